Source: an optimization exercise on an open RTL-to-GDS flow (aim: small area and a short achievable clock period). Production flows keep margins and buffers that such runs may drop. RTL that was checked went through simulation tests only; none was proved equivalent to the original. Order is by start time. A run may have started before the one above it ended, and the first run may already hold edits. The series may have gaps, and a smaller design here may also do less where the tests do not look. Function not checked in runs 23, 24 and 32 to 34: the RTL went through the layout flow alone.

## flow/run.sh

```bash
#!/bin/bash
# synth_recipe.tcl (not shown) runs the flow's synth.tcl, then flattens the netlist and writes it again
# the make line also repeats each setting of config.mk as NAME=value (left out here)
make -C /OpenROAD-flow-scripts/flow DESIGN_CONFIG=/design/flow/config.mk WORK_HOME=/design/flow/orfs CLKGATE_MAP_FILE= SYNTH_SCRIPT=/design/flow/synth_recipe.tcl finish
```

## flow/config.mk

```make
export PLATFORM = sky130hd
export DESIGN_NAME = ntt4point
export DESIGN_NICKNAME = ntt4point
export VERILOG_FILES = /design/flow/design.v
export SDC_FILE = /design/flow/constraint.sdc
export NUM_CORES = 4
export LEC_CHECK = 0
export CAP_MARGIN = 20
export CORE_MARGIN = 2
export CORE_UTILIZATION = 40
export SLEW_MARGIN = 20
```

## flow/constraint.sdc

```tcl
create_clock -name core_clock -period 60.0 [get_ports {clk}]
set_input_delay 12.0000 -clock core_clock [delete_from_list [all_inputs] [get_ports {clk}]]
set_output_delay 12.0000 -clock core_clock [all_outputs]
set_load 0.01 [all_outputs]
```

## flow/design.v

```verilog
module ntt4point(
    input clk, rst,
    input [15:0] in0, in1, in2, in3,
    output reg [15:0] out0, out1, out2, out3
);
    wire [15:0] q_val = 16'd7681;
    wire [15:0] phi1 = 16'd1925;
    wire [15:0] phi2 = 16'd3383;
    wire [15:0] phi3 = 16'd6468;
    wire [15:0] temp0, temp1, temp2, temp3;
    wire [15:0] y0, y1, y2, y3;
    ctbf u0(.in_up(in0), .in_down(in2), .twf(phi2), .q(q_val), .out_up(temp0), .out_down(temp2));
    ctbf u1(.in_up(in1), .in_down(in3), .twf(phi2), .q(q_val), .out_up(temp1), .out_down(temp3));
    ctbf u2(.in_up(temp0), .in_down(temp1), .twf(phi1), .q(q_val), .out_up(y0), .out_down(y1));
    ctbf u3(.in_up(temp2), .in_down(temp3), .twf(phi3), .q(q_val), .out_up(y2), .out_down(y3));
    always @(posedge clk) begin
      if (rst) begin
        out0 <= 0;
        out1 <= 0;
        out2 <= 0;
        out3 <= 0;
      end else begin
        out0 <= y0;   
        out1 <= y2;  
        out2 <= y1;  
        out3 <= y3; 
      end
    end  
endmodule
module ctbf(
  input [15:0] in_up, in_down, twf, q,
  output [15:0] out_up, out_down
);
  wire [15:0] temp;
  modmul mm(.a(in_down), .b(twf), .q(q), .y(temp));
  modadd ma(.a(in_up), .b(temp), .q(q), .y(out_up));
  modsub ms(.a(in_up), .b(temp), .q(q), .y(out_down)); 
endmodule
module modadd(
    input [15:0] a, b, q,
    output [15:0] y
);
    wire [16:0] sum;
    assign sum = a + b;
    assign y = (sum >= q) ? sum - q : sum;
endmodule
module modsub(
    input [15:0] a, b, q,
    output [15:0] y
);
    wire [15:0] aminusb;
    assign aminusb = a - b;
    assign y = (a >= b) ? aminusb : aminusb + q;
endmodule
module modmul(
    input [15:0] a, b, q,
    output [15:0] y
);
    wire [31:0] result;
    assign result = a * b;
    assign y = result % q;
endmodule
```

==> results of run 1 <==
[path summary, 6_finish.rpt]
path | slack (ns) | start | depth (start not counted) | end
max | 1.61 | in3[8] | 215 | out1[5]$_SDFF_PP0_
min | 12.26 | rst | 3 | out3[3]$_SDFF_PP0_
[metrics by stage]
stage,std cells,setup slack [ns]
2_1_floorplan,7936,0.0167
3_3_place_gp,11297,-1.76
3_5_place_dp,11297,-2.19
4_1_cts,11344,0.00470
5_1_grt,11517,-0.752
6_report,11519,1.61
[state kept, by name, indices dropped and copies added, names as in the netlist]
signal	count
out0	16
out1	16
out2	16
out3	16
[final cells by class]
class	count	area share, %
tap	1876	3.04
multi-input combinational	7000	72.5
inverter	648	3.15
antenna	2	0.00647
clock buffer	11	0.327
clock inverter	5	0.0712
sequential	64	1.66
timing repair buffer	1913	19.2
[layer usage]
layer / vias to the layer above / wire, microns / global-route usage, %
met5: - / 0 / 0
met4: 0 / 3230 / 3.97
met3: 229 / 7200 / 0.822
met2: 1662 / 94500 / 44.1
met1: 31335 / 92500 / 35.1
li1: 32535 / - / -
[synth_stat cells, types with 128 or more instances]
cell type  number  share of area [%]
fa_1          231                8.2
nor3_1        234                2.1
clkbuf_1      128               0.85
ha_1          513                 11
xor2_1        228                3.5
xnor2_1       597                9.2
nand3_1       280                2.5
o21ai_0       298                2.6
inv_1         641                4.3
a21oi_1       513                4.5
nand2_1       623                4.1
nor2_1        754                5.0
[worst max-delay path, delay by kind of cell]
| family | cells | cell delay [ns] |
|---|---|---|
| compound gates | 87 | 17.86 |
| simple gates | 60 | 14.68 |
| buf+inv | 41 | 6.06 |
| fa+ha+maj | 15 | 5.40 |
| xor+xnor | 10 | 2.03 |
| mux | 2 | 0.58 |
[kinds of logic after synthesis]
group	Yosys count	synth area share (%)
AOI/OAI and AO/OA	2291	28.8
xor gates and xnor gates	843	13.4
adders and majority gates	760	19.8
buffers and inverters	875	6.29
DFF	64	2.27
muxes	148	2.79
and+or+nand+nor	2955	26.7
[what timing repair did]
action,in CTS,in global routing
cloned,1,4
gates resized for setup,96,697
hold buffers,0,0
setup buffers,30,169
pin swaps,33,257
setup endpoints to repair,32,64
==> summary.txt, run 1 <==
Run status -> finished clean
Gpl congestion -> 0.971
Routed WL per cell -> 17.1 microns
Post-Layout Inst Area -> 77300 sq um
Syn Area/Cell -> 7.13 sq um
Floorplan core area -> 140000 sq um
Max-slew headroom -> 27.5%
Clk root buf -> clkbuf_16
Clock Sinks -> 64
Total global routing overflow -> 0
H-tree depth -> 3
Worst Tran Pin Value -> 1.08 ns
Max Cap Viol -> 0
Die area -> 144000 sq um
Fin crit period -> 58.39 ns
Iteration-0 DRC Markers -> 4514
Crit path required time -> 60.25 ns
Hold slack -> 12.26 ns
Max Clock Freq -> 17.1 MHz
EDFF count, synth -> 0
Number of port buffers -> 129
Post-DP HPWL -> 165 mm
Yosys Warn Count -> 1
Final period util -> 97.3%
Synth Flop Type -> dfxtp_1
Final setup fails -> 0
Crit Path Class -> in2reg
Area grow syn2layout -> 36.7%
Post-Route WL -> 197 mm
Total track usage -> 25.3%
Post-route setup TNS -> 0 ns
Mapped Cells -> 7936
Async SR Flop Fraction -> 0%
DRT Pass-1 Iters -> 6
Slew Limit Fails -> 0
First-pass GRT wire length -> 316 mm
Fin. Hold Viols -> 0
Max incr delay on CP -> 0.57 ns
Critical-path top delay cell -> or4b_4
Largest net degree at the start of global routing -> 65
Nets -> 10.4k
Commonest cells after routing, fill and taps aside -> buf_4 (1753), nor2_1 (728), inv_1 (631)
IO Pins -> 130
Vias -> 65.8k
Number of global-route vias before repair -> 62.5k
Sequential area share after synthesis -> 2.27%
Reg clk slew, reported paths -> 0.06 ns
Fraction of layout cells with a size suffix above 1 -> 28.6%
DP Area -> 71400 sq um
Hold Crit Class -> in2reg
Chip Height -> 380 microns
Initial antenna violation count -> 0
Clock Tree Buf Depth -> 2
Fill count -> 13.4k
Unique cell type count in the Yosys netlist -> 156
Die X -> 380 microns
Area of the multi-input gates -> 56100 sq um
Via density -> 5.71
Finished Core Util -> 55.3%
Num CTS Buffers -> 9
Initial Utilization -> 40.4%
Startpoint Class -> input pin
Most common cell after layout, fill and taps aside -> buf_4
Cell area after synthesis -> 56600 sq um
Antenna Nets Post-Route -> 0
Row cnt -> 137
CTS tree -> yes
Register area -> 1280 sq um
Post-route DRC -> 0
Critical path fanouts, max -> 8
Endpoint class of the critical path -> flip-flop
#FFs+latches synth -> 64
Setup repair after global routing missed its margin -> true
Most frequent CP cell -> buf_4
CP arrival -> 58.64 ns
Power of run 1 is left out: the tool's default activity adds up to more than one toggle a clock period on the data nets, which glitch-free logic cannot reach.
==> run 2: changes to the inputs <==
==> flow/design.v (replaced) <==
module ntt4point(
    input clk, rst,
    input [15:0] in0, in1, in2, in3,
    output [15:0] out0, out1, out2, out3
);
  wire n1 = ~in2[0];
  wire n2 = ~in2[0];
  wire n3 = ~in2[0];
  wire n4 = ~in2[0];
  wire n5 = ~in2[1];
  wire n6 = ~in2[1];
  wire n7 = ~in2[1];
  wire n8 = ~in2[2];
  wire n9 = ~in2[2];
  wire n10 = ~in2[2];
  wire n11 = ~in2[3];
  wire n12 = ~in2[3];
  wire n13 = ~in2[3];
  wire n14 = ~in2[4];
  wire n15 = ~in2[4];
  wire n16 = ~in2[5];
  wire n17 = ~in2[5];
  wire n18 = ~in2[6];
  wire n19 = ~in2[6];
  wire n20 = ~in2[7];
  wire n21 = ~in2[8];
  wire n22 = ~in2[8];
  wire n23 = ~in2[9];
  wire n24 = ~in2[9];
  wire n25 = ~in2[10];
  wire n26 = ~in2[11];
  wire n27 = ~in2[12];
  wire n28 = in2[1] ^ in2[4] ^ n21;
  wire n29 = (in2[1] & in2[4]) | (in2[1] & n21) | (in2[4] & n21);
  wire n30 = n1 ^ in2[2] ^ in2[5];
  wire n31 = (n1 & in2[2]) | (n1 & in2[5]) | (in2[2] & in2[5]);
  wire n32 = n5 ^ in2[3] ^ in2[6];
  wire n33 = (n5 & in2[3]) | (n5 & in2[6]) | (in2[3] & in2[6]);
  wire n34 = n2 ^ n8 ^ in2[4];
  wire n35 = (n2 & n8) | (n2 & in2[4]) | (n8 & in2[4]);
  wire n36 = n6 ^ n11 ^ in2[5];
  wire n37 = (n6 & n11) | (n6 & in2[5]) | (n11 & in2[5]);
  wire n38 = n9 ^ n14 ^ in2[6];
  wire n39 = (n9 & n14) | (n9 & in2[6]) | (n14 & in2[6]);
  wire n40 = in2[0] ^ n12 ^ n16;
  wire n41 = (in2[0] & n12) | (in2[0] & n16) | (n12 & n16);
  wire n42 = in2[1] ^ n15 ^ n18;
  wire n43 = (in2[1] & n15) | (in2[1] & n18) | (n15 & n18);
  wire n44 = n3 ^ in2[2] ^ n17;
  wire n45 = (n3 & in2[2]) | (n3 & n17) | (in2[2] & n17);
  wire n46 = n20 ^ n24 ^ in2[12];
  wire n47 = (n20 & n24) | (n20 & in2[12]) | (n24 & in2[12]);
  wire n48 = in2[3] ^ in2[4] ^ n19;
  wire n49 = (in2[3] & in2[4]) | (in2[3] & n19) | (in2[4] & n19);
  wire n50 = n7 ^ in2[5] ^ in2[7];
  wire n51 = (n7 & in2[5]) | (n7 & in2[7]) | (in2[5] & in2[7]);
  wire n52 = n10 ^ in2[6] ^ in2[7];
  wire n53 = (n10 & in2[6]) | (n10 & in2[7]) | (in2[6] & in2[7]);
  wire n54 = n4 ^ n13 ^ in2[9];
  wire n55 = (n4 & n13) | (n4 & in2[9]) | (n13 & in2[9]);
  wire n56 = ~n55;
  wire n57 = n28 ^ n23 ^ in2[10];
  wire n58 = (n28 & n23) | (n28 & in2[10]) | (n23 & in2[10]);
  wire n59 = n29 ^ n30 ^ in2[11];
  wire n60 = (n29 & n30) | (n29 & in2[11]) | (n30 & in2[11]);
  wire n61 = n31 ^ n32 ^ n25;
  wire n62 = (n31 & n32) | (n31 & n25) | (n32 & n25);
  wire n63 = n33 ^ n34 ^ in2[7];
  wire n64 = (n33 & n34) | (n33 & in2[7]) | (n34 & in2[7]);
  wire n65 = n35 ^ n36 ^ in2[8];
  wire n66 = (n35 & n36) | (n35 & in2[8]) | (n36 & in2[8]);
  wire n67 = n37 ^ n38 ^ in2[9];
  wire n68 = (n37 & n38) | (n37 & in2[9]) | (n38 & in2[9]);
  wire n69 = n39 ^ n40 ^ in2[7];
  wire n70 = (n39 & n40) | (n39 & in2[7]) | (n40 & in2[7]);
  wire n71 = n41 ^ n42 ^ in2[8];
  wire n72 = (n41 & n42) | (n41 & in2[8]) | (n42 & in2[8]);
  wire n73 = n43 ^ n44 ^ n46;
  wire n74 = (n43 & n44) | (n43 & n46) | (n44 & n46);
  wire n75 = n45 ^ n47 ^ n48;
  wire n76 = (n45 & n47) | (n45 & n48) | (n47 & n48);
  wire n77 = n51 ^ n52 ^ n22;
  wire n78 = (n51 & n52) | (n51 & n22) | (n52 & n22);
  wire n79 = n60 ^ n61 ^ in2[12];
  wire n80 = (n60 & n61) | (n60 & in2[12]) | (n61 & in2[12]);
  wire n81 = n62 ^ n63 ^ n26;
  wire n82 = (n62 & n63) | (n62 & n26) | (n63 & n26);
  wire n83 = n64 ^ n65 ^ n27;
  wire n84 = (n64 & n65) | (n64 & n27) | (n65 & n27);
  wire n85 = n68 ^ n69 ^ in2[10];
  wire n86 = (n68 & n69) | (n68 & in2[10]) | (n69 & in2[10]);
  wire n87 = n70 ^ n71 ^ in2[11];
  wire n88 = (n70 & n71) | (n70 & in2[11]) | (n71 & in2[11]);
  wire n89 = n74 ^ n75 ^ n55;
  wire n90 = (n74 & n75) | (n74 & n55) | (n75 & n55);
  wire n91 = n76 ^ n49 ^ n50;
  wire n92 = (n76 & n49) | (n76 & n50) | (n49 & n50);
  wire n93 = n78 ^ n53 ^ n54;
  wire n94 = (n78 & n53) | (n78 & n54) | (n53 & n54);
  wire n95 = ~n94;
  wire n96 = n57 ^ n56 ^ n95;
  wire n97 = (n57 & n56) | (n57 & n95) | (n56 & n95);
  wire n98 = n84 ^ n66 ^ n67;
  wire n99 = (n84 & n66) | (n84 & n67) | (n66 & n67);
  wire n100 = n88 ^ n72 ^ n73;
  wire n101 = (n88 & n72) | (n88 & n73) | (n72 & n73);
  wire n102 = n97 ^ n58 ^ n59;
  wire n103 = (n97 & n58) | (n97 & n59) | (n58 & n59);
  wire n104 = n101 ^ n89 ^ n94;
  wire n105 = (n101 & n89) | (n101 & n94) | (n89 & n94);
  wire n106 = n105 ^ n90 ^ n91;
  wire n107 = (n105 & n90) | (n105 & n91) | (n90 & n91);
  wire n108 = n107 ^ n92 ^ n77;
  wire n109 = (n107 & n92) | (n107 & n77) | (n92 & n77);
  wire n110 = ~in1[0];
  wire n111 = ~in1[1];
  wire n112 = ~in1[9];
  wire n113 = ~in1[10];
  wire n114 = ~in1[11];
  wire n115 = ~in1[12];
  wire n116 = ~in3[0];
  wire n117 = ~in3[0];
  wire n118 = ~in3[0];
  wire n119 = ~in3[1];
  wire n120 = ~in3[1];
  wire n121 = ~in3[1];
  wire n122 = ~in3[2];
  wire n123 = ~in3[2];
  wire n124 = ~in3[2];
  wire n125 = ~in3[3];
  wire n126 = ~in3[3];
  wire n127 = ~in3[4];
  wire n128 = ~in3[5];
  wire n129 = ~in3[6];
  wire n130 = ~in3[7];
  wire n131 = ~in3[7];
  wire n132 = ~in3[8];
  wire n133 = ~in3[12];
  wire n134 = in1[0] ^ in1[2] ^ n114;
  wire n135 = (in1[0] & in1[2]) | (in1[0] & n114) | (in1[2] & n114);
  wire n136 = n116 ^ in3[3] ^ in3[5];
  wire n137 = (n116 & in3[3]) | (n116 & in3[5]) | (in3[3] & in3[5]);
  wire n138 = in1[1] ^ in1[2] ^ in1[3];
  wire n139 = (in1[1] & in1[2]) | (in1[1] & in1[3]) | (in1[2] & in1[3]);
  wire n140 = n115 ^ n119 ^ in3[4];
  wire n141 = (n115 & n119) | (n115 & in3[4]) | (n119 & in3[4]);
  wire n142 = in1[0] ^ in1[3] ^ in1[4];
  wire n143 = (in1[0] & in1[3]) | (in1[0] & in1[4]) | (in1[3] & in1[4]);
  wire n144 = in3[0] ^ n122 ^ in3[5];
  wire n145 = (in3[0] & n122) | (in3[0] & in3[5]) | (n122 & in3[5]);
  wire n146 = in1[1] ^ in1[4] ^ in1[5];
  wire n147 = (in1[1] & in1[4]) | (in1[1] & in1[5]) | (in1[4] & in1[5]);
  wire n148 = in3[1] ^ n125 ^ in3[6];
  wire n149 = (in3[1] & n125) | (in3[1] & in3[6]) | (n125 & in3[6]);
  wire n150 = in1[2] ^ in1[5] ^ in1[6];
  wire n151 = (in1[2] & in1[5]) | (in1[2] & in1[6]) | (in1[5] & in1[6]);
  wire n152 = in3[2] ^ in3[4] ^ in3[7];
  wire n153 = (in3[2] & in3[4]) | (in3[2] & in3[7]) | (in3[4] & in3[7]);
  wire n154 = in1[3] ^ in1[6] ^ in1[7];
  wire n155 = (in1[3] & in1[6]) | (in1[3] & in1[7]) | (in1[6] & in1[7]);
  wire n156 = in3[3] ^ in3[4] ^ in3[5];
  wire n157 = (in3[3] & in3[4]) | (in3[3] & in3[5]) | (in3[4] & in3[5]);
  wire n158 = in1[4] ^ in1[7] ^ in1[8];
  wire n159 = (in1[4] & in1[7]) | (in1[4] & in1[8]) | (in1[7] & in1[8]);
  wire n160 = in3[0] ^ in3[5] ^ in3[6];
  wire n161 = (in3[0] & in3[5]) | (in3[0] & in3[6]) | (in3[5] & in3[6]);
  wire n162 = n110 ^ in1[5] ^ in1[8];
  wire n163 = (n110 & in1[5]) | (n110 & in1[8]) | (in1[5] & in1[8]);
  wire n164 = n112 ^ in3[1] ^ in3[6];
  wire n165 = (n112 & in3[1]) | (n112 & in3[6]) | (in3[1] & in3[6]);
  wire n166 = n130 ^ in3[10] ^ in3[12];
  wire n167 = (n130 & in3[10]) | (n130 & in3[12]) | (in3[10] & in3[12]);
  wire n168 = n111 ^ in1[6] ^ n113;
  wire n169 = (n111 & in1[6]) | (n111 & n113) | (in1[6] & n113);
  wire n170 = n117 ^ in3[2] ^ in3[8];
  wire n171 = (n117 & in3[2]) | (n117 & in3[8]) | (in3[2] & in3[8]);
  wire n172 = in1[7] ^ in1[9] ^ n120;
  wire n173 = (in1[7] & in1[9]) | (in1[7] & n120) | (in1[9] & n120);
  wire n174 = n128 ^ in3[7] ^ in3[8];
  wire n175 = (n128 & in3[7]) | (n128 & in3[8]) | (in3[7] & in3[8]);
  wire n176 = in1[8] ^ in1[10] ^ n118;
  wire n177 = (in1[8] & in1[10]) | (in1[8] & n118) | (in1[10] & n118);
  wire n178 = n123 ^ n129 ^ in3[9];
  wire n179 = (n123 & n129) | (n123 & in3[9]) | (n129 & in3[9]);
  wire n180 = in1[0] ^ in1[9] ^ in1[11];
  wire n181 = (in1[0] & in1[9]) | (in1[0] & in1[11]) | (in1[9] & in1[11]);
  wire n182 = n121 ^ n126 ^ n131;
  wire n183 = (n121 & n126) | (n121 & n131) | (n126 & n131);
  wire n184 = in1[1] ^ in1[10] ^ in1[12];
  wire n185 = (in1[1] & in1[10]) | (in1[1] & in1[12]) | (in1[10] & in1[12]);
  wire n186 = n124 ^ n127 ^ n132;
  wire n187 = (n124 & n127) | (n124 & n132) | (n127 & n132);
  wire n188 = ~n187;
  wire n189 = ~n185;
  wire n190 = n134 ^ n136 ^ in3[9];
  wire n191 = (n134 & n136) | (n134 & in3[9]) | (n136 & in3[9]);
  wire n192 = n133 ^ n188 ^ n189;
  wire n193 = (n133 & n188) | (n133 & n189) | (n188 & n189);
  wire n194 = n135 ^ n137 ^ n138;
  wire n195 = (n135 & n137) | (n135 & n138) | (n137 & n138);
  wire n196 = n140 ^ in3[6] ^ in3[10];
  wire n197 = (n140 & in3[6]) | (n140 & in3[10]) | (in3[6] & in3[10]);
  wire n198 = n139 ^ n141 ^ n142;
  wire n199 = (n139 & n141) | (n139 & n142) | (n141 & n142);
  wire n200 = n144 ^ in3[7] ^ in3[11];
  wire n201 = (n144 & in3[7]) | (n144 & in3[11]) | (in3[7] & in3[11]);
  wire n202 = n143 ^ n145 ^ n146;
  wire n203 = (n143 & n145) | (n143 & n146) | (n145 & n146);
  wire n204 = n148 ^ in3[8] ^ in3[12];
  wire n205 = (n148 & in3[8]) | (n148 & in3[12]) | (in3[8] & in3[12]);
  wire n206 = n147 ^ n149 ^ n150;
  wire n207 = (n147 & n149) | (n147 & n150) | (n149 & n150);
  wire n208 = n151 ^ n153 ^ n154;
  wire n209 = (n151 & n153) | (n151 & n154) | (n153 & n154);
  wire n210 = n156 ^ in3[8] ^ in3[10];
  wire n211 = (n156 & in3[8]) | (n156 & in3[10]) | (in3[8] & in3[10]);
  wire n212 = n155 ^ n157 ^ n158;
  wire n213 = (n155 & n157) | (n155 & n158) | (n157 & n158);
  wire n214 = n160 ^ in3[9] ^ in3[11];
  wire n215 = (n160 & in3[9]) | (n160 & in3[11]) | (in3[9] & in3[11]);
  wire n216 = n159 ^ n161 ^ n162;
  wire n217 = (n159 & n161) | (n159 & n162) | (n161 & n162);
  wire n218 = n163 ^ n165 ^ n167;
  wire n219 = (n163 & n165) | (n163 & n167) | (n165 & n167);
  wire n220 = n168 ^ n170 ^ in3[11];
  wire n221 = (n168 & n170) | (n168 & in3[11]) | (n170 & in3[11]);
  wire n222 = n169 ^ n171 ^ n172;
  wire n223 = (n169 & n171) | (n169 & n172) | (n171 & n172);
  wire n224 = n174 ^ n187 ^ n185;
  wire n225 = (n174 & n187) | (n174 & n185) | (n187 & n185);
  wire n226 = n173 ^ n175 ^ n176;
  wire n227 = (n173 & n175) | (n173 & n176) | (n175 & n176);
  wire n228 = n177 ^ n179 ^ n180;
  wire n229 = (n177 & n179) | (n177 & n180) | (n179 & n180);
  wire n230 = n181 ^ n183 ^ n184;
  wire n231 = (n181 & n183) | (n181 & n184) | (n183 & n184);
  wire n232 = ~n231;
  wire n233 = n190 ^ n192 ^ n232;
  wire n234 = (n190 & n192) | (n190 & n232) | (n192 & n232);
  wire n235 = n191 ^ n193 ^ n194;
  wire n236 = (n191 & n193) | (n191 & n194) | (n193 & n194);
  wire n237 = n195 ^ n197 ^ n198;
  wire n238 = (n195 & n197) | (n195 & n198) | (n197 & n198);
  wire n239 = n199 ^ n201 ^ n202;
  wire n240 = (n199 & n201) | (n199 & n202) | (n201 & n202);
  wire n241 = n203 ^ n205 ^ n206;
  wire n242 = (n203 & n205) | (n203 & n206) | (n205 & n206);
  wire n243 = n207 ^ n208 ^ n210;
  wire n244 = (n207 & n208) | (n207 & n210) | (n208 & n210);
  wire n245 = n209 ^ n211 ^ n212;
  wire n246 = (n209 & n211) | (n209 & n212) | (n211 & n212);
  wire n247 = n213 ^ n215 ^ n216;
  wire n248 = (n213 & n215) | (n213 & n216) | (n215 & n216);
  wire n249 = n217 ^ n218 ^ n220;
  wire n250 = (n217 & n218) | (n217 & n220) | (n218 & n220);
  wire n251 = n219 ^ n221 ^ n222;
  wire n252 = (n219 & n221) | (n219 & n222) | (n221 & n222);
  wire n253 = n223 ^ n225 ^ n226;
  wire n254 = (n223 & n225) | (n223 & n226) | (n225 & n226);
  wire n255 = n227 ^ n228 ^ n182;
  wire n256 = (n227 & n228) | (n227 & n182) | (n228 & n182);
  wire n257 = n229 ^ n230 ^ n186;
  wire n258 = (n229 & n230) | (n229 & n186) | (n230 & n186);
  wire n259 = ~n258;
  wire n260 = n234 ^ n235 ^ n196;
  wire n261 = (n234 & n235) | (n234 & n196) | (n235 & n196);
  wire n262 = n236 ^ n237 ^ n200;
  wire n263 = (n236 & n237) | (n236 & n200) | (n237 & n200);
  wire n264 = n238 ^ n239 ^ n204;
  wire n265 = (n238 & n239) | (n238 & n204) | (n239 & n204);
  wire n266 = n240 ^ n241 ^ n152;
  wire n267 = (n240 & n241) | (n240 & n152) | (n241 & n152);
  wire n268 = n244 ^ n245 ^ n214;
  wire n269 = (n244 & n245) | (n244 & n214) | (n245 & n214);
  wire n270 = n246 ^ n247 ^ n164;
  wire n271 = (n246 & n247) | (n246 & n164) | (n247 & n164);
  wire n272 = n250 ^ n251 ^ n224;
  wire n273 = (n250 & n251) | (n250 & n224) | (n251 & n224);
  wire n274 = n252 ^ n253 ^ n178;
  wire n275 = (n252 & n253) | (n252 & n178) | (n253 & n178);
  wire n276 = n254 ^ n255 ^ in3[10];
  wire n277 = (n254 & n255) | (n254 & in3[10]) | (n255 & in3[10]);
  wire n278 = n256 ^ n257 ^ in3[11];
  wire n279 = (n256 & n257) | (n256 & in3[11]) | (n257 & in3[11]);
  wire n280 = ~n279;
  wire n281 = n233 ^ n259 ^ n280;
  wire n282 = (n233 & n259) | (n233 & n280) | (n259 & n280);
  wire n283 = n265 ^ n266 ^ in3[9];
  wire n284 = (n265 & n266) | (n265 & in3[9]) | (n266 & in3[9]);
  wire n285 = n267 ^ n242 ^ n243;
  wire n286 = (n267 & n242) | (n267 & n243) | (n242 & n243);
  wire n287 = n269 ^ n270 ^ n166;
  wire n288 = (n269 & n270) | (n269 & n166) | (n270 & n166);
  wire n289 = n271 ^ n248 ^ n249;
  wire n290 = (n271 & n248) | (n271 & n249) | (n248 & n249);
  wire n291 = n272 ^ n231 ^ n258;
  wire n292 = (n272 & n231) | (n272 & n258) | (n231 & n258);
  wire n293 = n273 ^ n274 ^ in3[12];
  wire n294 = (n273 & n274) | (n273 & in3[12]) | (n274 & in3[12]);
  wire n295 = n290 ^ n291 ^ n279;
  wire n296 = (n290 & n291) | (n290 & n279) | (n291 & n279);
  wire n297 = n294 ^ n275 ^ n276;
  wire n298 = (n294 & n275) | (n294 & n276) | (n275 & n276);
  wire n299 = n296 ^ n292 ^ n293;
  wire n300 = (n296 & n292) | (n296 & n293) | (n292 & n293);
  wire n301 = n298 ^ n277 ^ n278;
  wire n302 = (n298 & n277) | (n298 & n278) | (n277 & n278);
  wire n303 = ~n302;
  wire n304 = ~in1[1];
  wire n305 = ~in1[2];
  wire n306 = ~in1[2];
  wire n307 = ~in1[2];
  wire n308 = ~in1[2];
  wire n309 = ~in1[3];
  wire n310 = ~in1[3];
  wire n311 = ~in1[4];
  wire n312 = ~in1[5];
  wire n313 = ~in1[6];
  wire n314 = ~in1[7];
  wire n315 = ~in1[8];
  wire n316 = ~in1[8];
  wire n317 = ~in1[8];
  wire n318 = ~in1[12];
  wire n319 = ~in3[0];
  wire n320 = ~in3[1];
  wire n321 = ~in3[4];
  wire n322 = ~in3[9];
  wire n323 = ~in3[11];
  wire n324 = ~in3[12];
  wire n325 = n304 ^ in1[3] ^ in1[5];
  wire n326 = (n304 & in1[3]) | (n304 & in1[5]) | (in1[3] & in1[5]);
  wire n327 = in1[9] ^ n318 ^ in3[0];
  wire n328 = (in1[9] & n318) | (in1[9] & in3[0]) | (n318 & in3[0]);
  wire n329 = in1[4] ^ in1[6] ^ in1[10];
  wire n330 = (in1[4] & in1[6]) | (in1[4] & in1[10]) | (in1[6] & in1[10]);
  wire n331 = in3[1] ^ in3[2] ^ in3[3];
  wire n332 = (in3[1] & in3[2]) | (in3[1] & in3[3]) | (in3[2] & in3[3]);
  wire n333 = in1[0] ^ n305 ^ in1[5];
  wire n334 = (in1[0] & n305) | (in1[0] & in1[5]) | (n305 & in1[5]);
  wire n335 = in1[7] ^ in1[11] ^ in3[0];
  wire n336 = (in1[7] & in1[11]) | (in1[7] & in3[0]) | (in1[11] & in3[0]);
  wire n337 = in1[1] ^ n309 ^ in1[6];
  wire n338 = (in1[1] & n309) | (in1[1] & in1[6]) | (n309 & in1[6]);
  wire n339 = in1[8] ^ in1[12] ^ in3[1];
  wire n340 = (in1[8] & in1[12]) | (in1[8] & in3[1]) | (in1[12] & in3[1]);
  wire n341 = in1[2] ^ in1[4] ^ in1[7];
  wire n342 = (in1[2] & in1[4]) | (in1[2] & in1[7]) | (in1[4] & in1[7]);
  wire n343 = in1[9] ^ in3[2] ^ in3[4];
  wire n344 = (in1[9] & in3[2]) | (in1[9] & in3[4]) | (in3[2] & in3[4]);
  wire n345 = in1[3] ^ in1[4] ^ in1[5];
  wire n346 = (in1[3] & in1[4]) | (in1[3] & in1[5]) | (in1[4] & in1[5]);
  wire n347 = in1[8] ^ in1[10] ^ in3[3];
  wire n348 = (in1[8] & in1[10]) | (in1[8] & in3[3]) | (in1[10] & in3[3]);
  wire n349 = in1[0] ^ in1[5] ^ in1[6];
  wire n350 = (in1[0] & in1[5]) | (in1[0] & in1[6]) | (in1[5] & in1[6]);
  wire n351 = in1[9] ^ in1[11] ^ in3[4];
  wire n352 = (in1[9] & in1[11]) | (in1[9] & in3[4]) | (in1[11] & in3[4]);
  wire n353 = in1[1] ^ in1[6] ^ in1[7];
  wire n354 = (in1[1] & in1[6]) | (in1[1] & in1[7]) | (in1[6] & in1[7]);
  wire n355 = in1[10] ^ in1[12] ^ n319;
  wire n356 = (in1[10] & in1[12]) | (in1[10] & n319) | (in1[12] & n319);
  wire n357 = in3[5] ^ in3[8] ^ n322;
  wire n358 = (in3[5] & in3[8]) | (in3[5] & n322) | (in3[8] & n322);
  wire n359 = in1[0] ^ n306 ^ in1[7];
  wire n360 = (in1[0] & n306) | (in1[0] & in1[7]) | (n306 & in1[7]);
  wire n361 = n315 ^ in1[11] ^ n320;
  wire n362 = (n315 & in1[11]) | (n315 & n320) | (in1[11] & n320);
  wire n363 = n307 ^ n312 ^ in3[7];
  wire n364 = (n307 & n312) | (n307 & in3[7]) | (n312 & in3[7]);
  wire n365 = in1[1] ^ n313 ^ n316;
  wire n366 = (in1[1] & n313) | (in1[1] & n316) | (n313 & n316);
  wire n367 = in1[9] ^ in1[12] ^ in3[8];
  wire n368 = (in1[9] & in1[12]) | (in1[9] & in3[8]) | (in1[12] & in3[8]);
  wire n369 = in1[0] ^ n310 ^ n314;
  wire n370 = (in1[0] & n310) | (in1[0] & n314) | (n310 & n314);
  wire n371 = n317 ^ in1[10] ^ in3[0];
  wire n372 = (n317 & in1[10]) | (n317 & in3[0]) | (in1[10] & in3[0]);
  wire n373 = in1[0] ^ in1[1] ^ n308;
  wire n374 = (in1[0] & in1[1]) | (in1[0] & n308) | (in1[1] & n308);
  wire n375 = n311 ^ in1[11] ^ in3[1];
  wire n376 = (n311 & in1[11]) | (n311 & in3[1]) | (in1[11] & in3[1]);
  wire n377 = ~n376;
  wire n378 = ~n374;
  wire n379 = n325 ^ n327 ^ in3[2];
  wire n380 = (n325 & n327) | (n325 & in3[2]) | (n327 & in3[2]);
  wire n381 = n323 ^ n377 ^ n378;
  wire n382 = (n323 & n377) | (n323 & n378) | (n377 & n378);
  wire n383 = n326 ^ n328 ^ n329;
  wire n384 = (n326 & n328) | (n326 & n329) | (n328 & n329);
  wire n385 = n330 ^ n332 ^ n333;
  wire n386 = (n330 & n332) | (n330 & n333) | (n332 & n333);
  wire n387 = n335 ^ in3[3] ^ n321;
  wire n388 = (n335 & in3[3]) | (n335 & n321) | (in3[3] & n321);
  wire n389 = n334 ^ n336 ^ n337;
  wire n390 = (n334 & n336) | (n334 & n337) | (n336 & n337);
  wire n391 = n338 ^ n340 ^ n341;
  wire n392 = (n338 & n340) | (n338 & n341) | (n340 & n341);
  wire n393 = n343 ^ in3[5] ^ in3[6];
  wire n394 = (n343 & in3[5]) | (n343 & in3[6]) | (in3[5] & in3[6]);
  wire n395 = n342 ^ n344 ^ n345;
  wire n396 = (n342 & n344) | (n342 & n345) | (n344 & n345);
  wire n397 = n347 ^ in3[6] ^ in3[7];
  wire n398 = (n347 & in3[6]) | (n347 & in3[7]) | (in3[6] & in3[7]);
  wire n399 = n346 ^ n348 ^ n349;
  wire n400 = (n346 & n348) | (n346 & n349) | (n348 & n349);
  wire n401 = n351 ^ in3[7] ^ in3[8];
  wire n402 = (n351 & in3[7]) | (n351 & in3[8]) | (in3[7] & in3[8]);
  wire n403 = n350 ^ n352 ^ n353;
  wire n404 = (n350 & n352) | (n350 & n353) | (n352 & n353);
  wire n405 = n354 ^ n356 ^ n358;
  wire n406 = (n354 & n356) | (n354 & n358) | (n356 & n358);
  wire n407 = n359 ^ n361 ^ in3[6];
  wire n408 = (n359 & n361) | (n359 & in3[6]) | (n361 & in3[6]);
  wire n409 = n360 ^ n362 ^ n363;
  wire n410 = (n360 & n362) | (n360 & n363) | (n362 & n363);
  wire n411 = in3[9] ^ in3[10] ^ n376;
  wire n412 = (in3[9] & in3[10]) | (in3[9] & n376) | (in3[10] & n376);
  wire n413 = n364 ^ n365 ^ n367;
  wire n414 = (n364 & n365) | (n364 & n367) | (n365 & n367);
  wire n415 = n366 ^ n368 ^ n369;
  wire n416 = (n366 & n368) | (n366 & n369) | (n368 & n369);
  wire n417 = n371 ^ in3[9] ^ in3[11];
  wire n418 = (n371 & in3[9]) | (n371 & in3[11]) | (in3[9] & in3[11]);
  wire n419 = n370 ^ n372 ^ n373;
  wire n420 = (n370 & n372) | (n370 & n373) | (n372 & n373);
  wire n421 = n375 ^ in3[10] ^ in3[12];
  wire n422 = (n375 & in3[10]) | (n375 & in3[12]) | (in3[10] & in3[12]);
  wire n423 = ~n422;
  wire n424 = ~n420;
  wire n425 = n379 ^ n381 ^ n423;
  wire n426 = (n379 & n381) | (n379 & n423) | (n381 & n423);
  wire n427 = n380 ^ n382 ^ n383;
  wire n428 = (n380 & n382) | (n380 & n383) | (n382 & n383);
  wire n429 = n384 ^ n385 ^ n387;
  wire n430 = (n384 & n385) | (n384 & n387) | (n385 & n387);
  wire n431 = n386 ^ n388 ^ n389;
  wire n432 = (n386 & n388) | (n386 & n389) | (n388 & n389);
  wire n433 = n390 ^ n391 ^ n393;
  wire n434 = (n390 & n391) | (n390 & n393) | (n391 & n393);
  wire n435 = n392 ^ n394 ^ n395;
  wire n436 = (n392 & n394) | (n392 & n395) | (n394 & n395);
  wire n437 = n396 ^ n398 ^ n399;
  wire n438 = (n396 & n398) | (n396 & n399) | (n398 & n399);
  wire n439 = n400 ^ n402 ^ n403;
  wire n440 = (n400 & n402) | (n400 & n403) | (n402 & n403);
  wire n441 = n404 ^ n405 ^ n407;
  wire n442 = (n404 & n405) | (n404 & n407) | (n405 & n407);
  wire n443 = n406 ^ n408 ^ n409;
  wire n444 = (n406 & n408) | (n406 & n409) | (n408 & n409);
  wire n445 = n411 ^ n374 ^ n422;
  wire n446 = (n411 & n374) | (n411 & n422) | (n374 & n422);
  wire n447 = n410 ^ n412 ^ n413;
  wire n448 = (n410 & n412) | (n410 & n413) | (n412 & n413);
  wire n449 = n414 ^ n415 ^ n417;
  wire n450 = (n414 & n415) | (n414 & n417) | (n415 & n417);
  wire n451 = n416 ^ n418 ^ n419;
  wire n452 = (n416 & n418) | (n416 & n419) | (n418 & n419);
  wire n453 = ~n452;
  wire n454 = n425 ^ n424 ^ n453;
  wire n455 = (n425 & n424) | (n425 & n453) | (n424 & n453);
  wire n456 = n426 ^ n427 ^ n331;
  wire n457 = (n426 & n427) | (n426 & n331) | (n427 & n331);
  wire n458 = n430 ^ n431 ^ n339;
  wire n459 = (n430 & n431) | (n430 & n339) | (n431 & n339);
  wire n460 = n434 ^ n435 ^ n397;
  wire n461 = (n434 & n435) | (n434 & n397) | (n435 & n397);
  wire n462 = n436 ^ n437 ^ n401;
  wire n463 = (n436 & n437) | (n436 & n401) | (n437 & n401);
  wire n464 = n438 ^ n439 ^ n355;
  wire n465 = (n438 & n439) | (n438 & n355) | (n439 & n355);
  wire n466 = n440 ^ n441 ^ in3[10];
  wire n467 = (n440 & n441) | (n440 & in3[10]) | (n441 & in3[10]);
  wire n468 = n442 ^ n443 ^ n445;
  wire n469 = (n442 & n443) | (n442 & n445) | (n443 & n445);
  wire n470 = n444 ^ n446 ^ n447;
  wire n471 = (n444 & n446) | (n444 & n447) | (n446 & n447);
  wire n472 = n450 ^ n451 ^ n421;
  wire n473 = (n450 & n451) | (n450 & n421) | (n451 & n421);
  wire n474 = ~n473;
  wire n475 = n455 ^ n456 ^ n324;
  wire n476 = (n455 & n456) | (n455 & n324) | (n456 & n324);
  wire n477 = n457 ^ n428 ^ n429;
  wire n478 = (n457 & n428) | (n457 & n429) | (n428 & n429);
  wire n479 = n459 ^ n432 ^ n433;
  wire n480 = (n459 & n432) | (n459 & n433) | (n432 & n433);
  wire n481 = n463 ^ n464 ^ n357;
  wire n482 = (n463 & n464) | (n463 & n357) | (n464 & n357);
  wire n483 = n467 ^ n468 ^ n420;
  wire n484 = (n467 & n468) | (n467 & n420) | (n468 & n420);
  wire n485 = n471 ^ n448 ^ n449;
  wire n486 = (n471 & n448) | (n471 & n449) | (n448 & n449);
  wire n487 = n478 ^ n458 ^ in3[5];
  wire n488 = (n478 & n458) | (n478 & in3[5]) | (n458 & in3[5]);
  wire n489 = n482 ^ n465 ^ n466;
  wire n490 = (n482 & n465) | (n482 & n466) | (n465 & n466);
  wire n491 = n483 ^ n452 ^ n473;
  wire n492 = (n483 & n452) | (n483 & n473) | (n452 & n473);
  wire n493 = n484 ^ n469 ^ n470;
  wire n494 = (n484 & n469) | (n484 & n470) | (n469 & n470);
  wire n495 = ~n281;
  wire n496 = ~n282;
  wire n497 = ~n261;
  wire n498 = ~n263;
  wire n499 = ~n283;
  wire n500 = ~n284;
  wire n501 = ~n286;
  wire n502 = ~n287;
  wire n503 = ~n288;
  wire n504 = ~n295;
  wire n505 = ~n299;
  wire n506 = ~n300;
  wire n507 = ~n301;
  wire n508 = ~n303;
  wire n509 = ~n260;
  wire n510 = ~n262;
  wire n511 = ~n264;
  wire n512 = ~n285;
  wire n513 = ~n268;
  wire n514 = ~n289;
  wire n515 = ~n302;
  wire n516 = ~n297;
  wire n517 = ~n96;
  wire n518 = ~n102;
  wire n519 = ~n103;
  wire n520 = ~n80;
  wire n521 = ~n82;
  wire n522 = ~n98;
  wire n523 = ~n99;
  wire n524 = ~n86;
  wire n525 = ~n100;
  wire n526 = ~n104;
  wire n527 = ~n106;
  wire n528 = ~n108;
  wire n529 = ~n109;
  wire n530 = ~n79;
  wire n531 = ~n81;
  wire n532 = ~n83;
  wire n533 = ~n85;
  wire n534 = ~n87;
  wire n535 = ~n93;
  wire n536 = ~n96;
  wire n537 = ~n102;
  wire n538 = ~n103;
  wire n539 = ~n80;
  wire n540 = ~n82;
  wire n541 = ~n98;
  wire n542 = ~n99;
  wire n543 = ~n86;
  wire n544 = ~n100;
  wire n545 = ~n104;
  wire n546 = ~n106;
  wire n547 = ~n108;
  wire n548 = ~n109;
  wire n549 = ~n79;
  wire n550 = ~n81;
  wire n551 = ~n83;
  wire n552 = ~n85;
  wire n553 = ~n87;
  wire n554 = ~n93;
  wire n555 = ~n454;
  wire n556 = ~n475;
  wire n557 = ~n476;
  wire n558 = ~n487;
  wire n559 = ~n488;
  wire n560 = ~n480;
  wire n561 = ~n461;
  wire n562 = ~n481;
  wire n563 = ~n489;
  wire n564 = ~n490;
  wire n565 = ~n492;
  wire n566 = ~n494;
  wire n567 = ~n486;
  wire n568 = ~n474;
  wire n569 = ~n477;
  wire n570 = ~n479;
  wire n571 = ~n460;
  wire n572 = ~n462;
  wire n573 = ~n491;
  wire n574 = ~n493;
  wire n575 = ~n485;
  wire n576 = ~n472;
  wire n577 = in0[0] ^ n96 ^ n281;
  wire n578 = (in0[0] & n96) | (in0[0] & n281) | (n96 & n281);
  wire n579 = in0[1] ^ n102 ^ n282;
  wire n580 = (in0[1] & n102) | (in0[1] & n282) | (n102 & n282);
  wire n581 = in0[2] ^ n103 ^ n79;
  wire n582 = (in0[2] & n103) | (in0[2] & n79) | (n103 & n79);
  wire n583 = in0[3] ^ n80 ^ n81;
  wire n584 = (in0[3] & n80) | (in0[3] & n81) | (n80 & n81);
  wire n585 = in0[4] ^ n82 ^ n83;
  wire n586 = (in0[4] & n82) | (in0[4] & n83) | (n82 & n83);
  wire n587 = in0[5] ^ n98 ^ n284;
  wire n588 = (in0[5] & n98) | (in0[5] & n284) | (n98 & n284);
  wire n589 = in0[6] ^ n99 ^ n85;
  wire n590 = (in0[6] & n99) | (in0[6] & n85) | (n99 & n85);
  wire n591 = in0[7] ^ n86 ^ n87;
  wire n592 = (in0[7] & n86) | (in0[7] & n87) | (n86 & n87);
  wire n593 = in0[8] ^ n100 ^ n288;
  wire n594 = (in0[8] & n100) | (in0[8] & n288) | (n100 & n288);
  wire n595 = in0[9] ^ n104 ^ n295;
  wire n596 = (in0[9] & n104) | (in0[9] & n295) | (n104 & n295);
  wire n597 = in0[10] ^ n106 ^ n299;
  wire n598 = (in0[10] & n106) | (in0[10] & n299) | (n106 & n299);
  wire n599 = in0[11] ^ n108 ^ n300;
  wire n600 = (in0[11] & n108) | (in0[11] & n300) | (n108 & n300);
  wire n601 = in0[12] ^ n109 ^ n93;
  wire n602 = (in0[12] & n109) | (in0[12] & n93) | (n109 & n93);
  wire n603 = ~n602;
  wire n604 = n577 ^ n303 ^ n603;
  wire n605 = (n577 & n303) | (n577 & n603) | (n303 & n603);
  wire n606 = n578 ^ n579 ^ n260;
  wire n607 = (n578 & n579) | (n578 & n260) | (n579 & n260);
  wire n608 = n580 ^ n581 ^ n261;
  wire n609 = (n580 & n581) | (n580 & n261) | (n581 & n261);
  wire n610 = n582 ^ n583 ^ n263;
  wire n611 = (n582 & n583) | (n582 & n263) | (n583 & n263);
  wire n612 = n584 ^ n585 ^ n283;
  wire n613 = (n584 & n585) | (n584 & n283) | (n585 & n283);
  wire n614 = n586 ^ n587 ^ n285;
  wire n615 = (n586 & n587) | (n586 & n285) | (n587 & n285);
  wire n616 = n588 ^ n589 ^ n286;
  wire n617 = (n588 & n589) | (n588 & n286) | (n589 & n286);
  wire n618 = n590 ^ n591 ^ n287;
  wire n619 = (n590 & n591) | (n590 & n287) | (n591 & n287);
  wire n620 = n592 ^ n593 ^ n289;
  wire n621 = (n592 & n593) | (n592 & n289) | (n593 & n289);
  wire n622 = n594 ^ n595 ^ n302;
  wire n623 = (n594 & n595) | (n594 & n302) | (n595 & n302);
  wire n624 = n598 ^ n599 ^ n297;
  wire n625 = (n598 & n599) | (n598 & n297) | (n599 & n297);
  wire n626 = n600 ^ n601 ^ n301;
  wire n627 = (n600 & n601) | (n600 & n301) | (n601 & n301);
  wire n628 = ~n627;
  wire n629 = n607 ^ n608 ^ n262;
  wire n630 = (n607 & n608) | (n607 & n262) | (n608 & n262);
  wire n631 = n609 ^ n610 ^ n264;
  wire n632 = (n609 & n610) | (n609 & n264) | (n610 & n264);
  wire n633 = n615 ^ n616 ^ n268;
  wire n634 = (n615 & n616) | (n615 & n268) | (n616 & n268);
  wire n635 = n621 ^ n622 ^ n602;
  wire n636 = (n621 & n622) | (n621 & n602) | (n622 & n602);
  wire n637 = n623 ^ n596 ^ n597;
  wire n638 = (n623 & n596) | (n623 & n597) | (n596 & n597);
  wire n639 = n632 ^ n611 ^ n612;
  wire n640 = (n632 & n611) | (n632 & n612) | (n611 & n612);
  wire n641 = n634 ^ n617 ^ n618;
  wire n642 = (n634 & n617) | (n634 & n618) | (n617 & n618);
  wire n643 = n640 ^ n613 ^ n614;
  wire n644 = (n640 & n613) | (n640 & n614) | (n613 & n614);
  wire n645 = n642 ^ n619 ^ n620;
  wire n646 = (n642 & n619) | (n642 & n620) | (n619 & n620);
  wire n647 = n646 ^ n635 ^ n627;
  wire n648 = (n646 & n635) | (n646 & n627) | (n635 & n627);
  wire n649 = n648 ^ n636 ^ n637;
  wire n650 = (n648 & n636) | (n648 & n637) | (n636 & n637);
  wire n651 = n650 ^ n638 ^ n624;
  wire n652 = (n650 & n638) | (n650 & n624) | (n638 & n624);
  wire n653 = n652 ^ n625 ^ n626;
  wire n654 = (n652 & n625) | (n652 & n626) | (n625 & n626);
  wire n655 = ~n654;
  wire n656 = n604 ^ n628 ^ n655;
  wire n657 = (n604 & n628) | (n604 & n655) | (n628 & n655);
  wire n658 = n657 ^ n605 ^ n606;
  wire n659 = (n657 & n605) | (n657 & n606) | (n605 & n606);
  wire n660 = ~(n659 ^ n629);
  wire n661 = n659 | n629;
  wire n662 = ~(n644 ^ n633);
  wire n663 = n644 | n633;
  wire n664 = ~(n647 ^ n654);
  wire n665 = n647 | n654;
  wire n666 = n661 ^ n630 ^ n631;
  wire n667 = (n661 & n630) | (n661 & n631) | (n630 & n631);
  wire n668 = ~(n667 ^ n639);
  wire n669 = n667 | n639;
  wire n670 = n669 ^ n643;
  wire n671 = n669 & n643;
  wire n672 = n662 ^ n671;
  wire n673 = n662 & n671;
  wire n674 = n663 ^ n641 ^ n673;
  wire n675 = (n663 & n641) | (n663 & n673) | (n641 & n673);
  wire n676 = ~(n645 ^ n675);
  wire n677 = n645 | n675;
  wire n678 = n664 ^ n677;
  wire n679 = n664 & n677;
  wire n680 = n665 ^ n649 ^ n679;
  wire n681 = (n665 & n649) | (n665 & n679) | (n649 & n679);
  wire n682 = ~(n651 ^ n681);
  wire n683 = n651 | n681;
  wire n684 = ~(n653 ^ n683);
  wire n685 = n653 | n683;
  wire n686 = ~n656;
  wire n687 = ~(n658 ^ n656);
  wire n688 = n658 | n656;
  wire n689 = ~(n660 ^ n688);
  wire n690 = n660 | n688;
  wire n691 = ~(n666 ^ n690);
  wire n692 = n666 | n690;
  wire n693 = ~(n668 ^ n692);
  wire n694 = n668 | n692;
  wire n695 = ~(n670 ^ n694);
  wire n696 = n670 | n694;
  wire n697 = ~(n672 ^ n696);
  wire n698 = n672 | n696;
  wire n699 = ~(n674 ^ n698);
  wire n700 = n674 | n698;
  wire n701 = ~(n676 ^ n700);
  wire n702 = n676 | n700;
  wire n703 = n678 ^ n702;
  wire n704 = n678 & n702;
  wire n705 = n680 ^ n704;
  wire n706 = n680 & n704;
  wire n707 = n682 ^ n706;
  wire n708 = n682 & n706;
  wire n709 = n684 ^ n708;
  wire n710 = n684 & n708;
  wire n711 = ~(n685 ^ n710);
  wire n712 = n685 | n710;
  wire n713 = ~n712;
  wire n714 = ~n658;
  wire n715 = ~(n660 ^ n658);
  wire n716 = n660 | n658;
  wire n717 = ~(n666 ^ n716);
  wire n718 = n666 | n716;
  wire n719 = ~(n668 ^ n718);
  wire n720 = n668 | n718;
  wire n721 = ~(n670 ^ n720);
  wire n722 = n670 | n720;
  wire n723 = ~(n672 ^ n722);
  wire n724 = n672 | n722;
  wire n725 = ~(n674 ^ n724);
  wire n726 = n674 | n724;
  wire n727 = ~(n676 ^ n726);
  wire n728 = n676 | n726;
  wire n729 = ~(n678 ^ n728);
  wire n730 = n678 | n728;
  wire n731 = n680 ^ n730;
  wire n732 = n680 & n730;
  wire n733 = n682 ^ n732;
  wire n734 = n682 & n732;
  wire n735 = n684 ^ n734;
  wire n736 = n684 & n734;
  wire n737 = n685 ^ n736;
  wire n738 = n685 & n736;
  wire n739 = ~n738;
  wire n740 = ~n713;
  wire n741 = n740 ? n686 : n656;
  wire n742 = n740 ? n687 : n658;
  wire n743 = n740 ? n689 : n660;
  wire n744 = n740 ? n691 : n666;
  wire n745 = n740 ? n693 : n668;
  wire n746 = n740 ? n695 : n670;
  wire n747 = n740 ? n697 : n672;
  wire n748 = n740 ? n699 : n674;
  wire n749 = n740 ? n701 : n676;
  wire n750 = n740 ? n703 : n678;
  wire n751 = n740 ? n705 : n680;
  wire n752 = n740 ? n707 : n682;
  wire n753 = n740 ? n709 : n684;
  wire n754 = ~n739;
  wire n755 = n754 ? n656 : n741;
  wire n756 = n754 ? n714 : n742;
  wire n757 = n754 ? n715 : n743;
  wire n758 = n754 ? n717 : n744;
  wire n759 = n754 ? n719 : n745;
  wire n760 = n754 ? n721 : n746;
  wire n761 = n754 ? n723 : n747;
  wire n762 = n754 ? n725 : n748;
  wire n763 = n754 ? n727 : n749;
  wire n764 = n754 ? n729 : n750;
  wire n765 = n754 ? n731 : n751;
  wire n766 = n754 ? n733 : n752;
  wire n767 = n754 ? n735 : n753;
  wire n768 = in0[0] ^ n96 ^ n495;
  wire n769 = (in0[0] & n96) | (in0[0] & n495) | (n96 & n495);
  wire n770 = in0[1] ^ n102 ^ n496;
  wire n771 = (in0[1] & n102) | (in0[1] & n496) | (n102 & n496);
  wire n772 = in0[2] ^ n103 ^ n79;
  wire n773 = (in0[2] & n103) | (in0[2] & n79) | (n103 & n79);
  wire n774 = in0[3] ^ n80 ^ n81;
  wire n775 = (in0[3] & n80) | (in0[3] & n81) | (n80 & n81);
  wire n776 = in0[4] ^ n82 ^ n83;
  wire n777 = (in0[4] & n82) | (in0[4] & n83) | (n82 & n83);
  wire n778 = in0[5] ^ n98 ^ n500;
  wire n779 = (in0[5] & n98) | (in0[5] & n500) | (n98 & n500);
  wire n780 = in0[6] ^ n99 ^ n85;
  wire n781 = (in0[6] & n99) | (in0[6] & n85) | (n99 & n85);
  wire n782 = in0[7] ^ n86 ^ n87;
  wire n783 = (in0[7] & n86) | (in0[7] & n87) | (n86 & n87);
  wire n784 = in0[8] ^ n100 ^ n503;
  wire n785 = (in0[8] & n100) | (in0[8] & n503) | (n100 & n503);
  wire n786 = in0[9] ^ n104 ^ n504;
  wire n787 = (in0[9] & n104) | (in0[9] & n504) | (n104 & n504);
  wire n788 = in0[10] ^ n106 ^ n505;
  wire n789 = (in0[10] & n106) | (in0[10] & n505) | (n106 & n505);
  wire n790 = in0[11] ^ n108 ^ n506;
  wire n791 = (in0[11] & n108) | (in0[11] & n506) | (n108 & n506);
  wire n792 = in0[12] ^ n109 ^ n93;
  wire n793 = (in0[12] & n109) | (in0[12] & n93) | (n109 & n93);
  wire n794 = ~n793;
  wire n795 = n768 ^ n508 ^ n794;
  wire n796 = (n768 & n508) | (n768 & n794) | (n508 & n794);
  wire n797 = n769 ^ n770 ^ n509;
  wire n798 = (n769 & n770) | (n769 & n509) | (n770 & n509);
  wire n799 = n771 ^ n772 ^ n497;
  wire n800 = (n771 & n772) | (n771 & n497) | (n772 & n497);
  wire n801 = n773 ^ n774 ^ n498;
  wire n802 = (n773 & n774) | (n773 & n498) | (n774 & n498);
  wire n803 = n775 ^ n776 ^ n499;
  wire n804 = (n775 & n776) | (n775 & n499) | (n776 & n499);
  wire n805 = n777 ^ n778 ^ n512;
  wire n806 = (n777 & n778) | (n777 & n512) | (n778 & n512);
  wire n807 = n779 ^ n780 ^ n501;
  wire n808 = (n779 & n780) | (n779 & n501) | (n780 & n501);
  wire n809 = n781 ^ n782 ^ n502;
  wire n810 = (n781 & n782) | (n781 & n502) | (n782 & n502);
  wire n811 = n783 ^ n784 ^ n514;
  wire n812 = (n783 & n784) | (n783 & n514) | (n784 & n514);
  wire n813 = n785 ^ n786 ^ n515;
  wire n814 = (n785 & n786) | (n785 & n515) | (n786 & n515);
  wire n815 = n789 ^ n790 ^ n516;
  wire n816 = (n789 & n790) | (n789 & n516) | (n790 & n516);
  wire n817 = n791 ^ n792 ^ n507;
  wire n818 = (n791 & n792) | (n791 & n507) | (n792 & n507);
  wire n819 = ~n818;
  wire n820 = n798 ^ n799 ^ n510;
  wire n821 = (n798 & n799) | (n798 & n510) | (n799 & n510);
  wire n822 = n800 ^ n801 ^ n511;
  wire n823 = (n800 & n801) | (n800 & n511) | (n801 & n511);
  wire n824 = n806 ^ n807 ^ n513;
  wire n825 = (n806 & n807) | (n806 & n513) | (n807 & n513);
  wire n826 = n812 ^ n813 ^ n793;
  wire n827 = (n812 & n813) | (n812 & n793) | (n813 & n793);
  wire n828 = n814 ^ n787 ^ n788;
  wire n829 = (n814 & n787) | (n814 & n788) | (n787 & n788);
  wire n830 = n823 ^ n802 ^ n803;
  wire n831 = (n823 & n802) | (n823 & n803) | (n802 & n803);
  wire n832 = n825 ^ n808 ^ n809;
  wire n833 = (n825 & n808) | (n825 & n809) | (n808 & n809);
  wire n834 = n831 ^ n804 ^ n805;
  wire n835 = (n831 & n804) | (n831 & n805) | (n804 & n805);
  wire n836 = n833 ^ n810 ^ n811;
  wire n837 = (n833 & n810) | (n833 & n811) | (n810 & n811);
  wire n838 = n837 ^ n826 ^ n818;
  wire n839 = (n837 & n826) | (n837 & n818) | (n826 & n818);
  wire n840 = n839 ^ n827 ^ n828;
  wire n841 = (n839 & n827) | (n839 & n828) | (n827 & n828);
  wire n842 = n841 ^ n829 ^ n815;
  wire n843 = (n841 & n829) | (n841 & n815) | (n829 & n815);
  wire n844 = n843 ^ n816 ^ n817;
  wire n845 = (n843 & n816) | (n843 & n817) | (n816 & n817);
  wire n846 = ~n845;
  wire n847 = n795 ^ n819 ^ n846;
  wire n848 = (n795 & n819) | (n795 & n846) | (n819 & n846);
  wire n849 = n848 ^ n796 ^ n797;
  wire n850 = (n848 & n796) | (n848 & n797) | (n796 & n797);
  wire n851 = ~(n838 ^ n845);
  wire n852 = n838 | n845;
  wire n853 = ~n847;
  wire n854 = ~(n849 ^ n847);
  wire n855 = n849 | n847;
  wire n856 = n850 ^ n820 ^ n855;
  wire n857 = (n850 & n820) | (n850 & n855) | (n820 & n855);
  wire n858 = n821 ^ n822 ^ n857;
  wire n859 = (n821 & n822) | (n821 & n857) | (n822 & n857);
  wire n860 = ~(n830 ^ n859);
  wire n861 = n830 | n859;
  wire n862 = n834 ^ n861;
  wire n863 = n834 & n861;
  wire n864 = n835 ^ n824 ^ n863;
  wire n865 = (n835 & n824) | (n835 & n863) | (n824 & n863);
  wire n866 = n832 ^ n865;
  wire n867 = n832 & n865;
  wire n868 = ~(n836 ^ n867);
  wire n869 = n836 | n867;
  wire n870 = n851 ^ n869;
  wire n871 = n851 & n869;
  wire n872 = n852 ^ n840 ^ n871;
  wire n873 = (n852 & n840) | (n852 & n871) | (n840 & n871);
  wire n874 = n842 ^ n873;
  wire n875 = n842 & n873;
  wire n876 = ~(n844 ^ n875);
  wire n877 = n844 | n875;
  wire n878 = ~n853;
  wire n879 = ~(n854 ^ n853);
  wire n880 = n854 | n853;
  wire n881 = ~(n856 ^ n880);
  wire n882 = n856 | n880;
  wire n883 = ~(n858 ^ n882);
  wire n884 = n858 | n882;
  wire n885 = ~(n860 ^ n884);
  wire n886 = n860 | n884;
  wire n887 = ~(n862 ^ n886);
  wire n888 = n862 | n886;
  wire n889 = ~(n864 ^ n888);
  wire n890 = n864 | n888;
  wire n891 = ~(n866 ^ n890);
  wire n892 = n866 | n890;
  wire n893 = ~(n868 ^ n892);
  wire n894 = n868 | n892;
  wire n895 = n870 ^ n894;
  wire n896 = n870 & n894;
  wire n897 = n872 ^ n896;
  wire n898 = n872 & n896;
  wire n899 = n874 ^ n898;
  wire n900 = n874 & n898;
  wire n901 = n876 ^ n900;
  wire n902 = n876 & n900;
  wire n903 = ~(n877 ^ n902);
  wire n904 = n877 | n902;
  wire n905 = ~n904;
  wire n906 = ~n905;
  wire n907 = n906 ? n878 : n853;
  wire n908 = n906 ? n879 : n854;
  wire n909 = n906 ? n881 : n856;
  wire n910 = n906 ? n883 : n858;
  wire n911 = n906 ? n885 : n860;
  wire n912 = n906 ? n887 : n862;
  wire n913 = n906 ? n889 : n864;
  wire n914 = n906 ? n891 : n866;
  wire n915 = n906 ? n893 : n868;
  wire n916 = n906 ? n895 : n870;
  wire n917 = n906 ? n897 : n872;
  wire n918 = n906 ? n899 : n874;
  wire n919 = n906 ? n901 : n876;
  wire n920 = in0[0] ^ n517 ^ n454;
  wire n921 = (in0[0] & n517) | (in0[0] & n454) | (n517 & n454);
  wire n922 = in0[1] ^ n518 ^ n475;
  wire n923 = (in0[1] & n518) | (in0[1] & n475) | (n518 & n475);
  wire n924 = in0[2] ^ n519 ^ n530;
  wire n925 = (in0[2] & n519) | (in0[2] & n530) | (n519 & n530);
  wire n926 = in0[3] ^ n520 ^ n531;
  wire n927 = (in0[3] & n520) | (in0[3] & n531) | (n520 & n531);
  wire n928 = in0[4] ^ n521 ^ n532;
  wire n929 = (in0[4] & n521) | (in0[4] & n532) | (n521 & n532);
  wire n930 = in0[5] ^ n522 ^ n480;
  wire n931 = (in0[5] & n522) | (in0[5] & n480) | (n522 & n480);
  wire n932 = in0[6] ^ n523 ^ n533;
  wire n933 = (in0[6] & n523) | (in0[6] & n533) | (n523 & n533);
  wire n934 = in0[7] ^ n524 ^ n534;
  wire n935 = (in0[7] & n524) | (in0[7] & n534) | (n524 & n534);
  wire n936 = in0[8] ^ n525 ^ n489;
  wire n937 = (in0[8] & n525) | (in0[8] & n489) | (n525 & n489);
  wire n938 = in0[9] ^ n526 ^ n490;
  wire n939 = (in0[9] & n526) | (in0[9] & n490) | (n526 & n490);
  wire n940 = in0[10] ^ n527 ^ n492;
  wire n941 = (in0[10] & n527) | (in0[10] & n492) | (n527 & n492);
  wire n942 = in0[11] ^ n528 ^ n494;
  wire n943 = (in0[11] & n528) | (in0[11] & n494) | (n528 & n494);
  wire n944 = in0[12] ^ n529 ^ n535;
  wire n945 = (in0[12] & n529) | (in0[12] & n535) | (n529 & n535);
  wire n946 = ~n945;
  wire n947 = n920 ^ n474 ^ n946;
  wire n948 = (n920 & n474) | (n920 & n946) | (n474 & n946);
  wire n949 = n923 ^ n924 ^ n476;
  wire n950 = (n923 & n924) | (n923 & n476) | (n924 & n476);
  wire n951 = n925 ^ n926 ^ n487;
  wire n952 = (n925 & n926) | (n925 & n487) | (n926 & n487);
  wire n953 = n927 ^ n928 ^ n488;
  wire n954 = (n927 & n928) | (n927 & n488) | (n928 & n488);
  wire n955 = n929 ^ n930 ^ n460;
  wire n956 = (n929 & n930) | (n929 & n460) | (n930 & n460);
  wire n957 = n931 ^ n932 ^ n461;
  wire n958 = (n931 & n932) | (n931 & n461) | (n932 & n461);
  wire n959 = n933 ^ n934 ^ n481;
  wire n960 = (n933 & n934) | (n933 & n481) | (n934 & n481);
  wire n961 = n937 ^ n938 ^ n491;
  wire n962 = (n937 & n938) | (n937 & n491) | (n938 & n491);
  wire n963 = n939 ^ n940 ^ n493;
  wire n964 = (n939 & n940) | (n939 & n493) | (n940 & n493);
  wire n965 = n941 ^ n942 ^ n485;
  wire n966 = (n941 & n942) | (n941 & n485) | (n942 & n485);
  wire n967 = n943 ^ n944 ^ n486;
  wire n968 = (n943 & n944) | (n943 & n486) | (n944 & n486);
  wire n969 = ~n968;
  wire n970 = n948 ^ n921 ^ n922;
  wire n971 = (n948 & n921) | (n948 & n922) | (n921 & n922);
  wire n972 = n952 ^ n953 ^ n479;
  wire n973 = (n952 & n953) | (n952 & n479) | (n953 & n479);
  wire n974 = n956 ^ n957 ^ n462;
  wire n975 = (n956 & n957) | (n956 & n462) | (n957 & n462);
  wire n976 = n960 ^ n935 ^ n936;
  wire n977 = (n960 & n935) | (n960 & n936) | (n935 & n936);
  wire n978 = n961 ^ n945 ^ n968;
  wire n979 = (n961 & n945) | (n961 & n968) | (n945 & n968);
  wire n980 = n966 ^ n967 ^ n472;
  wire n981 = (n966 & n967) | (n966 & n472) | (n967 & n472);
  wire n982 = ~n981;
  wire n983 = n947 ^ n969 ^ n982;
  wire n984 = (n947 & n969) | (n947 & n982) | (n969 & n982);
  wire n985 = n971 ^ n949 ^ n477;
  wire n986 = (n971 & n949) | (n971 & n477) | (n949 & n477);
  wire n987 = n973 ^ n954 ^ n955;
  wire n988 = (n973 & n954) | (n973 & n955) | (n954 & n955);
  wire n989 = n975 ^ n958 ^ n959;
  wire n990 = (n975 & n958) | (n975 & n959) | (n958 & n959);
  wire n991 = n977 ^ n978 ^ n981;
  wire n992 = (n977 & n978) | (n977 & n981) | (n978 & n981);
  wire n993 = n979 ^ n962 ^ n963;
  wire n994 = (n979 & n962) | (n979 & n963) | (n962 & n963);
  wire n995 = n986 ^ n950 ^ n951;
  wire n996 = (n986 & n950) | (n986 & n951) | (n950 & n951);
  wire n997 = n994 ^ n964 ^ n965;
  wire n998 = (n994 & n964) | (n994 & n965) | (n964 & n965);
  wire n999 = ~(n990 ^ n976);
  wire n1000 = n990 | n976;
  wire n1001 = ~(n992 ^ n993);
  wire n1002 = n992 | n993;
  wire n1003 = ~(n998 ^ n980);
  wire n1004 = n998 | n980;
  wire n1005 = ~n1004;
  wire n1006 = n1000 ^ n991 ^ n1004;
  wire n1007 = (n1000 & n991) | (n1000 & n1004) | (n991 & n1004);
  wire n1008 = ~(n1002 ^ n997);
  wire n1009 = n1002 | n997;
  wire n1010 = n983 ^ n1005;
  wire n1011 = n983 & n1005;
  wire n1012 = n984 ^ n970 ^ n1011;
  wire n1013 = (n984 & n970) | (n984 & n1011) | (n970 & n1011);
  wire n1014 = n985 ^ n1013;
  wire n1015 = n985 & n1013;
  wire n1016 = n995 ^ n1015;
  wire n1017 = n995 & n1015;
  wire n1018 = n996 ^ n972 ^ n1017;
  wire n1019 = (n996 & n972) | (n996 & n1017) | (n972 & n1017);
  wire n1020 = ~(n987 ^ n1019);
  wire n1021 = n987 | n1019;
  wire n1022 = n988 ^ n974 ^ n1021;
  wire n1023 = (n988 & n974) | (n988 & n1021) | (n974 & n1021);
  wire n1024 = n989 ^ n1023;
  wire n1025 = n989 & n1023;
  wire n1026 = n999 ^ n1025;
  wire n1027 = n999 & n1025;
  wire n1028 = n1006 ^ n1027;
  wire n1029 = n1006 & n1027;
  wire n1030 = n1007 ^ n1001 ^ n1029;
  wire n1031 = (n1007 & n1001) | (n1007 & n1029) | (n1001 & n1029);
  wire n1032 = n1008 ^ n1031;
  wire n1033 = n1008 & n1031;
  wire n1034 = n1009 ^ n1003 ^ n1033;
  wire n1035 = (n1009 & n1003) | (n1009 & n1033) | (n1003 & n1033);
  wire n1036 = ~n1028;
  wire n1037 = ~(n1030 ^ n1028);
  wire n1038 = n1030 | n1028;
  wire n1039 = ~(n1032 ^ n1038);
  wire n1040 = n1032 | n1038;
  wire n1041 = ~(n1034 ^ n1040);
  wire n1042 = n1034 | n1040;
  wire n1043 = n1035 ^ n1042;
  wire n1044 = n1035 & n1042;
  wire n1045 = ~n1010;
  wire n1046 = ~(n1012 ^ n1010);
  wire n1047 = n1012 | n1010;
  wire n1048 = ~(n1014 ^ n1047);
  wire n1049 = n1014 | n1047;
  wire n1050 = ~(n1016 ^ n1049);
  wire n1051 = n1016 | n1049;
  wire n1052 = ~(n1018 ^ n1051);
  wire n1053 = n1018 | n1051;
  wire n1054 = ~(n1020 ^ n1053);
  wire n1055 = n1020 | n1053;
  wire n1056 = ~(n1022 ^ n1055);
  wire n1057 = n1022 | n1055;
  wire n1058 = ~(n1024 ^ n1057);
  wire n1059 = n1024 | n1057;
  wire n1060 = ~(n1026 ^ n1059);
  wire n1061 = n1026 | n1059;
  wire n1062 = ~(n1028 ^ n1061);
  wire n1063 = n1028 | n1061;
  wire n1064 = ~(n1030 ^ n1063);
  wire n1065 = n1030 | n1063;
  wire n1066 = ~(n1032 ^ n1065);
  wire n1067 = n1032 | n1065;
  wire n1068 = ~(n1034 ^ n1067);
  wire n1069 = n1034 | n1067;
  wire n1070 = ~(n1035 ^ n1069);
  wire n1071 = n1035 | n1069;
  wire n1072 = ~n1071;
  wire n1073 = ~n1071;
  wire n1074 = ~n1012;
  wire n1075 = ~(n1014 ^ n1012);
  wire n1076 = n1014 | n1012;
  wire n1077 = ~(n1016 ^ n1076);
  wire n1078 = n1016 | n1076;
  wire n1079 = ~(n1018 ^ n1078);
  wire n1080 = n1018 | n1078;
  wire n1081 = ~(n1020 ^ n1080);
  wire n1082 = n1020 | n1080;
  wire n1083 = ~(n1022 ^ n1082);
  wire n1084 = n1022 | n1082;
  wire n1085 = ~(n1024 ^ n1084);
  wire n1086 = n1024 | n1084;
  wire n1087 = ~(n1026 ^ n1086);
  wire n1088 = n1026 | n1086;
  wire n1089 = n1028 ^ n1088;
  wire n1090 = n1028 & n1088;
  wire n1091 = n1030 ^ n1090;
  wire n1092 = n1030 & n1090;
  wire n1093 = n1032 ^ n1092;
  wire n1094 = n1032 & n1092;
  wire n1095 = n1034 ^ n1094;
  wire n1096 = n1034 & n1094;
  wire n1097 = ~(n1035 ^ n1096);
  wire n1098 = n1035 | n1096;
  wire n1099 = ~n1098;
  wire n1100 = ~n1098;
  wire n1101 = ~n1073;
  wire n1102 = n1101 ? n1045 : n1010;
  wire n1103 = n1101 ? n1046 : n1012;
  wire n1104 = n1101 ? n1048 : n1014;
  wire n1105 = n1101 ? n1050 : n1016;
  wire n1106 = n1101 ? n1052 : n1018;
  wire n1107 = n1101 ? n1054 : n1020;
  wire n1108 = n1101 ? n1056 : n1022;
  wire n1109 = n1101 ? n1058 : n1024;
  wire n1110 = n1101 ? n1060 : n1026;
  wire n1111 = n1101 ? n1062 : n1036;
  wire n1112 = n1101 ? n1064 : n1037;
  wire n1113 = n1101 ? n1066 : n1039;
  wire n1114 = n1101 ? n1068 : n1041;
  wire n1115 = ~n1100;
  wire n1116 = n1115 ? n1010 : n1102;
  wire n1117 = n1115 ? n1074 : n1103;
  wire n1118 = n1115 ? n1075 : n1104;
  wire n1119 = n1115 ? n1077 : n1105;
  wire n1120 = n1115 ? n1079 : n1106;
  wire n1121 = n1115 ? n1081 : n1107;
  wire n1122 = n1115 ? n1083 : n1108;
  wire n1123 = n1115 ? n1085 : n1109;
  wire n1124 = n1115 ? n1087 : n1110;
  wire n1125 = n1115 ? n1089 : n1111;
  wire n1126 = n1115 ? n1091 : n1112;
  wire n1127 = n1115 ? n1093 : n1113;
  wire n1128 = n1115 ? n1095 : n1114;
  wire n1129 = in0[0] ^ n536 ^ n555;
  wire n1130 = (in0[0] & n536) | (in0[0] & n555) | (n536 & n555);
  wire n1131 = in0[1] ^ n537 ^ n556;
  wire n1132 = (in0[1] & n537) | (in0[1] & n556) | (n537 & n556);
  wire n1133 = in0[2] ^ n538 ^ n549;
  wire n1134 = (in0[2] & n538) | (in0[2] & n549) | (n538 & n549);
  wire n1135 = in0[3] ^ n539 ^ n550;
  wire n1136 = (in0[3] & n539) | (in0[3] & n550) | (n539 & n550);
  wire n1137 = in0[4] ^ n540 ^ n551;
  wire n1138 = (in0[4] & n540) | (in0[4] & n551) | (n540 & n551);
  wire n1139 = in0[5] ^ n541 ^ n560;
  wire n1140 = (in0[5] & n541) | (in0[5] & n560) | (n541 & n560);
  wire n1141 = in0[6] ^ n542 ^ n552;
  wire n1142 = (in0[6] & n542) | (in0[6] & n552) | (n542 & n552);
  wire n1143 = in0[7] ^ n543 ^ n553;
  wire n1144 = (in0[7] & n543) | (in0[7] & n553) | (n543 & n553);
  wire n1145 = in0[8] ^ n544 ^ n563;
  wire n1146 = (in0[8] & n544) | (in0[8] & n563) | (n544 & n563);
  wire n1147 = in0[9] ^ n545 ^ n564;
  wire n1148 = (in0[9] & n545) | (in0[9] & n564) | (n545 & n564);
  wire n1149 = in0[10] ^ n546 ^ n565;
  wire n1150 = (in0[10] & n546) | (in0[10] & n565) | (n546 & n565);
  wire n1151 = in0[11] ^ n547 ^ n566;
  wire n1152 = (in0[11] & n547) | (in0[11] & n566) | (n547 & n566);
  wire n1153 = in0[12] ^ n548 ^ n554;
  wire n1154 = (in0[12] & n548) | (in0[12] & n554) | (n548 & n554);
  wire n1155 = ~n1154;
  wire n1156 = n1129 ^ n568 ^ n1155;
  wire n1157 = (n1129 & n568) | (n1129 & n1155) | (n568 & n1155);
  wire n1158 = n1132 ^ n1133 ^ n557;
  wire n1159 = (n1132 & n1133) | (n1132 & n557) | (n1133 & n557);
  wire n1160 = n1134 ^ n1135 ^ n558;
  wire n1161 = (n1134 & n1135) | (n1134 & n558) | (n1135 & n558);
  wire n1162 = n1136 ^ n1137 ^ n559;
  wire n1163 = (n1136 & n1137) | (n1136 & n559) | (n1137 & n559);
  wire n1164 = n1138 ^ n1139 ^ n571;
  wire n1165 = (n1138 & n1139) | (n1138 & n571) | (n1139 & n571);
  wire n1166 = n1140 ^ n1141 ^ n561;
  wire n1167 = (n1140 & n1141) | (n1140 & n561) | (n1141 & n561);
  wire n1168 = n1142 ^ n1143 ^ n562;
  wire n1169 = (n1142 & n1143) | (n1142 & n562) | (n1143 & n562);
  wire n1170 = n1146 ^ n1147 ^ n573;
  wire n1171 = (n1146 & n1147) | (n1146 & n573) | (n1147 & n573);
  wire n1172 = n1148 ^ n1149 ^ n574;
  wire n1173 = (n1148 & n1149) | (n1148 & n574) | (n1149 & n574);
  wire n1174 = n1150 ^ n1151 ^ n575;
  wire n1175 = (n1150 & n1151) | (n1150 & n575) | (n1151 & n575);
  wire n1176 = n1152 ^ n1153 ^ n567;
  wire n1177 = (n1152 & n1153) | (n1152 & n567) | (n1153 & n567);
  wire n1178 = ~n1177;
  wire n1179 = n1157 ^ n1130 ^ n1131;
  wire n1180 = (n1157 & n1130) | (n1157 & n1131) | (n1130 & n1131);
  wire n1181 = n1161 ^ n1162 ^ n570;
  wire n1182 = (n1161 & n1162) | (n1161 & n570) | (n1162 & n570);
  wire n1183 = n1165 ^ n1166 ^ n572;
  wire n1184 = (n1165 & n1166) | (n1165 & n572) | (n1166 & n572);
  wire n1185 = n1169 ^ n1144 ^ n1145;
  wire n1186 = (n1169 & n1144) | (n1169 & n1145) | (n1144 & n1145);
  wire n1187 = n1170 ^ n1154 ^ n1177;
  wire n1188 = (n1170 & n1154) | (n1170 & n1177) | (n1154 & n1177);
  wire n1189 = n1175 ^ n1176 ^ n576;
  wire n1190 = (n1175 & n1176) | (n1175 & n576) | (n1176 & n576);
  wire n1191 = ~n1190;
  wire n1192 = n1156 ^ n1178 ^ n1191;
  wire n1193 = (n1156 & n1178) | (n1156 & n1191) | (n1178 & n1191);
  wire n1194 = n1180 ^ n1158 ^ n569;
  wire n1195 = (n1180 & n1158) | (n1180 & n569) | (n1158 & n569);
  wire n1196 = n1182 ^ n1163 ^ n1164;
  wire n1197 = (n1182 & n1163) | (n1182 & n1164) | (n1163 & n1164);
  wire n1198 = n1184 ^ n1167 ^ n1168;
  wire n1199 = (n1184 & n1167) | (n1184 & n1168) | (n1167 & n1168);
  wire n1200 = n1186 ^ n1187 ^ n1190;
  wire n1201 = (n1186 & n1187) | (n1186 & n1190) | (n1187 & n1190);
  wire n1202 = n1188 ^ n1171 ^ n1172;
  wire n1203 = (n1188 & n1171) | (n1188 & n1172) | (n1171 & n1172);
  wire n1204 = n1195 ^ n1159 ^ n1160;
  wire n1205 = (n1195 & n1159) | (n1195 & n1160) | (n1159 & n1160);
  wire n1206 = n1203 ^ n1173 ^ n1174;
  wire n1207 = (n1203 & n1173) | (n1203 & n1174) | (n1173 & n1174);
  wire n1208 = ~(n1193 ^ n1179);
  wire n1209 = n1193 | n1179;
  wire n1210 = ~(n1205 ^ n1181);
  wire n1211 = n1205 | n1181;
  wire n1212 = ~(n1197 ^ n1183);
  wire n1213 = n1197 | n1183;
  wire n1214 = ~(n1201 ^ n1202);
  wire n1215 = n1201 | n1202;
  wire n1216 = ~(n1207 ^ n1189);
  wire n1217 = n1207 | n1189;
  wire n1218 = ~n1217;
  wire n1219 = ~(n1192 ^ n1218);
  wire n1220 = n1192 | n1218;
  wire n1221 = ~(n1209 ^ n1194);
  wire n1222 = n1209 | n1194;
  wire n1223 = ~(n1213 ^ n1198);
  wire n1224 = n1213 | n1198;
  wire n1225 = ~(n1222 ^ n1204);
  wire n1226 = n1222 | n1204;
  wire n1227 = n1224 ^ n1199 ^ n1185;
  wire n1228 = (n1224 & n1199) | (n1224 & n1185) | (n1199 & n1185);
  wire n1229 = n1228 ^ n1200 ^ n1217;
  wire n1230 = (n1228 & n1200) | (n1228 & n1217) | (n1200 & n1217);
  wire n1231 = n1220 ^ n1208;
  wire n1232 = n1220 & n1208;
  wire n1233 = n1221 ^ n1232;
  wire n1234 = n1221 & n1232;
  wire n1235 = n1225 ^ n1234;
  wire n1236 = n1225 & n1234;
  wire n1237 = n1226 ^ n1210 ^ n1236;
  wire n1238 = (n1226 & n1210) | (n1226 & n1236) | (n1210 & n1236);
  wire n1239 = n1211 ^ n1196 ^ n1238;
  wire n1240 = (n1211 & n1196) | (n1211 & n1238) | (n1196 & n1238);
  wire n1241 = n1212 ^ n1240;
  wire n1242 = n1212 & n1240;
  wire n1243 = n1223 ^ n1242;
  wire n1244 = n1223 & n1242;
  wire n1245 = n1227 ^ n1244;
  wire n1246 = n1227 & n1244;
  wire n1247 = n1229 ^ n1246;
  wire n1248 = n1229 & n1246;
  wire n1249 = n1230 ^ n1214 ^ n1248;
  wire n1250 = (n1230 & n1214) | (n1230 & n1248) | (n1214 & n1248);
  wire n1251 = n1215 ^ n1206 ^ n1250;
  wire n1252 = (n1215 & n1206) | (n1215 & n1250) | (n1206 & n1250);
  wire n1253 = n1216 ^ n1252;
  wire n1254 = n1216 & n1252;
  wire n1255 = ~n1247;
  wire n1256 = ~(n1249 ^ n1247);
  wire n1257 = n1249 | n1247;
  wire n1258 = ~(n1251 ^ n1257);
  wire n1259 = n1251 | n1257;
  wire n1260 = ~(n1253 ^ n1259);
  wire n1261 = n1253 | n1259;
  wire n1262 = n1254 ^ n1261;
  wire n1263 = n1254 & n1261;
  wire n1264 = ~n1219;
  wire n1265 = ~(n1231 ^ n1219);
  wire n1266 = n1231 | n1219;
  wire n1267 = ~(n1233 ^ n1266);
  wire n1268 = n1233 | n1266;
  wire n1269 = ~(n1235 ^ n1268);
  wire n1270 = n1235 | n1268;
  wire n1271 = ~(n1237 ^ n1270);
  wire n1272 = n1237 | n1270;
  wire n1273 = ~(n1239 ^ n1272);
  wire n1274 = n1239 | n1272;
  wire n1275 = ~(n1241 ^ n1274);
  wire n1276 = n1241 | n1274;
  wire n1277 = ~(n1243 ^ n1276);
  wire n1278 = n1243 | n1276;
  wire n1279 = ~(n1245 ^ n1278);
  wire n1280 = n1245 | n1278;
  wire n1281 = ~(n1247 ^ n1280);
  wire n1282 = n1247 | n1280;
  wire n1283 = ~(n1249 ^ n1282);
  wire n1284 = n1249 | n1282;
  wire n1285 = ~(n1251 ^ n1284);
  wire n1286 = n1251 | n1284;
  wire n1287 = ~(n1253 ^ n1286);
  wire n1288 = n1253 | n1286;
  wire n1289 = ~(n1254 ^ n1288);
  wire n1290 = n1254 | n1288;
  wire n1291 = ~n1290;
  wire n1292 = ~n1290;
  wire n1293 = ~n1231;
  wire n1294 = ~(n1233 ^ n1231);
  wire n1295 = n1233 | n1231;
  wire n1296 = ~(n1235 ^ n1295);
  wire n1297 = n1235 | n1295;
  wire n1298 = ~(n1237 ^ n1297);
  wire n1299 = n1237 | n1297;
  wire n1300 = ~(n1239 ^ n1299);
  wire n1301 = n1239 | n1299;
  wire n1302 = ~(n1241 ^ n1301);
  wire n1303 = n1241 | n1301;
  wire n1304 = ~(n1243 ^ n1303);
  wire n1305 = n1243 | n1303;
  wire n1306 = ~(n1245 ^ n1305);
  wire n1307 = n1245 | n1305;
  wire n1308 = n1247 ^ n1307;
  wire n1309 = n1247 & n1307;
  wire n1310 = n1249 ^ n1309;
  wire n1311 = n1249 & n1309;
  wire n1312 = n1251 ^ n1311;
  wire n1313 = n1251 & n1311;
  wire n1314 = n1253 ^ n1313;
  wire n1315 = n1253 & n1313;
  wire n1316 = ~(n1254 ^ n1315);
  wire n1317 = n1254 | n1315;
  wire n1318 = ~n1317;
  wire n1319 = ~n1317;
  wire n1320 = ~n1292;
  wire n1321 = n1320 ? n1264 : n1219;
  wire n1322 = n1320 ? n1265 : n1231;
  wire n1323 = n1320 ? n1267 : n1233;
  wire n1324 = n1320 ? n1269 : n1235;
  wire n1325 = n1320 ? n1271 : n1237;
  wire n1326 = n1320 ? n1273 : n1239;
  wire n1327 = n1320 ? n1275 : n1241;
  wire n1328 = n1320 ? n1277 : n1243;
  wire n1329 = n1320 ? n1279 : n1245;
  wire n1330 = n1320 ? n1281 : n1255;
  wire n1331 = n1320 ? n1283 : n1256;
  wire n1332 = n1320 ? n1285 : n1258;
  wire n1333 = n1320 ? n1287 : n1260;
  wire n1334 = ~n1319;
  wire n1335 = n1334 ? n1219 : n1321;
  wire n1336 = n1334 ? n1293 : n1322;
  wire n1337 = n1334 ? n1294 : n1323;
  wire n1338 = n1334 ? n1296 : n1324;
  wire n1339 = n1334 ? n1298 : n1325;
  wire n1340 = n1334 ? n1300 : n1326;
  wire n1341 = n1334 ? n1302 : n1327;
  wire n1342 = n1334 ? n1304 : n1328;
  wire n1343 = n1334 ? n1306 : n1329;
  wire n1344 = n1334 ? n1308 : n1330;
  wire n1345 = n1334 ? n1310 : n1331;
  wire n1346 = n1334 ? n1312 : n1332;
  wire n1347 = n1334 ? n1314 : n1333;
  reg [12:0] r0;
  wire [12:0] d0 = {n767, n766, n765, n764, n763, n762, n761, n760, n759, n758, n757, n756, n755};
  assign out0 = {3'b000, r0};
  reg [12:0] r1;
  wire [12:0] d1 = {n1128, n1127, n1126, n1125, n1124, n1123, n1122, n1121, n1120, n1119, n1118, n1117, n1116};
  assign out1 = {3'b000, r1};
  reg [12:0] r2;
  wire [12:0] d2 = {n919, n918, n917, n916, n915, n914, n913, n912, n911, n910, n909, n908, n907};
  assign out2 = {3'b000, r2};
  reg [12:0] r3;
  wire [12:0] d3 = {n1347, n1346, n1345, n1344, n1343, n1342, n1341, n1340, n1339, n1338, n1337, n1336, n1335};
  assign out3 = {3'b000, r3};
  always @(posedge clk) begin
    if (rst) begin
      r0 <= 13'd0;
      r1 <= 13'd0;
      r2 <= 13'd0;
      r3 <= 13'd0;
    end else begin
      r0 <= d0;
      r1 <= d1;
      r2 <= d2;
      r3 <= d3;
    end
  end
endmodule
==> run 2 against run 1 <==
Via count fell by 88%. Critical endpoint is now r0[4]$_SDFF_PP0_. Largest cell class unchanged. First-iteration DRC count fell by 92%. Synthesized area fell by 77%. Still clean on timing, DRC and antenna.
==> summary.txt, run 2 <==
Run status -> finished clean (unchanged)
Largest family of logic cells by synthesized area -> adder cells (was compound AO/OA/AOI/OAI gates)
Cell area after synthesis -> 13300 sq um (was 56600 sq um)
DRT Pass-1 Iters -> 5 (was 6)
Die area -> 34700 sq um (was 144000 sq um)
Critical path fanouts, max -> 9 (was 8)
Fin. Hold Viols -> 0 (unchanged)
End of the critical path -> r0[4]$_SDFF_PP0_ (was out1[5]$_SDFF_PP0_)
Setup Slack @ Placement -> 35.67 ns (was -2.19 ns)
Number of global-route vias before repair -> 8852 (was 62.5k)
Synth Flop Type -> dfxtp_1 (unchanged)
Max incr delay on CP -> 0.83 ns (was 0.57 ns)
Post-DP HPWL -> 26.9 mm (was 165 mm)
CTS Hold Bufs -> 0 (unchanged)
Post-CTS Setup Inserts -> 0 (was 30)
Slew Limit Fails -> 0 (unchanged)
Share of the synthesized area in the top cell type -> 55.5% (was 11.3%)
Commonest cells after routing, fill and taps aside -> inv_1 (499), fa_1 (368), ha_1 (134) (was buf_4 (1753), nor2_1 (728), inv_1 (631))
Post-synthesis mux area share -> 0.829% (was 2.79%)
Total track usage -> 18.3% (was 25.3%)
Post-route setup TNS -> 0 ns (unchanged)
#FFs+latches synth -> 52 (was 64)
Number of port buffers -> 105 (was 129)
Via density -> 4.45 (was 5.71)
Post-Synth Adder-Cell Area -> 68.1% (was 19.8%)
Antenna Nets Post-Route -> 0 (unchanged)
Die X -> 186 microns (was 380 microns)
Commonest cells post-synth -> inv_1 (499), fa_1 (368), ha_1 (134), dfxtp_1 (52), nand2_1 (36) (was nor2_1 (754), inv_1 (641), nand2_1 (623), xnor2_1 (597))
Post-Route WL -> 29.3 mm (was 197 mm)
Mapped Cells -> 1275 (was 7936)
IO Pins -> 130 (unchanged)
Setup repair after global routing missed its margin -> false (was true)
Most common cell after layout, fill and taps aside -> inv_1 (was buf_4)
Unique cell type count in the Yosys netlist -> 36 (was 156)
CP arrival -> 24.18 ns (was 58.64 ns)
Antenna Cells -> 0 (was 2)
Clock Sinks -> 52 (was 64)
Max Clock Freq -> 41.7 MHz (was 17.1 MHz)
Critical-path top delay cell -> clkdlybuf4s50_1 (was or4b_4)
Vias -> 8051 (was 65.8k)
Initial Utilization -> 40.7% (was 40.4%)
Row cnt -> 66 (was 137)
Synth Area in Simple Gates -> 3.91% (was 26.7%)
Endpoint class of the critical path -> flip-flop (unchanged)
Gpl congestion -> 0.924 (was 0.971)
Crit path required time -> 60.20 ns (was 60.25 ns)
Hold Crit Class -> in2reg (unchanged)
Nets -> 1934 (was 10.4k)
Final setup fails -> 0 (unchanged)
Compound-Gate Fraction of Synth Area -> 3.30% (was 28.8%)
Largest area contributor in the netlist -> fa_1 (was ha_1)
Startpoint Class -> input pin (unchanged)
Fraction of layout cells with a size suffix above 1 -> 1.32% (was 28.6%)
Area of the multi-input gates -> 10200 sq um (was 56100 sq um)
H-tree depth -> 2 (was 3)
Register area -> 1040 sq um (was 1280 sq um)
Reg clk slew, reported paths -> 0.07 ns (was 0.06 ns)
Async SR Flop Fraction -> 0% (unchanged)
Num CTS Buffers -> 5 (was 9)
CTS resizes -> 0 (was 96)
Crit Path Class -> in2reg (unchanged)
Area grow syn2layout -> 12.2% (was 36.7%)
EDFF count, synth -> 0 (unchanged)
Fin crit period -> 23.98 ns (was 58.39 ns)
Floorplan core area -> 32600 sq um (was 140000 sq um)
XOR/XNOR Fraction of Synth Area -> 0.452% (was 13.4%)
Clock Tree Buf Depth -> 2 (unchanged)
Worst Tran Pin Value -> 0.916 ns (was 1.08 ns)
Iteration-0 DRC Markers -> 371 (was 4514)
Most common cell in the synthesized netlist -> inv_1 (was nor2_1)
Most frequent CP cell -> fa_1 (was buf_4)
Chip Height -> 186 microns (was 380 microns)
Worst setup margin -> 36.02 ns (was 1.61 ns)
Initial antenna violation count -> 0 (unchanged)
Largest net degree at the start of global routing -> 49 (was 65)
Fill count -> 3098 (was 13.4k)
First-pass GRT wire length -> 47.1 mm (was 316 mm)
Max-slew headroom -> 38.9% (was 27.5%)
Syn Area/Cell -> 10.4 sq um (was 7.13 sq um)
Final period util -> 40.0% (was 97.3%)
CTS tree -> yes (unchanged)
Top cells by area, synth -> fa_1 (55%), inv_1 (14%), ha_1 (13%) (was ha_1 (11%), xnor2_1 (9.2%), fa_1 (8.2%))
Post-route DRC -> 0 (unchanged)
Crit. Startpoint -> in3[0] (was in3[8])
Total global routing overflow -> 0 (unchanged)
Yosys Warn Count -> 1 (unchanged)
Routed WL per cell -> 16.2 microns (was 17.1 microns)
Sequential area share after synthesis -> 7.84% (was 2.27%)
Max Cap Viol -> 0 (unchanged)
Clk root buf -> clkbuf_16 (unchanged)
-- run 2: cell type report --
| class | count | area share (%) |
|---|---|---|
| clock inverter | 3 | 0.311 |
| inverter | 500 | 12.6 |
| tap | 442 | 3.71 |
| sequential | 52 | 6.98 |
| multi-input combinational | 702 | 68.5 |
| clock buffer | 5 | 0.839 |
| timing repair buffer | 105 | 7.02 |
-- run 2: how the worst min path moves through the flow --
stage / from / slack, ns / endpoint / cells after the start
2_1_floorplan: r0[0]$_SDFF_PP0_ / 12.30 / out0[0] / 0
3_3_place_gp: rst / 12.65 / r2[0]$_SDFF_PP0_ / 2
3_5_place_dp: rst / 12.63 / r2[0]$_SDFF_PP0_ / 2
4_1_cts: rst / 12.31 / r2[0]$_SDFF_PP0_ / 2
5_1_grt: rst / 12.36 / r2[10]$_SDFF_PP0_ / 2
6_report: rst / 12.31 / r2[0]$_SDFF_PP0_ / 2
-- run 2: kinds of logic after synthesis --
family | count (synthesis)
buffers and inverters | 532
adders and majority gates | 502
and+or+nand+nor | 108
AOI/OAI and AO/OA | 63
DFF | 52
muxes | 11
xor gates and xnor gates | 6
other | 1
-- run 2: per-stage QoR --
step                      cell area (sq um)  util [%]  cells  hold slack (ns)
after floorplan                       13300         -   1286            12.30
after global placement                14700      45.2   1801            12.65
after detailed placement              14700      45.2   1801            12.63
after CTS                             14900      45.7   1809            12.31
after global routing                  14900      45.7   1809            12.36
final                                 14900      45.7   1809            12.31
-- run 2: worst max-delay path, delay by kind of cell --
family,cells,cell delay [ns]
and+or+nand+nor,2,0.78
AOI/OAI and AO/OA,1,0.28
buffers and inverters,14,1.95
adders and majority gates,28,9.14
-- run 2: metal layers --
metal | track usage (%) | vias to the layer above | part of all wire [%]
met1 | 25.6 | 4127 | 46
li1 | - | 3734 | -
met3 | 2.78 | 13 | 5.1
met5 | 0 | - | 0
met2 | 30.4 | 177 | 48
met4 | 3.59 | 0 | 1.2
Power of run 2 is left out for the same reason.
## Run 3: large edit since run 2, in outline
flow/design.v: 1378 -> 1628 lines; modules unchanged: 0
  ntt4point: edited, 1378 -> 1628 lines, shown in part
==> module ntt4point as of run 3, first 49 of 1628 lines <==
module ntt4point(
    input clk, rst,
    input [15:0] in0, in1, in2, in3,
    output [15:0] out0, out1, out2, out3
);
  wire n1 = ~in2[8];
  wire n2 = ~in2[9];
  wire n3 = ~in2[0];
  wire n4 = ~in2[1];
  wire n5 = ~in2[10];
  wire n6 = ~in2[2];
  wire n7 = ~in2[11];
  wire n8 = ~in2[3];
  wire n9 = ~in2[12];
  wire n10 = ~in2[4];
  wire n11 = ~in2[5];
  wire n12 = ~in2[6];
  wire n13 = ~in2[7];
  wire n14 = in2[1] ^ in2[4] ^ in2[10];
  wire n15 = (in2[1] & in2[4]) | (in2[1] & in2[10]) | (in2[4] & in2[10]);
  wire n16 = n1 ^ n2 ^ n14;
  wire n17 = (n1 & n2) | (n1 & n14) | (n2 & n14);
  wire n18 = in2[2] ^ in2[5] ^ in2[11];
  wire n19 = (in2[2] & in2[5]) | (in2[2] & in2[11]) | (in2[5] & in2[11]);
  wire n20 = n3 ^ n15 ^ n18;
  wire n21 = (n3 & n15) | (n3 & n18) | (n15 & n18);
  wire n22 = in2[3] ^ in2[6] ^ in2[12];
  wire n23 = (in2[3] & in2[6]) | (in2[3] & in2[12]) | (in2[6] & in2[12]);
  wire n24 = n4 ^ n5 ^ n19;
  wire n25 = (n4 & n5) | (n4 & n19) | (n5 & n19);
  wire n26 = n22 ^ n21 ^ n24;
  wire n27 = (n22 & n21) | (n22 & n24) | (n21 & n24);
  wire n28 = in2[4] ^ in2[7] ^ n3;
  wire n29 = (in2[4] & in2[7]) | (in2[4] & n3) | (in2[7] & n3);
  wire n30 = n6 ^ n7 ^ n23;
  wire n31 = (n6 & n7) | (n6 & n23) | (n7 & n23);
  wire n32 = n28 ^ n25 ^ n30;
  wire n33 = (n28 & n25) | (n28 & n30) | (n25 & n30);
  wire n34 = in2[5] ^ in2[8] ^ n4;
  wire n35 = (in2[5] & in2[8]) | (in2[5] & n4) | (in2[8] & n4);
  wire n36 = n8 ^ n9 ^ n29;
  wire n37 = (n8 & n9) | (n8 & n29) | (n9 & n29);
  wire n38 = n34 ^ n31 ^ n36;
  wire n39 = (n34 & n31) | (n34 & n36) | (n31 & n36);
  wire n40 = in2[6] ^ in2[9] ^ n6;
  wire n41 = (in2[6] & in2[9]) | (in2[6] & n6) | (in2[9] & n6);
  wire n42 = n10 ^ n35 ^ n40;
  wire n43 = (n10 & n35) | (n10 & n40) | (n35 & n40);
  wire n44 = n37 ^ n42 ^ n39;
removed: flow/run.sh
==> flow/flow/run.sh (new file) <==
#!/bin/bash
set -euo pipefail
cd "$(dirname "$0")/.."
cat >> config.mk <<'EOC'
export SYNTH_ARGS = -noabc
export BUFFER_PORTS_ARGS = -buffer_cell sky130_fd_sc_hd__buf_1
EOC
bash standard.sh > standard_flow.log 2>&1
==> flow/standard.sh (new file) <==
#!/bin/bash
# synth_recipe.tcl (not shown) runs the flow's synth.tcl, then flattens the netlist and writes it again
# the make line also repeats each setting of config.mk as NAME=value (left out here)
make -C /OpenROAD-flow-scripts/flow DESIGN_CONFIG=/design/flow/config.mk WORK_HOME=/design/flow/orfs CLKGATE_MAP_FILE= SYNTH_SCRIPT=/design/flow/synth_recipe.tcl "${@:-finish}"
--- a/flow/config.mk
+++ b/flow/config.mk
@@ -9,3 +9,5 @@
 export CORE_MARGIN = 2
 export CORE_UTILIZATION = 40
 export SLEW_MARGIN = 20
+export SYNTH_ARGS = -noabc
+export BUFFER_PORTS_ARGS = -buffer_cell sky130_fd_sc_hd__buf_1
==> run 3 against run 2 <==
Final area is 6.7% lower. Critical endpoint is now r0[7]$_SDFF_PP0_. Routed wire length is 2.3% lower. Utilization is 1.9 points lower.
==> summary.txt, run 3 <==
Run status -> finished clean (unchanged)
First-pass GRT wire length -> 46.9 mm (was 47.1 mm)
Async SR Flop Fraction -> 0% (unchanged)
Largest area contributor in the netlist -> fa_1 (unchanged)
Startpoint Class -> input pin (unchanged)
#FFs+latches synth -> 52 (unchanged)
Crit Path Class -> in2reg (unchanged)
Most common cell in the synthesized netlist -> fa_1 (was inv_1)
CP arrival -> 21.25 ns (was 24.18 ns)
Commonest cells post-synth -> fa_1 (360), inv_1 (334), ha_1 (76), nor2_1 (54), dfxtp_1 (52) (was inv_1 (499), fa_1 (368), ha_1 (134), dfxtp_1 (52), nand2_1 (36))
Share of the synthesized area in the top cell type -> 55.7% (was 55.5%)
DRT Pass-1 Iters -> 4 (was 5)
Cell area after synthesis -> 12900 sq um (was 13300 sq um)
Chip Height -> 184 microns (was 186 microns)
Antenna Nets Post-Route -> 0 (unchanged)
Sequential area share after synthesis -> 8.05% (was 7.84%)
Max Cap Viol -> 0 (unchanged)
Nets -> 1796 (was 1934)
Vias -> 8098 (was 8051)
Fill count -> 3073 (was 3098)
Unique cell type count in the Yosys netlist -> 80 (was 36)
Setup repair after global routing missed its margin -> false (unchanged)
Yosys Warn Count -> 1 (unchanged)
Area grow syn2layout -> 7.50% (was 12.2%)
Post-DP HPWL -> 25.8 mm (was 26.9 mm)
H-tree depth -> 2 (unchanged)
Fin. Hold Viols -> 0 (unchanged)
Initial antenna violation count -> 0 (unchanged)
Routed WL per cell -> 16.9 microns (was 16.2 microns)
Final period util -> 35.1% (was 40.0%)
Post-Route WL -> 28.6 mm (was 29.3 mm)
Most common cell after layout, fill and taps aside -> fa_1 (was inv_1)
Most frequent CP cell -> fa_1 (unchanged)
Number of port buffers -> 105 (unchanged)
Number of global-route vias before repair -> 8915 (was 8852)
Fin crit period -> 21.05 ns (was 23.98 ns)
Critical-path top delay cell -> buf_1 (was clkdlybuf4s50_1)
Clk root buf -> clkbuf_16 (unchanged)
EDFF count, synth -> 0 (unchanged)
Worst Tran Pin Value -> 0.890 ns (was 0.916 ns)
CTS resizes -> 0 (unchanged)
Post-route setup TNS -> 0 ns (unchanged)
Die X -> 184 microns (was 186 microns)
Crit path required time -> 60.19 ns (was 60.20 ns)
Initial Utilization -> 40.8% (was 40.7%)
Floorplan core area -> 31700 sq um (was 32600 sq um)
Clock Tree Buf Depth -> 2 (unchanged)
CTS tree -> yes (unchanged)
Dpl cells -> 1689 (was 1801)
IO Pins -> 130 (unchanged)
Post-route DRC -> 0 (unchanged)
Largest net degree at the start of global routing -> 53 (was 49)
Total global routing overflow -> 0 (unchanged)
Metal3 WL -> 1.40 mm (was 1.50 mm)
Syn Area/Cell -> 10.8 sq um (was 10.4 sq um)
Cell Count, Final, Fillers Out -> 1697 (was 1809)
Metal2 WL -> 13.3 mm (was 14.1 mm)
Max-slew headroom -> 40.6% (was 38.9%)
CTS Hold Bufs -> 0 (unchanged)
Worst hold stages -> 3 (was 2)
Synth Flop Type -> dfxtp_1 (unchanged)
Total track usage -> 18.2% (was 18.3%)
Top cells by area, synth -> fa_1 (56%), inv_1 (9.7%), dfxtp_1 (8.1%) (was fa_1 (55%), inv_1 (14%), ha_1 (13%))
Antenna Cells -> 0 (unchanged)
Post-CTS Setup Inserts -> 0 (unchanged)
Fraction of layout cells with a size suffix above 1 -> 3.40% (was 1.32%)
Slew Limit Fails -> 0 (unchanged)
Top Layer Used -> met4 (unchanged)
Critical path fanouts, max -> 14 (was 9)
Max Clock Freq -> 47.5 MHz (was 41.7 MHz)
Mapped Cells -> 1192 (was 1275)
Endpoint class of the critical path -> flip-flop (unchanged)
Iteration-0 DRC Markers -> 413 (was 371)
Via density -> 4.77 (was 4.45)
Row cnt -> 65 (was 66)
Commonest cells after routing, fill and taps aside -> fa_1 (360), inv_1 (334), buf_1 (104) (was inv_1 (499), fa_1 (368), ha_1 (134))
Reg clk slew, reported paths -> 0.07 ns (about the same)
Max incr delay on CP -> 0.64 ns (was 0.83 ns)
Num CTS Buffers -> 5 (unchanged)
Gpl congestion -> 0.888 (was 0.924)
Clock Sinks -> 52 (unchanged)
Metal-1 WL -> 13.5 mm (was 13.4 mm)
Final setup fails -> 0 (unchanged)
Die area -> 33800 sq um (was 34700 sq um)
Hold Crit Class -> in2reg (unchanged)
==> run 3: worst max-delay path: cells and delay by family <==
| family | cells | cell delay (ns) |
|---|---|---|
| adders and majority gates | 16 | 6.35 |
| and+or+nand+nor | 4 | 0.89 |
| AOI/OAI and AO/OA | 3 | 0.85 |
| buffers and inverters | 4 | 0.84 |
| xor gates and xnor gates | 1 | 0.27 |
==> run 3: path summary, 6_finish.rpt <==
| kind | startpoint | to | slack [ns] |
|---|---|---|---|
| hold / removal | rst | r1[6]$_SDFF_PP0_ | 12.26 |
| setup / recovery | in3[2] | r0[7]$_SDFF_PP0_ | 38.95 |
==> run 3: kinds of logic (layout without fill, tap and decap cells) <==
group | after synthesis | count (layout) | share of synthesized area [%]
adders and majority gates | 437 | 437 | 63.2
buffers and inverters | 361 | 453 | 11.0
and+or+nand+nor | 174 | 174 | 6.91
AOI/OAI and AO/OA | 120 | 120 | 7.55
DFF | 52 | 52 | 8.05
xor gates and xnor gates | 36 | 36 | 2.44
muxes | 11 | 11 | 0.900
other | 1 | 12 | 0.0290
==> run 3: metrics by stage <==
stage / worst slack, ns / utilization (%) / hold WS, ns / cell area (sq um)
6_report: 38.95 / 43.8 / 12.26 / 13900
2_1_floorplan: 40.08 / - / 12.30 / 13000
5_1_grt: 38.28 / 43.8 / 12.30 / 13900
3_5_place_dp: 38.69 / 43.3 / 12.38 / 13700
4_1_cts: 38.95 / 43.8 / 12.26 / 13900
3_3_place_gp: 38.69 / 43.3 / 12.39 / 13700
==> run 3: area by class of cell <==
class	instances	area, sq um	share of cell area, %
clock buffer	6	139	0.999
clock inverter	2	13.8	0.0990
inverter	335	1260	9.05
multi-input combinational	790	10500	75.6
sequential	52	1040	7.49
tap	402	503	3.62
timing repair buffer	110	433	3.11
==> run 3: routing by layer <==
layer	track usage, %	up-vias
li1	-	3778
met1	26.4	4127
met2	29.8	174
met3	1.88	19
met4	3.49	0
met5	0	-
Power of run 3 is left out for the same reason.
==> run 4: changes to the inputs <==
==> flow/flow/run.sh (replaced) <==
#!/bin/bash
set -euo pipefail
cd "$(dirname "$0")/.."
cat >> config.mk <<'EOC'
export SYNTH_ARGS = -noabc
export BUFFER_PORTS_ARGS = -buffer_cell sky130_fd_sc_hd__buf_1
export SETUP_SLACK_MARGIN = 41
EOC
bash standard.sh > standard_flow.log 2>&1
--- a/flow/config.mk
+++ b/flow/config.mk
@@ -11,3 +11,4 @@
 export SLEW_MARGIN = 20
 export SYNTH_ARGS = -noabc
 export BUFFER_PORTS_ARGS = -buffer_cell sky130_fd_sc_hd__buf_1
+export SETUP_SLACK_MARGIN = 41
==> run 4 against run 3 <==
Via count is 7.9% higher. Still clean on timing, DRC and antenna. First-iteration DRC count is 30% lower. Setup slack improved by 1.5 ns. Final cell count grew 5.5%. Critical path depth rose by 1. Final area is 14% higher. Global-route usage up 1.6 points. Routed wire length grew 9.3%. Critical endpoint unchanged.
==> summary.txt, run 4 <==
Run status -> finished clean (unchanged)
CP arrival -> 19.70 ns (was 21.25 ns)
Top cells by area, synth -> fa_1 (56%), inv_1 (9.7%), dfxtp_1 (8.1%) (unchanged)
Fin crit period -> 19.53 ns (was 21.05 ns)
Reg clk slew, reported paths -> 0.07 ns (about the same)
Commonest cells after routing, fill and taps aside -> inv_1 (312), fa_1 (289), buf_4 (75) (was fa_1 (360), inv_1 (334), buf_1 (104))
Number of global-route vias before repair -> 9782 (was 8915)
Chip Height -> 184 microns (unchanged)
Post-route setup TNS -> 0 ns (unchanged)
Startpoint Class -> input pin (unchanged)
Most common cell in the synthesized netlist -> fa_1 (unchanged)
Final setup fails -> 0 (unchanged)
Max Clock Freq -> 51.2 MHz (was 47.5 MHz)
Clk root buf -> clkbuf_16 (unchanged)
Syn Area/Cell -> 10.8 sq um (unchanged)
Gpl congestion -> 0.943 (was 0.888)
Via density -> 4.88 (was 4.77)
DRT Pass-1 Iters -> 4 (unchanged)
EDFF count, synth -> 0 (unchanged)
Total track usage -> 19.7% (was 18.2%)
Post-route DRC -> 0 (unchanged)
Mapped Cells -> 1192 (unchanged)
Endpoint class of the critical path -> flip-flop (unchanged)
Routed WL per cell -> 17.5 microns (was 16.9 microns)
Slew Limit Fails -> 0 (unchanged)
Num CTS Buffers -> 5 (unchanged)
Initial antenna violation count -> 0 (unchanged)
Fill count -> 2886 (was 3073)
Post-Route WL -> 31.3 mm (was 28.6 mm)
Critical path fanouts, max -> 6 (was 14)
Yosys Warn Count -> 1 (unchanged)
H-tree depth -> 2 (unchanged)
DP Area -> 14000 sq um (was 13700 sq um)
Clock Sinks -> 52 (unchanged)
Final period util -> 32.6% (was 35.1%)
Post-Layout Inst Area -> 15900 sq um (was 13900 sq um)
Most common cell after layout, fill and taps aside -> inv_1 (was fa_1)
Clock Tree Buf Depth -> 2 (unchanged)
Antenna Cells -> 0 (unchanged)
Hold Crit Class -> in2reg (unchanged)
Cell area after synthesis -> 12900 sq um (unchanged)
Antenna Nets Post-Route -> 0 (unchanged)
Unique cell type count in the Yosys netlist -> 80 (unchanged)
Initial Utilization -> 40.8% (unchanged)
Die X -> 184 microns (unchanged)
Max-slew headroom -> 46.8% (was 40.6%)
Area grow syn2layout -> 22.8% (was 7.50%)
First-pass GRT wire length -> 50.8 mm (was 46.9 mm)
IO Pins -> 130 (unchanged)
#FFs+latches synth -> 52 (unchanged)
Floorplan core area -> 31700 sq um (unchanged)
Post-DP HPWL -> 26.2 mm (was 25.8 mm)
Vias -> 8737 (was 8098)
Total global routing overflow -> 0 (unchanged)
Number of port buffers -> 105 (unchanged)
CTS Hold Bufs -> 0 (unchanged)
Most frequent CP cell -> fa_2 (was fa_1)
CTS tree -> yes (unchanged)
Fraction of layout cells with a size suffix above 1 -> 25.1% (was 3.40%)
Synth Flop Type -> dfxtp_1 (unchanged)
Share of the synthesized area in the top cell type -> 55.7% (unchanged)
Crit Path Class -> in2reg (unchanged)
Max Cap Viol -> 0 (unchanged)
Crit path required time -> 60.17 ns (was 60.19 ns)
Row cnt -> 65 (unchanged)
Critical-path top delay cell -> fa_2 (was buf_1)
Max incr delay on CP -> 0.59 ns (was 0.64 ns)
Fin. Hold Viols -> 0 (unchanged)
Sequential area share after synthesis -> 8.05% (unchanged)
Largest net degree at the start of global routing -> 53 (unchanged)
Setup repair after global routing missed its margin -> true (was false)
Commonest cells post-synth -> fa_1 (360), inv_1 (334), ha_1 (76), nor2_1 (54), dfxtp_1 (52) (unchanged)
Iteration-0 DRC Markers -> 289 (was 413)
Die area -> 33800 sq um (unchanged)
Worst Tran Pin Value -> 0.791 ns (was 0.890 ns)
Largest area contributor in the netlist -> fa_1 (unchanged)
Nets -> 1890 (was 1796)
Async SR Flop Fraction -> 0% (unchanged)
run 4: logic make-up (layout without fill, tap and decap cells):
kind of cell / count (synthesis) / count (layout) / synth area share (%)
AOI/OAI and AO/OA: 120 / 121 / 7.55
buffers and inverters: 361 / 546 / 11.0
adders and majority gates: 437 / 437 / 63.2
DFF: 52 / 52 / 8.05
other: 1 / 12 / 0.0290
xor gates and xnor gates: 36 / 36 / 2.44
muxes: 11 / 11 / 0.900
and+or+nand+nor: 174 / 174 / 6.91
run 4: worst max-delay path, delay by kind of cell:
kind,cells,cell delay (ns)
adders and majority gates,16,6.07
AOI/OAI and AO/OA,3,0.74
and+or+nand+nor,4,0.50
buffers and inverters,6,0.40
run 4: worst paths after layout:
path / slack (ns) / depth (start not counted) / start / end
hold / removal: 12.27 / 3 / rst / r1[11]$_SDFF_PP0_
setup / recovery: 40.47 / 29 / in1[1] / r0[7]$_SDFF_PP0_
run 4: metal layers:
layer / vias to the layer above / GRT usage (%) / wire [microns]
met4: 0 / 5.57 / 860
met1: 4530 / 26.3 / 13700
li1: 3967 / - / -
met5: - / 0 / 0
met3: 37 / 3.13 / 1520
met2: 203 / 33.5 / 15200
run 4: what timing repair did:
action	CTS	global route
cloned	2	1
setup buffers	68	24
setup endpoints to repair	52	52
pin swaps	99	54
gates resized for setup	203	69
run 4: area by class of cell:
type / count / area, sq um / share of cell area [%]
tap: 402 / 503 / 3.17
clock buffer: 5 / 125 / 0.788
clock inverter: 3 / 26.3 / 0.165
timing repair buffer: 203 / 1520 / 9.57
inverter: 335 / 1270 / 7.99
sequential: 52 / 1040 / 6.56
multi-input combinational: 791 / 11400 / 71.8
run 4: stage by stage:
stage	util [%]	std cells	hold slack, ns	worst slack, ns
CTS	48.5	1766	12.26	40.52
detailed placement	44.2	1688	12.39	39.07
global route	50.1	1791	12.30	40.25
finish	50.1	1791	12.27	40.47
floorplan	-	1203	12.30	40.50
global placement	44.2	1688	12.39	39.20
Power of run 4 is left out for the same reason.
==> run 5: changes to the inputs <==
==> flow/flow/run.sh (replaced) <==
#!/bin/bash
set -euo pipefail
cd "$(dirname "$0")/.."
cat >> config.mk <<'EOC'
export SYNTH_ARGS = -noabc
export BUFFER_PORTS_ARGS = -buffer_cell sky130_fd_sc_hd__buf_1
export SETUP_SLACK_MARGIN = 45
EOC
bash standard.sh > standard_flow.log 2>&1
--- a/flow/config.mk
+++ b/flow/config.mk
@@ -11,4 +11,4 @@
 export SLEW_MARGIN = 20
 export SYNTH_ARGS = -noabc
 export BUFFER_PORTS_ARGS = -buffer_cell sky130_fd_sc_hd__buf_1
-export SETUP_SLACK_MARGIN = 41
+export SETUP_SLACK_MARGIN = 45
==> run 5 against run 4 <==
Still clean. Via count down 0.85%. Count of clock-buffer cells in the layout up 1. Die area unchanged. Setup slack worse by 0.0051 ns. Synthesized area unchanged. Sequential share of layout area up 0.075 points. Routed wire length down 1.1%. Worst hold slack better by 0.025 ns. Final cell count about the same. Critical endpoint is now r0[2]$_SDFF_PP0_. Highest routed layer unchanged.
==> summary.txt, run 5 <==
Endpoint class of the critical path -> flip-flop (unchanged)
Most common cell after layout, fill and taps aside -> inv_1 (unchanged)
Chip Height -> 184 microns (unchanged)
Critical-path top delay cell -> fa_2 (unchanged)
Worst Tran Pin Value -> 0.675 ns (was 0.791 ns)
H-tree depth -> 2 (unchanged)
Largest area contributor in the netlist -> fa_1 (unchanged)
Cell family contributing the most delay on the critical path -> adder cells (unchanged)
Gpl congestion -> 0.901 (was 0.943)
Critical path fanouts, max -> 5 (was 6)
Via density -> 4.83 (was 4.88)
Total global routing overflow -> 0 (unchanged)
Antenna Cells -> 0 (unchanged)
Crit path buffers/inverters -> 10 (was 6)
Commonest cells post-synth -> fa_1 (360), inv_1 (334), ha_1 (76), nor2_1 (54), dfxtp_1 (52) (unchanged)
Clock Sinks -> 52 (unchanged)
Async SR Flop Fraction -> 0% (unchanged)
Initial antenna violation count -> 0 (unchanged)
Most common cell in the synthesized netlist -> fa_1 (unchanged)
Max Cap Viol -> 0 (unchanged)
Fill count -> 2910 (was 2886)
Hold Crit Class -> in2reg (unchanged)
Floorplan core area -> 31700 sq um (unchanged)
Clk root buf -> clkbuf_16 (unchanged)
Max Clock Freq -> 51.2 MHz (about the same)
Die X -> 184 microns (unchanged)
Crit Path Class -> in2reg (unchanged)
EDFF count, synth -> 0 (unchanged)
Initial Utilization -> 40.8% (unchanged)
Largest net degree at the start of global routing -> 53 (unchanged)
Fin crit period -> 19.54 ns (was 19.53 ns)
Cell area after synthesis -> 12900 sq um (unchanged)
Setup repair after global routing missed its margin -> true (unchanged)
Nets -> 1891 (was 1890)
Total track usage -> 19.4% (was 19.7%)
Fraction of layout cells with a size suffix above 1 -> 24.9% (was 25.1%)
Top cells by area, synth -> fa_1 (56%), inv_1 (9.7%), dfxtp_1 (8.1%) (unchanged)
Crit path required time -> 60.20 ns (was 60.17 ns)
Clock Tree Buf Depth -> 2 (unchanged)
Max-slew headroom -> 54.4% (was 46.8%)
WP depth -> 31 (was 29)
CP arrival -> 19.74 ns (was 19.70 ns)
Most frequent CP cell -> fa_2 (unchanged)
Commonest cells after routing, fill and taps aside -> inv_1 (308), fa_1 (290), buf_4 (95) (was inv_1 (312), fa_1 (289), buf_4 (75))
Post-Route WL -> 31.0 mm (was 31.3 mm)
Number of port buffers -> 105 (unchanged)
CTS Hold Bufs -> 0 (unchanged)
Post-route DRC -> 0 (unchanged)
Post-DP HPWL -> 26.3 mm (was 26.2 mm)
First-pass GRT wire length -> 49.9 mm (was 50.8 mm)
Row cnt -> 65 (unchanged)
Final period util -> 32.6% (about the same)
Run status -> finished clean (unchanged)
Crit. Startpoint -> in1[1] (unchanged)
Num CTS Buffers -> 5 (unchanged)
Slew Limit Fails -> 0 (unchanged)
Fin. Hold Viols -> 0 (unchanged)
#FFs+latches synth -> 52 (unchanged)
Routed WL per cell -> 17.3 microns (was 17.5 microns)
Unique cell type count in the Yosys netlist -> 80 (unchanged)
Mapped Cells -> 1192 (unchanged)
End of the critical path -> r0[2]$_SDFF_PP0_ (was r0[7]$_SDFF_PP0_)
Area of the multi-input gates -> 11300 sq um (was 11400 sq um)
Syn Area/Cell -> 10.8 sq um (unchanged)
CTS tree -> yes (unchanged)
Synth Flop Type -> dfxtp_1 (unchanged)
Reg clk slew, reported paths -> 0.07 ns (about the same)
IO Pins -> 130 (unchanged)
Max incr delay on CP -> 0.58 ns (was 0.59 ns)
Vias -> 8663 (was 8737)
Final setup fails -> 0 (unchanged)
Sequential area share after synthesis -> 8.05% (unchanged)
Number of global-route vias before repair -> 9614 (was 9782)
Post-route setup TNS -> 0 ns (unchanged)
Area grow syn2layout -> 21.4% (was 22.8%)
Register area -> 1040 sq um (unchanged)
Die area -> 33800 sq um (unchanged)
DRT Pass-1 Iters -> 5 (was 4)
Antenna Nets Post-Route -> 0 (unchanged)
Iteration-0 DRC Markers -> 456 (was 289)
Share of the synthesized area in the top cell type -> 55.7% (unchanged)
Startpoint Class -> input pin (unchanged)
Yosys Warn Count -> 1 (unchanged)
run 5: cell counts after synthesis:
Identical to the previous run, type by type.
run 5: cell type report:
class                      count  share of cell area, %
multi-input combinational    792                   72.3
clock buffer                   6                  0.885
timing repair buffer         203                   8.69
clock inverter                 2                  0.247
sequential                    52                   6.63
tap                          402                   3.20
inverter                     335                   8.05
run 5: kinds of logic after synthesis:
family	Yosys count	synth area share [%]
buffers and inverters	361	11.0
other	1	0.0290
xor gates and xnor gates	36	2.44
AOI/OAI and AO/OA	120	7.55
muxes	11	0.900
adders and majority gates	437	63.2
and+or+nand+nor	174	6.91
DFF	52	8.05
run 5: worst min-delay path by stage:
stage,cells past startpoint,start,slack (ns),endpoint
floorplan,0,r0[0]$_SDFF_PP0_,12.30,out0[0]
global placement,1,r1[0]$_SDFF_PP0_,12.39,out1[0]
detailed placement,1,r1[8]$_SDFF_PP0_,12.39,out1[8]
CTS,3,rst,12.28,r3[6]$_SDFF_PP0_
global route,3,rst,12.32,r3[0]$_SDFF_PP0_
finish,3,rst,12.29,r3[6]$_SDFF_PP0_
run 5: per-layer routing:
metal  wire [microns]  track usage (%)
met3             1230             2.22
met1            14000             26.6
met2            15500             33.9
met4              296             2.66
met5                0                0
run 5: metrics by stage:
step / setup WS, ns / cell area, sq um / hold WS [ns] / util, % / cells
4_1_cts: 40.52 / 15300 / 12.28 / 48.1 / 1759
2_1_floorplan: 40.50 / 13300 / 12.30 / - / 1203
6_report: 40.46 / 15700 / 12.29 / 49.5 / 1792
5_1_grt: 40.33 / 15700 / 12.32 / 49.5 / 1792
3_5_place_dp: 39.08 / 14000 / 12.39 / 44.3 / 1686
3_3_place_gp: 39.15 / 14000 / 12.39 / 44.3 / 1686
run 5: what timing repair did:
action	in CTS	in global routing
buffers inserted	63	32
gates cloned	2	1
gates resized for setup	180	56
setup endpoints to repair	52	52
pin swaps	68	54
Power of run 5 is left out for the same reason.
## Run 6: large edit since run 5, in outline
flow/design.v: 1628 -> 1592 lines; modules unchanged: 0
  ntt4point: edited, 1628 -> 1592 lines, shown in part
==> module ntt4point as of run 6, first 45 of 1592 lines <==
module ntt4point(
    input clk, rst,
    input [15:0] in0, in1, in2, in3,
    output [15:0] out0, out1, out2, out3
);
  wire n1 = ~in2[8];
  wire n2 = ~in2[9];
  wire n3 = ~in2[0];
  wire n4 = ~in2[1];
  wire n5 = ~in2[10];
  wire n6 = ~in2[2];
  wire n7 = ~in2[11];
  wire n8 = ~in2[3];
  wire n9 = ~in2[12];
  wire n10 = ~in2[4];
  wire n11 = ~in2[5];
  wire n12 = ~in2[6];
  wire n13 = ~in2[7];
  wire n14 = in2[1] ^ in2[4] ^ in2[10];
  wire n15 = (in2[1] & in2[4]) | (in2[1] & in2[10]) | (in2[4] & in2[10]);
  wire n16 = in2[2] ^ in2[5] ^ in2[11];
  wire n17 = (in2[2] & in2[5]) | (in2[2] & in2[11]) | (in2[5] & in2[11]);
  wire n18 = in2[3] ^ in2[6] ^ in2[12];
  wire n19 = (in2[3] & in2[6]) | (in2[3] & in2[12]) | (in2[6] & in2[12]);
  wire n20 = in2[4] ^ in2[7] ^ n3;
  wire n21 = (in2[4] & in2[7]) | (in2[4] & n3) | (in2[7] & n3);
  wire n22 = in2[5] ^ in2[8] ^ n4;
  wire n23 = (in2[5] & in2[8]) | (in2[5] & n4) | (in2[8] & n4);
  wire n24 = in2[6] ^ in2[9] ^ n6;
  wire n25 = (in2[6] & in2[9]) | (in2[6] & n6) | (in2[9] & n6);
  wire n26 = in2[0] ^ in2[7] ^ in2[10];
  wire n27 = (in2[0] & in2[7]) | (in2[0] & in2[10]) | (in2[7] & in2[10]);
  wire n28 = in2[1] ^ in2[8] ^ in2[11];
  wire n29 = (in2[1] & in2[8]) | (in2[1] & in2[11]) | (in2[8] & in2[11]);
  wire n30 = in2[2] ^ in2[12] ^ n3;
  wire n31 = (in2[2] & in2[12]) | (in2[2] & n3) | (in2[12] & n3);
  wire n32 = n11 ^ n13 ^ n2;
  wire n33 = (n11 & n13) | (n11 & n2) | (n13 & n2);
  wire n34 = in2[3] ^ in2[4] ^ n12;
  wire n35 = (in2[3] & in2[4]) | (in2[3] & n12) | (in2[4] & n12);
  wire n36 = in2[5] ^ in2[7] ^ n4;
  wire n37 = (in2[5] & in2[7]) | (in2[5] & n4) | (in2[7] & n4);
  wire n38 = in2[6] ^ in2[7] ^ n6;
  wire n39 = (in2[6] & in2[7]) | (in2[6] & n6) | (in2[7] & n6);
  wire n40 = in2[9] ^ n3 ^ n8;
==> flow/flow/run.sh (replaced) <==
#!/bin/bash
set -euo pipefail
cd "$(dirname "$0")/.."
cat >> config.mk <<'EOC'
export SYNTH_ARGS = -noabc
export BUFFER_PORTS_ARGS = -buffer_cell sky130_fd_sc_hd__buf_1
EOC
bash standard.sh > standard_flow.log 2>&1
--- a/flow/config.mk
+++ b/flow/config.mk
@@ -11,4 +11,3 @@
 export SLEW_MARGIN = 20
 export SYNTH_ARGS = -noabc
 export BUFFER_PORTS_ARGS = -buffer_cell sky130_fd_sc_hd__buf_1
-export SETUP_SLACK_MARGIN = 45
==> run 6 against run 5 <==
Setup slack got worse by 1.5 ns. Highest routed layer unchanged. Still clean. Count of clock-buffer cells in the layout is 1 higher. Final cell count decreased by 8.9%. Final area shrank 15%.
==> summary.txt, run 6 <==
First-pass GRT wire length -> 46.2 mm (was 49.9 mm)
Fill count -> 2892 (was 2910)
Async SR Flop Fraction -> 0% (unchanged)
Largest area contributor in the netlist -> fa_1 (unchanged)
Crit Path Class -> in2reg (unchanged)
Hold Crit Class -> in2reg (unchanged)
Initial antenna violation count -> 2 (was 0)
Via density -> 4.77 (was 4.83)
Largest net degree at the start of global routing -> 48 (was 53)
Syn Area/Cell -> 11.0 sq um (was 10.8 sq um)
Iteration-0 DRC Markers -> 333 (was 456)
Endpoint class of the critical path -> flip-flop (unchanged)
Clk root buf -> clkbuf_16 (unchanged)
Clock Sinks -> 52 (unchanged)
Post-route setup TNS -> 0 ns (unchanged)
Mapped Cells -> 1130 (was 1192)
Max Clock Freq -> 47.5 MHz (was 51.2 MHz)
Antenna Nets Post-Route -> 0 (unchanged)
Top cells by area, synth -> fa_1 (57%), inv_1 (9.8%), dfxtp_1 (8.4%) (was fa_1 (56%), inv_1 (9.7%), dfxtp_1 (8.1%))
Die X -> 180 microns (was 184 microns)
Max incr delay on CP -> 0.80 ns (was 0.58 ns)
Share of the synthesized area in the top cell type -> 56.8% (was 55.7%)
#FFs+latches synth -> 52 (unchanged)
Most frequent CP cell -> fa_1 (was fa_2)
Worst Tran Pin Value -> 0.991 ns (was 0.675 ns)
CP arrival -> 21.20 ns (was 19.74 ns)
Routed WL per cell -> 17.3 microns (about the same)
CTS tree -> yes (unchanged)
Final period util -> 35.1% (was 32.6%)
Unique cell type count in the Yosys netlist -> 68 (was 80)
H-tree depth -> 2 (unchanged)
Post-route DRC -> 0 (unchanged)
Max-slew headroom -> 33.9% (was 54.4%)
DP Area -> 13200 sq um (was 14000 sq um)
DRT Pass-1 Iters -> 4 (was 5)
Chip Height -> 180 microns (was 184 microns)
Sequential area share after synthesis -> 8.41% (was 8.05%)
Fin crit period -> 21.03 ns (was 19.54 ns)
Post-DP HPWL -> 25.6 mm (was 26.3 mm)
Max Cap Viol -> 0 (unchanged)
Synth Flop Type -> dfxtp_1 (unchanged)
Nets -> 1726 (was 1891)
Startpoint Class -> input pin (unchanged)
Most common cell in the synthesized netlist -> fa_1 (unchanged)
CTS Hold Bufs -> 0 (unchanged)
Cell area after synthesis -> 12400 sq um (was 12900 sq um)
End of the critical path -> r0[7]$_SDFF_PP0_ (was r0[2]$_SDFF_PP0_)
Run status -> finished clean (unchanged)
EDFF count, synth -> 0 (unchanged)
Most common cell after layout, fill and taps aside -> fa_1 (was inv_1)
Fin. Hold Viols -> 0 (unchanged)
Number of port buffers -> 105 (unchanged)
Die area -> 32400 sq um (was 33800 sq um)
Setup repair after global routing missed its margin -> false (was true)
Post-Layout Inst Area -> 13400 sq um (was 15700 sq um)
Row cnt -> 64 (was 65)
Post-CTS Setup Inserts -> 0 (was 63)
Reg clk slew, reported paths -> 0.06 ns (was 0.07 ns)
Slew Limit Fails -> 0 (unchanged)
Floorplan core area -> 30500 sq um (was 31700 sq um)
Post-Route WL -> 28.2 mm (was 31.0 mm)
Crit path required time -> 60.17 ns (was 60.20 ns)
Commonest cells post-synth -> fa_1 (351), inv_1 (323), ha_1 (75), nor2_1 (53), dfxtp_1 (52) (was fa_1 (360), inv_1 (334), ha_1 (76), nor2_1 (54), dfxtp_1 (52))
Fraction of layout cells with a size suffix above 1 -> 2.84% (was 24.9%)
Critical path fanouts, max -> 14 (was 5)
CTS resizes -> 0 (was 180)
Gpl congestion -> 0.903 (was 0.901)
Initial Utilization -> 40.6% (was 40.8%)
Yosys Warn Count -> 1 (unchanged)
Final setup fails -> 0 (unchanged)
Vias -> 7778 (was 8663)
Area grow syn2layout -> 7.86% (was 21.4%)
Num CTS Buffers -> 5 (unchanged)
Total global routing overflow -> 0 (unchanged)
Clock Tree Buf Depth -> 2 (unchanged)
Total track usage -> 18.4% (was 19.4%)
Commonest cells after routing, fill and taps aside -> fa_1 (351), inv_1 (323), buf_1 (104) (was inv_1 (308), fa_1 (290), buf_4 (95))
Number of global-route vias before repair -> 8692 (was 9614)
IO Pins -> 130 (unchanged)
Critical-path top delay cell -> a211oi_2 (was fa_2)
Crit. Startpoint -> in3[11] (was in1[1])
[run 6: changes by cell type in the layout (fill, tap and decap cells not counted), moves of 8 or more]
cell      before  now
buf_4         95    5
nor2_1        44   53
fa_1         290  351
xnor2_1       14   24
buf_6         25    0
o21ai_0        7   21
buf_1         69  104
inv_2         25    0
a211oi_1       7   15
inv_1        308  323
fa_2          70    0
[run 6: area by class of cell]
class,instances,area (sq um),area share (%)
clock buffer,7,153,1.14
timing repair buffer,110,433,3.24
multi-input combinational,742,10000,75.0
antenna,2,5.00,0.0375
tap,396,495,3.71
inverter,323,1210,9.08
sequential,52,1040,7.80
[run 6: per-stage QoR]
stage / hold WS [ns] / cells / util, % / worst slack (ns)
after floorplan: 12.23 / 1141 / - / 40.47
final: 12.23 / 1632 / 43.8 / 38.97
after detailed placement: 12.39 / 1623 / 43.2 / 38.71
after CTS: 12.24 / 1630 / 43.7 / 38.97
after global routing: 12.26 / 1630 / 43.7 / 38.53
after global placement: 12.39 / 1623 / 43.2 / 38.88
[run 6: cell families after synthesis]
family                   after synthesis  synth area share, %
adder cells (fa/ha/maj)              426                 64.4
buffers and inverters                347                 11.0
AND/OR/NAND/NOR                      149                 6.03
AO/OA/AOI/OAI                        109                 6.59
flip-flops                            52                 8.41
XOR/XNOR                              40                 3.04
multiplexers                           6                0.505
other                                  1               0.0303
[run 6: critical path, delay by kind of cell]
| kind | cells | cell delay (ns) |
|---|---|---|
| adder cells (fa/ha/maj) | 16 | 5.85 |
| AND/OR/NAND/NOR | 4 | 0.72 |
| AO/OA/AOI/OAI | 3 | 1.45 |
| XOR/XNOR | 1 | 0.23 |
| buffers and inverters | 6 | 0.95 |
[run 6: how the worst min path moves through the flow]
stage	depth (start not counted)	end	slack, ns	startpoint
2_1_floorplan	2	r3[7]$_SDFF_PP0_	12.23	rst
3_3_place_gp	1	out0[12]	12.39	r0[12]$_SDFF_PP0_
3_5_place_dp	1	out0[12]	12.39	r0[12]$_SDFF_PP0_
4_1_cts	3	r3[3]$_SDFF_PP0_	12.24	rst
5_1_grt	3	r3[0]$_SDFF_PP0_	12.26	rst
6_report	3	r3[3]$_SDFF_PP0_	12.23	rst
[run 6: metal layers]
layer / share of wire, % / global-route usage (%) / routed length, microns
met3: 5.1 / 2.74 / 1420
met5: 0 / 0 / 0
met2: 48 / 30.7 / 13600
met1: 45 / 25.4 / 12700
met4: 1.9 / 4.68 / 521
Power of run 6 is left out for the same reason.
## Run 7: large edit since run 6, in outline
flow/design.v: 1592 -> 1570 lines; modules unchanged: 0
  ntt4point: edited, 1592 -> 1566 lines, shown in part
  ntt_fa: new, 4 lines
==> module ntt4point as of run 7, first 51 of 1566 lines <==
module ntt4point(
    input clk, rst,
    input [15:0] in0, in1, in2, in3,
    output [15:0] out0, out1, out2, out3
);
  wire n1 = ~in2[8];
  wire n2 = ~in2[9];
  wire n3 = ~in2[0];
  wire n4 = ~in2[1];
  wire n5 = ~in2[10];
  wire n6 = ~in2[2];
  wire n7 = ~in2[11];
  wire n8 = ~in2[3];
  wire n9 = ~in2[12];
  wire n10 = ~in2[4];
  wire n11 = ~in2[5];
  wire n12 = ~in2[6];
  wire n13 = ~in2[7];
  wire n14, n15;
  ntt_fa fa_n14 (.a(in2[1]), .b(in2[4]), .c(in2[10]), .s(n14), .co(n15));
  wire n16, n17;
  ntt_fa fa_n16 (.a(in2[2]), .b(in2[5]), .c(in2[11]), .s(n16), .co(n17));
  wire n18, n19;
  ntt_fa fa_n18 (.a(in2[3]), .b(in2[6]), .c(in2[12]), .s(n18), .co(n19));
  wire n20, n21;
  ntt_fa fa_n20 (.a(in2[4]), .b(in2[7]), .c(n3), .s(n20), .co(n21));
  wire n22, n23;
  ntt_fa fa_n22 (.a(in2[5]), .b(in2[8]), .c(n4), .s(n22), .co(n23));
  wire n24, n25;
  ntt_fa fa_n24 (.a(in2[6]), .b(in2[9]), .c(n6), .s(n24), .co(n25));
  wire n26, n27;
  ntt_fa fa_n26 (.a(in2[0]), .b(in2[7]), .c(in2[10]), .s(n26), .co(n27));
  wire n28, n29;
  ntt_fa fa_n28 (.a(in2[1]), .b(in2[8]), .c(in2[11]), .s(n28), .co(n29));
  wire n30, n31;
  ntt_fa fa_n30 (.a(in2[2]), .b(in2[12]), .c(n3), .s(n30), .co(n31));
  wire n32, n33;
  ntt_fa fa_n32 (.a(n11), .b(n13), .c(n2), .s(n32), .co(n33));
  wire n34, n35;
  ntt_fa fa_n34 (.a(in2[3]), .b(in2[4]), .c(n12), .s(n34), .co(n35));
  wire n36, n37;
  ntt_fa fa_n36 (.a(in2[5]), .b(in2[7]), .c(n4), .s(n36), .co(n37));
  wire n38, n39;
  ntt_fa fa_n38 (.a(in2[6]), .b(in2[7]), .c(n6), .s(n38), .co(n39));
  wire n40, n41;
  ntt_fa fa_n40 (.a(in2[9]), .b(n3), .c(n8), .s(n40), .co(n41));
  wire n42, n43;
  ntt_fa fa_n42 (.a(n1), .b(n2), .c(n14), .s(n42), .co(n43));
  wire n44, n45;
  ntt_fa fa_n44 (.a(n3), .b(n15), .c(n16), .s(n44), .co(n45));
  wire n46, n47;
==> module ntt_fa as of run 7 <==
module ntt_fa(input a, b, c, output s, co);
  assign s = a ^ b ^ c;
  assign co = (a & b) | (a & c) | (b & c);
endmodule
==> flow/flow/run.sh (replaced) <==
#!/bin/bash
set -euo pipefail
cd "$(dirname "$0")/.."
cat >> config.mk <<'EOC'
export SYNTH_ARGS = -noabc
export SYNTH_KEEP_MODULES = ntt_fa
export BUFFER_PORTS_ARGS = -buffer_cell sky130_fd_sc_hd__buf_1
EOC
bash standard.sh > standard_flow.log 2>&1
--- a/flow/config.mk
+++ b/flow/config.mk
@@ -10,4 +10,5 @@
 export CORE_UTILIZATION = 40
 export SLEW_MARGIN = 20
 export SYNTH_ARGS = -noabc
+export SYNTH_KEEP_MODULES = ntt_fa
 export BUFFER_PORTS_ARGS = -buffer_cell sky130_fd_sc_hd__buf_1
==> run 7 against run 6 <==
Still clean. Routed wire length fell by 6.4%. Global-route usage fell by 0.23 points. Sequential cell count did not move. Die area fell by 3.7%. Final area fell by 3.6%. Synthesized cell count fell by 9.1%. Critical endpoint is now r0[6]$_SDFF_PP0_.
==> summary.txt, run 7 <==
Run status -> finished clean (unchanged)
Crit Path Class -> in2reg (unchanged)
Post-Synth Adder-Cell Area -> 66.2% (was 64.4%)
Final setup fails -> 0 (unchanged)
CTS Hold Bufs -> 0 (unchanged)
Endpoint class of the critical path -> flip-flop (unchanged)
Max incr delay on CP -> 0.91 ns (was 0.80 ns)
CTS tree -> yes (unchanged)
DRT Pass-1 Iters -> 5 (was 4)
CP arrival -> 21.48 ns (was 21.20 ns)
Die X -> 177 microns (was 180 microns)
Syn Area/Cell -> 11.6 sq um (was 11.0 sq um)
Synth Flop Type -> dfxtp_1 (unchanged)
Post-CTS Setup Inserts -> 0 (unchanged)
XOR/XNOR Fraction of Synth Area -> 2.79% (was 3.04%)
Crit path required time -> 60.15 ns (was 60.17 ns)
Yosys Warn Count -> 1 (unchanged)
Post-Route WL -> 26.4 mm (was 28.2 mm)
Share of the synthesized area in the top cell type -> 58.1% (was 56.8%)
Clock Sinks -> 52 (unchanged)
Gpl congestion -> 0.914 (was 0.903)
Num CTS Buffers -> 5 (unchanged)
Die area -> 31200 sq um (was 32400 sq um)
Commonest cells after routing, fill and taps aside -> fa_1 (346), inv_1 (198), buf_1 (104) (was fa_1 (351), inv_1 (323), buf_1 (104))
Top cells by area, synth -> fa_1 (58%), dfxtp_1 (8.7%), ha_1 (7.9%) (was fa_1 (57%), inv_1 (9.8%), dfxtp_1 (8.4%))
Cell area after synthesis -> 11900 sq um (was 12400 sq um)
Crit path buffers/inverters -> 5 (was 6)
Most frequent CP cell -> fa_1 (unchanged)
Most common cell in the synthesized netlist -> fa_1 (unchanged)
Initial Utilization -> 40.4% (was 40.6%)
H-tree depth -> 2 (unchanged)
Startpoint Class -> input pin (unchanged)
Cell family contributing the most delay on the critical path -> adder cells (unchanged)
Clk root buf -> clkbuf_16 (unchanged)
Row cnt -> 63 (was 64)
Critical-path top delay cell -> a22oi_1 (was a211oi_2)
Largest area contributor in the netlist -> fa_1 (unchanged)
EDFF count, synth -> 0 (unchanged)
Worst Tran Pin Value -> 1.15 ns (was 0.991 ns)
Chip Height -> 177 microns (was 180 microns)
Post-route setup TNS -> 0 ns (unchanged)
Reg clk slew, reported paths -> 0.06 ns (about the same)
Async SR Flop Fraction -> 0% (unchanged)
Setup repair after global routing missed its margin -> false (unchanged)
Post-DP HPWL -> 23.9 mm (was 25.6 mm)
Max-slew headroom -> 23.6% (was 33.9%)
Clock Tree Buf Depth -> 2 (unchanged)
Largest family of logic cells by synthesized area -> adder cells (unchanged)
Mapped Cells -> 1027 (was 1130)
Compound-Gate Fraction of Synth Area -> 6.85% (was 6.59%)
Number of port buffers -> 105 (unchanged)
#FFs+latches synth -> 52 (unchanged)
Hold Crit Class -> in2reg (unchanged)
Antenna Nets Post-Route -> 0 (unchanged)
Post-route DRC -> 0 (unchanged)
Fin. Hold Viols -> 0 (unchanged)
Floorplan core area -> 29500 sq um (was 30500 sq um)
Via density -> 4.88 (was 4.77)
Max Clock Freq -> 46.9 MHz (was 47.5 MHz)
CTS resizes -> 0 (unchanged)
Critical path fanouts, max -> 13 (was 14)
Fin crit period -> 21.33 ns (was 21.03 ns)
Cell Count, Final, Fillers Out -> 1519 (was 1632)
Iteration-0 DRC Markers -> 400 (was 333)
First-pass GRT wire length -> 42.9 mm (was 46.2 mm)
Max Cap Viol -> 0 (unchanged)
Number of global-route vias before repair -> 8051 (was 8692)
Most common cell after layout, fill and taps aside -> fa_1 (unchanged)
Largest net degree at the start of global routing -> 55 (was 48)
Commonest cells post-synth -> fa_1 (346), inv_1 (198), nor2_1 (78), ha_1 (75), dfxtp_1 (52) (was fa_1 (351), inv_1 (323), ha_1 (75), nor2_1 (53), dfxtp_1 (52))
Area grow syn2layout -> 7.99% (was 7.86%)
Vias -> 7417 (was 7778)
Synth Area in Simple Gates -> 7.28% (was 6.03%)
Dpl cells -> 1514 (was 1623)
Fraction of layout cells with a size suffix above 1 -> 2.83% (was 2.84%)
Slew Limit Fails -> 0 (unchanged)
Total global routing overflow -> 0 (unchanged)
Post-synthesis mux area share -> 0.735% (was 0.505%)
IO Pins -> 130 (unchanged)
Unique cell type count in the Yosys netlist -> 69 (was 68)
Hold slack -> 12.27 ns (was 12.23 ns)
Total track usage -> 18.2% (was 18.4%)
Initial antenna violation count -> 0 (was 2)
Routed WL per cell -> 17.3 microns (about the same)
Nets -> 1618 (was 1726)
Antenna Cells -> 0 (was 2)
Final period util -> 35.6% (was 35.1%)
Sequential area share after synthesis -> 8.74% (was 8.41%)
run 7: through the flow:
stage	worst slack, ns	util, %	instance area (sq um)
final	38.67	43.6	12900
after global routing	38.19	43.6	12900
after CTS	38.67	43.6	12900
after detailed placement	38.35	43.2	12700
after global placement	38.43	43.2	12700
after floorplan	40.17	-	12000
run 7: worst paths after layout:
check             startpoint          endpoint  depth (start not counted)  slack [ns]
hold / removal           rst  r1[9]$_SDFF_PP0_                          3       12.27
setup / recovery      in3[0]  r0[6]$_SDFF_PP0_                         29       38.67
run 7: modules after synthesis (local to each module, per instance):
module / copies in the design / cell area (sq um) / cells inside / flip-flops and latches
ntt4point: 1 / 5130 / 688 / 52
ntt_fa: 339 / 20.0 / 1 / 0
run 7: area by class of cell:
type                    count  area, sq um
multi-input cells         764        10000
fillers                  2824        16600
clock buffers               5          125
inverters                 199          748
well taps                 390          488
flip-flops and latches     52         1040
repair buffers            109          425
run 7: cell families after synthesis:
group / Yosys count
AOI/OAI and AO/OA: 112
xor gates and xnor gates: 38
adders and majority gates: 423
buffers and inverters: 222
DFF: 52
muxes: 8
other: 1
and+or+nand+nor: 171
run 7: worst min-delay path: cells and delay by family:
family / cells / cell delay [ns]
buffers and inverters: 2 / 0.37
AND/OR/NAND/NOR: 1 / 0.15
run 7: layer usage:
layer	GRT usage (%)	vias up	share of wire, %
li1	-	3382	-
met1	25.9	3818	47
met2	28.6	199	45
met3	4.16	18	6.7
met4	3.72	0	1.4
met5	0	-	0
Power of run 7 is left out for the same reason.
==> run 8: changes to the inputs <==
--- a/flow/flow/run.sh
+++ b/flow/flow/run.sh
@@ -5,5 +5,6 @@
 export SYNTH_ARGS = -noabc
 export SYNTH_KEEP_MODULES = ntt_fa
 export BUFFER_PORTS_ARGS = -buffer_cell sky130_fd_sc_hd__buf_1
+export SETUP_SLACK_MARGIN = 39
 EOC
 bash standard.sh > standard_flow.log 2>&1
--- a/flow/config.mk
+++ b/flow/config.mk
@@ -12,3 +12,4 @@
 export SYNTH_ARGS = -noabc
 export SYNTH_KEEP_MODULES = ntt_fa
 export BUFFER_PORTS_ARGS = -buffer_cell sky130_fd_sc_hd__buf_1
+export SETUP_SLACK_MARGIN = 39
==> run 8 against run 7 <==
Still clean on timing, DRC and antenna. Synthesized cell count unchanged. Synthesized area stayed put. Sequential cell count stayed put. Routed wire length barely moved. Non-clock buffer count increased by 1. Final area rose by 0.30%. Largest cell class unchanged.
==> summary.txt, run 8 <==
Run status -> finished clean (unchanged)
Most common cell after layout, fill and taps aside -> fa_1 (unchanged)
Setup Slack @ Placement -> 38.35 ns (unchanged)
Async SR Flop Fraction -> 0% (unchanged)
Top cells by area, synth -> fa_1 (58%), dfxtp_1 (8.7%), ha_1 (7.9%) (unchanged)
Total global routing overflow -> 0 (unchanged)
Chip Height -> 177 microns (unchanged)
IO Pins -> 130 (unchanged)
Post-Route WL -> 26.4 mm (about the same)
Post-route DRC -> 0 (unchanged)
Largest area contributor in the netlist -> fa_1 (unchanged)
Post-route setup TNS -> 0 ns (unchanged)
Row cnt -> 63 (unchanged)
#FFs+latches synth -> 52 (unchanged)
Finished Core Util -> 43.8% (was 43.6%)
Vias -> 7447 (was 7417)
Synth Flop Type -> dfxtp_1 (unchanged)
Startpoint Class -> input pin (unchanged)
Die X -> 177 microns (unchanged)
EDFF count, synth -> 0 (unchanged)
Initial Utilization -> 40.4% (unchanged)
Cell area after synthesis -> 11900 sq um (unchanged)
Area grow syn2layout -> 8.32% (was 7.99%)
Endpoint class of the critical path -> flip-flop (unchanged)
Mapped Cells -> 1027 (unchanged)
Yosys Warn Count -> 1 (unchanged)
Clock Sinks -> 52 (unchanged)
Crit. Startpoint -> in1[5] (was in3[0])
Post-DP HPWL -> 23.9 mm (unchanged)
Via density -> 4.90 (was 4.88)
Most frequent CP cell -> fa_1 (unchanged)
H-tree depth -> 2 (unchanged)
Fin. Hold Viols -> 0 (unchanged)
Hold_sp -> rst (unchanged)
Fraction of layout cells with a size suffix above 1 -> 3.98% (was 2.83%)
Commonest cells post-synth -> fa_1 (346), inv_1 (198), nor2_1 (78), ha_1 (75), dfxtp_1 (52) (unchanged)
Reg clk slew, reported paths -> 0.06 ns (about the same)
Number of port buffers -> 105 (unchanged)
Share of the synthesized area in the top cell type -> 58.1% (unchanged)
Worst setup margin -> 39.38 ns (was 38.67 ns)
CP arrival -> 20.80 ns (was 21.48 ns)
Hold Crit Class -> in2reg (unchanged)
Syn Area/Cell -> 11.6 sq um (unchanged)
Crit Path Class -> in2reg (unchanged)
Antenna Cells -> 0 (unchanged)
Sequential area share after synthesis -> 8.74% (unchanged)
Largest net degree at the start of global routing -> 55 (unchanged)
Worst Tran Pin Value -> 0.849 ns (was 1.15 ns)
Nets -> 1619 (was 1618)
Number of global-route vias before repair -> 8059 (was 8051)
Clock Tree Buf Depth -> 2 (unchanged)
Most common cell in the synthesized netlist -> fa_1 (unchanged)
Iteration-0 DRC Markers -> 410 (was 400)
Initial antenna violation count -> 0 (unchanged)
Clk root buf -> clkbuf_16 (unchanged)
Routed WL per cell -> 17.4 microns (was 17.3 microns)
Cell family contributing the most delay on the critical path -> adder cells (unchanged)
Worst path cell trace -> buf_1 -> fa_1 -> fa_1 -> fa_1 -> fa_1 -> fa_1 -> fa_1 -> ha_1 -> fa_1 -> fa_1 -> fa_1 -> fa_1 -> fa_1 -> inv_1 -> fa_1 -> nor2_1 -> fa_1 -> or4b_1 -> a211oi_2 -> a211oi_4 -> a31oi_4 -> o21ai_0 -> mux2_2 -> mux2_4
Slew Limit Fails -> 0 (unchanged)
Max Clock Freq -> 48.5 MHz (was 46.9 MHz)
Setup repair after global routing missed its margin -> false (unchanged)
Floorplan core area -> 29500 sq um (unchanged)
First-pass GRT wire length -> 42.9 mm (about the same)
Critical-path top delay cell -> or4b_1 (was a22oi_1)
Gpl congestion -> 0.914 (unchanged)
Total track usage -> 18.2% (about the same)
Die area -> 31200 sq um (unchanged)
Crit path required time -> 60.18 ns (was 60.15 ns)
Commonest cells after routing, fill and taps aside -> fa_1 (346), inv_1 (198), buf_1 (93) (was fa_1 (346), inv_1 (198), buf_1 (104))
Max incr delay on CP -> 0.65 ns (was 0.91 ns)
Antenna Nets Post-Route -> 0 (unchanged)
Critical path fanouts, max -> 17 (was 13)
Final period util -> 34.4% (was 35.6%)
CTS tree -> yes (unchanged)
Max Cap Viol -> 0 (unchanged)
Final setup fails -> 0 (unchanged)
Fin crit period -> 20.62 ns (was 21.33 ns)
Crit path buffers/inverters -> 2 (was 5)
Num CTS Buffers -> 5 (unchanged)
Unique cell type count in the Yosys netlist -> 69 (unchanged)
DRT Pass-1 Iters -> 6 (was 5)
Max-slew headroom -> 43.4% (was 23.6%)
-- run 8: path summary, 6_finish.rpt --
kind	end	slack (ns)	depth (start not counted)
max	r3[7]$_SDFF_PP0_	39.38	24
min	r1[9]$_SDFF_PP0_	12.27	3
-- run 8: layer usage --
metal	vias to the layer above	wire, microns	track usage, %
met5	-	0	0
met4	0	353	3.72
met3	18	1790	4.16
met2	207	12000	28.6
met1	3837	12300	25.9
li1	3385	-	-
-- run 8: final cells by class --
type,instances,area [sq um]
fill,2821,16600
multi-input combinational,764,10000
sequential,52,1040
inverter,199,748
tap,390,488
timing repair buffer,110,459
clock buffer,5,125
-- run 8: cells by family after synthesis --
logic type | synth area share [%]
AND/OR/NAND/NOR | 7.28
flip-flops | 8.74
AO/OA/AOI/OAI | 6.85
other | 0.0315
multiplexers | 0.735
adder cells (fa/ha/maj) | 66.2
XOR/XNOR | 2.79
buffers and inverters | 7.40
-- run 8: modules after synthesis (local to each module, per instance) --
module | copies in the design | cells | flip-flops and latches | cell area [sq um]
ntt_fa | 339 | 1 | 0 | 20.0
ntt4point | 1 | 688 | 52 | 5130
-- run 8: per-stage QoR --
step	std cells	cell area (sq um)	hold slack [ns]
after floorplan	1038	12000	12.30
after global placement	1514	12700	12.39
final	1520	12900	12.27
after CTS	1519	12900	12.27
after global routing	1520	12900	12.31
after detailed placement	1514	12700	12.39
-- run 8: worst min-delay path, cell delays in order --
cell and delay, ns:
clkbuf_2 0.08, buf_4 0.29, nor2_1 0.15
-- run 8: timing repair --
item / in CTS / in global routing
resized for setup: 2 / 13
hold buffers: 0 / 0
gates cloned: 0 / 0
buffers inserted: 0 / 1
pin swaps: 0 / 1
hold endpoints to repair: 0 / 0
endpoints found under the setup margin: 11 / 14
Power of run 8 is left out for the same reason.
==> run 9: changes to the inputs <==
==> flow/flow/run.sh (replaced) <==
#!/bin/bash
set -euo pipefail
cd "$(dirname "$0")/.."
cat >> config.mk <<'EOC'
export SYNTH_ARGS = -noabc
export SYNTH_KEEP_MODULES = ntt_fa
export BUFFER_PORTS_ARGS = -buffer_cell sky130_fd_sc_hd__buf_1
export SETUP_SLACK_MARGIN = 40.3
EOC
bash standard.sh > standard_flow.log 2>&1
--- a/flow/config.mk
+++ b/flow/config.mk
@@ -12,4 +12,4 @@
 export SYNTH_ARGS = -noabc
 export SYNTH_KEEP_MODULES = ntt_fa
 export BUFFER_PORTS_ARGS = -buffer_cell sky130_fd_sc_hd__buf_1
-export SETUP_SLACK_MARGIN = 39
+export SETUP_SLACK_MARGIN = 40.3
==> run 9 against run 8 <==
Setup slack better by 1.2 ns. Critical path depth rose by 3. First-iteration DRC count up 6.1%. Global-route usage is 0.41 points higher. Synthesized area unchanged. Sequential share of layout area down 0.43 points. Worst hold slack worse by 0.0079 ns. Fmax grew 5.9%. Largest cell class unchanged. Critical path type unchanged.
==> summary.txt, run 9 <==
Setup repair after global routing missed its margin -> false (unchanged)
Startpoint Class -> input pin (unchanged)
Cell area after synthesis -> 11900 sq um (unchanged)
#FFs+latches synth -> 52 (unchanged)
Antenna Nets Post-Route -> 0 (unchanged)
Hold EP -> r3[12]$_SDFF_PP0_ (was r1[9]$_SDFF_PP0_)
Num CTS Buffers -> 5 (unchanged)
Slew Limit Fails -> 0 (unchanged)
Max Clock Freq -> 51.4 MHz (was 48.5 MHz)
Initial antenna violation count -> 4 (was 0)
Final setup fails -> 0 (unchanged)
Area grow syn2layout -> 14.4% (was 8.32%)
Most common cell in the synthesized netlist -> fa_1 (unchanged)
Reg clk slew, reported paths -> 0.06 ns (about the same)
Crit path required time -> 60.19 ns (was 60.18 ns)
H-tree depth -> 2 (unchanged)
Mapped Cells -> 1027 (unchanged)
Fin crit period -> 19.47 ns (was 20.62 ns)
Worst Tran Pin Value -> 0.584 ns (was 0.849 ns)
Most common cell after layout, fill and taps aside -> fa_1 (unchanged)
Final period util -> 32.4% (was 34.4%)
Sequential area share after synthesis -> 8.74% (unchanged)
Initial Utilization -> 40.4% (unchanged)
Via density -> 4.94 (was 4.90)
Fraction of layout cells with a size suffix above 1 -> 15.5% (was 3.98%)
IO Pins -> 130 (unchanged)
First-pass GRT wire length -> 43.6 mm (was 42.9 mm)
Endpoint class of the critical path -> flip-flop (unchanged)
Worst hold stages -> 3 (unchanged)
Clk root buf -> clkbuf_16 (unchanged)
Hold Crit Class -> in2reg (unchanged)
Post-Synth Adder-Cell Area -> 66.2% (unchanged)
Row cnt -> 63 (unchanged)
Top cells by area, synth -> fa_1 (58%), dfxtp_1 (8.7%), ha_1 (7.9%) (unchanged)
Post-route DRC -> 0 (unchanged)
EDFF count, synth -> 0 (unchanged)
Max Cap Viol -> 0 (unchanged)
Iteration-0 DRC Markers -> 435 (was 410)
CTS tree -> yes (unchanged)
Largest area contributor in the netlist -> fa_1 (unchanged)
Commonest cells post-synth -> fa_1 (346), inv_1 (198), nor2_1 (78), ha_1 (75), dfxtp_1 (52) (unchanged)
Post-Route WL -> 27.8 mm (was 26.4 mm)
Clock Sinks -> 52 (unchanged)
CP arrival -> 19.65 ns (was 20.80 ns)
Chip Height -> 177 microns (unchanged)
Total track usage -> 18.6% (was 18.2%)
Gpl congestion -> 0.899 (was 0.914)
Total global routing overflow -> 0 (unchanged)
Floorplan core area -> 29500 sq um (unchanged)
Post-DP HPWL -> 24.4 mm (was 23.9 mm)
Nets -> 1651 (was 1619)
Synth Area in Simple Gates -> 7.28% (unchanged)
Fin. Hold Viols -> 0 (unchanged)
Clock Tree Buf Depth -> 2 (unchanged)
Die X -> 177 microns (unchanged)
XOR/XNOR Fraction of Synth Area -> 2.79% (unchanged)
Yosys Warn Count -> 1 (unchanged)
DRT Pass-1 Iters -> 4 (was 6)
Async SR Flop Fraction -> 0% (unchanged)
Largest family of logic cells by synthesized area -> adder cells (unchanged)
Post-synthesis mux area share -> 0.735% (unchanged)
Routed WL per cell -> 17.9 microns (was 17.4 microns)
Run status -> finished clean (unchanged)
Syn Area/Cell -> 11.6 sq um (unchanged)
Largest net degree at the start of global routing -> 55 (unchanged)
Vias -> 7699 (was 7447)
Compound-Gate Fraction of Synth Area -> 6.85% (unchanged)
Post-route setup TNS -> 0 ns (unchanged)
Hold_sp -> rst (unchanged)
Max-slew headroom -> 61.1% (was 43.4%)
Number of global-route vias before repair -> 8276 (was 8059)
Commonest cells after routing, fill and taps aside -> fa_1 (299), inv_1 (188), nor2_1 (77) (was fa_1 (346), inv_1 (198), buf_1 (93))
Number of port buffers -> 105 (unchanged)
Crit Path Class -> in2reg (unchanged)
Fill count -> 2756 (was 2821)
Synth Flop Type -> dfxtp_1 (unchanged)
Share of the synthesized area in the top cell type -> 58.1% (unchanged)
Die area -> 31200 sq um (unchanged)
Unique cell type count in the Yosys netlist -> 69 (unchanged)
Critical path fanouts, max -> 10 (was 17)
==> run 9: cell counts after synthesis <==
Identical to the previous run, type by type.
==> run 9: routing by layer <==
| metal | GRT usage, % | wire (microns) | up-vias |
|---|---|---|---|
| met2 | 29.7 | 13000 | 202 |
| met5 | 0 | 14 | - |
| li1 | - | - | 3465 |
| met4 | 5.85 | 579 | 2 |
| met3 | 2.89 | 1480 | 29 |
| met1 | 26.2 | 12700 | 4001 |
==> run 9: cells by family after synthesis <==
group | after synthesis
buffers and inverters | 222
AOI/OAI and AO/OA | 112
and+or+nand+nor | 171
adders and majority gates | 423
xor gates and xnor gates | 38
muxes | 8
other | 1
DFF | 52
==> run 9: through the flow <==
stage                     utilization (%)  cell area (sq um)  hold WS (ns)  setup slack, ns  cells
after floorplan                         -              12000         12.30            40.27   1038
after global placement               43.2              12700         12.39            38.48   1512
after detailed placement             43.2              12700         12.39            38.35   1512
after CTS                            45.0              13300         12.26            40.32   1539
after global routing                 46.2              13600         12.30            40.26   1558
final                                46.2              13600         12.26            40.53   1558
==> run 9: final cells by class <==
| type | instances | area (sq um) | area share [%] |
|---|---|---|---|
| Sequential cell | 52 | 1040 | 7.64 |
| Tap cell | 390 | 488 | 3.58 |
| Inverter | 199 | 759 | 5.57 |
| Timing Repair Buffer | 141 | 810 | 5.94 |
| Multi-Input combinational cell | 765 | 10400 | 76.1 |
| Antenna cell | 3 | 7.51 | 0.0551 |
| Clock buffer | 8 | 146 | 1.07 |
==> run 9: modules after synthesis, one instance, submodules excluded <==
module / flip-flops and latches / cells inside / cell area, sq um
ntt4point: 52 / 688 / 5130
ntt_fa: 0 / 1 / 20.0
==> run 9: repair_timing <==
item	4_1_cts	5_1_grt
pin swaps	16	25
hold buffers	0	0
gates resized for setup	101	65
setup buffers	19	15
endpoints found under the setup margin	50	41
gates cloned	0	1
==> run 9: critical path, stage by stage <==
cell and delay (ns):
clkbuf_4 0.17, fa_2 0.37, fa_1 0.54, fa_2 0.48, fa_2 0.39, fa_2 0.36
fa_2 0.37, fa_2 0.38, fa_2 0.42, fa_2 0.45, fa_2 0.37, fa_2 0.35
fa_2 0.35, fa_1 0.36, inv_1 0.08, fa_2 0.21, ha_4 0.15, a31o_4 0.17
fa_2 0.48, o31a_1 0.35, nand4_1 0.12, a22oi_2 0.09, buf_6 0.15, buf_4 0.13
nor2_1 0.08, a21oi_1 0.05, a22o_1 0.22
==> run 9: how the worst max path moves through the flow <==
| stage | startpoint | end | depth (start not counted) |
|---|---|---|---|
| 2_1_floorplan | in3[1] | r0[6]$_SDFF_PP0_ | 29 |
| 3_3_place_gp | in3[1] | r0[6]$_SDFF_PP0_ | 29 |
| 3_5_place_dp | in3[1] | r0[6]$_SDFF_PP0_ | 29 |
| 4_1_cts | in1[6] | r0[5]$_SDFF_PP0_ | 29 |
| 5_1_grt | in3[1] | r0[6]$_SDFF_PP0_ | 29 |
| 6_report | in2[7] | r0[8]$_SDFF_PP0_ | 27 |
Power of run 9 is left out for the same reason.
==> run 10: changes to the inputs <==
==> flow/flow/run.sh (replaced) <==
#!/bin/bash
set -euo pipefail
cd "$(dirname "$0")/.."
cat >> config.mk <<'EOC'
export SYNTH_ARGS = -noabc
export SYNTH_KEEP_MODULES = ntt_fa
export BUFFER_PORTS_ARGS = -buffer_cell sky130_fd_sc_hd__buf_1
export SETUP_SLACK_MARGIN = 40.7
EOC
bash standard.sh > standard_flow.log 2>&1
--- a/flow/config.mk
+++ b/flow/config.mk
@@ -12,4 +12,4 @@
 export SYNTH_ARGS = -noabc
 export SYNTH_KEEP_MODULES = ntt_fa
 export BUFFER_PORTS_ARGS = -buffer_cell sky130_fd_sc_hd__buf_1
-export SETUP_SLACK_MARGIN = 40.3
+export SETUP_SLACK_MARGIN = 40.7
==> run 10 against run 9 <==
Still clean. Sequential share of layout area is 0.29 points lower. Sequential cell count stayed put. Fmax is 0.52% higher. Critical path depth is 3 lower. Synthesized cell count stayed put. Final area is 4.0% higher. Synthesized area stayed put. Non-clock buffer count is 21 higher. Largest cell class unchanged.
==> summary.txt, run 10 <==
Run status -> finished clean (unchanged)
Fraction of layout cells with a size suffix above 1 -> 21.6% (was 15.5%)
Share of the synthesized area in the top cell type -> 58.1% (unchanged)
Metal-1 WL -> 12.7 mm (about the same)
H-tree depth -> 2 (unchanged)
Max incr delay on CP -> 0.55 ns (was 0.54 ns)
Largest area contributor in the netlist -> fa_1 (unchanged)
Fin. Hold Viols -> 0 (unchanged)
Number of port buffers -> 105 (unchanged)
Via density -> 4.92 (was 4.94)
Most common cell after layout, fill and taps aside -> fa_1 (unchanged)
Mapped Cells -> 1027 (unchanged)
Critical path fanouts, max -> 8 (was 10)
DRT Pass-1 Iters -> 5 (was 4)
Post-DP HPWL -> 24.3 mm (was 24.4 mm)
Die area -> 31200 sq um (unchanged)
Top cells by area, synth -> fa_1 (58%), dfxtp_1 (8.7%), ha_1 (7.9%) (unchanged)
Initial antenna violation count -> 1 (was 4)
Syn Area/Cell -> 11.6 sq um (unchanged)
Final period util -> 32.3% (was 32.4%)
First-pass GRT wire length -> 43.9 mm (was 43.6 mm)
Max-slew headroom -> 61.6% (was 61.1%)
Sequential area share after synthesis -> 8.74% (unchanged)
Row cnt -> 63 (unchanged)
Post-Route WL -> 28.1 mm (was 27.8 mm)
Floorplan core area -> 29500 sq um (unchanged)
Max Clock Freq -> 51.6 MHz (was 51.4 MHz)
Fin crit period -> 19.36 ns (was 19.47 ns)
#FFs+latches synth -> 52 (unchanged)
Top Layer Used -> met4 (was met5)
Crit Path Class -> in2reg (unchanged)
Worst Tran Pin Value -> 0.571 ns (was 0.584 ns)
Async SR Flop Fraction -> 0% (unchanged)
Hold Crit Class -> in2reg (unchanged)
Endpoint class of the critical path -> flip-flop (unchanged)
Clk root buf -> clkbuf_16 (unchanged)
EDFF count, synth -> 0 (unchanged)
Reg clk slew, reported paths -> 0.06 ns (about the same)
Cell area after synthesis -> 11900 sq um (unchanged)
Commonest cells after routing, fill and taps aside -> fa_1 (277), inv_1 (179), nor2_1 (73) (was fa_1 (299), inv_1 (188), nor2_1 (77))
Startpoint Class -> input pin (unchanged)
Post-route DRC -> 0 (unchanged)
Cell family contributing the most delay on the critical path -> adder cells (unchanged)
Register area -> 1040 sq um (unchanged)
Num CTS Buffers -> 5 (unchanged)
Chip Height -> 177 microns (unchanged)
Final setup fails -> 0 (unchanged)
Crit path required time -> 60.19 ns (about the same)
Worst setup margin -> 40.64 ns (was 40.53 ns)
Area grow syn2layout -> 19.0% (was 14.4%)
Number of global-route vias before repair -> 8373 (was 8276)
Unique cell type count in the Yosys netlist -> 69 (unchanged)
Worst path cell trace -> buf_8 -> fa_2 -> fa_2 -> fa_1 -> fa_2 -> fa_2 -> fa_1 -> ha_2 -> fa_2 -> fa_2 -> fa_2 -> fa_2 -> fa_2 -> inv_2 -> fa_2 -> nor2_2 -> fa_1 -> or4b_4 -> a211oi_4 -> a211oi_4 -> a31oi_4 -> o21ai_0 -> mux2_4 -> mux2_4
Commonest cells post-synth -> fa_1 (346), inv_1 (198), nor2_1 (78), ha_1 (75), dfxtp_1 (52) (unchanged)
Area of the multi-input gates -> 10600 sq um (was 10400 sq um)
Gpl congestion -> 0.940 (was 0.899)
Most common cell in the synthesized netlist -> fa_1 (unchanged)
Total track usage -> 18.6% (about the same)
Worst hold stages -> 3 (unchanged)
CP arrival -> 19.55 ns (was 19.65 ns)
Nets -> 1672 (was 1651)
WP depth -> 24 (was 27)
Max Cap Viol -> 0 (unchanged)
Metal3 WL -> 1.60 mm (was 1.48 mm)
Slew Limit Fails -> 0 (unchanged)
Die X -> 177 microns (unchanged)
Iteration-0 DRC Markers -> 478 (was 435)
CTS tree -> yes (unchanged)
Largest net degree at the start of global routing -> 55 (unchanged)
Most frequent CP cell -> fa_2 (unchanged)
Clock Sinks -> 52 (unchanged)
Crit path buffers/inverters -> 2 (was 4)
Hold EP -> r1[11]$_SDFF_PP0_ (was r3[12]$_SDFF_PP0_)
Post-route setup TNS -> 0 ns (unchanged)
Fill count -> 2689 (was 2756)
Yosys Warn Count -> 1 (unchanged)
Setup Slack @ Placement -> 39.04 ns (was 38.35 ns)
Hold_sp -> rst (unchanged)
Antenna Nets Post-Route -> 0 (unchanged)
Total global routing overflow -> 0 (unchanged)
IO Pins -> 130 (unchanged)
Routed WL per cell -> 17.8 microns (was 17.9 microns)
CTS Hold Bufs -> 0 (unchanged)
Metal2 WL -> 13.3 mm (was 13.0 mm)
Synth Flop Type -> dfxtp_1 (unchanged)
Vias -> 7763 (was 7699)
Setup repair after global routing missed its margin -> true (was false)
Critical-path top delay cell -> or4b_4 (was fa_1)
Initial Utilization -> 40.4% (unchanged)
Clock Tree Buf Depth -> 2 (unchanged)
## run 10: cell counts after synthesis
Identical to the previous run, type by type.
## run 10: logic make-up (layout without fill, tap and decap cells)
| kind of cell | after synthesis | count (layout) | share of synthesized area [%] |
|---|---|---|---|
| flops | 52 | 52 | 8.74 |
| other cells | 1 | 13 | 0.0315 |
| mux | 8 | 8 | 0.735 |
| xor+xnor | 38 | 38 | 2.79 |
| fa+ha+maj | 423 | 423 | 66.2 |
| compound gates | 112 | 112 | 6.85 |
| simple gates | 171 | 172 | 7.28 |
| buf+inv | 222 | 369 | 7.40 |
## run 10: area by class of cell
type / count / share of cell area, %
Multi-Input combinational cell: 765 / 74.6
Timing Repair Buffer: 162 / 8.20
Sequential cell: 52 / 7.34
Inverter: 199 / 5.39
Tap cell: 390 / 3.44
Clock buffer: 8 / 1.03
Antenna cell: 1 / 0.0177
## run 10: per-layer routing
metal | vias up | track usage (%)
met5 | - | 0
met4 | 0 | 4.58
met3 | 24 | 2.99
met2 | 203 | 29.9
met1 | 4033 | 26.6
li1 | 3503 | -
## run 10: timing repair
| item | CTS | global route |
|---|---|---|
| pin swaps | 28 | 40 |
| gates cloned | 0 | 2 |
| buffers inserted | 27 | 28 |
| gates resized for setup | 149 | 83 |
| setup endpoints to repair | 50 | 47 |
## run 10: tightest hold or removal path, delay by kind of cell
| kind | cells | cell delay (ns) |
|---|---|---|
| buffers and inverters | 2 | 0.37 |
| and+or+nand+nor | 1 | 0.15 |
## run 10: worst max path at each step
stage / startpoint / end / slack [ns]
finish: in1[7] / r3[7]$_SDFF_PP0_ / 40.64
global route: in2[2] / r1[12]$_SDFF_PP0_ / 40.46
CTS: in1[1] / r3[7]$_SDFF_PP0_ / 40.62
detailed placement: in3[1] / r0[6]$_SDFF_PP0_ / 39.04
global placement: in3[1] / r0[6]$_SDFF_PP0_ / 39.09
floorplan: in1[8] / r3[7]$_SDFF_PP0_ / 40.56
## run 10: per-module statistics from Yosys (local to each module, per instance)
module	copies in the design	cell area, sq um
ntt_fa	339	20.0
ntt4point	1	5130
## run 10: stage by stage
step,util (%),cell area [sq um],hold slack (ns),instances
floorplan,-,12100,12.30,1038
global placement,43.6,12900,12.39,1511
detailed placement,43.6,12900,12.39,1511
CTS,46.2,13600,12.27,1546
global route,48.1,14200,12.30,1577
finish,48.1,14200,12.26,1577
Power of run 10 is left out for the same reason.
==> run 11: changes to the inputs <==
==> flow/flow/run.sh (replaced) <==
#!/bin/bash
set -euo pipefail
cd "$(dirname "$0")/.."
cat >> config.mk <<'EOC'
export SYNTH_ARGS = -noabc
export SYNTH_KEEP_MODULES = ntt_fa
export BUFFER_PORTS_ARGS = -buffer_cell sky130_fd_sc_hd__buf_1
export SETUP_SLACK_MARGIN = 39.8
EOC
bash standard.sh > standard_flow.log 2>&1
--- a/flow/config.mk
+++ b/flow/config.mk
@@ -7,9 +7,9 @@
 export LEC_CHECK = 0
 export CAP_MARGIN = 20
 export CORE_MARGIN = 2
-export CORE_UTILIZATION = 40
+export CORE_UTILIZATION = 55
 export SLEW_MARGIN = 20
 export SYNTH_ARGS = -noabc
 export SYNTH_KEEP_MODULES = ntt_fa
 export BUFFER_PORTS_ARGS = -buffer_cell sky130_fd_sc_hd__buf_1
-export SETUP_SLACK_MARGIN = 40.7
+export SETUP_SLACK_MARGIN = 39.8
==> run 11 against run 10 <==
Still clean on timing, DRC and antenna. Die area down 27%. Synthesized cell count unchanged. Sequential cell count unchanged. Largest cell class unchanged.
==> summary.txt, run 11 <==
Run status -> finished clean (unchanged)
Max-slew headroom -> 62.1% (was 61.6%)
XOR/XNOR Fraction of Synth Area -> 2.79% (unchanged)
Yosys Warn Count -> 1 (unchanged)
Initial Utilization -> 56.3% (was 40.4%)
Commonest cells post-synth -> fa_1 (346), inv_1 (198), nor2_1 (78), ha_1 (75), dfxtp_1 (52) (unchanged)
IO Pins -> 130 (unchanged)
H-tree depth -> 2 (unchanged)
Largest family of logic cells by synthesized area -> adder cells (unchanged)
Gpl congestion -> 0.936 (was 0.940)
Die X -> 151 microns (was 177 microns)
Routed WL per cell -> 19.3 microns (was 17.8 microns)
Synth Area in Simple Gates -> 7.28% (unchanged)
Critical path fanouts, max -> 12 (was 8)
Antenna Nets Post-Route -> 0 (unchanged)
Chip Height -> 151 microns (was 177 microns)
Synth Flop Type -> dfxtp_1 (unchanged)
Largest net degree at the start of global routing -> 55 (unchanged)
Syn Area/Cell -> 11.6 sq um (unchanged)
Fin. Hold Viols -> 0 (unchanged)
Post-route setup TNS -> 0 ns (unchanged)
Async SR Flop Fraction -> 0% (unchanged)
Slew Limit Fails -> 0 (unchanged)
CP arrival -> 20.06 ns (was 19.55 ns)
Crit Path Class -> in2reg (unchanged)
Area grow syn2layout -> 10.2% (was 19.0%)
Nets -> 1633 (was 1672)
Total global routing overflow -> 0 (unchanged)
Fraction of layout cells with a size suffix above 1 -> 8.81% (was 21.6%)
Compound-Gate Fraction of Synth Area -> 6.85% (unchanged)
Num CTS Buffers -> 5 (unchanged)
EDFF count, synth -> 0 (unchanged)
Mapped Cells -> 1027 (unchanged)
Setup repair after global routing missed its margin -> false (was true)
Total track usage -> 26.4% (was 18.6%)
Number of global-route vias before repair -> 8037 (was 8373)
Crit path required time -> 60.16 ns (was 60.19 ns)
Clock Sinks -> 52 (unchanged)
Iteration-0 DRC Markers -> 327 (was 478)
Worst Tran Pin Value -> 0.567 ns (was 0.571 ns)
Cell area after synthesis -> 11900 sq um (unchanged)
Clk root buf -> clkbuf_16 (unchanged)
Fin crit period -> 19.90 ns (was 19.36 ns)
Unique cell type count in the Yosys netlist -> 69 (unchanged)
Fill count -> 1811 (was 2689)
Vias -> 7508 (was 7763)
Share of the synthesized area in the top cell type -> 58.1% (unchanged)
Post-DP HPWL -> 24.4 mm (was 24.3 mm)
Post-route DRC -> 0 (unchanged)
Die area -> 22900 sq um (was 31200 sq um)
Endpoint class of the critical path -> flip-flop (unchanged)
Initial antenna violation count -> 2 (was 1)
Hold Crit Class -> in2reg (unchanged)
First-pass GRT wire length -> 44.0 mm (was 43.9 mm)
Post-Synth Adder-Cell Area -> 66.2% (unchanged)
Via density -> 5.28 (was 4.92)
Max incr delay on CP -> 0.58 ns (was 0.55 ns)
Final setup fails -> 0 (unchanged)
Max Clock Freq -> 50.2 MHz (was 51.6 MHz)
Floorplan core area -> 21200 sq um (was 29500 sq um)
Most common cell after layout, fill and taps aside -> fa_1 (unchanged)
Row cnt -> 53 (was 63)
Critical-path top delay cell -> fa_1 (was or4b_4)
#FFs+latches synth -> 52 (unchanged)
Startpoint Class -> input pin (unchanged)
Most frequent CP cell -> fa_1 (was fa_2)
Number of port buffers -> 105 (unchanged)
Largest area contributor in the netlist -> fa_1 (unchanged)
Max Cap Viol -> 0 (unchanged)
Final period util -> 33.2% (was 32.3%)
Reg clk slew, reported paths -> 0.07 ns (was 0.06 ns)
Sequential area share after synthesis -> 8.74% (unchanged)
Commonest cells after routing, fill and taps aside -> fa_1 (333), inv_1 (195), nor2_1 (78) (was fa_1 (277), inv_1 (179), nor2_1 (73))
Top cells by area, synth -> fa_1 (58%), dfxtp_1 (8.7%), ha_1 (7.9%) (unchanged)
Post-Route WL -> 27.4 mm (was 28.1 mm)
Clock Tree Buf Depth -> 2 (unchanged)
CTS Hold Bufs -> 0 (unchanged)
CTS tree -> yes (unchanged)
DRT Pass-1 Iters -> 4 (was 5)
Most common cell in the synthesized netlist -> fa_1 (unchanged)
Post-synthesis mux area share -> 0.735% (unchanged)
-- run 11: cell counts after synthesis --
No cell type changed its count.
-- run 11: routing by layer --
| layer | routed length, microns | track usage (%) |
|---|---|---|
| met1 | 12600 | 39.1 |
| met2 | 13000 | 41.9 |
| met3 | 1540 | 4.58 |
| met4 | 312 | 4.81 |
| met5 | 0 | 0 |
-- run 11: timing repair --
item | in CTS | in global routing
gates resized for setup | 35 | 48
buffers inserted | 10 | 5
endpoints found under the setup margin | 31 | 46
gates cloned | 0 | 0
pin swaps | 5 | 7
-- run 11: Yosys stat by module (local to each module, per instance) --
module / flip-flops and latches / cell area [sq um]
ntt4point: 52 / 5130
ntt_fa: 0 / 20.0
-- run 11: logic make-up (layout without fill, tap and decap cells) --
| group | after synthesis | count (layout) |
|---|---|---|
| AOI/OAI and AO/OA | 112 | 112 |
| xor gates and xnor gates | 38 | 38 |
| adders and majority gates | 423 | 423 |
| buffers and inverters | 222 | 330 |
| DFF | 52 | 52 |
| muxes | 8 | 8 |
| other | 1 | 14 |
| and+or+nand+nor | 171 | 171 |
-- run 11: path summary, 6_finish.rpt --
kind | slack, ns | cells past startpoint | startpoint | end
worst max-delay path | 40.10 | 29 | in3[0] | r0[9]$_SDFF_PP0_
worst min-delay path | 12.26 | 3 | rst | r0[5]$_SDFF_PP0_
-- run 11: per-stage QoR --
stage          hold slack (ns)  area [sq um]  setup slack [ns]  cells  util, %
3_3_place_gp             12.39         12600             38.44   1399     59.5
5_1_grt                  12.29         13100             39.80   1421     62.0
4_1_cts                  12.26         12900             39.81   1416     61.2
3_5_place_dp             12.38         12600             38.38   1399     59.5
6_report                 12.26         13100             40.10   1423     62.1
2_1_floorplan            12.30         12000             40.17   1038        -
-- run 11: area by class of cell --
cell class | instances | area (sq um) | share of cell area, %
Tap cell | 275 | 344 | 2.62
Multi-Input combinational cell | 764 | 10200 | 77.4
Antenna cell | 2 | 5.00 | 0.0381
Sequential cell | 52 | 1040 | 7.93
Clock inverter | 2 | 60.1 | 0.458
Inverter | 199 | 757 | 5.77
Timing Repair Buffer | 124 | 631 | 4.80
Clock buffer | 5 | 125 | 0.953
-- run 11: worst max-delay path, delay by kind of cell --
kind / cells / cell delay, ns
buf+inv: 6 / 0.72
xor+xnor: 1 / 0.18
simple gates: 2 / 0.22
fa+ha+maj: 16 / 6.12
compound gates: 4 / 0.80
Power of run 11 is left out for the same reason.
==> run 12: changes to the inputs <==
--- a/flow/config.mk
+++ b/flow/config.mk
@@ -7,7 +7,7 @@
 export LEC_CHECK = 0
 export CAP_MARGIN = 20
 export CORE_MARGIN = 2
-export CORE_UTILIZATION = 55
+export CORE_UTILIZATION = 70
 export SLEW_MARGIN = 20
 export SYNTH_ARGS = -noabc
 export SYNTH_KEEP_MODULES = ntt_fa
==> run 12 against run 11 <==
Final cell count down 4.0%. Setup slack worse by 0.043 ns. Via count up 3.2%. Global-route usage up 5.9 points. Count of clock-buffer cells in the layout up 1. Critical path depth unchanged. Synthesized cell count unchanged. Sequential cell count unchanged. Worst hold slack about the same.
==> summary.txt, run 12 <==
Run status -> finished clean (unchanged)
Total global routing overflow -> 0 (unchanged)
Post-route DRC -> 0 (unchanged)
Worst Tran Pin Value -> 0.653 ns (was 0.567 ns)
Chip Height -> 134 microns (was 151 microns)
EDFF count, synth -> 0 (unchanged)
Area grow syn2layout -> 9.26% (was 10.2%)
Max Clock Freq -> 50.1 MHz (was 50.2 MHz)
Crit path required time -> 60.16 ns (about the same)
Clk root buf -> clkbuf_16 (unchanged)
Synth Flop Type -> dfxtp_1 (unchanged)
Clock Sinks -> 52 (unchanged)
Setup repair after global routing missed its margin -> true (was false)
Commonest cells post-synth -> fa_1 (346), inv_1 (198), nor2_1 (78), ha_1 (75), dfxtp_1 (52) (unchanged)
Max incr delay on CP -> 0.59 ns (was 0.58 ns)
Largest net degree at the start of global routing -> 55 (unchanged)
Crit path buffers/inverters -> 6 (unchanged)
Post-route setup TNS -> 0 ns (unchanged)
Routed WL per cell -> 19.6 microns (was 19.3 microns)
Via density -> 5.67 (was 5.28)
Fraction of layout cells with a size suffix above 1 -> 8.73% (was 8.81%)
Mapped Cells -> 1027 (unchanged)
Final period util -> 33.2% (about the same)
Critical-path top delay cell -> fa_2 (was fa_1)
CP arrival -> 20.11 ns (was 20.06 ns)
Initial antenna violation count -> 0 (was 2)
Post-DP HPWL -> 23.5 mm (was 24.4 mm)
Cell family contributing the most delay on the critical path -> adder cells (unchanged)
Crit Path Class -> in2reg (unchanged)
Final setup fails -> 0 (unchanged)
First-pass GRT wire length -> 43.4 mm (was 44.0 mm)
IO Pins -> 130 (unchanged)
Sequential area share after synthesis -> 8.74% (unchanged)
Number of port buffers -> 105 (unchanged)
Startpoint Class -> input pin (unchanged)
Floorplan core area -> 16600 sq um (was 21200 sq um)
Yosys Warn Count -> 1 (unchanged)
Max-slew headroom -> 56.5% (was 62.1%)
Max Cap Viol -> 0 (unchanged)
Slew Limit Fails -> 0 (unchanged)
Num CTS Buffers -> 5 (unchanged)
Endpoint class of the critical path -> flip-flop (unchanged)
Syn Area/Cell -> 11.6 sq um (unchanged)
Gpl congestion -> 0.962 (was 0.936)
CTS tree -> yes (unchanged)
Fin. Hold Viols -> 0 (unchanged)
Largest area contributor in the netlist -> fa_1 (unchanged)
Die area -> 18100 sq um (was 22900 sq um)
Share of the synthesized area in the top cell type -> 58.1% (unchanged)
Clock Tree Buf Depth -> 2 (unchanged)
Reg clk slew, reported paths -> 0.07 ns (about the same)
Unique cell type count in the Yosys netlist -> 69 (unchanged)
Total track usage -> 32.3% (was 26.4%)
Hold Crit Class -> in2reg (unchanged)
Cell area after synthesis -> 11900 sq um (unchanged)
DRT Pass-1 Iters -> 5 (was 4)
Die X -> 134 microns (was 151 microns)
Antenna Nets Post-Route -> 0 (unchanged)
#FFs+latches synth -> 52 (unchanged)
Number of global-route vias before repair -> 8526 (was 8037)
Fill count -> 1092 (was 1811)
Iteration-0 DRC Markers -> 452 (was 327)
Initial Utilization -> 71.9% (was 56.3%)
Row cnt -> 47 (was 53)
Top cells by area, synth -> fa_1 (58%), dfxtp_1 (8.7%), ha_1 (7.9%) (unchanged)
Most common cell after layout, fill and taps aside -> fa_1 (unchanged)
Vias -> 7749 (was 7508)
Post-Route WL -> 26.7 mm (was 27.4 mm)
H-tree depth -> 2 (unchanged)
Async SR Flop Fraction -> 0% (unchanged)
Nets -> 1632 (was 1633)
CTS Hold Bufs -> 0 (unchanged)
Most common cell in the synthesized netlist -> fa_1 (unchanged)
Fin crit period -> 19.94 ns (was 19.90 ns)
Most frequent CP cell -> fa_1 (unchanged)
Antenna Cells -> 0 (was 2)
Commonest cells after routing, fill and taps aside -> fa_1 (337), inv_1 (195), buf_1 (79) (was fa_1 (333), inv_1 (195), nor2_1 (78))
Critical path fanouts, max -> 8 (was 12)
## run 12: final cells by class
cell class,instances,area [sq um],share of cell area (%)
clock inverters,2,38.8,0.298
multi-input cells,764,10200,78.1
well taps,220,275,2.11
clock buffers,6,139,1.07
repair buffers,123,596,4.57
inverters,199,756,5.80
flip-flops and latches,52,1040,8.00
## run 12: routing by layer
metal / track usage (%) / vias to the layer above / wire length, microns
met5: 0 / - / 0
met4: 7.49 / 0 / 555
li1: - / 3419 / -
met3: 5.18 / 38 / 1820
met2: 54.6 / 298 / 13400
met1: 45.0 / 3994 / 10900
## run 12: metrics by stage
| step | std cells | instance area (sq um) | setup slack [ns] | util [%] | hold WS, ns |
|---|---|---|---|---|---|
| 6_report | 1366 | 13000 | 40.06 | 78.5 | 12.26 |
| 2_1_floorplan | 1038 | 12000 | 40.17 | - | 12.30 |
| 5_1_grt | 1366 | 13000 | 39.76 | 78.5 | 12.30 |
| 3_5_place_dp | 1344 | 12500 | 38.32 | 75.5 | 12.39 |
| 4_1_cts | 1360 | 12800 | 39.82 | 77.4 | 12.26 |
| 3_3_place_gp | 1344 | 12500 | 38.44 | 75.5 | 12.39 |
## run 12: per-module statistics from Yosys (local to each module, per instance)
module     copies in the design  cells inside  flip-flops and latches
ntt4point                     1           688                      52
ntt_fa                      339             1                       0
## run 12: path summary, 6_finish.rpt
path                   start          endpoint  slack [ns]  depth (start not counted)
worst max-delay path  in3[3]  r0[7]$_SDFF_PP0_       40.06                         29
worst min-delay path     rst  r1[3]$_SDFF_PP0_       12.26                          3
## run 12: timing repair
item / in CTS / in global routing
gates resized for setup: 36 / 38
gates cloned: 0 / 0
pin swaps: 4 / 9
setup endpoints to repair: 28 / 40
buffers inserted: 8 / 6
## run 12: cell families after synthesis
family / synth area share [%]
compound gates: 6.85
xor+xnor: 2.79
fa+ha+maj: 66.2
buf+inv: 7.40
flops: 8.74
mux: 0.735
other cells: 0.0315
simple gates: 7.28
Power of run 12 is left out for the same reason.
==> run 13: changes to the inputs <==
--- a/flow/config.mk
+++ b/flow/config.mk
@@ -7,7 +7,7 @@
 export LEC_CHECK = 0
 export CAP_MARGIN = 20
 export CORE_MARGIN = 2
-export CORE_UTILIZATION = 70
+export CORE_UTILIZATION = 40
 export SLEW_MARGIN = 20
 export SYNTH_ARGS = -noabc
 export SYNTH_KEEP_MODULES = ntt_fa
==> run 13 against run 12 <==
Setup slack improved by 0.029 ns. Synthesized cell count is the same. Still clean. Largest cell class unchanged. Synthesized area stayed put. Highest routed layer unchanged. Die area rose by 72%. Sequential cell count unchanged. Via count down 2.6%. Critical endpoint is now r3[7]$_SDFF_PP0_. Count of clock-buffer cells in the layout is 1 lower.
==> summary.txt, run 13 <==
Reg clk slew, reported paths -> 0.06 ns (was 0.07 ns)
Share of the synthesized area in the top cell type -> 58.1% (unchanged)
Chip Height -> 177 microns (was 134 microns)
Nets -> 1636 (was 1632)
Crit path required time -> 60.18 ns (was 60.16 ns)
Yosys Warn Count -> 1 (unchanged)
CTS Hold Bufs -> 0 (unchanged)
Metal3 WL -> 2.04 mm (was 1.82 mm)
Startpoint Class -> input pin (unchanged)
Syn Area/Cell -> 11.6 sq um (unchanged)
Max Clock Freq -> 50.2 MHz (was 50.1 MHz)
Critical path fanouts, max -> 8 (unchanged)
Top Layer Used -> met4 (unchanged)
Setup repair after global routing missed its margin -> true (unchanged)
Clock Sinks -> 52 (unchanged)
Clock Tree Buf Depth -> 2 (unchanged)
Antenna Cells -> 0 (unchanged)
CP arrival -> 20.10 ns (was 20.11 ns)
Slew Limit Fails -> 0 (unchanged)
Antenna Nets Post-Route -> 0 (unchanged)
Synth Flop Type -> dfxtp_1 (unchanged)
Metal2 WL -> 12.4 mm (was 13.4 mm)
Initial Utilization -> 40.4% (was 71.9%)
Number of global-route vias before repair -> 8104 (was 8526)
Total track usage -> 18.3% (was 32.3%)
#FFs+latches synth -> 52 (unchanged)
Via density -> 4.91 (was 5.67)
Vias -> 7548 (was 7749)
Most common cell in the synthesized netlist -> fa_1 (unchanged)
Fraction of layout cells with a size suffix above 1 -> 8.72% (was 8.73%)
Async SR Flop Fraction -> 0% (unchanged)
Num CTS Buffers -> 5 (unchanged)
Area grow syn2layout -> 11.2% (was 9.26%)
Number of port buffers -> 105 (unchanged)
Row cnt -> 63 (was 47)
Mapped Cells -> 1027 (unchanged)
Final period util -> 33.2% (about the same)
Largest net degree at the start of global routing -> 55 (unchanged)
Cell area after synthesis -> 11900 sq um (unchanged)
DRT Pass-1 Iters -> 4 (was 5)
EDFF count, synth -> 0 (unchanged)
Max-slew headroom -> 59.9% (was 56.5%)
Fill count -> 2788 (was 1092)
Post-route setup TNS -> 0 ns (unchanged)
CTS tree -> yes (unchanged)
Most common cell after layout, fill and taps aside -> fa_1 (unchanged)
Run status -> finished clean (unchanged)
Commonest cells post-synth -> fa_1 (346), inv_1 (198), nor2_1 (78), ha_1 (75), dfxtp_1 (52) (unchanged)
IO Pins -> 130 (unchanged)
Initial antenna violation count -> 0 (unchanged)
First-pass GRT wire length -> 43.1 mm (was 43.4 mm)
Post-DP HPWL -> 23.9 mm (was 23.5 mm)
Top cells by area, synth -> fa_1 (58%), dfxtp_1 (8.7%), ha_1 (7.9%) (unchanged)
Worst setup margin -> 40.08 ns (was 40.06 ns)
Metal-1 WL -> 12.0 mm (was 10.9 mm)
Routed WL per cell -> 17.4 microns (was 19.6 microns)
Clk root buf -> clkbuf_16 (unchanged)
Fin. Hold Viols -> 0 (unchanged)
Iteration-0 DRC Markers -> 383 (was 452)
Final setup fails -> 0 (unchanged)
Die X -> 177 microns (was 134 microns)
Worst Tran Pin Value -> 0.600 ns (was 0.653 ns)
Post-route DRC -> 0 (unchanged)
Gpl congestion -> 0.914 (was 0.962)
Hold Crit Class -> in2reg (unchanged)
Unique cell type count in the Yosys netlist -> 69 (unchanged)
Largest area contributor in the netlist -> fa_1 (unchanged)
Endpoint class of the critical path -> flip-flop (unchanged)
Setup Slack @ Placement -> 38.35 ns (was 38.32 ns)
H-tree depth -> 2 (unchanged)
Max Cap Viol -> 0 (unchanged)
Total global routing overflow -> 0 (unchanged)
Crit Path Class -> in2reg (unchanged)
Die area -> 31200 sq um (was 18100 sq um)
Floorplan core area -> 29500 sq um (was 16600 sq um)
Post-Route WL -> 26.7 mm (about the same)
Fin crit period -> 19.92 ns (was 19.94 ns)
Sequential area share after synthesis -> 8.74% (unchanged)
Commonest cells after routing, fill and taps aside -> fa_1 (337), inv_1 (196), buf_1 (79) (was fa_1 (337), inv_1 (195), buf_1 (79))
## run 13: worst paths after layout
check / startpoint / cells past startpoint / slack (ns) / endpoint
worst max-delay path: in1[6] / 24 / 40.08 / r3[7]$_SDFF_PP0_
worst min-delay path: rst / 3 / 12.26 / r1[9]$_SDFF_PP0_
## run 13: critical path, stage by stage
cell	delay, ns
clkbuf_4	0.21
fa_1	0.50
fa_1	0.40
fa_1	0.49
fa_1	0.40
fa_1	0.46
fa_1	0.40
ha_1	0.23
fa_1	0.39
fa_2	0.42
fa_1	0.40
fa_1	0.40
fa_1	0.38
inv_1	0.08
fa_2	0.47
nor2_2	0.14
fa_1	0.46
or4b_4	0.55
a211oi_4	0.29
a211oi_4	0.08
a31oi_4	0.24
o21ai_0	0.10
mux2_2	0.27
mux2_4	0.30
## run 13: cells by family after synthesis
| group | Yosys count | synth area share [%] |
|---|---|---|
| buffers and inverters | 222 | 7.40 |
| AND/OR/NAND/NOR | 171 | 7.28 |
| AO/OA/AOI/OAI | 112 | 6.85 |
| multiplexers | 8 | 0.735 |
| other | 1 | 0.0315 |
| adder cells (fa/ha/maj) | 423 | 66.2 |
| flip-flops | 52 | 8.74 |
| XOR/XNOR | 38 | 2.79 |
## run 13: layout make-up
class                      count  area (sq um)  share of cell area [%]
timing repair buffer         126           633                    4.78
clock buffer                   5           125                   0.944
sequential                    52          1040                    7.86
multi-input combinational    765         10200                    77.0
tap                          390           488                    3.68
inverter                     199           757                    5.71
## run 13: modules after synthesis (local to each module, per instance)
module     cell area, sq um  cells inside  copies in the design  flip-flops and latches
ntt4point              5130           688                     1                      52
ntt_fa                 20.0             1                   339                       0
## run 13: routing by layer
| metal | track usage [%] | vias to the layer above |
|---|---|---|
| li1 | - | 3425 |
| met1 | 26.0 | 3892 |
| met2 | 29.0 | 213 |
| met3 | 3.94 | 18 |
| met4 | 3.72 | 0 |
| met5 | 0 | - |
## run 13: timing repair
item | in CTS | in global routing
pin swaps | 4 | 9
setup buffers | 6 | 11
gates resized for setup | 32 | 44
cloned | 0 | 1
setup endpoints to repair | 27 | 47
## run 13: per-stage QoR
step	area [sq um]	hold slack, ns	utilization (%)	std cells
floorplan	12000	12.30	-	1038
global placement	12700	12.39	43.2	1514
detailed placement	12700	12.39	43.2	1514
CTS	13000	12.27	44.0	1525
global route	13300	12.31	44.9	1537
finish	13300	12.26	44.9	1537
Power of run 13 is left out for the same reason.
==> run 14: changes to the inputs <==
--- a/flow/flow/run.sh
+++ b/flow/flow/run.sh
@@ -5,6 +5,7 @@
 export SYNTH_ARGS = -noabc
 export SYNTH_KEEP_MODULES = ntt_fa
 export BUFFER_PORTS_ARGS = -buffer_cell sky130_fd_sc_hd__buf_1
+export CTS_BUF_LIST = sky130_fd_sc_hd__clkbuf_8
 export SETUP_SLACK_MARGIN = 39.8
 EOC
 bash standard.sh > standard_flow.log 2>&1
--- a/flow/config.mk
+++ b/flow/config.mk
@@ -12,4 +12,5 @@
 export SYNTH_ARGS = -noabc
 export SYNTH_KEEP_MODULES = ntt_fa
 export BUFFER_PORTS_ARGS = -buffer_cell sky130_fd_sc_hd__buf_1
+export CTS_BUF_LIST = sky130_fd_sc_hd__clkbuf_8
 export SETUP_SLACK_MARGIN = 39.8
==> run 14 against run 13 <==
Setup slack better by 0.020 ns. Final cell count decreased by 0.13%. Worst hold slack lost 0.022 ns. Final area down 0.60%. Count of clock-buffer cells in the layout is the same. Die area is the same. Critical path depth unchanged. Synthesized cell count did not move. First-iteration DRC count is 7.8% lower. Non-clock buffer count fell by 2.
==> summary.txt, run 14 <==
Run status -> finished clean (unchanged)
Total global routing overflow -> 0 (unchanged)
Row cnt -> 63 (unchanged)
Via density -> 4.92 (was 4.91)
Die X -> 177 microns (unchanged)
Final period util -> 33.2% (about the same)
Clock Tree Buf Depth -> 2 (unchanged)
Top cells by area, synth -> fa_1 (58%), dfxtp_1 (8.7%), ha_1 (7.9%) (unchanged)
Synth Flop Type -> dfxtp_1 (unchanged)
Worst Tran Pin Value -> 0.590 ns (was 0.600 ns)
Crit. Startpoint -> in1[5] (was in1[6])
Max Clock Freq -> 50.3 MHz (was 50.2 MHz)
CTS tree -> yes (unchanged)
Initial Utilization -> 40.4% (unchanged)
Unique cell type count in the Yosys netlist -> 69 (unchanged)
Antenna Cells -> 0 (unchanged)
Most common cell after layout, fill and taps aside -> fa_1 (unchanged)
Most frequent CP cell -> fa_1 (unchanged)
Post-route setup TNS -> 0 ns (unchanged)
Total track usage -> 18.3% (about the same)
H-tree depth -> 2 (unchanged)
Most common cell in the synthesized netlist -> fa_1 (unchanged)
Worst path cell trace -> buf_2 -> fa_1 -> fa_1 -> fa_1 -> fa_1 -> fa_1 -> fa_1 -> ha_1 -> fa_1 -> fa_2 -> fa_1 -> fa_1 -> fa_1 -> inv_1 -> fa_1 -> nor2_1 -> fa_1 -> or4b_4 -> a211oi_4 -> a211oi_4 -> a31oi_4 -> o21ai_0 -> mux2_2 -> mux2_4 (was clkbuf_4 -> fa_1 -> fa_1 -> fa_1 -> fa_1 -> fa_1 -> fa_1 -> ha_1 -> fa_1 -> fa_2 -> fa_1 -> fa_1 -> fa_1 -> inv_1 -> fa_2 -> nor2_2 -> fa_1 -> or4b_4 -> a211oi_4 -> a211oi_4 -> a31oi_4 -> o21ai_0 -> mux2_2 -> mux2_4)
Chip Height -> 177 microns (unchanged)
Final setup fails -> 0 (unchanged)
Cell area after synthesis -> 11900 sq um (unchanged)
Max Cap Viol -> 0 (unchanged)
Floorplan core area -> 29500 sq um (unchanged)
Largest net degree at the start of global routing -> 55 (unchanged)
CTS Hold Bufs -> 0 (unchanged)
Num CTS Buffers -> 5 (unchanged)
Gpl congestion -> 0.914 (unchanged)
Die area -> 31200 sq um (unchanged)
Post-route DRC -> 0 (unchanged)
Slew Limit Fails -> 0 (unchanged)
Nets -> 1634 (was 1636)
Hold Crit Class -> in2reg (unchanged)
Post-Route WL -> 26.8 mm (was 26.7 mm)
Fraction of layout cells with a size suffix above 1 -> 8.21% (was 8.72%)
Commonest cells post-synth -> fa_1 (346), inv_1 (198), nor2_1 (78), ha_1 (75), dfxtp_1 (52) (unchanged)
Critical path fanouts, max -> 8 (unchanged)
DRT Pass-1 Iters -> 4 (unchanged)
IO Pins -> 130 (unchanged)
#FFs+latches synth -> 52 (unchanged)
Endpoint class of the critical path -> flip-flop (unchanged)
Area grow syn2layout -> 10.5% (was 11.2%)
Largest area contributor in the netlist -> fa_1 (unchanged)
Fin. Hold Viols -> 0 (unchanged)
End of the critical path -> r3[7]$_SDFF_PP0_ (unchanged)
Clk root buf -> clkbuf_8 (was clkbuf_16)
Max incr delay on CP -> 0.61 ns (was 0.55 ns)
Initial antenna violation count -> 0 (unchanged)
Critical-path top delay cell -> or4b_4 (unchanged)
Number of global-route vias before repair -> 8102 (was 8104)
Clock Sinks -> 52 (unchanged)
Crit path required time -> 60.21 ns (was 60.18 ns)
Routed WL per cell -> 17.5 microns (was 17.4 microns)
Mapped Cells -> 1027 (unchanged)
Cell Count, Final, Fillers Out -> 1535 (was 1537)
First-pass GRT wire length -> 43.1 mm (about the same)
EDFF count, synth -> 0 (unchanged)
Post-DP HPWL -> 23.9 mm (unchanged)
Dpl cells -> 1514 (unchanged)
Max-slew headroom -> 60.6% (was 59.9%)
Startpoint Class -> input pin (unchanged)
Fin crit period -> 19.90 ns (was 19.92 ns)
Hold_sp -> rst (unchanged)
Crit Path Class -> in2reg (unchanged)
Antenna Nets Post-Route -> 0 (unchanged)
Number of port buffers -> 105 (unchanged)
CP arrival -> 20.10 ns (about the same)
Vias -> 7558 (was 7548)
Syn Area/Cell -> 11.6 sq um (unchanged)
Async SR Flop Fraction -> 0% (unchanged)
Iteration-0 DRC Markers -> 353 (was 383)
Sequential area share after synthesis -> 8.74% (unchanged)
Commonest cells after routing, fill and taps aside -> fa_1 (340), inv_1 (196), buf_1 (80) (was fa_1 (337), inv_1 (196), buf_1 (79))
Share of the synthesized area in the top cell type -> 58.1% (unchanged)
Setup repair after global routing missed its margin -> true (unchanged)
Reg clk slew, reported paths -> 0.08 ns (was 0.06 ns)
Yosys Warn Count -> 1 (unchanged)
run 14: cell counts after synthesis:
No cell type changed its count.
run 14: per-layer routing:
metal / share of wire (%) / routed length, microns / track usage (%)
met1: 45 / 12100 / 26.1
met2: 46 / 12400 / 29.0
met3: 7.4 / 1990 / 4.01
met4: 1.3 / 350 / 3.72
met5: 0 / 0 / 0
run 14: kinds of logic (layout without fill, tap and decap cells):
kind of cell / after synthesis / in the layout / share of synthesized area (%)
other cells: 1 / 12 / 0.0315
buf+inv: 222 / 328 / 7.40
fa+ha+maj: 423 / 423 / 66.2
compound gates: 112 / 112 / 6.85
flops: 52 / 52 / 8.74
simple gates: 171 / 172 / 7.28
xor+xnor: 38 / 38 / 2.79
mux: 8 / 8 / 0.735
run 14: worst min-delay path by stage:
stage	endpoint	slack (ns)	depth (start not counted)
after floorplan	out0[0]	12.30	0
after global placement	out0[5]	12.39	1
after detailed placement	out3[9]	12.39	1
after CTS	r1[9]$_SDFF_PP0_	12.24	3
after global routing	r3[10]$_SDFF_PP0_	12.27	3
final	r1[9]$_SDFF_PP0_	12.24	3
run 14: per-module statistics from Yosys (local to each module, per instance):
module / flops+latches / cells inside / cell area, sq um
ntt4point: 52 / 688 / 5130
ntt_fa: 0 / 1 / 20.0
run 14: repair_timing:
item | in CTS | in global routing
resized for setup | 31 | 40
endpoints found under the setup margin | 27 | 45
cloned | 0 | 1
pin swaps | 2 | 7
setup buffers | 5 | 10
hold endpoints to repair | 0 | 0
run 14: worst max-delay path: cells and delay by family:
kind                     cells  cell delay, ns
adder cells (fa/ha/maj)     14            5.78
AND/OR/NAND/NOR              2            0.76
AO/OA/AOI/OAI                4            0.67
multiplexers                 2            0.57
buffers and inverters        2            0.30
run 14: per-stage QoR:
stage	utilization, %	hold WS [ns]	setup WS, ns	instance area (sq um)
final	44.7	12.24	40.10	13200
after global placement	43.2	12.39	38.43	12700
after floorplan	-	12.30	40.17	12000
after detailed placement	43.2	12.39	38.35	12700
after CTS	43.8	12.24	39.82	12900
after global routing	44.7	12.27	39.76	13200
run 14: layout make-up:
cell class	count	area, sq um
well taps	390	488
repair buffers	124	614
inverters	199	757
clock buffers	5	68.8
multi-input cells	765	10200
flip-flops and latches	52	1040
fillers	2800	16300
Power of run 14 is left out for the same reason.
==> run 15: changes to the inputs <==
==> flow/flow/run.sh (replaced) <==
#!/bin/bash
set -euo pipefail
cd "$(dirname "$0")/.."
cat >> config.mk <<'EOC'
export SYNTH_ARGS = -noabc
export SYNTH_KEEP_MODULES = ntt_fa
export BUFFER_PORTS_ARGS = -buffer_cell sky130_fd_sc_hd__buf_1
export DONT_USE_CELLS += sky130_fd_sc_hd__ha_1
export SETUP_SLACK_MARGIN = 39.8
EOC
bash standard.sh > standard_flow.log 2>&1
--- a/flow/config.mk
+++ b/flow/config.mk
@@ -12,5 +12,5 @@
 export SYNTH_ARGS = -noabc
 export SYNTH_KEEP_MODULES = ntt_fa
 export BUFFER_PORTS_ARGS = -buffer_cell sky130_fd_sc_hd__buf_1
-export CTS_BUF_LIST = sky130_fd_sc_hd__clkbuf_8
+export DONT_USE_CELLS += sky130_fd_sc_hd__ha_1
 export SETUP_SLACK_MARGIN = 39.8
==> run 15 against run 14 <==
Still clean. Fmax down 0.14%. Die area down 1.5%. Sequential cell count unchanged. Final area down 0.67%. Utilization up 0.78 points. First-iteration DRC count up 48%. Routed wire length up 5.4%. Critical path depth up 2. Critical path type unchanged. Critical endpoint is now r2[7]$_SDFF_PP0_. Largest cell class unchanged.
==> summary.txt, run 15 <==
Commonest cells after routing, fill and taps aside -> fa_1 (332), inv_1 (120), nor2_1 (78) (was fa_1 (340), inv_1 (196), buf_1 (80))
Setup repair after global routing missed its margin -> true (unchanged)
Top cells by area, synth -> fa_1 (59%), dfxtp_1 (8.9%), inv_1 (4.0%) (was fa_1 (58%), dfxtp_1 (8.7%), ha_1 (7.9%))
Die area -> 30700 sq um (was 31200 sq um)
Post-Route WL -> 28.2 mm (was 26.8 mm)
Worst Tran Pin Value -> 0.663 ns (was 0.590 ns)
Max Clock Freq -> 50.2 MHz (was 50.3 MHz)
First-pass GRT wire length -> 45.7 mm (was 43.1 mm)
CP arrival -> 20.12 ns (was 20.10 ns)
#FFs+latches synth -> 52 (unchanged)
Slew Limit Fails -> 0 (unchanged)
Clock Tree Buf Depth -> 2 (unchanged)
Antenna Nets Post-Route -> 0 (unchanged)
Gpl congestion -> 0.925 (was 0.914)
CTS Hold Bufs -> 0 (unchanged)
Fin crit period -> 19.92 ns (was 19.90 ns)
Floorplan core area -> 28800 sq um (was 29500 sq um)
Share of the synthesized area in the top cell type -> 59.1% (was 58.1%)
Clk root buf -> clkbuf_16 (was clkbuf_8)
Nets -> 1555 (was 1634)
Endpoint class of the critical path -> flip-flop (unchanged)
Crit path required time -> 60.19 ns (was 60.21 ns)
Finished Core Util -> 45.5% (was 44.7%)
Cell area after synthesis -> 11700 sq um (was 11900 sq um)
Clock Sinks -> 52 (unchanged)
Crit Path Class -> in2reg (unchanged)
Max Cap Viol -> 0 (unchanged)
Area grow syn2layout -> 11.5% (was 10.5%)
Startpoint Class -> input pin (unchanged)
Number of port buffers -> 105 (unchanged)
Vias -> 7889 (was 7558)
Number of global-route vias before repair -> 8414 (was 8102)
Post-route DRC -> 0 (unchanged)
Fin. Hold Viols -> 0 (unchanged)
Chip Height -> 175 microns (was 177 microns)
Async SR Flop Fraction -> 0% (unchanged)
Yosys Warn Count -> 1 (unchanged)
EDFF count, synth -> 0 (unchanged)
CTS tree -> yes (unchanged)
Die X -> 175 microns (was 177 microns)
Total global routing overflow -> 0 (unchanged)
Run status -> finished clean (unchanged)
Post-DP HPWL -> 24.8 mm (was 23.9 mm)
Critical path fanouts, max -> 5 (was 8)
Hold Crit Class -> in2reg (unchanged)
Initial antenna violation count -> 0 (unchanged)
DRT Pass-1 Iters -> 5 (was 4)
Max-slew headroom -> 55.7% (was 60.6%)
Fraction of layout cells with a size suffix above 1 -> 11.8% (was 8.21%)
Num CTS Buffers -> 5 (unchanged)
Antenna Cells -> 0 (unchanged)
Initial Utilization -> 40.8% (was 40.4%)
Synth Flop Type -> dfxtp_1 (unchanged)
H-tree depth -> 2 (unchanged)
Most common cell in the synthesized netlist -> fa_1 (unchanged)
Mapped Cells -> 1028 (was 1027)
Unique cell type count in the Yosys netlist -> 82 (was 69)
Sequential area share after synthesis -> 8.87% (was 8.74%)
Final period util -> 33.2% (about the same)
Post-route setup TNS -> 0 ns (unchanged)
Most common cell after layout, fill and taps aside -> fa_1 (unchanged)
Iteration-0 DRC Markers -> 521 (was 353)
Largest area contributor in the netlist -> fa_1 (unchanged)
Hold slack -> 12.26 ns (was 12.24 ns)
Reg clk slew, reported paths -> 0.06 ns (was 0.08 ns)
Total track usage -> 19.5% (was 18.3%)
Largest net degree at the start of global routing -> 60 (was 55)
Routed WL per cell -> 18.5 microns (was 17.5 microns)
Syn Area/Cell -> 11.4 sq um (was 11.6 sq um)
Final setup fails -> 0 (unchanged)
IO Pins -> 130 (unchanged)
Row cnt -> 62 (was 63)
Via density -> 5.17 (was 4.92)
Commonest cells post-synth -> fa_1 (346), inv_1 (124), nor2_1 (79), dfxtp_1 (52) (was fa_1 (346), inv_1 (198), nor2_1 (78), ha_1 (75), dfxtp_1 (52))
## run 15: cells by family (layout without fill, tap and decap cells)
family	after synthesis	after routing	synth area share [%]
flip-flops	52	52	8.87
AO/OA/AOI/OAI	148	149	9.18
XOR/XNOR	72	72	5.63
AND/OR/NAND/NOR	229	229	9.63
multiplexers	16	16	1.42
buffers and inverters	156	259	5.45
adder cells (fa/ha/maj)	354	354	59.8
other	1	12	0.0320
## run 15: path summary, 6_finish.rpt
kind / start / endpoint / slack (ns) / cells past startpoint
max: in2[0] / r2[7]$_SDFF_PP0_ / 40.08 / 26
min: rst / r3[6]$_SDFF_PP0_ / 12.26 / 3
## run 15: layout make-up
cell class / count / area [sq um]
Clock buffer: 7 / 153
Fill cell: 2706 / 15700
Inverter: 124 / 473
Multi-Input combinational cell: 832 / 10300
Sequential cell: 52 / 1040
Tap cell: 384 / 480
Timing Repair Buffer: 128 / 633
## run 15: modules after synthesis, one instance, submodules excluded
| module | cells | times used |
|---|---|---|
| ntt4point | 689 | 1 |
| ntt_fa | 1 | 339 |
## run 15: per-layer routing
metal | vias up | track usage (%) | share of wire, %
met5 | - | 0 | 0
met4 | 0 | 3.96 | 1.2
met3 | 14 | 3.92 | 6.3
met2 | 219 | 29.3 | 45
met1 | 4141 | 29.6 | 48
li1 | 3515 | - | -
## run 15: metrics by stage
stage          instances  setup WS [ns]  cell area, sq um
2_1_floorplan       1039          40.02             11800
3_3_place_gp        1498          38.51             12500
3_5_place_dp        1498          38.39             12500
4_1_cts             1513          39.80             12800
5_1_grt             1527          39.76             13100
6_report            1527          40.08             13100
## run 15: critical path, cell delays in order
cell and delay [ns]:
buf_1 0.15, fa_1 0.45, fa_1 0.46, fa_1 0.53, fa_1 0.41, fa_1 0.42
fa_1 0.39, fa_1 0.40, fa_2 0.59, inv_1 0.07, fa_2 0.37, fa_2 0.44
and2_1 0.17, fa_1 0.41, maj3_2 0.37, a211oi_4 0.30, o211ai_1 0.14, inv_1 0.11
fa_1 0.22, inv_1 0.08, or4_4 0.56, nand4_1 0.19, nand2_1 0.11, and2_4 0.19
a211oi_4 0.26, mux2_1 0.34
## run 15: repair_timing
item | 4_1_cts | 5_1_grt
resized for setup | 47 | 54
buffers inserted | 8 | 13
setup endpoints to repair | 44 | 43
gates cloned | 0 | 1
pin swaps | 3 | 13
Power of run 15 is left out for the same reason.
==> run 16: changes to the inputs <==
==> flow/flow/run.sh (replaced) <==
#!/bin/bash
set -euo pipefail
cd "$(dirname "$0")/.."
cat >> config.mk <<'EOC'
export SYNTH_ARGS = -noabc
export SYNTH_KEEP_MODULES = ntt_fa
export DONT_USE_CELLS += sky130_fd_sc_hd__ha_1
export BUFFER_PORTS_ARGS = -buffer_cell sky130_fd_sc_hd__buf_1
export CTS_BUF_LIST = sky130_fd_sc_hd__clkbuf_8
export SETUP_SLACK_MARGIN = 39.8
EOC
bash standard.sh > standard_flow.log 2>&1
--- a/flow/config.mk
+++ b/flow/config.mk
@@ -11,6 +11,7 @@
 export SLEW_MARGIN = 20
 export SYNTH_ARGS = -noabc
 export SYNTH_KEEP_MODULES = ntt_fa
+export DONT_USE_CELLS += sky130_fd_sc_hd__ha_1
 export BUFFER_PORTS_ARGS = -buffer_cell sky130_fd_sc_hd__buf_1
-export DONT_USE_CELLS += sky130_fd_sc_hd__ha_1
+export CTS_BUF_LIST = sky130_fd_sc_hd__clkbuf_8
 export SETUP_SLACK_MARGIN = 39.8
==> run 16 against run 15 <==
Die area stayed put. Synthesized cell count is the same. Final area is 0.50% lower. Highest routed layer unchanged.
==> summary.txt, run 16 <==
Setup repair after global routing missed its margin -> true (unchanged)
Largest area contributor in the netlist -> fa_1 (unchanged)
DRT Pass-1 Iters -> 5 (unchanged)
CTS tree -> yes (unchanged)
Fin. Hold Viols -> 0 (unchanged)
Num CTS Buffers -> 5 (unchanged)
Synth Flop Type -> dfxtp_1 (unchanged)
Syn Area/Cell -> 11.4 sq um (unchanged)
Top Layer Used -> met4 (unchanged)
Number of global-route vias before repair -> 8452 (was 8414)
Final setup fails -> 0 (unchanged)
Initial Utilization -> 40.8% (unchanged)
Crit Path Class -> in2reg (unchanged)
IO Pins -> 130 (unchanged)
Antenna Nets Post-Route -> 0 (unchanged)
Synth Area in Simple Gates -> 9.63% (unchanged)
Clock Tree Buf Depth -> 2 (unchanged)
Fin crit period -> 19.94 ns (was 19.92 ns)
Post-Synth Adder-Cell Area -> 59.8% (unchanged)
Metal-1 WL -> 13.4 mm (was 13.5 mm)
Floorplan core area -> 28800 sq um (unchanged)
Commonest cells post-synth -> fa_1 (346), inv_1 (124), nor2_1 (79), dfxtp_1 (52) (unchanged)
Post-synthesis mux area share -> 1.42% (unchanged)
Number of port buffers -> 105 (unchanged)
Most common cell in the synthesized netlist -> fa_1 (unchanged)
Worst hold stages -> 3 (unchanged)
Final period util -> 33.2% (about the same)
Iteration-0 DRC Markers -> 591 (was 521)
Antenna Cells -> 0 (unchanged)
Register area -> 1040 sq um (unchanged)
Area grow syn2layout -> 11.0% (was 11.5%)
Post-DP HPWL -> 24.8 mm (unchanged)
Endpoint class of the critical path -> flip-flop (unchanged)
Total track usage -> 19.5% (unchanged)
Die X -> 175 microns (unchanged)
Max-slew headroom -> 59.0% (was 55.7%)
Hold EP -> r3[6]$_SDFF_PP0_ (unchanged)
Post-route DRC -> 0 (unchanged)
Fraction of layout cells with a size suffix above 1 -> 11.5% (was 11.8%)
Die area -> 30700 sq um (unchanged)
EDFF count, synth -> 0 (unchanged)
Run status -> finished clean (unchanged)
Most common cell after layout, fill and taps aside -> fa_1 (unchanged)
Yosys Warn Count -> 1 (unchanged)
Vias -> 7895 (was 7889)
Fill count -> 2724 (was 2706)
Top cells by area, synth -> fa_1 (59%), dfxtp_1 (8.9%), inv_1 (4.0%) (unchanged)
Commonest cells after routing, fill and taps aside -> fa_1 (335), inv_1 (120), nor2_1 (78) (was fa_1 (332), inv_1 (120), nor2_1 (78))
Post-route setup TNS -> 0 ns (unchanged)
Chip Height -> 175 microns (unchanged)
CP arrival -> 20.17 ns (was 20.12 ns)
Sequential area share after synthesis -> 8.87% (unchanged)
Total global routing overflow -> 0 (unchanged)
Compound-Gate Fraction of Synth Area -> 9.18% (unchanged)
CTS Hold Bufs -> 0 (unchanged)
Share of the synthesized area in the top cell type -> 59.1% (unchanged)
Setup Slack @ Placement -> 38.39 ns (unchanged)
Largest net degree at the start of global routing -> 60 (unchanged)
Via density -> 5.16 (was 5.17)
Worst setup margin -> 40.06 ns (was 40.08 ns)
XOR/XNOR Fraction of Synth Area -> 5.63% (unchanged)
Largest family of logic cells by synthesized area -> adder cells (unchanged)
Routed WL per cell -> 18.4 microns (was 18.5 microns)
Finished Core Util -> 45.2% (was 45.5%)
Slew Limit Fails -> 0 (unchanged)
Row cnt -> 62 (unchanged)
Hold_sp -> rst (unchanged)
Worst Tran Pin Value -> 0.615 ns (was 0.663 ns)
Metal3 WL -> 1.74 mm (was 1.77 mm)
Critical path fanouts, max -> 8 (was 5)
First-pass GRT wire length -> 45.8 mm (was 45.7 mm)
Gpl congestion -> 0.925 (unchanged)
Reg clk slew, reported paths -> 0.09 ns (was 0.06 ns)
Metal2 WL -> 12.6 mm (was 12.7 mm)
H-tree depth -> 2 (unchanged)
Unique cell type count in the Yosys netlist -> 82 (unchanged)
Crit path required time -> 60.22 ns (was 60.19 ns)
Max Clock Freq -> 50.1 MHz (was 50.2 MHz)
Initial antenna violation count -> 0 (unchanged)
Clk root buf -> clkbuf_8 (was clkbuf_16)
Post-Route WL -> 28.2 mm (about the same)
Cell area after synthesis -> 11700 sq um (unchanged)
Nets -> 1557 (was 1555)
#FFs+latches synth -> 52 (unchanged)
Clock Sinks -> 52 (unchanged)
Mapped Cells -> 1028 (unchanged)
Area of the multi-input gates -> 10300 sq um (about the same)
Async SR Flop Fraction -> 0% (unchanged)
Max Cap Viol -> 0 (unchanged)
Hold Crit Class -> in2reg (unchanged)
Startpoint Class -> input pin (unchanged)
-- run 16: cells by family after synthesis --
| kind of cell | after synthesis |
|---|---|
| xor gates and xnor gates | 72 |
| muxes | 16 |
| buffers and inverters | 156 |
| DFF | 52 |
| other | 1 |
| and+or+nand+nor | 229 |
| AOI/OAI and AO/OA | 148 |
| adders and majority gates | 354 |
-- run 16: metrics by stage --
step / hold WS [ns] / instances / cell area [sq um]
2_1_floorplan: 12.22 / 1039 / 11800
3_3_place_gp: 12.39 / 1498 / 12500
3_5_place_dp: 12.39 / 1498 / 12500
4_1_cts: 12.22 / 1516 / 12800
5_1_grt: 12.29 / 1529 / 13000
6_report: 12.23 / 1529 / 13000
-- run 16: cell type report --
| class | count | area share [%] |
|---|---|---|
| flip-flops and latches | 52 | 8.00 |
| repair buffers | 130 | 4.98 |
| inverters | 124 | 3.63 |
| multi-input cells | 832 | 79.0 |
| clock buffers | 7 | 0.740 |
| well taps | 384 | 3.69 |
-- run 16: how the worst max path moves through the flow --
stage                start          endpoint  slack (ns)
floorplan           in2[2]  r0[6]$_SDFF_PP0_       40.02
global placement    in3[0]  r0[5]$_SDFF_PP0_       38.51
detailed placement  in3[0]  r0[6]$_SDFF_PP0_       38.39
CTS                 in2[1]  r0[8]$_SDFF_PP0_       39.81
global route        in1[5]  r3[1]$_SDFF_PP0_       39.77
finish              in1[5]  r3[9]$_SDFF_PP0_       40.06
-- run 16: worst max-delay path, cell delays in order --
cell and delay, ns:
buf_2 0.23, fa_1 0.46, fa_1 0.45, fa_1 0.49, fa_1 0.39, fa_1 0.39
fa_1 0.51, and2_1 0.20, fa_1 0.40, fa_1 0.46, fa_1 0.41, fa_1 0.40
fa_1 0.37, inv_1 0.08, fa_1 0.50, inv_1 0.11, and2_1 0.14, fa_1 0.50
nor3_4 0.31, a41oi_1 0.18, o2111a_1 0.33, o21ai_4 0.20, a41oi_1 0.07, o221ai_1 0.23
mux2_2 0.36
-- run 16: repair_timing --
action,CTS,global route
resized for setup,43,52
pin swaps,5,10
cloned,0,1
endpoints found under the setup margin,42,43
setup buffers,11,12
-- run 16: metal layers --
metal | up-vias | global-route usage [%]
met3 | 15 | 3.85
li1 | 3527 | -
met5 | - | 0
met1 | 4127 | 29.5
met2 | 226 | 29.3
met4 | 0 | 4.17
-- run 16: per-module statistics from Yosys, one instance, submodules excluded --
module | cells | times used | area [sq um]
ntt4point | 689 | 1 | 4940
ntt_fa | 1 | 339 | 20.0
Power of run 16 is left out for the same reason.
==> run 17: changes to the inputs <==
--- a/flow/flow/run.sh
+++ b/flow/flow/run.sh
@@ -7,6 +7,6 @@
 export DONT_USE_CELLS += sky130_fd_sc_hd__ha_1
 export BUFFER_PORTS_ARGS = -buffer_cell sky130_fd_sc_hd__buf_1
 export CTS_BUF_LIST = sky130_fd_sc_hd__clkbuf_8
-export SETUP_SLACK_MARGIN = 39.8
+export SETUP_SLACK_MARGIN = 40.2
 EOC
 bash standard.sh > standard_flow.log 2>&1
--- a/flow/config.mk
+++ b/flow/config.mk
@@ -14,4 +14,4 @@
 export DONT_USE_CELLS += sky130_fd_sc_hd__ha_1
 export BUFFER_PORTS_ARGS = -buffer_cell sky130_fd_sc_hd__buf_1
 export CTS_BUF_LIST = sky130_fd_sc_hd__clkbuf_8
-export SETUP_SLACK_MARGIN = 39.8
+export SETUP_SLACK_MARGIN = 40.2
==> run 17 against run 16 <==
Still clean on timing, DRC and antenna. Global-route usage grew 0.064 points. Count of clock-buffer cells in the layout shrank 2. Utilization grew 1.5 points. Synthesized area is the same. Largest cell class unchanged. Highest routed layer unchanged.
==> summary.txt, run 17 <==
CTS tree -> yes (unchanged)
IO Pins -> 130 (unchanged)
Slew Limit Fails -> 0 (unchanged)
Top Layer Used -> met4 (unchanged)
Crit path buffers/inverters -> 5 (was 3)
Final period util -> 32.6% (was 33.2%)
Die area -> 30700 sq um (unchanged)
Via density -> 5.19 (was 5.16)
Synth Flop Type -> dfxtp_1 (unchanged)
Gpl congestion -> 0.911 (was 0.925)
CTS Hold Bufs -> 0 (unchanged)
Hold Crit Class -> in2reg (unchanged)
Startpoint Class -> input pin (unchanged)
Total global routing overflow -> 0 (unchanged)
Post-DP HPWL -> 24.8 mm (about the same)
Critical path fanouts, max -> 5 (was 8)
Largest net degree at the start of global routing -> 60 (unchanged)
Iteration-0 DRC Markers -> 483 (was 591)
Chip Height -> 175 microns (unchanged)
Post-route DRC -> 0 (unchanged)
Setup repair after global routing missed its margin -> false (was true)
Most frequent CP cell -> fa_2 (was fa_1)
Top cells by area, synth -> fa_1 (59%), dfxtp_1 (8.9%), inv_1 (4.0%) (unchanged)
Row cnt -> 62 (unchanged)
Max Clock Freq -> 51.1 MHz (was 50.1 MHz)
Most common cell in the synthesized netlist -> fa_1 (unchanged)
Fill count -> 2687 (was 2724)
Fraction of layout cells with a size suffix above 1 -> 18.9% (was 11.5%)
Reg clk slew, reported paths -> 0.09 ns (about the same)
EDFF count, synth -> 0 (unchanged)
Mapped Cells -> 1028 (unchanged)
Total track usage -> 19.6% (was 19.5%)
Max-slew headroom -> 56.5% (was 59.0%)
Async SR Flop Fraction -> 0% (unchanged)
Final setup fails -> 0 (unchanged)
Number of port buffers -> 105 (unchanged)
First-pass GRT wire length -> 46.0 mm (was 45.8 mm)
Nets -> 1583 (was 1557)
Antenna Nets Post-Route -> 0 (unchanged)
Worst Tran Pin Value -> 0.650 ns (was 0.615 ns)
Die X -> 175 microns (unchanged)
Area grow syn2layout -> 14.5% (was 11.0%)
Run status -> finished clean (unchanged)
Area of the multi-input gates -> 10400 sq um (was 10300 sq um)
Syn Area/Cell -> 11.4 sq um (unchanged)
Share of the synthesized area in the top cell type -> 59.1% (unchanged)
Crit path required time -> 60.23 ns (was 60.22 ns)
Unique cell type count in the Yosys netlist -> 82 (unchanged)
Clk root buf -> clkbuf_8 (unchanged)
Vias -> 8073 (was 7895)
Metal2 WL -> 13.1 mm (was 12.6 mm)
Crit Path Class -> in2reg (unchanged)
Clock Tree Buf Depth -> 2 (unchanged)
Largest area contributor in the netlist -> fa_1 (unchanged)
Clock Sinks -> 52 (unchanged)
Fin crit period -> 19.56 ns (was 19.94 ns)
Num CTS Buffers -> 5 (unchanged)
Routed WL per cell -> 18.5 microns (was 18.4 microns)
Fin. Hold Viols -> 0 (unchanged)
Initial antenna violation count -> 0 (unchanged)
Max incr delay on CP -> 0.62 ns (was 0.51 ns)
Cell family contributing the most delay on the critical path -> adder cells (unchanged)
CP arrival -> 19.79 ns (was 20.17 ns)
Number of global-route vias before repair -> 8504 (was 8452)
#FFs+latches synth -> 52 (unchanged)
Yosys Warn Count -> 1 (unchanged)
Critical-path top delay cell -> fa_2 (was fa_1)
DRT Pass-1 Iters -> 6 (was 5)
Commonest cells after routing, fill and taps aside -> fa_1 (290), inv_1 (115), nor2_1 (77) (was fa_1 (335), inv_1 (120), nor2_1 (78))
Antenna Cells -> 0 (unchanged)
Metal3 WL -> 1.71 mm (was 1.74 mm)
Post-Route WL -> 28.8 mm (was 28.2 mm)
Commonest cells post-synth -> fa_1 (346), inv_1 (124), nor2_1 (79), dfxtp_1 (52) (unchanged)
Metal-1 WL -> 13.5 mm (was 13.4 mm)
H-tree depth -> 2 (unchanged)
Sequential area share after synthesis -> 8.87% (unchanged)
Initial Utilization -> 40.8% (unchanged)
Max Cap Viol -> 0 (unchanged)
Endpoint class of the critical path -> flip-flop (unchanged)
Most common cell after layout, fill and taps aside -> fa_1 (unchanged)
Register area -> 1040 sq um (unchanged)
Floorplan core area -> 28800 sq um (unchanged)
Post-route setup TNS -> 0 ns (unchanged)
Cell area after synthesis -> 11700 sq um (unchanged)
## run 17: changes by cell type in the layout (fill, tap and decap cells not counted), moves of 3 or more
| cell | delta |
|---|---|
| buf_6 | +6 |
| fa_2 | +45 |
| fa_1 | -45 |
| inv_2 | +5 |
| clkbuf_2 | -9 |
| inv_1 | -5 |
| buf_4 | +28 |
| a211oi_2 | +3 |
## run 17: path summary, 6_finish.rpt
path / from / to / slack, ns / depth (start not counted)
setup / recovery: in2[7] / r2[7]$_SDFF_PP0_ / 40.44 / 27
hold / removal: rst / r3[4]$_SDFF_PP0_ / 12.23 / 3
## run 17: area by class of cell
type                       count  share of cell area [%]
clock buffer                   5                   0.512
clock inverter                 2                  0.0652
inverter                     124                    3.55
multi-input combinational    831                    77.7
sequential                    52                    7.75
tap                          384                    3.58
timing repair buffer         157                    6.83
## run 17: per-stage QoR
stage / cells / utilization (%) / hold slack, ns / setup slack [ns] / instance area [sq um]
floorplan: 1039 / - / 12.22 / 40.18 / 11800
global placement: 1499 / 43.5 / 12.39 / 38.58 / 12500
detailed placement: 1499 / 43.5 / 12.39 / 38.56 / 12500
CTS: 1524 / 44.9 / 12.23 / 40.19 / 12900
global route: 1555 / 46.7 / 12.26 / 40.20 / 13400
finish: 1555 / 46.7 / 12.23 / 40.44 / 13400
## run 17: kinds of logic after synthesis
group	Yosys count	share of synthesized area [%]
buf+inv	156	5.45
xor+xnor	72	5.63
simple gates	229	9.63
flops	52	8.87
compound gates	148	9.18
other cells	1	0.0320
fa+ha+maj	354	59.8
mux	16	1.42
## run 17: metal layers
| layer | up-vias | global-route usage (%) |
|---|---|---|
| met2 | 256 | 29.8 |
| met1 | 4222 | 29.3 |
| met5 | - | 0 |
| met3 | 17 | 3.44 |
| li1 | 3578 | - |
| met4 | 0 | 4.72 |
## run 17: modules after synthesis (local to each module, per instance)
module     flip-flops and latches  times used  cells inside  cell area [sq um]
ntt4point                      52           1           689               4940
ntt_fa                          0         339             1               20.0
## run 17: worst min-delay path, cell delays in order
cell and delay (ns):
clkbuf_2 0.08, buf_4 0.30, nor2_1 0.15
## run 17: what timing repair did
| item | in CTS | in global routing |
|---|---|---|
| cloned | 0 | 0 |
| resized for setup | 80 | 97 |
| setup endpoints to repair | 51 | 43 |
| setup buffers | 18 | 31 |
| pin swaps | 15 | 42 |
Power of run 17 is left out for the same reason.
==> run 18: changes to the inputs <==
--- a/flow/flow/run.sh
+++ b/flow/flow/run.sh
@@ -7,6 +7,6 @@
 export DONT_USE_CELLS += sky130_fd_sc_hd__ha_1
 export BUFFER_PORTS_ARGS = -buffer_cell sky130_fd_sc_hd__buf_1
 export CTS_BUF_LIST = sky130_fd_sc_hd__clkbuf_8
-export SETUP_SLACK_MARGIN = 40.2
+export SETUP_SLACK_MARGIN = 38.6
 EOC
 bash standard.sh > standard_flow.log 2>&1
--- a/flow/config.mk
+++ b/flow/config.mk
@@ -14,4 +14,4 @@
 export DONT_USE_CELLS += sky130_fd_sc_hd__ha_1
 export BUFFER_PORTS_ARGS = -buffer_cell sky130_fd_sc_hd__buf_1
 export CTS_BUF_LIST = sky130_fd_sc_hd__clkbuf_8
-export SETUP_SLACK_MARGIN = 40.2
+export SETUP_SLACK_MARGIN = 38.6
==> run 18 against run 17 <==
Sequential cell count unchanged. Synthesized area unchanged. Fmax is 6.5% lower. Worst hold slack lost 0.0041 ns. Global-route usage down 0.17 points. Utilization fell by 2.9 points. First-iteration DRC count grew 13%. Largest cell class unchanged.
==> summary.txt, run 18 <==
Run status -> finished clean (unchanged)
Final period util -> 34.9% (was 32.6%)
Endpoint class of the critical path -> flip-flop (unchanged)
Unique cell type count in the Yosys netlist -> 82 (unchanged)
H-tree depth -> 2 (unchanged)
Worst Tran Pin Value -> 0.856 ns (was 0.650 ns)
CTS Hold Bufs -> 0 (unchanged)
Setup repair after global routing missed its margin -> true (was false)
EDFF count, synth -> 0 (unchanged)
Clock Sinks -> 52 (unchanged)
IO Pins -> 130 (unchanged)
Crit path buffers/inverters -> 3 (was 5)
Gpl congestion -> 0.925 (was 0.911)
Post-Route WL -> 27.7 mm (was 28.8 mm)
Die area -> 30700 sq um (unchanged)
Antenna Cells -> 0 (unchanged)
Post-DP HPWL -> 24.8 mm (about the same)
Number of port buffers -> 105 (unchanged)
Post-CTS Setup Inserts -> 0 (was 18)
Async SR Flop Fraction -> 0% (unchanged)
Initial Utilization -> 40.8% (unchanged)
Most common cell after layout, fill and taps aside -> fa_1 (unchanged)
Crit Path Class -> in2reg (unchanged)
Register area -> 1040 sq um (unchanged)
Hold_sp -> rst (unchanged)
Iteration-0 DRC Markers -> 547 (was 483)
DRT Pass-1 Iters -> 5 (was 6)
Post-Synth Adder-Cell Area -> 59.8% (unchanged)
Largest family of logic cells by synthesized area -> adder cells (unchanged)
XOR/XNOR Fraction of Synth Area -> 5.63% (unchanged)
Hold EP -> r3[0]$_SDFF_PP0_ (was r3[4]$_SDFF_PP0_)
Number of global-route vias before repair -> 8377 (was 8504)
Fin crit period -> 20.91 ns (was 19.56 ns)
CTS tree -> yes (unchanged)
Total track usage -> 19.4% (was 19.6%)
Crit path required time -> 60.22 ns (was 60.23 ns)
Die X -> 175 microns (unchanged)
Cell area after synthesis -> 11700 sq um (unchanged)
Cell family contributing the most delay on the critical path -> adder cells (unchanged)
Via density -> 5.18 (was 5.19)
Synth Area in Simple Gates -> 9.63% (unchanged)
Area grow syn2layout -> 7.43% (was 14.5%)
Initial antenna violation count -> 0 (unchanged)
Largest area contributor in the netlist -> fa_1 (unchanged)
Floorplan core area -> 28800 sq um (unchanged)
Syn Area/Cell -> 11.4 sq um (unchanged)
Startpoint Class -> input pin (unchanged)
Max Cap Viol -> 0 (unchanged)
CP arrival -> 21.13 ns (was 19.79 ns)
Chip Height -> 175 microns (unchanged)
Slew Limit Fails -> 0 (unchanged)
Synth Flop Type -> dfxtp_1 (unchanged)
Largest net degree at the start of global routing -> 60 (unchanged)
Fraction of layout cells with a size suffix above 1 -> 4.64% (was 18.9%)
Max-slew headroom -> 42.9% (was 56.5%)
Top cells by area, synth -> fa_1 (59%), dfxtp_1 (8.9%), inv_1 (4.0%) (unchanged)
CTS resizes -> 0 (was 80)
Area of the multi-input gates -> 10100 sq um (was 10400 sq um)
#FFs+latches synth -> 52 (unchanged)
Critical-path top delay cell -> buf_1 (was fa_2)
Yosys Warn Count -> 1 (unchanged)
Commonest cells post-synth -> fa_1 (346), inv_1 (124), nor2_1 (79), dfxtp_1 (52) (unchanged)
Total global routing overflow -> 0 (unchanged)
Post-route setup TNS -> 0 ns (unchanged)
Max incr delay on CP -> 0.57 ns (was 0.62 ns)
DP Area -> 12500 sq um (about the same)
Clk root buf -> clkbuf_8 (unchanged)
Hold Crit Class -> in2reg (unchanged)
Clock Tree Buf Depth -> 2 (unchanged)
First-pass GRT wire length -> 45.5 mm (was 46.0 mm)
Most common cell in the synthesized netlist -> fa_1 (unchanged)
Nets -> 1533 (was 1583)
Share of the synthesized area in the top cell type -> 59.1% (unchanged)
Antenna Nets Post-Route -> 0 (unchanged)
Reg clk slew, reported paths -> 0.09 ns (about the same)
Compound-Gate Fraction of Synth Area -> 9.18% (unchanged)
Routed WL per cell -> 18.4 microns (was 18.5 microns)
Post-route DRC -> 0 (unchanged)
Final setup fails -> 0 (unchanged)
Critical path fanouts, max -> 13 (was 5)
Vias -> 7794 (was 8073)
Mapped Cells -> 1028 (unchanged)
Most frequent CP cell -> fa_1 (was fa_2)
Num CTS Buffers -> 5 (unchanged)
Post-Layout Inst Area -> 12600 sq um (was 13400 sq um)
Row cnt -> 62 (unchanged)
Post-synthesis mux area share -> 1.42% (unchanged)
Fin. Hold Viols -> 0 (unchanged)
Max Clock Freq -> 47.8 MHz (was 51.1 MHz)
Fill count -> 2742 (was 2687)
Sequential area share after synthesis -> 8.87% (unchanged)
Worst hold stages -> 3 (unchanged)
Commonest cells after routing, fill and taps aside -> fa_1 (346), inv_1 (124), buf_1 (98) (was fa_1 (290), inv_1 (115), nor2_1 (77))
## run 18: cell counts after synthesis
Identical to the previous run, type by type.
## run 18: worst max-delay path by stage
stage / from / slack [ns] / endpoint / cells past startpoint
finish: in1[7] / 39.09 / r3[9]$_SDFF_PP0_ / 25
global placement: in3[0] / 38.51 / r0[5]$_SDFF_PP0_ / 27
global route: in3[8] / 38.59 / r0[5]$_SDFF_PP0_ / 25
floorplan: in2[2] / 40.02 / r0[6]$_SDFF_PP0_ / 27
detailed placement: in3[0] / 38.39 / r0[6]$_SDFF_PP0_ / 26
CTS: in3[0] / 38.69 / r0[6]$_SDFF_PP0_ / 27
## run 18: area by class of cell
type                    instances  share of cell area (%)
inverters                     124                    3.69
multi-input cells             831                    80.2
repair buffers                107                    3.32
flip-flops and latches         52                    8.26
well taps                     384                    3.81
clock buffers                   7                   0.764
## run 18: kinds of logic (layout without fill, tap and decap cells)
kind of cell | count (synthesis) | in the layout
AOI/OAI and AO/OA | 148 | 148
xor gates and xnor gates | 72 | 72
adders and majority gates | 354 | 354
buffers and inverters | 156 | 238
DFF | 52 | 52
muxes | 16 | 16
other | 1 | 12
and+or+nand+nor | 229 | 229
## run 18: per-stage QoR
stage | util (%) | hold slack [ns] | instances | setup slack, ns
floorplan | - | 12.22 | 1039 | 40.02
global placement | 43.4 | 12.39 | 1498 | 38.51
detailed placement | 43.4 | 12.39 | 1498 | 38.39
CTS | 43.7 | 12.22 | 1505 | 38.69
global route | 43.8 | 12.29 | 1505 | 38.59
finish | 43.8 | 12.23 | 1505 | 39.09
## run 18: modules after synthesis (local to each module, per instance)
module | cells inside | copies in the design
ntt4point | 689 | 1
ntt_fa | 1 | 339
## run 18: per-layer routing
layer | vias up | part of all wire (%) | global-route usage, %
li1 | 3475 | - | -
met1 | 4070 | 48 | 29.3
met2 | 236 | 44 | 28.9
met3 | 13 | 6.7 | 4.13
met4 | 0 | 1.3 | 4.13
met5 | - | 0 | 0
## run 18: tightest hold or removal path: cells and delay by family
family / cells / cell delay, ns
buf+inv: 2 / 0.37
simple gates: 1 / 0.15
Power of run 18 is left out for the same reason.
==> run 19: changes to the inputs <==
--- a/flow/flow/run.sh
+++ b/flow/flow/run.sh
@@ -7,6 +7,6 @@
 export DONT_USE_CELLS += sky130_fd_sc_hd__ha_1
 export BUFFER_PORTS_ARGS = -buffer_cell sky130_fd_sc_hd__buf_1
 export CTS_BUF_LIST = sky130_fd_sc_hd__clkbuf_8
-export SETUP_SLACK_MARGIN = 38.6
+export SETUP_SLACK_MARGIN = 39.0
 EOC
 bash standard.sh > standard_flow.log 2>&1
--- a/flow/config.mk
+++ b/flow/config.mk
@@ -14,4 +14,4 @@
 export DONT_USE_CELLS += sky130_fd_sc_hd__ha_1
 export BUFFER_PORTS_ARGS = -buffer_cell sky130_fd_sc_hd__buf_1
 export CTS_BUF_LIST = sky130_fd_sc_hd__clkbuf_8
-export SETUP_SLACK_MARGIN = 38.6
+export SETUP_SLACK_MARGIN = 39.0
==> run 19 against run 18 <==
Sequential share of layout area hardly changed. Sequential cell count stayed put. Die area stayed put.
==> summary.txt, run 19 <==
Crit Path Class -> in2reg (unchanged)
Commonest cells post-synth -> fa_1 (346), inv_1 (124), nor2_1 (79), dfxtp_1 (52) (unchanged)
Antenna Cells -> 0 (unchanged)
H-tree depth -> 2 (unchanged)
Sequential area share after synthesis -> 8.87% (unchanged)
Nets -> 1533 (unchanged)
CP arrival -> 20.80 ns (was 21.13 ns)
Most common cell in the synthesized netlist -> fa_1 (unchanged)
Post-synthesis mux area share -> 1.42% (unchanged)
Most common cell after layout, fill and taps aside -> fa_1 (unchanged)
Total global routing overflow -> 0 (unchanged)
Hold EP -> r3[6]$_SDFF_PP0_ (was r3[0]$_SDFF_PP0_)
Total track usage -> 19.4% (unchanged)
Worst hold stages -> 3 (unchanged)
Max Clock Freq -> 48.7 MHz (was 47.8 MHz)
Clock Tree Buf Depth -> 2 (unchanged)
Synth Area in Simple Gates -> 9.63% (unchanged)
Max Cap Viol -> 0 (unchanged)
Num CTS Buffers -> 5 (unchanged)
Number of global-route vias before repair -> 8377 (unchanged)
Post-route setup TNS -> 0 ns (unchanged)
Crit path required time -> 60.25 ns (was 60.22 ns)
Dpl cells -> 1498 (unchanged)
Slew Limit Fails -> 0 (unchanged)
DRT Pass-1 Iters -> 5 (unchanged)
Area grow syn2layout -> 7.91% (was 7.43%)
Iteration-0 DRC Markers -> 514 (was 547)
First-pass GRT wire length -> 45.5 mm (unchanged)
Post-CTS Setup Inserts -> 0 (unchanged)
Commonest cells after routing, fill and taps aside -> fa_1 (345), inv_1 (124), buf_1 (92) (was fa_1 (346), inv_1 (124), buf_1 (98))
Vias -> 7765 (was 7794)
#FFs+latches synth -> 52 (unchanged)
Compound-Gate Fraction of Synth Area -> 9.18% (unchanged)
Run status -> finished clean (unchanged)
Unique cell type count in the Yosys netlist -> 82 (unchanged)
Largest family of logic cells by synthesized area -> adder cells (unchanged)
Cell Count, Final, Fillers Out -> 1505 (unchanged)
EDFF count, synth -> 0 (unchanged)
Cell area after synthesis -> 11700 sq um (unchanged)
Clock Sinks -> 52 (unchanged)
Fin crit period -> 20.55 ns (was 20.91 ns)
Via density -> 5.16 (was 5.18)
Die X -> 175 microns (unchanged)
Async SR Flop Fraction -> 0% (unchanged)
Routed WL per cell -> 18.4 microns (about the same)
Initial antenna violation count -> 0 (unchanged)
Gpl congestion -> 0.925 (unchanged)
Antenna Nets Post-Route -> 0 (unchanged)
Fin. Hold Viols -> 0 (unchanged)
Max-slew headroom -> 42.4% (was 42.9%)
Mapped Cells -> 1028 (unchanged)
Worst Tran Pin Value -> 0.864 ns (was 0.856 ns)
Post-Synth Adder-Cell Area -> 59.8% (unchanged)
Clk root buf -> clkbuf_8 (unchanged)
Chip Height -> 175 microns (unchanged)
Hold_sp -> rst (unchanged)
Syn Area/Cell -> 11.4 sq um (unchanged)
CTS tree -> yes (unchanged)
Reg clk slew, reported paths -> 0.09 ns (about the same)
Number of port buffers -> 105 (unchanged)
Top cells by area, synth -> fa_1 (59%), dfxtp_1 (8.9%), inv_1 (4.0%) (unchanged)
Post-route DRC -> 0 (unchanged)
Fraction of layout cells with a size suffix above 1 -> 5.53% (was 4.64%)
Post-Route WL -> 27.7 mm (about the same)
Largest net degree at the start of global routing -> 60 (unchanged)
Post-DP HPWL -> 24.8 mm (unchanged)
Setup repair after global routing missed its margin -> false (was true)
Startpoint Class -> input pin (unchanged)
Yosys Warn Count -> 1 (unchanged)
Row cnt -> 62 (unchanged)
Initial Utilization -> 40.8% (unchanged)
Final setup fails -> 0 (unchanged)
XOR/XNOR Fraction of Synth Area -> 5.63% (unchanged)
Endpoint class of the critical path -> flip-flop (unchanged)
IO Pins -> 130 (unchanged)
Floorplan core area -> 28800 sq um (unchanged)
Critical path fanouts, max -> 10 (was 13)
Share of the synthesized area in the top cell type -> 59.1% (unchanged)
Fill count -> 2728 (was 2742)
Final period util -> 34.3% (was 34.9%)
Largest area contributor in the netlist -> fa_1 (unchanged)
Hold Crit Class -> in2reg (unchanged)
Die area -> 30700 sq um (unchanged)
Crit. Startpoint -> in3[0] (was in1[7])
Synth Flop Type -> dfxtp_1 (unchanged)
-- run 19: cell counts after synthesis --
Identical to the previous run, type by type.
-- run 19: final cells by class --
type / instances / area [sq um] / area share, %
clock buffer: 7 / 96.3 / 0.761
inverter: 124 / 465 / 3.68
multi-input combinational: 831 / 10100 / 80.1
sequential: 52 / 1040 / 8.22
tap: 384 / 480 / 3.80
timing repair buffer: 107 / 432 / 3.41
-- run 19: worst max-delay path, cell delays in order --
cell and delay [ns]:
buf_2 0.24, inv_1 0.24, fa_1 0.45, fa_1 0.39, fa_1 0.48, fa_1 0.54
fa_1 0.44, fa_1 0.39, fa_1 0.47, or2_2 0.35, fa_1 0.52, fa_1 0.41
fa_1 0.40, fa_1 0.41, fa_1 0.37, inv_1 0.07, fa_2 0.32, a41oi_1 0.20
o31ai_2 0.37, a21oi_1 0.19, o31ai_4 0.37, maj3_1 0.30, o2bb2ai_1 0.27, nor2_1 0.11
or3_1 0.32, a21oi_1 0.17
-- run 19: metal layers --
metal	up-vias	wire length, microns	track usage, %
met5	-	0	0
met2	219	12300	28.9
met4	0	361	4.13
met3	13	1780	4.13
met1	4061	13300	29.3
li1	3472	-	-
-- run 19: cells by family after synthesis --
group,after synthesis
AO/OA/AOI/OAI,148
XOR/XNOR,72
adder cells (fa/ha/maj),354
buffers and inverters,156
flip-flops,52
multiplexers,16
other,1
AND/OR/NAND/NOR,229
-- run 19: Yosys stat by module (local to each module, per instance) --
| module | times used | flops+latches | cells | area, sq um |
|---|---|---|---|---|
| ntt_fa | 339 | 0 | 1 | 20.0 |
| ntt4point | 1 | 52 | 689 | 4940 |
-- run 19: worst max-delay path by stage --
stage | slack [ns] | cells after the start | endpoint
6_report | 39.45 | 26 | r0[8]$_SDFF_PP0_
5_1_grt | 39.03 | 26 | r0[8]$_SDFF_PP0_
4_1_cts | 39.03 | 26 | r0[6]$_SDFF_PP0_
3_5_place_dp | 38.39 | 26 | r0[6]$_SDFF_PP0_
3_3_place_gp | 38.51 | 27 | r0[5]$_SDFF_PP0_
2_1_floorplan | 40.02 | 27 | r0[6]$_SDFF_PP0_
-- run 19: metrics by stage --
stage                     hold slack, ns  instance area, sq um  setup slack (ns)  util [%]
after floorplan                    12.22                 11800             40.02         -
after CTS                          12.22                 12600             39.03      43.8
final                              12.23                 12700             39.45      44.0
after detailed placement           12.39                 12500             38.39      43.4
after global placement             12.39                 12500             38.51      43.4
after global routing               12.29                 12700             39.03      44.0
-- run 19: what timing repair did --
item,4_1_cts,5_1_grt
endpoints found under the hold margin,0,0
resized for setup,7,17
hold buffers,0,0
pin swaps,0,0
setup endpoints to repair,12,21
Power of run 19 is left out for the same reason.
==> run 20: changes to the inputs <==
--- a/flow/flow/run.sh
+++ b/flow/flow/run.sh
@@ -7,6 +7,6 @@
 export DONT_USE_CELLS += sky130_fd_sc_hd__ha_1
 export BUFFER_PORTS_ARGS = -buffer_cell sky130_fd_sc_hd__buf_1
 export CTS_BUF_LIST = sky130_fd_sc_hd__clkbuf_8
-export SETUP_SLACK_MARGIN = 39.0
+export SETUP_SLACK_MARGIN = 39.4
 EOC
 bash standard.sh > standard_flow.log 2>&1
--- a/flow/config.mk
+++ b/flow/config.mk
@@ -14,4 +14,4 @@
 export DONT_USE_CELLS += sky130_fd_sc_hd__ha_1
 export BUFFER_PORTS_ARGS = -buffer_cell sky130_fd_sc_hd__buf_1
 export CTS_BUF_LIST = sky130_fd_sc_hd__clkbuf_8
-export SETUP_SLACK_MARGIN = 39.0
+export SETUP_SLACK_MARGIN = 39.4
==> run 20 against run 19 <==
Sequential cell count stayed put. Setup slack better by 0.27 ns. Synthesized area stayed put. Via count is 0.10% higher. Count of clock-buffer cells in the layout stayed put. Largest cell class unchanged. Worst hold slack worse by 0.00060 ns. Final cell count is 0.47% higher. Global-route usage hardly changed.
==> summary.txt, run 20 <==
Post-DP HPWL -> 24.8 mm (unchanged)
Reg clk slew, reported paths -> 0.09 ns (about the same)
Clock Sinks -> 52 (unchanged)
Iteration-0 DRC Markers -> 541 (was 514)
EDFF count, synth -> 0 (unchanged)
Top cells by area, synth -> fa_1 (59%), dfxtp_1 (8.9%), inv_1 (4.0%) (unchanged)
DRT Pass-1 Iters -> 5 (unchanged)
Post-route setup TNS -> 0 ns (unchanged)
Num CTS Buffers -> 5 (unchanged)
Floorplan core area -> 28800 sq um (unchanged)
CP arrival -> 20.50 ns (was 20.80 ns)
Most common cell after layout, fill and taps aside -> fa_1 (unchanged)
H-tree depth -> 2 (unchanged)
Setup repair after global routing missed its margin -> false (unchanged)
Fraction of layout cells with a size suffix above 1 -> 7.98% (was 5.53%)
Cell family contributing the most delay on the critical path -> adder cells (unchanged)
Hold Crit Class -> in2reg (unchanged)
Final setup fails -> 0 (unchanged)
Vias -> 7773 (was 7765)
Commonest cells after routing, fill and taps aside -> fa_1 (344), inv_1 (122), nor2_1 (79), buf_1 (79), dfxtp_1 (52) (was fa_1 (345), inv_1 (124), buf_1 (92))
Total track usage -> 19.4% (about the same)
Max Clock Freq -> 49.3 MHz (was 48.7 MHz)
Sequential area share after synthesis -> 8.87% (unchanged)
Worst Tran Pin Value -> 0.778 ns (was 0.864 ns)
IO Pins -> 130 (unchanged)
Row cnt -> 62 (unchanged)
Yosys Warn Count -> 1 (unchanged)
CTS tree -> yes (unchanged)
Post-route DRC -> 0 (unchanged)
Startpoint Class -> input pin (unchanged)
Via density -> 5.14 (was 5.16)
Clock Tree Buf Depth -> 2 (unchanged)
Clk root buf -> clkbuf_8 (unchanged)
Finished Core Util -> 44.4% (was 44.0%)
Max incr delay on CP -> 0.51 ns (was 0.54 ns)
Number of global-route vias before repair -> 8385 (was 8377)
Chip Height -> 175 microns (unchanged)
Syn Area/Cell -> 11.4 sq um (unchanged)
Critical path fanouts, max -> 13 (was 10)
Endpoint class of the critical path -> flip-flop (unchanged)
Async SR Flop Fraction -> 0% (unchanged)
Commonest cells post-synth -> fa_1 (346), inv_1 (124), nor2_1 (79), dfxtp_1 (52) (unchanged)
First-pass GRT wire length -> 45.5 mm (about the same)
Dpl cells -> 1498 (unchanged)
Number of port buffers -> 105 (unchanged)
Cell Count, Final, Fillers Out -> 1512 (was 1505)
Total global routing overflow -> 0 (unchanged)
Final period util -> 33.8% (was 34.3%)
Setup Slack @ Placement -> 38.39 ns (unchanged)
Max-slew headroom -> 48.2% (was 42.4%)
Worst setup margin -> 39.72 ns (was 39.45 ns)
Critical-path top delay cell -> fa_1 (unchanged)
Largest net degree at the start of global routing -> 60 (unchanged)
Initial Utilization -> 40.8% (unchanged)
Post-Route WL -> 27.8 mm (was 27.7 mm)
Most frequent CP cell -> fa_1 (unchanged)
Slew Limit Fails -> 0 (unchanged)
Crit path required time -> 60.22 ns (was 60.25 ns)
Area grow syn2layout -> 8.93% (was 7.91%)
Mapped Cells -> 1028 (unchanged)
Share of the synthesized area in the top cell type -> 59.1% (unchanged)
Routed WL per cell -> 18.4 microns (about the same)
Unique cell type count in the Yosys netlist -> 82 (unchanged)
Run status -> finished clean (unchanged)
Die area -> 30700 sq um (unchanged)
Fin. Hold Viols -> 0 (unchanged)
Die X -> 175 microns (unchanged)
#FFs+latches synth -> 52 (unchanged)
Synth Flop Type -> dfxtp_1 (unchanged)
Fin crit period -> 20.28 ns (was 20.55 ns)
Fill count -> 2726 (was 2728)
Cell area after synthesis -> 11700 sq um (unchanged)
Crit path buffers/inverters -> 3 (unchanged)
Gpl congestion -> 0.925 (unchanged)
Crit Path Class -> in2reg (unchanged)
Largest area contributor in the netlist -> fa_1 (unchanged)
Most common cell in the synthesized netlist -> fa_1 (unchanged)
Max Cap Viol -> 0 (unchanged)
Nets -> 1540 (was 1533)
Antenna Nets Post-Route -> 0 (unchanged)
Initial antenna violation count -> 0 (unchanged)
Antenna Cells -> 0 (unchanged)
==> run 20: cell counts after synthesis <==
Identical to the previous run, type by type.
==> run 20: per-layer routing <==
metal	vias up	wire length (microns)	GRT usage [%]
li1	3481	-	-
met1	4062	13300	29.3
met2	219	12400	29.2
met3	11	1770	4.09
met4	0	297	3.78
met5	-	0	0
==> run 20: path summary, 6_finish.rpt <==
check               end   start  slack [ns]  cells past startpoint
min    r3[0]$_SDFF_PP0_     rst       12.23                      3
max    r3[9]$_SDFF_PP0_  in1[5]       39.72                     25
==> run 20: through the flow <==
step,hold slack [ns],area (sq um)
finish,12.23,12800
global route,12.29,12800
CTS,12.22,12600
detailed placement,12.39,12500
global placement,12.39,12500
floorplan,12.22,11800
==> run 20: what timing repair did <==
action,4_1_cts,5_1_grt
endpoints found under the setup margin,22,37
buffers inserted,0,7
pin swaps,0,5
gates cloned,0,0
gates resized for setup,18,35
hold buffers,0,0
==> run 20: modules after synthesis, one instance, submodules excluded <==
module,copies in the design,flip-flops and latches,cells,area (sq um)
ntt_fa,339,0,1,20.0
ntt4point,1,52,689,4940
==> run 20: cell families after synthesis <==
| family | synth area share [%] |
|---|---|
| AOI/OAI and AO/OA | 9.18 |
| xor gates and xnor gates | 5.63 |
| adders and majority gates | 59.8 |
| buffers and inverters | 5.45 |
| DFF | 8.87 |
| muxes | 1.42 |
| other | 0.0320 |
| and+or+nand+nor | 9.63 |
==> run 20: cell type report <==
class                           count  area, sq um  area share [%]
Clock buffer                        7         96.3           0.754
Sequential cell                    52         1040            8.15
Multi-Input combinational cell    831        10200            79.7
Tap cell                          384          480            3.76
Inverter                          124          473            3.70
Timing Repair Buffer              114          497            3.89
Power of run 20 is left out for the same reason.
--- run 21: outline of the changes from run 20 ---
flow/design.v: 1570 -> 1478 lines; modules unchanged: 1
  ntt4point: edited, 1566 -> 1474 lines, shown in part
==> module ntt4point as of run 21, first 51 of 1474 lines <==
module ntt4point(
    input clk, rst,
    input [15:0] in0, in1, in2, in3,
    output [15:0] out0, out1, out2, out3
);
  wire n1 = ~in2[8];
  wire n2 = ~in2[9];
  wire n3 = ~in2[0];
  wire n4 = ~in2[1];
  wire n5 = ~in2[10];
  wire n6 = ~in2[2];
  wire n7 = ~in2[11];
  wire n8 = ~in2[3];
  wire n9 = ~in2[12];
  wire n10 = ~in2[4];
  wire n11 = ~in2[5];
  wire n12 = ~in2[6];
  wire n13 = ~in2[7];
  wire n14, n15;
  ntt_fa fa_n14 (.a(in2[1]), .b(in2[4]), .c(in2[10]), .s(n14), .co(n15));
  wire n16, n17;
  ntt_fa fa_n16 (.a(in2[2]), .b(in2[5]), .c(in2[11]), .s(n16), .co(n17));
  wire n18, n19;
  ntt_fa fa_n18 (.a(in2[3]), .b(in2[6]), .c(in2[12]), .s(n18), .co(n19));
  wire n20, n21;
  ntt_fa fa_n20 (.a(in2[4]), .b(in2[7]), .c(n3), .s(n20), .co(n21));
  wire n22, n23;
  ntt_fa fa_n22 (.a(in2[5]), .b(in2[8]), .c(n4), .s(n22), .co(n23));
  wire n24, n25;
  ntt_fa fa_n24 (.a(in2[6]), .b(in2[9]), .c(n6), .s(n24), .co(n25));
  wire n26, n27;
  ntt_fa fa_n26 (.a(in2[0]), .b(in2[7]), .c(in2[10]), .s(n26), .co(n27));
  wire n28, n29;
  ntt_fa fa_n28 (.a(in2[1]), .b(in2[8]), .c(in2[11]), .s(n28), .co(n29));
  wire n30, n31;
  ntt_fa fa_n30 (.a(in2[2]), .b(in2[12]), .c(n3), .s(n30), .co(n31));
  wire n32, n33;
  ntt_fa fa_n32 (.a(n11), .b(n13), .c(n2), .s(n32), .co(n33));
  wire n34, n35;
  ntt_fa fa_n34 (.a(in2[3]), .b(in2[4]), .c(n12), .s(n34), .co(n35));
  wire n36, n37;
  ntt_fa fa_n36 (.a(in2[5]), .b(in2[7]), .c(n4), .s(n36), .co(n37));
  wire n38, n39;
  ntt_fa fa_n38 (.a(in2[6]), .b(in2[7]), .c(n6), .s(n38), .co(n39));
  wire n40, n41;
  ntt_fa fa_n40 (.a(in2[9]), .b(n3), .c(n8), .s(n40), .co(n41));
  wire n42, n43;
  ntt_fa fa_n42 (.a(n1), .b(n2), .c(n14), .s(n42), .co(n43));
  wire n44, n45;
  ntt_fa fa_n44 (.a(n3), .b(n15), .c(n16), .s(n44), .co(n45));
  wire n46, n47;
==> run 21 against run 20 <==
Routed wire length decreased by 5.9%. Setup slack improved by 0.0024 ns. Sequential share of layout area increased by 0.13 points. Via count decreased by 8.6%. Final cell count decreased by 4.0%. Sequential cell count unchanged. First-iteration DRC count decreased by 36%. Synthesized area decreased by 3.3%. Fmax about the same. Utilization increased by 0.76 points. Die area decreased by 3.3%. Synthesized cell count decreased by 7.8%. Critical path type unchanged.
==> summary.txt, run 21 <==
Most common cell after layout, fill and taps aside -> fa_1 (unchanged)
EDFF count, synth -> 0 (unchanged)
Nets -> 1492 (was 1540)
Most frequent CP cell -> fa_1 (unchanged)
Mapped Cells -> 948 (was 1028)
Most common cell in the synthesized netlist -> fa_1 (unchanged)
Slew Limit Fails -> 0 (unchanged)
Largest area contributor in the netlist -> fa_1 (unchanged)
CP arrival -> 20.47 ns (was 20.50 ns)
WP depth -> 30 (was 25)
Vias -> 7104 (was 7773)
Crit path buffers/inverters -> 3 (unchanged)
Number of global-route vias before repair -> 7619 (was 8385)
Clock Tree Buf Depth -> 2 (unchanged)
Die area -> 29700 sq um (was 30700 sq um)
Post-route setup TNS -> 0 ns (unchanged)
Setup Slack @ Placement -> 38.30 ns (was 38.39 ns)
Fin crit period -> 20.28 ns (about the same)
Setup repair after global routing missed its margin -> false (unchanged)
Share of the synthesized area in the top cell type -> 62.9% (was 59.1%)
Max Clock Freq -> 49.3 MHz (about the same)
Hold slack -> 12.24 ns (was 12.23 ns)
Syn Area/Cell -> 12.0 sq um (was 11.4 sq um)
Commonest cells after routing, fill and taps aside -> fa_1 (339), inv_1 (125), nor2_1 (76) (was fa_1 (344), inv_1 (122), nor2_1 (79), buf_1 (79), dfxtp_1 (52))
Largest net degree at the start of global routing -> 56 (was 60)
Num CTS Buffers -> 5 (unchanged)
Initial Utilization -> 40.7% (was 40.8%)
Max-slew headroom -> 57.7% (was 48.2%)
Total track usage -> 18.9% (was 19.4%)
Clock Sinks -> 52 (unchanged)
Worst Tran Pin Value -> 0.633 ns (was 0.778 ns)
Chip Height -> 172 microns (was 175 microns)
Critical path fanouts, max -> 6 (was 13)
Routed WL per cell -> 18.0 microns (was 18.4 microns)
Sequential area share after synthesis -> 9.18% (was 8.87%)
Max incr delay on CP -> 0.52 ns (was 0.51 ns)
Max Cap Viol -> 0 (unchanged)
Total global routing overflow -> 0 (unchanged)
Crit path required time -> 60.19 ns (was 60.22 ns)
Reg clk slew, reported paths -> 0.09 ns (about the same)
IO Pins -> 130 (unchanged)
Endpoint class of the critical path -> flip-flop (unchanged)
Antenna Nets Post-Route -> 0 (unchanged)
H-tree depth -> 2 (unchanged)
Hold Crit Class -> in2reg (unchanged)
Floorplan core area -> 27900 sq um (was 28800 sq um)
Post-Route WL -> 26.1 mm (was 27.8 mm)
Crit Path Class -> in2reg (unchanged)
Number of port buffers -> 105 (unchanged)
Worst setup margin -> 39.72 ns (about the same)
Fill count -> 2647 (was 2726)
First-pass GRT wire length -> 41.7 mm (was 45.5 mm)
Final setup fails -> 0 (unchanged)
Die X -> 172 microns (was 175 microns)
Post-route DRC -> 0 (unchanged)
CTS tree -> yes (unchanged)
Finished Core Util -> 45.2% (was 44.4%)
Async SR Flop Fraction -> 0% (unchanged)
Crit. Startpoint -> in3[0] (was in1[5])
Final period util -> 33.8% (about the same)
Synth Flop Type -> dfxtp_1 (unchanged)
Commonest cells post-synth -> fa_1 (356), inv_1 (130), nor2_1 (77), dfxtp_1 (52), xnor2_1 (36) (was fa_1 (346), inv_1 (124), nor2_1 (79), dfxtp_1 (52))
#FFs+latches synth -> 52 (unchanged)
Top cells by area, synth -> fa_1 (63%), dfxtp_1 (9.2%), inv_1 (4.3%) (was fa_1 (59%), dfxtp_1 (8.9%), inv_1 (4.0%))
Iteration-0 DRC Markers -> 345 (was 541)
Yosys Warn Count -> 1 (unchanged)
Critical-path top delay cell -> fa_1 (unchanged)
Cell family contributing the most delay on the critical path -> adder cells (unchanged)
Area grow syn2layout -> 11.0% (was 8.93%)
Via density -> 4.90 (was 5.14)
Gpl congestion -> 0.934 (was 0.925)
Row cnt -> 61 (was 62)
Run status -> finished clean (unchanged)
Unique cell type count in the Yosys netlist -> 72 (was 82)
Startpoint Class -> input pin (unchanged)
Fin. Hold Viols -> 0 (unchanged)
DRT Pass-1 Iters -> 4 (was 5)
End of the critical path -> r0[7]$_SDFF_PP0_ (was r3[9]$_SDFF_PP0_)
Post-DP HPWL -> 23.3 mm (was 24.8 mm)
Clk root buf -> clkbuf_8 (unchanged)
Fraction of layout cells with a size suffix above 1 -> 11.7% (was 7.98%)
Initial antenna violation count -> 2 (was 0)
Cell area after synthesis -> 11300 sq um (was 11700 sq um)
[run 21: cell types whose count changed after synthesis, moves of 8 or more]
cell,change
fa_1,+10
xnor2_1,-9
o21ai_0,-16
xor2_1,+8
and2_1,-8
nand2_1,-13
a21oi_1,-8
[run 21: cell families (layout without fill, tap and decap cells)]
logic type	count (synthesis)	in the layout	synth area share [%]
compound gates	98	98	6.35
fa+ha+maj	362	362	63.4
mux	6	6	0.541
flops	52	52	9.18
simple gates	199	199	8.73
buf+inv	157	269	5.60
xor+xnor	73	73	6.15
other cells	1	14	0.0331
[run 21: routing by layer]
layer | vias up | routed length, microns | global-route usage [%]
met2 | 157 | 12300 | 30.0
met1 | 3751 | 12400 | 28.3
met4 | 0 | 299 | 3.65
li1 | 3185 | - | -
met5 | - | 0 | 0
met3 | 11 | 1150 | 2.24
[run 21: area by class of cell]
cell class                 count  area (sq um)  area share [%]
tap                          378           473            3.76
clock inverter                 3          38.8           0.308
multi-input combinational    750          9780            77.7
sequential                    52          1040            8.28
inverter                     130           495            3.94
clock buffer                   5          68.8           0.547
timing repair buffer         131           677            5.38
antenna                        2          5.00          0.0398
[run 21: per-stage QoR]
| step | std cells | cell area (sq um) |
|---|---|---|
| after floorplan | 959 | 11400 |
| after global placement | 1417 | 12100 |
| after detailed placement | 1417 | 12100 |
| after CTS | 1426 | 12300 |
| after global routing | 1450 | 12600 |
| final | 1451 | 12600 |
[run 21: repair_timing]
item                                    in CTS  in global routing
gates resized for setup                     28                 56
pin swaps                                    1                 11
endpoints found under the setup margin      17                 30
hold endpoints to repair                     0                  0
buffers inserted                             1                 23
hold buffers                                 0                  0
[run 21: Yosys stat by module, one instance, submodules excluded]
module | times used | flops+latches | cells inside | area [sq um]
ntt4point | 1 | 52 | 609 | 4550
ntt_fa | 339 | 0 | 1 | 20.0
[run 21: how the worst min path moves through the flow]
| stage | depth (start not counted) | start | slack [ns] | endpoint |
|---|---|---|---|---|
| 2_1_floorplan | 0 | r0[0]$_SDFF_PP0_ | 12.30 | out0[0] |
| 3_3_place_gp | 1 | r2[3]$_SDFF_PP0_ | 12.39 | out2[3] |
| 3_5_place_dp | 1 | r2[9]$_SDFF_PP0_ | 12.39 | out2[9] |
| 4_1_cts | 3 | rst | 12.23 | r1[1]$_SDFF_PP0_ |
| 5_1_grt | 3 | rst | 12.28 | r2[0]$_SDFF_PP0_ |
| 6_report | 3 | rst | 12.24 | r1[1]$_SDFF_PP0_ |
Power of run 21 is left out for the same reason.
==> run 22: changes to the inputs <==
--- a/flow/flow/run.sh
+++ b/flow/flow/run.sh
@@ -7,6 +7,6 @@
 export DONT_USE_CELLS += sky130_fd_sc_hd__ha_1
 export BUFFER_PORTS_ARGS = -buffer_cell sky130_fd_sc_hd__buf_1
 export CTS_BUF_LIST = sky130_fd_sc_hd__clkbuf_8
-export SETUP_SLACK_MARGIN = 39.4
+export SETUP_SLACK_MARGIN = 39.0
 EOC
 bash standard.sh > standard_flow.log 2>&1
--- a/flow/config.mk
+++ b/flow/config.mk
@@ -14,4 +14,4 @@
 export DONT_USE_CELLS += sky130_fd_sc_hd__ha_1
 export BUFFER_PORTS_ARGS = -buffer_cell sky130_fd_sc_hd__buf_1
 export CTS_BUF_LIST = sky130_fd_sc_hd__clkbuf_8
-export SETUP_SLACK_MARGIN = 39.4
+export SETUP_SLACK_MARGIN = 39.0
==> run 22 against run 21 <==
Worst hold slack got worse by 0.0015 ns. Non-clock buffer count fell by 17. Fmax fell by 1.6%. Routed wire length fell by 1.5%. Largest cell class unchanged. Final area fell by 1.8%. Synthesized area did not move. Via count fell by 1.4%. Setup slack got worse by 0.33 ns. Critical path type unchanged. Critical path depth did not move. Still clean on timing, DRC and antenna.
==> summary.txt, run 22 <==
Top cells by area, synth -> fa_1 (63%), dfxtp_1 (9.2%), inv_1 (4.3%) (unchanged)
Grt met2 use -> 29.8% (was 30.0%)
IO Pins -> 130 (unchanged)
Total track usage -> 18.8% (was 18.9%)
M1 GR Usage -> 28.2% (was 28.3%)
Max Cap Viol -> 0 (unchanged)
First-pass GRT wire length -> 41.5 mm (was 41.7 mm)
Syn Area/Cell -> 12.0 sq um (unchanged)
Unique cell type count in the Yosys netlist -> 72 (unchanged)
CTS tree -> yes (unchanged)
Critical path fanouts, max -> 5 (was 6)
Fin crit period -> 20.61 ns (was 20.28 ns)
Commonest cells post-synth -> fa_1 (356), inv_1 (130), nor2_1 (77), dfxtp_1 (52), xnor2_1 (36) (unchanged)
Sequential area share after synthesis -> 9.18% (unchanged)
Hold Crit Class -> in2reg (unchanged)
Worst Tran Pin Value -> 0.830 ns (was 0.633 ns)
Endpoint class of the critical path -> flip-flop (unchanged)
Post-DP HPWL -> 23.3 mm (unchanged)
DP Area -> 12100 sq um (unchanged)
Setup repair after global routing missed its margin -> false (unchanged)
Share of the synthesized area in the top cell type -> 62.9% (unchanged)
Num CTS Buffers -> 5 (unchanged)
Total global routing overflow -> 0 (unchanged)
Top Usage Layer GRT -> met2 (unchanged)
Vias -> 7004 (was 7104)
Most frequent CP cell -> fa_1 (unchanged)
EDFF count, synth -> 0 (unchanged)
Most common cell after layout, fill and taps aside -> fa_1 (unchanged)
Max incr delay on CP -> 0.48 ns (was 0.52 ns)
Clk root buf -> clkbuf_8 (unchanged)
Area grow syn2layout -> 9.01% (was 11.0%)
Chip Height -> 172 microns (unchanged)
Commonest cells after routing, fill and taps aside -> fa_1 (350), inv_1 (128), buf_1 (85) (was fa_1 (339), inv_1 (125), nor2_1 (76))
Iteration-0 DRC Markers -> 383 (was 345)
Largest area contributor in the netlist -> fa_1 (unchanged)
Slew Limit Fails -> 0 (unchanged)
Largest net degree at the start of global routing -> 56 (unchanged)
CP arrival -> 20.80 ns (was 20.47 ns)
Die X -> 172 microns (unchanged)
Critical-path top delay cell -> fa_1 (unchanged)
DRT Pass-1 Iters -> 4 (unchanged)
Fin. Hold Viols -> 0 (unchanged)
Number of port buffers -> 105 (unchanged)
Post-Route WL -> 25.7 mm (was 26.1 mm)
Reg clk slew, reported paths -> 0.09 ns (about the same)
Via density -> 4.88 (was 4.90)
Crit path required time -> 60.19 ns (about the same)
Yosys Warn Count -> 1 (unchanged)
Final period util -> 34.3% (was 33.8%)
Max Clock Freq -> 48.5 MHz (was 49.3 MHz)
Routed WL per cell -> 17.9 microns (was 18.0 microns)
Clock Sinks -> 52 (unchanged)
Post-route DRC -> 0 (unchanged)
Synth Flop Type -> dfxtp_1 (unchanged)
Fraction of layout cells with a size suffix above 1 -> 7.69% (was 11.7%)
Number of global-route vias before repair -> 7601 (was 7619)
Async SR Flop Fraction -> 0% (unchanged)
Max-slew headroom -> 44.7% (was 57.7%)
Post-Layout Inst Area -> 12400 sq um (was 12600 sq um)
Initial antenna violation count -> 2 (unchanged)
Startpoint Class -> input pin (unchanged)
Antenna Nets Post-Route -> 0 (unchanged)
Final setup fails -> 0 (unchanged)
Most common cell in the synthesized netlist -> fa_1 (unchanged)
GR Util met3 -> 2.31% (was 2.24%)
Run status -> finished clean (unchanged)
Initial Utilization -> 40.7% (unchanged)
Nets -> 1475 (was 1492)
Mapped Cells -> 948 (unchanged)
H-tree depth -> 2 (unchanged)
Post-route setup TNS -> 0 ns (unchanged)
Cell area after synthesis -> 11300 sq um (unchanged)
Gpl congestion -> 0.934 (unchanged)
#FFs+latches synth -> 52 (unchanged)
Floorplan core area -> 27900 sq um (unchanged)
Die area -> 29700 sq um (unchanged)
Crit Path Class -> in2reg (unchanged)
Fill count -> 2666 (was 2647)
Row cnt -> 61 (unchanged)
Clock Tree Buf Depth -> 2 (unchanged)
Hold slack -> 12.24 ns (about the same)
run 22: cell counts after synthesis:
No cell type changed its count.
run 22: cell type report:
cell class	count	area, sq um	area share, %
Timing Repair Buffer	114	492	3.98
Inverter	130	495	4.01
Multi-Input combinational cell	750	9740	78.8
Sequential cell	52	1040	8.42
Clock buffer	5	68.8	0.557
Tap cell	378	473	3.83
Clock inverter	3	38.8	0.314
Antenna cell	2	5.00	0.0405
run 22: routing by layer:
| metal | up-vias | wire length (microns) | part of all wire [%] |
|---|---|---|---|
| li1 | 3150 | - | - |
| met1 | 3666 | 12000 | 47 |
| met2 | 175 | 12000 | 47 |
| met3 | 13 | 1400 | 5.4 |
| met4 | 0 | 336 | 1.3 |
| met5 | - | 0 | 0 |
run 22: final timing paths:
check / start / end / slack [ns] / cells after the start
min: rst / r1[1]$_SDFF_PP0_ / 12.24 / 3
max: in2[2] / r0[7]$_SDFF_PP0_ / 39.39 / 30
run 22: through the flow:
| step | util, % | worst slack [ns] | instances |
|---|---|---|---|
| after floorplan | - | 39.65 | 959 |
| after global placement | 43.5 | 38.31 | 1417 |
| after detailed placement | 43.5 | 38.30 | 1417 |
| after CTS | 43.9 | 38.97 | 1425 |
| after global routing | 44.4 | 38.99 | 1433 |
| final | 44.4 | 39.39 | 1434 |
run 22: worst max-delay path, delay by kind of cell:
family,cells,cell delay [ns]
and+or+nand+nor,5,0.93
muxes,1,0.23
adders and majority gates,19,6.97
xor gates and xnor gates,1,0.16
buffers and inverters,3,0.36
AOI/OAI and AO/OA,1,0.13
run 22: logic make-up after synthesis:
kind of cell             after synthesis  synth area share, %
AO/OA/AOI/OAI                         98                 6.35
XOR/XNOR                              73                 6.15
adder cells (fa/ha/maj)              362                 63.4
buffers and inverters                157                 5.60
flip-flops                            52                 9.18
multiplexers                           6                0.541
other                                  1               0.0331
AND/OR/NAND/NOR                      199                 8.73
run 22: what timing repair did:
action | 4_1_cts | 5_1_grt
endpoints found under the setup margin | 14 | 15
gates resized for setup | 7 | 32
setup buffers | 0 | 7
hold buffers | 0 | 0
pin swaps | 0 | 1
run 22: Yosys stat by module, one instance, submodules excluded:
module,cells,flip-flops and latches,copies in the design
ntt4point,609,52,1
ntt_fa,1,0,339
Power of run 22 is left out for the same reason.
## Run 23: large edit since run 22, in outline
flow/design.v: 1478 -> 1425 lines; modules unchanged: 1
  ntt4point: edited, 1474 -> 1421 lines, shown in part
==> module ntt4point, changes in run 23, first 38 of 2678 lines <==
@@ -13,1450 +13,1397 @@
   wire n8 = ~in2[3];
   wire n9 = ~in2[12];
   wire n10 = ~in2[4];
-  wire n11 = ~in2[5];
-  wire n12 = ~in2[6];
-  wire n13 = ~in2[7];
+  wire n11 = ~in2[7];
+  wire n12, n13;
+  ntt_fa fa_n12 (.a(in2[1]), .b(in2[4]), .c(in2[10]), .s(n12), .co(n13));
   wire n14, n15;
-  ntt_fa fa_n14 (.a(in2[1]), .b(in2[4]), .c(in2[10]), .s(n14), .co(n15));
+  ntt_fa fa_n14 (.a(in2[2]), .b(in2[5]), .c(in2[11]), .s(n14), .co(n15));
   wire n16, n17;
-  ntt_fa fa_n16 (.a(in2[2]), .b(in2[5]), .c(in2[11]), .s(n16), .co(n17));
+  ntt_fa fa_n16 (.a(in2[3]), .b(in2[6]), .c(in2[12]), .s(n16), .co(n17));
   wire n18, n19;
-  ntt_fa fa_n18 (.a(in2[3]), .b(in2[6]), .c(in2[12]), .s(n18), .co(n19));
+  ntt_fa fa_n18 (.a(in2[4]), .b(in2[7]), .c(n3), .s(n18), .co(n19));
   wire n20, n21;
-  ntt_fa fa_n20 (.a(in2[4]), .b(in2[7]), .c(n3), .s(n20), .co(n21));
+  ntt_fa fa_n20 (.a(in2[5]), .b(in2[8]), .c(n4), .s(n20), .co(n21));
   wire n22, n23;
-  ntt_fa fa_n22 (.a(in2[5]), .b(in2[8]), .c(n4), .s(n22), .co(n23));
+  ntt_fa fa_n22 (.a(in2[6]), .b(in2[9]), .c(n6), .s(n22), .co(n23));
   wire n24, n25;
-  ntt_fa fa_n24 (.a(in2[6]), .b(in2[9]), .c(n6), .s(n24), .co(n25));
+  ntt_fa fa_n24 (.a(in2[0]), .b(in2[5]), .c(in2[7]), .s(n24), .co(n25));
   wire n26, n27;
-  ntt_fa fa_n26 (.a(in2[0]), .b(in2[7]), .c(in2[10]), .s(n26), .co(n27));
+  ntt_fa fa_n26 (.a(in2[1]), .b(in2[5]), .c(in2[6]), .s(n26), .co(n27));
   wire n28, n29;
-  ntt_fa fa_n28 (.a(in2[1]), .b(in2[8]), .c(in2[11]), .s(n28), .co(n29));
+  ntt_fa fa_n28 (.a(in2[8]), .b(in2[11]), .c(n10), .s(n28), .co(n29));
   wire n30, n31;
-  ntt_fa fa_n30 (.a(in2[2]), .b(in2[12]), .c(n3), .s(n30), .co(n31));
+  ntt_fa fa_n30 (.a(in2[2]), .b(in2[6]), .c(in2[12]), .s(n30), .co(n31));
   wire n32, n33;
--- a/flow/flow/run.sh
+++ b/flow/flow/run.sh
@@ -7,6 +7,6 @@
 export DONT_USE_CELLS += sky130_fd_sc_hd__ha_1
 export BUFFER_PORTS_ARGS = -buffer_cell sky130_fd_sc_hd__buf_1
 export CTS_BUF_LIST = sky130_fd_sc_hd__clkbuf_8
-export SETUP_SLACK_MARGIN = 39.0
+export SETUP_SLACK_MARGIN = 39.4
 EOC
 bash standard.sh > standard_flow.log 2>&1
--- a/flow/config.mk
+++ b/flow/config.mk
@@ -14,4 +14,4 @@
 export DONT_USE_CELLS += sky130_fd_sc_hd__ha_1
 export BUFFER_PORTS_ARGS = -buffer_cell sky130_fd_sc_hd__buf_1
 export CTS_BUF_LIST = sky130_fd_sc_hd__clkbuf_8
-export SETUP_SLACK_MARGIN = 39.0
+export SETUP_SLACK_MARGIN = 39.4
==> run 23 against run 22 <==
Count of clock-buffer cells in the layout rose by 1. Via count rose by 3.2%. Synthesized cell count rose by 0.63%. Global-route usage rose by 0.40 points. Final cell count rose by 2.2%.
==> summary.txt, run 23 <==
Largest family of logic cells by synthesized area -> adder cells (unchanged)
Largest net degree at the start of global routing -> 58 (was 56)
Share of the synthesized area in the top cell type -> 61.8% (was 62.9%)
Hold Crit Class -> in2reg (unchanged)
Die X -> 172 microns (about the same)
Vias -> 7227 (was 7004)
Sequential area share after synthesis -> 9.21% (was 9.18%)
First-pass GRT wire length -> 42.1 mm (was 41.5 mm)
Clk root buf -> clkbuf_8 (unchanged)
Iteration-0 DRC Markers -> 304 (was 383)
Unique cell type count in the Yosys netlist -> 66 (was 72)
Max-slew headroom -> 62.8% (was 44.7%)
Synth Area in Simple Gates -> 9.03% (was 8.73%)
Slew Limit Fails -> 0 (unchanged)
Chip Height -> 172 microns (about the same)
Total track usage -> 19.2% (was 18.8%)
Startpoint Class -> input pin (unchanged)
Setup repair after global routing missed its margin -> false (unchanged)
XOR/XNOR Fraction of Synth Area -> 6.67% (was 6.15%)
Crit Path Class -> in2reg (unchanged)
Number of global-route vias before repair -> 7755 (was 7601)
Fin. Hold Viols -> 0 (unchanged)
Antenna Nets Post-Route -> 0 (unchanged)
Post-Synth Adder-Cell Area -> 62.4% (was 63.4%)
Commonest cells post-synth -> fa_1 (349), inv_1 (127), nor2_1 (70), xnor2_1 (53), dfxtp_1 (52) (was fa_1 (356), inv_1 (130), nor2_1 (77), dfxtp_1 (52), xnor2_1 (36))
Total global routing overflow -> 0 (unchanged)
Row cnt -> 61 (unchanged)
EDFF count, synth -> 0 (unchanged)
Most common cell in the synthesized netlist -> fa_1 (unchanged)
Post-DP HPWL -> 23.6 mm (was 23.3 mm)
Max incr delay on CP -> 0.56 ns (was 0.48 ns)
Worst Tran Pin Value -> 0.559 ns (was 0.830 ns)
CTS tree -> yes (unchanged)
Endpoint class of the critical path -> flip-flop (unchanged)
Num CTS Buffers -> 5 (unchanged)
Clock Tree Buf Depth -> 2 (unchanged)
Floorplan core area -> 27800 sq um (was 27900 sq um)
H-tree depth -> 2 (unchanged)
Max Cap Viol -> 0 (unchanged)
Post-synthesis mux area share -> 0.531% (was 0.541%)
Die area -> 29600 sq um (was 29700 sq um)
Commonest cells after routing, fill and taps aside -> fa_1 (312), inv_1 (123), buf_1 (70) (was fa_1 (350), inv_1 (128), buf_1 (85))
Fin crit period -> 20.31 ns (was 20.61 ns)
Syn Area/Cell -> 11.9 sq um (was 12.0 sq um)
Fraction of layout cells with a size suffix above 1 -> 15.1% (was 7.69%)
Synth Flop Type -> dfxtp_1 (unchanged)
Critical path fanouts, max -> 8 (was 5)
Gpl congestion -> 0.937 (was 0.934)
Number of port buffers -> 105 (unchanged)
Cell area after synthesis -> 11300 sq um (about the same)
Reg clk slew, reported paths -> 0.10 ns (was 0.09 ns)
Post-route DRC -> 0 (unchanged)
Most common cell after layout, fill and taps aside -> fa_1 (unchanged)
Initial antenna violation count -> 2 (unchanged)
DRT Pass-1 Iters -> 5 (was 4)
Initial Utilization -> 40.7% (about the same)
Final period util -> 33.8% (was 34.3%)
Run status -> finished clean (unchanged)
Compound-Gate Fraction of Synth Area -> 6.74% (was 6.35%)
Post-Route WL -> 26.7 mm (was 25.7 mm)
Critical-path top delay cell -> fa_1 (unchanged)
Crit path required time -> 60.24 ns (was 60.19 ns)
Top cells by area, synth -> fa_1 (62%), dfxtp_1 (9.2%), inv_1 (4.2%) (was fa_1 (63%), dfxtp_1 (9.2%), inv_1 (4.3%))
CP arrival -> 20.55 ns (was 20.80 ns)
#FFs+latches synth -> 52 (unchanged)
CTS Hold Bufs -> 0 (unchanged)
Clock Sinks -> 52 (unchanged)
Nets -> 1499 (was 1475)
Yosys Warn Count -> 1 (unchanged)
Most frequent CP cell -> fa_2 (was fa_1)
Routed WL per cell -> 18.2 microns (was 17.9 microns)
IO Pins -> 130 (unchanged)
Async SR Flop Fraction -> 0% (unchanged)
Area grow syn2layout -> 12.8% (was 9.01%)
Via density -> 4.93 (was 4.88)
Worst hold stages -> 3 (unchanged)
Final setup fails -> 0 (unchanged)
Finished Core Util -> 45.9% (was 44.4%)
Largest area contributor in the netlist -> fa_1 (unchanged)
Mapped Cells -> 954 (was 948)
Post-route setup TNS -> 0 ns (unchanged)
Max Clock Freq -> 49.2 MHz (was 48.5 MHz)
-- run 23: layer usage --
metal / part of all wire [%] / global-route usage, % / vias to the layer above
met4: 1.2 / 3.29 / 0
li1: - / - / 3219
met3: 5.8 / 3.16 / 16
met5: 0 / 0 / -
met1: 44 / 27.1 / 3800
met2: 49 / 32.1 / 192
-- run 23: cell families (layout without fill, tap and decap cells) --
family / Yosys count / count (layout)
adder cells (fa/ha/maj): 356 / 356
AND/OR/NAND/NOR: 202 / 202
buffers and inverters: 149 / 269
AO/OA/AOI/OAI: 104 / 104
XOR/XNOR: 84 / 84
flip-flops: 52 / 52
multiplexers: 6 / 6
other: 1 / 14
-- run 23: final timing paths --
check | startpoint | end | slack, ns
worst max-delay path | in3[1] | r0[5]$_SDFF_PP0_ | 39.69
worst min-delay path | rst | r1[8]$_SDFF_PP0_ | 12.24
-- run 23: worst max-delay path, delay by kind of cell --
kind	cells	cell delay [ns]
adder cells (fa/ha/maj)	14	5.76
buffers and inverters	1	0.18
AO/OA/AOI/OAI	5	1.07
XOR/XNOR	1	0.16
AND/OR/NAND/NOR	7	1.37
-- run 23: cell type report --
cell class                 count  area [sq um]
timing repair buffer         134           711
tap                          378           473
antenna                        2          5.00
sequential                    52          1040
clock inverter                 2          10.0
inverter                     127           484
multi-input combinational    764          9950
fill                        2644         15000
clock buffer                   6          82.6
-- run 23: per-stage QoR --
step	instance area [sq um]	worst slack [ns]	hold slack, ns	cells
after global placement	12100	37.86	12.39	1428
final	12800	39.69	12.24	1465
after CTS	12400	39.45	12.24	1444
after global routing	12800	39.37	12.28	1465
after detailed placement	12100	37.78	12.39	1428
after floorplan	11300	39.51	12.30	965
-- run 23: repair_timing --
item,CTS,global route
resized for setup,77,55
buffers inserted,8,19
pin swaps,11,34
endpoints found under the setup margin,39,29
-- run 23: Yosys stat by module (local to each module, per instance) --
module	flops+latches	cells inside	area (sq um)	copies in the design
ntt4point	52	621	4640	1
ntt_fa	0	1	20.0	333
Power of run 23 is left out for the same reason.
==> run 24: changes to the inputs <==
--- a/flow/flow/run.sh
+++ b/flow/flow/run.sh
@@ -7,6 +7,6 @@
 export DONT_USE_CELLS += sky130_fd_sc_hd__ha_1
 export BUFFER_PORTS_ARGS = -buffer_cell sky130_fd_sc_hd__buf_1
 export CTS_BUF_LIST = sky130_fd_sc_hd__clkbuf_8
-export SETUP_SLACK_MARGIN = 39.4
+export SETUP_SLACK_MARGIN = 39.0
 EOC
 bash standard.sh > standard_flow.log 2>&1
--- a/flow/config.mk
+++ b/flow/config.mk
@@ -14,4 +14,4 @@
 export DONT_USE_CELLS += sky130_fd_sc_hd__ha_1
 export BUFFER_PORTS_ARGS = -buffer_cell sky130_fd_sc_hd__buf_1
 export CTS_BUF_LIST = sky130_fd_sc_hd__clkbuf_8
-export SETUP_SLACK_MARGIN = 39.4
+export SETUP_SLACK_MARGIN = 39.0
==> run 24 against run 23 <==
Sequential share of layout area up 0.18 points. Routed wire length fell by 1.5%. Sequential cell count did not move. Setup slack got worse by 0.38 ns. Non-clock buffer count is 13 lower.
==> summary.txt, run 24 <==
Clock Tree Buf Depth -> 2 (unchanged)
Cell Count, Final, Fillers Out -> 1450 (was 1465)
Chip Height -> 172 microns (unchanged)
Setup Slack @ Placement -> 37.91 ns (was 37.78 ns)
Most frequent CP cell -> fa_1 (was fa_2)
Antenna Nets Post-Route -> 0 (unchanged)
Initial Utilization -> 40.7% (unchanged)
Fin. Hold Viols -> 0 (unchanged)
DRT Pass-1 Iters -> 4 (was 5)
Synth Flop Type -> dfxtp_1 (unchanged)
Number of port buffers -> 105 (unchanged)
CTS tree -> yes (unchanged)
Nets -> 1486 (was 1499)
Largest area contributor in the netlist -> fa_1 (unchanged)
Fin crit period -> 20.69 ns (was 20.31 ns)
EDFF count, synth -> 0 (unchanged)
Worst Tran Pin Value -> 0.556 ns (was 0.559 ns)
Crit Path Class -> in2reg (unchanged)
Clock Sinks -> 52 (unchanged)
Syn Area/Cell -> 11.9 sq um (unchanged)
Fraction of layout cells with a size suffix above 1 -> 10.7% (was 15.1%)
Critical path fanouts, max -> 9 (was 8)
Clk root buf -> clkbuf_8 (unchanged)
Row cnt -> 61 (unchanged)
Max incr delay on CP -> 0.51 ns (was 0.56 ns)
Max Clock Freq -> 48.3 MHz (was 49.2 MHz)
Hold Crit Class -> in2reg (unchanged)
Total global routing overflow -> 0 (unchanged)
Iteration-0 DRC Markers -> 388 (was 304)
Post-route setup TNS -> 0 ns (unchanged)
Max-slew headroom -> 62.9% (was 62.8%)
Crit path required time -> 60.24 ns (about the same)
Setup repair after global routing missed its margin -> false (unchanged)
Final period util -> 34.5% (was 33.8%)
IO Pins -> 130 (unchanged)
Top cells by area, synth -> fa_1 (62%), dfxtp_1 (9.2%), inv_1 (4.2%) (unchanged)
Cell area after synthesis -> 11300 sq um (unchanged)
Share of the synthesized area in the top cell type -> 61.8% (unchanged)
Post-route DRC -> 0 (unchanged)
Commonest cells post-synth -> fa_1 (349), inv_1 (127), nor2_1 (70), xnor2_1 (53), dfxtp_1 (52) (unchanged)
Initial antenna violation count -> 2 (unchanged)
CP arrival -> 20.93 ns (was 20.55 ns)
Endpoint class of the critical path -> flip-flop (unchanged)
Worst setup margin -> 39.31 ns (was 39.69 ns)
Final setup fails -> 0 (unchanged)
#FFs+latches synth -> 52 (unchanged)
Total track usage -> 19.0% (was 19.2%)
Via density -> 4.95 (was 4.93)
Critical-path top delay cell -> fa_1 (unchanged)
Largest net degree at the start of global routing -> 58 (unchanged)
Die X -> 172 microns (unchanged)
Run status -> finished clean (unchanged)
Most common cell in the synthesized netlist -> fa_1 (unchanged)
Floorplan core area -> 27800 sq um (unchanged)
Sequential area share after synthesis -> 9.21% (unchanged)
Commonest cells after routing, fill and taps aside -> fa_1 (335), inv_1 (126), buf_1 (72) (was fa_1 (312), inv_1 (123), buf_1 (70))
Max Cap Viol -> 0 (unchanged)
Die area -> 29600 sq um (unchanged)
Reg clk slew, reported paths -> 0.09 ns (was 0.10 ns)
Slew Limit Fails -> 0 (unchanged)
H-tree depth -> 2 (unchanged)
Area grow syn2layout -> 10.3% (was 12.8%)
Startpoint Class -> input pin (unchanged)
Post-DP HPWL -> 23.6 mm (about the same)
Post-Route WL -> 26.3 mm (was 26.7 mm)
Async SR Flop Fraction -> 0% (unchanged)
Routed WL per cell -> 18.1 microns (was 18.2 microns)
Yosys Warn Count -> 1 (unchanged)
Mapped Cells -> 954 (unchanged)
Unique cell type count in the Yosys netlist -> 66 (unchanged)
Number of global-route vias before repair -> 7716 (was 7755)
Num CTS Buffers -> 5 (unchanged)
Most common cell after layout, fill and taps aside -> fa_1 (unchanged)
Gpl congestion -> 0.912 (was 0.937)
Vias -> 7175 (was 7227)
Dpl cells -> 1429 (was 1428)
First-pass GRT wire length -> 41.5 mm (was 42.1 mm)
Finished Core Util -> 44.9% (was 45.9%)
[run 24: cell count changes in the layout (fill, tap and decap cells not counted), moves of 3 or more]
cell,delta
buf_4,-23
fa_1,+23
fa_2,-23
clkbuf_2,+13
buf_2,-7
clkbuf_4,+4
inv_1,+3
[run 24: path summary, 6_finish.rpt]
kind | start | end | slack, ns | depth (start not counted)
worst min-delay path | rst | r1[6]$_SDFF_PP0_ | 12.22 | 3
worst max-delay path | in1[0] | r0[5]$_SDFF_PP0_ | 39.31 | 30
[run 24: kinds of logic after synthesis]
group,count (synthesis),share of synthesized area (%)
XOR/XNOR,84,6.67
flip-flops,52,9.21
adder cells (fa/ha/maj),356,62.4
multiplexers,6,0.531
AO/OA/AOI/OAI,104,6.74
other,1,0.0332
AND/OR/NAND/NOR,202,9.03
buffers and inverters,149,5.35
[run 24: worst max-delay path, delay by kind of cell]
| family | cells | cell delay [ns] |
|---|---|---|
| AOI/OAI and AO/OA | 5 | 1.17 |
| adders and majority gates | 15 | 5.82 |
| xor gates and xnor gates | 1 | 0.21 |
| and+or+nand+nor | 7 | 1.44 |
| buffers and inverters | 2 | 0.27 |
[run 24: routing by layer]
metal	wire length [microns]	vias up	share of wire, %	global-route usage, %
li1	-	3198	-	-
met1	11800	3766	45	26.6
met2	12600	191	48	31.2
met3	1590	20	6.0	3.34
met4	355	0	1.3	4.09
met5	0	-	0	0
[run 24: timing repair]
item,4_1_cts,5_1_grt
gates cloned,0,0
pin swaps,1,11
endpoints found under the setup margin,27,21
setup buffers,3,10
hold buffers,0,0
gates resized for setup,32,46
[run 24: through the flow]
stage	cell area (sq um)	hold WS, ns
CTS	12300	12.23
detailed placement	12100	12.39
global placement	12100	12.39
floorplan	11300	12.30
global route	12500	12.28
finish	12500	12.22
[run 24: final cells by class]
| class | instances | area [sq um] |
|---|---|---|
| antenna | 1 | 2.50 |
| clock buffer | 7 | 96.3 |
| fill | 2652 | 15300 |
| inverter | 127 | 477 |
| multi-input combinational | 764 | 9800 |
| sequential | 52 | 1040 |
| tap | 378 | 473 |
| timing repair buffer | 121 | 579 |
[run 24: modules after synthesis (local to each module, per instance)]
module	copies in the design	flops+latches	area [sq um]
ntt4point	1	52	4640
ntt_fa	333	0	20.0
Power of run 24 is left out for the same reason.
==> run 25: changes to the inputs <==
==> flow/design.v: back to that of run 21 <==
--- a/flow/flow/run.sh
+++ b/flow/flow/run.sh
@@ -8,5 +8,6 @@
 export BUFFER_PORTS_ARGS = -buffer_cell sky130_fd_sc_hd__buf_1
 export CTS_BUF_LIST = sky130_fd_sc_hd__clkbuf_8
 export SETUP_SLACK_MARGIN = 39.0
+export GPL_TIMING_DRIVEN = 1
 EOC
 bash standard.sh > standard_flow.log 2>&1
--- a/flow/config.mk
+++ b/flow/config.mk
@@ -15,3 +15,4 @@
 export BUFFER_PORTS_ARGS = -buffer_cell sky130_fd_sc_hd__buf_1
 export CTS_BUF_LIST = sky130_fd_sc_hd__clkbuf_8
 export SETUP_SLACK_MARGIN = 39.0
+export GPL_TIMING_DRIVEN = 1
==> run 25 against run 24 <==
Global-route usage decreased by 0.17 points. Final cell count shrank 1.1%. Utilization is 0.53 points lower. Sequential share of layout area grew 0.077 points.
==> summary.txt, run 25 <==
Post-route setup TNS -> 0 ns (unchanged)
Area grow syn2layout -> 9.01% (was 10.3%)
Initial antenna violation count -> 2 (unchanged)
Iteration-0 DRC Markers -> 383 (was 388)
Via density -> 4.88 (was 4.95)
Hold Crit Class -> in2reg (unchanged)
Nets -> 1475 (was 1486)
Fin crit period -> 20.61 ns (was 20.69 ns)
Reg clk slew, reported paths -> 0.09 ns (about the same)
First-pass GRT wire length -> 41.5 mm (about the same)
CP arrival -> 20.80 ns (was 20.93 ns)
Total track usage -> 18.8% (was 19.0%)
Post-route DRC -> 0 (unchanged)
Number of port buffers -> 105 (unchanged)
Slew Limit Fails -> 0 (unchanged)
Run status -> finished clean (unchanged)
Max Cap Viol -> 0 (unchanged)
EDFF count, synth -> 0 (unchanged)
Vias -> 7004 (was 7175)
Floorplan core area -> 27900 sq um (was 27800 sq um)
Cell area after synthesis -> 11300 sq um (about the same)
Register area -> 1040 sq um (unchanged)
Post-Route WL -> 25.7 mm (was 26.3 mm)
Most frequent CP cell -> fa_1 (unchanged)
Most common cell after layout, fill and taps aside -> fa_1 (unchanged)
Unique cell type count in the Yosys netlist -> 72 (was 66)
Most common cell in the synthesized netlist -> fa_1 (unchanged)
H-tree depth -> 2 (unchanged)
Largest net degree at the start of global routing -> 56 (was 58)
Total global routing overflow -> 0 (unchanged)
Commonest cells after routing, fill and taps aside -> fa_1 (350), inv_1 (128), buf_1 (85) (was fa_1 (335), inv_1 (126), buf_1 (72))
Initial Utilization -> 40.7% (about the same)
Gpl congestion -> 0.934 (was 0.912)
Fin. Hold Viols -> 0 (unchanged)
#FFs+latches synth -> 52 (unchanged)
Startpoint Class -> input pin (unchanged)
Die area -> 29700 sq um (was 29600 sq um)
Critical-path top delay cell -> fa_1 (unchanged)
Num CTS Buffers -> 5 (unchanged)
Clock Sinks -> 52 (unchanged)
Final period util -> 34.3% (was 34.5%)
Max incr delay on CP -> 0.48 ns (was 0.51 ns)
Area of the multi-input gates -> 9740 sq um (was 9800 sq um)
Mapped Cells -> 948 (was 954)
Finished Core Util -> 44.4% (was 44.9%)
Endpoint class of the critical path -> flip-flop (unchanged)
Crit Path Class -> in2reg (unchanged)
Syn Area/Cell -> 12.0 sq um (was 11.9 sq um)
Max Clock Freq -> 48.5 MHz (was 48.3 MHz)
Row cnt -> 61 (unchanged)
Number of global-route vias before repair -> 7601 (was 7716)
Fraction of layout cells with a size suffix above 1 -> 7.69% (was 10.7%)
Synth Flop Type -> dfxtp_1 (unchanged)
Max-slew headroom -> 44.7% (was 62.9%)
Routed WL per cell -> 17.9 microns (was 18.1 microns)
Post-DP HPWL -> 23.3 mm (was 23.6 mm)
Chip Height -> 172 microns (about the same)
Worst Tran Pin Value -> 0.830 ns (was 0.556 ns)
Commonest cells post-synth -> fa_1 (356), inv_1 (130), nor2_1 (77), dfxtp_1 (52), xnor2_1 (36) (was fa_1 (349), inv_1 (127), nor2_1 (70), xnor2_1 (53), dfxtp_1 (52))
Setup repair after global routing missed its margin -> false (unchanged)
Top cells by area, synth -> fa_1 (63%), dfxtp_1 (9.2%), inv_1 (4.3%) (was fa_1 (62%), dfxtp_1 (9.2%), inv_1 (4.2%))
Share of the synthesized area in the top cell type -> 62.9% (was 61.8%)
Antenna Nets Post-Route -> 0 (unchanged)
Fill count -> 2666 (was 2652)
CTS tree -> yes (unchanged)
Largest area contributor in the netlist -> fa_1 (unchanged)
Critical path fanouts, max -> 5 (was 9)
Crit path required time -> 60.19 ns (was 60.24 ns)
DRT Pass-1 Iters -> 4 (unchanged)
Final setup fails -> 0 (unchanged)
Clock Tree Buf Depth -> 2 (unchanged)
IO Pins -> 130 (unchanged)
Async SR Flop Fraction -> 0% (unchanged)
Die X -> 172 microns (about the same)
Sequential area share after synthesis -> 9.18% (was 9.21%)
Clk root buf -> clkbuf_8 (unchanged)
Yosys Warn Count -> 1 (unchanged)
[run 25: changes by cell type in the layout (fill, tap and decap cells not counted), moves of 6 or more]
cell and change:
xnor2_1 -17, fa_1 +15, buf_1 +13, fa_2 -8, nor2_1 +7, and2_1 -6, buf_4 -6, clkbuf_4 -6
[run 25: critical path, delay by kind of cell]
kind / cells / cell delay, ns
compound gates: 1 / 0.13
buf+inv: 3 / 0.36
xor+xnor: 1 / 0.16
fa+ha+maj: 19 / 6.97
mux: 1 / 0.23
simple gates: 5 / 0.93
[run 25: per-module statistics from Yosys, one instance, submodules excluded]
module / flops+latches / cells inside
ntt4point: 52 / 609
ntt_fa: 0 / 1
[run 25: kinds of logic (layout without fill, tap and decap cells)]
logic type	after synthesis	in the layout	synth area share (%)
simple gates	199	199	8.73
buf+inv	157	252	5.60
xor+xnor	73	73	6.15
fa+ha+maj	362	362	63.4
flops	52	52	9.18
compound gates	98	98	6.35
other cells	1	14	0.0331
mux	6	6	0.541
[run 25: path summary, 6_finish.rpt]
kind,from,end,slack [ns],cells past startpoint
hold / removal,rst,r1[1]$_SDFF_PP0_,12.24,3
setup / recovery,in2[2],r0[7]$_SDFF_PP0_,39.39,30
[run 25: area by class of cell]
| cell class | instances | area share, % |
|---|---|---|
| timing repair buffer | 114 | 3.98 |
| multi-input combinational | 750 | 78.8 |
| clock inverter | 3 | 0.314 |
| inverter | 130 | 4.01 |
| antenna | 2 | 0.0405 |
| sequential | 52 | 8.42 |
| clock buffer | 5 | 0.557 |
| tap | 378 | 3.83 |
[run 25: repair_timing]
item,in CTS,in global routing
pin swaps,0,1
cloned,0,0
hold buffers,0,0
gates resized for setup,7,32
setup buffers,0,7
setup endpoints to repair,14,15
[run 25: routing by layer]
metal  GRT usage [%]  vias up  share of wire (%)
met2            29.8      175                 47
li1                -     3150                  -
met3            2.31       13                5.4
met4            3.65        0                1.3
met1            28.2     3666                 47
met5               0        -                  0
[run 25: per-stage QoR]
step / cells / area (sq um) / setup WS, ns / hold WS (ns)
floorplan: 959 / 11400 / 39.65 / 12.30
global placement: 1417 / 12100 / 38.31 / 12.39
detailed placement: 1417 / 12100 / 38.30 / 12.39
CTS: 1425 / 12200 / 38.97 / 12.23
global route: 1433 / 12400 / 38.99 / 12.28
finish: 1434 / 12400 / 39.39 / 12.24
Power of run 25 is left out for the same reason.
==> run 26: changes to the inputs <==
--- a/flow/flow/run.sh
+++ b/flow/flow/run.sh
@@ -8,6 +8,6 @@
 export BUFFER_PORTS_ARGS = -buffer_cell sky130_fd_sc_hd__buf_1
 export CTS_BUF_LIST = sky130_fd_sc_hd__clkbuf_8
 export SETUP_SLACK_MARGIN = 39.0
-export GPL_TIMING_DRIVEN = 1
+export TNS_END_PERCENT = 20
 EOC
 bash standard.sh > standard_flow.log 2>&1
--- a/flow/config.mk
+++ b/flow/config.mk
@@ -15,4 +15,4 @@
 export BUFFER_PORTS_ARGS = -buffer_cell sky130_fd_sc_hd__buf_1
 export CTS_BUF_LIST = sky130_fd_sc_hd__clkbuf_8
 export SETUP_SLACK_MARGIN = 39.0
-export GPL_TIMING_DRIVEN = 1
+export TNS_END_PERCENT = 20
==> run 26 against run 25 <==
Die area did not move. Routed wire length did not move. Final area did not move. Count of clock-buffer cells in the layout did not move. Via count did not move. Worst hold slack did not move. Global-route usage did not move. Non-clock buffer count did not move. Utilization did not move. Synthesized area did not move. Setup slack did not move. Critical path depth did not move.
==> summary.txt, run 26 <==
Initial Utilization -> 40.7% (unchanged)
Total global routing overflow -> 0 (unchanged)
Nets -> 1475 (unchanged)
DP Area -> 12100 sq um (unchanged)
Post-Route WL -> 25.7 mm (unchanged)
Crit Path Class -> in2reg (unchanged)
Endpoint class of the critical path -> flip-flop (unchanged)
Post-route setup TNS -> 0 ns (unchanged)
Floorplan core area -> 27900 sq um (unchanged)
Largest net degree at the start of global routing -> 56 (unchanged)
Vias -> 7004 (unchanged)
Largest area contributor in the netlist -> fa_1 (unchanged)
Iteration-0 DRC Markers -> 383 (unchanged)
Die area -> 29700 sq um (unchanged)
Number of global-route vias before repair -> 7601 (unchanged)
Max Cap Viol -> 0 (unchanged)
Hold_sp -> rst (unchanged)
Post-route DRC -> 0 (unchanged)
Critical path fanouts, max -> 5 (unchanged)
Top cells by area, synth -> fa_1 (63%), dfxtp_1 (9.2%), inv_1 (4.3%) (unchanged)
Yosys Warn Count -> 1 (unchanged)
Top Layer Used -> met4 (unchanged)
Clock Sinks -> 52 (unchanged)
Mapped Cells -> 948 (unchanged)
Routed WL per cell -> 17.9 microns (unchanged)
Synth Flop Type -> dfxtp_1 (unchanged)
Hold slack -> 12.24 ns (unchanged)
H-tree depth -> 2 (unchanged)
Async SR Flop Fraction -> 0% (unchanged)
Worst setup margin -> 39.39 ns (unchanged)
Critical-path top delay cell -> fa_1 (unchanged)
Via density -> 4.88 (unchanged)
Cell area after synthesis -> 11300 sq um (unchanged)
Antenna Nets Post-Route -> 0 (unchanged)
End of the critical path -> r0[7]$_SDFF_PP0_ (unchanged)
Share of the synthesized area in the top cell type -> 62.9% (unchanged)
Gpl congestion -> 0.934 (unchanged)
Slew Limit Fails -> 0 (unchanged)
Most common cell in the synthesized netlist -> fa_1 (unchanged)
Crit. Startpoint -> in2[2] (unchanged)
Fin crit period -> 20.61 ns (unchanged)
Metal3 WL -> 1.40 mm (unchanged)
Fin. Hold Viols -> 0 (unchanged)
Max incr delay on CP -> 0.48 ns (about the same)
Most common cell after layout, fill and taps aside -> fa_1 (unchanged)
Fraction of layout cells with a size suffix above 1 -> 7.69% (unchanged)
Crit path buffers/inverters -> 3 (unchanged)
DRT Pass-1 Iters -> 4 (unchanged)
Clock Tree Buf Depth -> 2 (unchanged)
Metal2 WL -> 12.0 mm (unchanged)
CP arrival -> 20.80 ns (about the same)
Most frequent CP cell -> fa_1 (unchanged)
Commonest cells post-synth -> fa_1 (356), inv_1 (130), nor2_1 (77), dfxtp_1 (52), xnor2_1 (36) (unchanged)
Setup Slack @ Placement -> 38.30 ns (unchanged)
EDFF count, synth -> 0 (unchanged)
Cell family contributing the most delay on the critical path -> adder cells (unchanged)
First-pass GRT wire length -> 41.5 mm (unchanged)
Unique cell type count in the Yosys netlist -> 72 (unchanged)
CTS Hold Bufs -> 0 (unchanged)
Area grow syn2layout -> 9.01% (unchanged)
Final setup fails -> 0 (unchanged)
Sequential area share after synthesis -> 9.18% (unchanged)
Clk root buf -> clkbuf_8 (unchanged)
Max-slew headroom -> 44.7% (unchanged)
Setup repair after global routing missed its margin -> false (unchanged)
CTS tree -> yes (unchanged)
Metal-1 WL -> 12.0 mm (unchanged)
Hold Crit Class -> in2reg (unchanged)
Row cnt -> 61 (unchanged)
Commonest cells after routing, fill and taps aside -> fa_1 (350), inv_1 (128), buf_1 (85) (unchanged)
IO Pins -> 130 (unchanged)
Post-Layout Inst Area -> 12400 sq um (unchanged)
Initial antenna violation count -> 2 (unchanged)
Max Clock Freq -> 48.5 MHz (unchanged)
Final period util -> 34.3% (unchanged)
Post-DP HPWL -> 23.3 mm (unchanged)
Die X -> 172 microns (unchanged)
Worst Tran Pin Value -> 0.830 ns (unchanged)
Num CTS Buffers -> 5 (unchanged)
Run status -> finished clean (unchanged)
Number of port buffers -> 105 (unchanged)
Syn Area/Cell -> 12.0 sq um (unchanged)
WP depth -> 30 (unchanged)
Startpoint Class -> input pin (unchanged)
Chip Height -> 172 microns (unchanged)
Crit path required time -> 60.19 ns (about the same)
Reg clk slew, reported paths -> 0.09 ns (about the same)
#FFs+latches synth -> 52 (unchanged)
Total track usage -> 18.8% (unchanged)
[run 26: cell counts in the layout (fill, tap and decap cells not counted)]
Identical to the previous run, type by type.
[run 26: kinds of logic after synthesis]
family / count (synthesis) / share of synthesized area, %
adder cells (fa/ha/maj): 362 / 63.4
AND/OR/NAND/NOR: 199 / 8.73
buffers and inverters: 157 / 5.60
AO/OA/AOI/OAI: 98 / 6.35
XOR/XNOR: 73 / 6.15
flip-flops: 52 / 9.18
multiplexers: 6 / 0.541
other: 1 / 0.0331
[run 26: worst min path at each step]
stage | endpoint | depth (start not counted)
2_1_floorplan | out0[0] | 0
3_3_place_gp | out2[3] | 1
3_5_place_dp | out2[9] | 1
4_1_cts | r1[1]$_SDFF_PP0_ | 3
5_1_grt | r2[0]$_SDFF_PP0_ | 3
6_report | r1[1]$_SDFF_PP0_ | 3
[run 26: repair_timing]
action / 4_1_cts / 5_1_grt
setup buffers: 0 / 7
resized for setup: 7 / 32
pin swaps: 0 / 1
endpoints found under the setup margin: 14 / 15
[run 26: cell type report]
cell class | count | area, sq um
Fill cell | 2666 | 15500
Multi-Input combinational cell | 750 | 9740
Sequential cell | 52 | 1040
Inverter | 130 | 495
Timing Repair Buffer | 114 | 492
Tap cell | 378 | 473
Clock buffer | 5 | 68.8
Clock inverter | 3 | 38.8
Antenna cell | 2 | 5.00
[run 26: layer usage]
metal,global-route usage (%),vias up
met5,0,-
met4,3.65,0
met3,2.31,13
met2,29.8,175
met1,28.2,3666
li1,-,3150
[run 26: metrics by stage]
step                      instances  util (%)
final                          1434      44.4
after global routing           1433      44.4
after detailed placement       1417      43.5
after CTS                      1425      43.9
after global placement         1417      43.5
after floorplan                 959         -
[run 26: Yosys stat by module (local to each module, per instance)]
module | cells | times used | area [sq um] | flip-flops and latches
ntt4point | 609 | 1 | 4550 | 52
ntt_fa | 1 | 339 | 20.0 | 0
Power of run 26 is left out for the same reason.
==> run 27: changes to the inputs <==
--- a/flow/flow/run.sh
+++ b/flow/flow/run.sh
@@ -8,6 +8,6 @@
 export BUFFER_PORTS_ARGS = -buffer_cell sky130_fd_sc_hd__buf_1
 export CTS_BUF_LIST = sky130_fd_sc_hd__clkbuf_8
 export SETUP_SLACK_MARGIN = 39.0
-export TNS_END_PERCENT = 20
+export SKIP_GATE_CLONING = 1
 EOC
 bash standard.sh > standard_flow.log 2>&1
--- a/flow/config.mk
+++ b/flow/config.mk
@@ -15,4 +15,4 @@
 export BUFFER_PORTS_ARGS = -buffer_cell sky130_fd_sc_hd__buf_1
 export CTS_BUF_LIST = sky130_fd_sc_hd__clkbuf_8
 export SETUP_SLACK_MARGIN = 39.0
-export TNS_END_PERCENT = 20
+export SKIP_GATE_CLONING = 1
==> run 27 against run 26 <==
Still clean on timing, DRC and antenna. Final cell count stayed put. Count of clock-buffer cells in the layout stayed put. Synthesized area stayed put. Routed wire length stayed put. Sequential cell count stayed put. Fmax stayed put. Sequential share of layout area stayed put. Final area stayed put. Non-clock buffer count stayed put. Utilization stayed put. First-iteration DRC count stayed put. Global-route usage stayed put. Critical path type unchanged. Critical endpoint unchanged. Highest routed layer unchanged.
==> summary.txt, run 27 <==
Run status -> finished clean (unchanged)
Chip Height -> 172 microns (unchanged)
Total global routing overflow -> 0 (unchanged)
Total track usage -> 18.8% (unchanged)
H-tree depth -> 2 (unchanged)
Worst hold stages -> 3 (unchanged)
Sequential area share after synthesis -> 9.18% (unchanged)
Top cells by area, synth -> fa_1 (63%), dfxtp_1 (9.2%), inv_1 (4.3%) (unchanged)
Die area -> 29700 sq um (unchanged)
Vias -> 7004 (unchanged)
Largest area contributor in the netlist -> fa_1 (unchanged)
Clock Sinks -> 52 (unchanged)
IO Pins -> 130 (unchanged)
Most common cell after layout, fill and taps aside -> fa_1 (unchanged)
Max-slew headroom -> 44.7% (unchanged)
Post-route setup TNS -> 0 ns (unchanged)
Most common cell in the synthesized netlist -> fa_1 (unchanged)
Cell area after synthesis -> 11300 sq um (unchanged)
Final setup fails -> 0 (unchanged)
Synth Flop Type -> dfxtp_1 (unchanged)
Slew Limit Fails -> 0 (unchanged)
Area grow syn2layout -> 9.01% (unchanged)
Iteration-0 DRC Markers -> 383 (unchanged)
Max incr delay on CP -> 0.48 ns (about the same)
Initial Utilization -> 40.7% (unchanged)
Reg clk slew, reported paths -> 0.09 ns (about the same)
Number of global-route vias before repair -> 7601 (unchanged)
Syn Area/Cell -> 12.0 sq um (unchanged)
Critical-path top delay cell -> fa_1 (unchanged)
#FFs+latches synth -> 52 (unchanged)
Yosys Warn Count -> 1 (unchanged)
Nets -> 1475 (unchanged)
EDFF count, synth -> 0 (unchanged)
Setup repair after global routing missed its margin -> false (unchanged)
Post-DP HPWL -> 23.3 mm (unchanged)
Floorplan core area -> 27900 sq um (unchanged)
Unique cell type count in the Yosys netlist -> 72 (unchanged)
Endpoint class of the critical path -> flip-flop (unchanged)
Max Cap Viol -> 0 (unchanged)
Initial antenna violation count -> 2 (unchanged)
Routed WL per cell -> 17.9 microns (unchanged)
Fill count -> 2666 (unchanged)
Critical path fanouts, max -> 5 (unchanged)
Most frequent CP cell -> fa_1 (unchanged)
Fraction of layout cells with a size suffix above 1 -> 7.69% (unchanged)
Mapped Cells -> 948 (unchanged)
Post-Route WL -> 25.7 mm (unchanged)
Max Clock Freq -> 48.5 MHz (unchanged)
Fin crit period -> 20.61 ns (unchanged)
Clock Tree Buf Depth -> 2 (unchanged)
CP arrival -> 20.80 ns (about the same)
Row cnt -> 61 (unchanged)
Worst Tran Pin Value -> 0.830 ns (unchanged)
Share of the synthesized area in the top cell type -> 62.9% (unchanged)
Commonest cells post-synth -> fa_1 (356), inv_1 (130), nor2_1 (77), dfxtp_1 (52), xnor2_1 (36) (unchanged)
Number of port buffers -> 105 (unchanged)
Fin. Hold Viols -> 0 (unchanged)
Largest net degree at the start of global routing -> 56 (unchanged)
Worst setup margin -> 39.39 ns (unchanged)
Clk root buf -> clkbuf_8 (unchanged)
Crit path required time -> 60.19 ns (about the same)
Die X -> 172 microns (unchanged)
Post-route DRC -> 0 (unchanged)
Hold slack -> 12.24 ns (unchanged)
First-pass GRT wire length -> 41.5 mm (unchanged)
Setup Slack @ Placement -> 38.30 ns (unchanged)
Num CTS Buffers -> 5 (unchanged)
Via density -> 4.88 (unchanged)
DRT Pass-1 Iters -> 4 (unchanged)
CTS tree -> yes (unchanged)
Final period util -> 34.3% (unchanged)
Hold Crit Class -> in2reg (unchanged)
Commonest cells after routing, fill and taps aside -> fa_1 (350), inv_1 (128), buf_1 (85) (unchanged)
Async SR Flop Fraction -> 0% (unchanged)
Antenna Nets Post-Route -> 0 (unchanged)
Gpl congestion -> 0.934 (unchanged)
Startpoint Class -> input pin (unchanged)
CTS Hold Bufs -> 0 (unchanged)
Crit Path Class -> in2reg (unchanged)
-- run 27: cell counts after synthesis --
Identical to the previous run, type by type.
-- run 27: cells by family after synthesis --
kind of cell | after synthesis | share of synthesized area [%]
xor+xnor | 73 | 6.15
other cells | 1 | 0.0331
compound gates | 98 | 6.35
simple gates | 199 | 8.73
mux | 6 | 0.541
flops | 52 | 9.18
fa+ha+maj | 362 | 63.4
buf+inv | 157 | 5.60
-- run 27: worst max-delay path: cells and delay by family --
family                     cells  cell delay (ns)
buffers and inverters          3             0.36
AOI/OAI and AO/OA              1             0.13
xor gates and xnor gates       1             0.16
muxes                          1             0.23
and+or+nand+nor                5             0.93
adders and majority gates     19             6.97
-- run 27: worst paths after layout --
| kind | start | to |
|---|---|---|
| worst min-delay path | rst | r1[1]$_SDFF_PP0_ |
| worst max-delay path | in2[2] | r0[7]$_SDFF_PP0_ |
-- run 27: per-stage QoR --
stage	utilization (%)	area, sq um	std cells
2_1_floorplan	-	11400	959
3_3_place_gp	43.5	12100	1417
3_5_place_dp	43.5	12100	1417
4_1_cts	43.9	12200	1425
5_1_grt	44.4	12400	1433
6_report	44.4	12400	1434
-- run 27: final cells by class --
type / instances / area [sq um] / share of cell area (%)
multi-input combinational: 750 / 9740 / 78.8
inverter: 130 / 495 / 4.01
clock inverter: 3 / 38.8 / 0.314
tap: 378 / 473 / 3.83
antenna: 2 / 5.00 / 0.0405
clock buffer: 5 / 68.8 / 0.557
timing repair buffer: 114 / 492 / 3.98
sequential: 52 / 1040 / 8.42
-- run 27: Yosys stat by module (local to each module, per instance) --
module	flops+latches	copies in the design	cell area [sq um]	cells inside
ntt_fa	0	339	20.0	1
ntt4point	52	1	4550	609
-- run 27: repair_timing --
item,in CTS,in global routing
buffers inserted,0,7
pin swaps,0,1
setup endpoints to repair,14,15
endpoints found under the hold margin,0,0
gates resized for setup,7,32
-- run 27: per-layer routing --
| metal | track usage (%) | part of all wire (%) | vias up |
|---|---|---|---|
| met5 | 0 | 0 | - |
| met4 | 3.65 | 1.3 | 0 |
| met3 | 2.31 | 5.4 | 13 |
| met2 | 29.8 | 47 | 175 |
| met1 | 28.2 | 47 | 3666 |
| li1 | - | - | 3150 |
Power of run 27 is left out for the same reason.
==> run 28: changes to the inputs <==
--- a/flow/flow/run.sh
+++ b/flow/flow/run.sh
@@ -8,6 +8,6 @@
 export BUFFER_PORTS_ARGS = -buffer_cell sky130_fd_sc_hd__buf_1
 export CTS_BUF_LIST = sky130_fd_sc_hd__clkbuf_8
 export SETUP_SLACK_MARGIN = 39.0
-export SKIP_GATE_CLONING = 1
+export TNS_END_PERCENT = 0
 EOC
 bash standard.sh > standard_flow.log 2>&1
--- a/flow/config.mk
+++ b/flow/config.mk
@@ -15,4 +15,4 @@
 export BUFFER_PORTS_ARGS = -buffer_cell sky130_fd_sc_hd__buf_1
 export CTS_BUF_LIST = sky130_fd_sc_hd__clkbuf_8
 export SETUP_SLACK_MARGIN = 39.0
-export SKIP_GATE_CLONING = 1
+export TNS_END_PERCENT = 0
==> run 28 against run 27 <==
Synthesized cell count unchanged. Still clean on timing, DRC and antenna. Worst hold slack about the same. Count of clock-buffer cells in the layout unchanged. Routed wire length up 0.20%. Fmax down 0.33%. Final area down 0.23%. Via count up 0.19%. Critical endpoint unchanged.
==> summary.txt, run 28 <==
Fin. Hold Viols -> 0 (unchanged)
Vias -> 7017 (was 7004)
End of the critical path -> r0[7]$_SDFF_PP0_ (unchanged)
Num CTS Buffers -> 5 (unchanged)
Iteration-0 DRC Markers -> 396 (was 383)
Fill count -> 2667 (was 2666)
CTS tree -> yes (unchanged)
Clock Sinks -> 52 (unchanged)
Fraction of layout cells with a size suffix above 1 -> 6.94% (was 7.69%)
EDFF count, synth -> 0 (unchanged)
Row cnt -> 61 (unchanged)
Area grow syn2layout -> 8.75% (was 9.01%)
Floorplan core area -> 27900 sq um (unchanged)
Share of the synthesized area in the top cell type -> 62.9% (unchanged)
Cell Count, Final, Fillers Out -> 1432 (was 1434)
Clock Tree Buf Depth -> 2 (unchanged)
Max Cap Viol -> 0 (unchanged)
Post-Layout Inst Area -> 12300 sq um (was 12400 sq um)
First-pass GRT wire length -> 41.5 mm (unchanged)
Number of port buffers -> 105 (unchanged)
Setup repair after global routing missed its margin -> true (was false)
Gpl congestion -> 0.934 (unchanged)
Die X -> 172 microns (unchanged)
DP Area -> 12100 sq um (unchanged)
Post-DP HPWL -> 23.3 mm (unchanged)
Unique cell type count in the Yosys netlist -> 72 (unchanged)
H-tree depth -> 2 (unchanged)
Endpoint class of the critical path -> flip-flop (unchanged)
Total track usage -> 18.8% (unchanged)
Yosys Warn Count -> 1 (unchanged)
Number of global-route vias before repair -> 7601 (unchanged)
Crit Path Class -> in2reg (unchanged)
Final setup fails -> 0 (unchanged)
Fin crit period -> 20.68 ns (was 20.61 ns)
Die area -> 29700 sq um (unchanged)
Final period util -> 34.5% (was 34.3%)
CP arrival -> 20.87 ns (was 20.80 ns)
Max-slew headroom -> 43.8% (was 44.7%)
CTS Hold Bufs -> 0 (unchanged)
Dpl cells -> 1417 (unchanged)
Routed WL per cell -> 18.0 microns (was 17.9 microns)
Top cells by area, synth -> fa_1 (63%), dfxtp_1 (9.2%), inv_1 (4.3%) (unchanged)
Chip Height -> 172 microns (unchanged)
Initial antenna violation count -> 2 (unchanged)
Commonest cells post-synth -> fa_1 (356), inv_1 (130), nor2_1 (77), dfxtp_1 (52), xnor2_1 (36) (unchanged)
Reg clk slew, reported paths -> 0.09 ns (about the same)
Largest area contributor in the netlist -> fa_1 (unchanged)
IO Pins -> 130 (unchanged)
Async SR Flop Fraction -> 0% (unchanged)
Hold Crit Class -> in2reg (unchanged)
DRT Pass-1 Iters -> 4 (unchanged)
Nets -> 1473 (was 1475)
Via density -> 4.90 (was 4.88)
Clk root buf -> clkbuf_8 (unchanged)
Mapped Cells -> 948 (unchanged)
#FFs+latches synth -> 52 (unchanged)
Crit. Startpoint -> in2[2] (unchanged)
Sequential area share after synthesis -> 9.18% (unchanged)
Max incr delay on CP -> 0.48 ns (about the same)
Post-Route WL -> 25.8 mm (was 25.7 mm)
Cell area after synthesis -> 11300 sq um (unchanged)
Max Clock Freq -> 48.4 MHz (was 48.5 MHz)
Largest net degree at the start of global routing -> 56 (unchanged)
Most common cell in the synthesized netlist -> fa_1 (unchanged)
Initial Utilization -> 40.7% (unchanged)
Synth Flop Type -> dfxtp_1 (unchanged)
Worst hold stages -> 3 (unchanged)
Most common cell after layout, fill and taps aside -> fa_1 (unchanged)
Commonest cells after routing, fill and taps aside -> fa_1 (352), inv_1 (130), buf_1 (87) (was fa_1 (350), inv_1 (128), buf_1 (85))
Slew Limit Fails -> 0 (unchanged)
Run status -> finished clean (unchanged)
Critical path fanouts, max -> 5 (unchanged)
Antenna Nets Post-Route -> 0 (unchanged)
Startpoint Class -> input pin (unchanged)
Critical-path top delay cell -> fa_1 (unchanged)
Worst Tran Pin Value -> 0.843 ns (was 0.830 ns)
Crit path required time -> 60.19 ns (about the same)
Post-route setup TNS -> 0 ns (unchanged)
Total global routing overflow -> 0 (unchanged)
Syn Area/Cell -> 12.0 sq um (unchanged)
Post-route DRC -> 0 (unchanged)
Most frequent CP cell -> fa_1 (unchanged)
run 28: cell counts after synthesis:
Identical to the previous run, type by type.
run 28: how the worst min path moves through the flow:
stage / endpoint / slack [ns] / startpoint
after floorplan: out0[0] / 12.30 / r0[0]$_SDFF_PP0_
after global placement: out2[3] / 12.39 / r2[3]$_SDFF_PP0_
after detailed placement: out2[9] / 12.39 / r2[9]$_SDFF_PP0_
after CTS: r1[1]$_SDFF_PP0_ / 12.23 / rst
after global routing: r2[0]$_SDFF_PP0_ / 12.28 / rst
final: r1[1]$_SDFF_PP0_ / 12.24 / rst
run 28: worst max-delay path: cells and delay by family:
kind	cells	cell delay [ns]
AO/OA/AOI/OAI	1	0.13
XOR/XNOR	1	0.16
adder cells (fa/ha/maj)	19	6.98
buffers and inverters	3	0.42
multiplexers	1	0.23
AND/OR/NAND/NOR	5	0.93
run 28: kinds of logic (layout without fill, tap and decap cells):
kind of cell | count (synthesis) | in the layout | synth area share, %
AO/OA/AOI/OAI | 98 | 98 | 6.35
XOR/XNOR | 73 | 73 | 6.15
adder cells (fa/ha/maj) | 362 | 362 | 63.4
buffers and inverters | 157 | 250 | 5.60
flip-flops | 52 | 52 | 9.18
multiplexers | 6 | 6 | 0.541
other | 1 | 14 | 0.0331
AND/OR/NAND/NOR | 199 | 199 | 8.73
run 28: layer usage:
| metal | up-vias | global-route usage [%] | share of wire, % |
|---|---|---|---|
| met3 | 11 | 2.31 | 5.1 |
| met4 | 0 | 3.65 | 1.2 |
| met1 | 3690 | 28.2 | 47 |
| li1 | 3149 | - | - |
| met2 | 167 | 29.8 | 46 |
| met5 | - | 0 | 0 |
run 28: stage by stage:
stage               utilization (%)  hold WS (ns)  worst slack [ns]
global placement               43.5         12.39             38.31
CTS                            43.9         12.23             38.95
floorplan                         -         12.30             39.65
detailed placement             43.5         12.39             38.30
global route                   44.2         12.28             38.91
finish                         44.3         12.24             39.32
run 28: layout make-up:
class / count / area [sq um] / area share [%]
timing repair buffer: 112 / 472 / 3.83
clock inverter: 3 / 38.8 / 0.315
sequential: 52 / 1040 / 8.44
antenna: 2 / 5.00 / 0.0406
multi-input combinational: 750 / 9740 / 79.0
clock buffer: 5 / 68.8 / 0.558
tap: 378 / 473 / 3.84
inverter: 130 / 492 / 3.99
run 28: timing repair:
item / CTS / global route
resized for setup: 5 / 27
buffers inserted: 0 / 5
endpoints found under the setup margin: 14 / 16
pin swaps: 0 / 1
run 28: Yosys stat by module (local to each module, per instance):
module | cells | times used | area [sq um] | flops+latches
ntt_fa | 1 | 339 | 20.0 | 0
ntt4point | 609 | 1 | 4550 | 52
Power of run 28 is left out for the same reason.
==> run 29: changes to the inputs <==
--- a/flow/flow/run.sh
+++ b/flow/flow/run.sh
@@ -8,6 +8,5 @@
 export BUFFER_PORTS_ARGS = -buffer_cell sky130_fd_sc_hd__buf_1
 export CTS_BUF_LIST = sky130_fd_sc_hd__clkbuf_8
 export SETUP_SLACK_MARGIN = 39.0
-export TNS_END_PERCENT = 0
 EOC
 bash standard.sh > standard_flow.log 2>&1
==> flow/config.mk (replaced) <==
export PLATFORM = sky130hd
export DESIGN_NAME = ntt4point
export DESIGN_NICKNAME = ntt4point
export VERILOG_FILES = /design/flow/design.v
export SDC_FILE = /design/flow/constraint.sdc
export NUM_CORES = 4
export LEC_CHECK = 0
export CAP_MARGIN = 0
export CORE_MARGIN = 2
export CORE_UTILIZATION = 60
export PLACE_DENSITY = 0.8
export SLEW_MARGIN = 0
export SYNTH_ARGS = -noabc
export SYNTH_KEEP_MODULES = ntt_fa
export DONT_USE_CELLS += sky130_fd_sc_hd__ha_1
export BUFFER_PORTS_ARGS = -buffer_cell sky130_fd_sc_hd__buf_1
export CTS_BUF_LIST = sky130_fd_sc_hd__clkbuf_8
export SETUP_SLACK_MARGIN = 39.0
==> run 29 against run 28 <==
Still clean. First-iteration DRC count decreased by 11%. Fmax about the same. Count of clock-buffer cells in the layout increased by 1. Setup slack improved by 0.011 ns. Synthesized cell count unchanged.
==> summary.txt, run 29 <==
Run status -> finished clean (unchanged)
Unique cell type count in the Yosys netlist -> 72 (unchanged)
Top cells by area, synth -> fa_1 (63%), dfxtp_1 (9.2%), inv_1 (4.3%) (unchanged)
Mapped Cells -> 948 (unchanged)
IO Pins -> 130 (unchanged)
DRT Pass-1 Iters -> 5 (was 4)
Share of the synthesized area in the top cell type -> 62.9% (unchanged)
Largest area contributor in the netlist -> fa_1 (unchanged)
Clock Sinks -> 52 (unchanged)
Reg clk slew, reported paths -> 0.10 ns (was 0.09 ns)
Max incr delay on CP -> 0.60 ns (was 0.48 ns)
Critical-path top delay cell -> fa_2 (was fa_1)
Floorplan core area -> 18600 sq um (was 27900 sq um)
Area grow syn2layout -> 6.92% (was 8.75%)
#FFs+latches synth -> 52 (unchanged)
Total track usage -> 27.3% (was 18.8%)
Initial Utilization -> 60.8% (was 40.7%)
Most common cell in the synthesized netlist -> fa_1 (unchanged)
Clock Tree Buf Depth -> 2 (unchanged)
Max Cap Viol -> 0 (unchanged)
Antenna Cells -> 0 (was 2)
Syn Area/Cell -> 12.0 sq um (unchanged)
Nets -> 1471 (was 1473)
Vias -> 7248 (was 7017)
H-tree depth -> 2 (unchanged)
Fin crit period -> 20.66 ns (was 20.68 ns)
Crit Path Class -> in2reg (unchanged)
Setup repair after global routing missed its margin -> true (unchanged)
CTS Hold Bufs -> 0 (unchanged)
Iteration-0 DRC Markers -> 351 (was 396)
Yosys Warn Count -> 1 (unchanged)
Slew Limit Fails -> 0 (unchanged)
Max-slew headroom -> 30.0% (was 43.8%)
Die area -> 20000 sq um (was 29700 sq um)
EDFF count, synth -> 0 (unchanged)
CP arrival -> 20.83 ns (was 20.87 ns)
Endpoint class of the critical path -> flip-flop (unchanged)
Number of global-route vias before repair -> 8066 (was 7601)
Gpl congestion -> 0.964 (was 0.934)
Fin. Hold Viols -> 0 (unchanged)
Startpoint Class -> input pin (unchanged)
Max Clock Freq -> 48.4 MHz (about the same)
Cell Count, Final, Fillers Out -> 1284 (was 1432)
Routed WL per cell -> 19.6 microns (was 18.0 microns)
Via density -> 5.64 (was 4.90)
Clk root buf -> clkbuf_8 (unchanged)
Most frequent CP cell -> fa_1 (unchanged)
Finished Core Util -> 65.0% (was 44.3%)
Synth Flop Type -> dfxtp_1 (unchanged)
Fill count -> 1453 (was 2667)
Post-DP HPWL -> 22.6 mm (was 23.3 mm)
First-pass GRT wire length -> 40.9 mm (was 41.5 mm)
Crit path required time -> 60.16 ns (was 60.19 ns)
Total global routing overflow -> 0 (unchanged)
Post-route setup TNS -> 0 ns (unchanged)
Sequential area share after synthesis -> 9.18% (unchanged)
Die X -> 141 microns (was 172 microns)
Antenna Nets Post-Route -> 0 (unchanged)
Final period util -> 34.4% (was 34.5%)
Hold Crit Class -> in2reg (unchanged)
Fraction of layout cells with a size suffix above 1 -> 7.24% (was 6.94%)
CTS tree -> yes (unchanged)
Post-route DRC -> 0 (unchanged)
Num CTS Buffers -> 5 (unchanged)
Dpl cells -> 1272 (was 1417)
Worst Tran Pin Value -> 1.05 ns (was 0.843 ns)
Largest net degree at the start of global routing -> 56 (unchanged)
Critical path fanouts, max -> 6 (was 5)
Final setup fails -> 0 (unchanged)
Row cnt -> 50 (was 61)
Commonest cells after routing, fill and taps aside -> fa_1 (349), inv_1 (128), buf_1 (85) (was fa_1 (352), inv_1 (130), buf_1 (87))
Async SR Flop Fraction -> 0% (unchanged)
Number of port buffers -> 105 (unchanged)
Initial antenna violation count -> 0 (was 2)
Cell area after synthesis -> 11300 sq um (unchanged)
Commonest cells post-synth -> fa_1 (356), inv_1 (130), nor2_1 (77), dfxtp_1 (52), xnor2_1 (36) (unchanged)
Post-Route WL -> 25.1 mm (was 25.8 mm)
Chip Height -> 141 microns (was 172 microns)
Most common cell after layout, fill and taps aside -> fa_1 (unchanged)
## run 29: cell types whose count changed in the layout (fill, tap and decap cells not counted), moves of 2 or more
cell / before / now
fa_1: 352 / 349
buf_2: 3 / 9
inv_1: 130 / 128
buf_4: 7 / 5
fa_2: 4 / 7
clkinvlp_4: 1 / 3
buf_1: 87 / 85
clkbuf_2: 14 / 10
diode_2: 2 / 0
## run 29: per-module statistics from Yosys, one instance, submodules excluded
module	flops+latches	times used
ntt4point	52	1
ntt_fa	0	339
## run 29: timing repair
action,4_1_cts,5_1_grt
setup buffers,1,3
gates resized for setup,12,23
endpoints found under the setup margin,14,15
endpoints found under the hold margin,0,0
## run 29: logic make-up (layout without fill, tap and decap cells)
| logic type | Yosys count | in the layout | share of synthesized area [%] |
|---|---|---|---|
| xor+xnor | 73 | 73 | 6.15 |
| flops | 52 | 52 | 9.18 |
| simple gates | 199 | 199 | 8.73 |
| fa+ha+maj | 362 | 362 | 63.4 |
| other cells | 1 | 12 | 0.0331 |
| mux | 6 | 6 | 0.541 |
| buf+inv | 157 | 248 | 5.60 |
| compound gates | 98 | 98 | 6.35 |
## run 29: cell type report
cell class	instances	area (sq um)	area share [%]
timing repair buffer	110	459	3.79
inverter	130	495	4.09
sequential	52	1040	8.59
multi-input combinational	750	9740	80.3
clock buffer	6	82.6	0.681
clock inverter	2	11.3	0.0929
tap	234	293	2.42
## run 29: critical path, delay by kind of cell
family | cells | cell delay, ns
AOI/OAI and AO/OA | 1 | 0.13
adders and majority gates | 18 | 6.76
xor gates and xnor gates | 2 | 0.27
buffers and inverters | 3 | 0.54
muxes | 1 | 0.23
and+or+nand+nor | 5 | 0.88
## run 29: final timing paths
| kind | startpoint | end | depth (start not counted) | slack (ns) |
|---|---|---|---|---|
| hold / removal | rst | r1[2]$_SDFF_PP0_ | 2 | 12.52 |
| setup / recovery | in3[1] | r0[7]$_SDFF_PP0_ | 30 | 39.34 |
## run 29: per-layer routing
layer  GRT usage (%)  share of wire [%]
met1            37.0                 39
met2            44.1                 48
met3            7.42                9.6
met4            8.21                3.1
met5               0                  0
## run 29: stage by stage
step	hold WS (ns)	area [sq um]	worst slack (ns)
global placement	12.39	11900	38.41
floorplan	12.30	11400	39.65
detailed placement	12.38	11900	38.28
global route	12.62	12100	38.97
finish	12.52	12100	39.34
CTS	12.52	12100	39.02
Power of run 29 is left out for the same reason.
==> run 30: changes to the inputs <==
--- a/flow/config.mk
+++ b/flow/config.mk
@@ -5,11 +5,11 @@
 export SDC_FILE = /design/flow/constraint.sdc
 export NUM_CORES = 4
 export LEC_CHECK = 0
-export CAP_MARGIN = 0
+export CAP_MARGIN = 10
 export CORE_MARGIN = 2
 export CORE_UTILIZATION = 60
 export PLACE_DENSITY = 0.8
-export SLEW_MARGIN = 0
+export SLEW_MARGIN = 10
 export SYNTH_ARGS = -noabc
 export SYNTH_KEEP_MODULES = ntt_fa
 export DONT_USE_CELLS += sky130_fd_sc_hd__ha_1
==> run 30 against run 29 <==
Still clean. Setup slack did not move. Global-route usage did not move. Sequential share of layout area did not move. Sequential cell count did not move. Final area did not move. Synthesized area did not move. Fmax did not move. Critical path type unchanged.
==> summary.txt, run 30 <==
Crit path required time -> 60.16 ns (about the same)
Fin. Hold Viols -> 0 (unchanged)
Commonest cells after routing, fill and taps aside -> fa_1 (349), inv_1 (128), buf_1 (85) (unchanged)
Mapped Cells -> 948 (unchanged)
Largest family of logic cells by synthesized area -> adder cells (unchanged)
Synth Flop Type -> dfxtp_1 (unchanged)
Syn Area/Cell -> 12.0 sq um (unchanged)
Via density -> 5.64 (unchanged)
Final setup fails -> 0 (unchanged)
Crit path buffers/inverters -> 3 (unchanged)
Row cnt -> 50 (unchanged)
Share of the synthesized area in the top cell type -> 62.9% (unchanged)
Total global routing overflow -> 0 (unchanged)
Async SR Flop Fraction -> 0% (unchanged)
Antenna Nets Post-Route -> 0 (unchanged)
Sequential area share after synthesis -> 9.18% (unchanged)
CTS tree -> yes (unchanged)
Most common cell in the synthesized netlist -> fa_1 (unchanged)
Critical-path top delay cell -> fa_2 (unchanged)
Num CTS Buffers -> 5 (unchanged)
Antenna Cells -> 0 (unchanged)
Setup repair after global routing missed its margin -> true (unchanged)
Total track usage -> 27.3% (unchanged)
First-pass GRT wire length -> 40.9 mm (unchanged)
Most frequent CP cell -> fa_1 (unchanged)
DRT Pass-1 Iters -> 5 (unchanged)
Max Clock Freq -> 48.4 MHz (unchanged)
Compound-Gate Fraction of Synth Area -> 6.35% (unchanged)
Endpoint class of the critical path -> flip-flop (unchanged)
Worst Tran Pin Value -> 1.05 ns (unchanged)
Routed WL per cell -> 19.6 microns (unchanged)
EDFF count, synth -> 0 (unchanged)
Floorplan core area -> 18600 sq um (unchanged)
Reg clk slew, reported paths -> 0.10 ns (about the same)
Initial antenna violation count -> 0 (unchanged)
Number of global-route vias before repair -> 8066 (unchanged)
Max-slew headroom -> 30.0% (unchanged)
Initial Utilization -> 60.8% (unchanged)
Fin crit period -> 20.66 ns (unchanged)
Yosys Warn Count -> 1 (unchanged)
Final period util -> 34.4% (unchanged)
Post-DP HPWL -> 22.6 mm (unchanged)
Synth Area in Simple Gates -> 8.73% (unchanged)
Clk root buf -> clkbuf_8 (unchanged)
Cell area after synthesis -> 11300 sq um (unchanged)
Vias -> 7248 (unchanged)
Fraction of layout cells with a size suffix above 1 -> 7.24% (unchanged)
Post-route setup TNS -> 0 ns (unchanged)
Max incr delay on CP -> 0.60 ns (about the same)
Number of port buffers -> 105 (unchanged)
Die area -> 20000 sq um (unchanged)
Iteration-0 DRC Markers -> 351 (unchanged)
Post-route DRC -> 0 (unchanged)
Die X -> 141 microns (unchanged)
Chip Height -> 141 microns (unchanged)
Top cells by area, synth -> fa_1 (63%), dfxtp_1 (9.2%), inv_1 (4.3%) (unchanged)
Crit Path Class -> in2reg (unchanged)
Hold Crit Class -> in2reg (unchanged)
Slew Limit Fails -> 0 (unchanged)
Clock Tree Buf Depth -> 2 (unchanged)
Largest net degree at the start of global routing -> 56 (unchanged)
Clock Sinks -> 52 (unchanged)
H-tree depth -> 2 (unchanged)
Area grow syn2layout -> 6.92% (unchanged)
Unique cell type count in the Yosys netlist -> 72 (unchanged)
Run status -> finished clean (unchanged)
Max Cap Viol -> 0 (unchanged)
CTS Hold Bufs -> 0 (unchanged)
Commonest cells post-synth -> fa_1 (356), inv_1 (130), nor2_1 (77), dfxtp_1 (52), xnor2_1 (36) (unchanged)
Post-synthesis mux area share -> 0.541% (unchanged)
IO Pins -> 130 (unchanged)
Critical path fanouts, max -> 6 (unchanged)
Post-Route WL -> 25.1 mm (unchanged)
XOR/XNOR Fraction of Synth Area -> 6.15% (unchanged)
Largest area contributor in the netlist -> fa_1 (unchanged)
Startpoint Class -> input pin (unchanged)
Most common cell after layout, fill and taps aside -> fa_1 (unchanged)
Nets -> 1471 (unchanged)
CP arrival -> 20.83 ns (about the same)
#FFs+latches synth -> 52 (unchanged)
Post-Synth Adder-Cell Area -> 63.4% (unchanged)
Gpl congestion -> 0.964 (unchanged)
Cell family contributing the most delay on the critical path -> adder cells (unchanged)
Fill count -> 1453 (unchanged)
[run 30: cell counts after synthesis]
Identical to the previous run, type by type.
[run 30: Yosys stat by module, one instance, submodules excluded]
module | cells | copies in the design | flip-flops and latches
ntt4point | 609 | 1 | 52
ntt_fa | 1 | 339 | 0
[run 30: metrics by stage]
stage                     util, %  worst slack [ns]  instance area [sq um]  instances  hold WS [ns]
after global placement       64.0             38.41                  11900       1272         12.39
after detailed placement     64.0             38.28                  11900       1272         12.38
after global routing         65.0             38.97                  12100       1284         12.62
after floorplan                 -             39.65                  11400        959         12.30
final                        65.0             39.34                  12100       1284         12.52
after CTS                    64.6             39.02                  12100       1281         12.52
[run 30: cells by family after synthesis]
logic type,after synthesis
AOI/OAI and AO/OA,98
and+or+nand+nor,199
other,1
xor gates and xnor gates,73
adders and majority gates,362
muxes,6
buffers and inverters,157
DFF,52
[run 30: layout make-up]
class                      instances  area, sq um  area share (%)
clock inverter                     2         11.3          0.0929
sequential                        52         1040            8.59
tap                              234          293            2.42
clock buffer                       6         82.6           0.681
timing repair buffer             110          459            3.79
inverter                         130          495            4.09
multi-input combinational        750         9740            80.3
[run 30: final timing paths]
kind	start	to	slack (ns)	cells past startpoint
max	in3[1]	r0[7]$_SDFF_PP0_	39.34	30
min	rst	r1[2]$_SDFF_PP0_	12.52	2
[run 30: repair_timing]
| action | CTS | global route |
|---|---|---|
| setup endpoints to repair | 14 | 15 |
| cloned | 0 | 0 |
| resized for setup | 12 | 23 |
| setup buffers | 1 | 3 |
[run 30: routing by layer]
layer | share of wire [%] | routed length [microns] | up-vias | GRT usage (%)
li1 | - | - | 3147 | -
met1 | 39 | 9760 | 3751 | 37.0
met2 | 48 | 12200 | 304 | 44.1
met3 | 9.6 | 2420 | 46 | 7.42
met4 | 3.1 | 782 | 0 | 8.21
met5 | 0 | 0 | - | 0
Power of run 30 is left out for the same reason.
==> run 31: changes to the inputs <==
--- a/flow/config.mk
+++ b/flow/config.mk
@@ -5,11 +5,11 @@
 export SDC_FILE = /design/flow/constraint.sdc
 export NUM_CORES = 4
 export LEC_CHECK = 0
-export CAP_MARGIN = 10
+export CAP_MARGIN = 20
 export CORE_MARGIN = 2
 export CORE_UTILIZATION = 60
 export PLACE_DENSITY = 0.8
-export SLEW_MARGIN = 10
+export SLEW_MARGIN = 20
 export SYNTH_ARGS = -noabc
 export SYNTH_KEEP_MODULES = ntt_fa
 export DONT_USE_CELLS += sky130_fd_sc_hd__ha_1
==> run 31 against run 30 <==
Still clean. Sequential cell count is the same. Final cell count unchanged. Global-route usage unchanged. Critical path depth unchanged. Utilization did not move. Synthesized cell count stayed put. Routed wire length did not move. Non-clock buffer count did not move. Die area is the same. Final area unchanged. First-iteration DRC count did not move.
==> summary.txt, run 31 <==
Run status -> finished clean (unchanged)
Die X -> 141 microns (unchanged)
Post-route setup TNS -> 0 ns (unchanged)
Cell family contributing the most delay on the critical path -> adder cells (unchanged)
Largest net degree at the start of global routing -> 56 (unchanged)
Area grow syn2layout -> 6.92% (unchanged)
Sequential area share after synthesis -> 9.18% (unchanged)
Final period util -> 34.4% (unchanged)
Routed WL per cell -> 19.6 microns (unchanged)
Startpoint Class -> input pin (unchanged)
Total track usage -> 27.3% (unchanged)
Final setup fails -> 0 (unchanged)
Commonest cells after routing, fill and taps aside -> fa_1 (349), inv_1 (128), buf_1 (85) (unchanged)
Crit path buffers/inverters -> 3 (unchanged)
Worst Tran Pin Value -> 1.05 ns (unchanged)
Via density -> 5.64 (unchanged)
Cell area after synthesis -> 11300 sq um (unchanged)
Hold_sp -> rst (unchanged)
Largest area contributor in the netlist -> fa_1 (unchanged)
Worst hold stages -> 2 (unchanged)
Antenna Cells -> 0 (unchanged)
Initial antenna violation count -> 0 (unchanged)
Endpoint class of the critical path -> flip-flop (unchanged)
Number of port buffers -> 105 (unchanged)
Async SR Flop Fraction -> 0% (unchanged)
Critical path fanouts, max -> 6 (unchanged)
Hold Crit Class -> in2reg (unchanged)
Post-Route WL -> 25.1 mm (unchanged)
DRT Pass-1 Iters -> 5 (unchanged)
Antenna Nets Post-Route -> 0 (unchanged)
H-tree depth -> 2 (unchanged)
Chip Height -> 141 microns (unchanged)
Share of the synthesized area in the top cell type -> 62.9% (unchanged)
Nets -> 1471 (unchanged)
Post-route DRC -> 0 (unchanged)
Setup Slack @ Placement -> 38.28 ns (unchanged)
Most common cell after layout, fill and taps aside -> fa_1 (unchanged)
DP Area -> 11900 sq um (unchanged)
#FFs+latches synth -> 52 (unchanged)
Number of global-route vias before repair -> 8066 (unchanged)
Mapped Cells -> 948 (unchanged)
Clk root buf -> clkbuf_8 (unchanged)
CP arrival -> 20.83 ns (about the same)
Finished Core Util -> 65.0% (unchanged)
Floorplan core area -> 18600 sq um (unchanged)
Top cells by area, synth -> fa_1 (63%), dfxtp_1 (9.2%), inv_1 (4.3%) (unchanged)
Post-Layout Inst Area -> 12100 sq um (unchanged)
Max incr delay on CP -> 0.60 ns (about the same)
CTS tree -> yes (unchanged)
First-pass GRT wire length -> 40.9 mm (unchanged)
Commonest cells post-synth -> fa_1 (356), inv_1 (130), nor2_1 (77), dfxtp_1 (52), xnor2_1 (36) (unchanged)
Post-DP HPWL -> 22.6 mm (unchanged)
Critical-path top delay cell -> fa_2 (unchanged)
Fin crit period -> 20.66 ns (unchanged)
IO Pins -> 130 (unchanged)
Crit. Startpoint -> in3[1] (unchanged)
Num CTS Buffers -> 5 (unchanged)
Clock Tree Buf Depth -> 2 (unchanged)
Synth Flop Type -> dfxtp_1 (unchanged)
Clock Sinks -> 52 (unchanged)
EDFF count, synth -> 0 (unchanged)
Slew Limit Fails -> 0 (unchanged)
Fraction of layout cells with a size suffix above 1 -> 7.24% (unchanged)
Initial Utilization -> 60.8% (unchanged)
Fill count -> 1453 (unchanged)
Max Cap Viol -> 0 (unchanged)
Die area -> 20000 sq um (unchanged)
Worst setup margin -> 39.34 ns (unchanged)
Fin. Hold Viols -> 0 (unchanged)
Row cnt -> 50 (unchanged)
Crit Path Class -> in2reg (unchanged)
Gpl congestion -> 0.964 (unchanged)
Syn Area/Cell -> 12.0 sq um (unchanged)
Hold EP -> r1[2]$_SDFF_PP0_ (unchanged)
Vias -> 7248 (unchanged)
Setup repair after global routing missed its margin -> true (unchanged)
CTS Hold Bufs -> 0 (unchanged)
Most common cell in the synthesized netlist -> fa_1 (unchanged)
Iteration-0 DRC Markers -> 351 (unchanged)
Max-slew headroom -> 30.0% (unchanged)
Max Clock Freq -> 48.4 MHz (unchanged)
Crit path required time -> 60.16 ns (about the same)
Most frequent CP cell -> fa_1 (unchanged)
Total global routing overflow -> 0 (unchanged)
Unique cell type count in the Yosys netlist -> 72 (unchanged)
Reg clk slew, reported paths -> 0.10 ns (about the same)
Yosys Warn Count -> 1 (unchanged)
-- run 31: cells by family (layout without fill, tap and decap cells) --
kind of cell | count (synthesis) | count (layout) | share of synthesized area (%)
xor gates and xnor gates | 73 | 73 | 6.15
and+or+nand+nor | 199 | 199 | 8.73
muxes | 6 | 6 | 0.541
adders and majority gates | 362 | 362 | 63.4
buffers and inverters | 157 | 248 | 5.60
DFF | 52 | 52 | 9.18
AOI/OAI and AO/OA | 98 | 98 | 6.35
other | 1 | 12 | 0.0331
-- run 31: routing by layer --
layer	vias up	wire [microns]	track usage (%)
met5	-	0	0
met4	0	782	8.21
met3	46	2420	7.42
met2	304	12200	44.1
met1	3751	9760	37.0
li1	3147	-	-
-- run 31: per-stage QoR --
| step | cells | hold WS [ns] |
|---|---|---|
| after CTS | 1281 | 12.52 |
| after global placement | 1272 | 12.39 |
| after global routing | 1284 | 12.62 |
| after detailed placement | 1272 | 12.38 |
| final | 1284 | 12.52 |
| after floorplan | 959 | 12.30 |
-- run 31: final cells by class --
type	instances	area (sq um)	area share, %
Clock buffer	6	82.6	0.681
Clock inverter	2	11.3	0.0929
Inverter	130	495	4.09
Multi-Input combinational cell	750	9740	80.3
Sequential cell	52	1040	8.59
Tap cell	234	293	2.42
Timing Repair Buffer	110	459	3.79
-- run 31: Yosys stat by module, one instance, submodules excluded --
module | cells | times used | flip-flops and latches | area (sq um)
ntt4point | 609 | 1 | 52 | 4550
ntt_fa | 1 | 339 | 0 | 20.0
-- run 31: how the worst max path moves through the flow --
| stage | cells after the start | end | slack [ns] |
|---|---|---|---|
| global placement | 30 | r0[7]$_SDFF_PP0_ | 38.41 |
| CTS | 30 | r0[7]$_SDFF_PP0_ | 39.02 |
| finish | 30 | r0[7]$_SDFF_PP0_ | 39.34 |
| global route | 30 | r0[7]$_SDFF_PP0_ | 38.97 |
| floorplan | 30 | r0[7]$_SDFF_PP0_ | 39.65 |
| detailed placement | 30 | r0[7]$_SDFF_PP0_ | 38.28 |
-- run 31: what timing repair did --
item | CTS | global route
resized for setup | 12 | 23
hold endpoints to repair | 0 | 0
setup endpoints to repair | 14 | 15
buffers inserted | 1 | 3
Power of run 31 is left out for the same reason.
--- run 32: outline of the changes from run 31 ---
flow/design.v: 1478 -> 1457 lines; modules unchanged: 1
  ntt4point: edited, 1474 -> 1453 lines, shown in part
==> module ntt4point as of run 32, first 51 of 1453 lines <==
module ntt4point(
    input clk, rst,
    input [15:0] in0, in1, in2, in3,
    output [15:0] out0, out1, out2, out3
);
  wire n1 = ~in2[8];
  wire n2 = ~in2[9];
  wire n3 = ~in2[0];
  wire n4 = ~in2[1];
  wire n5 = ~in2[10];
  wire n6 = ~in2[2];
  wire n7 = ~in2[11];
  wire n8 = ~in2[3];
  wire n9 = ~in2[12];
  wire n10 = ~in2[4];
  wire n11 = ~in2[5];
  wire n12 = ~in2[6];
  wire n13 = ~in2[7];
  wire n14, n15;
  ntt_fa fa_n14 (.a(in2[1]), .b(in2[4]), .c(in2[10]), .s(n14), .co(n15));
  wire n16, n17;
  ntt_fa fa_n16 (.a(in2[2]), .b(in2[5]), .c(in2[11]), .s(n16), .co(n17));
  wire n18, n19;
  ntt_fa fa_n18 (.a(in2[3]), .b(in2[6]), .c(in2[12]), .s(n18), .co(n19));
  wire n20, n21;
  ntt_fa fa_n20 (.a(in2[4]), .b(in2[7]), .c(n3), .s(n20), .co(n21));
  wire n22, n23;
  ntt_fa fa_n22 (.a(in2[5]), .b(in2[8]), .c(n4), .s(n22), .co(n23));
  wire n24, n25;
  ntt_fa fa_n24 (.a(in2[6]), .b(in2[9]), .c(n6), .s(n24), .co(n25));
  wire n26, n27;
  ntt_fa fa_n26 (.a(in2[0]), .b(in2[7]), .c(in2[10]), .s(n26), .co(n27));
  wire n28, n29;
  ntt_fa fa_n28 (.a(in2[1]), .b(in2[8]), .c(in2[11]), .s(n28), .co(n29));
  wire n30, n31;
  ntt_fa fa_n30 (.a(in2[2]), .b(in2[12]), .c(n3), .s(n30), .co(n31));
  wire n32, n33;
  ntt_fa fa_n32 (.a(n11), .b(n13), .c(n2), .s(n32), .co(n33));
  wire n34, n35;
  ntt_fa fa_n34 (.a(in2[3]), .b(in2[4]), .c(n12), .s(n34), .co(n35));
  wire n36, n37;
  ntt_fa fa_n36 (.a(in2[5]), .b(in2[7]), .c(n4), .s(n36), .co(n37));
  wire n38, n39;
  ntt_fa fa_n38 (.a(in2[6]), .b(in2[7]), .c(n6), .s(n38), .co(n39));
  wire n40, n41;
  ntt_fa fa_n40 (.a(in2[9]), .b(n3), .c(n8), .s(n40), .co(n41));
  wire n42, n43;
  ntt_fa fa_n42 (.a(n1), .b(n2), .c(n14), .s(n42), .co(n43));
  wire n44, n45;
  ntt_fa fa_n44 (.a(n3), .b(n15), .c(n16), .s(n44), .co(n45));
  wire n46, n47;
==> run 32 against run 31 <==
Routed wire length is 6.2% higher. Die area grew 1.2%. Final area rose by 2.4%. Sequential cell count unchanged. Via count up 5.3%. Synthesized cell count grew 0.74%. Non-clock buffer count grew 12. Critical path depth fell by 1. Fmax shrank 0.31%. Utilization rose by 1.1 points. Worst hold slack got worse by 0.27 ns. Largest cell class unchanged. Highest routed layer is now met5.
==> summary.txt, run 32 <==
Via density -> 5.85 (was 5.64)
Commonest cells after routing, fill and taps aside -> fa_1 (347), inv_1 (126), buf_1 (81) (was fa_1 (349), inv_1 (128), buf_1 (85))
Fraction of layout cells with a size suffix above 1 -> 9.06% (was 7.24%)
Num CTS Buffers -> 5 (unchanged)
Max Cap Viol -> 0 (unchanged)
Fin crit period -> 20.73 ns (was 20.66 ns)
Post-route DRC -> 0 (unchanged)
Number of global-route vias before repair -> 8381 (was 8066)
Cell area after synthesis -> 11500 sq um (was 11300 sq um)
Iteration-0 DRC Markers -> 460 (was 351)
Nets -> 1493 (was 1471)
Routed WL per cell -> 20.5 microns (was 19.6 microns)
Largest area contributor in the netlist -> fa_1 (unchanged)
Clock Tree Buf Depth -> 2 (unchanged)
Hold Crit Class -> in2reg (unchanged)
Commonest cells post-synth -> fa_1 (356), inv_1 (129), nor2_1 (65), dfxtp_1 (52), xnor2_1 (45) (was fa_1 (356), inv_1 (130), nor2_1 (77), dfxtp_1 (52), xnor2_1 (36))
Largest net degree at the start of global routing -> 60 (was 56)
Die X -> 142 microns (was 141 microns)
H-tree depth -> 2 (unchanged)
Chip Height -> 142 microns (was 141 microns)
Most frequent CP cell -> fa_1 (unchanged)
Reg clk slew, reported paths -> 0.10 ns (about the same)
Gpl congestion -> 0.970 (was 0.964)
CTS tree -> yes (unchanged)
Post-Route WL -> 26.7 mm (was 25.1 mm)
Synth Flop Type -> dfxtp_1 (unchanged)
Max Clock Freq -> 48.2 MHz (was 48.4 MHz)
EDFF count, synth -> 0 (unchanged)
Number of port buffers -> 105 (unchanged)
Crit path required time -> 60.19 ns (was 60.16 ns)
Run status -> finished clean (unchanged)
Antenna Nets Post-Route -> 0 (unchanged)
Die area -> 20300 sq um (was 20000 sq um)
Most common cell in the synthesized netlist -> fa_1 (unchanged)
Sequential area share after synthesis -> 9.07% (was 9.18%)
Yosys Warn Count -> 1 (unchanged)
Slew Limit Fails -> 0 (unchanged)
Critical path fanouts, max -> 9 (was 6)
Area of the multi-input gates -> 9930 sq um (was 9740 sq um)
Row cnt -> 50 (unchanged)
Post-DP HPWL -> 23.5 mm (was 22.6 mm)
Final period util -> 34.5% (was 34.4%)
Clock Sinks -> 52 (unchanged)
Unique cell type count in the Yosys netlist -> 75 (was 72)
CP arrival -> 20.92 ns (was 20.83 ns)
Endpoint class of the critical path -> flip-flop (unchanged)
Initial Utilization -> 61.2% (was 60.8%)
Async SR Flop Fraction -> 0% (unchanged)
First-pass GRT wire length -> 42.6 mm (was 40.9 mm)
Post-route setup TNS -> 0 ns (unchanged)
Top cells by area, synth -> fa_1 (62%), dfxtp_1 (9.1%), inv_1 (4.2%) (was fa_1 (63%), dfxtp_1 (9.2%), inv_1 (4.3%))
IO Pins -> 130 (unchanged)
Setup repair after global routing missed its margin -> false (was true)
Worst Tran Pin Value -> 0.638 ns (was 1.05 ns)
Share of the synthesized area in the top cell type -> 62.1% (was 62.9%)
Max incr delay on CP -> 0.51 ns (was 0.60 ns)
Antenna Cells -> 0 (unchanged)
Crit Path Class -> in2reg (unchanged)
#FFs+latches synth -> 52 (unchanged)
Fill count -> 1408 (was 1453)
Fin. Hold Viols -> 0 (unchanged)
Startpoint Class -> input pin (unchanged)
Mapped Cells -> 955 (was 948)
Most common cell after layout, fill and taps aside -> fa_1 (unchanged)
Final setup fails -> 0 (unchanged)
Finished Core Util -> 66.1% (was 65.0%)
Critical-path top delay cell -> fa_1 (was fa_2)
Syn Area/Cell -> 12.0 sq um (about the same)
Total global routing overflow -> 0 (unchanged)
Vias -> 7629 (was 7248)
CTS Hold Bufs -> 0 (unchanged)
Initial antenna violation count -> 1 (was 0)
Total track usage -> 28.2% (was 27.3%)
Area grow syn2layout -> 8.10% (was 6.92%)
Max-slew headroom -> 56.9% (was 30.0%)
Clk root buf -> clkbuf_8 (unchanged)
Floorplan core area -> 18800 sq um (was 18600 sq um)
DRT Pass-1 Iters -> 6 (was 5)
Register area -> 1040 sq um (unchanged)
## run 32: cell count changes in the layout (fill, tap and decap cells not counted), sizes merged, moves of 5 or more
| cell | delta |
|---|---|
| nor2 | -12 |
| nor2b | +9 |
| xnor2 | +9 |
| clkbuf | +7 |
| buf | +6 |
| xor2 | -6 |
| and2 | +5 |
## run 32: Yosys stat by module (local to each module, per instance)
module / flops+latches / cell area, sq um
ntt_fa: 0 / 20.0
ntt4point: 52 / 4770
## run 32: critical path, delay by kind of cell
| kind | cells | cell delay (ns) |
|---|---|---|
| xor gates and xnor gates | 3 | 0.46 |
| and+or+nand+nor | 9 | 2.04 |
| AOI/OAI and AO/OA | 2 | 0.51 |
| buffers and inverters | 2 | 0.27 |
| adders and majority gates | 13 | 5.63 |
## run 32: what timing repair did
item / 4_1_cts / 5_1_grt
buffers inserted: 0 / 14
pin swaps: 0 / 7
setup endpoints to repair: 10 / 22
resized for setup: 12 / 39
## run 32: stage by stage
step	hold slack, ns	setup WS [ns]	instances	cell area, sq um
global route	12.29	38.97	1305	12400
detailed placement	12.38	37.98	1284	12100
finish	12.25	39.27	1305	12400
CTS	12.24	39.03	1291	12200
floorplan	12.18	39.46	966	11500
global placement	12.39	38.18	1284	12100
## run 32: metal layers
metal  share of wire (%)  up-vias  track usage [%]
met2                  50      338             46.8
li1                    -     3231                -
met1                  39     3990             37.5
met5               0.049        -                0
met4                 3.4        2             10.3
met3                 7.9       68             5.45
## run 32: area by class of cell
class	instances	area share [%]
clock buffer	7	0.776
sequential	52	8.39
multi-input combinational	761	80.0
timing repair buffer	122	4.53
tap	234	2.36
inverter	129	3.96
## run 32: cell families after synthesis
kind of cell,count (synthesis),synth area share [%]
buf+inv,153,5.46
flops,52,9.07
xor+xnor,74,5.89
simple gates,211,9.95
fa+ha+maj,360,62.4
mux,6,0.610
other cells,1,0.0327
compound gates,98,6.56
## run 32: worst paths after layout
path / from / to / slack [ns] / cells past startpoint
setup / recovery: in1[0] / r3[8]$_SDFF_PP0_ / 39.27 / 29
hold / removal: rst / r3[3]$_SDFF_PP0_ / 12.25 / 3
Power of run 32 is left out for the same reason.
## Run 33: large edit since run 32, in outline
flow/design.v: 1457 -> 1416 lines; modules unchanged: 1
  ntt4point: edited, 1453 -> 1412 lines, shown in part
==> module ntt4point, changes in run 33, first 38 of 2514 lines <==
@@ -13,79 +13,79 @@
   wire n8 = ~in2[3];
   wire n9 = ~in2[12];
   wire n10 = ~in2[4];
-  wire n11 = ~in2[5];
-  wire n12 = ~in2[6];
-  wire n13 = ~in2[7];
+  wire n11 = ~in2[7];
+  wire n12, n13;
+  ntt_fa fa_n12 (.a(in2[1]), .b(in2[4]), .c(in2[10]), .s(n12), .co(n13));
   wire n14, n15;
-  ntt_fa fa_n14 (.a(in2[1]), .b(in2[4]), .c(in2[10]), .s(n14), .co(n15));
+  ntt_fa fa_n14 (.a(in2[2]), .b(in2[5]), .c(in2[11]), .s(n14), .co(n15));
   wire n16, n17;
-  ntt_fa fa_n16 (.a(in2[2]), .b(in2[5]), .c(in2[11]), .s(n16), .co(n17));
+  ntt_fa fa_n16 (.a(in2[3]), .b(in2[6]), .c(in2[12]), .s(n16), .co(n17));
   wire n18, n19;
-  ntt_fa fa_n18 (.a(in2[3]), .b(in2[6]), .c(in2[12]), .s(n18), .co(n19));
+  ntt_fa fa_n18 (.a(in2[4]), .b(in2[7]), .c(n3), .s(n18), .co(n19));
   wire n20, n21;
-  ntt_fa fa_n20 (.a(in2[4]), .b(in2[7]), .c(n3), .s(n20), .co(n21));
+  ntt_fa fa_n20 (.a(in2[5]), .b(in2[8]), .c(n4), .s(n20), .co(n21));
   wire n22, n23;
-  ntt_fa fa_n22 (.a(in2[5]), .b(in2[8]), .c(n4), .s(n22), .co(n23));
+  ntt_fa fa_n22 (.a(in2[6]), .b(in2[9]), .c(n6), .s(n22), .co(n23));
   wire n24, n25;
-  ntt_fa fa_n24 (.a(in2[6]), .b(in2[9]), .c(n6), .s(n24), .co(n25));
+  ntt_fa fa_n24 (.a(in2[0]), .b(in2[5]), .c(in2[7]), .s(n24), .co(n25));
   wire n26, n27;
-  ntt_fa fa_n26 (.a(in2[0]), .b(in2[7]), .c(in2[10]), .s(n26), .co(n27));
+  ntt_fa fa_n26 (.a(in2[1]), .b(in2[5]), .c(in2[6]), .s(n26), .co(n27));
   wire n28, n29;
-  ntt_fa fa_n28 (.a(in2[1]), .b(in2[8]), .c(in2[11]), .s(n28), .co(n29));
+  ntt_fa fa_n28 (.a(in2[8]), .b(in2[11]), .c(n10), .s(n28), .co(n29));
   wire n30, n31;
-  ntt_fa fa_n30 (.a(in2[2]), .b(in2[12]), .c(n3), .s(n30), .co(n31));
+  ntt_fa fa_n30 (.a(in2[2]), .b(in2[6]), .c(in2[12]), .s(n30), .co(n31));
   wire n32, n33;
==> run 33 against run 32 <==
Count of clock-buffer cells in the layout shrank 2. Final cell count grew 6.2%. Non-clock buffer count is the same. Synthesized area grew 0.89%. Critical path type unchanged. Critical path depth grew 5. Via count grew 4.9%. Sequential cell count is the same. Utilization grew 0.83 points. Fmax grew 0.35%. Die area grew 0.87%.
==> summary.txt, run 33 <==
Sequential area share after synthesis -> 8.99% (was 9.07%)
Slew Limit Fails -> 0 (unchanged)
Cell area after synthesis -> 11600 sq um (was 11500 sq um)
Largest net degree at the start of global routing -> 54 (was 60)
Synth Flop Type -> dfxtp_1 (unchanged)
Crit. Startpoint -> in2[0] (was in1[0])
Crit Path Class -> in2reg (unchanged)
Startpoint Class -> input pin (unchanged)
CTS tree -> yes (unchanged)
Commonest cells post-synth -> fa_1 (344), inv_1 (131), nor2_1 (80), dfxtp_1 (52), nand2_1 (42) (was fa_1 (356), inv_1 (129), nor2_1 (65), dfxtp_1 (52), xnor2_1 (45))
Most common cell in the synthesized netlist -> fa_1 (unchanged)
Reg clk slew, reported paths -> 0.10 ns (about the same)
Final period util -> 34.4% (was 34.5%)
Total track usage -> 28.6% (was 28.2%)
Largest family of logic cells by synthesized area -> adder cells (unchanged)
Setup Slack @ Placement -> 37.69 ns (was 37.98 ns)
Critical-path top delay cell -> fa_2 (was fa_1)
Total global routing overflow -> 0 (unchanged)
Routed WL per cell -> 19.8 microns (was 20.5 microns)
Yosys Warn Count -> 1 (unchanged)
Worst hold stages -> 3 (unchanged)
Area grow syn2layout -> 8.85% (was 8.10%)
DRT Pass-1 Iters -> 5 (was 6)
Compound-Gate Fraction of Synth Area -> 8.78% (was 6.56%)
Post-Route WL -> 27.4 mm (was 26.7 mm)
H-tree depth -> 2 (unchanged)
Final setup fails -> 0 (unchanged)
Most common cell after layout, fill and taps aside -> fa_1 (unchanged)
Via density -> 5.77 (was 5.85)
IO Pins -> 130 (unchanged)
Share of the synthesized area in the top cell type -> 59.5% (was 62.1%)
Mapped Cells -> 1012 (was 955)
Post-synthesis mux area share -> 0.810% (was 0.610%)
Post-route DRC -> 0 (unchanged)
Hold Crit Class -> in2reg (unchanged)
First-pass GRT wire length -> 43.7 mm (was 42.6 mm)
Hold slack -> 12.23 ns (was 12.25 ns)
Cell family contributing the most delay on the critical path -> adder cells (unchanged)
Commonest cells after routing, fill and taps aside -> fa_1 (328), inv_1 (126), nor2_1 (78) (was fa_1 (347), inv_1 (126), buf_1 (81))
Fraction of layout cells with a size suffix above 1 -> 10.8% (was 9.06%)
Chip Height -> 143 microns (was 142 microns)
Async SR Flop Fraction -> 0% (unchanged)
End of the critical path -> r3[8]$_SDFF_PP0_ (unchanged)
Clock Sinks -> 52 (unchanged)
WP depth -> 34 (was 29)
Fin crit period -> 20.66 ns (was 20.73 ns)
Gpl congestion -> 0.994 (was 0.970)
Floorplan core area -> 18800 sq um (about the same)
Crit path buffers/inverters -> 3 (was 2)
Max Clock Freq -> 48.4 MHz (was 48.2 MHz)
Initial antenna violation count -> 2 (was 1)
Number of global-route vias before repair -> 8410 (was 8381)
Syn Area/Cell -> 11.4 sq um (was 12.0 sq um)
Clock Tree Buf Depth -> 2 (unchanged)
Nets -> 1533 (was 1493)
EDFF count, synth -> 0 (unchanged)
Largest area contributor in the netlist -> fa_1 (unchanged)
Num CTS Buffers -> 5 (unchanged)
Post-DP HPWL -> 24.0 mm (was 23.5 mm)
Metal3 WL -> 2.37 mm (was 2.11 mm)
Vias -> 8003 (was 7629)
Max-slew headroom -> 58.8% (was 56.9%)
Fin. Hold Viols -> 0 (unchanged)
Unique cell type count in the Yosys netlist -> 86 (was 75)
Setup repair after global routing missed its margin -> false (unchanged)
Most frequent CP cell -> fa_1 (unchanged)
Post-Synth Adder-Cell Area -> 60.0% (was 62.4%)
Worst setup margin -> 39.35 ns (was 39.27 ns)
Top Layer Used -> met4 (was met5)
Run status -> finished clean (unchanged)
Metal2 WL -> 13.5 mm (was 13.4 mm)
Synth Area in Simple Gates -> 9.67% (was 9.95%)
Post-route setup TNS -> 0 ns (unchanged)
Iteration-0 DRC Markers -> 441 (was 460)
Die area -> 20400 sq um (was 20300 sq um)
Die X -> 143 microns (was 142 microns)
Clk root buf -> clkbuf_8 (unchanged)
Max incr delay on CP -> 0.58 ns (was 0.51 ns)
Antenna Nets Post-Route -> 0 (unchanged)
Top cells by area, synth -> fa_1 (59%), dfxtp_1 (9.0%), inv_1 (4.2%) (was fa_1 (62%), dfxtp_1 (9.1%), inv_1 (4.2%))
Crit path required time -> 60.19 ns (about the same)
Worst Tran Pin Value -> 0.616 ns (was 0.638 ns)
Row cnt -> 50 (unchanged)
Max Cap Viol -> 0 (unchanged)
CP arrival -> 20.85 ns (was 20.92 ns)
Initial Utilization -> 61.5% (was 61.2%)
Metal-1 WL -> 10.8 mm (was 10.3 mm)
Critical path fanouts, max -> 5 (was 9)
Finished Core Util -> 67.0% (was 66.1%)
XOR/XNOR Fraction of Synth Area -> 6.00% (was 5.89%)
Number of port buffers -> 105 (unchanged)
#FFs+latches synth -> 52 (unchanged)
Endpoint class of the critical path -> flip-flop (unchanged)
-- run 33: changes by cell type in the layout (fill, tap and decap cells not counted), sizes merged, moves of 7 or more --
cell    change
xor2        +8
nor2       +15
nand2      +13
nand4       -7
o21ai      +16
a211oi      +8
fa         -12
nor3        +9
-- run 33: worst min-delay path by stage --
stage	start	end	slack (ns)
final	rst	r0[0]$_SDFF_PP0_	12.23
after global routing	rst	r2[8]$_SDFF_PP0_	12.27
after CTS	rst	r0[0]$_SDFF_PP0_	12.23
after detailed placement	r2[1]$_SDFF_PP0_	out2[1]	12.38
after global placement	r0[4]$_SDFF_PP0_	out0[4]	12.38
after floorplan	r0[0]$_SDFF_PP0_	out0[0]	12.30
-- run 33: cell type report --
class                   count  area, sq um
multi-input cells         811        10000
fillers                  1419         6220
flip-flops and latches     52         1040
repair buffers            122          578
inverters                 131          499
well taps                 260          325
clock buffers               5         68.8
clock inverters             3         46.3
diodes                      2         5.00
-- run 33: modules after synthesis, one instance, submodules excluded --
module | cells | times used | area [sq um] | flip-flops and latches
ntt4point | 684 | 1 | 5020 | 52
ntt_fa | 1 | 328 | 20.0 | 0
-- run 33: metrics by stage --
step | cells | area, sq um
floorplan | 1023 | 11600
global placement | 1360 | 12200
detailed placement | 1360 | 12200
CTS | 1371 | 12400
global route | 1384 | 12600
finish | 1386 | 12600
-- run 33: routing by layer --
layer  GRT usage (%)  up-vias
met2            46.8      355
met1            39.7     4173
met5               0        -
met3            5.40       49
met4            7.92        0
li1                -     3426
-- run 33: cells by family after synthesis --
kind of cell / count (synthesis)
AOI/OAI and AO/OA: 138
xor gates and xnor gates: 76
adders and majority gates: 350
buffers and inverters: 160
DFF: 52
muxes: 9
other: 1
and+or+nand+nor: 226
-- run 33: timing repair --
item	4_1_cts	5_1_grt
pin swaps	2	5
resized for setup	32	47
setup buffers	3	13
hold buffers	0	0
endpoints found under the setup margin	20	15
Power of run 33 is left out for the same reason.
==> run 34: changes to the inputs <==
==> flow/design.v (replaced) <==
module ntt4point(
    input clk, rst,
    input [15:0] in0, in1, in2, in3,
    output [15:0] out0, out1, out2, out3
);
  wire n1 = ~in2[8];
  wire n2 = ~in2[9];
  wire n3 = ~in2[0];
  wire n4 = ~in2[1];
  wire n5 = ~in2[10];
  wire n6 = ~in2[2];
  wire n7 = ~in2[11];
  wire n8 = ~in2[3];
  wire n9 = ~in2[12];
  wire n10 = ~in2[4];
  wire n11 = ~in2[5];
  wire n12 = ~in2[6];
  wire n13 = ~in2[7];
  wire n14, n15;
  ntt_fa fa_n14 (.a(in2[1]), .b(in2[4]), .c(in2[10]), .s(n14), .co(n15));
  wire n16, n17;
  ntt_fa fa_n16 (.a(in2[2]), .b(in2[5]), .c(in2[11]), .s(n16), .co(n17));
  wire n18, n19;
  ntt_fa fa_n18 (.a(in2[3]), .b(in2[6]), .c(in2[12]), .s(n18), .co(n19));
  wire n20, n21;
  ntt_fa fa_n20 (.a(in2[4]), .b(in2[7]), .c(n3), .s(n20), .co(n21));
  wire n22, n23;
  ntt_fa fa_n22 (.a(in2[5]), .b(in2[8]), .c(n4), .s(n22), .co(n23));
  wire n24, n25;
  ntt_fa fa_n24 (.a(in2[6]), .b(in2[9]), .c(n6), .s(n24), .co(n25));
  wire n26, n27;
  ntt_fa fa_n26 (.a(in2[0]), .b(in2[7]), .c(in2[10]), .s(n26), .co(n27));
  wire n28, n29;
  ntt_fa fa_n28 (.a(in2[1]), .b(in2[8]), .c(in2[11]), .s(n28), .co(n29));
  wire n30, n31;
  ntt_fa fa_n30 (.a(in2[2]), .b(in2[12]), .c(n3), .s(n30), .co(n31));
  wire n32, n33;
  ntt_fa fa_n32 (.a(n11), .b(n13), .c(n2), .s(n32), .co(n33));
  wire n34, n35;
  ntt_fa fa_n34 (.a(in2[3]), .b(in2[4]), .c(n12), .s(n34), .co(n35));
  wire n36, n37;
  ntt_fa fa_n36 (.a(in2[5]), .b(in2[7]), .c(n4), .s(n36), .co(n37));
  wire n38, n39;
  ntt_fa fa_n38 (.a(in2[6]), .b(in2[7]), .c(n6), .s(n38), .co(n39));
  wire n40, n41;
  ntt_fa fa_n40 (.a(in2[9]), .b(n3), .c(n8), .s(n40), .co(n41));
  wire n42, n43;
  ntt_fa fa_n42 (.a(n1), .b(n2), .c(n14), .s(n42), .co(n43));
  wire n44, n45;
  ntt_fa fa_n44 (.a(n3), .b(n15), .c(n16), .s(n44), .co(n45));
  wire n46, n47;
  ntt_fa fa_n46 (.a(n4), .b(n5), .c(n17), .s(n46), .co(n47));
  wire n48, n49;
  ntt_fa fa_n48 (.a(n6), .b(n7), .c(n19), .s(n48), .co(n49));
  wire n50, n51;
  ntt_fa fa_n50 (.a(n8), .b(n9), .c(n21), .s(n50), .co(n51));
  wire n52, n53;
  ntt_fa fa_n52 (.a(n10), .b(n23), .c(n24), .s(n52), .co(n53));
  wire n54, n55;
  ntt_fa fa_n54 (.a(n8), .b(n11), .c(n25), .s(n54), .co(n55));
  wire n56, n57;
  ntt_fa fa_n56 (.a(n10), .b(n12), .c(n27), .s(n56), .co(n57));
  wire n58, n59;
  ntt_fa fa_n58 (.a(n29), .b(n30), .c(n32), .s(n58), .co(n59));
  wire n60, n61;
  ntt_fa fa_n60 (.a(n31), .b(n33), .c(n41), .s(n60), .co(n61));
  wire n62, n63;
  ntt_fa fa_n62 (.a(n1), .b(n37), .c(n38), .s(n62), .co(n63));
  wire n64, n65;
  ntt_fa fa_n64 (.a(n18), .b(n45), .c(n46), .s(n64), .co(n65));
  wire n66, n67;
  ntt_fa fa_n66 (.a(n20), .b(n47), .c(n48), .s(n66), .co(n67));
  wire n68, n69;
  ntt_fa fa_n68 (.a(n22), .b(n49), .c(n50), .s(n68), .co(n69));
  wire n70, n71;
  ntt_fa fa_n70 (.a(n26), .b(n53), .c(n54), .s(n70), .co(n71));
  wire n72, n73;
  ntt_fa fa_n72 (.a(n28), .b(n55), .c(n56), .s(n72), .co(n73));
  wire n74, n75;
  ntt_fa fa_n74 (.a(n34), .b(n59), .c(n60), .s(n74), .co(n75));
  wire n76, n77;
  ntt_fa fa_n76 (.a(n35), .b(n36), .c(n61), .s(n76), .co(n77));
  wire n78, n79;
  ntt_fa fa_n78 (.a(n39), .b(n40), .c(n63), .s(n78), .co(n79));
  wire n80, n81;
  ntt_fa fa_n80 (.a(n51), .b(n52), .c(n69), .s(n80), .co(n81));
  wire n82, n83;
  ntt_fa fa_n82 (.a(n57), .b(n58), .c(n73), .s(n82), .co(n83));
  wire n84 = ~in1[11];
  wire n85 = ~in3[0];
  wire n86 = ~in3[12];
  wire n87 = ~in1[12];
  wire n88 = ~in3[1];
  wire n89 = ~in3[2];
  wire n90 = ~in3[3];
  wire n91 = ~in1[0];
  wire n92 = ~in1[9];
  wire n93 = ~in3[7];
  wire n94 = ~in1[1];
  wire n95 = ~in1[10];
  wire n96 = ~in3[5];
  wire n97 = ~in3[6];
  wire n98 = ~in3[4];
  wire n99 = ~in3[8];
  wire n100, n101;
  ntt_fa fa_n100 (.a(in1[0]), .b(in1[2]), .c(in3[3]), .s(n100), .co(n101));
  wire n102, n103;
  ntt_fa fa_n102 (.a(in3[5]), .b(in3[9]), .c(n84), .s(n102), .co(n103));
  wire n104, n105;
  ntt_fa fa_n104 (.a(in1[1]), .b(in1[2]), .c(in1[3]), .s(n104), .co(n105));
  wire n106, n107;
  ntt_fa fa_n106 (.a(in3[4]), .b(in3[6]), .c(in3[10]), .s(n106), .co(n107));
  wire n108, n109;
  ntt_fa fa_n108 (.a(in1[0]), .b(in1[3]), .c(in1[4]), .s(n108), .co(n109));
  wire n110, n111;
  ntt_fa fa_n110 (.a(in3[0]), .b(in3[5]), .c(in3[7]), .s(n110), .co(n111));
  wire n112, n113;
  ntt_fa fa_n112 (.a(in1[1]), .b(in1[4]), .c(in1[5]), .s(n112), .co(n113));
  wire n114, n115;
  ntt_fa fa_n114 (.a(in3[1]), .b(in3[6]), .c(in3[8]), .s(n114), .co(n115));
  wire n116, n117;
  ntt_fa fa_n116 (.a(in1[2]), .b(in1[5]), .c(in1[6]), .s(n116), .co(n117));
  wire n118, n119;
  ntt_fa fa_n118 (.a(in3[2]), .b(in3[4]), .c(in3[7]), .s(n118), .co(n119));
  wire n120, n121;
  ntt_fa fa_n120 (.a(in1[3]), .b(in1[6]), .c(in1[7]), .s(n120), .co(n121));
  wire n122, n123;
  ntt_fa fa_n122 (.a(in3[3]), .b(in3[4]), .c(in3[5]), .s(n122), .co(n123));
  wire n124, n125;
  ntt_fa fa_n124 (.a(in1[4]), .b(in1[7]), .c(in1[8]), .s(n124), .co(n125));
  wire n126, n127;
  ntt_fa fa_n126 (.a(in3[0]), .b(in3[5]), .c(in3[6]), .s(n126), .co(n127));
  wire n128, n129;
  ntt_fa fa_n128 (.a(in1[5]), .b(in1[8]), .c(in3[1]), .s(n128), .co(n129));
  wire n130, n131;
  ntt_fa fa_n130 (.a(in3[6]), .b(in3[10]), .c(in3[12]), .s(n130), .co(n131));
  wire n132, n133;
  ntt_fa fa_n132 (.a(n91), .b(n92), .c(n93), .s(n132), .co(n133));
  wire n134, n135;
  ntt_fa fa_n134 (.a(in1[6]), .b(in3[2]), .c(in3[8]), .s(n134), .co(n135));
  wire n136, n137;
  ntt_fa fa_n136 (.a(in3[11]), .b(n94), .c(n95), .s(n136), .co(n137));
  wire n138, n139;
  ntt_fa fa_n138 (.a(in1[7]), .b(in1[9]), .c(in3[7]), .s(n138), .co(n139));
  wire n140, n141;
  ntt_fa fa_n140 (.a(in3[8]), .b(n88), .c(n96), .s(n140), .co(n141));
  wire n142, n143;
  ntt_fa fa_n142 (.a(in1[8]), .b(in1[10]), .c(in3[9]), .s(n142), .co(n143));
  wire n144, n145;
  ntt_fa fa_n144 (.a(in3[12]), .b(n85), .c(n89), .s(n144), .co(n145));
  wire n146, n147;
  ntt_fa fa_n146 (.a(in1[0]), .b(in1[9]), .c(in1[11]), .s(n146), .co(n147));
  wire n148, n149;
  ntt_fa fa_n148 (.a(in3[10]), .b(n88), .c(n90), .s(n148), .co(n149));
  wire n150, n151;
  ntt_fa fa_n150 (.a(in1[1]), .b(in1[10]), .c(in1[12]), .s(n150), .co(n151));
  wire n152, n153;
  ntt_fa fa_n152 (.a(in3[11]), .b(n89), .c(n98), .s(n152), .co(n153));
  wire n154, n155;
  ntt_fa fa_n154 (.a(n85), .b(n86), .c(n100), .s(n154), .co(n155));
  wire n156 = ~n102;
  wire n157, n158;
  ntt_fa fa_n157 (.a(n151), .b(n153), .c(n156), .s(n157), .co(n158));
  wire n159, n160;
  ntt_fa fa_n159 (.a(n87), .b(n88), .c(n101), .s(n159), .co(n160));
  wire n161, n162;
  ntt_fa fa_n161 (.a(n103), .b(n104), .c(n106), .s(n161), .co(n162));
  wire n163, n164;
  ntt_fa fa_n163 (.a(in3[11]), .b(n89), .c(n105), .s(n163), .co(n164));
  wire n165, n166;
  ntt_fa fa_n165 (.a(n107), .b(n108), .c(n110), .s(n165), .co(n166));
  wire n167, n168;
  ntt_fa fa_n167 (.a(in3[12]), .b(n90), .c(n109), .s(n167), .co(n168));
  wire n169, n170;
  ntt_fa fa_n169 (.a(n111), .b(n112), .c(n114), .s(n169), .co(n170));
  wire n171, n172;
  ntt_fa fa_n171 (.a(in3[9]), .b(n113), .c(n115), .s(n171), .co(n172));
  wire n173, n174;
  ntt_fa fa_n173 (.a(in3[8]), .b(in3[10]), .c(n117), .s(n173), .co(n174));
  wire n175, n176;
  ntt_fa fa_n175 (.a(n119), .b(n120), .c(n122), .s(n175), .co(n176));
  wire n177, n178;
  ntt_fa fa_n177 (.a(in3[9]), .b(in3[11]), .c(n121), .s(n177), .co(n178));
  wire n179, n180;
  ntt_fa fa_n179 (.a(n123), .b(n124), .c(n126), .s(n179), .co(n180));
  wire n181, n182;
  ntt_fa fa_n181 (.a(n125), .b(n127), .c(n128), .s(n181), .co(n182));
  wire n183, n184;
  ntt_fa fa_n183 (.a(n85), .b(n129), .c(n131), .s(n183), .co(n184));
  wire n185, n186;
  ntt_fa fa_n185 (.a(n133), .b(n134), .c(n136), .s(n185), .co(n186));
  wire n187, n188;
  ntt_fa fa_n187 (.a(n135), .b(n151), .c(n137), .s(n187), .co(n188));
  wire n189, n190;
  ntt_fa fa_n189 (.a(n138), .b(n153), .c(n140), .s(n189), .co(n190));
  wire n191, n192;
  ntt_fa fa_n191 (.a(n97), .b(n139), .c(n141), .s(n191), .co(n192));
  wire n193, n194;
  ntt_fa fa_n193 (.a(n93), .b(n143), .c(n145), .s(n193), .co(n194));
  wire n195, n196;
  ntt_fa fa_n195 (.a(n99), .b(n147), .c(n149), .s(n195), .co(n196));
  wire n197 = ~n154;
  wire n198, n199;
  ntt_fa fa_n198 (.a(n196), .b(n197), .c(n157), .s(n198), .co(n199));
  wire n200, n201;
  ntt_fa fa_n200 (.a(n155), .b(n159), .c(n161), .s(n200), .co(n201));
  wire n202, n203;
  ntt_fa fa_n202 (.a(n160), .b(n162), .c(n163), .s(n202), .co(n203));
  wire n204, n205;
  ntt_fa fa_n204 (.a(n164), .b(n166), .c(n167), .s(n204), .co(n205));
  wire n206, n207;
  ntt_fa fa_n206 (.a(n116), .b(n118), .c(n168), .s(n206), .co(n207));
  wire n208, n209;
  ntt_fa fa_n208 (.a(n172), .b(n173), .c(n175), .s(n208), .co(n209));
  wire n210, n211;
  ntt_fa fa_n210 (.a(n174), .b(n176), .c(n177), .s(n210), .co(n211));
  wire n212, n213;
  ntt_fa fa_n212 (.a(n130), .b(n132), .c(n178), .s(n212), .co(n213));
  wire n214, n215;
  ntt_fa fa_n214 (.a(n182), .b(n183), .c(n185), .s(n214), .co(n215));
  wire n216, n217;
  ntt_fa fa_n216 (.a(n184), .b(n196), .c(n186), .s(n216), .co(n217));
  wire n218, n219;
  ntt_fa fa_n218 (.a(n142), .b(n144), .c(n188), .s(n218), .co(n219));
  wire n220, n221;
  ntt_fa fa_n220 (.a(n146), .b(n148), .c(n192), .s(n220), .co(n221));
  wire n222, n223;
  ntt_fa fa_n222 (.a(n150), .b(n152), .c(n194), .s(n222), .co(n223));
  wire n224 = ~n200;
  wire n225, n226;
  ntt_fa fa_n225 (.a(n158), .b(n224), .c(n199), .s(n225), .co(n226));
  wire n227, n228;
  ntt_fa fa_n227 (.a(n165), .b(n201), .c(n202), .s(n227), .co(n228));
  wire n229, n230;
  ntt_fa fa_n229 (.a(n169), .b(n203), .c(n204), .s(n229), .co(n230));
  wire n231, n232;
  ntt_fa fa_n231 (.a(n170), .b(n171), .c(n205), .s(n231), .co(n232));
  wire n233, n234;
  ntt_fa fa_n233 (.a(n179), .b(n209), .c(n210), .s(n233), .co(n234));
  wire n235, n236;
  ntt_fa fa_n235 (.a(n180), .b(n181), .c(n211), .s(n235), .co(n236));
  wire n237, n238;
  ntt_fa fa_n237 (.a(n187), .b(n189), .c(n223), .s(n237), .co(n238));
  wire n239, n240;
  ntt_fa fa_n239 (.a(n190), .b(n191), .c(n217), .s(n239), .co(n240));
  wire n241, n242;
  ntt_fa fa_n241 (.a(n193), .b(n219), .c(n220), .s(n241), .co(n242));
  wire n243, n244;
  ntt_fa fa_n243 (.a(n195), .b(n221), .c(n222), .s(n243), .co(n244));
  wire n245, n246;
  ntt_fa fa_n245 (.a(n223), .b(n198), .c(n244), .s(n245), .co(n246));
  wire n247, n248;
  ntt_fa fa_n247 (.a(n206), .b(n230), .c(n231), .s(n247), .co(n248));
  wire n249, n250;
  ntt_fa fa_n249 (.a(n207), .b(n208), .c(n232), .s(n249), .co(n250));
  wire n251, n252;
  ntt_fa fa_n251 (.a(n212), .b(n234), .c(n235), .s(n251), .co(n252));
  wire n253, n254;
  ntt_fa fa_n253 (.a(n213), .b(n214), .c(n236), .s(n253), .co(n254));
  wire n255, n256;
  ntt_fa fa_n255 (.a(n215), .b(n216), .c(n237), .s(n255), .co(n256));
  wire n257, n258;
  ntt_fa fa_n257 (.a(n218), .b(n238), .c(n239), .s(n257), .co(n258));
  wire n259, n260;
  ntt_fa fa_n259 (.a(n244), .b(n254), .c(n255), .s(n259), .co(n260));
  wire n261, n262;
  ntt_fa fa_n261 (.a(n240), .b(n241), .c(n258), .s(n261), .co(n262));
  wire n263, n264;
  ntt_fa fa_n263 (.a(n256), .b(n257), .c(n260), .s(n263), .co(n264));
  wire n265, n266;
  ntt_fa fa_n265 (.a(n242), .b(n243), .c(n262), .s(n265), .co(n266));
  wire n267 = ~in3[11];
  wire n268 = ~in1[2];
  wire n269 = ~in1[3];
  wire n270 = ~in3[9];
  wire n271 = ~in1[8];
  wire n272 = ~in1[5];
  wire n273 = ~in1[6];
  wire n274 = ~in1[7];
  wire n275 = ~in1[4];
  wire n276, n277;
  ntt_fa fa_n276 (.a(in1[3]), .b(in1[5]), .c(in1[9]), .s(n276), .co(n277));
  wire n278, n279;
  ntt_fa fa_n278 (.a(in3[0]), .b(in3[2]), .c(n94), .s(n278), .co(n279));
  wire n280, n281;
  ntt_fa fa_n280 (.a(in1[4]), .b(in1[6]), .c(in1[10]), .s(n280), .co(n281));
  wire n282, n283;
  ntt_fa fa_n282 (.a(in3[1]), .b(in3[2]), .c(in3[3]), .s(n282), .co(n283));
  wire n284, n285;
  ntt_fa fa_n284 (.a(in1[0]), .b(in1[5]), .c(in1[7]), .s(n284), .co(n285));
  wire n286, n287;
  ntt_fa fa_n286 (.a(in1[11]), .b(in3[0]), .c(in3[3]), .s(n286), .co(n287));
  wire n288, n289;
  ntt_fa fa_n288 (.a(in1[1]), .b(in1[6]), .c(in1[8]), .s(n288), .co(n289));
  wire n290, n291;
  ntt_fa fa_n290 (.a(in1[12]), .b(in3[1]), .c(in3[5]), .s(n290), .co(n291));
  wire n292, n293;
  ntt_fa fa_n292 (.a(in1[2]), .b(in1[4]), .c(in1[7]), .s(n292), .co(n293));
  wire n294, n295;
  ntt_fa fa_n294 (.a(in1[9]), .b(in3[2]), .c(in3[4]), .s(n294), .co(n295));
  wire n296, n297;
  ntt_fa fa_n296 (.a(in1[3]), .b(in1[4]), .c(in1[5]), .s(n296), .co(n297));
  wire n298, n299;
  ntt_fa fa_n298 (.a(in1[8]), .b(in1[10]), .c(in3[3]), .s(n298), .co(n299));
  wire n300, n301;
  ntt_fa fa_n300 (.a(in1[0]), .b(in1[5]), .c(in1[6]), .s(n300), .co(n301));
  wire n302, n303;
  ntt_fa fa_n302 (.a(in1[9]), .b(in1[11]), .c(in3[4]), .s(n302), .co(n303));
  wire n304, n305;
  ntt_fa fa_n304 (.a(in1[1]), .b(in1[6]), .c(in1[7]), .s(n304), .co(n305));
  wire n306, n307;
  ntt_fa fa_n306 (.a(in1[10]), .b(in1[12]), .c(in3[5]), .s(n306), .co(n307));
  wire n308, n309;
  ntt_fa fa_n308 (.a(in3[8]), .b(n85), .c(n270), .s(n308), .co(n309));
  wire n310, n311;
  ntt_fa fa_n310 (.a(in1[0]), .b(in1[7]), .c(in1[11]), .s(n310), .co(n311));
  wire n312, n313;
  ntt_fa fa_n312 (.a(in3[6]), .b(in3[10]), .c(n268), .s(n312), .co(n313));
  wire n314, n315;
  ntt_fa fa_n314 (.a(in3[7]), .b(in3[9]), .c(in3[10]), .s(n314), .co(n315));
  wire n316, n317;
  ntt_fa fa_n316 (.a(in1[1]), .b(in1[9]), .c(in1[12]), .s(n316), .co(n317));
  wire n318, n319;
  ntt_fa fa_n318 (.a(in3[8]), .b(n273), .c(n271), .s(n318), .co(n319));
  wire n320, n321;
  ntt_fa fa_n320 (.a(in1[0]), .b(in1[10]), .c(in3[0]), .s(n320), .co(n321));
  wire n322, n323;
  ntt_fa fa_n322 (.a(in3[9]), .b(in3[11]), .c(n269), .s(n322), .co(n323));
  wire n324, n325;
  ntt_fa fa_n324 (.a(in1[0]), .b(in1[1]), .c(in1[11]), .s(n324), .co(n325));
  wire n326, n327;
  ntt_fa fa_n326 (.a(in3[1]), .b(in3[10]), .c(in3[12]), .s(n326), .co(n327));
  wire n328, n329;
  ntt_fa fa_n328 (.a(n87), .b(n267), .c(n276), .s(n328), .co(n329));
  wire n330 = ~n278;
  wire n331, n332;
  ntt_fa fa_n331 (.a(n325), .b(n327), .c(n330), .s(n331), .co(n332));
  wire n333, n334;
  ntt_fa fa_n333 (.a(n86), .b(n277), .c(n279), .s(n333), .co(n334));
  wire n335, n336;
  ntt_fa fa_n335 (.a(n268), .b(n98), .c(n281), .s(n335), .co(n336));
  wire n337, n338;
  ntt_fa fa_n337 (.a(n283), .b(n284), .c(n286), .s(n337), .co(n338));
  wire n339, n340;
  ntt_fa fa_n339 (.a(n269), .b(n285), .c(n287), .s(n339), .co(n340));
  wire n341, n342;
  ntt_fa fa_n341 (.a(in3[5]), .b(in3[6]), .c(n289), .s(n341), .co(n342));
  wire n343, n344;
  ntt_fa fa_n343 (.a(n291), .b(n292), .c(n294), .s(n343), .co(n344));
  wire n345, n346;
  ntt_fa fa_n345 (.a(in3[6]), .b(in3[7]), .c(n293), .s(n345), .co(n346));
  wire n347, n348;
  ntt_fa fa_n347 (.a(n295), .b(n296), .c(n298), .s(n347), .co(n348));
  wire n349, n350;
  ntt_fa fa_n349 (.a(in3[7]), .b(in3[8]), .c(n297), .s(n349), .co(n350));
  wire n351, n352;
  ntt_fa fa_n351 (.a(n299), .b(n300), .c(n302), .s(n351), .co(n352));
  wire n353, n354;
  ntt_fa fa_n353 (.a(n301), .b(n303), .c(n304), .s(n353), .co(n354));
  wire n355, n356;
  ntt_fa fa_n355 (.a(n271), .b(n88), .c(n305), .s(n355), .co(n356));
  wire n357, n358;
  ntt_fa fa_n357 (.a(n307), .b(n309), .c(n310), .s(n357), .co(n358));
  wire n359, n360;
  ntt_fa fa_n359 (.a(n268), .b(n272), .c(n311), .s(n359), .co(n360));
  wire n361, n362;
  ntt_fa fa_n361 (.a(n325), .b(n327), .c(n313), .s(n361), .co(n362));
  wire n363, n364;
  ntt_fa fa_n363 (.a(n315), .b(n316), .c(n318), .s(n363), .co(n364));
  wire n365, n366;
  ntt_fa fa_n365 (.a(n274), .b(n271), .c(n317), .s(n365), .co(n366));
  wire n367, n368;
  ntt_fa fa_n367 (.a(n319), .b(n320), .c(n322), .s(n367), .co(n368));
  wire n369, n370;
  ntt_fa fa_n369 (.a(n268), .b(n275), .c(n321), .s(n369), .co(n370));
  wire n371, n372;
  ntt_fa fa_n371 (.a(n323), .b(n324), .c(n326), .s(n371), .co(n372));
  wire n373, n374;
  ntt_fa fa_n373 (.a(n370), .b(n372), .c(n331), .s(n373), .co(n374));
  wire n375, n376;
  ntt_fa fa_n375 (.a(n280), .b(n282), .c(n329), .s(n375), .co(n376));
  wire n377, n378;
  ntt_fa fa_n377 (.a(n334), .b(n335), .c(n337), .s(n377), .co(n378));
  wire n379, n380;
  ntt_fa fa_n379 (.a(n288), .b(n290), .c(n336), .s(n379), .co(n380));
  wire n381, n382;
  ntt_fa fa_n381 (.a(n340), .b(n341), .c(n343), .s(n381), .co(n382));
  wire n383, n384;
  ntt_fa fa_n383 (.a(n342), .b(n344), .c(n345), .s(n383), .co(n384));
  wire n385, n386;
  ntt_fa fa_n385 (.a(n346), .b(n348), .c(n349), .s(n385), .co(n386));
  wire n387, n388;
  ntt_fa fa_n387 (.a(n306), .b(n308), .c(n350), .s(n387), .co(n388));
  wire n389, n390;
  ntt_fa fa_n389 (.a(n312), .b(n354), .c(n355), .s(n389), .co(n390));
  wire n391, n392;
  ntt_fa fa_n391 (.a(n314), .b(n356), .c(n370), .s(n391), .co(n392));
  wire n393, n394;
  ntt_fa fa_n393 (.a(n358), .b(n359), .c(n372), .s(n393), .co(n394));
  wire n395, n396;
  ntt_fa fa_n395 (.a(n360), .b(n362), .c(n363), .s(n395), .co(n396));
  wire n397, n398;
  ntt_fa fa_n397 (.a(n365), .b(n364), .c(n367), .s(n397), .co(n398));
  wire n399, n400;
  ntt_fa fa_n399 (.a(n366), .b(n369), .c(n368), .s(n399), .co(n400));
  wire n401 = ~n328;
  wire n402, n403;
  ntt_fa fa_n402 (.a(n401), .b(n400), .c(n373), .s(n402), .co(n403));
  wire n404 = ~n332;
  wire n405, n406;
  ntt_fa fa_n405 (.a(n333), .b(n404), .c(n375), .s(n405), .co(n406));
  wire n407, n408;
  ntt_fa fa_n407 (.a(n338), .b(n339), .c(n379), .s(n407), .co(n408));
  wire n409, n410;
  ntt_fa fa_n409 (.a(n347), .b(n382), .c(n383), .s(n409), .co(n410));
  wire n411, n412;
  ntt_fa fa_n411 (.a(n351), .b(n384), .c(n385), .s(n411), .co(n412));
  wire n413, n414;
  ntt_fa fa_n413 (.a(n352), .b(n353), .c(n386), .s(n413), .co(n414));
  wire n415, n416;
  ntt_fa fa_n415 (.a(n357), .b(n388), .c(n389), .s(n415), .co(n416));
  wire n417, n418;
  ntt_fa fa_n417 (.a(n361), .b(n390), .c(n391), .s(n417), .co(n418));
  wire n419, n420;
  ntt_fa fa_n419 (.a(n392), .b(n394), .c(n395), .s(n419), .co(n420));
  wire n421, n422;
  ntt_fa fa_n421 (.a(n371), .b(n398), .c(n399), .s(n421), .co(n422));
  wire n423 = ~n405;
  wire n424, n425;
  ntt_fa fa_n424 (.a(n374), .b(n423), .c(n403), .s(n424), .co(n425));
  wire n426, n427;
  ntt_fa fa_n426 (.a(n376), .b(n377), .c(n406), .s(n426), .co(n427));
  wire n428, n429;
  ntt_fa fa_n428 (.a(n380), .b(n381), .c(n408), .s(n428), .co(n429));
  wire n430, n431;
  ntt_fa fa_n430 (.a(n387), .b(n412), .c(n413), .s(n430), .co(n431));
  wire n432, n433;
  ntt_fa fa_n432 (.a(n393), .b(n400), .c(n416), .s(n432), .co(n433));
  wire n434, n435;
  ntt_fa fa_n434 (.a(n396), .b(n397), .c(n420), .s(n434), .co(n435));
  wire n436, n437;
  ntt_fa fa_n436 (.a(n378), .b(n407), .c(n427), .s(n436), .co(n437));
  wire n438, n439;
  ntt_fa fa_n438 (.a(n414), .b(n415), .c(n431), .s(n438), .co(n439));
  wire n440, n441;
  ntt_fa fa_n440 (.a(n417), .b(n422), .c(n432), .s(n440), .co(n441));
  wire n442, n443;
  ntt_fa fa_n442 (.a(n418), .b(n419), .c(n433), .s(n442), .co(n443));
  wire n444 = ~n41;
  wire n445, n446;
  ntt_fa fa_n445 (.a(in0[0]), .b(n444), .c(n42), .s(n445), .co(n446));
  wire n447, n448;
  ntt_fa fa_n447 (.a(in0[1]), .b(n43), .c(n44), .s(n447), .co(n448));
  wire n449, n450;
  ntt_fa fa_n449 (.a(in0[3]), .b(n65), .c(n66), .s(n449), .co(n450));
  wire n451, n452;
  ntt_fa fa_n451 (.a(in0[4]), .b(n67), .c(n68), .s(n451), .co(n452));
  wire n453, n454;
  ntt_fa fa_n453 (.a(in0[6]), .b(n70), .c(n81), .s(n453), .co(n454));
  wire n455, n456;
  ntt_fa fa_n455 (.a(in0[7]), .b(n71), .c(n72), .s(n455), .co(n456));
  wire n457, n458;
  ntt_fa fa_n457 (.a(in0[9]), .b(n79), .c(n74), .s(n457), .co(n458));
  wire n459, n460;
  ntt_fa fa_n459 (.a(in0[10]), .b(n75), .c(n76), .s(n459), .co(n460));
  wire n461, n462;
  ntt_fa fa_n461 (.a(in0[11]), .b(n62), .c(n77), .s(n461), .co(n462));
  wire n463, n464;
  ntt_fa fa_n463 (.a(in0[2]), .b(n448), .c(n64), .s(n463), .co(n464));
  wire n465, n466;
  ntt_fa fa_n465 (.a(in0[5]), .b(n452), .c(n80), .s(n465), .co(n466));
  wire n467, n468;
  ntt_fa fa_n467 (.a(in0[8]), .b(n456), .c(n82), .s(n467), .co(n468));
  wire n469, n470;
  ntt_fa fa_n469 (.a(in0[12]), .b(n78), .c(n462), .s(n469), .co(n470));
  wire n471, n472;
  ntt_fa fa_n471 (.a(n83), .b(n457), .c(n468), .s(n471), .co(n472));
  wire n473, n474;
  ntt_fa fa_n473 (.a(n458), .b(n459), .c(n472), .s(n473), .co(n474));
  wire n475, n476;
  ntt_fa fa_n475 (.a(n460), .b(n461), .c(n474), .s(n475), .co(n476));
  wire n477 = ~in0[0];
  wire n478 = ~in0[1];
  wire n479 = ~in0[2];
  wire n480 = ~in0[3];
  wire n481 = ~in0[4];
  wire n482 = ~in0[5];
  wire n483 = ~in0[6];
  wire n484 = ~in0[7];
  wire n485 = ~in0[8];
  wire n486 = ~in0[9];
  wire n487 = ~in0[10];
  wire n488 = ~in0[11];
  wire n489 = ~in0[12];
  wire n490, n491;
  ntt_fa fa_n490 (.a(n477), .b(n444), .c(n42), .s(n490), .co(n491));
  wire n492, n493;
  ntt_fa fa_n492 (.a(n478), .b(n43), .c(n44), .s(n492), .co(n493));
  wire n494, n495;
  ntt_fa fa_n494 (.a(n480), .b(n65), .c(n66), .s(n494), .co(n495));
  wire n496, n497;
  ntt_fa fa_n496 (.a(n481), .b(n67), .c(n68), .s(n496), .co(n497));
  wire n498, n499;
  ntt_fa fa_n498 (.a(n483), .b(n70), .c(n81), .s(n498), .co(n499));
  wire n500, n501;
  ntt_fa fa_n500 (.a(n484), .b(n71), .c(n72), .s(n500), .co(n501));
  wire n502, n503;
  ntt_fa fa_n502 (.a(n486), .b(n79), .c(n74), .s(n502), .co(n503));
  wire n504, n505;
  ntt_fa fa_n504 (.a(n487), .b(n75), .c(n76), .s(n504), .co(n505));
  wire n506, n507;
  ntt_fa fa_n506 (.a(n488), .b(n62), .c(n77), .s(n506), .co(n507));
  wire n508, n509;
  ntt_fa fa_n508 (.a(n479), .b(n493), .c(n64), .s(n508), .co(n509));
  wire n510, n511;
  ntt_fa fa_n510 (.a(n482), .b(n497), .c(n80), .s(n510), .co(n511));
  wire n512, n513;
  ntt_fa fa_n512 (.a(n485), .b(n501), .c(n82), .s(n512), .co(n513));
  wire n514, n515;
  ntt_fa fa_n514 (.a(n489), .b(n78), .c(n507), .s(n514), .co(n515));
  wire n516, n517;
  ntt_fa fa_n516 (.a(n83), .b(n502), .c(n513), .s(n516), .co(n517));
  wire n518, n519;
  ntt_fa fa_n518 (.a(n503), .b(n504), .c(n517), .s(n518), .co(n519));
  wire n520, n521;
  ntt_fa fa_n520 (.a(n505), .b(n506), .c(n519), .s(n520), .co(n521));
  wire n585 = ~n445;
  wire n586, n587;
  ntt_fa fa_n586 (.a(n79), .b(n585), .c(n470), .s(n586), .co(n587));
  wire n588, n589;
  ntt_fa fa_n588 (.a(n245), .b(n586), .c(n266), .s(n588), .co(n589));
  wire n590 = ~n225;
  wire n591, n592;
  ntt_fa fa_n591 (.a(n446), .b(n447), .c(n590), .s(n591), .co(n592));
  wire n593 = ~n591;
  wire n594, n595;
  ntt_fa fa_n594 (.a(n246), .b(n587), .c(n593), .s(n594), .co(n595));
  wire n596 = n463 ^ n227;
  wire n597 = n463 | n227;
  wire n598 = ~n592;
  wire n599, n600;
  ntt_fa fa_n599 (.a(n226), .b(n596), .c(n598), .s(n599), .co(n600));
  wire n601, n602;
  ntt_fa fa_n601 (.a(n464), .b(n228), .c(n449), .s(n601), .co(n602));
  wire n603, n604;
  ntt_fa fa_n603 (.a(n229), .b(n597), .c(n601), .s(n603), .co(n604));
  wire n605 = n450 ^ n451;
  wire n606 = n450 | n451;
  wire n607 = ~n605;
  wire n608, n609;
  ntt_fa fa_n608 (.a(n607), .b(n247), .c(n602), .s(n608), .co(n609));
  wire n610, n611;
  ntt_fa fa_n610 (.a(n606), .b(n248), .c(n249), .s(n610), .co(n611));
  wire n612, n613;
  ntt_fa fa_n612 (.a(n465), .b(n609), .c(n610), .s(n612), .co(n613));
  wire n614 = n233 ^ n250;
  wire n615 = n233 | n250;
  wire n616 = ~n614;
  wire n617, n618;
  ntt_fa fa_n617 (.a(n466), .b(n453), .c(n616), .s(n617), .co(n618));
  wire n619, n620;
  ntt_fa fa_n619 (.a(n611), .b(n617), .c(n613), .s(n619), .co(n620));
  wire n621, n622;
  ntt_fa fa_n621 (.a(n455), .b(n454), .c(n251), .s(n621), .co(n622));
  wire n623, n624;
  ntt_fa fa_n623 (.a(n615), .b(n621), .c(n618), .s(n623), .co(n624));
  wire n625 = n252 ^ n253;
  wire n626 = n252 | n253;
  wire n627 = ~n625;
  wire n628, n629;
  ntt_fa fa_n628 (.a(n467), .b(n627), .c(n622), .s(n628), .co(n629));
  wire n630 = n470 ^ n626;
  wire n631 = n470 | n626;
  wire n632 = ~n630;
  wire n633, n634;
  ntt_fa fa_n633 (.a(n471), .b(n632), .c(n259), .s(n633), .co(n634));
  wire n635, n636;
  ntt_fa fa_n635 (.a(n266), .b(n629), .c(n633), .s(n635), .co(n636));
  wire n637, n638;
  ntt_fa fa_n637 (.a(n631), .b(n473), .c(n263), .s(n637), .co(n638));
  wire n639, n640;
  ntt_fa fa_n639 (.a(n634), .b(n636), .c(n637), .s(n639), .co(n640));
  wire n641 = n261 ^ n264;
  wire n642 = n261 | n264;
  wire n643 = ~n641;
  wire n644, n645;
  ntt_fa fa_n644 (.a(n643), .b(n475), .c(n638), .s(n644), .co(n645));
  wire n646 = n469 ^ n265;
  wire n647 = n469 | n265;
  wire n648 = ~n646;
  wire n649, n650;
  ntt_fa fa_n649 (.a(n642), .b(n648), .c(n476), .s(n649), .co(n650));
  wire n651, n652;
  ntt_fa fa_n651 (.a(n647), .b(n588), .c(n650), .s(n651), .co(n652));
  wire n653, n654;
  ntt_fa fa_n653 (.a(n594), .b(n589), .c(n652), .s(n653), .co(n654));
  wire n655, n656;
  ntt_fa fa_n655 (.a(n595), .b(n599), .c(n654), .s(n655), .co(n656));
  wire n657 = ~n603;
  wire n658, n659;
  ntt_fa fa_n658 (.a(n657), .b(n600), .c(n656), .s(n658), .co(n659));
  wire n660 = ~n659;
  wire n661, n662;
  ntt_fa fa_n661 (.a(n604), .b(n608), .c(n660), .s(n661), .co(n662));
  wire n663, n664;
  ntt_fa fa_n663 (.a(n647), .b(n635), .c(n650), .s(n663), .co(n664));
  wire n665 = ~n651;
  wire n666 = ~n653;
  wire n667 = ~n655;
  wire n668 = ~n658;
  wire n669 = n612 & n662;
  wire n670 = n612 ^ n662;
  wire n671 = n620 & n623;
  wire n672 = n620 ^ n623;
  wire n673 = n624 & n628;
  wire n674 = n624 ^ n628;
  wire n675 = n639 & n664;
  wire n676 = n639 ^ n664;
  wire n677 = n640 & n644;
  wire n678 = n640 ^ n644;
  wire n679 = n645 & n649;
  wire n680 = n645 ^ n649;
  wire n681 = n666 & n665;
  wire n682 = n667 & n681;
  wire n683 = n661 & n668;
  wire n684 = n670 & n683;
  wire n685 = n672 & n619;
  wire n686 = n674 & n671;
  wire n687 = n673 | n686;
  wire n688 = n674 & n685;
  wire n689 = n676 & n663;
  wire n690 = n678 & n675;
  wire n691 = n677 | n690;
  wire n692 = n678 & n689;
  wire n693 = n688 & n669;
  wire n694 = n687 | n693;
  wire n695 = n692 & n694;
  wire n696 = n691 | n695;
  wire n697 = n619 & n669;
  wire n698 = n685 & n669;
  wire n699 = n671 | n698;
  wire n700 = n663 & n694;
  wire n701 = n689 & n694;
  wire n702 = n675 | n701;
  wire n703 = n680 & n696;
  wire n704 = n679 | n703;
  wire n705 = n619 ^ n669;
  wire n706 = n672 ^ n697;
  wire n707 = n674 ^ n699;
  wire n708 = n663 ^ n694;
  wire n709 = n676 ^ n700;
  wire n710 = n678 ^ n702;
  wire n711 = n680 ^ n696;
  wire n712 = n666 | n665;
  wire n713 = n667 | n712;
  wire n714 = n661 | n668;
  wire n715 = n670 | n714;
  wire n716 = n706 | n705;
  wire n717 = n707 | n716;
  wire n718 = n709 & n708;
  wire n719 = n710 & n718;
  wire n720 = n715 | n713;
  wire n721 = n717 | n720;
  wire n722 = n719 & n721;
  wire n723 = n711 & n722;
  wire n724 = n704 | n723;
  wire n725 = n668 | n713;
  wire n726 = n714 | n713;
  wire n727 = n705 | n720;
  wire n728 = n716 | n720;
  wire n729 = n708 & n721;
  wire n730 = n718 & n721;
  wire n731 = n711 & n722;
  wire n732 = n711 & n722;
  wire n733 = n704 | n732;
  wire n734 = n653 ^ n665;
  wire n735 = n655 ^ n712;
  wire n736 = n658 ^ n713;
  wire n737 = ~n661;
  wire n738 = n737 ^ n725;
  wire n739 = ~n670;
  wire n740 = n739 ^ n726;
  wire n741 = ~n705;
  wire n742 = n741 ^ n720;
  wire n743 = ~n706;
  wire n744 = n743 ^ n727;
  wire n745 = ~n707;
  wire n746 = n745 ^ n728;
  wire n747 = n708 ^ n721;
  wire n748 = n709 ^ n729;
  wire n749 = n710 ^ n730;
  wire n750 = n711 ^ n722;
  wire n751 = ~n704;
  wire n752 = n751 ^ n731;
  wire n753 = ~n733;
  wire n754 = n733 ? n651 : n665;
  wire n755 = n733 ? n734 : n666;
  wire n756 = n733 ? n735 : n667;
  wire n757 = n733 ? n736 : n668;
  wire n758 = n733 ? n738 : n661;
  wire n759 = n733 ? n740 : n670;
  wire n760 = n733 ? n742 : n705;
  wire n761 = n733 ? n744 : n706;
  wire n762 = n733 ? n746 : n707;
  wire n763 = n733 ? n747 : n708;
  wire n764 = n733 ? n748 : n709;
  wire n765 = n733 ? n749 : n710;
  wire n766 = n733 ? n750 : n711;
  wire n767 = n667 | n666;
  wire n768 = n661 | n668;
  wire n769 = n670 | n768;
  wire n770 = n706 | n705;
  wire n771 = n707 | n770;
  wire n772 = n709 & n708;
  wire n773 = n710 & n772;
  wire n774 = n710 & n709;
  wire n775 = n704 & n711;
  wire n776 = n769 | n767;
  wire n777 = n771 | n776;
  wire n778 = n774 & n777;
  wire n779 = n773 | n778;
  wire n780 = n775 & n779;
  wire n781 = n668 | n767;
  wire n782 = n768 | n767;
  wire n783 = n705 | n776;
  wire n784 = n770 | n776;
  wire n785 = n708 | n777;
  wire n786 = n709 & n777;
  wire n787 = n772 | n786;
  wire n788 = n711 & n779;
  wire n789 = n775 & n779;
  wire n790 = n655 ^ n666;
  wire n791 = n658 ^ n767;
  wire n792 = n737 ^ n781;
  wire n793 = n739 ^ n782;
  wire n794 = n741 ^ n776;
  wire n795 = n743 ^ n783;
  wire n796 = n745 ^ n784;
  wire n797 = ~n708;
  wire n798 = n797 ^ n777;
  wire n799 = n709 ^ n785;
  wire n800 = n710 ^ n787;
  wire n801 = n711 ^ n779;
  wire n802 = n704 ^ n788;
  wire n803 = ~n789;
  wire n804 = n789 ? n665 : n754;
  wire n805 = n789 ? n653 : n755;
  wire n806 = n789 ? n790 : n756;
  wire n807 = n789 ? n791 : n757;
  wire n808 = n789 ? n792 : n758;
  wire n809 = n789 ? n793 : n759;
  wire n810 = n789 ? n794 : n760;
  wire n811 = n789 ? n795 : n761;
  wire n812 = n789 ? n796 : n762;
  wire n813 = n789 ? n798 : n763;
  wire n814 = n789 ? n799 : n764;
  wire n815 = n789 ? n800 : n765;
  wire n816 = n789 ? n801 : n766;
  wire n898 = n79 ^ n470;
  wire n899 = n79 & n470;
  wire n900 = ~n898;
  wire n901, n902;
  ntt_fa fa_n901 (.a(n445), .b(n245), .c(n900), .s(n901), .co(n902));
  wire n903 = n446 ^ n447;
  wire n904 = n446 | n447;
  wire n905 = ~n903;
  wire n906, n907;
  ntt_fa fa_n906 (.a(n905), .b(n225), .c(n246), .s(n906), .co(n907));
  wire n908 = ~n899;
  wire n909, n910;
  ntt_fa fa_n909 (.a(n908), .b(n906), .c(n902), .s(n909), .co(n910));
  wire n911, n912;
  ntt_fa fa_n911 (.a(n904), .b(n463), .c(n226), .s(n911), .co(n912));
  wire n913 = ~n227;
  wire n914, n915;
  ntt_fa fa_n914 (.a(n913), .b(n911), .c(n907), .s(n914), .co(n915));
  wire n916 = ~n228;
  wire n917, n918;
  ntt_fa fa_n917 (.a(n464), .b(n916), .c(n449), .s(n917), .co(n918));
  wire n919 = ~n229;
  wire n920, n921;
  ntt_fa fa_n920 (.a(n919), .b(n912), .c(n917), .s(n920), .co(n921));
  wire n922 = n450 ^ n451;
  wire n923 = n450 | n451;
  wire n924 = ~n918;
  wire n925, n926;
  ntt_fa fa_n925 (.a(n922), .b(n247), .c(n924), .s(n925), .co(n926));
  wire n927 = ~n923;
  wire n928, n929;
  ntt_fa fa_n928 (.a(n927), .b(n248), .c(n249), .s(n928), .co(n929));
  wire n930 = ~n465;
  wire n931, n932;
  ntt_fa fa_n931 (.a(n930), .b(n928), .c(n926), .s(n931), .co(n932));
  wire n933 = ~n466;
  wire n934, n935;
  ntt_fa fa_n934 (.a(n233), .b(n250), .c(n933), .s(n934), .co(n935));
  wire n936 = ~n453;
  wire n937, n938;
  ntt_fa fa_n937 (.a(n936), .b(n929), .c(n934), .s(n937), .co(n938));
  wire n939 = ~n251;
  wire n940, n941;
  ntt_fa fa_n940 (.a(n455), .b(n454), .c(n939), .s(n940), .co(n941));
  wire n942 = ~n940;
  wire n943, n944;
  ntt_fa fa_n943 (.a(n935), .b(n942), .c(n938), .s(n943), .co(n944));
  wire n945 = n252 ^ n253;
  wire n946 = n252 & n253;
  wire n947 = ~n945;
  wire n948, n949;
  ntt_fa fa_n948 (.a(n467), .b(n947), .c(n941), .s(n948), .co(n949));
  wire n950 = n470 ^ n471;
  wire n951 = n470 | n471;
  wire n952, n953;
  ntt_fa fa_n952 (.a(n946), .b(n259), .c(n950), .s(n952), .co(n953));
  wire n954 = ~n949;
  wire n955, n956;
  ntt_fa fa_n955 (.a(n266), .b(n954), .c(n952), .s(n955), .co(n956));
  wire n957 = ~n263;
  wire n958, n959;
  ntt_fa fa_n958 (.a(n951), .b(n473), .c(n957), .s(n958), .co(n959));
  wire n960 = ~n958;
  wire n961, n962;
  ntt_fa fa_n961 (.a(n953), .b(n960), .c(n956), .s(n961), .co(n962));
  wire n963 = ~n475;
  wire n964, n965;
  ntt_fa fa_n964 (.a(n261), .b(n264), .c(n963), .s(n964), .co(n965));
  wire n966 = ~n959;
  wire n967, n968;
  ntt_fa fa_n967 (.a(n966), .b(n964), .c(n962), .s(n967), .co(n968));
  wire n969 = n469 ^ n476;
  wire n970 = n469 | n476;
  wire n971, n972;
  ntt_fa fa_n971 (.a(n265), .b(n969), .c(n965), .s(n971), .co(n972));
  wire n973 = ~n970;
  wire n974, n975;
  ntt_fa fa_n974 (.a(n901), .b(n266), .c(n973), .s(n974), .co(n975));
  wire n976, n977;
  ntt_fa fa_n976 (.a(n973), .b(n955), .c(n972), .s(n976), .co(n977));
  wire n978 = n972 & n974;
  wire n979 = n972 ^ n974;
  wire n980 = n909 & n975;
  wire n981 = n909 ^ n975;
  wire n982 = n910 & n914;
  wire n983 = n910 ^ n914;
  wire n984 = n915 & n920;
  wire n985 = n915 ^ n920;
  wire n986 = n921 & ~n925;
  wire n987 = ~(n921 ^ n925);
  wire n988 = ~n931;
  wire n989 = ~(n932 | n937);
  wire n990 = n932 ^ n937;
  wire n991 = ~n943;
  wire n992 = n948 & ~n944;
  wire n993 = ~(n948 ^ n944);
  wire n994 = ~n976;
  wire n995 = ~(n961 | n977);
  wire n996 = n961 ^ n977;
  wire n997 = ~n967;
  wire n998 = ~(n968 | n971);
  wire n999 = n968 ^ n971;
  wire n1000 = n981 & n978;
  wire n1001 = n980 | n1000;
  wire n1002 = n981 & n979;
  wire n1003 = n983 & n1001;
  wire n1004 = n982 | n1003;
  wire n1005 = n983 & n1002;
  wire n1006 = n987 & n984;
  wire n1007 = n986 | n1006;
  wire n1008 = n987 & n985;
  wire n1009 = n988 & n1007;
  wire n1010 = n988 & n1008;
  wire n1011 = n991 & n989;
  wire n1012 = n991 & n990;
  wire n1013 = n993 & n1011;
  wire n1014 = n992 | n1013;
  wire n1015 = n993 & n1012;
  wire n1016 = n996 & n994;
  wire n1017 = n997 & n995;
  wire n1018 = n997 & n1016;
  wire n1019 = n1010 & n1004;
  wire n1020 = n1009 | n1019;
  wire n1021 = n1015 & n1020;
  wire n1022 = n1014 | n1021;
  wire n1023 = n1018 & n1022;
  wire n1024 = n1017 | n1023;
  wire n1025 = n985 & n1004;
  wire n1026 = n984 | n1025;
  wire n1027 = n1008 & n1004;
  wire n1028 = n1007 | n1027;
  wire n1029 = n990 & n1020;
  wire n1030 = n989 | n1029;
  wire n1031 = n1012 & n1020;
  wire n1032 = n1011 | n1031;
  wire n1033 = n994 & n1022;
  wire n1034 = n1016 & n1022;
  wire n1035 = n995 | n1034;
  wire n1036 = n999 & n1024;
  wire n1037 = n998 | n1036;
  wire n1038 = n981 ^ n978;
  wire n1039 = n983 ^ n1001;
  wire n1040 = n985 ^ n1004;
  wire n1041 = n987 ^ n1026;
  wire n1042 = n988 ^ n1028;
  wire n1043 = n990 ^ n1020;
  wire n1044 = n991 ^ n1030;
  wire n1045 = n993 ^ n1032;
  wire n1046 = n994 ^ n1022;
  wire n1047 = n996 ^ n1033;
  wire n1048 = n997 ^ n1035;
  wire n1049 = n999 ^ n1024;
  wire n1050 = n1038 | n979;
  wire n1051 = n1039 | n1050;
  wire n1052 = n1041 | n1040;
  wire n1053 = n1042 | n1052;
  wire n1054 = n1044 | n1043;
  wire n1055 = n1045 | n1054;
  wire n1056 = n1047 & n1046;
  wire n1057 = n1048 & n1056;
  wire n1058 = n1053 | n1051;
  wire n1059 = n1055 | n1058;
  wire n1060 = n1057 & n1059;
  wire n1061 = n1049 & n1060;
  wire n1062 = n1037 | n1061;
  wire n1063 = n1040 | n1051;
  wire n1064 = n1052 | n1051;
  wire n1065 = n1043 | n1058;
  wire n1066 = n1054 | n1058;
  wire n1067 = n1046 & n1059;
  wire n1068 = n1056 & n1059;
  wire n1069 = n1049 & n1060;
  wire n1070 = n1049 & n1060;
  wire n1071 = n1037 | n1070;
  wire n1072 = ~n979;
  wire n1073 = ~n1038;
  wire n1074 = n1073 ^ n979;
  wire n1075 = ~n1039;
  wire n1076 = n1075 ^ n1050;
  wire n1077 = ~n1040;
  wire n1078 = n1077 ^ n1051;
  wire n1079 = ~n1041;
  wire n1080 = n1079 ^ n1063;
  wire n1081 = ~n1042;
  wire n1082 = n1081 ^ n1064;
  wire n1083 = ~n1043;
  wire n1084 = n1083 ^ n1058;
  wire n1085 = ~n1044;
  wire n1086 = n1085 ^ n1065;
  wire n1087 = ~n1045;
  wire n1088 = n1087 ^ n1066;
  wire n1089 = n1046 ^ n1059;
  wire n1090 = n1047 ^ n1067;
  wire n1091 = n1048 ^ n1068;
  wire n1092 = n1049 ^ n1060;
  wire n1093 = ~n1037;
  wire n1094 = n1093 ^ n1069;
  wire n1095 = ~n1071;
  wire n1096 = n1071 ? n1072 : n979;
  wire n1097 = n1071 ? n1074 : n1038;
  wire n1098 = n1071 ? n1076 : n1039;
  wire n1099 = n1071 ? n1078 : n1040;
  wire n1100 = n1071 ? n1080 : n1041;
  wire n1101 = n1071 ? n1082 : n1042;
  wire n1102 = n1071 ? n1084 : n1043;
  wire n1103 = n1071 ? n1086 : n1044;
  wire n1104 = n1071 ? n1088 : n1045;
  wire n1105 = n1071 ? n1089 : n1046;
  wire n1106 = n1071 ? n1090 : n1047;
  wire n1107 = n1071 ? n1091 : n1048;
  wire n1108 = n1071 ? n1092 : n1049;
  wire n1264 = n79 ^ n515;
  wire n1265 = n79 | n515;
  wire n1266, n1267;
  ntt_fa fa_n1266 (.a(n490), .b(n422), .c(n402), .s(n1266), .co(n1267));
  wire n1268 = n491 ^ n492;
  wire n1269 = n491 & n492;
  wire n1270, n1271;
  ntt_fa fa_n1270 (.a(n1268), .b(n424), .c(n1267), .s(n1270), .co(n1271));
  wire n1272 = n1269 ^ n508;
  wire n1273 = n1269 & n508;
  wire n1274 = ~n426;
  wire n1275, n1276;
  ntt_fa fa_n1275 (.a(n1272), .b(n1274), .c(n425), .s(n1275), .co(n1276));
  wire n1277 = n509 ^ n494;
  wire n1278 = n509 & n494;
  wire n1279 = ~n436;
  wire n1280, n1281;
  ntt_fa fa_n1280 (.a(n1273), .b(n1277), .c(n1279), .s(n1280), .co(n1281));
  wire n1282 = n495 ^ n496;
  wire n1283 = n495 & n496;
  wire n1284 = ~n428;
  wire n1285, n1286;
  ntt_fa fa_n1285 (.a(n1278), .b(n1282), .c(n1284), .s(n1285), .co(n1286));
  wire n1287 = ~n437;
  wire n1288, n1289;
  ntt_fa fa_n1288 (.a(n1287), .b(n1285), .c(n1281), .s(n1288), .co(n1289));
  wire n1290 = ~n1283;
  wire n1291, n1292;
  ntt_fa fa_n1291 (.a(n409), .b(n429), .c(n1290), .s(n1291), .co(n1292));
  wire n1293 = ~n1291;
  wire n1294, n1295;
  ntt_fa fa_n1294 (.a(n510), .b(n1286), .c(n1293), .s(n1294), .co(n1295));
  wire n1296 = ~n511;
  wire n1297, n1298;
  ntt_fa fa_n1297 (.a(n410), .b(n411), .c(n1296), .s(n1297), .co(n1298));
  wire n1299 = ~n498;
  wire n1300, n1301;
  ntt_fa fa_n1300 (.a(n1299), .b(n1292), .c(n1297), .s(n1300), .co(n1301));
  wire n1302 = ~n430;
  wire n1303, n1304;
  ntt_fa fa_n1303 (.a(n500), .b(n499), .c(n1302), .s(n1303), .co(n1304));
  wire n1305 = ~n1303;
  wire n1306, n1307;
  ntt_fa fa_n1306 (.a(n1298), .b(n1305), .c(n1301), .s(n1306), .co(n1307));
  wire n1308 = n512 ^ n1304;
  wire n1309 = n512 & n1304;
  wire n1310 = ~n1308;
  wire n1311, n1312;
  ntt_fa fa_n1311 (.a(n438), .b(n1310), .c(n1307), .s(n1311), .co(n1312));
  wire n1313 = ~n439;
  wire n1314, n1315;
  ntt_fa fa_n1314 (.a(n515), .b(n1313), .c(n516), .s(n1314), .co(n1315));
  wire n1316 = ~n440;
  wire n1317, n1318;
  ntt_fa fa_n1317 (.a(n1316), .b(n1309), .c(n1314), .s(n1317), .co(n1318));
  wire n1319 = n441 ^ n442;
  wire n1320 = n441 | n442;
  wire n1321, n1322;
  ntt_fa fa_n1321 (.a(n1319), .b(n518), .c(n1315), .s(n1321), .co(n1322));
  wire n1323 = n434 ^ n443;
  wire n1324 = n434 | n443;
  wire n1325, n1326;
  ntt_fa fa_n1325 (.a(n1323), .b(n520), .c(n1322), .s(n1325), .co(n1326));
  wire n1327 = n421 ^ n435;
  wire n1328 = n421 | n435;
  wire n1329 = ~n1324;
  wire n1330, n1331;
  ntt_fa fa_n1330 (.a(n514), .b(n1327), .c(n1329), .s(n1330), .co(n1331));
  wire n1332, n1333;
  ntt_fa fa_n1332 (.a(n1330), .b(n521), .c(n1326), .s(n1332), .co(n1333));
  wire n1334, n1335;
  ntt_fa fa_n1334 (.a(n1264), .b(n1266), .c(n1328), .s(n1334), .co(n1335));
  wire n1336 = ~n1334;
  wire n1337, n1338;
  ntt_fa fa_n1337 (.a(n1336), .b(n1331), .c(n1333), .s(n1337), .co(n1338));
  wire n1339 = ~n1265;
  wire n1340, n1341;
  ntt_fa fa_n1340 (.a(n1339), .b(n1270), .c(n1335), .s(n1340), .co(n1341));
  wire n1342, n1343;
  ntt_fa fa_n1342 (.a(n1271), .b(n1275), .c(n1341), .s(n1342), .co(n1343));
  wire n1344, n1345;
  ntt_fa fa_n1344 (.a(n1276), .b(n1280), .c(n1343), .s(n1344), .co(n1345));
  wire n1346 = ~n1328;
  wire n1347, n1348;
  ntt_fa fa_n1347 (.a(n1346), .b(n1331), .c(n1317), .s(n1347), .co(n1348));
  wire n1349 = ~n1312;
  wire n1350, n1351;
  ntt_fa fa_n1350 (.a(n1349), .b(n1347), .c(n1333), .s(n1350), .co(n1351));
  wire n1352, n1353;
  ntt_fa fa_n1352 (.a(n1318), .b(n1321), .c(n1348), .s(n1352), .co(n1353));
  wire n1354 = ~n1320;
  wire n1355, n1356;
  ntt_fa fa_n1355 (.a(n1354), .b(n1325), .c(n1353), .s(n1355), .co(n1356));
  wire n1357 = n1338 & ~n1340;
  wire n1358 = ~(n1338 ^ n1340);
  wire n1359 = ~n1342;
  wire n1360 = ~n1344;
  wire n1361 = ~(n1288 | n1345);
  wire n1362 = n1288 ^ n1345;
  wire n1363 = ~(n1289 | n1294);
  wire n1364 = n1289 ^ n1294;
  wire n1365 = n1300 & ~n1295;
  wire n1366 = ~(n1300 ^ n1295);
  wire n1367 = ~n1350;
  wire n1368 = ~(n1351 | n1352);
  wire n1369 = n1351 ^ n1352;
  wire n1370 = ~n1355;
  wire n1371 = ~(n1332 | n1356);
  wire n1372 = n1332 ^ n1356;
  wire n1373 = n1358 & n1337;
  wire n1374 = n1359 & n1357;
  wire n1375 = n1359 & n1373;
  wire n1376 = n1362 & n1360;
  wire n1377 = n1364 & n1361;
  wire n1378 = n1363 | n1377;
  wire n1379 = n1364 & n1376;
  wire n1380 = n1306 & n1365;
  wire n1381 = n1306 & n1366;
  wire n1382 = n1311 & n1380;
  wire n1383 = n1311 & n1381;
  wire n1384 = n1369 & n1367;
  wire n1385 = n1370 & n1368;
  wire n1386 = n1370 & n1384;
  wire n1387 = n1379 & n1374;
  wire n1388 = n1378 | n1387;
  wire n1389 = n1383 & n1388;
  wire n1390 = n1382 | n1389;
  wire n1391 = n1386 & n1390;
  wire n1392 = n1385 | n1391;
  wire n1393 = n1360 & n1374;
  wire n1394 = n1376 & n1374;
  wire n1395 = n1361 | n1394;
  wire n1396 = n1366 & n1388;
  wire n1397 = n1365 | n1396;
  wire n1398 = n1381 & n1388;
  wire n1399 = n1380 | n1398;
  wire n1400 = n1367 & n1390;
  wire n1401 = n1384 & n1390;
  wire n1402 = n1368 | n1401;
  wire n1403 = n1372 & n1392;
  wire n1404 = n1371 | n1403;
  wire n1405 = n1359 ^ n1357;
  wire n1406 = n1360 ^ n1374;
  wire n1407 = n1362 ^ n1393;
  wire n1408 = n1364 ^ n1395;
  wire n1409 = n1366 ^ n1388;
  wire n1410 = n1306 ^ n1397;
  wire n1411 = n1311 ^ n1399;
  wire n1412 = n1367 ^ n1390;
  wire n1413 = n1369 ^ n1400;
  wire n1414 = n1370 ^ n1402;
  wire n1415 = n1372 ^ n1392;
  wire n1416 = n1358 | n1337;
  wire n1417 = n1405 | n1416;
  wire n1418 = n1407 | n1406;
  wire n1419 = n1408 | n1418;
  wire n1420 = n1410 | n1409;
  wire n1421 = n1411 | n1420;
  wire n1422 = n1413 & n1412;
  wire n1423 = n1414 & n1422;
  wire n1424 = n1419 | n1417;
  wire n1425 = n1421 | n1424;
  wire n1426 = n1423 & n1425;
  wire n1427 = n1415 & n1426;
  wire n1428 = n1404 | n1427;
  wire n1429 = n1406 | n1417;
  wire n1430 = n1418 | n1417;
  wire n1431 = n1409 | n1424;
  wire n1432 = n1420 | n1424;
  wire n1433 = n1412 & n1425;
  wire n1434 = n1422 & n1425;
  wire n1435 = n1415 & n1426;
  wire n1436 = n1415 & n1426;
  wire n1437 = n1404 | n1436;
  wire n1438 = ~n1337;
  wire n1439 = ~n1358;
  wire n1440 = n1439 ^ n1337;
  wire n1441 = ~n1405;
  wire n1442 = n1441 ^ n1416;
  wire n1443 = ~n1406;
  wire n1444 = n1443 ^ n1417;
  wire n1445 = ~n1407;
  wire n1446 = n1445 ^ n1429;
  wire n1447 = ~n1408;
  wire n1448 = n1447 ^ n1430;
  wire n1449 = ~n1409;
  wire n1450 = n1449 ^ n1424;
  wire n1451 = ~n1410;
  wire n1452 = n1451 ^ n1431;
  wire n1453 = ~n1411;
  wire n1454 = n1453 ^ n1432;
  wire n1455 = n1412 ^ n1425;
  wire n1456 = n1413 ^ n1433;
  wire n1457 = n1414 ^ n1434;
  wire n1458 = n1415 ^ n1426;
  wire n1459 = ~n1404;
  wire n1460 = n1459 ^ n1435;
  wire n1461 = ~n1437;
  wire n1462 = n1437 ? n1438 : n1337;
  wire n1463 = n1437 ? n1440 : n1358;
  wire n1464 = n1437 ? n1442 : n1405;
  wire n1465 = n1437 ? n1444 : n1406;
  wire n1466 = n1437 ? n1446 : n1407;
  wire n1467 = n1437 ? n1448 : n1408;
  wire n1468 = n1437 ? n1450 : n1409;
  wire n1469 = n1437 ? n1452 : n1410;
  wire n1470 = n1437 ? n1454 : n1411;
  wire n1471 = n1437 ? n1455 : n1412;
  wire n1472 = n1437 ? n1456 : n1413;
  wire n1473 = n1437 ? n1457 : n1414;
  wire n1474 = n1437 ? n1458 : n1415;
  wire n1617 = ~n490;
  wire n1618, n1619;
  ntt_fa fa_n1618 (.a(n79), .b(n1617), .c(n422), .s(n1618), .co(n1619));
  wire n1620, n1621;
  ntt_fa fa_n1620 (.a(n402), .b(n515), .c(n1618), .s(n1620), .co(n1621));
  wire n1622 = n491 ^ n492;
  wire n1623 = n491 & n492;
  wire n1624 = ~n1622;
  wire n1625, n1626;
  ntt_fa fa_n1625 (.a(n1624), .b(n1619), .c(n424), .s(n1625), .co(n1626));
  wire n1627 = n1623 ^ n508;
  wire n1628 = n1623 & n508;
  wire n1629 = ~n425;
  wire n1630, n1631;
  ntt_fa fa_n1630 (.a(n1627), .b(n426), .c(n1629), .s(n1630), .co(n1631));
  wire n1632 = n509 ^ n494;
  wire n1633 = n509 & n494;
  wire n1634, n1635;
  ntt_fa fa_n1634 (.a(n1628), .b(n1632), .c(n436), .s(n1634), .co(n1635));
  wire n1636 = n495 ^ n496;
  wire n1637 = n495 & n496;
  wire n1638, n1639;
  ntt_fa fa_n1638 (.a(n1633), .b(n1636), .c(n428), .s(n1638), .co(n1639));
  wire n1640, n1641;
  ntt_fa fa_n1640 (.a(n437), .b(n1638), .c(n1635), .s(n1640), .co(n1641));
  wire n1642, n1643;
  ntt_fa fa_n1642 (.a(n409), .b(n429), .c(n1637), .s(n1642), .co(n1643));
  wire n1644, n1645;
  ntt_fa fa_n1644 (.a(n510), .b(n1639), .c(n1642), .s(n1644), .co(n1645));
  wire n1646 = n410 ^ n411;
  wire n1647 = n410 & n411;
  wire n1648, n1649;
  ntt_fa fa_n1648 (.a(n1646), .b(n511), .c(n498), .s(n1648), .co(n1649));
  wire n1650, n1651;
  ntt_fa fa_n1650 (.a(n1643), .b(n1648), .c(n1645), .s(n1650), .co(n1651));
  wire n1652 = n500 ^ n1647;
  wire n1653 = n500 & n1647;
  wire n1654, n1655;
  ntt_fa fa_n1654 (.a(n499), .b(n430), .c(n1652), .s(n1654), .co(n1655));
  wire n1656, n1657;
  ntt_fa fa_n1656 (.a(n1649), .b(n1654), .c(n1651), .s(n1656), .co(n1657));
  wire n1658, n1659;
  ntt_fa fa_n1658 (.a(n512), .b(n1653), .c(n438), .s(n1658), .co(n1659));
  wire n1660, n1661;
  ntt_fa fa_n1660 (.a(n1655), .b(n1658), .c(n1657), .s(n1660), .co(n1661));
  wire n1662, n1663;
  ntt_fa fa_n1662 (.a(n515), .b(n439), .c(n516), .s(n1662), .co(n1663));
  wire n1664, n1665;
  ntt_fa fa_n1664 (.a(n440), .b(n1659), .c(n1662), .s(n1664), .co(n1665));
  wire n1666 = n441 ^ n442;
  wire n1667 = n441 & n442;
  wire n1668, n1669;
  ntt_fa fa_n1668 (.a(n1666), .b(n518), .c(n1663), .s(n1668), .co(n1669));
  wire n1670, n1671;
  ntt_fa fa_n1670 (.a(n434), .b(n443), .c(n1667), .s(n1670), .co(n1671));
  wire n1672, n1673;
  ntt_fa fa_n1672 (.a(n1670), .b(n520), .c(n1669), .s(n1672), .co(n1673));
  wire n1674 = n421 ^ n514;
  wire n1675 = n421 & n514;
  wire n1676, n1677;
  ntt_fa fa_n1676 (.a(n435), .b(n1674), .c(n1671), .s(n1676), .co(n1677));
  wire n1678, n1679;
  ntt_fa fa_n1678 (.a(n521), .b(n1676), .c(n1673), .s(n1678), .co(n1679));
  wire n1680, n1681;
  ntt_fa fa_n1680 (.a(n1675), .b(n1620), .c(n1677), .s(n1680), .co(n1681));
  wire n1682, n1683;
  ntt_fa fa_n1682 (.a(n1621), .b(n1625), .c(n1681), .s(n1682), .co(n1683));
  wire n1684 = ~n1630;
  wire n1685, n1686;
  ntt_fa fa_n1685 (.a(n1626), .b(n1684), .c(n1683), .s(n1685), .co(n1686));
  wire n1687 = ~n1686;
  wire n1688, n1689;
  ntt_fa fa_n1688 (.a(n1631), .b(n1634), .c(n1687), .s(n1688), .co(n1689));
  wire n1690, n1691;
  ntt_fa fa_n1690 (.a(n1675), .b(n1664), .c(n1677), .s(n1690), .co(n1691));
  wire n1692, n1693;
  ntt_fa fa_n1692 (.a(n1690), .b(n1661), .c(n1679), .s(n1692), .co(n1693));
  wire n1694, n1695;
  ntt_fa fa_n1694 (.a(n1665), .b(n1668), .c(n1691), .s(n1694), .co(n1695));
  wire n1696 = n1679 & n1680;
  wire n1697 = n1679 ^ n1680;
  wire n1698 = ~n1688;
  wire n1699 = ~(n1640 | n1689);
  wire n1700 = n1640 ^ n1689;
  wire n1701 = ~(n1641 | n1644);
  wire n1702 = n1641 ^ n1644;
  wire n1703 = ~n1650;
  wire n1704 = ~n1656;
  wire n1705 = ~n1660;
  wire n1706 = ~n1692;
  wire n1707 = ~(n1693 | n1694);
  wire n1708 = n1693 ^ n1694;
  wire n1709 = ~(n1672 | n1695);
  wire n1710 = n1672 ^ n1695;
  wire n1711 = ~n1678;
  wire n1712 = n1682 & n1696;
  wire n1713 = n1682 & n1697;
  wire n1714 = n1685 & n1712;
  wire n1715 = n1685 & n1713;
  wire n1716 = n1700 & n1698;
  wire n1717 = n1702 & n1699;
  wire n1718 = n1701 | n1717;
  wire n1719 = n1702 & n1716;
  wire n1720 = n1704 & n1703;
  wire n1721 = n1705 & n1720;
  wire n1722 = n1708 & n1706;
  wire n1723 = n1710 & n1707;
  wire n1724 = n1709 | n1723;
  wire n1725 = n1710 & n1722;
  wire n1726 = n1719 & n1714;
  wire n1727 = n1718 | n1726;
  wire n1728 = n1721 & n1727;
  wire n1729 = n1725 & n1728;
  wire n1730 = n1724 | n1729;
  wire n1731 = n1698 & n1714;
  wire n1732 = n1716 & n1714;
  wire n1733 = n1699 | n1732;
  wire n1734 = n1703 & n1727;
  wire n1735 = n1720 & n1727;
  wire n1736 = n1706 & n1728;
  wire n1737 = n1722 & n1728;
  wire n1738 = n1707 | n1737;
  wire n1739 = n1711 & n1730;
  wire n1740 = n1682 ^ n1696;
  wire n1741 = n1685 ^ n1712;
  wire n1742 = n1698 ^ n1714;
  wire n1743 = n1700 ^ n1731;
  wire n1744 = n1702 ^ n1733;
  wire n1745 = n1703 ^ n1727;
  wire n1746 = n1704 ^ n1734;
  wire n1747 = n1705 ^ n1735;
  wire n1748 = n1706 ^ n1728;
  wire n1749 = n1708 ^ n1736;
  wire n1750 = n1710 ^ n1738;
  wire n1751 = n1711 ^ n1730;
  wire n1752 = n1740 | n1697;
  wire n1753 = n1741 | n1752;
  wire n1754 = n1743 | n1742;
  wire n1755 = n1744 | n1754;
  wire n1756 = n1746 | n1745;
  wire n1757 = n1747 | n1756;
  wire n1758 = n1749 & n1748;
  wire n1759 = n1750 & n1758;
  wire n1760 = n1755 | n1753;
  wire n1761 = n1757 | n1760;
  wire n1762 = n1759 & n1761;
  wire n1763 = n1751 & n1762;
  wire n1764 = n1739 | n1763;
  wire n1765 = n1742 | n1753;
  wire n1766 = n1754 | n1753;
  wire n1767 = n1745 | n1760;
  wire n1768 = n1756 | n1760;
  wire n1769 = n1748 & n1761;
  wire n1770 = n1758 & n1761;
  wire n1771 = n1751 & n1762;
  wire n1772 = n1751 & n1762;
  wire n1773 = n1739 | n1772;
  wire n1774 = ~n1697;
  wire n1775 = ~n1740;
  wire n1776 = n1775 ^ n1697;
  wire n1777 = ~n1741;
  wire n1778 = n1777 ^ n1752;
  wire n1779 = ~n1742;
  wire n1780 = n1779 ^ n1753;
  wire n1781 = ~n1743;
  wire n1782 = n1781 ^ n1765;
  wire n1783 = ~n1744;
  wire n1784 = n1783 ^ n1766;
  wire n1785 = ~n1745;
  wire n1786 = n1785 ^ n1760;
  wire n1787 = ~n1746;
  wire n1788 = n1787 ^ n1767;
  wire n1789 = ~n1747;
  wire n1790 = n1789 ^ n1768;
  wire n1791 = n1748 ^ n1761;
  wire n1792 = n1749 ^ n1769;
  wire n1793 = n1750 ^ n1770;
  wire n1794 = n1751 ^ n1762;
  wire n1795 = ~n1739;
  wire n1796 = n1795 ^ n1771;
  wire n1797 = ~n1773;
  wire n1798 = n1773 ? n1774 : n1697;
  wire n1799 = n1773 ? n1776 : n1740;
  wire n1800 = n1773 ? n1778 : n1741;
  wire n1801 = n1773 ? n1780 : n1742;
  wire n1802 = n1773 ? n1782 : n1743;
  wire n1803 = n1773 ? n1784 : n1744;
  wire n1804 = n1773 ? n1786 : n1745;
  wire n1805 = n1773 ? n1788 : n1746;
  wire n1806 = n1773 ? n1790 : n1747;
  wire n1807 = n1773 ? n1791 : n1748;
  wire n1808 = n1773 ? n1792 : n1749;
  wire n1809 = n1773 ? n1793 : n1750;
  wire n1810 = n1773 ? n1794 : n1751;
  reg [12:0] r0;
  wire [12:0] d0 = {n816, n815, n814, n813, n812, n811, n810, n809, n808, n807, n806, n805, n804};
  assign out0 = {3'b000, r0};
  reg [12:0] r1;
  wire [12:0] d1 = {n1474, n1473, n1472, n1471, n1470, n1469, n1468, n1467, n1466, n1465, n1464, n1463, n1462};
  assign out1 = {3'b000, r1};
  reg [12:0] r2;
  wire [12:0] d2 = {n1108, n1107, n1106, n1105, n1104, n1103, n1102, n1101, n1100, n1099, n1098, n1097, n1096};
  assign out2 = {3'b000, r2};
  reg [12:0] r3;
  wire [12:0] d3 = {n1810, n1809, n1808, n1807, n1806, n1805, n1804, n1803, n1802, n1801, n1800, n1799, n1798};
  assign out3 = {3'b000, r3};
  always @(posedge clk) begin
    if (rst) begin
      r0 <= 13'd0;
      r1 <= 13'd0;
      r2 <= 13'd0;
      r3 <= 13'd0;
    end else begin
      r0 <= d0;
      r1 <= d1;
      r2 <= d2;
      r3 <= d3;
    end
  end
endmodule
module ntt_fa(input a, b, c, output s, co);
  assign s = a ^ b ^ c;
  assign co = (a & b) | (a & c) | (b & c);
endmodule
==> run 34 against run 33 <==
Still clean on timing, DRC and antenna. Final cell count decreased by 4.3%. Synthesized cell count decreased by 3.9%. Sequential cell count unchanged. Setup slack got worse by 0.071 ns. Via count decreased by 5.0%. Global-route usage decreased by 0.71 points. Non-clock buffer count unchanged. Critical endpoint is now r0[6]$_SDFF_PP0_.
==> summary.txt, run 34 <==
Fin. Hold Viols -> 0 (unchanged)
Synth Flop Type -> dfxtp_1 (unchanged)
Total global routing overflow -> 0 (unchanged)
Critical path fanouts, max -> 6 (was 5)
Max Cap Viol -> 0 (unchanged)
Crit Path Class -> in2reg (unchanged)
First-pass GRT wire length -> 41.8 mm (was 43.7 mm)
Most common cell in the synthesized netlist -> fa_1 (unchanged)
Hold Crit Class -> in2reg (unchanged)
Post-DP HPWL -> 23.1 mm (was 24.0 mm)
Initial Utilization -> 61.0% (was 61.5%)
Die X -> 142 microns (was 143 microns)
Clock Tree Buf Depth -> 2 (unchanged)
Yosys Warn Count -> 1 (unchanged)
DRT Pass-1 Iters -> 4 (was 5)
Run status -> finished clean (unchanged)
Critical-path top delay cell -> fa_1 (was fa_2)
Iteration-0 DRC Markers -> 367 (was 441)
Clock Sinks -> 52 (unchanged)
Async SR Flop Fraction -> 0% (unchanged)
Largest area contributor in the netlist -> fa_1 (unchanged)
Vias -> 7603 (was 8003)
Sequential area share after synthesis -> 9.13% (was 8.99%)
Nets -> 1502 (was 1533)
Initial antenna violation count -> 2 (unchanged)
Cell area after synthesis -> 11400 sq um (was 11600 sq um)
H-tree depth -> 2 (unchanged)
Share of the synthesized area in the top cell type -> 61.1% (was 59.5%)
Syn Area/Cell -> 11.7 sq um (was 11.4 sq um)
Largest net degree at the start of global routing -> 64 (was 54)
Most frequent CP cell -> fa_1 (unchanged)
Max incr delay on CP -> 0.53 ns (was 0.58 ns)
Fill count -> 1400 (was 1419)
Post-route setup TNS -> 0 ns (unchanged)
Via density -> 5.73 (was 5.77)
#FFs+latches synth -> 52 (unchanged)
IO Pins -> 130 (unchanged)
Fin crit period -> 20.73 ns (was 20.66 ns)
Antenna Nets Post-Route -> 0 (unchanged)
Clk root buf -> clkbuf_8 (unchanged)
EDFF count, synth -> 0 (unchanged)
Max-slew headroom -> 46.9% (was 58.8%)
Unique cell type count in the Yosys netlist -> 69 (was 86)
Commonest cells post-synth -> fa_1 (348), inv_1 (118), nor2_1 (69), dfxtp_1 (52), xnor2_1 (45) (was fa_1 (344), inv_1 (131), nor2_1 (80), dfxtp_1 (52), nand2_1 (42))
Die area -> 20100 sq um (was 20400 sq um)
Num CTS Buffers -> 5 (unchanged)
Endpoint class of the critical path -> flip-flop (unchanged)
CTS tree -> yes (unchanged)
Reg clk slew, reported paths -> 0.10 ns (about the same)
Setup repair after global routing missed its margin -> true (was false)
Gpl congestion -> 0.960 (was 0.994)
Floorplan core area -> 18700 sq um (was 18800 sq um)
Area grow syn2layout -> 7.92% (was 8.85%)
Number of port buffers -> 105 (unchanged)
Startpoint Class -> input pin (unchanged)
Mapped Cells -> 973 (was 1012)
Fraction of layout cells with a size suffix above 1 -> 9.27% (was 10.8%)
Final setup fails -> 0 (unchanged)
Worst Tran Pin Value -> 0.797 ns (was 0.616 ns)
Chip Height -> 142 microns (was 143 microns)
Max Clock Freq -> 48.2 MHz (was 48.4 MHz)
Total track usage -> 27.9% (was 28.6%)
Slew Limit Fails -> 0 (unchanged)
Final period util -> 34.5% (was 34.4%)
CP arrival -> 20.94 ns (was 20.85 ns)
Routed WL per cell -> 19.9 microns (was 19.8 microns)
Most common cell after layout, fill and taps aside -> fa_1 (unchanged)
Post-Route WL -> 26.4 mm (was 27.4 mm)
Top cells by area, synth -> fa_1 (61%), dfxtp_1 (9.1%), inv_1 (3.9%) (was fa_1 (59%), dfxtp_1 (9.0%), inv_1 (4.2%))
Commonest cells after routing, fill and taps aside -> fa_1 (342), inv_1 (116), buf_1 (82) (was fa_1 (328), inv_1 (126), nor2_1 (78))
Post-route DRC -> 0 (unchanged)
CTS Hold Bufs -> 0 (unchanged)
Crit path required time -> 60.21 ns (was 60.19 ns)
Row cnt -> 50 (unchanged)
Number of global-route vias before repair -> 8181 (was 8410)
==> run 34: cell types whose count changed in the layout (fill, tap and decap cells not counted), moves of 8 or more <==
cell / delta
buf_1: +10
xor2_1: -9
o21ai_0: -9
or3_1: +8
fa_2: -10
inv_1: -10
a21oi_1: +15
nor3_1: -13
nor2_1: -9
fa_1: +14
==> run 34: layer usage <==
metal  vias to the layer above  share of wire [%]  global-route usage [%]
met4                         2                2.4                    8.53
met1                      3936                 39                    36.2
met2                       324                 50                    46.7
met5                         -              0.053                       0
li1                       3287                  -                       -
met3                        54                8.8                    7.15
==> run 34: critical path, delay by kind of cell <==
family / cells / cell delay [ns]
adders and majority gates: 15 / 6.08
AOI/OAI and AO/OA: 4 / 0.94
buffers and inverters: 4 / 0.70
and+or+nand+nor: 4 / 0.60
muxes: 2 / 0.60
==> run 34: modules after synthesis, one instance, submodules excluded <==
module,cells,cell area [sq um],flops+latches
ntt4point,634,4620,52
ntt_fa,1,20.0,0
==> run 34: timing repair <==
action | CTS | global route
setup buffers | 1 | 15
endpoints found under the setup margin | 24 | 33
pin swaps | 2 | 4
gates resized for setup | 19 | 25
==> run 34: kinds of logic (layout without fill, tap and decap cells) <==
family          count (synthesis)  in the layout  synth area share (%)
fa+ha+maj                     353            353                  61.6
xor+xnor                       72             72                  5.60
buf+inv                       143            248                  5.15
flops                          52             52                  9.13
other cells                     1             15                0.0329
simple gates                  221            221                  9.85
mux                            11             11                  1.01
compound gates                120            120                  7.66
==> run 34: area by class of cell <==
cell class	instances	area (sq um)	area share, %
multi-input combinational	789	9870	80.2
inverter	118	450	3.66
timing repair buffer	122	557	4.52
tap	234	293	2.38
clock buffer	5	68.8	0.559
clock inverter	3	20.0	0.163
antenna	3	7.51	0.0610
sequential	52	1040	8.46
==> run 34: final timing paths <==
check,startpoint,endpoint,slack [ns],depth (start not counted)
max,in3[0],r0[6]$_SDFF_PP0_,39.27,29
min,rst,r0[8]$_SDFF_PP0_,12.27,3
==> run 34: through the flow <==
step	utilization, %	std cells	area (sq um)	hold WS (ns)	setup slack (ns)
3_3_place_gp	64.1	1299	12000	12.38	38.22
2_1_floorplan	-	984	11400	12.30	39.58
3_5_place_dp	64.1	1299	12000	12.38	38.00
5_1_grt	65.7	1323	12300	12.29	38.95
6_report	65.8	1326	12300	12.27	39.27
4_1_cts	64.8	1308	12100	12.26	39.00
Power of run 34 is left out for the same reason.
==> run 35: changes to the inputs <==
==> flow/design.v: back to that of run 21 <==
--- a/flow/flow/run.sh
+++ b/flow/flow/run.sh
@@ -7,6 +7,6 @@
 export DONT_USE_CELLS += sky130_fd_sc_hd__ha_1
 export BUFFER_PORTS_ARGS = -buffer_cell sky130_fd_sc_hd__buf_1
 export CTS_BUF_LIST = sky130_fd_sc_hd__clkbuf_8
-export SETUP_SLACK_MARGIN = 39.0
+export SETUP_SLACK_MARGIN = 38.8
 EOC
 bash standard.sh > standard_flow.log 2>&1
--- a/flow/config.mk
+++ b/flow/config.mk
@@ -15,4 +15,4 @@
 export DONT_USE_CELLS += sky130_fd_sc_hd__ha_1
 export BUFFER_PORTS_ARGS = -buffer_cell sky130_fd_sc_hd__buf_1
 export CTS_BUF_LIST = sky130_fd_sc_hd__clkbuf_8
-export SETUP_SLACK_MARGIN = 39.0
+export SETUP_SLACK_MARGIN = 38.8
==> run 35 against run 34 <==
Still clean on timing, DRC and antenna. Global-route usage is 0.60 points lower. Final cell count down 3.2%. Worst hold slack gained 0.25 ns. Non-clock buffer count decreased by 13. Fmax decreased by 0.46%. Synthesized cell count shrank 2.6%. Sequential cell count unchanged. Final area down 1.8%. Synthesized area shrank 0.57%. Critical path type unchanged. Highest routed layer is now met4.
==> summary.txt, run 35 <==
Run status -> finished clean (unchanged)
Syn Area/Cell -> 12.0 sq um (was 11.7 sq um)
Row cnt -> 50 (unchanged)
CTS Hold Bufs -> 0 (unchanged)
CTS tree -> yes (unchanged)
Worst Tran Pin Value -> 1.06 ns (was 0.797 ns)
Most common cell in the synthesized netlist -> fa_1 (unchanged)
EDFF count, synth -> 0 (unchanged)
Number of port buffers -> 105 (unchanged)
Crit. Startpoint -> in2[6] (was in3[0])
Clock Sinks -> 52 (unchanged)
Routed WL per cell -> 19.5 microns (was 19.9 microns)
Most frequent CP cell -> fa_1 (unchanged)
Clk root buf -> clkbuf_8 (unchanged)
H-tree depth -> 2 (unchanged)
Max Clock Freq -> 48.0 MHz (was 48.2 MHz)
Synth Flop Type -> dfxtp_1 (unchanged)
Largest net degree at the start of global routing -> 56 (was 64)
Register area -> 1040 sq um (unchanged)
Area of the multi-input gates -> 9720 sq um (was 9870 sq um)
Cell family contributing the most delay on the critical path -> adder cells (unchanged)
DRT Pass-1 Iters -> 5 (was 4)
Crit Path Class -> in2reg (unchanged)
Unique cell type count in the Yosys netlist -> 72 (was 69)
Fin. Hold Viols -> 0 (unchanged)
Num CTS Buffers -> 5 (unchanged)
Post-route setup TNS -> 0 ns (unchanged)
Area grow syn2layout -> 6.63% (was 7.92%)
Fraction of layout cells with a size suffix above 1 -> 6.20% (was 9.27%)
Hold Crit Class -> in2reg (unchanged)
Floorplan core area -> 18600 sq um (was 18700 sq um)
Top cells by area, synth -> fa_1 (63%), dfxtp_1 (9.2%), inv_1 (4.3%) (was fa_1 (61%), dfxtp_1 (9.1%), inv_1 (3.9%))
Die X -> 141 microns (was 142 microns)
Post-Layout Inst Area -> 12100 sq um (was 12300 sq um)
Total track usage -> 27.3% (was 27.9%)
Hold_sp -> rst (unchanged)
Post-route DRC -> 0 (unchanged)
Number of global-route vias before repair -> 8056 (was 8181)
Commonest cells after routing, fill and taps aside -> fa_1 (353), inv_1 (130), buf_1 (87) (was fa_1 (342), inv_1 (116), buf_1 (82))
Clock Tree Buf Depth -> 2 (unchanged)
IO Pins -> 130 (unchanged)
Yosys Warn Count -> 1 (unchanged)
Antenna Nets Post-Route -> 0 (unchanged)
Critical-path top delay cell -> fa_1 (unchanged)
Post-DP HPWL -> 22.6 mm (was 23.1 mm)
Setup repair after global routing missed its margin -> true (unchanged)
Endpoint class of the critical path -> flip-flop (unchanged)
Initial antenna violation count -> 0 (was 2)
DP Area -> 11900 sq um (was 12000 sq um)
Final setup fails -> 0 (unchanged)
First-pass GRT wire length -> 40.9 mm (was 41.8 mm)
Max incr delay on CP -> 0.50 ns (was 0.53 ns)
Commonest cells post-synth -> fa_1 (356), inv_1 (130), nor2_1 (77), dfxtp_1 (52), xnor2_1 (36) (was fa_1 (348), inv_1 (118), nor2_1 (69), dfxtp_1 (52), xnor2_1 (45))
Slew Limit Fails -> 0 (unchanged)
Largest area contributor in the netlist -> fa_1 (unchanged)
Share of the synthesized area in the top cell type -> 62.9% (was 61.1%)
Total global routing overflow -> 0 (unchanged)
Fin crit period -> 20.82 ns (was 20.73 ns)
Reg clk slew, reported paths -> 0.10 ns (about the same)
Final period util -> 34.7% (was 34.5%)
Post-Route WL -> 25.1 mm (was 26.4 mm)
Startpoint Class -> input pin (unchanged)
Vias -> 7243 (was 7603)
Crit path required time -> 60.16 ns (was 60.21 ns)
Max-slew headroom -> 29.2% (was 46.9%)
Initial Utilization -> 60.8% (was 61.0%)
Async SR Flop Fraction -> 0% (unchanged)
Mapped Cells -> 948 (was 973)
Max Cap Viol -> 0 (unchanged)
Cell area after synthesis -> 11300 sq um (was 11400 sq um)
CP arrival -> 20.98 ns (was 20.94 ns)
Die area -> 20000 sq um (was 20100 sq um)
Gpl congestion -> 0.964 (was 0.960)
Iteration-0 DRC Markers -> 422 (was 367)
Antenna Cells -> 0 (was 3)
#FFs+latches synth -> 52 (unchanged)
Chip Height -> 141 microns (was 142 microns)
Critical path fanouts, max -> 5 (was 6)
Via density -> 5.65 (was 5.73)
Sequential area share after synthesis -> 9.18% (was 9.13%)
Crit path buffers/inverters -> 2 (was 4)
Most common cell after layout, fill and taps aside -> fa_1 (unchanged)
Fill count -> 1460 (was 1400)
Nets -> 1470 (was 1502)
-- run 35: cell types whose count changed in the layout (fill, tap and decap cells not counted), moves of 8 or more --
cell / before / now
buf_4: 15 / 4
o21ai_0: 18 / 10
nor2_1: 69 / 77
buf_2: 12 / 2
fa_1: 342 / 353
a21oi_1: 39 / 23
nor3_1: 6 / 16
inv_1: 116 / 130
xnor2_1: 45 / 36
nand2_1: 43 / 32
-- run 35: repair_timing --
item	4_1_cts	5_1_grt
setup endpoints to repair	8	15
gates resized for setup	3	23
buffers inserted	0	3
gates cloned	0	0
-- run 35: cells by family after synthesis --
| group | Yosys count | share of synthesized area, % |
|---|---|---|
| buffers and inverters | 157 | 5.60 |
| other | 1 | 0.0331 |
| AND/OR/NAND/NOR | 199 | 8.73 |
| AO/OA/AOI/OAI | 98 | 6.35 |
| multiplexers | 6 | 0.541 |
| XOR/XNOR | 73 | 6.15 |
| adder cells (fa/ha/maj) | 362 | 63.4 |
| flip-flops | 52 | 9.18 |
-- run 35: path summary, 6_finish.rpt --
path | endpoint | cells after the start
worst max-delay path | r0[7]$_SDFF_PP0_ | 29
worst min-delay path | r1[2]$_SDFF_PP0_ | 2
-- run 35: per-stage QoR --
stage	instances	utilization, %	hold WS, ns	worst slack (ns)
floorplan	959	-	12.30	39.65
global placement	1272	64.0	12.39	38.41
detailed placement	1272	64.0	12.38	38.28
CTS	1280	64.5	12.52	38.83
global route	1283	64.8	12.62	38.75
finish	1283	64.8	12.52	39.18
-- run 35: layout make-up --
cell class              count  area share, %
clock buffers               6          0.683
clock inverters             2         0.0931
flip-flops and latches     52           8.61
inverters                 130           4.07
repair buffers            109           3.72
multi-input cells         750           80.4
well taps                 234           2.42
-- run 35: per-module statistics from Yosys (local to each module, per instance) --
module | flops+latches | cells
ntt_fa | 0 | 1
ntt4point | 52 | 609
-- run 35: per-layer routing --
layer  track usage [%]  up-vias  share of wire [%]
met5                 0        -                  0
met4              8.37        0                3.0
met3              7.32       44                9.4
met2              43.8      294                 48
met1              37.1     3759                 39
li1                  -     3146                  -
Power of run 35 is left out for the same reason.
==> run 36: changes to the inputs <==
--- a/flow/flow/run.sh
+++ b/flow/flow/run.sh
@@ -7,6 +7,6 @@
 export DONT_USE_CELLS += sky130_fd_sc_hd__ha_1
 export BUFFER_PORTS_ARGS = -buffer_cell sky130_fd_sc_hd__buf_1
 export CTS_BUF_LIST = sky130_fd_sc_hd__clkbuf_8
-export SETUP_SLACK_MARGIN = 38.8
+export SETUP_SLACK_MARGIN = 39.2
 EOC
 bash standard.sh > standard_flow.log 2>&1
--- a/flow/config.mk
+++ b/flow/config.mk
@@ -15,4 +15,4 @@
 export DONT_USE_CELLS += sky130_fd_sc_hd__ha_1
 export BUFFER_PORTS_ARGS = -buffer_cell sky130_fd_sc_hd__buf_1
 export CTS_BUF_LIST = sky130_fd_sc_hd__clkbuf_8
-export SETUP_SLACK_MARGIN = 38.8
+export SETUP_SLACK_MARGIN = 39.2
==> run 36 against run 35 <==
Still clean. First-iteration DRC count fell by 4.3%. Worst hold slack got worse by 0.011 ns. Die area is the same. Non-clock buffer count grew 8. Synthesized area did not move. Largest cell class unchanged. Highest routed layer unchanged.
==> summary.txt, run 36 <==
Slew Limit Fails -> 0 (unchanged)
Share of the synthesized area in the top cell type -> 62.9% (unchanged)
Clk root buf -> clkbuf_8 (unchanged)
Post-route setup TNS -> 0 ns (unchanged)
Iteration-0 DRC Markers -> 404 (was 422)
Max Clock Freq -> 48.8 MHz (was 48.0 MHz)
Cell area after synthesis -> 11300 sq um (unchanged)
Max incr delay on CP -> 0.50 ns (about the same)
Grt met2 use -> 44.2% (was 43.8%)
Post-Layout Inst Area -> 12200 sq um (was 12100 sq um)
Most common cell in the synthesized netlist -> fa_1 (unchanged)
Unique cell type count in the Yosys netlist -> 72 (unchanged)
Dpl cells -> 1272 (unchanged)
Endpoint class of the critical path -> flip-flop (unchanged)
Nets -> 1478 (was 1470)
Total global routing overflow -> 0 (unchanged)
Hold Crit Class -> in2reg (unchanged)
Post-route DRC -> 0 (unchanged)
Number of port buffers -> 105 (unchanged)
Reg clk slew, reported paths -> 0.10 ns (about the same)
CP arrival -> 20.67 ns (was 20.98 ns)
Num CTS Buffers -> 5 (unchanged)
Commonest cells post-synth -> fa_1 (356), inv_1 (130), nor2_1 (77), dfxtp_1 (52), xnor2_1 (36) (unchanged)
Yosys Warn Count -> 1 (unchanged)
Vias -> 7317 (was 7243)
Die X -> 141 microns (unchanged)
Max Cap Viol -> 0 (unchanged)
Clock Tree Buf Depth -> 2 (unchanged)
#FFs+latches synth -> 52 (unchanged)
Final period util -> 34.2% (was 34.7%)
Syn Area/Cell -> 12.0 sq um (unchanged)
Fraction of layout cells with a size suffix above 1 -> 9.65% (was 6.20%)
CTS tree -> yes (unchanged)
Largest area contributor in the netlist -> fa_1 (unchanged)
Startpoint Class -> input pin (unchanged)
DP Area -> 11900 sq um (unchanged)
Antenna Cells -> 0 (unchanged)
Cell Count, Final, Fillers Out -> 1291 (was 1283)
Mapped Cells -> 948 (unchanged)
Gpl congestion -> 0.964 (unchanged)
Most frequent CP cell -> fa_1 (unchanged)
Number of global-route vias before repair -> 8073 (was 8056)
Routed WL per cell -> 19.7 microns (was 19.5 microns)
Sequential area share after synthesis -> 9.18% (unchanged)
Fin. Hold Viols -> 0 (unchanged)
Top Usage Layer GRT -> met2 (unchanged)
Area grow syn2layout -> 7.81% (was 6.63%)
Initial antenna violation count -> 0 (unchanged)
Worst Tran Pin Value -> 1.04 ns (was 1.06 ns)
Row cnt -> 50 (unchanged)
Via density -> 5.67 (was 5.65)
Largest net degree at the start of global routing -> 56 (unchanged)
DRT Pass-1 Iters -> 5 (unchanged)
Critical-path top delay cell -> fa_1 (unchanged)
Synth Flop Type -> dfxtp_1 (unchanged)
Chip Height -> 141 microns (unchanged)
Max-slew headroom -> 30.5% (was 29.2%)
Floorplan core area -> 18600 sq um (unchanged)
EDFF count, synth -> 0 (unchanged)
Post-DP HPWL -> 22.6 mm (unchanged)
Crit path required time -> 60.16 ns (about the same)
Die area -> 20000 sq um (unchanged)
H-tree depth -> 2 (unchanged)
CTS Hold Bufs -> 0 (unchanged)
GR Util met3 -> 7.32% (unchanged)
Most common cell after layout, fill and taps aside -> fa_1 (unchanged)
Crit Path Class -> in2reg (unchanged)
Initial Utilization -> 60.8% (unchanged)
Critical path fanouts, max -> 5 (unchanged)
First-pass GRT wire length -> 40.9 mm (about the same)
IO Pins -> 130 (unchanged)
Clock Sinks -> 52 (unchanged)
Antenna Nets Post-Route -> 0 (unchanged)
Worst setup margin -> 39.49 ns (was 39.18 ns)
M1 GR Usage -> 37.0% (was 37.1%)
Fin crit period -> 20.51 ns (was 20.82 ns)
Post-Route WL -> 25.5 mm (was 25.1 mm)
Total track usage -> 27.3% (about the same)
Async SR Flop Fraction -> 0% (unchanged)
Setup repair after global routing missed its margin -> false (was true)
Commonest cells after routing, fill and taps aside -> fa_1 (341), inv_1 (127), nor2_1 (77) (was fa_1 (353), inv_1 (130), buf_1 (87))
Run status -> finished clean (unchanged)
Top cells by area, synth -> fa_1 (63%), dfxtp_1 (9.2%), inv_1 (4.3%) (unchanged)
Setup Slack @ Placement -> 38.28 ns (unchanged)
Final setup fails -> 0 (unchanged)
## run 36: changes by cell type in the layout (fill, tap and decap cells not counted), moves of 2 or more
cell	before	now
inv_2	0	2
inv_1	130	127
buf_1	87	75
fa_1	353	341
clkbuf_2	15	12
fa_2	3	15
buf_4	4	13
clkbuf_4	1	4
buf_2	2	12
## run 36: path summary, 6_finish.rpt
path,startpoint,end,slack (ns),depth (start not counted)
max,in2[7],r0[7]$_SDFF_PP0_,39.49,29
min,rst,r1[2]$_SDFF_PP0_,12.51,2
## run 36: final cells by class
cell class,count,area (sq um)
Fill cell,1443,6420
Clock inverter,2,11.3
Sequential cell,52,1040
Clock buffer,6,82.6
Timing Repair Buffer,117,541
Tap cell,234,293
Multi-Input combinational cell,750,9760
Inverter,130,495
## run 36: critical path: cells and delay by family
kind            cells  cell delay [ns]
simple gates        5             0.89
fa+ha+maj          19             6.99
xor+xnor            1             0.17
compound gates      1             0.13
mux                 1             0.23
buf+inv             2             0.26
## run 36: timing repair
item,in CTS,in global routing
buffers inserted,1,10
gates resized for setup,25,36
pin swaps,0,7
setup endpoints to repair,16,15
gates cloned,0,0
## run 36: per-layer routing
metal	up-vias	part of all wire [%]
li1	3165	-
met1	3807	39
met2	303	49
met3	42	9.1
met4	0	2.7
met5	-	0
## run 36: stage by stage
step	hold WS, ns	utilization, %
finish	12.51	65.6
floorplan	12.30	-
global placement	12.39	64.0
global route	12.62	65.6
detailed placement	12.38	64.0
CTS	12.52	64.8
## run 36: per-module statistics from Yosys (local to each module, per instance)
module / cells / times used / flops+latches
ntt_fa: 1 / 339 / 0
ntt4point: 609 / 1 / 52
## run 36: cell families (layout without fill, tap and decap cells)
logic type / Yosys count / count (layout) / synth area share, %
compound gates: 98 / 98 / 6.35
xor+xnor: 73 / 73 / 6.15
fa+ha+maj: 362 / 362 / 63.4
buf+inv: 157 / 255 / 5.60
flops: 52 / 52 / 9.18
mux: 6 / 6 / 0.541
other cells: 1 / 12 / 0.0331
simple gates: 199 / 199 / 8.73
Power of run 36 is left out for the same reason.
==> run 37: changes to the inputs <==
==> flow/run.sh (new file) <==
#!/bin/bash
# synth_recipe.tcl (not shown) runs the flow's synth.tcl, then flattens the netlist and writes it again
# the make line also repeats each setting of config.mk as NAME=value (left out here)
make -C /OpenROAD-flow-scripts/flow DESIGN_CONFIG=/design/flow/config.mk WORK_HOME=/design/flow/orfs CLKGATE_MAP_FILE= SYNTH_SCRIPT=/design/flow/synth_recipe.tcl finish
==> flow/config.mk (replaced) <==
export PLATFORM = sky130hd
export DESIGN_NAME = ntt4point
export DESIGN_NICKNAME = ntt4point
export VERILOG_FILES = /design/flow/design.v
export SDC_FILE = /design/flow/constraint.sdc
export NUM_CORES = 4
export LEC_CHECK = 0
export CAP_MARGIN = 20
export CORE_MARGIN = 2
export CORE_UTILIZATION = 60
export CTS_BUF_LIST = sky130_fd_sc_hd__clkbuf_8
export PLACE_DENSITY = 0.8
export SETUP_SLACK_MARGIN = 5
export SLEW_MARGIN = 20
removed: flow/flow/run.sh
removed: flow/standard.sh
==> run 37 against run 36 <==
Final cell count grew 26%. Final area grew 16%. Routed wire length grew 7.1%. Global-route usage shrank 1.1 points. Critical path depth grew 8. Critical endpoint is now r0[5]$_SDFF_PP0_. First-iteration DRC count grew 13%. Highest routed layer unchanged. Synthesized area grew 13%. Utilization grew 2.1 points. Die area grew 13%. Sequential share of layout area shrank 1.2 points. Setup slack lost 1.1 ns.
==> summary.txt, run 37 <==
Most frequent CP cell -> fa_1 (unchanged)
DRT Pass-1 Iters -> 5 (unchanged)
Clock Tree Buf Depth -> 2 (unchanged)
Hold_sp -> rst (unchanged)
Max Cap Viol -> 0 (unchanged)
Slew Limit Fails -> 0 (unchanged)
Number of port buffers -> 105 (unchanged)
Crit path required time -> 60.20 ns (was 60.16 ns)
Max incr delay on CP -> 0.83 ns (was 0.50 ns)
Top Layer Used -> met4 (unchanged)
Crit Path Class -> in2reg (unchanged)
Mapped Cells -> 1249 (was 948)
Cell area after synthesis -> 12800 sq um (was 11300 sq um)
Share of the synthesized area in the top cell type -> 55.8% (was 62.9%)
Dpl cells -> 1614 (was 1272)
Synth Flop Type -> dfxtp_1 (unchanged)
Total global routing overflow -> 0 (unchanged)
Initial Utilization -> 61.1% (was 60.8%)
Finished Core Util -> 67.7% (was 65.6%)
Floorplan core area -> 21000 sq um (was 18600 sq um)
Chip Height -> 150 microns (was 141 microns)
Post-route DRC -> 0 (unchanged)
Vias -> 8189 (was 7317)
XOR/XNOR Fraction of Synth Area -> 2.43% (was 6.15%)
CTS resizes -> 0 (was 25)
Post-route setup TNS -> 0 ns (unchanged)
Metal3 WL -> 1.88 mm (was 2.32 mm)
Yosys Warn Count -> 1 (unchanged)
Die X -> 150 microns (was 141 microns)
H-tree depth -> 2 (unchanged)
Hold EP -> r2[7]$_SDFF_PP0_ (was r1[2]$_SDFF_PP0_)
Clock Sinks -> 52 (unchanged)
Via density -> 5.05 (was 5.67)
Nets -> 1860 (was 1478)
Iteration-0 DRC Markers -> 458 (was 404)
Metal-1 WL -> 11.4 mm (was 9.97 mm)
Top cells by area, synth -> fa_1 (56%), inv_1 (13%), ha_1 (8.9%) (was fa_1 (63%), dfxtp_1 (9.2%), inv_1 (4.3%))
Number of global-route vias before repair -> 8920 (was 8073)
Largest net degree at the start of global routing -> 57 (was 56)
Largest area contributor in the netlist -> fa_1 (unchanged)
Cell Count, Final, Fillers Out -> 1622 (was 1291)
Endpoint class of the critical path -> flip-flop (unchanged)
CP arrival -> 21.83 ns (was 20.67 ns)
Most common cell in the synthesized netlist -> inv_1 (was fa_1)
Most common cell after layout, fill and taps aside -> inv_1 (was fa_1)
Max Clock Freq -> 46.2 MHz (was 48.8 MHz)
Unique cell type count in the Yosys netlist -> 53 (was 72)
Post-DP HPWL -> 25.1 mm (was 22.6 mm)
Synth Area in Simple Gates -> 6.39% (was 8.73%)
Max-slew headroom -> 51.0% (was 30.5%)
Sequential area share after synthesis -> 8.13% (was 9.18%)
Hold Crit Class -> in2reg (unchanged)
Num CTS Buffers -> 5 (unchanged)
Run status -> finished clean (unchanged)
Antenna Cells -> 0 (unchanged)
Antenna Nets Post-Route -> 0 (unchanged)
Post-synthesis mux area share -> 0.0782% (was 0.541%)
Commonest cells after routing, fill and taps aside -> inv_1 (458), fa_1 (357), clkdlybuf4s50_1 (104) (was fa_1 (341), inv_1 (127), nor2_1 (77))
Fraction of layout cells with a size suffix above 1 -> 1.86% (was 9.65%)
Hold slack -> 12.28 ns (was 12.51 ns)
Critical-path top delay cell -> clkdlybuf4s50_1 (was fa_1)
Setup repair after global routing missed its margin -> false (unchanged)
Clk root buf -> clkbuf_8 (unchanged)
CTS tree -> yes (unchanged)
Async SR Flop Fraction -> 0% (unchanged)
First-pass GRT wire length -> 44.6 mm (was 40.9 mm)
Area grow syn2layout -> 10.7% (was 7.81%)
Post-Route WL -> 27.3 mm (was 25.5 mm)
Worst hold stages -> 3 (was 2)
Reg clk slew, reported paths -> 0.08 ns (was 0.10 ns)
Syn Area/Cell -> 10.3 sq um (was 12.0 sq um)
CTS Hold Bufs -> 0 (unchanged)
Row cnt -> 53 (was 50)
EDFF count, synth -> 0 (unchanged)
Fin crit period -> 21.63 ns (was 20.51 ns)
Largest family of logic cells by synthesized area -> adder cells (unchanged)
Metal2 WL -> 13.2 mm (was 12.5 mm)
Compound-Gate Fraction of Synth Area -> 3.62% (was 6.35%)
Final period util -> 36.0% (was 34.2%)
Fin. Hold Viols -> 0 (unchanged)
Worst Tran Pin Value -> 0.733 ns (was 1.04 ns)
Routed WL per cell -> 16.8 microns (was 19.7 microns)
#FFs+latches synth -> 52 (unchanged)
Post-Synth Adder-Cell Area -> 64.7% (was 63.4%)
Gpl congestion -> 0.994 (was 0.964)
IO Pins -> 130 (unchanged)
Post-CTS Setup Inserts -> 0 (was 1)
Startpoint Class -> input pin (unchanged)
Initial antenna violation count -> 0 (unchanged)
Crit path buffers/inverters -> 10 (was 2)
Total track usage -> 26.2% (was 27.3%)
Critical path fanouts, max -> 15 (was 5)
Final setup fails -> 0 (unchanged)
Commonest cells post-synth -> inv_1 (457), fa_1 (357), ha_1 (91), dfxtp_1 (52), nor2_1 (52) (was fa_1 (356), inv_1 (130), nor2_1 (77), dfxtp_1 (52), xnor2_1 (36))
Cell family contributing the most delay on the critical path -> adder cells (unchanged)
Die area -> 22500 sq um (was 20000 sq um)
==> run 37: changes by cell type in the layout (fill, tap and decap cells not counted), sizes merged, moves of 8 or more <==
cell / previous run / this run
buf: 101 / 2
nor2: 77 / 52
and2: 9 / 1
a211oi: 4 / 18
inv: 129 / 458
clkbuf: 22 / 6
clkdlybuf4s50: 0 / 104
xnor2: 36 / 18
nand2: 32 / 40
or2: 10 / 2
xor2: 33 / 15
ha: 0 / 91
==> run 37: worst max path at each step <==
stage,slack [ns],depth (start not counted),endpoint,from
floorplan,39.91,35,r0[1]$_SDFF_PP0_,in1[1]
global placement,38.18,37,r0[3]$_SDFF_PP0_,in1[1]
detailed placement,37.98,37,r0[5]$_SDFF_PP0_,in1[1]
CTS,38.30,37,r0[5]$_SDFF_PP0_,in1[1]
global route,37.69,37,r0[5]$_SDFF_PP0_,in1[1]
finish,38.37,37,r0[5]$_SDFF_PP0_,in1[1]
==> run 37: per-layer routing <==
| layer | vias to the layer above | global-route usage (%) |
|---|---|---|
| met5 | - | 0 |
| met4 | 0 | 8.02 |
| met3 | 45 | 4.03 |
| met2 | 276 | 42.6 |
| met1 | 4175 | 37.1 |
| li1 | 3693 | - |
==> run 37: worst min-delay path, stage by stage <==
cell and delay (ns):
buf_2 0.10, buf_4 0.29, nor2_1 0.15
==> run 37: metrics by stage <==
stage	cell area, sq um	worst slack [ns]
after floorplan	12800	39.91
after global placement	14100	38.18
after detailed placement	14100	37.98
after CTS	14200	38.30
after global routing	14200	37.69
final	14200	38.37
==> run 37: cell families after synthesis <==
logic type,Yosys count
xor gates and xnor gates,33
adders and majority gates,448
buffers and inverters,484
DFF,52
other,1
muxes,1
AOI/OAI and AO/OA,68
and+or+nand+nor,162
==> run 37: cell type report <==
type,instances,area (sq um)
Clock inverter,2,11.3
Multi-Input combinational cell,724,9930
Inverter,457,1720
Fill cell,1650,6770
Timing Repair Buffer,106,1050
Sequential cell,52,1040
Tap cell,275,344
Clock buffer,6,82.6
Power of run 37 is left out for the same reason.

-- afterwards: timing with drivers on the ports --
No port has a modelled driver above. Below, the same layouts with a new extraction and two added sets of constraints.
Step 1 (the two cells are an assumption about what drives the block):
set clk [get_ports {clk}]
set_driving_cell -lib_cell sky130_fd_sc_hd__clkbuf_16 $clk
set_driving_cell -lib_cell sky130_fd_sc_hd__buf_2 [delete_from_list [all_inputs] $clk]
Step 2 times the ports against the registers' clock, not the clock port: input delays grow and output delays shrink by t, the midpoint of the rising clock arrivals with the driver on.
Three values: ideal, step 1, step 2; two values: the first two.
run	t, ns	setup WS [ns]	worst register clock-pin slew, ns
run 1	0.360	1.611 / 1.623 / 1.263	0.06 / 0.06
run 2	0.351	36.021 / 36.045 / 35.694	0.07 / 0.07
run 3	0.337	38.947 / 38.960 / 38.623	0.07 / 0.07
run 4	0.349	40.468 / 40.455 / 40.106	0.07 / 0.07
run 5	0.339	40.462 / 40.463 / 40.124	0.07 / 0.07
run 6	0.336	38.967 / 38.989 / 38.653	0.06 / 0.06
run 7	0.330	38.669 / 38.688 / 38.358	0.06 / 0.06
run 8	0.330	39.377 / 39.397 / 39.067	0.06 / 0.06
run 9	0.336	40.535 / 40.512 / 40.176	0.07 / 0.07
run 10	0.337	40.636 / 40.615 / 40.279	0.06 / 0.06
run 11	0.339	40.099 / 40.119 / 39.780	0.08 / 0.08
run 12	0.330	40.056 / 40.069 / 39.739	0.07 / 0.07
run 13	0.330	40.085 / 40.094 / 39.764	0.06 / 0.06
run 14	0.346	40.105 / 40.108 / 39.761	0.08 / 0.08
run 15	0.347	40.077 / 40.095 / 39.748	0.06 / 0.06
run 16	0.363	40.056 / 40.069 / 39.705	0.09 / 0.09
run 17	0.369	40.442 / 40.453 / 40.084	0.09 / 0.09
run 18	0.367	39.089 / 39.105 / 38.738	0.09 / 0.09
run 19	0.366	39.449 / 39.469 / 39.102	0.09 / 0.09
run 20	0.365	39.718 / 39.739 / 39.373	0.09 / 0.09
run 21	0.353	39.720 / 39.689 / 39.336	0.09 / 0.09
run 22	0.354	39.393 / 39.375 / 39.021	0.09 / 0.09
run 23	0.345	39.691 / 39.712 / 39.367	0.10 / 0.10
run 24	0.348	39.310 / 39.325 / 38.977	0.09 / 0.09
run 25	0.354	39.393 / 39.375 / 39.021	0.09 / 0.09
run 26	0.354	39.393 / 39.375 / 39.021	0.09 / 0.09
run 27	0.354	39.393 / 39.375 / 39.021	0.09 / 0.09
run 28	0.353	39.325 / 39.316 / 38.962	0.09 / 0.09
run 29	0.344	39.336 / 39.348 / 39.004	0.10 / 0.10
run 30	0.344	39.336 / 39.348 / 39.004	0.10 / 0.10
run 31	0.344	39.336 / 39.348 / 39.004	0.10 / 0.10
run 32	0.347	39.273 / 39.288 / 38.942	0.10 / 0.10
run 33	0.355	39.345 / 39.362 / 39.006	0.11 / 0.11
run 34	0.347	39.274 / 39.248 / 38.901	0.10 / 0.10
run 35	0.344	39.178 / 39.188 / 38.844	0.10 / 0.10
run 36	0.344	39.491 / 39.472 / 39.128	0.10 / 0.10
run 37	0.341	38.370 / 38.375 / 38.034	0.09 / 0.09
After both steps every run listed still meets setup and hold. For run 21, which loses most, drivers alone change the setup slack by -0.031 ns; drivers and shift together by -0.384 ns.
